Background: an optimization exercise with open tools, aiming at small area, a short achievable clock period and few clock cycles per item. Do not read the settings as production practice.
RTL that was checked went through simulation tests only; none was proved equivalent to the original.
Order is by start time. A run may have started before the one above it ended, and the first run may already hold edits.
The series may have gaps, and a smaller design here may also do less where the tests do not look.
Function not checked in runs 2 to 4, 6 to 10, 16, 21, 24 and 30: the RTL went through the layout flow alone.
Power figures rest on the tool's default switching activity, not on a simulated workload.

--- config.mk ---
export PLATFORM = sky130hd
export DESIGN_NAME = RGB2YUV
export DESIGN_NICKNAME = RGB2YUV
export VERILOG_FILES = /design/flow/design.v
export SDC_FILE = /design/flow/constraint.sdc
export NUM_CORES = 4
export LEC_CHECK = 0
export CAP_MARGIN = 20
export CORE_MARGIN = 2
export CORE_UTILIZATION = 40
export SLEW_MARGIN = 20
--- constraint.sdc ---
create_clock -name core_clock -period 10.0 [get_ports {clk}]
set_input_delay 2.0000 -clock core_clock [delete_from_list [all_inputs] [get_ports {clk}]]
set_output_delay 2.0000 -clock core_clock [all_outputs]
set_load 0.01 [all_outputs]
--- design.v ---
module Add(A, B, Add);
	input signed [9-1:0] A, B;
	output [9-1:0] Add;
	assign Add = A + B;
endmodule
module MUX2 (
	input [9-1:0] A, B,
	input S,
	output reg [9-1:0] Y
);
	always @(*) begin
		case (S)
			1'b0: Y = A;
			1'b1: Y = B;
			default : Y = A;
		endcase
	end
endmodule
module MUX3 (
	input [9-1:0] A, B, C,
	input [1:0] S,
	output reg [9-1:0] Y
);
	always @(*) begin
		case (S)
			2'b00: Y = A;
			2'b01: Y = B;
			2'b10: Y = C;
			default : Y = A;
		endcase
	end
endmodule
module MUX4 (
	input [9-1:0] A, B, C, D,
	input [1:0] S,
	output reg [9-1:0] Y
);
	always @(*) begin
		case (S)
			2'b00: Y = A;
			2'b01: Y = B;
			2'b10: Y = C;
			2'b11: Y = D;
		endcase
	end
endmodule
module Mul(A, B, Mul);
	input signed [9-1:0] A, B; 
	output [9-1:0] Mul;
	wire s;
	wire [7:0] N;
	assign {s, Mul, N} = A * B;
endmodule
module ROM (clk, addr, data);
	input clk;
	input [2:0] addr;
	output reg [8:0] data;
	always @(*) 
	begin
		case(addr)
		3'b000: data <= 9'b001001100;
		3'b001: data <= 9'b010010110;
		3'b010: data <= 9'b111010101;
		3'b011: data <= 9'b110101100;
		3'b100: data <= 9'b010000000;
		3'b101: data <= 9'b110010101;
		3'b110: data <= 9'b111101100;
		3'b111: data <= 9'b000011101;
		endcase
	end
endmodule
module Register (
	input [9-1:0] D,
	input reset, clk, load,
	output reg [9-1:0] Q
);
	always @(posedge clk or negedge reset) begin
		if(!reset)
			Q <= 9'b0;
		else if(load)
			Q <= D;
	end
endmodule
`timescale 1ns/1ps
module Controller ( start, rst_n, clk, done, control);
	input start, rst_n, clk;
	output reg done;
	output reg [21:0] control;
	reg [3:0] Current_State, Next_State;
	always @(posedge clk or negedge rst_n) begin
		if(!rst_n) Current_State <= 4'b0000;
		else Current_State <= Next_State;
	end
	always @(Current_State or start) 
	begin
		case (Current_State)
			4'b0000:
			begin
				control = 22'b1_1_1_0_0_0_000_00_00_00_0_00_0_0_0_0;
				done = 1'b0;
				if(~start) Next_State = 4'b0000;
				else Next_State = 4'b0001;
			end
			4'b0001:
			begin
				control = 22'b0_0_0_1_0_0_000_10_00_00_0_00_0_0_0_0; 
				done = 1'b0;
				Next_State = 4'b0010;
			end
			4'b0010:
			begin
				control = 22'b0_0_0_0_1_0_001_01_00_00_0_00_0_0_0_0;
				done = 1'b0;
				Next_State = 4'b0011;
			end
			4'b0011:
			begin
				control = 22'b0_0_0_1_1_0_010_10_10_11_0_00_0_1_0_0;
				done = 1'b0;
				Next_State = 4'b0100;
			end
			4'b0100:
			begin
				control = 22'b0_0_0_0_0_1_011_01_00_00_0_00_0_0_0_0;
				done = 1'b0;
				Next_State = 4'b0101;
			end
			4'b0101:
			begin
				control = 22'b0_0_0_0_1_1_100_00_01_00_0_00_0_0_0_1;
				done = 1'b0;
				Next_State = 4'b0110;
			end
			4'b0110:
			begin
				control = 22'b1_0_0_0_1_0_100_10_00_11_1_00_0_0_0_0;
				done = 1'b0;
				Next_State = 4'b0111;
			end
			4'b0111:
			begin
				control = 22'b1_1_0_0_0_0_101_01_11_00_1_01_0_0_0_0;
				done = 1'b0;
				Next_State = 4'b1000;
			end
			4'b1000:
			begin
				control = 22'b0_1_0_0_1_0_110_00_01_10_0_01_0_0_1_0;
				done = 1'b0;
				Next_State = 4'b1001;
			end
			4'b1001:
			begin
				control = 22'b0_1_1_0_0_0_111_00_00_10_0_01_1_0_0_0;
				done = 1'b0;
				Next_State = 4'b1010;
			end
			4'b1010:
			begin
				control = 22'b0_1_0_0_0_0_000_00_10_10_0_10_0_0_0_0;
				done = 1'b0;
				Next_State = 4'b1011;
			end
			4'b1011:
			begin
				control = 22'b0_0_1_0_0_0_000_00_01_01_0_00_1_0_0_0; 
				done = 1'b1;
				Next_State = 4'b0000;
			end
			default:
				begin
					control= 22'b0_0_1_0_0_0_000_00_01_01_0_00_1_0_0_0;
					done = 1'b1;
					Next_State = 4'b0000;
				end
		endcase
	end
endmodule
`timescale 1ns/1ps
module Datapath ( inportR, inportG, inportB, control, clk, rst_n, outportY, outportU, outportV, done );
	input [9-1:0] inportR, inportG, inportB;
	input [21:0] control;
	input clk, rst_n, done;
	output [9-1:0] outportY, outportU, outportV;
	wire [9-1:0] M1_OUT, M2_OUT, M3_OUT, M4_OUT, M5_OUT, M6_OUT, M7_OUT;
	wire [9-1:0] M8_OUT, M9_OUT, Fadd, Fmul, R1, R2, R3, R4, R5, R6, data;
	Register r1( .D(M4_OUT), .reset(rst_n), .clk(clk), .load(control[21:21]), .Q(R1) );
	Register r2( .D(M5_OUT), .reset(rst_n), .clk(clk), .load(control[20:20]), .Q(R2) );
	Register r3( .D(M6_OUT), .reset(rst_n), .clk(clk), .load(control[19:19]), .Q(R3) );
	Register r4( .D(M7_OUT), .reset(rst_n), .clk(clk), .load(control[18:18]), .Q(R4) );
	Register r5( .D(M8_OUT), .reset(rst_n), .clk(clk), .load(control[17:17]), .Q(R5) );
	Register r6( .D(M9_OUT), .reset(rst_n), .clk(clk), .load(control[16:16]), .Q(R6) );
	MUX3 M1 ( .A(R3), .B(R2), .C(R1), .S(control[12:11]), .Y(M1_OUT) );
	MUX4 M2 ( .A(9'b010000000), .B(R5), .C(R4), .D(R1), .S(control[10:9]), .Y(M2_OUT) );
	MUX4 M3 ( .A(R6), .B(R3), .C(R2), .D(R5), .S(control[8:7]), .Y(M3_OUT) );
	MUX2 M4 ( .A(inportR), .B(Fadd), .S(control[6:6]), .Y(M4_OUT) );
	MUX3 M5 ( .A(inportG), .B(Fmul), .C(Fadd), .S(control[5:4]), .Y(M5_OUT) );
	MUX2 M6 ( .A(inportB), .B(Fadd), .S(control[3:3]), .Y(M6_OUT) );
	MUX2 M7 ( .A(Fmul), .B(Fadd), .S(control[2:2]), .Y(M7_OUT) );
	MUX2 M8 ( .A(Fmul), .B(Fadd), .S(control[1:1]), .Y(M8_OUT) );
	MUX2 M9 ( .A(Fmul), .B(Fadd), .S(control[0:0]), .Y(M9_OUT) );
	Mul FU1 ( .A(M1_OUT), .B(data), .Mul(Fmul) );
	Add FU2 ( .A(M2_OUT), .B(M3_OUT), .Add(Fadd) );
	ROM FU3 ( .clk(clk), .addr(control[15:13]), .data(data) );
	Register r7(R2, rst_n, clk, done, outportY);
	Register r9(R1, rst_n, clk, done, outportU);
	Register r8(Fadd, rst_n, clk, done, outportV);
endmodule
`timescale 1ns/1ps
module RGB2YUV (start, clk, rst_n, inportR, inportG, inportB, done, outportY, outportU, outportV);
	input start, clk, rst_n;
	input [9-1:0] inportR, inportG, inportB;
	output done;
	output [9-1:0] outportY, outportU, outportV;
	wire [21:0] control;
	Controller Controller( .start(start), .rst_n(rst_n), .clk(clk), .done(done), .control(control) );
	Datapath Datapath( .inportR(inportR), .inportG(inportG), .inportB(inportB), .control(control), .clk(clk), 
	.rst_n(rst_n), .outportY(outportY), .outportU(outportU), .outportV(outportV) ,.done(done) );
endmodule
--- run.sh ---
#!/bin/bash
# synth_recipe.tcl (not shown) runs the flow's synth.tcl, then flattens the netlist and writes it again
# the make line also repeats each setting of config.mk as NAME=value (left out here)
make -C /OpenROAD-flow-scripts/flow DESIGN_CONFIG=/design/flow/config.mk WORK_HOME=/design/flow/orfs CLKGATE_MAP_FILE= SYNTH_SCRIPT=/design/flow/synth_recipe.tcl finish
==> results.yml, run 1 <==
setup_path:
  worstSetupPathType: "reg -> reg"
  arrival_ps: 8470
  end_kind: "flop"
  critPathTopFamily: "adder cells"
  path_max_fanout: 14
  worst-path-buf-inv: 6
  worst_path_max_delay_cell: "o311ai_0"
  worstPathRequired_ps: 10270
  slowest_delay_ps: 910
  crit_path_start_kind: "flop"
  r2r-start: "Controller.Current_State[0]$_DFF_PN0_"
  crit_start: "Controller.Current_State[0]$_DFF_PN0_"
placement:
  gp_congestion: 0.968
  port_buffers: 57
  dpl.hpwl_mm: 18.4
  dp_slack_ps: 2000
routing:
  routed-via-count: 6683
  firstDrtPassIters: 7
  wl_mm: 23.9
  drc: 0
  wl_per_cell_um: 19.5
  routed_via_density: 5.47
  ant_nets: 0
  drtIter0Drc: 711
timing:
  skew_ps: 8.61
  setup_tns_ps: 0
  finalCritPeriodShare_pct: 82.0
  rsz0062_at_grt: "no"
  slew_violations: 0
  setup_ws_ps: 1800
  hold_viol: 0
  worstMarginPinSlew_ps: 1220
  timing.final.crit_period_ps: 8200
  relSlewSlack_pct: 17.9
  fmax_mhz: 122
  setup_violations: 0
logic_synthesis:
  syn_inst: 919
  async_flop_share_pct: 100
  yosysMostFrequentCell: "nand2_1"
  yosys_warnings: 6
  synth_edf_count: 0
  ys_types: 55
  ys_seq_area_share_pct: 27.6
  synth-seq-cells: 85
  netlist_top_cells_count: "173 x nand2_1, 103 x inv_1, 85 x dfrtp_1, 82 x nor2_1, 82 x o21ai_0"
  synth_area_mm2: 0.00771
  synth_ff_type: "dfrtp_1"
  synth_area_leaders: "dfrtp_1 28%, fa_1 17%, nand2_1 8.4%"
  yosys.area.top_type: "dfrtp_1"
  synth.top_cell.area_share_pct: 27.6
  synth_area_per_cell_um2: 8.39
floorplanning:
  ios: 58
  fp.coreArea_mm2: 0.0188
  die-area_mm2: 0.0204
  row_count: 50
  die_w_um: 143
  start_util_pct: 40.9
  die_h_um: 143
clock_network:
  htreeDepth: 3
  ctsResizeCount: 0
  clkTransAtPathRegs_ps: 70
  clock-sinks: 85
  cts_root_buf: "clkbuf_16"
  clock_latency_ps: 350
  cts_buffers: 9
  cts_setup_buffers: 0
  cts_buffer_depth: 2
  cts_tree: "done"
  postCtsHoldBufs: 0
global_routing:
  grt_pass1_vias: 6579
  track_usage_pct: 24.6
  grt_start_max_net_pins: 59
  grt_remaining_overflow: 0
  grt_pass1_wl_mm: 37.9
  antenna_found_initial: 0
finish:
  diodes: 0
  area_delta_synth_final_pct: 14.4
  drive_above_1_share_pct: 4.57
  final_nets: 1096
status:
  status: "timing/DRC/antenna clean"
min_path:
  min_from: "Datapath.r7.Q[7]$_DFFE_PN0P_"
  hp-class: "reg -> reg"
job:
  cap_violations: 0
path summary, 6_finish.rpt:
path                            cells past startpoint                      endpoint  slack [ps]
worst max-delay path                               25  Datapath.r2.Q[5]$_DFFE_PN0P_        1800
worst min-delay path                                2  Datapath.r7.Q[7]$_DFFE_PN0P_         470
worst max register to register                     25  Datapath.r2.Q[5]$_DFFE_PN0P_        1800
worst min register to register                      2  Datapath.r7.Q[7]$_DFFE_PN0P_         470
max in group asynchronous                           2  Datapath.r7.Q[7]$_DFFE_PN0P_        7340
min in group asynchronous                           1  Datapath.r5.Q[4]$_DFFE_PN0P_        1580
worst reg2reg max path: cells and delay by family, from the launching register on:
| kind | cells | cell delay (ps) |
|---|---|---|
| AO/OA/AOI/OAI | 8 | 2820 |
| adder cells (fa/ha/maj) | 7 | 3280 |
| buffers and inverters | 6 | 740 |
| flip-flops | 1 | 670 |
| multiplexers | 1 | 80 |
| AND/OR/NAND/NOR | 3 | 530 |
metrics by stage:
stage	std cells	cell area, µm²	hold slack (ps)	utilization, %
2_1_floorplan	919	7710	450	-
3_3_place_gp	1206	8530	459	45.3
3_5_place_dp	1206	8530	462	45.3
4_1_cts	1222	8810	479	46.8
5_1_grt	1222	8810	502	46.8
6_report	1222	8810	471	46.8
layer usage:
| layer | GRT usage (%) | wire (µm) |
|---|---|---|
| met5 | 0 | 0 |
| met4 | 6.04 | 498 |
| met3 | 3.76 | 1640 |
| met2 | 37.2 | 10700 |
| met1 | 36.9 | 11000 |
final cells by class:
| type | instances | area, µm² |
|---|---|---|
| Fill cell | 1905 | 10000 |
| Timing Repair Buffer | 68 | 651 |
| Clock inverter | 6 | 47.5 |
| Inverter | 105 | 394 |
| Multi-Input combinational cell | 688 | 5030 |
| Tap cell | 260 | 325 |
| Sequential cell | 85 | 2130 |
| Clock buffer | 10 | 239 |
placed cells by master, fill, tap and decap left out, types with 4 or more instances in the layout:
master             n
dfrtp_1           85
nor2b_1           11
clkbuf_16          9
a22oi_1           29
clkinvlp_4         4
buf_4             12
mux2_2             8
nor3_1             5
xor2_1             7
inv_1            103
nand2b_1          11
o211ai_1           7
clkdlybuf4s50_1   56
a222oi_1           7
a221oi_1           6
o21ai_0           82
a21oi_1           42
and2_1             5
a21o_1             6
nand3_1            6
fa_1              67
o21a_1             9
mux2i_1           14
nor2_1            82
nand2_1          173
ha_1              42
xnor2_1           23
kinds of logic after synthesis:
family                     synth area share (%)
AOI/OAI and AO/OA                          17.7
xor gates and xnor gates                   3.41
adders and majority gates                  24.2
buffers and inverters                      7.22
DFF                                        27.6
muxes                                      2.99
and+or+nand+nor                            16.9
state kept, by name, indices dropped and copies added, names as in the netlist:
signal / flops
Datapath.r3.Q: 9
Datapath.r9.Q: 9
Datapath.r2.Q: 9
Datapath.r7.Q: 9
Datapath.r4.Q: 9
Datapath.r5.Q: 9
Datapath.r1.Q: 9
Datapath.r6.Q: 9
Datapath.r8.Q: 9
Controller.Current_State: 4
Power of run 1 is left out: the tool's default activity adds up to more than one toggle a clock period on the data nets, which glitch-free logic cannot reach.
==> inputs of run 2 (changes only) <==
==> design.v (replaced) <==
`timescale 1ns/1ps
module RGB2YUV (start, clk, rst_n, inportR, inportG, inportB, done, outportY, outportU, outportV);
	input start, clk, rst_n;
	input [8:0] inportR, inportG, inportB;
	output done;
	output reg [8:0] outportY, outportU, outportV;
	function [8:0] m;
		input [8:0] x;
		input [8:0] c;
		reg signed [17:0] p;
		begin
			p = $signed({{9{x[8]}}, x}) * $signed({{9{c[8]}}, c});
			m = p[16:8];
		end
	endfunction
	wire [8:0] y = m(inportR, 9'd76) + m(inportG, 9'd150) + m(inportB, 9'd29);
	wire [8:0] u = 9'd128 + m(inportB, 9'd128) + m(inportR, 9'h1D5) + m(inportG, 9'h1AC);
	wire [8:0] v = m(inportR, 9'd128) + m(inportG, 9'h195) + 9'd128 + m(inportB, 9'h1EC);
	assign done = start;
	always @(posedge clk or negedge rst_n) begin
		if (!rst_n) begin
			outportY <= 9'd0;
			outportU <= 9'd0;
			outportV <= 9'd0;
		end else if (start) begin
			outportY <= y;
			outportU <= u;
			outportV <= v;
		end
	end
endmodule
==> run 2 against run 1 <==
- synthesized cell count increased by 7.0%
- highest routed layer unchanged
- critical path depth rose by 2
- die area increased by 19%
- clock skew fell by 8.6 ps
- clock-buffer cell count decreased by 6
- via count decreased by 5.8%
- global-route usage fell by 7.9 points
- non-clock buffer count fell by 7
- still clean on timing, DRC and antenna
- setup slack worse by 98 ps
==> results.yml, run 2 <==
global_routing:
  grt_pass1_wl_mm: 32.2
  antenna_found_initial: 0
  grt_remaining_overflow: 0
  grt_pass1_vias: 6589
  track_usage_pct: 16.6
  grt_start_max_net_pins: 36
finish:
  ff_latch_area_um2: 676
  diodes: 0
  multi_input_area_mm2: 0.00749
  layout_commonest_cell: "inv_1"
  final_nets: 1417
  mostFrequentLayoutCells: "266 x inv_1, 239 x ha_1, 106 x fa_1, 64 x xnor2_1, 57 x clkdlybuf4s50_1"
  drive_above_1_share_pct: 4.13
  area_delta_synth_final_pct: 10.9
  n_fill_cell: 2195
  top_regs: "outportU: 9 flops, outportV: 9 flops, outportY: 9 flops"
logic_synthesis:
  synth_ff_type: "dfrtp_1"
  yosys.area.top_type: "ha_1"
  synth.top_cell.area_share_pct: 32.5
  ys_types: 52
  synth-seq-cells: 27
  netlist_top_cells_count: "266 x inv_1, 239 x ha_1, 106 x fa_1, 64 x xnor2_1, 43 x nor2_1"
  syn_inst: 983
  synth_edf_count: 0
  async_flop_share_pct: 100
  yosysMostFrequentCell: "inv_1"
  synth_area_leaders: "ha_1 32%, fa_1 23%, inv_1 11%"
  synth_area_per_cell_um2: 9.36
  synth_area_mm2: 0.00920
  yosys_warnings: 1
  ys_seq_area_share_pct: 7.34
clock_network:
  clock-sinks: 27
  cts_setup_buffers: 0
  ctsResizeCount: 0
  postCtsHoldBufs: 0
  cts_buffer_depth: 2
  htreeDepth: 1
  clock_latency_ps: 270
  clkTransAtPathRegs_ps: 70
  cts_root_buf: "clkbuf_16"
  cts_tree: "done"
  cts_buffers: 3
min_path:
  hp-class: "reg -> reg"
placement:
  dp_slack_ps: 1390
  gp_congestion: 0.831
  port_buffers: 57
  dpl.hpwl_mm: 17.0
job:
  cap_violations: 0
floorplanning:
  fp.coreArea_mm2: 0.0226
  ios: 58
  die-area_mm2: 0.0242
  start_util_pct: 40.6
  row_count: 55
  die_h_um: 156
  die_w_um: 156
timing:
  skew_ps: 0
  finalCritPeriodShare_pct: 83.0
  slew_violations: 0
  fmax_mhz: 121
  rsz0062_at_grt: "no"
  hold_viol: 0
  setup_violations: 0
  worstMarginPinSlew_ps: 659
  setup_tns_ps: 0
  relSlewSlack_pct: 55.5
  setup_ws_ps: 1700
  timing.final.crit_period_ps: 8300
setup_path:
  worstSetupPathType: "in -> reg"
  crit_path_start_kind: "input port"
  end_kind: "flop"
  path_max_fanout: 10
  arrival_ps: 8460
  worstPathRequired_ps: 10160
routing:
  wl_per_cell_um: 14.3
  ant_nets: 0
  routed_via_density: 4.75
  routed-via-count: 6296
  drtIter0Drc: 198
  firstDrtPassIters: 4
  drc: 0
  wl_mm: 19.0
status:
  status: "timing/DRC/antenna clean"
run 2: cell count changes in the layout (fill, tap and decap cells not counted), moves of 11 or more:
cell and change:
nor3_1 +11, ha_1 +197, xnor2_1 +41, inv_1 +163, nor2_1 -39, fa_1 +39, nand2_1 -159, dfrtp_1 -58
xor2_1 +18, o21ai_0 -66, a22oi_1 -29, mux2_2 +14
run 2: final cells by class:
| class | count | area share (%) |
|---|---|---|
| Inverter | 267 | 9.82 |
| Timing Repair Buffer | 61 | 5.88 |
| Multi-Input combinational cell | 682 | 73.4 |
| Clock buffer | 4 | 0.772 |
| Sequential cell | 27 | 6.62 |
| Tap cell | 285 | 3.49 |
run 2: cell families after synthesis:
logic type | count (synthesis) | share of synthesized area (%)
adders and majority gates | 345 | 55.6
DFF | 27 | 7.34
and+or+nand+nor | 123 | 6.68
AOI/OAI and AO/OA | 97 | 7.26
buffers and inverters | 274 | 11.2
xor gates and xnor gates | 90 | 8.72
muxes | 27 | 3.24
run 2: layer usage:
metal  part of all wire [%]  wire (µm)  GRT usage, %  vias to the layer above
met2                     48       9010          29.5                       56
met1                     49       9250          22.7                     2988
met5                      0          0             0                        -
met4                    1.7        331          3.54                        0
li1                       -          -             -                     3241
met3                    1.9        364         0.583                       11
run 2: final timing paths:
path	from	endpoint	slack, ps	cells past startpoint
worst max-delay path	inportG[5]	outportV[8]$_DFFE_PN0P_	1700	27
worst min-delay path	outportY[5]$_DFFE_PN0P_	outportY[5]$_DFFE_PN0P_	510	1
worst max register to register	outportU[8]$_DFFE_PN0P_	outportU[8]$_DFFE_PN0P_	8970	3
worst min register to register	outportY[5]$_DFFE_PN0P_	outportY[5]$_DFFE_PN0P_	510	1
max in group asynchronous	rst_n	outportV[1]$_DFFE_PN0P_	7600	2
min in group asynchronous	rst_n	outportV[6]$_DFFE_PN0P_	2120	2
run 2: stage by stage:
step | instances | cell area (µm²) | hold WS [ps] | util [%]
after detailed placement | 1322 | 10100 | 500 | 44.7
after CTS | 1326 | 10200 | 517 | 45.1
after global routing | 1326 | 10200 | 533 | 45.1
final | 1326 | 10200 | 512 | 45.1
after floorplan | 983 | 9200 | 547 | -
after global placement | 1322 | 10100 | 491 | 44.7
run 2: critical path, stage by stage:
cell	delay (ps)
clkdlybuf4s50_1	840
inv_1	100
ha_1	340
inv_1	70
ha_1	290
ha_1	320
fa_1	500
ha_1	330
a21oi_1	240
nand2_1	120
a21oi_1	240
nor2b_1	70
nor2_1	110
xor2_1	200
fa_1	430
inv_1	70
ha_1	230
ha_1	240
fa_1	400
a21o_1	170
a21oi_1	230
o21bai_1	90
a21oi_1	170
xnor2_1	150
xnor2_1	150
xnor2_1	90
mux2_2	260
Power of run 2 is not shown: the default activity estimate is doubtful for this run.
==> inputs of run 3 (changes only) <==
==> design.v (replaced) <==
`timescale 1ns/1ps
module RGB2YUV (start, clk, rst_n, inportR, inportG, inportB, done, outportY, outportU, outportV);
	input start, clk, rst_n;
	input [8:0] inportR, inportG, inportB;
	output done;
	output reg [8:0] outportY, outportU, outportV;
	wire [8:0] y, u, v;
	wire s1;
	wire c2;
	assign s1 = ~inportR[4] ^ inportR[2];
	assign c2 = ~inportR[4] & inportR[2];
	wire s3;
	wire c4;
	assign s3 = ~inportR[5] ^ inportR[3] ^ inportR[1];
	assign c4 = (~inportR[5] & inportR[3]) | (~inportR[5] & inportR[1]) | (inportR[3] & inportR[1]);
	wire k5;
	assign k5 = ~inportR[0] & 1'b1;
	wire k6;
	assign k6 = ~inportR[1] & k5;
	wire k7;
	assign k7 = (~inportR[2] & inportR[0]) | ((~inportR[2] | inportR[0]) & k6);
	wire k8;
	assign k8 = (~inportR[3] & inportR[1]) | ((~inportR[3] | inportR[1]) & k7);
	wire k9;
	assign k9 = (inportR[0] & s1) | ((inportR[0] | s1) & k8);
	wire k10;
	assign k10 = (s3 & c2) | ((s3 | c2) & k9);
	wire s11;
	wire c12;
	assign s11 = ~inportG[6] ^ ~inportG[4];
	assign c12 = ~inportG[6] & ~inportG[4];
	wire s13;
	wire c14;
	assign s13 = ~inportG[2] ^ ~inportG[0];
	assign c14 = ~inportG[2] & ~inportG[0];
	wire s15;
	wire c16;
	assign s15 = ~inportG[3] ^ ~inportG[1];
	assign c16 = ~inportG[3] & ~inportG[1];
	wire s17;
	wire c18;
	assign s17 = ~inportG[4] ^ ~inportG[2] ^ inportG[0];
	assign c18 = (~inportG[4] & ~inportG[2]) | (~inportG[4] & inportG[0]) | (~inportG[2] & inportG[0]);
	wire s19;
	wire c20;
	assign s19 = ~inportG[5] ^ ~inportG[3] ^ inportG[1];
	assign c20 = (~inportG[5] & ~inportG[3]) | (~inportG[5] & inportG[1]) | (~inportG[3] & inportG[1]);
	wire s21;
	wire c22;
	assign s21 = inportG[2] ^ inportG[0] ^ s11;
	assign c22 = (inportG[2] & inportG[0]) | (inportG[2] & s11) | (inportG[0] & s11);
	wire k23;
	assign k23 = ~inportG[0] & 1'b1;
	wire k24;
	assign k24 = ~inportG[1] & k23;
	wire k25;
	assign k25 = (1'b1 & s13) | ((1'b1 | s13) & k24);
	wire k26;
	assign k26 = (s15 & c14) | ((s15 | c14) & k25);
	wire k27;
	assign k27 = (s17 & c16) | ((s17 | c16) & k26);
	wire k28;
	assign k28 = (s19 & c18) | ((s19 | c18) & k27);
	wire k29;
	assign k29 = (s21 & c20) | ((s21 | c20) & k28);
	wire s30;
	wire c31;
	assign s30 = inportB[2] ^ ~inportB[0];
	assign c31 = inportB[2] & ~inportB[0];
	wire s32;
	wire c33;
	assign s32 = inportB[3] ^ ~inportB[1];
	assign c33 = inportB[3] & ~inportB[1];
	wire s34;
	wire c35;
	assign s34 = inportB[4] ^ ~inportB[2];
	assign c35 = inportB[4] & ~inportB[2];
	wire s36;
	wire c37;
	assign s36 = inportB[5] ^ ~inportB[3] ^ inportB[0];
	assign c37 = (inportB[5] & ~inportB[3]) | (inportB[5] & inportB[0]) | (~inportB[3] & inportB[0]);
	wire s38;
	wire c39;
	assign s38 = inportB[6] ^ ~inportB[4] ^ inportB[1];
	assign c39 = (inportB[6] & ~inportB[4]) | (inportB[6] & inportB[1]) | (~inportB[4] & inportB[1]);
	wire s40;
	wire c41;
	assign s40 = inportB[7] ^ ~inportB[5] ^ inportB[2];
	assign c41 = (inportB[7] & ~inportB[5]) | (inportB[7] & inportB[2]) | (~inportB[5] & inportB[2]);
	wire k42;
	assign k42 = 1'b1 & s30;
	wire k43;
	assign k43 = (s32 & c31) | ((s32 | c31) & k42);
	wire k44;
	assign k44 = (s34 & c33) | ((s34 | c33) & k43);
	wire k45;
	assign k45 = (s36 & c35) | ((s36 | c35) & k44);
	wire k46;
	assign k46 = (s38 & c37) | ((s38 | c37) & k45);
	wire k47;
	assign k47 = (s40 & c39) | ((s40 | c39) & k46);
	wire [8:0] sg48;
	function [8:0] f_sg48;
		input [2:0] s;
		case (s)
			3'd0: f_sg48 = 9'd494;
			3'd1: f_sg48 = 9'd418;
			3'd2: f_sg48 = 9'd344;
			3'd3: f_sg48 = 9'd268;
			3'd4: f_sg48 = 9'd465;
			3'd5: f_sg48 = 9'd389;
			3'd6: f_sg48 = 9'd315;
			3'd7: f_sg48 = 9'd239;
			default: f_sg48 = 9'd0;
		endcase
	endfunction
	assign sg48 = f_sg48({inportB[8], inportG[8], inportR[8]});
	wire s49;
	wire c50;
	assign s49 = ~inportR[6] ^ inportR[4] ^ inportR[2];
	assign c50 = (~inportR[6] & inportR[4]) | (~inportR[6] & inportR[2]) | (inportR[4] & inportR[2]);
	wire s51;
	wire c52;
	assign s51 = c4 ^ k10 ^ ~inportG[7];
	assign c52 = (c4 & k10) | (c4 & ~inportG[7]) | (k10 & ~inportG[7]);
	wire s53;
	wire c54;
	assign s53 = ~inportG[5] ^ inportG[3] ^ inportG[1];
	assign c54 = (~inportG[5] & inportG[3]) | (~inportG[5] & inportG[1]) | (inportG[3] & inportG[1]);
	wire s55;
	wire c56;
	assign s55 = c12 ^ c22 ^ k29;
	assign c56 = (c12 & c22) | (c12 & k29) | (c22 & k29);
	wire s57;
	wire c58;
	assign s57 = ~inportR[7] ^ inportR[5] ^ inportR[3];
	assign c58 = (~inportR[7] & inportR[5]) | (~inportR[7] & inportR[3]) | (inportR[5] & inportR[3]);
	wire s59;
	wire c60;
	assign s59 = ~inportG[6] ^ inportG[4] ^ inportG[2];
	assign c60 = (~inportG[6] & inportG[4]) | (~inportG[6] & inportG[2]) | (inportG[4] & inportG[2]);
	wire s61;
	wire c62;
	assign s61 = ~inportB[6] ^ inportB[3] ^ c41;
	assign c62 = (~inportB[6] & inportB[3]) | (~inportB[6] & c41) | (inportB[3] & c41);
	wire s63;
	wire c64;
	assign s63 = k47 ^ sg48[0];
	assign c64 = k47 & sg48[0];
	wire s65;
	wire c66;
	assign s65 = ~inportB[7] ^ inportB[4] ^ sg48[1];
	assign c66 = (~inportB[7] & inportB[4]) | (~inportB[7] & sg48[1]) | (inportB[4] & sg48[1]);
	wire s67;
	wire c68;
	assign s67 = c50 ^ c52 ^ s57;
	assign c68 = (c50 & c52) | (c50 & s57) | (c52 & s57);
	wire s69;
	wire c70;
	assign s69 = s59 ^ c54;
	assign c70 = s59 & c54;
	wire s71;
	wire c72;
	assign s71 = inportR[6] ^ inportR[4] ^ ~inportG[7];
	assign c72 = (inportR[6] & inportR[4]) | (inportR[6] & ~inportG[7]) | (inportR[4] & ~inportG[7]);
	wire s73;
	wire c74;
	assign s73 = inportG[5] ^ inportG[3] ^ inportB[5];
	assign c74 = (inportG[5] & inportG[3]) | (inportG[5] & inportB[5]) | (inportG[3] & inportB[5]);
	wire s75;
	wire c76;
	assign s75 = sg48[2] ^ c58 ^ c60;
	assign c76 = (sg48[2] & c58) | (sg48[2] & c60) | (c58 & c60);
	wire s77;
	wire c78;
	assign s77 = inportR[7] ^ inportR[5] ^ inportG[6];
	assign c78 = (inportR[7] & inportR[5]) | (inportR[7] & inportG[6]) | (inportR[5] & inportG[6]);
	wire s79;
	wire c80;
	assign s79 = inportG[4] ^ inportB[6];
	assign c80 = inportG[4] & inportB[6];
	wire s81;
	wire c82;
	assign s81 = inportR[6] ^ inportG[7];
	assign c82 = inportR[6] & inportG[7];
	wire s83;
	wire c84;
	assign s83 = s49 ^ s51 ^ s53;
	assign c84 = (s49 & s51) | (s49 & s53) | (s51 & s53);
	wire s85;
	wire c86;
	assign s85 = c56 ^ s65 ^ s67;
	assign c86 = (c56 & s65) | (c56 & s67) | (s65 & s67);
	wire s87;
	wire c88;
	assign s87 = s69 ^ c62;
	assign c88 = s69 & c62;
	wire s89;
	wire c90;
	assign s89 = s71 ^ s73 ^ s75;
	assign c90 = (s71 & s73) | (s71 & s75) | (s73 & s75);
	wire s91;
	wire c92;
	assign s91 = c66 ^ c68 ^ c70;
	assign c92 = (c66 & c68) | (c66 & c70) | (c68 & c70);
	wire s93;
	wire c94;
	assign s93 = sg48[3] ^ s77 ^ s79;
	assign c94 = (sg48[3] & s77) | (sg48[3] & s79) | (s77 & s79);
	wire s95;
	wire c96;
	assign s95 = c72 ^ c74 ^ c76;
	assign c96 = (c72 & c74) | (c72 & c76) | (c74 & c76);
	wire s97;
	wire c98;
	assign s97 = inportG[5] ^ inportB[7] ^ sg48[4];
	assign c98 = (inportG[5] & inportB[7]) | (inportG[5] & sg48[4]) | (inportB[7] & sg48[4]);
	wire s99;
	wire c100;
	assign s99 = s81 ^ c78 ^ c80;
	assign c100 = (s81 & c78) | (s81 & c80) | (c78 & c80);
	wire s101;
	wire c102;
	assign s101 = inportR[7] ^ inportG[6] ^ sg48[5];
	assign c102 = (inportR[7] & inportG[6]) | (inportR[7] & sg48[5]) | (inportG[6] & sg48[5]);
	wire s103;
	wire c104;
	assign s103 = s55 ^ s61;
	assign c104 = s55 & s61;
	wire s105;
	wire c106;
	assign s105 = c64 ^ s85 ^ s87;
	assign c106 = (c64 & s85) | (c64 & s87) | (s85 & s87);
	wire s107;
	wire c108;
	assign s107 = s89 ^ s91 ^ c86;
	assign c108 = (s89 & s91) | (s89 & c86) | (s91 & c86);
	wire s109;
	wire c110;
	assign s109 = s93 ^ s95 ^ c90;
	assign c110 = (s93 & s95) | (s93 & c90) | (s95 & c90);
	wire s111;
	wire c112;
	assign s111 = s97 ^ s99 ^ c94;
	assign c112 = (s97 & s99) | (s97 & c94) | (s99 & c94);
	wire s113;
	wire c114;
	assign s113 = c82 ^ s101 ^ c98;
	assign c114 = (c82 & s101) | (c82 & c98) | (s101 & c98);
	wire s115;
	wire c116;
	assign s115 = inportG[7] ^ sg48[6];
	assign c116 = inportG[7] & sg48[6];
	wire s117;
	wire c118;
	assign s117 = s63 ^ s83;
	assign c118 = s63 & s83;
	wire s119;
	wire c120;
	assign s119 = c84 ^ s105 ^ c104;
	assign c120 = (c84 & s105) | (c84 & c104) | (s105 & c104);
	wire s121;
	wire c122;
	assign s121 = c88 ^ s107 ^ c106;
	assign c122 = (c88 & s107) | (c88 & c106) | (s107 & c106);
	wire s123;
	wire c124;
	assign s123 = c92 ^ s109 ^ c108;
	assign c124 = (c92 & s109) | (c92 & c108) | (s109 & c108);
	wire s125;
	wire c126;
	assign s125 = c96 ^ s111 ^ c110;
	assign c126 = (c96 & s111) | (c96 & c110) | (s111 & c110);
	wire s127;
	wire c128;
	assign s127 = c100 ^ s113 ^ c112;
	assign c128 = (c100 & s113) | (c100 & c112) | (s113 & c112);
	wire s129;
	wire c130;
	assign s129 = c102 ^ s115 ^ c114;
	assign c130 = (c102 & s115) | (c102 & c114) | (s115 & c114);
	wire s131;
	wire c132;
	assign s131 = sg48[7] ^ c116;
	assign c132 = sg48[7] & c116;
	wire s133;
	wire c134;
	assign s133 = s103 ^ s117;
	assign c134 = s103 & s117;
	wire s135;
	wire c136;
	assign s135 = s119 ^ c118 ^ c134;
	assign c136 = (s119 & c118) | (s119 & c134) | (c118 & c134);
	wire s137;
	wire c138;
	assign s137 = s121 ^ c120 ^ c136;
	assign c138 = (s121 & c120) | (s121 & c136) | (c120 & c136);
	wire s139;
	wire c140;
	assign s139 = s123 ^ c122 ^ c138;
	assign c140 = (s123 & c122) | (s123 & c138) | (c122 & c138);
	wire s141;
	wire c142;
	assign s141 = s125 ^ c124 ^ c140;
	assign c142 = (s125 & c124) | (s125 & c140) | (c124 & c140);
	wire s143;
	wire c144;
	assign s143 = s127 ^ c126 ^ c142;
	assign c144 = (s127 & c126) | (s127 & c142) | (c126 & c142);
	wire s145;
	wire c146;
	assign s145 = s129 ^ c128 ^ c144;
	assign c146 = (s129 & c128) | (s129 & c144) | (c128 & c144);
	wire s147;
	wire c148;
	assign s147 = s131 ^ c130 ^ c146;
	assign c148 = (s131 & c130) | (s131 & c146) | (c130 & c146);
	wire s149;
	wire c150;
	assign s149 = sg48[8] ^ c132 ^ c148;
	assign c150 = (sg48[8] & c132) | (sg48[8] & c148) | (c132 & c148);
	assign y = {s149, s147, s145, s143, s141, s139, s137, s135, s133};
	wire s151;
	wire c152;
	assign s151 = inportR[6] ^ inportR[4];
	assign c152 = inportR[6] & inportR[4];
	wire s153;
	wire c154;
	assign s153 = inportR[7] ^ inportR[5];
	assign c154 = inportR[7] & inportR[5];
	wire s155;
	wire c156;
	assign s155 = inportR[2] ^ ~inportR[0];
	assign c156 = inportR[2] & ~inportR[0];
	wire s157;
	wire c158;
	assign s157 = inportR[3] ^ ~inportR[1] ^ s153;
	assign c158 = (inportR[3] & ~inportR[1]) | (inportR[3] & s153) | (~inportR[1] & s153);
	wire s159;
	wire c160;
	assign s159 = inportR[4] ^ inportR[2];
	assign c160 = inportR[4] & inportR[2];
	wire s161;
	wire c162;
	assign s161 = inportR[5] ^ inportR[3] ^ inportR[1];
	assign c162 = (inportR[5] & inportR[3]) | (inportR[5] & inportR[1]) | (inportR[3] & inportR[1]);
	wire s163;
	wire c164;
	assign s163 = 1'b1 ^ s151 ^ s155;
	assign c164 = (1'b1 & s151) | (1'b1 & s155) | (s151 & s155);
	wire s165;
	wire c166;
	assign s165 = c152 ^ s157 ^ c156;
	assign c166 = (c152 & s157) | (c152 & c156) | (s157 & c156);
	wire k167;
	assign k167 = inportR[2] & inportR[0];
	wire k168;
	assign k168 = (inportR[3] & inportR[1]) | ((inportR[3] | inportR[1]) & k167);
	wire k169;
	assign k169 = (inportR[0] & s159) | ((inportR[0] | s159) & k168);
	wire k170;
	assign k170 = (s161 & c160) | ((s161 | c160) & k169);
	wire k171;
	assign k171 = (s163 & c162) | ((s163 | c162) & k170);
	wire k172;
	assign k172 = (s165 & c164) | ((s165 | c164) & k171);
	wire s173;
	wire c174;
	assign s173 = ~inportG[4] ^ ~inportG[2];
	assign c174 = ~inportG[4] & ~inportG[2];
	wire s175;
	wire c176;
	assign s175 = ~inportG[5] ^ ~inportG[3];
	assign c176 = ~inportG[5] & ~inportG[3];
	wire s177;
	wire c178;
	assign s177 = ~inportG[2] ^ ~inportG[0];
	assign c178 = ~inportG[2] & ~inportG[0];
	wire s179;
	wire c180;
	assign s179 = ~inportG[3] ^ ~inportG[1];
	assign c180 = ~inportG[3] & ~inportG[1];
	wire s181;
	wire c182;
	assign s181 = ~inportG[0] ^ 1'b1 ^ s173;
	assign c182 = (~inportG[0] & 1'b1) | (~inportG[0] & s173) | (1'b1 & s173);
	wire s183;
	wire c184;
	assign s183 = ~inportG[1] ^ s175 ^ c174;
	assign c184 = (~inportG[1] & s175) | (~inportG[1] & c174) | (s175 & c174);
	wire k185;
	assign k185 = ~inportG[0] & 1'b1;
	wire k186;
	assign k186 = ~inportG[1] & k185;
	wire k187;
	assign k187 = (1'b1 & s177) | ((1'b1 | s177) & k186);
	wire k188;
	assign k188 = (s179 & c178) | ((s179 | c178) & k187);
	wire k189;
	assign k189 = (s181 & c180) | ((s181 | c180) & k188);
	wire k190;
	assign k190 = (s183 & c182) | ((s183 | c182) & k189);
	wire [8:0] sg191;
	function [8:0] f_sg191;
		input [2:0] s;
		case (s)
			3'd0: f_sg191 = 9'd492;
			3'd1: f_sg191 = 9'd364;
			3'd2: f_sg191 = 9'd23;
			3'd3: f_sg191 = 9'd407;
			3'd4: f_sg191 = 9'd64;
			3'd5: f_sg191 = 9'd448;
			3'd6: f_sg191 = 9'd107;
			3'd7: f_sg191 = 9'd491;
			default: f_sg191 = 9'd0;
		endcase
	endfunction
	assign sg191 = f_sg191({inportG[8], inportR[8], inportB[8]});
	wire s192;
	wire c193;
	assign s192 = inportB[1] ^ inportR[6] ^ inportR[4];
	assign c193 = (inportB[1] & inportR[6]) | (inportB[1] & inportR[4]) | (inportR[6] & inportR[4]);
	wire s194;
	wire c195;
	assign s194 = ~inportR[2] ^ c154 ^ c158;
	assign c195 = (~inportR[2] & c154) | (~inportR[2] & c158) | (c154 & c158);
	wire s196;
	wire c197;
	assign s196 = c166 ^ k172 ^ ~inportG[6];
	assign c197 = (c166 & k172) | (c166 & ~inportG[6]) | (k172 & ~inportG[6]);
	wire s198;
	wire c199;
	assign s198 = inportB[2] ^ inportR[7] ^ inportR[5];
	assign c199 = (inportB[2] & inportR[7]) | (inportB[2] & inportR[5]) | (inportR[7] & inportR[5]);
	wire s200;
	wire c201;
	assign s200 = ~inportG[4] ^ ~inportG[2] ^ c176;
	assign c201 = (~inportG[4] & ~inportG[2]) | (~inportG[4] & c176) | (~inportG[2] & c176);
	wire s202;
	wire c203;
	assign s202 = c184 ^ k190;
	assign c203 = c184 & k190;
	wire s204;
	wire c205;
	assign s204 = ~inportR[3] ^ ~inportG[7] ^ ~inportG[5];
	assign c205 = (~inportR[3] & ~inportG[7]) | (~inportR[3] & ~inportG[5]) | (~inportG[7] & ~inportG[5]);
	wire s206;
	wire c207;
	assign s206 = ~inportG[3] ^ sg191[1] ^ c193;
	assign c207 = (~inportG[3] & sg191[1]) | (~inportG[3] & c193) | (sg191[1] & c193);
	wire s208;
	wire c209;
	assign s208 = s198 ^ c195;
	assign c209 = s198 & c195;
	wire s210;
	wire c211;
	assign s210 = inportB[3] ^ inportR[6] ^ ~inportR[4];
	assign c211 = (inportB[3] & inportR[6]) | (inportB[3] & ~inportR[4]) | (inportR[6] & ~inportR[4]);
	wire s212;
	wire c213;
	assign s212 = ~inportG[6] ^ ~inportG[4] ^ sg191[2];
	assign c213 = (~inportG[6] & ~inportG[4]) | (~inportG[6] & sg191[2]) | (~inportG[4] & sg191[2]);
	wire s214;
	wire c215;
	assign s214 = inportB[4] ^ inportR[7] ^ ~inportR[5];
	assign c215 = (inportB[4] & inportR[7]) | (inportB[4] & ~inportR[5]) | (inportR[7] & ~inportR[5]);
	wire s216;
	wire c217;
	assign s216 = sg191[0] ^ s192 ^ s194;
	assign c217 = (sg191[0] & s192) | (sg191[0] & s194) | (s192 & s194);
	wire s218;
	wire c219;
	assign s218 = c197 ^ s204 ^ s206;
	assign c219 = (c197 & s204) | (c197 & s206) | (s204 & s206);
	wire s220;
	wire c221;
	assign s220 = s208 ^ c201;
	assign c221 = s208 & c201;
	wire s222;
	wire c223;
	assign s222 = c199 ^ s210 ^ s212;
	assign c223 = (c199 & s210) | (c199 & s212) | (s210 & s212);
	wire s224;
	wire c225;
	assign s224 = c205 ^ c207 ^ c209;
	assign c225 = (c205 & c207) | (c205 & c209) | (c207 & c209);
	wire s226;
	wire c227;
	assign s226 = ~inportG[7] ^ ~inportG[5] ^ sg191[3];
	assign c227 = (~inportG[7] & ~inportG[5]) | (~inportG[7] & sg191[3]) | (~inportG[5] & sg191[3]);
	wire s228;
	wire c229;
	assign s228 = s214 ^ c211 ^ c213;
	assign c229 = (s214 & c211) | (s214 & c213) | (c211 & c213);
	wire s230;
	wire c231;
	assign s230 = inportB[5] ^ ~inportR[6] ^ ~inportG[6];
	assign c231 = (inportB[5] & ~inportR[6]) | (inportB[5] & ~inportG[6]) | (~inportR[6] & ~inportG[6]);
	wire s232;
	wire c233;
	assign s232 = sg191[4] ^ c215;
	assign c233 = sg191[4] & c215;
	wire s234;
	wire c235;
	assign s234 = inportB[6] ^ ~inportR[7] ^ ~inportG[7];
	assign c235 = (inportB[6] & ~inportR[7]) | (inportB[6] & ~inportG[7]) | (~inportR[7] & ~inportG[7]);
	wire s236;
	wire c237;
	assign s236 = s196 ^ s200;
	assign c237 = s196 & s200;
	wire s238;
	wire c239;
	assign s238 = c203 ^ s218 ^ s220;
	assign c239 = (c203 & s218) | (c203 & s220) | (s218 & s220);
	wire s240;
	wire c241;
	assign s240 = s222 ^ s224 ^ c219;
	assign c241 = (s222 & s224) | (s222 & c219) | (s224 & c219);
	wire s242;
	wire c243;
	assign s242 = s226 ^ s228 ^ c223;
	assign c243 = (s226 & s228) | (s226 & c223) | (s228 & c223);
	wire s244;
	wire c245;
	assign s244 = s230 ^ s232 ^ c227;
	assign c245 = (s230 & s232) | (s230 & c227) | (s232 & c227);
	wire s246;
	wire c247;
	assign s246 = sg191[5] ^ s234 ^ c231;
	assign c247 = (sg191[5] & s234) | (sg191[5] & c231) | (s234 & c231);
	wire s248;
	wire c249;
	assign s248 = inportB[7] ^ sg191[6];
	assign c249 = inportB[7] & sg191[6];
	wire s250;
	wire c251;
	assign s250 = s202 ^ s216;
	assign c251 = s202 & s216;
	wire s252;
	wire c253;
	assign s252 = c217 ^ s238 ^ c237;
	assign c253 = (c217 & s238) | (c217 & c237) | (s238 & c237);
	wire s254;
	wire c255;
	assign s254 = c221 ^ s240 ^ c239;
	assign c255 = (c221 & s240) | (c221 & c239) | (s240 & c239);
	wire s256;
	wire c257;
	assign s256 = c225 ^ s242 ^ c241;
	assign c257 = (c225 & s242) | (c225 & c241) | (s242 & c241);
	wire s258;
	wire c259;
	assign s258 = c229 ^ s244 ^ c243;
	assign c259 = (c229 & s244) | (c229 & c243) | (s244 & c243);
	wire s260;
	wire c261;
	assign s260 = c233 ^ s246 ^ c245;
	assign c261 = (c233 & s246) | (c233 & c245) | (s246 & c245);
	wire s262;
	wire c263;
	assign s262 = c235 ^ s248 ^ c247;
	assign c263 = (c235 & s248) | (c235 & c247) | (s248 & c247);
	wire s264;
	wire c265;
	assign s264 = sg191[7] ^ c249;
	assign c265 = sg191[7] & c249;
	wire s266;
	wire c267;
	assign s266 = s236 ^ s250;
	assign c267 = s236 & s250;
	wire s268;
	wire c269;
	assign s268 = s252 ^ c251 ^ c267;
	assign c269 = (s252 & c251) | (s252 & c267) | (c251 & c267);
	wire s270;
	wire c271;
	assign s270 = s254 ^ c253 ^ c269;
	assign c271 = (s254 & c253) | (s254 & c269) | (c253 & c269);
	wire s272;
	wire c273;
	assign s272 = s256 ^ c255 ^ c271;
	assign c273 = (s256 & c255) | (s256 & c271) | (c255 & c271);
	wire s274;
	wire c275;
	assign s274 = s258 ^ c257 ^ c273;
	assign c275 = (s258 & c257) | (s258 & c273) | (c257 & c273);
	wire s276;
	wire c277;
	assign s276 = s260 ^ c259 ^ c275;
	assign c277 = (s260 & c259) | (s260 & c275) | (c259 & c275);
	wire s278;
	wire c279;
	assign s278 = s262 ^ c261 ^ c277;
	assign c279 = (s262 & c261) | (s262 & c277) | (c261 & c277);
	wire s280;
	wire c281;
	assign s280 = s264 ^ c263 ^ c279;
	assign c281 = (s264 & c263) | (s264 & c279) | (c263 & c279);
	wire s282;
	wire c283;
	assign s282 = sg191[8] ^ c265 ^ c281;
	assign c283 = (sg191[8] & c265) | (sg191[8] & c281) | (c265 & c281);
	assign u = {s282, s280, s278, s276, s274, s272, s270, s268, s266};
	wire s284;
	wire c285;
	assign s284 = inportG[7] ^ inportG[5];
	assign c285 = inportG[7] & inportG[5];
	wire s286;
	wire c287;
	assign s286 = inportG[3] ^ ~inportG[0];
	assign c287 = inportG[3] & ~inportG[0];
	wire s288;
	wire c289;
	assign s288 = inportG[4] ^ inportG[2];
	assign c289 = inportG[4] & inportG[2];
	wire s290;
	wire c291;
	assign s290 = inportG[5] ^ inportG[3] ^ inportG[1];
	assign c291 = (inportG[5] & inportG[3]) | (inportG[5] & inportG[1]) | (inportG[3] & inportG[1]);
	wire s292;
	wire c293;
	assign s292 = inportG[6] ^ inportG[4] ^ inportG[2];
	assign c293 = (inportG[6] & inportG[4]) | (inportG[6] & inportG[2]) | (inportG[4] & inportG[2]);
	wire s294;
	wire c295;
	assign s294 = 1'b1 ^ s284 ^ s286;
	assign c295 = (1'b1 & s284) | (1'b1 & s286) | (s284 & s286);
	wire k296;
	assign k296 = inportG[2] & inportG[0];
	wire k297;
	assign k297 = (inportG[3] & inportG[1]) | ((inportG[3] | inportG[1]) & k296);
	wire k298;
	assign k298 = (inportG[0] & s288) | ((inportG[0] | s288) & k297);
	wire k299;
	assign k299 = (s290 & c289) | ((s290 | c289) & k298);
	wire k300;
	assign k300 = (s292 & c291) | ((s292 | c291) & k299);
	wire k301;
	assign k301 = (s294 & c293) | ((s294 | c293) & k300);
	wire s302;
	wire c303;
	assign s302 = ~inportB[2] ^ ~inportB[0];
	assign c303 = ~inportB[2] & ~inportB[0];
	wire s304;
	wire c305;
	assign s304 = ~inportB[3] ^ ~inportB[1];
	assign c305 = ~inportB[3] & ~inportB[1];
	wire s306;
	wire c307;
	assign s306 = ~inportB[4] ^ ~inportB[2];
	assign c307 = ~inportB[4] & ~inportB[2];
	wire s308;
	wire c309;
	assign s308 = ~inportB[5] ^ ~inportB[3];
	assign c309 = ~inportB[5] & ~inportB[3];
	wire k310;
	assign k310 = ~inportB[0] & 1'b1;
	wire k311;
	assign k311 = ~inportB[1] & k310;
	wire k312;
	assign k312 = (1'b1 & s302) | ((1'b1 | s302) & k311);
	wire k313;
	assign k313 = (s304 & c303) | ((s304 | c303) & k312);
	wire k314;
	assign k314 = (s306 & c305) | ((s306 | c305) & k313);
	wire k315;
	assign k315 = (s308 & c307) | ((s308 | c307) & k314);
	wire [8:0] sg316;
	function [8:0] f_sg316;
		input [2:0] s;
		case (s)
			3'd0: f_sg316 = 9'd492;
			3'd1: f_sg316 = 9'd364;
			3'd2: f_sg316 = 9'd87;
			3'd3: f_sg316 = 9'd471;
			3'd4: f_sg316 = 9'd0;
			3'd5: f_sg316 = 9'd384;
			3'd6: f_sg316 = 9'd107;
			3'd7: f_sg316 = 9'd491;
			default: f_sg316 = 9'd0;
		endcase
	endfunction
	assign sg316 = f_sg316({inportB[8], inportG[8], inportR[8]});
	wire s317;
	wire c318;
	assign s317 = inportR[1] ^ inportG[6] ^ inportG[4];
	assign c318 = (inportR[1] & inportG[6]) | (inportR[1] & inportG[4]) | (inportG[6] & inportG[4]);
	wire s319;
	wire c320;
	assign s319 = ~inportG[1] ^ c285 ^ c287;
	assign c320 = (~inportG[1] & c285) | (~inportG[1] & c287) | (c285 & c287);
	wire s321;
	wire c322;
	assign s321 = c295 ^ k301 ^ ~inportB[6];
	assign c322 = (c295 & k301) | (c295 & ~inportB[6]) | (k301 & ~inportB[6]);
	wire s323;
	wire c324;
	assign s323 = ~inportB[4] ^ c309;
	assign c324 = ~inportB[4] & c309;
	wire s325;
	wire c326;
	assign s325 = inportR[2] ^ inportG[7] ^ inportG[5];
	assign c326 = (inportR[2] & inportG[7]) | (inportR[2] & inportG[5]) | (inportG[7] & inportG[5]);
	wire s327;
	wire c328;
	assign s327 = ~inportG[2] ^ ~inportB[7] ^ ~inportB[5];
	assign c328 = (~inportG[2] & ~inportB[7]) | (~inportG[2] & ~inportB[5]) | (~inportB[7] & ~inportB[5]);
	wire s329;
	wire c330;
	assign s329 = sg316[1] ^ c318;
	assign c330 = sg316[1] & c318;
	wire s331;
	wire c332;
	assign s331 = inportR[3] ^ inportG[6] ^ ~inportG[3];
	assign c332 = (inportR[3] & inportG[6]) | (inportR[3] & ~inportG[3]) | (inportG[6] & ~inportG[3]);
	wire s333;
	wire c334;
	assign s333 = k315 ^ sg316[0] ^ s317;
	assign c334 = (k315 & sg316[0]) | (k315 & s317) | (sg316[0] & s317);
	wire s335;
	wire c336;
	assign s335 = c320 ^ s325 ^ s327;
	assign c336 = (c320 & s325) | (c320 & s327) | (s325 & s327);
	wire s337;
	wire c338;
	assign s337 = s329 ^ c322;
	assign c338 = s329 & c322;
	wire s339;
	wire c340;
	assign s339 = ~inportB[6] ^ sg316[2] ^ s331;
	assign c340 = (~inportB[6] & sg316[2]) | (~inportB[6] & s331) | (sg316[2] & s331);
	wire s341;
	wire c342;
	assign s341 = c326 ^ c328 ^ c330;
	assign c342 = (c326 & c328) | (c326 & c330) | (c328 & c330);
	wire s343;
	wire c344;
	assign s343 = inportR[4] ^ inportG[7] ^ ~inportG[4];
	assign c344 = (inportR[4] & inportG[7]) | (inportR[4] & ~inportG[4]) | (inportG[7] & ~inportG[4]);
	wire s345;
	wire c346;
	assign s345 = ~inportB[7] ^ sg316[3] ^ c332;
	assign c346 = (~inportB[7] & sg316[3]) | (~inportB[7] & c332) | (sg316[3] & c332);
	wire s347;
	wire c348;
	assign s347 = inportR[5] ^ ~inportG[5];
	assign c348 = inportR[5] & ~inportG[5];
	wire s349;
	wire c350;
	assign s349 = s319 ^ s321;
	assign c350 = s319 & s321;
	wire s351;
	wire c352;
	assign s351 = c324 ^ s335 ^ s337;
	assign c352 = (c324 & s335) | (c324 & s337) | (s335 & s337);
	wire s353;
	wire c354;
	assign s353 = s339 ^ s341 ^ c336;
	assign c354 = (s339 & s341) | (s339 & c336) | (s341 & c336);
	wire s355;
	wire c356;
	assign s355 = s343 ^ s345 ^ c340;
	assign c356 = (s343 & s345) | (s343 & c340) | (s345 & c340);
	wire s357;
	wire c358;
	assign s357 = sg316[4] ^ s347 ^ c344;
	assign c358 = (sg316[4] & s347) | (sg316[4] & c344) | (s347 & c344);
	wire s359;
	wire c360;
	assign s359 = inportR[6] ^ ~inportG[6] ^ sg316[5];
	assign c360 = (inportR[6] & ~inportG[6]) | (inportR[6] & sg316[5]) | (~inportG[6] & sg316[5]);
	wire s361;
	wire c362;
	assign s361 = inportR[7] ^ ~inportG[7];
	assign c362 = inportR[7] & ~inportG[7];
	wire s363;
	wire c364;
	assign s363 = s323 ^ s333;
	assign c364 = s323 & s333;
	wire s365;
	wire c366;
	assign s365 = c334 ^ s351 ^ c350;
	assign c366 = (c334 & s351) | (c334 & c350) | (s351 & c350);
	wire s367;
	wire c368;
	assign s367 = c338 ^ s353 ^ c352;
	assign c368 = (c338 & s353) | (c338 & c352) | (s353 & c352);
	wire s369;
	wire c370;
	assign s369 = c342 ^ s355 ^ c354;
	assign c370 = (c342 & s355) | (c342 & c354) | (s355 & c354);
	wire s371;
	wire c372;
	assign s371 = c346 ^ s357 ^ c356;
	assign c372 = (c346 & s357) | (c346 & c356) | (s357 & c356);
	wire s373;
	wire c374;
	assign s373 = c348 ^ s359 ^ c358;
	assign c374 = (c348 & s359) | (c348 & c358) | (s359 & c358);
	wire s375;
	wire c376;
	assign s375 = sg316[6] ^ s361 ^ c360;
	assign c376 = (sg316[6] & s361) | (sg316[6] & c360) | (s361 & c360);
	wire s377;
	wire c378;
	assign s377 = sg316[7] ^ c362;
	assign c378 = sg316[7] & c362;
	wire s379;
	wire c380;
	assign s379 = s349 ^ s363;
	assign c380 = s349 & s363;
	wire s381;
	wire c382;
	assign s381 = s365 ^ c364 ^ c380;
	assign c382 = (s365 & c364) | (s365 & c380) | (c364 & c380);
	wire s383;
	wire c384;
	assign s383 = s367 ^ c366 ^ c382;
	assign c384 = (s367 & c366) | (s367 & c382) | (c366 & c382);
	wire s385;
	wire c386;
	assign s385 = s369 ^ c368 ^ c384;
	assign c386 = (s369 & c368) | (s369 & c384) | (c368 & c384);
	wire s387;
	wire c388;
	assign s387 = s371 ^ c370 ^ c386;
	assign c388 = (s371 & c370) | (s371 & c386) | (c370 & c386);
	wire s389;
	wire c390;
	assign s389 = s373 ^ c372 ^ c388;
	assign c390 = (s373 & c372) | (s373 & c388) | (c372 & c388);
	wire s391;
	wire c392;
	assign s391 = s375 ^ c374 ^ c390;
	assign c392 = (s375 & c374) | (s375 & c390) | (c374 & c390);
	wire s393;
	wire c394;
	assign s393 = s377 ^ c376 ^ c392;
	assign c394 = (s377 & c376) | (s377 & c392) | (c376 & c392);
	wire s395;
	wire c396;
	assign s395 = sg316[8] ^ c378 ^ c394;
	assign c396 = (sg316[8] & c378) | (sg316[8] & c394) | (c378 & c394);
	assign v = {s395, s393, s391, s389, s387, s385, s383, s381, s379};
	assign done = start;
	always @(posedge clk or negedge rst_n) begin
		if (!rst_n) begin
			outportY <= 9'd0;
			outportU <= 9'd0;
			outportV <= 9'd0;
		end else if (start) begin
			outportY <= y;
			outportU <= u;
			outportV <= v;
		end
	end
endmodule
==> run 3 against run 2 <==
- first-iteration DRC count is 42% lower
- synthesized cell count down 52%
- non-clock buffer count grew 9
- utilization up 2.7 points
- critical path type unchanged
- setup slack got worse by 870 ps
- still clean
- die area decreased by 41%
==> results.yml, run 3 <==
status:
  status: "timing/DRC/antenna clean"
routing:
  drc: 0
  routed_via_density: 4.67
  wl_per_cell_um: 15.9
  routed-via-count: 3359
  firstDrtPassIters: 4
  ant_nets: 0
  drtIter0Drc: 114
  wl_mm: 11.4
finish:
  area_delta_synth_final_pct: 17.7
  final_cell_area_mm2: 0.00625
  diodes: 0
  n_fill_cell: 1214
  final_nets: 767
  postLayoutCoreUtil_pct: 47.8
  top_regs: "outportU: 9 flops, outportV: 9 flops, outportY: 9 flops"
  drive_above_1_share_pct: 4.96
  mostFrequentLayoutCells: "146 x inv_1, 119 x fa_1, 73 x ha_1, 57 x clkdlybuf4s50_1, 27 x dfrtp_1"
  ff_latch_area_um2: 676
  layout_commonest_cell: "inv_1"
  stdcell_count: 720
  multi_input_area_mm2: 0.00404
timing:
  relSlewSlack_pct: 60.6
  skew_ps: 0
  fmax_mhz: 109
  setup_ws_ps: 836
  hold_viol: 0
  setup_violations: 0
  setup_tns_ps: 0
  timing.final.crit_period_ps: 9160
  finalCritPeriodShare_pct: 91.6
  slew_violations: 0
  worstMarginPinSlew_ps: 590
  holdWs_ps: 486
  rsz0062_at_grt: "no"
placement:
  port_buffers: 57
  place_area_mm2: 0.00617
  gp_congestion: 0.954
  dpl.hpwl_mm: 10.2
  dp_slack_ps: 509
  dp.cells: 716
power:
  p_sw_share_pct: 43.8
  p_int_mw: 0.752
  leakagePower_nw: 3.12
  total_power_mw: 1.34
  pwr-share-clk_pct: 7.1
  power_density_mw_per_mm2: 214
  p_comb_share_pct: 77.8
  p_switching_mw: 0.585
  max-vdd-ir-drop_mv: 0.147
  power_frac_seq_pct: 15.2
logic_synthesis:
  synth.top_cell.area_share_pct: 44.9
  synth_area_mm2: 0.00531
  yosys_warnings: 1
  ys_seq_area_share_pct: 12.7
  synth-seq-cells: 27
  synth_area_per_cell_um2: 11.2
  synth_ff_type: "dfrtp_1"
  ys_types: 39
  yosys.area.top_type: "fa_1"
  yosysMostFrequentCell: "inv_1"
  synth_area_leaders: "fa_1 45%, ha_1 17%, dfrtp_1 13%"
  synth_edf_count: 0
  async_flop_share_pct: 100
  netlist_top_cells_count: "146 x inv_1, 119 x fa_1, 73 x ha_1, 27 x dfrtp_1, 18 x mux2_1"
  syn_inst: 475
floorplanning:
  fp.coreArea_mm2: 0.0131
  ios: 58
  die_w_um: 119
  start_util_pct: 40.6
  die-area_mm2: 0.0142
  row_count: 42
  die_h_um: 119
setup_path:
  path_max_fanout: 3
  worst-path-buf-inv: 6
  cpMostUsedCell: "fa_1"
  arrival_ps: 9320
  slowest_delay_ps: 550
  critPathTopFamily: "adder cells"
  worstPathRequired_ps: 10150
  crit_path_start_kind: "input port"
  reg2regPathDepth: 1
  cp_num_cells: 27
  worstSetupPathType: "in -> reg"
  end_kind: "flop"
  worst_path_max_delay_cell: "fa_1"
global_routing:
  antenna_found_initial: 0
  grt_remaining_overflow: 0
  grt_start_max_net_pins: 31
  track_usage_pct: 17.8
  grt_pass1_vias: 3869
  grt_pass1_wl_mm: 19.5
clock_network:
  clock-sinks: 27
  clkTransAtPathRegs_ps: 70
  cts_buffer_depth: 2
  clock_latency_ps: 260
  ctsResizeCount: 0
  cts_root_buf: "clkbuf_16"
  cts_buffers: 3
  postCtsHoldBufs: 0
  cts_setup_buffers: 0
  htreeDepth: 1
  cts_tree: "done"
min_path:
  worstHoldPathCells: 1
  hp-class: "reg -> reg"
job:
  cap_violations: 0
## run 3: kinds of logic after synthesis
logic type	Yosys count	synth area share (%)
AND/OR/NAND/NOR	30	2.64
buffers and inverters	155	11.2
adder cells (fa/ha/maj)	194	62.5
multiplexers	27	5.56
XOR/XNOR	6	0.990
flip-flops	27	12.7
AO/OA/AOI/OAI	36	4.38
## run 3: worst paths after layout
path | startpoint | end | slack, ps
max | inportR[5] | outportU[8]$_DFFE_PN0P_ | 840
min | outportV[0]$_DFFE_PN0P_ | outportV[0]$_DFFE_PN0P_ | 490
max reg2reg | outportV[7]$_DFFE_PN0P_ | outportV[7]$_DFFE_PN0P_ | 9190
min reg2reg | outportV[0]$_DFFE_PN0P_ | outportV[0]$_DFFE_PN0P_ | 490
max in group asynchronous | rst_n | outportY[2]$_DFFE_PN0P_ | 7630
min in group asynchronous | rst_n | outportY[8]$_DFFE_PN0P_ | 2110
## run 3: layer usage
metal / part of all wire, % / global-route usage [%] / wire [µm]
met1: 41 / 22.3 / 4740
met2: 54 / 33.4 / 6140
met3: 2.9 / 1.82 / 330
met4: 2.0 / 3.65 / 230
met5: 0 / 0 / 0
## run 3: layout make-up
type	count	area share [%]
Tap cell	176	3.52
Clock buffer	3	1.20
Inverter	150	9.09
Multi-Input combinational cell	293	64.6
Clock inverter	1	0.0801
Timing Repair Buffer	70	10.7
Sequential cell	27	10.8
## run 3: power groups by stage
stage | registers (mW) | logic (mW) | clock network, mW
floorplan | 0.231 | 0.657 | 0
global placement | 0.205 | 1.05 | 0
detailed placement | 0.206 | 1.07 | 0
CTS | 0.204 | 1.08 | 0.0983
global route | 0.211 | 1.22 | 0.101
finish | 0.203 | 1.04 | 0.0948
==> inputs of run 4 (changes only) <==
==> design.v (replaced) <==
`timescale 1ns/1ps
module RGB2YUV (start, clk, rst_n, inportR, inportG, inportB, done, outportY, outportU, outportV);
	input start, clk, rst_n;
	input [8:0] inportR, inportG, inportB;
	output done;
	output reg [8:0] outportY, outportU, outportV;
	wire [10:0] g51;
	assign g51 = {inportG[7], inportG[6], inportG[5], inportG[4], inportG[3], inportG[2], inportG[1], inportG[0]} + {inportG[7], inportG[6], inportG[5], inportG[4], inportG[3], inportG[2], inportG[1], inportG[0], 2'd0};
	wire [12:0] g212;
	assign g212 = {g51[10], g51[9], g51[8], g51[7], g51[6], g51[5], g51[4], g51[3], g51[2], g51[1], g51[0]} + {inportG[7], inportG[6], inportG[5], inportG[4], inportG[3], inportG[2], inportG[1], inportG[0], 4'd0};
	wire [10:0] b53;
	assign b53 = {inportB[7], inportB[6], inportB[5], inportB[4], inportB[3], inportB[2], inportB[1], inportB[0]} + {inportB[7], inportB[6], inportB[5], inportB[4], inportB[3], inportB[2], inportB[1], inportB[0], 2'd0};
	wire [8:0] y, u, v;
	wire s4;
	wire c5;
	assign s4 = ~inportR[4] ^ inportR[2];
	assign c5 = ~inportR[4] & inportR[2];
	wire s6;
	wire c7;
	assign s6 = ~inportR[5] ^ inportR[3] ^ inportR[1];
	assign c7 = (~inportR[5] & inportR[3]) | (~inportR[5] & inportR[1]) | (inportR[3] & inportR[1]);
	wire k8;
	assign k8 = ~inportR[0] & 1'b1;
	wire k9;
	assign k9 = ~inportR[1] & k8;
	wire k10;
	assign k10 = (~inportR[2] & inportR[0]) | ((~inportR[2] | inportR[0]) & k9);
	wire k11;
	assign k11 = (~inportR[3] & inportR[1]) | ((~inportR[3] | inportR[1]) & k10);
	wire k12;
	assign k12 = (inportR[0] & s4) | ((inportR[0] | s4) & k11);
	wire k13;
	assign k13 = (s6 & c5) | ((s6 | c5) & k12);
	wire s14;
	wire c15;
	assign s14 = inportG[0] ^ g212[7];
	assign c15 = inportG[0] & g212[7];
	wire k16;
	assign k16 = g212[0] & inportG[0];
	wire k17;
	assign k17 = (g212[1] & inportG[1]) | ((g212[1] | inportG[1]) & k16);
	wire k18;
	assign k18 = (g212[2] & inportG[2]) | ((g212[2] | inportG[2]) & k17);
	wire k19;
	assign k19 = (g212[3] & inportG[3]) | ((g212[3] | inportG[3]) & k18);
	wire k20;
	assign k20 = (g212[4] & inportG[4]) | ((g212[4] | inportG[4]) & k19);
	wire k21;
	assign k21 = (g212[5] & inportG[5]) | ((g212[5] | inportG[5]) & k20);
	wire k22;
	assign k22 = (g212[6] & inportG[6]) | ((g212[6] | inportG[6]) & k21);
	wire k23;
	assign k23 = (inportG[7] & s14) | ((inportG[7] | s14) & k22);
	wire s24;
	wire c25;
	assign s24 = b53[4] ^ inportB[1];
	assign c25 = b53[4] & inportB[1];
	wire s26;
	wire c27;
	assign s26 = b53[5] ^ inportB[2] ^ inportB[1];
	assign c27 = (b53[5] & inportB[2]) | (b53[5] & inportB[1]) | (inportB[2] & inportB[1]);
	wire s28;
	wire c29;
	assign s28 = b53[6] ^ inportB[3] ^ inportB[2];
	assign c29 = (b53[6] & inportB[3]) | (b53[6] & inportB[2]) | (inportB[3] & inportB[2]);
	wire s30;
	wire c31;
	assign s30 = b53[7] ^ inportB[4] ^ inportB[3];
	assign c31 = (b53[7] & inportB[4]) | (b53[7] & inportB[3]) | (inportB[4] & inportB[3]);
	wire k32;
	assign k32 = b53[3] & inportB[0];
	wire k33;
	assign k33 = (inportB[0] & s24) | ((inportB[0] | s24) & k32);
	wire k34;
	assign k34 = (s26 & c25) | ((s26 | c25) & k33);
	wire k35;
	assign k35 = (s28 & c27) | ((s28 | c27) & k34);
	wire k36;
	assign k36 = (s30 & c29) | ((s30 | c29) & k35);
	wire [8:0] sg37;
	function [8:0] f_sg37;
		input [2:0] s;
		case (s)
			3'd0: f_sg37 = 9'd508;
			3'd1: f_sg37 = 9'd432;
			3'd2: f_sg37 = 9'd358;
			3'd3: f_sg37 = 9'd282;
			3'd4: f_sg37 = 9'd479;
			3'd5: f_sg37 = 9'd403;
			3'd6: f_sg37 = 9'd329;
			3'd7: f_sg37 = 9'd253;
			default: f_sg37 = 9'd0;
		endcase
	endfunction
	assign sg37 = f_sg37({inportB[8], inportG[8], inportR[8]});
	wire s38;
	wire c39;
	assign s38 = ~inportR[6] ^ inportR[4] ^ inportR[2];
	assign c39 = (~inportR[6] & inportR[4]) | (~inportR[6] & inportR[2]) | (inportR[4] & inportR[2]);
	wire s40;
	wire c41;
	assign s40 = c7 ^ k13 ^ inportG[1];
	assign c41 = (c7 & k13) | (c7 & inportG[1]) | (k13 & inportG[1]);
	wire s42;
	wire c43;
	assign s42 = g212[8] ^ c15 ^ k23;
	assign c43 = (g212[8] & c15) | (g212[8] & k23) | (c15 & k23);
	wire s44;
	wire c45;
	assign s44 = ~inportR[7] ^ inportR[5] ^ inportR[3];
	assign c45 = (~inportR[7] & inportR[5]) | (~inportR[7] & inportR[3]) | (inportR[5] & inportR[3]);
	wire s46;
	wire c47;
	assign s46 = inportG[2] ^ g212[9];
	assign c47 = inportG[2] & g212[9];
	wire s48;
	wire c49;
	assign s48 = inportR[6] ^ inportR[4];
	assign c49 = inportR[6] & inportR[4];
	wire s50;
	wire c51;
	assign s50 = b53[8] ^ inportB[5] ^ inportB[4];
	assign c51 = (b53[8] & inportB[5]) | (b53[8] & inportB[4]) | (inportB[5] & inportB[4]);
	wire s52;
	wire c53;
	assign s52 = c31 ^ k36;
	assign c53 = c31 & k36;
	wire s54;
	wire c55;
	assign s54 = b53[9] ^ inportB[6] ^ inportB[5];
	assign c55 = (b53[9] & inportB[6]) | (b53[9] & inportB[5]) | (inportB[6] & inportB[5]);
	wire s56;
	wire c57;
	assign s56 = sg37[1] ^ c39 ^ s44;
	assign c57 = (sg37[1] & c39) | (sg37[1] & s44) | (c39 & s44);
	wire s58;
	wire c59;
	assign s58 = s46 ^ c41;
	assign c59 = s46 & c41;
	wire s60;
	wire c61;
	assign s60 = inportG[3] ^ g212[10] ^ b53[10];
	assign c61 = (inportG[3] & g212[10]) | (inportG[3] & b53[10]) | (g212[10] & b53[10]);
	wire s62;
	wire c63;
	assign s62 = inportB[7] ^ inportB[6] ^ sg37[2];
	assign c63 = (inportB[7] & inportB[6]) | (inportB[7] & sg37[2]) | (inportB[6] & sg37[2]);
	wire s64;
	wire c65;
	assign s64 = s48 ^ c45 ^ c47;
	assign c65 = (s48 & c45) | (s48 & c47) | (c45 & c47);
	wire s66;
	wire c67;
	assign s66 = inportR[7] ^ inportR[5] ^ inportG[4];
	assign c67 = (inportR[7] & inportR[5]) | (inportR[7] & inportG[4]) | (inportR[5] & inportG[4]);
	wire s68;
	wire c69;
	assign s68 = g212[11] ^ inportB[7] ^ sg37[3];
	assign c69 = (g212[11] & inportB[7]) | (g212[11] & sg37[3]) | (inportB[7] & sg37[3]);
	wire s70;
	wire c71;
	assign s70 = sg37[0] ^ s38 ^ s40;
	assign c71 = (sg37[0] & s38) | (sg37[0] & s40) | (s38 & s40);
	wire s72;
	wire c73;
	assign s72 = c43 ^ s54 ^ s56;
	assign c73 = (c43 & s54) | (c43 & s56) | (s54 & s56);
	wire s74;
	wire c75;
	assign s74 = s58 ^ c51;
	assign c75 = s58 & c51;
	wire s76;
	wire c77;
	assign s76 = s60 ^ s62 ^ s64;
	assign c77 = (s60 & s62) | (s60 & s64) | (s62 & s64);
	wire s78;
	wire c79;
	assign s78 = c55 ^ c57 ^ c59;
	assign c79 = (c55 & c57) | (c55 & c59) | (c57 & c59);
	wire s80;
	wire c81;
	assign s80 = c49 ^ s66 ^ s68;
	assign c81 = (c49 & s66) | (c49 & s68) | (s66 & s68);
	wire s82;
	wire c83;
	assign s82 = c61 ^ c63 ^ c65;
	assign c83 = (c61 & c63) | (c61 & c65) | (c63 & c65);
	wire s84;
	wire c85;
	assign s84 = inportR[6] ^ inportG[5] ^ g212[12];
	assign c85 = (inportR[6] & inportG[5]) | (inportR[6] & g212[12]) | (inportG[5] & g212[12]);
	wire s86;
	wire c87;
	assign s86 = sg37[4] ^ c67 ^ c69;
	assign c87 = (sg37[4] & c67) | (sg37[4] & c69) | (c67 & c69);
	wire s88;
	wire c89;
	assign s88 = inportR[7] ^ inportG[6];
	assign c89 = inportR[7] & inportG[6];
	wire s90;
	wire c91;
	assign s90 = s42 ^ s50;
	assign c91 = s42 & s50;
	wire s92;
	wire c93;
	assign s92 = c53 ^ s72 ^ s74;
	assign c93 = (c53 & s72) | (c53 & s74) | (s72 & s74);
	wire s94;
	wire c95;
	assign s94 = s76 ^ s78 ^ c73;
	assign c95 = (s76 & s78) | (s76 & c73) | (s78 & c73);
	wire s96;
	wire c97;
	assign s96 = s80 ^ s82 ^ c77;
	assign c97 = (s80 & s82) | (s80 & c77) | (s82 & c77);
	wire s98;
	wire c99;
	assign s98 = s84 ^ s86 ^ c81;
	assign c99 = (s84 & s86) | (s84 & c81) | (s86 & c81);
	wire s100;
	wire c101;
	assign s100 = sg37[5] ^ s88 ^ c85;
	assign c101 = (sg37[5] & s88) | (sg37[5] & c85) | (s88 & c85);
	wire s102;
	wire c103;
	assign s102 = inportG[7] ^ sg37[6];
	assign c103 = inportG[7] & sg37[6];
	wire s104;
	wire c105;
	assign s104 = s52 ^ s70;
	assign c105 = s52 & s70;
	wire s106;
	wire c107;
	assign s106 = c71 ^ s92 ^ c91;
	assign c107 = (c71 & s92) | (c71 & c91) | (s92 & c91);
	wire s108;
	wire c109;
	assign s108 = c75 ^ s94 ^ c93;
	assign c109 = (c75 & s94) | (c75 & c93) | (s94 & c93);
	wire s110;
	wire c111;
	assign s110 = c79 ^ s96 ^ c95;
	assign c111 = (c79 & s96) | (c79 & c95) | (s96 & c95);
	wire s112;
	wire c113;
	assign s112 = c83 ^ s98 ^ c97;
	assign c113 = (c83 & s98) | (c83 & c97) | (s98 & c97);
	wire s114;
	wire c115;
	assign s114 = c87 ^ s100 ^ c99;
	assign c115 = (c87 & s100) | (c87 & c99) | (s100 & c99);
	wire s116;
	wire c117;
	assign s116 = c89 ^ s102 ^ c101;
	assign c117 = (c89 & s102) | (c89 & c101) | (s102 & c101);
	wire s118;
	wire c119;
	assign s118 = sg37[7] ^ c103;
	assign c119 = sg37[7] & c103;
	assign y = {sg37[8], s118, s116, s114, s112, s110, s108, s106, s90} + {c119, c117, c115, c113, c111, c109, c107, c105, s104};
	wire s120;
	wire c121;
	assign s120 = inportR[6] ^ inportR[4];
	assign c121 = inportR[6] & inportR[4];
	wire s122;
	wire c123;
	assign s122 = inportR[7] ^ inportR[5];
	assign c123 = inportR[7] & inportR[5];
	wire s124;
	wire c125;
	assign s124 = inportR[2] ^ ~inportR[0];
	assign c125 = inportR[2] & ~inportR[0];
	wire s126;
	wire c127;
	assign s126 = inportR[3] ^ ~inportR[1] ^ s122;
	assign c127 = (inportR[3] & ~inportR[1]) | (inportR[3] & s122) | (~inportR[1] & s122);
	wire s128;
	wire c129;
	assign s128 = inportR[4] ^ inportR[2];
	assign c129 = inportR[4] & inportR[2];
	wire s130;
	wire c131;
	assign s130 = inportR[5] ^ inportR[3] ^ inportR[1];
	assign c131 = (inportR[5] & inportR[3]) | (inportR[5] & inportR[1]) | (inportR[3] & inportR[1]);
	wire s132;
	wire c133;
	assign s132 = 1'b1 ^ s120 ^ s124;
	assign c133 = (1'b1 & s120) | (1'b1 & s124) | (s120 & s124);
	wire s134;
	wire c135;
	assign s134 = c121 ^ s126 ^ c125;
	assign c135 = (c121 & s126) | (c121 & c125) | (s126 & c125);
	wire k136;
	assign k136 = inportR[2] & inportR[0];
	wire k137;
	assign k137 = (inportR[3] & inportR[1]) | ((inportR[3] | inportR[1]) & k136);
	wire k138;
	assign k138 = (inportR[0] & s128) | ((inportR[0] | s128) & k137);
	wire k139;
	assign k139 = (s130 & c129) | ((s130 | c129) & k138);
	wire k140;
	assign k140 = (s132 & c131) | ((s132 | c131) & k139);
	wire k141;
	assign k141 = (s134 & c133) | ((s134 | c133) & k140);
	wire k142;
	assign k142 = ~g212[0] & 1'b1;
	wire k143;
	assign k143 = ~g212[1] & k142;
	wire k144;
	assign k144 = ~g212[2] & k143;
	wire k145;
	assign k145 = ~g212[3] & k144;
	wire k146;
	assign k146 = ~g212[4] & k145;
	wire k147;
	assign k147 = ~g212[5] & k146;
	wire [8:0] sg148;
	function [8:0] f_sg148;
		input [2:0] s;
		case (s)
			3'd0: f_sg148 = 9'd448;
			3'd1: f_sg148 = 9'd320;
			3'd2: f_sg148 = 9'd491;
			3'd3: f_sg148 = 9'd363;
			3'd4: f_sg148 = 9'd20;
			3'd5: f_sg148 = 9'd404;
			3'd6: f_sg148 = 9'd63;
			3'd7: f_sg148 = 9'd447;
			default: f_sg148 = 9'd0;
		endcase
	endfunction
	assign sg148 = f_sg148({inportG[8], inportR[8], inportB[8]});
	wire s149;
	wire c150;
	assign s149 = inportB[1] ^ inportR[6] ^ inportR[4];
	assign c150 = (inportB[1] & inportR[6]) | (inportB[1] & inportR[4]) | (inportR[6] & inportR[4]);
	wire s151;
	wire c152;
	assign s151 = ~inportR[2] ^ c123 ^ c127;
	assign c152 = (~inportR[2] & c123) | (~inportR[2] & c127) | (c123 & c127);
	wire s153;
	wire c154;
	assign s153 = c135 ^ k141;
	assign c154 = c135 & k141;
	wire s155;
	wire c156;
	assign s155 = inportB[2] ^ inportR[7] ^ inportR[5];
	assign c156 = (inportB[2] & inportR[7]) | (inportB[2] & inportR[5]) | (inportR[7] & inportR[5]);
	wire s157;
	wire c158;
	assign s157 = ~inportR[3] ^ ~g212[7];
	assign c158 = ~inportR[3] & ~g212[7];
	wire s159;
	wire c160;
	assign s159 = inportB[3] ^ inportR[6];
	assign c160 = inportB[3] & inportR[6];
	wire s161;
	wire c162;
	assign s161 = ~g212[6] ^ k147 ^ sg148[0];
	assign c162 = (~g212[6] & k147) | (~g212[6] & sg148[0]) | (k147 & sg148[0]);
	wire s163;
	wire c164;
	assign s163 = sg148[1] ^ c150 ^ s155;
	assign c164 = (sg148[1] & c150) | (sg148[1] & s155) | (c150 & s155);
	wire s165;
	wire c166;
	assign s165 = s157 ^ c152;
	assign c166 = s157 & c152;
	wire s167;
	wire c168;
	assign s167 = ~inportR[4] ^ ~g212[8] ^ sg148[2];
	assign c168 = (~inportR[4] & ~g212[8]) | (~inportR[4] & sg148[2]) | (~g212[8] & sg148[2]);
	wire s169;
	wire c170;
	assign s169 = s159 ^ c156 ^ c158;
	assign c170 = (s159 & c156) | (s159 & c158) | (c156 & c158);
	wire s171;
	wire c172;
	assign s171 = inportB[4] ^ inportR[7] ^ ~inportR[5];
	assign c172 = (inportB[4] & inportR[7]) | (inportB[4] & ~inportR[5]) | (inportR[7] & ~inportR[5]);
	wire s173;
	wire c174;
	assign s173 = ~g212[9] ^ sg148[3] ^ c160;
	assign c174 = (~g212[9] & sg148[3]) | (~g212[9] & c160) | (sg148[3] & c160);
	wire s175;
	wire c176;
	assign s175 = inportB[5] ^ ~inportR[6] ^ ~g212[10];
	assign c176 = (inportB[5] & ~inportR[6]) | (inportB[5] & ~g212[10]) | (~inportR[6] & ~g212[10]);
	wire s177;
	wire c178;
	assign s177 = inportB[6] ^ ~inportR[7];
	assign c178 = inportB[6] & ~inportR[7];
	wire s179;
	wire c180;
	assign s179 = s149 ^ s151;
	assign c180 = s149 & s151;
	wire s181;
	wire c182;
	assign s181 = c154 ^ s163 ^ s165;
	assign c182 = (c154 & s163) | (c154 & s165) | (s163 & s165);
	wire s183;
	wire c184;
	assign s183 = s167 ^ s169 ^ c164;
	assign c184 = (s167 & s169) | (s167 & c164) | (s169 & c164);
	wire s185;
	wire c186;
	assign s185 = s171 ^ s173 ^ c168;
	assign c186 = (s171 & s173) | (s171 & c168) | (s173 & c168);
	wire s187;
	wire c188;
	assign s187 = sg148[4] ^ s175 ^ c172;
	assign c188 = (sg148[4] & s175) | (sg148[4] & c172) | (s175 & c172);
	wire s189;
	wire c190;
	assign s189 = ~g212[11] ^ sg148[5] ^ s177;
	assign c190 = (~g212[11] & sg148[5]) | (~g212[11] & s177) | (sg148[5] & s177);
	wire s191;
	wire c192;
	assign s191 = inportB[7] ^ ~g212[12] ^ sg148[6];
	assign c192 = (inportB[7] & ~g212[12]) | (inportB[7] & sg148[6]) | (~g212[12] & sg148[6]);
	wire s193;
	wire c194;
	assign s193 = s153 ^ s161;
	assign c194 = s153 & s161;
	wire s195;
	wire c196;
	assign s195 = c162 ^ s181 ^ c180;
	assign c196 = (c162 & s181) | (c162 & c180) | (s181 & c180);
	wire s197;
	wire c198;
	assign s197 = c166 ^ s183 ^ c182;
	assign c198 = (c166 & s183) | (c166 & c182) | (s183 & c182);
	wire s199;
	wire c200;
	assign s199 = c170 ^ s185 ^ c184;
	assign c200 = (c170 & s185) | (c170 & c184) | (s185 & c184);
	wire s201;
	wire c202;
	assign s201 = c174 ^ s187 ^ c186;
	assign c202 = (c174 & s187) | (c174 & c186) | (s187 & c186);
	wire s203;
	wire c204;
	assign s203 = c176 ^ s189 ^ c188;
	assign c204 = (c176 & s189) | (c176 & c188) | (s189 & c188);
	wire s205;
	wire c206;
	assign s205 = c178 ^ s191 ^ c190;
	assign c206 = (c178 & s191) | (c178 & c190) | (s191 & c190);
	wire s207;
	wire c208;
	assign s207 = sg148[7] ^ c192;
	assign c208 = sg148[7] & c192;
	assign u = {sg148[8], s207, s205, s203, s201, s199, s197, s195, s179} + {c208, c206, c204, c202, c200, c198, c196, c194, s193};
	wire s209;
	wire c210;
	assign s209 = g212[7] ^ ~inportG[0];
	assign c210 = g212[7] & ~inportG[0];
	wire k211;
	assign k211 = 1'b1 & s209;
	wire k212;
	assign k212 = ~b53[0] & 1'b1;
	wire k213;
	assign k213 = ~b53[1] & k212;
	wire k214;
	assign k214 = ~b53[2] & k213;
	wire k215;
	assign k215 = ~b53[3] & k214;
	wire k216;
	assign k216 = ~b53[4] & k215;
	wire k217;
	assign k217 = ~b53[5] & k216;
	wire [8:0] sg218;
	function [8:0] f_sg218;
		input [2:0] s;
		case (s)
			3'd0: f_sg218 = 9'd480;
			3'd1: f_sg218 = 9'd352;
			3'd2: f_sg218 = 9'd75;
			3'd3: f_sg218 = 9'd459;
			3'd4: f_sg218 = 9'd500;
			3'd5: f_sg218 = 9'd372;
			3'd6: f_sg218 = 9'd95;
			3'd7: f_sg218 = 9'd479;
			default: f_sg218 = 9'd0;
		endcase
	endfunction
	assign sg218 = f_sg218({inportB[8], inportG[8], inportR[8]});
	wire s219;
	wire c220;
	assign s219 = inportR[1] ^ g212[8] ^ ~inportG[1];
	assign c220 = (inportR[1] & g212[8]) | (inportR[1] & ~inportG[1]) | (g212[8] & ~inportG[1]);
	wire s221;
	wire c222;
	assign s221 = c210 ^ k211 ^ ~b53[6];
	assign c222 = (c210 & k211) | (c210 & ~b53[6]) | (k211 & ~b53[6]);
	wire s223;
	wire c224;
	assign s223 = inportR[2] ^ g212[9] ^ ~inportG[2];
	assign c224 = (inportR[2] & g212[9]) | (inportR[2] & ~inportG[2]) | (g212[9] & ~inportG[2]);
	wire s225;
	wire c226;
	assign s225 = ~b53[7] ^ sg218[1];
	assign c226 = ~b53[7] & sg218[1];
	wire s227;
	wire c228;
	assign s227 = inportR[3] ^ g212[10] ^ ~inportG[3];
	assign c228 = (inportR[3] & g212[10]) | (inportR[3] & ~inportG[3]) | (g212[10] & ~inportG[3]);
	wire s229;
	wire c230;
	assign s229 = ~b53[8] ^ sg218[2];
	assign c230 = ~b53[8] & sg218[2];
	wire s231;
	wire c232;
	assign s231 = inportR[4] ^ g212[11] ^ ~inportG[4];
	assign c232 = (inportR[4] & g212[11]) | (inportR[4] & ~inportG[4]) | (g212[11] & ~inportG[4]);
	wire s233;
	wire c234;
	assign s233 = ~b53[9] ^ sg218[3];
	assign c234 = ~b53[9] & sg218[3];
	wire s235;
	wire c236;
	assign s235 = inportR[5] ^ g212[12] ^ ~inportG[5];
	assign c236 = (inportR[5] & g212[12]) | (inportR[5] & ~inportG[5]) | (g212[12] & ~inportG[5]);
	wire s237;
	wire c238;
	assign s237 = ~b53[10] ^ sg218[4];
	assign c238 = ~b53[10] & sg218[4];
	wire s239;
	wire c240;
	assign s239 = inportR[6] ^ ~inportG[6];
	assign c240 = inportR[6] & ~inportG[6];
	wire s241;
	wire c242;
	assign s241 = k217 ^ sg218[0];
	assign c242 = k217 & sg218[0];
	wire s243;
	wire c244;
	assign s243 = c220 ^ s223 ^ s225;
	assign c244 = (c220 & s223) | (c220 & s225) | (s223 & s225);
	wire s245;
	wire c246;
	assign s245 = s227 ^ s229 ^ c224;
	assign c246 = (s227 & s229) | (s227 & c224) | (s229 & c224);
	wire s247;
	wire c248;
	assign s247 = s231 ^ s233 ^ c228;
	assign c248 = (s231 & s233) | (s231 & c228) | (s233 & c228);
	wire s249;
	wire c250;
	assign s249 = s235 ^ s237 ^ c232;
	assign c250 = (s235 & s237) | (s235 & c232) | (s237 & c232);
	wire s251;
	wire c252;
	assign s251 = sg218[5] ^ s239 ^ c236;
	assign c252 = (sg218[5] & s239) | (sg218[5] & c236) | (s239 & c236);
	wire s253;
	wire c254;
	assign s253 = inportR[7] ^ ~inportG[7] ^ sg218[6];
	assign c254 = (inportR[7] & ~inportG[7]) | (inportR[7] & sg218[6]) | (~inportG[7] & sg218[6]);
	wire s255;
	wire c256;
	assign s255 = s219 ^ s221;
	assign c256 = s219 & s221;
	wire s257;
	wire c258;
	assign s257 = c222 ^ s243 ^ c242;
	assign c258 = (c222 & s243) | (c222 & c242) | (s243 & c242);
	wire s259;
	wire c260;
	assign s259 = c226 ^ s245 ^ c244;
	assign c260 = (c226 & s245) | (c226 & c244) | (s245 & c244);
	wire s261;
	wire c262;
	assign s261 = c230 ^ s247 ^ c246;
	assign c262 = (c230 & s247) | (c230 & c246) | (s247 & c246);
	wire s263;
	wire c264;
	assign s263 = c234 ^ s249 ^ c248;
	assign c264 = (c234 & s249) | (c234 & c248) | (s249 & c248);
	wire s265;
	wire c266;
	assign s265 = c238 ^ s251 ^ c250;
	assign c266 = (c238 & s251) | (c238 & c250) | (s251 & c250);
	wire s267;
	wire c268;
	assign s267 = c240 ^ s253 ^ c252;
	assign c268 = (c240 & s253) | (c240 & c252) | (s253 & c252);
	wire s269;
	wire c270;
	assign s269 = sg218[7] ^ c254;
	assign c270 = sg218[7] & c254;
	assign v = {sg218[8], s269, s267, s265, s263, s261, s259, s257, s241} + {c270, c268, c266, c264, c262, c260, c258, c256, s255};
	assign done = start;
	always @(posedge clk or negedge rst_n) begin
		if (!rst_n) begin
			outportY <= 9'd0;
			outportU <= 9'd0;
			outportV <= 9'd0;
		end else if (start) begin
			outportY <= y;
			outportU <= u;
			outportV <= v;
		end
	end
endmodule
==> run 4 against run 3 <==
- worst hold slack better by 22 ps
- routed wire length is 9.2% higher
- highest routed layer unchanged
- cell area is 3.4% higher
- first-iteration DRC count is 22% higher
- non-clock buffer count is 10 lower
- clock skew stayed put
- largest cell class unchanged
- synthesized area is 5.2% higher
- maximum frequency is 7.8% higher
- clock-buffer cell count stayed put
- utilization is 0.86 points lower
- setup slack better by 660 ps
==> results.yml, run 4 <==
floorplanning:
  fp.coreArea_mm2: 0.0138
  die-area_mm2: 0.0149
  row_count: 43
  ios: 58
  die_h_um: 122
  die_w_um: 122
  start_util_pct: 40.5
timing:
  skew_ps: 0
  slew_violations: 0
  fmax_mhz: 118
  setup_tns_ps: 0
  relSlewSlack_pct: 50.9
  worstMarginPinSlew_ps: 735
  rsz0062_at_grt: "no"
  hold_viol: 0
  finalCritPeriodShare_pct: 85.0
  setup_violations: 0
  timing.final.crit_period_ps: 8500
clock_network:
  cts_setup_buffers: 0
  cts_tree: "done"
  clock-sinks: 27
  htreeDepth: 1
  postCtsHoldBufs: 0
  clock_latency_ps: 260
  clkTransAtPathRegs_ps: 70
  cts_root_buf: "clkbuf_16"
  cts_buffer_depth: 2
  cts_buffers: 3
  ctsResizeCount: 0
status:
  status: "timing/DRC/antenna clean"
global_routing:
  grt_start_max_net_pins: 41
  track_usage_pct: 18.6
  antenna_found_initial: 0
  grt_pass1_vias: 4338
  grt_pass1_wl_mm: 21.5
  grt_remaining_overflow: 0
routing:
  drtIter0Drc: 139
  ant_nets: 0
  routed_via_density: 4.98
  routed-via-count: 3930
  wl_mm: 12.5
  wl_per_cell_um: 15.8
  firstDrtPassIters: 6
  drc: 0
finish:
  postLayoutCoreUtil_pct: 46.9
  diodes: 0
  top_regs: "outportU: 9 flops, outportV: 9 flops, outportY: 9 flops"
  final_cell_area_mm2: 0.00646
  final_nets: 819
  multi_input_area_mm2: 0.00439
  ff_latch_area_um2: 676
  n_fill_cell: 1332
  layout_commonest_cell: "inv_1"
  mostFrequentLayoutCells: "132 x inv_1, 92 x ha_1, 87 x fa_1, 57 x clkdlybuf4s50_1, 28 x xnor2_1"
  area_delta_synth_final_pct: 15.7
  stdcell_count: 789
  drive_above_1_share_pct: 6.24
logic_synthesis:
  syn_inst: 551
  synth_edf_count: 0
  yosys_warnings: 1
  synth_area_per_cell_um2: 10.1
  yosys.area.top_type: "fa_1"
  ys_seq_area_share_pct: 12.1
  synth_ff_type: "dfrtp_1"
  ys_types: 46
  yosysMostFrequentCell: "inv_1"
  synth.top_cell.area_share_pct: 31.2
  synth_area_leaders: "fa_1 31%, ha_1 21%, dfrtp_1 12%"
  synth-seq-cells: 27
  synth_area_mm2: 0.00558
  netlist_top_cells_count: "132 x inv_1, 92 x ha_1, 87 x fa_1, 28 x xnor2_1, 27 x dfrtp_1"
  async_flop_share_pct: 100
setup_path:
  reg2reg_slack_ps: 8980
  r2r-start: "outportU[7]$_DFFE_PN0P_"
  worst_path_max_delay_cell: "clkdlybuf4s50_1"
  r2r-end: "outportU[7]$_DFFE_PN0P_"
  path_max_fanout: 6
  end_kind: "flop"
  arrival_ps: 8660
  reg2regPathDepth: 3
  path_cells: "clkdlybuf4s50_1 -> ha_1 -> ha_1 -> fa_1 -> maj3_2 -> maj3_2 -> maj3_2 -> maj3_2 -> fa_1 -> fa_1 -> fa_1 -> inv_1 -> fa_1 -> inv_1 -> fa_1 -> a21o_1 -> a21oi_1 -> o21ai_0 -> a31oi_1 -> xor2_1 -> mux2_2"
  cpMostUsedCell: "fa_1"
  slowest_delay_ps: 680
  worstSetupPathType: "in -> reg"
  worstPathRequired_ps: 10160
  crit_path_start_kind: "input port"
placement:
  port_buffers: 57
  place_area_mm2: 0.00638
  gp_congestion: 0.879
  dp.cells: 785
  dpl.hpwl_mm: 10.8
min_path:
  min_from: "outportU[0]$_DFFE_PN0P_"
  min_delay_worst_endpoint: "outportU[0]$_DFFE_PN0P_"
  worstHoldPathCells: 1
  hp-class: "reg -> reg"
job:
  cap_violations: 0
run 4: cell types whose count changed after synthesis, sizes merged, moves of 5 or more:
cell,change
mux2i,-5
a21oi,+14
inv,-17
nor2b,+6
maj3,+7
ha,+19
nor3,+10
o21bai,+5
a31oi,+5
fa,-32
xnor2,+24
a21o,+12
run 4: through the flow:
stage / hold WS (ps) / setup WS [ps]
3_5_place_dp: 496 / 1220
3_3_place_gp: 490 / 1310
5_1_grt: 530 / 1240
4_1_cts: 511 / 1490
2_1_floorplan: 551 / 2190
6_report: 508 / 1500
run 4: per-layer routing:
| layer | wire length [µm] | GRT usage (%) |
|---|---|---|
| met1 | 5510 | 24.0 |
| met2 | 6170 | 32.9 |
| met3 | 459 | 2.29 |
| met4 | 357 | 4.96 |
| met5 | 0 | 0 |
run 4: cells by family after synthesis:
logic type / synth area share [%]
AND/OR/NAND/NOR: 5.51
AO/OA/AOI/OAI: 9.48
adder cells (fa/ha/maj): 53.5
buffers and inverters: 9.34
multiplexers: 4.86
flip-flops: 12.1
XOR/XNOR: 5.18
run 4: worst max path at each step:
stage	from	to	depth (start not counted)
after floorplan	inportG[0]	outportY[8]$_DFFE_PN0P_	19
after global placement	inportG[3]	outportY[8]$_DFFE_PN0P_	21
after detailed placement	inportG[3]	outportY[8]$_DFFE_PN0P_	21
after CTS	inportG[3]	outportY[8]$_DFFE_PN0P_	21
after global routing	inportG[3]	outportY[8]$_DFFE_PN0P_	21
final	inportG[3]	outportY[8]$_DFFE_PN0P_	21
run 4: critical path: cells and delay by family:
kind	cells	cell delay (ps)
multiplexers	1	270
buffers and inverters	3	800
XOR/XNOR	1	80
adder cells (fa/ha/maj)	12	4700
AO/OA/AOI/OAI	4	810
run 4: layout make-up:
cell class / count / area share (%)
flip-flops and latches: 27 / 10.5
well taps: 180 / 3.49
clock inverters: 1 / 0.136
clock buffers: 3 / 1.16
multi-input cells: 386 / 67.9
repair buffers: 60 / 9.18
inverters: 132 / 7.67
Power of run 4 is not shown: the default activity estimate is doubtful for this run.
==> run 5: too many edits to list; what changed since run 4 <==
design.v: 605 -> 1133 lines; modules unchanged: 0
  RGB2YUV: edited, 604 -> 1132 lines, shown in part
==> module RGB2YUV as of run 5, first 68 of 1132 lines <==
module RGB2YUV (start, clk, rst_n, inportR, inportG, inportB, done, outportY, outportU, outportV);
	input start, clk, rst_n;
	input [8:0] inportR, inportG, inportB;
	output done;
	output reg [8:0] outportY, outportU, outportV;
	wire [8:0] y, u, v;
	wire n_inportR_0 = ~inportR[0];
	wire n_inportR_1 = ~inportR[1];
	wire n_inportR_2 = ~inportR[2];
	wire n_inportR_3 = ~inportR[3];
	wire n_inportR_4 = ~inportR[4];
	wire n_inportR_5 = ~inportR[5];
	wire n_inportR_6 = ~inportR[6];
	wire n_inportR_7 = ~inportR[7];
	wire s1;
	wire c2;
	assign s1 = inportR[2] ^ inportR[0] ^ n_inportR_4;
	assign c2 = (inportR[2] & inportR[0]) | (inportR[2] & n_inportR_4) | (inportR[0] & n_inportR_4);
	wire s3;
	wire c4;
	assign s3 = inportR[3] ^ inportR[1] ^ n_inportR_5;
	assign c4 = (inportR[3] & inportR[1]) | (inportR[3] & n_inportR_5) | (inportR[1] & n_inportR_5);
	wire g5;
	assign g5 = n_inportR_0 & 1'b1;
	wire g6;
	assign g6 = n_inportR_0 | 1'b1;
	wire g7;
	assign g7 = n_inportR_2 & inportR[0];
	wire g8;
	assign g8 = n_inportR_2 | inportR[0];
	wire g9;
	assign g9 = n_inportR_3 & inportR[1];
	wire g10;
	assign g10 = n_inportR_3 | inportR[1];
	wire g11;
	assign g11 = c2 & s3;
	wire g12;
	assign g12 = c2 | s3;
	wire g13;
	assign g13 = n_inportR_1 & g5;
	wire g14;
	assign g14 = n_inportR_1 & g6;
	wire g15;
	assign g15 = g8 & n_inportR_1;
	wire g16;
	assign g16 = g9 | (g10 & g7);
	wire g17;
	assign g17 = g10 & g8;
	wire g18;
	assign g18 = s1 & g9;
	wire g19;
	assign g19 = s1 & g10;
	wire g20;
	assign g20 = g12 & s1;
	wire g21;
	assign g21 = g7 | (g15 & g5);
	wire g22;
	assign g22 = g16 | (g17 & g13);
	wire g23;
	assign g23 = g17 & g14;
	wire g24;
	assign g24 = g18 | (g19 & g7);
	wire g25;
	assign g25 = g19 & g15;
	wire g26;
	assign g26 = g11 | (g20 & g16);
	wire g27;
	assign g27 = g20 & g17;
==> run 5 against run 4 <==
- synthesized area decreased by 6.8%
- clock skew stayed put
- final cell count shrank 8.9%
- synthesized cell count shrank 11%
- non-clock buffer count decreased by 2
- cell area down 6.4%
==> results.yml, run 5 <==
timing:
  worstMarginPinSlew_ps: 807
  rsz0062_at_grt: "no"
  timing.final.crit_period_ps: 7270
  setup_tns_ps: 0
  setup_violations: 0
  skew_ps: 0
  setup_ws_ps: 2730
  hold_viol: 0
  relSlewSlack_pct: 46.2
  fmax_mhz: 138
  finalCritPeriodShare_pct: 72.7
  slew_violations: 0
  holdWs_ps: 509
routing:
  routed_via_density: 4.60
  routed-via-count: 3307
  wl_per_cell_um: 15.6
  drc: 0
  wl_mm: 11.2
  firstDrtPassIters: 4
  drtIter0Drc: 122
  ant_nets: 0
placement:
  port_buffers: 57
  dpl.hpwl_mm: 10.1
  gp_congestion: 0.905
  dp_slack_ps: 2410
  place_area_mm2: 0.00596
finish:
  mostFrequentLayoutCells: "161 x inv_1, 124 x fa_1, 56 x clkdlybuf4s50_1, 43 x ha_1, 27 x dfrtp_1"
  n_fill_cell: 1226
  area_delta_synth_final_pct: 16.1
  final_nets: 745
  layout_commonest_cell: "inv_1"
  multi_input_area_mm2: 0.00390
  drive_above_1_share_pct: 3.84
  ff_latch_area_um2: 676
  diodes: 0
  final_cell_area_mm2: 0.00604
  postLayoutCoreUtil_pct: 47.7
  top_regs: "outportU: 9 flops, outportV: 9 flops, outportY: 9 flops"
setup_path:
  r2r-start: "outportU[7]$_DFFE_PN0P_"
  end_kind: "flop"
  crit_start: "inportG[2]"
  path_max_fanout: 7
  worstPathRequired_ps: 10150
  crit_path_start_kind: "input port"
  path_cells: "clkdlybuf4s50_1 -> inv_1 -> fa_1 -> inv_1 -> fa_1 -> inv_1 -> fa_1 -> inv_1 -> fa_1 -> inv_1 -> fa_1 -> fa_1 -> fa_1 -> inv_1 -> fa_1 -> inv_1 -> fa_1 -> inv_1 -> ha_1 -> ha_1 -> xnor2_1 -> mux2_2"
  worstSetupPathType: "in -> reg"
  worst_path_max_delay_cell: "clkdlybuf4s50_1"
  slowest_delay_ps: 610
  reg2reg_slack_ps: 9120
  cpMostUsedCell: "fa_1"
  arrival_ps: 7420
global_routing:
  grt_remaining_overflow: 0
  grt_pass1_wl_mm: 19.6
  grt_busiest_layer: "met2"
  track_usage_pct: 18.1
  grtUsageMet3_pct: 3.44
  grt_start_max_net_pins: 41
  use_met2_pct: 32.0
  grt_pass1_vias: 3771
  antenna_found_initial: 0
  use_met1_pct: 23.4
clock_network:
  htreeDepth: 1
  postCtsHoldBufs: 0
  clock_latency_ps: 270
  ctsResizeCount: 0
  cts_root_buf: "clkbuf_16"
  cts_tree: "done"
  cts_buffer_depth: 2
  clkTransAtPathRegs_ps: 70
  cts_setup_buffers: 0
  clock-sinks: 27
  cts_buffers: 3
floorplanning:
  ios: 58
  fp.coreArea_mm2: 0.0127
  die_h_um: 118
  die_w_um: 118
  row_count: 41
  start_util_pct: 41.1
  die-area_mm2: 0.0139
logic_synthesis:
  synth-seq-cells: 27
  yosys.area.top_type: "fa_1"
  synth_area_per_cell_um2: 10.6
  synth_area_mm2: 0.00520
  yosysMostFrequentCell: "inv_1"
  synth_ff_type: "dfrtp_1"
  yosys_warnings: 1
  synth.top_cell.area_share_pct: 47.7
  synth_edf_count: 0
  async_flop_share_pct: 100
  ys_types: 29
  netlist_top_cells_count: "161 x inv_1, 124 x fa_1, 43 x ha_1, 27 x dfrtp_1, 22 x a21oi_1"
  ys_seq_area_share_pct: 13.0
  syn_inst: 491
  synth_area_leaders: "fa_1 48%, dfrtp_1 13%, inv_1 12%"
status:
  status: "timing/DRC/antenna clean"
power:
  max-vdd-ir-drop_mv: 0.138
  leakagePower_nw: 2.97
  power_density_mw_per_mm2: 225
min_path:
  hp-class: "reg -> reg"
  min_from: "outportY[3]$_DFFE_PN0P_"
job:
  cap_violations: 0
==> run 5: cells by family after synthesis <==
family / synth area share [%]
adder cells (fa/ha/maj): 59.4
buffers and inverters: 12.2
AND/OR/NAND/NOR: 4.13
AO/OA/AOI/OAI: 4.21
flip-flops: 13.0
XOR/XNOR: 3.20
multiplexers: 3.87
==> run 5: area by class of cell <==
class | count | share of cell area [%]
Multi-Input combinational cell | 297 | 64.5
Timing Repair Buffer | 58 | 9.48
Inverter | 161 | 10.0
Clock buffer | 3 | 1.24
Tap cell | 172 | 3.56
Sequential cell | 27 | 11.2
Clock inverter | 1 | 0.0828
==> run 5: path summary, 6_finish.rpt <==
path / depth (start not counted) / endpoint
min in group asynchronous: 2 / outportY[4]$_DFFE_PN0P_
setup / recovery: 22 / outportY[7]$_DFFE_PN0P_
hold reg to reg: 1 / outportY[3]$_DFFE_PN0P_
setup reg to reg: 3 / outportU[7]$_DFFE_PN0P_
hold / removal: 1 / outportY[3]$_DFFE_PN0P_
max in group asynchronous: 2 / outportY[0]$_DFFE_PN0P_
==> run 5: stage by stage <==
stage	power (mW)	std cells
floorplan	0.915	491
global placement	1.28	715
detailed placement	1.30	715
CTS	1.40	719
global route	1.54	719
finish	1.36	719
==> run 5: worst max-delay path, delay by kind of cell <==
kind / cells / cell delay [ps]
xor gates and xnor gates: 1 / 70
adders and majority gates: 11 / 3670
buffers and inverters: 9 / 1400
muxes: 1 / 270
==> run 5: power breakdown <==
part | internal (mW) | switching (mW)
sequential | 0.173 | 0.0300
clock | 0.0541 | 0.0388
combinational | 0.523 | 0.540
total | 0.750 | 0.609
==> run 5: metal layers <==
layer | up-vias | share of wire [%]
met5 | - | 0
met4 | 0 | 1.7
met3 | 12 | 5.8
met2 | 87 | 52
met1 | 1689 | 40
li1 | 1519 | -
Testbench counts for the RTL of run 5, summed over its fixed seeds: cycles 3,208, items 3,200.
==> inputs of run 6 (changes only) <==
==> design.v (replaced) <==
`timescale 1ns/1ps
module RGB2YUV (start, clk, rst_n, inportR, inportG, inportB, done, outportY, outportU, outportV);
	input start, clk, rst_n;
	input [8:0] inportR, inportG, inportB;
	output done;
	output reg [8:0] outportY, outportU, outportV;
	wire [8:0] y, u, v;
	wire n_inportR_0 = ~inportR[0];
	wire n_inportR_1 = ~inportR[1];
	wire n_inportR_2 = ~inportR[2];
	wire n_inportR_3 = ~inportR[3];
	wire n_inportR_4 = ~inportR[4];
	wire n_inportR_5 = ~inportR[5];
	wire n_inportR_6 = ~inportR[6];
	wire n_inportR_7 = ~inportR[7];
	wire s1;
	wire c2;
	FA fa_s1 (.a(inportR[2]), .b(inportR[0]), .c(n_inportR_4), .s(s1), .co(c2));
	wire s3;
	wire c4;
	FA fa_s3 (.a(inportR[3]), .b(inportR[1]), .c(n_inportR_5), .s(s3), .co(c4));
	wire g5;
	assign g5 = n_inportR_0 & 1'b1;
	wire g6;
	assign g6 = n_inportR_0 | 1'b1;
	wire g7;
	assign g7 = n_inportR_2 & inportR[0];
	wire g8;
	assign g8 = n_inportR_2 | inportR[0];
	wire g9;
	assign g9 = n_inportR_3 & inportR[1];
	wire g10;
	assign g10 = n_inportR_3 | inportR[1];
	wire g11;
	assign g11 = c2 & s3;
	wire g12;
	assign g12 = c2 | s3;
	wire g13;
	assign g13 = n_inportR_1 & g5;
	wire g14;
	assign g14 = n_inportR_1 & g6;
	wire g15;
	assign g15 = g8 & n_inportR_1;
	wire g16;
	assign g16 = g9 | (g10 & g7);
	wire g17;
	assign g17 = g10 & g8;
	wire g18;
	assign g18 = s1 & g9;
	wire g19;
	assign g19 = s1 & g10;
	wire g20;
	assign g20 = g12 & s1;
	wire g21;
	assign g21 = g7 | (g15 & g5);
	wire g22;
	assign g22 = g16 | (g17 & g13);
	wire g23;
	assign g23 = g17 & g14;
	wire g24;
	assign g24 = g18 | (g19 & g7);
	wire g25;
	assign g25 = g19 & g15;
	wire g26;
	assign g26 = g11 | (g20 & g16);
	wire g27;
	assign g27 = g20 & g17;
	wire g28;
	assign g28 = g24 | (g25 & g5);
	wire g29;
	assign g29 = g26 | (g27 & g13);
	wire n_inportG_0 = ~inportG[0];
	wire n_inportG_1 = ~inportG[1];
	wire n_inportG_2 = ~inportG[2];
	wire n_inportG_3 = ~inportG[3];
	wire n_inportG_4 = ~inportG[4];
	wire n_inportG_5 = ~inportG[5];
	wire n_inportG_6 = ~inportG[6];
	wire n_inportG_7 = ~inportG[7];
	wire s30;
	wire c31;
	FA fa_s30 (.a(1'b1), .b(n_inportG_2), .c(n_inportG_0), .s(s30), .co(c31));
	wire s32;
	wire c33;
	FA fa_s32 (.a(n_inportG_3), .b(n_inportG_1), .c(c31), .s(s32), .co(c33));
	wire s34;
	wire c35;
	FA fa_s34 (.a(inportG[0]), .b(n_inportG_4), .c(n_inportG_2), .s(s34), .co(c35));
	wire s36;
	wire c37;
	FA fa_s36 (.a(inportG[1]), .b(n_inportG_5), .c(n_inportG_3), .s(s36), .co(c37));
	wire s38;
	wire c39;
	FA fa_s38 (.a(inportG[2]), .b(inportG[0]), .c(n_inportG_6), .s(s38), .co(c39));
	wire s40;
	wire c41;
	FA fa_s40 (.a(n_inportG_4), .b(c37), .c(s38), .s(s40), .co(c41));
	wire g42;
	assign g42 = n_inportG_0 & 1'b1;
	wire g43;
	assign g43 = n_inportG_0 | 1'b1;
	wire g44;
	assign g44 = c33 & s34;
	wire g45;
	assign g45 = c33 | s34;
	wire g46;
	assign g46 = c35 & s36;
	wire g47;
	assign g47 = c35 | s36;
	wire g48;
	assign g48 = n_inportG_1 & g42;
	wire g49;
	assign g49 = n_inportG_1 & g43;
	wire g50;
	assign g50 = s30 & n_inportG_1;
	wire g51;
	assign g51 = s32 & s30;
	wire g52;
	assign g52 = g45 & s32;
	wire g53;
	assign g53 = g46 | (g47 & g44);
	wire g54;
	assign g54 = g47 & g45;
	wire g55;
	assign g55 = s40 & g46;
	wire g56;
	assign g56 = s40 & g47;
	wire g57;
	assign g57 = g50 & g42;
	wire g58;
	assign g58 = g51 & g48;
	wire g59;
	assign g59 = g51 & g49;
	wire g60;
	assign g60 = g52 & g50;
	wire g61;
	assign g61 = g54 & g51;
	wire g62;
	assign g62 = g55 | (g56 & g44);
	wire g63;
	assign g63 = g56 & g52;
	wire g64;
	assign g64 = g44 | (g60 & g42);
	wire g65;
	assign g65 = g53 | (g61 & g48);
	wire g66;
	assign g66 = g62 | (g63 & g57);
	wire n_inportB_0 = ~inportB[0];
	wire n_inportB_1 = ~inportB[1];
	wire n_inportB_2 = ~inportB[2];
	wire n_inportB_3 = ~inportB[3];
	wire n_inportB_4 = ~inportB[4];
	wire n_inportB_5 = ~inportB[5];
	wire n_inportB_6 = ~inportB[6];
	wire n_inportB_7 = ~inportB[7];
	wire s67;
	wire c68;
	FA fa_s67 (.a(inportB[2]), .b(1'b1), .c(n_inportB_0), .s(s67), .co(c68));
	wire s69;
	wire c70;
	FA fa_s69 (.a(inportB[3]), .b(n_inportB_1), .c(c68), .s(s69), .co(c70));
	wire s71;
	wire c72;
	FA fa_s71 (.a(inportB[4]), .b(n_inportB_2), .c(c70), .s(s71), .co(c72));
	wire s73;
	wire c74;
	FA fa_s73 (.a(inportB[5]), .b(inportB[0]), .c(n_inportB_3), .s(s73), .co(c74));
	wire s75;
	wire c76;
	FA fa_s75 (.a(inportB[6]), .b(inportB[1]), .c(n_inportB_4), .s(s75), .co(c76));
	wire s77;
	wire c78;
	FA fa_s77 (.a(inportB[7]), .b(inportB[2]), .c(n_inportB_5), .s(s77), .co(c78));
	wire g79;
	assign g79 = c72 & s73;
	wire g80;
	assign g80 = c72 | s73;
	wire g81;
	assign g81 = c74 & s75;
	wire g82;
	assign g82 = c74 | s75;
	wire g83;
	assign g83 = c76 & s77;
	wire g84;
	assign g84 = c76 | s77;
	wire g85;
	assign g85 = inportB[1] & inportB[0];
	wire g86;
	assign g86 = s67 & inportB[1];
	wire g87;
	assign g87 = s69 & s67;
	wire g88;
	assign g88 = s71 & s69;
	wire g89;
	assign g89 = g80 & s71;
	wire g90;
	assign g90 = g81 | (g82 & g79);
	wire g91;
	assign g91 = g82 & g80;
	wire g92;
	assign g92 = g83 | (g84 & g81);
	wire g93;
	assign g93 = g84 & g82;
	wire g94;
	assign g94 = g87 & g85;
	wire g95;
	assign g95 = g88 & g86;
	wire g96;
	assign g96 = g89 & g87;
	wire g97;
	assign g97 = g91 & g88;
	wire g98;
	assign g98 = g92 | (g93 & g79);
	wire g99;
	assign g99 = g93 & g89;
	wire g100;
	assign g100 = g99 & g94;
	wire [8:0] sg_y;
	function [8:0] f_y;
		input [2:0] s;
		case (s)
			3'd0: f_y = 9'd494;
			3'd1: f_y = 9'd418;
			3'd2: f_y = 9'd344;
			3'd3: f_y = 9'd268;
			3'd4: f_y = 9'd465;
			3'd5: f_y = 9'd389;
			3'd6: f_y = 9'd315;
			3'd7: f_y = 9'd239;
			default: f_y = 9'd0;
		endcase
	endfunction
	assign sg_y = f_y({inportB[8], inportG[8], inportR[8]});
	wire s101;
	wire c102;
	FA fa_s101 (.a(inportR[4]), .b(inportR[2]), .c(inportG[3]), .s(s101), .co(c102));
	wire s103;
	wire c104;
	FA fa_s103 (.a(inportG[1]), .b(inportB[3]), .c(n_inportR_6), .s(s103), .co(c104));
	wire s105;
	wire c106;
	FA fa_s105 (.a(n_inportG_7), .b(n_inportG_5), .c(n_inportB_6), .s(s105), .co(c106));
	wire s107;
	wire c108;
	FA fa_s107 (.a(sg_y[0]), .b(c4), .c(c39), .s(s107), .co(c108));
	wire s109;
	wire c110;
	FA fa_s109 (.a(c78), .b(s101), .c(s103), .s(s109), .co(c110));
	wire s111;
	wire c112;
	FA fa_s111 (.a(s105), .b(s107), .c(c41), .s(s111), .co(c112));
	wire s113;
	wire c114;
	FA fa_s113 (.a(s109), .b(g29), .c(s111), .s(s113), .co(c114));
	wire s115;
	wire c116;
	FA fa_s115 (.a(g66), .b(g98), .c(s113), .s(s115), .co(c116));
	wire s117;
	wire c118;
	FA fa_s117 (.a(inportR[5]), .b(inportR[3]), .c(inportG[4]), .s(s117), .co(c118));
	wire s119;
	wire c120;
	FA fa_s119 (.a(inportG[2]), .b(inportB[4]), .c(n_inportR_7), .s(s119), .co(c120));
	wire s121;
	wire c122;
	FA fa_s121 (.a(n_inportG_6), .b(n_inportB_7), .c(sg_y[1]), .s(s121), .co(c122));
	wire s123;
	wire c124;
	FA fa_s123 (.a(c102), .b(c104), .c(c106), .s(s123), .co(c124));
	wire s125;
	wire c126;
	FA fa_s125 (.a(s117), .b(s119), .c(s121), .s(s125), .co(c126));
	wire s127;
	wire c128;
	FA fa_s127 (.a(c108), .b(s123), .c(c110), .s(s127), .co(c128));
	wire s129;
	wire c130;
	FA fa_s129 (.a(s125), .b(c112), .c(s127), .s(s129), .co(c130));
	wire s131;
	wire c132;
	FA fa_s131 (.a(c114), .b(s129), .c(c116), .s(s131), .co(c132));
	wire s133;
	wire c134;
	FA fa_s133 (.a(inportR[6]), .b(inportR[4]), .c(inportG[5]), .s(s133), .co(c134));
	wire s135;
	wire c136;
	FA fa_s135 (.a(inportG[3]), .b(inportB[5]), .c(n_inportG_7), .s(s135), .co(c136));
	wire s137;
	wire c138;
	FA fa_s137 (.a(sg_y[2]), .b(c118), .c(c120), .s(s137), .co(c138));
	wire s139;
	wire c140;
	FA fa_s139 (.a(s133), .b(s135), .c(c122), .s(s139), .co(c140));
	wire s141;
	wire c142;
	FA fa_s141 (.a(c124), .b(s137), .c(s139), .s(s141), .co(c142));
	wire s143;
	wire c144;
	FA fa_s143 (.a(c126), .b(c128), .c(s141), .s(s143), .co(c144));
	wire s145;
	wire c146;
	FA fa_s145 (.a(c130), .b(s143), .c(c132), .s(s145), .co(c146));
	wire s147;
	wire c148;
	FA fa_s147 (.a(inportR[7]), .b(inportR[5]), .c(inportG[6]), .s(s147), .co(c148));
	wire s149;
	wire c150;
	FA fa_s149 (.a(inportG[4]), .b(inportB[6]), .c(sg_y[3]), .s(s149), .co(c150));
	wire s151;
	wire c152;
	FA fa_s151 (.a(c134), .b(c136), .c(s147), .s(s151), .co(c152));
	wire s153;
	wire c154;
	FA fa_s153 (.a(s149), .b(c138), .c(s151), .s(s153), .co(c154));
	wire s155;
	wire c156;
	FA fa_s155 (.a(c140), .b(s153), .c(c142), .s(s155), .co(c156));
	wire s157;
	wire c158;
	FA fa_s157 (.a(c144), .b(s155), .c(c146), .s(s157), .co(c158));
	wire s159;
	wire c160;
	FA fa_s159 (.a(inportR[6]), .b(inportG[7]), .c(inportG[5]), .s(s159), .co(c160));
	wire s161;
	wire c162;
	FA fa_s161 (.a(inportB[7]), .b(sg_y[4]), .c(c148), .s(s161), .co(c162));
	wire s163;
	wire c164;
	FA fa_s163 (.a(s159), .b(c150), .c(c152), .s(s163), .co(c164));
	wire s165;
	wire c166;
	FA fa_s165 (.a(s161), .b(c154), .c(s163), .s(s165), .co(c166));
	wire s167;
	wire c168;
	FA fa_s167 (.a(s165), .b(c156), .c(c158), .s(s167), .co(c168));
	wire s169;
	wire c170;
	FA fa_s169 (.a(inportR[7]), .b(inportG[6]), .c(sg_y[5]), .s(s169), .co(c170));
	wire s171;
	wire c172;
	FA fa_s171 (.a(c160), .b(c162), .c(s169), .s(s171), .co(c172));
	wire s173;
	wire c174;
	FA fa_s173 (.a(c164), .b(s171), .c(c166), .s(s173), .co(c174));
	wire s175;
	wire c176;
	FA fa_s175 (.a(inportG[7]), .b(sg_y[6]), .c(c170), .s(s175), .co(c176));
	wire s177;
	wire c178;
	FA fa_s177 (.a(s175), .b(c172), .c(c174), .s(s177), .co(c178));
	wire s179;
	wire c180;
	FA fa_s179 (.a(sg_y[7]), .b(c176), .c(c178), .s(s179), .co(c180));
	wire g181;
	assign g181 = c168 & s173;
	wire g182;
	assign g182 = c168 | s173;
	wire g183;
	assign g183 = s131 & s115;
	wire g184;
	assign g184 = s145 & s131;
	wire g185;
	assign g185 = s157 & s145;
	wire g186;
	assign g186 = s167 & s157;
	wire g187;
	assign g187 = g182 & s167;
	wire g188;
	assign g188 = s177 & g181;
	wire g189;
	assign g189 = s177 & g182;
	wire g190;
	assign g190 = s179 & s177;
	wire g191;
	assign g191 = g185 & g183;
	wire g192;
	assign g192 = g186 & g184;
	wire g193;
	assign g193 = g187 & g185;
	wire g194;
	assign g194 = g189 & g186;
	wire g195;
	assign g195 = g190 & g181;
	wire g196;
	assign g196 = g190 & g187;
	wire g197;
	assign g197 = g196 & g191;
	assign y = {(sg_y[8] ^ c180 ^ g195), (s179 ^ g188), (s177 ^ g181), (c168 ^ s173), (s167), (s157), (s145), (s131), (s115)};
	wire s198;
	wire c199;
	FA fa_s198 (.a(inportR[4]), .b(inportR[2]), .c(inportR[0]), .s(s198), .co(c199));
	wire s200;
	wire c201;
	FA fa_s200 (.a(inportR[5]), .b(inportR[3]), .c(inportR[1]), .s(s200), .co(c201));
	wire s202;
	wire c203;
	FA fa_s202 (.a(inportR[6]), .b(inportR[4]), .c(inportR[2]), .s(s202), .co(c203));
	wire s204;
	wire c205;
	FA fa_s204 (.a(1'b1), .b(n_inportR_0), .c(c201), .s(s204), .co(c205));
	wire s206;
	wire c207;
	FA fa_s206 (.a(inportR[7]), .b(inportR[5]), .c(inportR[3]), .s(s206), .co(c207));
	wire s208;
	wire c209;
	FA fa_s208 (.a(n_inportR_1), .b(c203), .c(s206), .s(s208), .co(c209));
	wire g210;
	assign g210 = inportR[2] & inportR[0];
	wire g211;
	assign g211 = inportR[2] | inportR[0];
	wire g212;
	assign g212 = inportR[3] & inportR[1];
	wire g213;
	assign g213 = inportR[3] | inportR[1];
	wire g214;
	assign g214 = c199 & s200;
	wire g215;
	assign g215 = c199 | s200;
	wire g216;
	assign g216 = s202 & s204;
	wire g217;
	assign g217 = s202 | s204;
	wire g218;
	assign g218 = c205 & s208;
	wire g219;
	assign g219 = c205 | s208;
	wire g220;
	assign g220 = inportR[1] & inportR[0];
	wire g221;
	assign g221 = g211 & inportR[1];
	wire g222;
	assign g222 = g212 | (g213 & g210);
	wire g223;
	assign g223 = g213 & g211;
	wire g224;
	assign g224 = s198 & g212;
	wire g225;
	assign g225 = s198 & g213;
	wire g226;
	assign g226 = g215 & s198;
	wire g227;
	assign g227 = g216 | (g217 & g214);
	wire g228;
	assign g228 = g217 & g215;
	wire g229;
	assign g229 = g218 | (g219 & g216);
	wire g230;
	assign g230 = g219 & g217;
	wire g231;
	assign g231 = g223 & g220;
	wire g232;
	assign g232 = g224 | (g225 & g210);
	wire g233;
	assign g233 = g225 & g221;
	wire g234;
	assign g234 = g214 | (g226 & g222);
	wire g235;
	assign g235 = g226 & g223;
	wire g236;
	assign g236 = g227 | (g228 & g224);
	wire g237;
	assign g237 = g228 & g225;
	wire g238;
	assign g238 = g229 | (g230 & g214);
	wire g239;
	assign g239 = g230 & g226;
	wire g240;
	assign g240 = g236 | (g237 & g210);
	wire g241;
	assign g241 = g238 | (g239 & g222);
	wire g242;
	assign g242 = g239 & g231;
	wire s243;
	wire c244;
	FA fa_s243 (.a(1'b1), .b(n_inportG_2), .c(n_inportG_0), .s(s243), .co(c244));
	wire s245;
	wire c246;
	FA fa_s245 (.a(n_inportG_3), .b(n_inportG_1), .c(c244), .s(s245), .co(c246));
	wire s247;
	wire c248;
	FA fa_s247 (.a(1'b1), .b(n_inportG_4), .c(n_inportG_2), .s(s247), .co(c248));
	wire s249;
	wire c250;
	FA fa_s249 (.a(n_inportG_0), .b(s247), .c(c246), .s(s249), .co(c250));
	wire s251;
	wire c252;
	FA fa_s251 (.a(n_inportG_5), .b(n_inportG_3), .c(n_inportG_1), .s(s251), .co(c252));
	wire s253;
	wire c254;
	FA fa_s253 (.a(c248), .b(s251), .c(c250), .s(s253), .co(c254));
	wire g255;
	assign g255 = n_inportG_0 & 1'b1;
	wire g256;
	assign g256 = n_inportG_0 | 1'b1;
	wire g257;
	assign g257 = n_inportG_1 & g255;
	wire g258;
	assign g258 = n_inportG_1 & g256;
	wire g259;
	assign g259 = s243 & n_inportG_1;
	wire g260;
	assign g260 = s245 & s243;
	wire g261;
	assign g261 = s249 & s245;
	wire g262;
	assign g262 = s253 & s249;
	wire g263;
	assign g263 = g259 & g255;
	wire g264;
	assign g264 = g260 & g257;
	wire g265;
	assign g265 = g260 & g258;
	wire g266;
	assign g266 = g261 & g259;
	wire g267;
	assign g267 = g262 & g260;
	wire g268;
	assign g268 = g266 & g255;
	wire g269;
	assign g269 = g267 & g257;
	wire [8:0] sg_u;
	function [8:0] f_u;
		input [2:0] s;
		case (s)
			3'd0: f_u = 9'd492;
			3'd1: f_u = 9'd364;
			3'd2: f_u = 9'd23;
			3'd3: f_u = 9'd407;
			3'd4: f_u = 9'd64;
			3'd5: f_u = 9'd448;
			3'd6: f_u = 9'd107;
			3'd7: f_u = 9'd491;
			default: f_u = 9'd0;
		endcase
	endfunction
	assign sg_u = f_u({inportG[8], inportR[8], inportB[8]});
	wire s270;
	wire c271;
	FA fa_s270 (.a(inportB[1]), .b(inportR[6]), .c(inportR[4]), .s(s270), .co(c271));
	wire s272;
	wire c273;
	FA fa_s272 (.a(n_inportR_2), .b(n_inportG_6), .c(n_inportG_4), .s(s272), .co(c273));
	wire s274;
	wire c275;
	FA fa_s274 (.a(n_inportG_2), .b(sg_u[0]), .c(c207), .s(s274), .co(c275));
	wire s276;
	wire c277;
	FA fa_s276 (.a(c252), .b(s270), .c(s272), .s(s276), .co(c277));
	wire s278;
	wire c279;
	FA fa_s278 (.a(c209), .b(s274), .c(s276), .s(s278), .co(c279));
	wire s280;
	wire c281;
	FA fa_s280 (.a(s278), .b(c254), .c(g241), .s(s280), .co(c281));
	wire s282;
	wire c283;
	FA fa_s282 (.a(inportB[2]), .b(inportR[7]), .c(inportR[5]), .s(s282), .co(c283));
	wire s284;
	wire c285;
	FA fa_s284 (.a(n_inportR_3), .b(n_inportG_7), .c(n_inportG_5), .s(s284), .co(c285));
	wire s286;
	wire c287;
	FA fa_s286 (.a(n_inportG_3), .b(sg_u[1]), .c(c271), .s(s286), .co(c287));
	wire s288;
	wire c289;
	FA fa_s288 (.a(c273), .b(s282), .c(s284), .s(s288), .co(c289));
	wire s290;
	wire c291;
	FA fa_s290 (.a(c275), .b(s286), .c(c277), .s(s290), .co(c291));
	wire s292;
	wire c293;
	FA fa_s292 (.a(s288), .b(c279), .c(s290), .s(s292), .co(c293));
	wire s294;
	wire c295;
	FA fa_s294 (.a(inportB[3]), .b(inportR[6]), .c(n_inportR_4), .s(s294), .co(c295));
	wire s296;
	wire c297;
	FA fa_s296 (.a(n_inportG_6), .b(n_inportG_4), .c(sg_u[2]), .s(s296), .co(c297));
	wire s298;
	wire c299;
	FA fa_s298 (.a(c283), .b(c285), .c(s294), .s(s298), .co(c299));
	wire s300;
	wire c301;
	FA fa_s300 (.a(c287), .b(s296), .c(c289), .s(s300), .co(c301));
	wire s302;
	wire c303;
	FA fa_s302 (.a(s298), .b(c291), .c(s300), .s(s302), .co(c303));
	wire s304;
	wire c305;
	FA fa_s304 (.a(inportB[4]), .b(inportR[7]), .c(n_inportR_5), .s(s304), .co(c305));
	wire s306;
	wire c307;
	FA fa_s306 (.a(n_inportG_7), .b(n_inportG_5), .c(sg_u[3]), .s(s306), .co(c307));
	wire s308;
	wire c309;
	FA fa_s308 (.a(c295), .b(s304), .c(c297), .s(s308), .co(c309));
	wire s310;
	wire c311;
	FA fa_s310 (.a(s306), .b(c299), .c(s308), .s(s310), .co(c311));
	wire s312;
	wire c313;
	FA fa_s312 (.a(c301), .b(s310), .c(c303), .s(s312), .co(c313));
	wire s314;
	wire c315;
	FA fa_s314 (.a(inportB[5]), .b(n_inportR_6), .c(n_inportG_6), .s(s314), .co(c315));
	wire s316;
	wire c317;
	FA fa_s316 (.a(sg_u[4]), .b(c305), .c(s314), .s(s316), .co(c317));
	wire s318;
	wire c319;
	FA fa_s318 (.a(c307), .b(s316), .c(c309), .s(s318), .co(c319));
	wire s320;
	wire c321;
	FA fa_s320 (.a(c311), .b(s318), .c(c313), .s(s320), .co(c321));
	wire s322;
	wire c323;
	FA fa_s322 (.a(inportB[6]), .b(n_inportR_7), .c(n_inportG_7), .s(s322), .co(c323));
	wire s324;
	wire c325;
	FA fa_s324 (.a(sg_u[5]), .b(c315), .c(s322), .s(s324), .co(c325));
	wire s326;
	wire c327;
	FA fa_s326 (.a(c317), .b(s324), .c(c319), .s(s326), .co(c327));
	wire s328;
	wire c329;
	FA fa_s328 (.a(inportB[7]), .b(sg_u[6]), .c(c323), .s(s328), .co(c329));
	wire s330;
	wire c331;
	FA fa_s330 (.a(s328), .b(c325), .c(c327), .s(s330), .co(c331));
	wire s332;
	wire c333;
	FA fa_s332 (.a(sg_u[7]), .b(c329), .c(c331), .s(s332), .co(c333));
	wire g334;
	assign g334 = g269 & s280;
	wire g335;
	assign g335 = g269 | s280;
	wire g336;
	assign g336 = c281 & s292;
	wire g337;
	assign g337 = c281 | s292;
	wire g338;
	assign g338 = c293 & s302;
	wire g339;
	assign g339 = c293 | s302;
	wire g340;
	assign g340 = c321 & s326;
	wire g341;
	assign g341 = c321 | s326;
	wire g342;
	assign g342 = g336 | (g337 & g334);
	wire g343;
	assign g343 = g337 & g335;
	wire g344;
	assign g344 = g338 | (g339 & g336);
	wire g345;
	assign g345 = g339 & g337;
	wire g346;
	assign g346 = s312 & g338;
	wire g347;
	assign g347 = s312 & g339;
	wire g348;
	assign g348 = s320 & s312;
	wire g349;
	assign g349 = g341 & s320;
	wire g350;
	assign g350 = s330 & g340;
	wire g351;
	assign g351 = s330 & g341;
	wire g352;
	assign g352 = s332 & s330;
	wire g353;
	assign g353 = g344 | (g345 & g334);
	wire g354;
	assign g354 = g346 | (g347 & g342);
	wire g355;
	assign g355 = g347 & g343;
	wire g356;
	assign g356 = g348 & g344;
	wire g357;
	assign g357 = g348 & g345;
	wire g358;
	assign g358 = g340 | (g349 & g346);
	wire g359;
	assign g359 = g349 & g347;
	wire g360;
	assign g360 = g351 & g348;
	wire g361;
	assign g361 = g352 & g340;
	wire g362;
	assign g362 = g352 & g349;
	wire g363;
	assign g363 = g356 | (g357 & g334);
	wire g364;
	assign g364 = g358 | (g359 & g342);
	wire g365;
	assign g365 = g350 | (g360 & g353);
	wire g366;
	assign g366 = g361 | (g362 & g354);
	wire g367;
	assign g367 = g362 & g355;
	assign u = {(sg_u[8] ^ c333 ^ g366), (s332 ^ g365), (s330 ^ g364), (c321 ^ s326 ^ g363), (s320 ^ g354), (s312 ^ g353), (c293 ^ s302 ^ g342), (c281 ^ s292 ^ g334), (g269 ^ s280)};
	wire s368;
	wire c369;
	FA fa_s368 (.a(inportG[4]), .b(inportG[2]), .c(inportG[0]), .s(s368), .co(c369));
	wire s370;
	wire c371;
	FA fa_s370 (.a(inportG[5]), .b(inportG[3]), .c(inportG[1]), .s(s370), .co(c371));
	wire s372;
	wire c373;
	FA fa_s372 (.a(inportG[6]), .b(inportG[4]), .c(inportG[2]), .s(s372), .co(c373));
	wire s374;
	wire c375;
	FA fa_s374 (.a(inportG[7]), .b(inportG[5]), .c(inportG[3]), .s(s374), .co(c375));
	wire s376;
	wire c377;
	FA fa_s376 (.a(1'b1), .b(n_inportG_0), .c(c373), .s(s376), .co(c377));
	wire g378;
	assign g378 = inportG[2] & inportG[0];
	wire g379;
	assign g379 = inportG[2] | inportG[0];
	wire g380;
	assign g380 = inportG[3] & inportG[1];
	wire g381;
	assign g381 = inportG[3] | inportG[1];
	wire g382;
	assign g382 = c369 & s370;
	wire g383;
	assign g383 = c369 | s370;
	wire g384;
	assign g384 = c371 & s372;
	wire g385;
	assign g385 = c371 | s372;
	wire g386;
	assign g386 = s374 & s376;
	wire g387;
	assign g387 = s374 | s376;
	wire g388;
	assign g388 = inportG[1] & inportG[0];
	wire g389;
	assign g389 = g379 & inportG[1];
	wire g390;
	assign g390 = g380 | (g381 & g378);
	wire g391;
	assign g391 = g381 & g379;
	wire g392;
	assign g392 = s368 & g380;
	wire g393;
	assign g393 = s368 & g381;
	wire g394;
	assign g394 = g383 & s368;
	wire g395;
	assign g395 = g384 | (g385 & g382);
	wire g396;
	assign g396 = g385 & g383;
	wire g397;
	assign g397 = g386 | (g387 & g384);
	wire g398;
	assign g398 = g387 & g385;
	wire g399;
	assign g399 = g391 & g388;
	wire g400;
	assign g400 = g392 | (g393 & g378);
	wire g401;
	assign g401 = g393 & g389;
	wire g402;
	assign g402 = g382 | (g394 & g390);
	wire g403;
	assign g403 = g394 & g391;
	wire g404;
	assign g404 = g395 | (g396 & g392);
	wire g405;
	assign g405 = g396 & g393;
	wire g406;
	assign g406 = g397 | (g398 & g382);
	wire g407;
	assign g407 = g398 & g394;
	wire g408;
	assign g408 = g404 | (g405 & g378);
	wire g409;
	assign g409 = g406 | (g407 & g390);
	wire g410;
	assign g410 = g407 & g399;
	wire s411;
	wire c412;
	FA fa_s411 (.a(1'b1), .b(n_inportB_2), .c(n_inportB_0), .s(s411), .co(c412));
	wire s413;
	wire c414;
	FA fa_s413 (.a(n_inportB_3), .b(n_inportB_1), .c(c412), .s(s413), .co(c414));
	wire s415;
	wire c416;
	FA fa_s415 (.a(n_inportB_4), .b(n_inportB_2), .c(c414), .s(s415), .co(c416));
	wire s417;
	wire c418;
	FA fa_s417 (.a(n_inportB_5), .b(n_inportB_3), .c(c416), .s(s417), .co(c418));
	wire g419;
	assign g419 = n_inportB_0 & 1'b1;
	wire g420;
	assign g420 = n_inportB_0 | 1'b1;
	wire g421;
	assign g421 = n_inportB_1 & g419;
	wire g422;
	assign g422 = n_inportB_1 & g420;
	wire g423;
	assign g423 = s411 & n_inportB_1;
	wire g424;
	assign g424 = s413 & s411;
	wire g425;
	assign g425 = s415 & s413;
	wire g426;
	assign g426 = s417 & s415;
	wire g427;
	assign g427 = g423 & g419;
	wire g428;
	assign g428 = g424 & g421;
	wire g429;
	assign g429 = g424 & g422;
	wire g430;
	assign g430 = g425 & g423;
	wire g431;
	assign g431 = g426 & g424;
	wire g432;
	assign g432 = g430 & g419;
	wire g433;
	assign g433 = g431 & g421;
	wire [8:0] sg_v;
	function [8:0] f_v;
		input [2:0] s;
		case (s)
			3'd0: f_v = 9'd492;
			3'd1: f_v = 9'd364;
			3'd2: f_v = 9'd87;
			3'd3: f_v = 9'd471;
			3'd4: f_v = 9'd0;
			3'd5: f_v = 9'd384;
			3'd6: f_v = 9'd107;
			3'd7: f_v = 9'd491;
			default: f_v = 9'd0;
		endcase
	endfunction
	assign sg_v = f_v({inportB[8], inportG[8], inportR[8]});
	wire s434;
	wire c435;
	FA fa_s434 (.a(inportR[1]), .b(inportG[6]), .c(inportG[4]), .s(s434), .co(c435));
	wire s436;
	wire c437;
	FA fa_s436 (.a(n_inportG_1), .b(n_inportB_6), .c(n_inportB_4), .s(s436), .co(c437));
	wire s438;
	wire c439;
	FA fa_s438 (.a(sg_v[0]), .b(c375), .c(s434), .s(s438), .co(c439));
	wire s440;
	wire c441;
	FA fa_s440 (.a(s436), .b(c377), .c(s438), .s(s440), .co(c441));
	wire s442;
	wire c443;
	FA fa_s442 (.a(s440), .b(g409), .c(c418), .s(s442), .co(c443));
	wire s444;
	wire c445;
	FA fa_s444 (.a(inportR[2]), .b(inportG[7]), .c(inportG[5]), .s(s444), .co(c445));
	wire s446;
	wire c447;
	FA fa_s446 (.a(n_inportG_2), .b(n_inportB_7), .c(n_inportB_5), .s(s446), .co(c447));
	wire s448;
	wire c449;
	FA fa_s448 (.a(sg_v[1]), .b(c435), .c(c437), .s(s448), .co(c449));
	wire s450;
	wire c451;
	FA fa_s450 (.a(s444), .b(s446), .c(c439), .s(s450), .co(c451));
	wire s452;
	wire c453;
	FA fa_s452 (.a(s448), .b(c441), .c(s450), .s(s452), .co(c453));
	wire s454;
	wire c455;
	FA fa_s454 (.a(inportR[3]), .b(inportG[6]), .c(n_inportG_3), .s(s454), .co(c455));
	wire s456;
	wire c457;
	FA fa_s456 (.a(n_inportB_6), .b(sg_v[2]), .c(c445), .s(s456), .co(c457));
	wire s458;
	wire c459;
	FA fa_s458 (.a(c447), .b(s454), .c(c449), .s(s458), .co(c459));
	wire s460;
	wire c461;
	FA fa_s460 (.a(s456), .b(c451), .c(s458), .s(s460), .co(c461));
	wire s462;
	wire c463;
	FA fa_s462 (.a(inportR[4]), .b(inportG[7]), .c(n_inportG_4), .s(s462), .co(c463));
	wire s464;
	wire c465;
	FA fa_s464 (.a(n_inportB_7), .b(sg_v[3]), .c(c455), .s(s464), .co(c465));
	wire s466;
	wire c467;
	FA fa_s466 (.a(s462), .b(c457), .c(s464), .s(s466), .co(c467));
	wire s468;
	wire c469;
	FA fa_s468 (.a(c459), .b(s466), .c(c461), .s(s468), .co(c469));
	wire s470;
	wire c471;
	FA fa_s470 (.a(inportR[5]), .b(n_inportG_5), .c(sg_v[4]), .s(s470), .co(c471));
	wire s472;
	wire c473;
	FA fa_s472 (.a(c463), .b(s470), .c(c465), .s(s472), .co(c473));
	wire s474;
	wire c475;
	FA fa_s474 (.a(c467), .b(s472), .c(c469), .s(s474), .co(c475));
	wire s476;
	wire c477;
	FA fa_s476 (.a(inportR[6]), .b(n_inportG_6), .c(sg_v[5]), .s(s476), .co(c477));
	wire s478;
	wire c479;
	FA fa_s478 (.a(c471), .b(s476), .c(c473), .s(s478), .co(c479));
	wire s480;
	wire c481;
	FA fa_s480 (.a(inportR[7]), .b(n_inportG_7), .c(sg_v[6]), .s(s480), .co(c481));
	wire s482;
	wire c483;
	FA fa_s482 (.a(c477), .b(s480), .c(c479), .s(s482), .co(c483));
	wire s484;
	wire c485;
	FA fa_s484 (.a(sg_v[7]), .b(c481), .c(c483), .s(s484), .co(c485));
	wire g486;
	assign g486 = g433 & s442;
	wire g487;
	assign g487 = g433 | s442;
	wire g488;
	assign g488 = c443 & s452;
	wire g489;
	assign g489 = c443 | s452;
	wire g490;
	assign g490 = c453 & s460;
	wire g491;
	assign g491 = c453 | s460;
	wire g492;
	assign g492 = c475 & s478;
	wire g493;
	assign g493 = c475 | s478;
	wire g494;
	assign g494 = g488 | (g489 & g486);
	wire g495;
	assign g495 = g489 & g487;
	wire g496;
	assign g496 = g490 | (g491 & g488);
	wire g497;
	assign g497 = g491 & g489;
	wire g498;
	assign g498 = s468 & g490;
	wire g499;
	assign g499 = s468 & g491;
	wire g500;
	assign g500 = s474 & s468;
	wire g501;
	assign g501 = g493 & s474;
	wire g502;
	assign g502 = s482 & g492;
	wire g503;
	assign g503 = s482 & g493;
	wire g504;
	assign g504 = s484 & s482;
	wire g505;
	assign g505 = g496 | (g497 & g486);
	wire g506;
	assign g506 = g498 | (g499 & g494);
	wire g507;
	assign g507 = g499 & g495;
	wire g508;
	assign g508 = g500 & g496;
	wire g509;
	assign g509 = g500 & g497;
	wire g510;
	assign g510 = g492 | (g501 & g498);
	wire g511;
	assign g511 = g501 & g499;
	wire g512;
	assign g512 = g503 & g500;
	wire g513;
	assign g513 = g504 & g492;
	wire g514;
	assign g514 = g504 & g501;
	wire g515;
	assign g515 = g508 | (g509 & g486);
	wire g516;
	assign g516 = g510 | (g511 & g494);
	wire g517;
	assign g517 = g502 | (g512 & g505);
	wire g518;
	assign g518 = g513 | (g514 & g506);
	wire g519;
	assign g519 = g514 & g507;
	assign v = {(sg_v[8] ^ c485 ^ g518), (s484 ^ g517), (s482 ^ g516), (c475 ^ s478 ^ g515), (s474 ^ g506), (s468 ^ g505), (c453 ^ s460 ^ g494), (c443 ^ s452 ^ g486), (g433 ^ s442)};
	assign done = start;
	always @(posedge clk or negedge rst_n) begin
		if (!rst_n) begin
			outportY <= 9'd0;
			outportU <= 9'd0;
			outportV <= 9'd0;
		end else if (start) begin
			outportY <= y;
			outportU <= u;
			outportV <= v;
		end
	end
endmodule
module FA (a, b, c, s, co);
	input a, b, c;
	output s, co;
	assign s = a ^ b ^ c;
	assign co = (a & b) | (a & c) | (b & c);
endmodule
--- a/config.mk
+++ b/config.mk
@@ -10,2 +10,4 @@
 export CORE_UTILIZATION = 40
 export SLEW_MARGIN = 20
+export SYNTH_HIERARCHICAL = 1
+export SYNTH_MINIMUM_KEEP_SIZE = 0
==> run 6 against run 5 <==
- total power fell by 2.5%
- maximum frequency fell by 2.9%
- worst hold slack improved by 2.0 ps
- first-iteration DRC count is 24% lower
- via count is 8.2% lower
- critical path depth decreased by 5
- non-clock buffer count unchanged
- routed wire length down 7.4%
- clock power grew 6.4%
==> results.yml, run 6 <==
timing:
  setup_tns_ps: 0
  fmax_mhz: 134
  holdWs_ps: 511
  timing.final.crit_period_ps: 7490
  hold_viol: 0
  rsz0062_at_grt: "no"
  skew_ps: 0
  slew_violations: 0
  finalCritPeriodShare_pct: 74.9
  setup_violations: 0
  worstMarginPinSlew_ps: 806
  relSlewSlack_pct: 46.3
global_routing:
  grt_remaining_overflow: 0
  antenna_found_initial: 0
  grt_pass1_vias: 3668
  track_usage_pct: 18.9
  grt_start_max_net_pins: 44
  grt_pass1_wl_mm: 18.7
logic_synthesis:
  synth-seq-cells: 27
  yosysMostFrequentCell: "fa_1"
  synthMuxAreaShare_pct: 4.39
  synth_area_leaders: "fa_1 56%, dfrtp_1 14%, ha_1 6.2%"
  syn_inst: 377
  synth_compound_area_share_pct: 6.39
  synth_top_family_by_area: "adder cells"
  synth.top_cell.area_share_pct: 56.1
  synth_area_mm2: 0.00482
  yosys.area.top_type: "fa_1"
  synthAdderAreaFrac_pct: 63.0
  synth_xor_area_share_pct: 3.09
  async_flop_share_pct: 100
  ys_types: 39
  yosys_warnings: 7
  synth_edf_count: 0
  netlist_top_cells_count: "135 x fa_1, 47 x inv_1, 27 x dfrtp_1, 24 x ha_1, 20 x a21oi_1"
  synth_area_per_cell_um2: 12.8
  ys_seq_area_share_pct: 14.0
  synth_ff_type: "dfrtp_1"
  synth-simple-area-share_pct: 4.62
placement:
  dpl.hpwl_mm: 9.16
  port_buffers: 57
  gp_congestion: 0.891
  dp.cells: 581
  place_area_mm2: 0.00556
setup_path:
  r2r-start: "outportU[7]$_DFFE_PN0P_"
  cpMostUsedCell: "fa_1"
  cp_num_cells: 17
  worstPathRequired_ps: 10170
  worst-path-buf-inv: 2
  slowest_delay_ps: 740
  reg2regPathDepth: 2
  path_cells: "clkdlybuf4s50_1 -> inv_1 -> fa_1 -> fa_1 -> nand2_1 -> nor3_1 -> maj3_2 -> maj3_2 -> and2_1 -> fa_1 -> fa_1 -> fa_1 -> fa_1 -> fa_1 -> ha_1 -> ha_1 -> mux2_2"
  reg2reg_slack_ps: 9240
  path_max_fanout: 7
  crit_end: "outportY[6]$_DFFE_PN0P_"
  end_kind: "flop"
  critPathTopFamily: "adder cells"
  worst_path_max_delay_cell: "clkdlybuf4s50_1"
  crit_path_start_kind: "input port"
  worstSetupPathType: "in -> reg"
  crit_start: "inportG[2]"
  arrival_ps: 7650
  r2r-end: "outportU[7]$_DFFE_PN0P_"
finish:
  area_delta_synth_final_pct: 17.1
  layout_commonest_cell: "fa_1"
  final_cell_area_mm2: 0.00564
  top_regs: "outportU: 9 flops, outportV: 9 flops, outportY: 9 flops"
  stdcell_count: 585
  final_nets: 628
  diodes: 0
  drive_above_1_share_pct: 6.39
  mostFrequentLayoutCells: "135 x fa_1, 56 x clkdlybuf4s50_1, 47 x inv_1, 27 x dfrtp_1, 24 x ha_1"
floorplanning:
  die-area_mm2: 0.0129
  fp.coreArea_mm2: 0.0119
  start_util_pct: 40.6
  row_count: 40
  die_h_um: 114
  die_w_um: 114
  ios: 58
clock_network:
  postCtsHoldBufs: 0
  cts_setup_buffers: 0
  htreeDepth: 1
  clkTransAtPathRegs_ps: 70
  clock-sinks: 27
  clock_latency_ps: 280
  cts_buffer_depth: 2
  cts_buffers: 3
  ctsResizeCount: 0
  cts_root_buf: "clkbuf_16"
  cts_tree: "done"
power:
  total_power_mw: 1.32
  leakagePower_nw: 2.34
  power_density_mw_per_mm2: 235
  max-vdd-ir-drop_mv: 0.158
routing:
  drtIter0Drc: 93
  routed_via_density: 5.19
  firstDrtPassIters: 4
  routed-via-count: 3037
  drc: 0
  wl_mm: 10.4
  ant_nets: 0
  wl_per_cell_um: 17.8
job:
  cap_violations: 0
min_path:
  hp-class: "reg -> reg"
status:
  status: "timing/DRC/antenna clean"
==> run 6: changes by cell type after synthesis, sizes merged, moves of 3 or more <==
cell and delta:
ha -19, inv -114, o2111ai +3, nand4 +3, mux2i -8, mux2 +8, nand3 +3, fa +11
maj3 -4
==> run 6: final cells by class <==
type	instances	area (µm²)
Clock buffer	3	75.1
Clock inverter	1	7.51
Multi-Input combinational cell	302	3950
Fill cell	1049	6220
Inverter	47	176
Tap cell	147	184
Timing Repair Buffer	58	573
Sequential cell	27	676
==> run 6: per-layer routing <==
| metal | up-vias | part of all wire (%) | global-route usage [%] |
|---|---|---|---|
| met5 | - | 0 | 0 |
| met4 | 0 | 3.1 | 7.24 |
| met3 | 21 | 4.9 | 3.56 |
| met2 | 87 | 51 | 30.8 |
| met1 | 1618 | 41 | 25.4 |
| li1 | 1311 | - | - |
==> run 6: stage by stage <==
stage               setup slack [ps]  utilization [%]
floorplan                       3270                -
global placement                2250             46.9
detailed placement              2170             46.9
CTS                             2470             47.6
global route                    2270             47.6
finish                          2510             47.6
==> run 6: worst min path at each step <==
stage / cells after the start / end / slack [ps] / startpoint
after detailed placement: 1 / outportY[5]$_DFFE_PN0P_ / 500 / outportY[5]$_DFFE_PN0P_
final: 1 / outportY[1]$_DFFE_PN0P_ / 510 / outportY[1]$_DFFE_PN0P_
after global placement: 1 / outportY[1]$_DFFE_PN0P_ / 490 / outportY[1]$_DFFE_PN0P_
after global routing: 1 / outportU[1]$_DFFE_PN0P_ / 540 / outportU[1]$_DFFE_PN0P_
after CTS: 1 / outportV[3]$_DFFE_PN0P_ / 510 / outportV[3]$_DFFE_PN0P_
after floorplan: 1 / outportV[0]$_DFFE_PN0P_ / 550 / outportV[0]$_DFFE_PN0P_
==> run 6: modules after synthesis, one instance, submodules excluded <==
module   area, µm²  copies in the design  flip-flops and latches  cells
RGB2YUV       2160                     1                      27    244
FA            20.0                   133                       0      1
==> run 6: kinds of logic (layout without fill, tap and decap cells) <==
kind of cell	after synthesis	in the layout
AND/OR/NAND/NOR	48	48
XOR/XNOR	17	17
buffers and inverters	54	109
adder cells (fa/ha/maj)	162	162
AO/OA/AOI/OAI	49	49
multiplexers	19	19
other	1	7
flip-flops	27	27
==> run 6: power by group <==
part / leakage, nW / switching [mW] / total, mW / internal [mW]
clock network: 0.0371 / 0.0441 / 0.0988 / 0.0547
registers: 0.310 / 0.0294 / 0.202 / 0.172
logic: 1.99 / 0.498 / 1.02 / 0.526
==> inputs of run 7 (changes only) <==
--- a/config.mk
+++ b/config.mk
@@ -8,5 +8,5 @@
 export CAP_MARGIN = 20
 export CORE_MARGIN = 2
-export CORE_UTILIZATION = 40
+export CORE_UTILIZATION = 70
 export SLEW_MARGIN = 20
 export SYNTH_HIERARCHICAL = 1
==> run 7 against run 6 <==
- total power is 1.5% lower
- worst hold slack better by 2.3 ps
- critical path depth fell by 3
- synthesized cell count unchanged
- combinational power about the same
==> results.yml, run 7 <==
status:
  status: "timing/DRC/antenna clean"
floorplanning:
  start_util_pct: 71.7
  die_w_um: 87.0
  die-area_mm2: 0.00756
  row_count: 30
  die_h_um: 87.0
  fp.coreArea_mm2: 0.00672
  ios: 58
clock_network:
  ctsResizeCount: 0
  cts_root_buf: "clkbuf_8"
  postCtsHoldBufs: 0
  htreeDepth: 1
  clock_latency_ps: 270
  cts_buffer_depth: 2
  clkTransAtPathRegs_ps: 90
  cts_setup_buffers: 0
  cts_buffers: 3
  clock-sinks: 27
  cts_tree: "done"
global_routing:
  grt_start_max_net_pins: 44
  grt_pass1_wl_mm: 17.9
  antenna_found_initial: 0
  grt_remaining_overflow: 0
  track_usage_pct: 32.3
  grt_pass1_vias: 3644
finish:
  n_fill_cell: 399
  postLayoutCoreUtil_pct: 82.2
  layout_commonest_cell: "fa_1"
  diodes: 0
  top_regs: "outportU: 9 flops, outportV: 9 flops, outportY: 9 flops"
  area_delta_synth_final_pct: 14.6
  final_nets: 628
  mostFrequentLayoutCells: "135 x fa_1, 56 x clkdlybuf4s50_1, 47 x inv_1, 27 x dfrtp_1, 24 x ha_1"
  drive_above_1_share_pct: 6.39
  stdcell_count: 518
logic_synthesis:
  synth.top_cell.area_share_pct: 56.1
  synth_area_per_cell_um2: 12.8
  yosys_warnings: 7
  synth_area_leaders: "fa_1 56%, dfrtp_1 14%, ha_1 6.2%"
  synth_area_mm2: 0.00482
  synth_xor_area_share_pct: 3.09
  yosys.area.top_type: "fa_1"
  synth-seq-cells: 27
  netlist_top_cells_count: "135 x fa_1, 47 x inv_1, 27 x dfrtp_1, 24 x ha_1, 20 x a21oi_1"
  yosysMostFrequentCell: "fa_1"
  synth_edf_count: 0
  async_flop_share_pct: 100
  synthMuxAreaShare_pct: 4.39
  synthAdderAreaFrac_pct: 63.0
  synth_ff_type: "dfrtp_1"
  synth_top_family_by_area: "adder cells"
  ys_types: 39
  synth-simple-area-share_pct: 4.62
  syn_inst: 377
  ys_seq_area_share_pct: 14.0
  synth_compound_area_share_pct: 6.39
timing:
  setup_ws_ps: 2540
  finalCritPeriodShare_pct: 74.6
  setup_tns_ps: 0
  slew_violations: 0
  relSlewSlack_pct: 60.4
  rsz0062_at_grt: "no"
  fmax_mhz: 134
  hold_viol: 0
  skew_ps: 0
  timing.final.crit_period_ps: 7460
  setup_violations: 0
  worstMarginPinSlew_ps: 592
job:
  cap_violations: 0
placement:
  dpl.hpwl_mm: 9.21
  dp.cells: 514
  dp_slack_ps: 2210
  port_buffers: 57
  gp_congestion: 0.916
power:
  max-vdd-ir-drop_mv: 0.188
  total_power_mw: 1.30
  leakagePower_nw: 2.32
  power_density_mw_per_mm2: 236
setup_path:
  worstPathRequired_ps: 10160
  crit_path_start_kind: "input port"
  end_kind: "flop"
  arrival_ps: 7620
  path_max_fanout: 6
  worstSetupPathType: "in -> reg"
routing:
  routed_via_density: 5.81
  wl_mm: 10.3
  drtIter0Drc: 127
  drc: 0
  ant_nets: 0
  firstDrtPassIters: 4
  wl_per_cell_um: 19.9
  routed-via-count: 3009
min_path:
  hp-class: "reg -> reg"
## run 7: cell count changes in the layout (fill, tap and decap cells not counted), sizes merged
cell	change
clkinv	+1
clkinvlp	-1
## run 7: cell type report
| cell class | count | area [µm²] | share of cell area [%] |
|---|---|---|---|
| timing repair buffer | 58 | 573 | 10.4 |
| clock inverter | 1 | 5.00 | 0.0906 |
| multi-input combinational | 302 | 3950 | 71.6 |
| inverter | 47 | 176 | 3.19 |
| clock buffer | 3 | 41.3 | 0.747 |
| sequential | 27 | 676 | 12.2 |
| tap | 80 | 100 | 1.81 |
## run 7: final timing paths
check / start / to / slack, ps / cells after the start
max: inportG[6] / outportY[6]$_DFFE_PN0P_ / 2540 / 14
min: outportY[4]$_DFFE_PN0P_ / outportY[4]$_DFFE_PN0P_ / 510 / 1
max reg2reg: outportU[7]$_DFFE_PN0P_ / outportU[7]$_DFFE_PN0P_ / 9220 / 2
min reg2reg: outportY[4]$_DFFE_PN0P_ / outportY[4]$_DFFE_PN0P_ / 510 / 1
max in group asynchronous: rst_n / outportY[7]$_DFFE_PN0P_ / 7890 / 1
min in group asynchronous: rst_n / outportU[2]$_DFFE_PN0P_ / 1720 / 1
## run 7: per-layer routing
metal,track usage [%],part of all wire [%],wire length [µm],vias up
li1,-,-,-,1320
met1,41.3,37,3860,1574
met2,59.1,56,5760,94
met3,3.89,4.5,467,21
met4,7.39,2.2,228,0
met5,0,0,0,-
## run 7: cells by family (layout without fill, tap and decap cells)
logic type               count (synthesis)  after routing
multiplexers                            19             19
AND/OR/NAND/NOR                         48             48
buffers and inverters                   54            109
AO/OA/AOI/OAI                           49             49
adder cells (fa/ha/maj)                162            162
XOR/XNOR                                17             17
flip-flops                              27             27
other                                    1              7
## run 7: metrics by stage
stage	hold WS (ps)	instance area [µm²]
floorplan	551	4840
global placement	491	5480
detailed placement	496	5480
CTS	521	5520
global route	539	5520
finish	513	5520
## run 7: where the power goes
group	total (mW)	switching, mW	internal (mW)
Combinational	1.04	0.517	0.523
Clock	0.0615	0.0336	0.0279
Sequential	0.203	0.0310	0.172
## run 7: critical path, stage by stage
cell	delay (ps)
clkdlybuf4s50_1	720
inv_1	300
fa_1	450
fa_1	460
fa_1	540
fa_1	430
fa_1	410
fa_1	390
fa_1	390
fa_1	400
fa_1	380
ha_1	230
ha_1	270
mux2_2	260
## run 7: modules after synthesis, one instance, submodules excluded
module	copies in the design	cell area [µm²]	flops+latches
RGB2YUV	1	2160	27
FA	133	20.0	0
==> inputs of run 8 (changes only) <==
--- a/config.mk
+++ b/config.mk
@@ -9,4 +9,5 @@
 export CORE_MARGIN = 2
 export CORE_UTILIZATION = 70
+export SETUP_SLACK_MARGIN = 3
 export SLEW_MARGIN = 20
 export SYNTH_HIERARCHICAL = 1
==> run 8 against run 7 <==
- still clean
- sequential power barely moved
- synthesized area did not move
- setup slack improved by 590 ps
- critical path type unchanged
- critical endpoint unchanged
- largest cell class unchanged
==> results.yml, run 8 <==
status:
  status: "timing/DRC/antenna clean"
clock_network:
  cts_buffers: 3
  cts_root_buf: "clkbuf_8"
  postCtsHoldBufs: 0
  clock_latency_ps: 270
  cts_tree: "done"
  htreeDepth: 1
  clock-sinks: 27
  clkTransAtPathRegs_ps: 90
  cts_buffer_depth: 2
logic_synthesis:
  yosys.area.top_type: "fa_1"
  synth_area_leaders: "fa_1 56%, dfrtp_1 14%, ha_1 6.2%"
  ys_types: 39
  synth_area_mm2: 0.00482
  yosysMostFrequentCell: "fa_1"
  netlist_top_cells_count: "135 x fa_1, 47 x inv_1, 27 x dfrtp_1, 24 x ha_1, 20 x a21oi_1"
  synth_edf_count: 0
  synth_ff_type: "dfrtp_1"
  synth.top_cell.area_share_pct: 56.1
  async_flop_share_pct: 100
  syn_inst: 377
  ys_seq_area_share_pct: 14.0
  yosys_warnings: 7
  synth_area_per_cell_um2: 12.8
  synth-seq-cells: 27
floorplanning:
  die_w_um: 87.0
  die_h_um: 87.0
  ios: 58
  start_util_pct: 71.7
  row_count: 30
  die-area_mm2: 0.00756
  fp.coreArea_mm2: 0.00672
timing:
  fmax_mhz: 146
  relSlewSlack_pct: 60.8
  setup_ws_ps: 3140
  worstMarginPinSlew_ps: 588
  finalCritPeriodShare_pct: 68.6
  slew_violations: 0
  rsz0062_at_grt: "no"
  setup_violations: 0
  setup_tns_ps: 0
  timing.final.crit_period_ps: 6860
  hold_viol: 0
  skew_ps: 0
setup_path:
  crit_path_start_kind: "input port"
  path_max_fanout: 6
  end_kind: "flop"
  worstSetupPathType: "in -> reg"
  crit_start: "inportG[7]"
  arrival_ps: 7030
  r2r-start: "outportY[3]$_DFFE_PN0P_"
  path_cells: "clkdlybuf4s15_1 -> clkinvlp_4 -> fa_1 -> fa_1 -> fa_1 -> fa_1 -> fa_1 -> fa_1 -> fa_1 -> fa_1 -> ha_1 -> ha_1 -> mux2_2"
  worst_path_max_delay_cell: "fa_1"
  slowest_delay_ps: 550
  cpMostUsedCell: "fa_1"
  worstPathRequired_ps: 10160
placement:
  dp_slack_ps: 2210
  port_buffers: 57
  dpl.hpwl_mm: 9.21
  gp_congestion: 0.916
  dp.cells: 514
finish:
  drive_above_1_share_pct: 10.2
  diodes: 0
  final_nets: 630
  postLayoutCoreUtil_pct: 82.2
  layout_commonest_cell: "fa_1"
  area_delta_synth_final_pct: 14.6
  stdcell_count: 520
  mostFrequentLayoutCells: "134 x fa_1, 42 x inv_1, 35 x clkdlybuf4s50_1, 27 x dfrtp_1, 23 x ha_1"
  top_regs: "outportU: 9 flops, outportV: 9 flops, outportY: 9 flops"
global_routing:
  track_usage_pct: 32.3
  grt_remaining_overflow: 0
  grt_pass1_wl_mm: 17.9
  antenna_found_initial: 0
  grt_start_max_net_pins: 44
  grt_pass1_vias: 3636
routing:
  routed-via-count: 3033
  ant_nets: 0
  drtIter0Drc: 166
  drc: 0
  wl_mm: 10.4
  wl_per_cell_um: 19.9
  routed_via_density: 5.83
  firstDrtPassIters: 4
min_path:
  hp-class: "reg -> reg"
  min_from: "outportY[4]$_DFFE_PN0P_"
power:
  leakagePower_nw: 2.37
  max-vdd-ir-drop_mv: 0.189
  total_power_mw: 1.30
  power_density_mw_per_mm2: 236
job:
  cap_violations: 0
[run 8: cells by family (layout without fill, tap and decap cells)]
family                     count (synthesis)  count (layout)  share of synthesized area, %
AOI/OAI and AO/OA                         49              49                          6.39
xor gates and xnor gates                  17              17                          3.09
adders and majority gates                162             162                          63.0
buffers and inverters                     54             111                          4.41
DFF                                       27              27                          14.0
muxes                                     19              19                          4.39
other                                      1               7                        0.0778
and+or+nand+nor                           48              48                          4.62
[run 8: repair_timing]
item | CTS | global route
setup buffers | 2 | 0
gates resized for setup | 30 | 17
setup endpoints to repair | 5 | 3
[run 8: area by class of cell]
class	count	area [µm²]
clock buffer	3	41.3
clock inverter	1	5.00
fill	402	1190
inverter	47	184
multi-input combinational	302	3960
sequential	27	676
tap	80	100
timing repair buffer	60	561
[run 8: through the flow]
stage          hold slack (ps)  area [µm²]
3_5_place_dp               496        5480
2_1_floorplan              551        4840
5_1_grt                    539        5520
4_1_cts                    521        5540
3_3_place_gp               491        5480
6_report                   514        5520
[run 8: where the power goes]
part | internal [mW] | total (mW) | switching [mW]
Clock | 0.0279 | 0.0612 | 0.0333
Sequential | 0.172 | 0.203 | 0.0307
Combinational | 0.523 | 1.04 | 0.517
[run 8: final timing paths]
path                                           end  slack (ps)  cells past startpoint
hold reg to reg            outportY[4]$_DFFE_PN0P_         510                      1
setup / recovery           outportY[6]$_DFFE_PN0P_        3140                     13
setup reg to reg           outportY[3]$_DFFE_PN0P_        9230                      1
min in group asynchronous  outportU[2]$_DFFE_PN0P_        1720                      1
hold / removal             outportY[4]$_DFFE_PN0P_         510                      1
max in group asynchronous  outportU[7]$_DFFE_PN0P_        7900                      1
[run 8: critical path: cells and delay by family]
family | cells | cell delay (ps)
multiplexers | 1 | 260
buffers and inverters | 2 | 750
adder cells (fa/ha/maj) | 10 | 4030
[run 8: Yosys stat by module, one instance, submodules excluded]
module   area [µm²]  cells inside  copies in the design
RGB2YUV        2160           244                     1
FA             20.0             1                   133
[run 8: metal layers]
layer | vias to the layer above | share of wire (%) | GRT usage (%)
li1 | 1321 | - | -
met1 | 1593 | 37 | 41.4
met2 | 96 | 56 | 59.0
met3 | 23 | 4.3 | 4.08
met4 | 0 | 2.5 | 7.81
met5 | - | 0 | 0
==> inputs of run 9 (changes only) <==
--- a/config.mk
+++ b/config.mk
@@ -9,5 +9,5 @@
 export CORE_MARGIN = 2
 export CORE_UTILIZATION = 70
-export SETUP_SLACK_MARGIN = 3
+export SETUP_SLACK_MARGIN = 5
 export SLEW_MARGIN = 20
 export SYNTH_HIERARCHICAL = 1
==> run 9 against run 8 <==
- largest cell class unchanged
- sequential cell count unchanged
- cell area up 15%
- final cell count up 6.7%
- still clean
==> results.yml, run 9 <==
logic_synthesis:
  ys_seq_area_share_pct: 14.0
  syn_inst: 377
  ys_types: 39
  synth.top_cell.area_share_pct: 56.1
  yosys_warnings: 7
  synth_area_per_cell_um2: 12.8
  synth_area_leaders: "fa_1 56%, dfrtp_1 14%, ha_1 6.2%"
  netlist_top_cells_count: "135 x fa_1, 47 x inv_1, 27 x dfrtp_1, 24 x ha_1, 20 x a21oi_1"
  yosys.area.top_type: "fa_1"
  synth_edf_count: 0
  yosysMostFrequentCell: "fa_1"
  synth_ff_type: "dfrtp_1"
  async_flop_share_pct: 100
  synth-seq-cells: 27
  synth_area_mm2: 0.00482
setup_path:
  end_kind: "flop"
  worstPathRequired_ps: 10180
  worst-path-buf-inv: 2
  worstSetupPathType: "in -> reg"
  worst_path_max_delay_cell: "fa_1"
  reg2reg_slack_ps: 9140
  path_cells: "buf_12 -> inv_6 -> fa_2 -> fa_1 -> fa_1 -> fa_1 -> fa_2 -> fa_2 -> fa_2 -> fa_2 -> fa_2 -> ha_4 -> ha_4 -> mux2_2"
  arrival_ps: 6540
  slowest_delay_ps: 570
  cpMostUsedCell: "fa_2"
  path_max_fanout: 5
  crit_path_start_kind: "input port"
  critPathTopFamily: "adder cells"
clock_network:
  clock-sinks: 27
  postCtsHoldBufs: 0
  clkTransAtPathRegs_ps: 120
  cts_buffer_depth: 2
  clock_latency_ps: 280
  cts_root_buf: "clkbuf_8"
  htreeDepth: 1
  cts_tree: "done"
  cts_buffers: 3
finish:
  final_cell_area_mm2: 0.00635
  final_nets: 665
  area_delta_synth_final_pct: 31.7
  postLayoutCoreUtil_pct: 94.5
  drive_above_1_share_pct: 40.4
  mostFrequentLayoutCells: "88 x fa_1, 47 x fa_2, 31 x buf_4, 30 x inv_1, 29 x clkdlybuf4s50_1"
  layout_commonest_cell: "fa_1"
  diodes: 0
  stdcell_count: 555
  top_regs: "outportU: 9 flops, outportV: 9 flops, outportY: 9 flops"
power:
  p_sw_share_pct: 45.8
  pwr-share-clk_pct: 4.1
  power_density_mw_per_mm2: 274
  p_comb_share_pct: 83.7
  p_int_mw: 0.944
  power_frac_seq_pct: 12.1
  max-vdd-ir-drop_mv: 0.241
  leakagePower_nw: 2.52
  p_switching_mw: 0.797
  total_power_mw: 1.74
timing:
  relSlewSlack_pct: 61.5
  holdWs_ps: 523
  hold_viol: 0
  worstMarginPinSlew_ps: 578
  setup_tns_ps: 0
  setup_violations: 0
  skew_ps: 0
  slew_violations: 0
  finalCritPeriodShare_pct: 63.6
  setup_ws_ps: 3640
  timing.final.crit_period_ps: 6360
  fmax_mhz: 157
  rsz0062_at_grt: "yes"
routing:
  drc: 0
  drtIter0Drc: 353
  firstDrtPassIters: 5
  ant_nets: 0
  routed_via_density: 6.77
  wl_per_cell_um: 28.5
  routed-via-count: 3759
  wl_mm: 15.8
placement:
  place_area_mm2: 0.00563
  gp_congestion: 0.932
  dp.cells: 515
  dp_slack_ps: 2320
  port_buffers: 57
  dpl.hpwl_mm: 9.15
floorplanning:
  fp.coreArea_mm2: 0.00672
  die_h_um: 87.0
  die-area_mm2: 0.00756
  start_util_pct: 71.7
  die_w_um: 87.0
  ios: 58
  row_count: 30
job:
  cap_violations: 0
global_routing:
  grt_remaining_overflow: 0
  antenna_found_initial: 0
  track_usage_pct: 39.4
  grt_pass1_wl_mm: 21.3
  grt_pass1_vias: 4069
  grt_start_max_net_pins: 43
status:
  status: "timing/DRC/antenna clean"
min_path:
  hp-class: "reg -> reg"
[run 9: cell counts after synthesis]
No cell type changed its count.
[run 9: layer usage]
metal,routed length (µm),track usage [%]
met5,0,0
met4,1480,19.3
met2,7730,66.5
met1,4990,48.0
met3,1620,9.29
[run 9: Yosys stat by module (local to each module, per instance)]
module	times used	cell area, µm²	cells inside	flip-flops and latches
FA	133	20.0	1	0
RGB2YUV	1	2160	244	27
[run 9: worst paths after layout]
| path | cells after the start | end | from |
|---|---|---|---|
| worst min register to register | 1 | outportV[1]$_DFFE_PN0P_ | outportV[1]$_DFFE_PN0P_ |
| worst max register to register | 2 | outportU[7]$_DFFE_PN0P_ | outportU[7]$_DFFE_PN0P_ |
| max in group asynchronous | 2 | outportU[6]$_DFFE_PN0P_ | rst_n |
| worst max-delay path | 14 | outportY[6]$_DFFE_PN0P_ | inportR[5] |
| worst min-delay path | 1 | outportV[1]$_DFFE_PN0P_ | outportV[1]$_DFFE_PN0P_ |
| min in group asynchronous | 2 | outportV[0]$_DFFE_PN0P_ | rst_n |
[run 9: cells by family (layout without fill, tap and decap cells)]
family | Yosys count | in the layout | share of synthesized area (%)
AOI/OAI and AO/OA | 49 | 49 | 6.39
adders and majority gates | 162 | 162 | 63.0
xor gates and xnor gates | 17 | 17 | 3.09
other | 1 | 7 | 0.0778
DFF | 27 | 27 | 14.0
buffers and inverters | 54 | 146 | 4.41
muxes | 19 | 19 | 4.39
and+or+nand+nor | 48 | 48 | 4.62
[run 9: cell type report]
cell class / count / area (µm²)
clock inverter: 1 / 7.51
inverter: 47 / 223
fill: 176 / 372
sequential: 27 / 676
timing repair buffer: 95 / 930
multi-input combinational: 302 / 4370
clock buffer: 3 / 41.3
tap: 80 / 100
[run 9: power groups by stage]
| stage | Clock [mW] | Combinational (mW) | Sequential (mW) |
|---|---|---|---|
| final | 0.0720 | 1.46 | 0.211 |
| after floorplan | 0 | 0.732 | 0.227 |
| after global routing | 0.0744 | 1.57 | 0.214 |
| after CTS | 0.0704 | 1.24 | 0.201 |
| after detailed placement | 0 | 1.11 | 0.203 |
| after global placement | 0 | 1.05 | 0.199 |
[run 9: repair_timing]
item	4_1_cts	5_1_grt
pin swaps	30	28
buffers inserted	22	14
endpoints found under the setup margin	28	24
resized for setup	220	42
==> inputs of run 10 (changes only) <==
--- a/config.mk
+++ b/config.mk
@@ -8,5 +8,6 @@
 export CAP_MARGIN = 20
 export CORE_MARGIN = 2
-export CORE_UTILIZATION = 70
+export CORE_UTILIZATION = 85
+export PLACE_DENSITY = 0.9
 export SETUP_SLACK_MARGIN = 5
 export SLEW_MARGIN = 20
==> run 10 against run 9 <==
- the run now fails in global placement (3_3_place_gp)
- synthesized area is the same
- synthesized cell count is the same
==> results.yml, run 10 <==
status:
  status: "did not finish"
  stop_stage: "global placement (3_3_place_gp)"
  stop_error: "[ERROR GPL-0301] Utilization 101.640 % exceeds 100%."
floorplanning:
  die_w_um: 79.3
  row_count: 27
  ios: 58
  start_util_pct: 87.5
  die_h_um: 79.3
logic_synthesis:
  ys_types: 39
  synthAdderAreaFrac_pct: 63.0
  synth_top_family_by_area: "adder cells"
  synth_area_per_cell_um2: 12.8
  synth_area_leaders: "fa_1 56%, dfrtp_1 14%, ha_1 6.2%"
  syn_inst: 377
  synth_edf_count: 0
  netlist_top_cells_count: "135 x fa_1, 47 x inv_1, 27 x dfrtp_1, 24 x ha_1, 20 x a21oi_1"
  synth-simple-area-share_pct: 4.62
  synth.top_cell.area_share_pct: 56.1
  yosys.area.top_type: "fa_1"
  synth_ff_type: "dfrtp_1"
  ys_seq_area_share_pct: 14.0
  yosys_warnings: 7
  synthMuxAreaShare_pct: 4.39
  synth_area_mm2: 0.00482
  synth-seq-cells: 27
  synth_compound_area_share_pct: 6.39
  synth_xor_area_share_pct: 3.09
  async_flop_share_pct: 100
  yosysMostFrequentCell: "fa_1"
placement:
  port_buffers: 57
[run 10: cell counts after synthesis]
Identical to the previous run, type by type.
[run 10: per-module statistics from Yosys (local to each module, per instance)]
module	times used	area, µm²
RGB2YUV	1	2160
FA	133	20.0
[run 10: cell families after synthesis]
family,after synthesis
adder cells (fa/ha/maj),162
multiplexers,19
buffers and inverters,54
AND/OR/NAND/NOR,48
XOR/XNOR,17
flip-flops,27
other,1
AO/OA/AOI/OAI,49
==> inputs of run 11 (changes only) <==
==> design.v (replaced) <==
`timescale 1ns/1ps
module RGB2YUV (start, clk, rst_n, inportR, inportG, inportB, done, outportY, outportU, outportV);
	input start, clk, rst_n;
	input [8:0] inportR, inportG, inportB;
	output done;
	output reg [8:0] outportY, outportU, outportV;
	wire [8:0] y, u, v;
	wire n_inportR_0 = ~inportR[0];
	wire n_inportR_1 = ~inportR[1];
	wire n_inportR_2 = ~inportR[2];
	wire n_inportR_3 = ~inportR[3];
	wire n_inportR_4 = ~inportR[4];
	wire n_inportR_5 = ~inportR[5];
	wire n_inportR_6 = ~inportR[6];
	wire n_inportR_7 = ~inportR[7];
	wire s1;
	wire c2;
	FA fa_s1 (.a(inportR[2]), .b(inportR[0]), .c(n_inportR_4), .s(s1), .co(c2));
	wire s3;
	wire c4;
	FA fa_s3 (.a(inportR[3]), .b(inportR[1]), .c(n_inportR_5), .s(s3), .co(c4));
	wire g5;
	assign g5 = n_inportR_0 & 1'b1;
	wire g6;
	assign g6 = n_inportR_0 | 1'b1;
	wire g7;
	assign g7 = n_inportR_2 & inportR[0];
	wire g8;
	assign g8 = n_inportR_2 | inportR[0];
	wire g9;
	assign g9 = n_inportR_3 & inportR[1];
	wire g10;
	assign g10 = n_inportR_3 | inportR[1];
	wire g11;
	assign g11 = c2 & s3;
	wire g12;
	assign g12 = c2 | s3;
	wire g13;
	assign g13 = n_inportR_1 & g5;
	wire g14;
	assign g14 = n_inportR_1 & g6;
	wire g15;
	assign g15 = g8 & n_inportR_1;
	wire g16;
	assign g16 = g9 | (g10 & g7);
	wire g17;
	assign g17 = g10 & g8;
	wire g18;
	assign g18 = s1 & g9;
	wire g19;
	assign g19 = s1 & g10;
	wire g20;
	assign g20 = g12 & s1;
	wire g21;
	assign g21 = g7 | (g15 & g5);
	wire g22;
	assign g22 = g16 | (g17 & g13);
	wire g23;
	assign g23 = g17 & g14;
	wire g24;
	assign g24 = g18 | (g19 & g7);
	wire g25;
	assign g25 = g19 & g15;
	wire g26;
	assign g26 = g11 | (g20 & g16);
	wire g27;
	assign g27 = g20 & g17;
	wire g28;
	assign g28 = g24 | (g25 & g5);
	wire g29;
	assign g29 = g26 | (g27 & g13);
	wire n_inportG_0 = ~inportG[0];
	wire n_inportG_1 = ~inportG[1];
	wire n_inportG_2 = ~inportG[2];
	wire n_inportG_3 = ~inportG[3];
	wire n_inportG_4 = ~inportG[4];
	wire n_inportG_5 = ~inportG[5];
	wire n_inportG_6 = ~inportG[6];
	wire n_inportG_7 = ~inportG[7];
	wire s30;
	wire c31;
	FA fa_s30 (.a(1'b1), .b(n_inportG_2), .c(n_inportG_0), .s(s30), .co(c31));
	wire s32;
	wire c33;
	FA fa_s32 (.a(n_inportG_3), .b(n_inportG_1), .c(c31), .s(s32), .co(c33));
	wire s34;
	wire c35;
	FA fa_s34 (.a(inportG[0]), .b(n_inportG_4), .c(n_inportG_2), .s(s34), .co(c35));
	wire s36;
	wire c37;
	FA fa_s36 (.a(inportG[1]), .b(n_inportG_5), .c(n_inportG_3), .s(s36), .co(c37));
	wire s38;
	wire c39;
	FA fa_s38 (.a(inportG[2]), .b(inportG[0]), .c(n_inportG_6), .s(s38), .co(c39));
	wire s40;
	wire c41;
	FA fa_s40 (.a(n_inportG_4), .b(c37), .c(s38), .s(s40), .co(c41));
	wire g42;
	assign g42 = n_inportG_0 & 1'b1;
	wire g43;
	assign g43 = n_inportG_0 | 1'b1;
	wire g44;
	assign g44 = c33 & s34;
	wire g45;
	assign g45 = c33 | s34;
	wire g46;
	assign g46 = c35 & s36;
	wire g47;
	assign g47 = c35 | s36;
	wire g48;
	assign g48 = n_inportG_1 & g42;
	wire g49;
	assign g49 = n_inportG_1 & g43;
	wire g50;
	assign g50 = s30 & n_inportG_1;
	wire g51;
	assign g51 = s32 & s30;
	wire g52;
	assign g52 = g45 & s32;
	wire g53;
	assign g53 = g46 | (g47 & g44);
	wire g54;
	assign g54 = g47 & g45;
	wire g55;
	assign g55 = s40 & g46;
	wire g56;
	assign g56 = s40 & g47;
	wire g57;
	assign g57 = g50 & g42;
	wire g58;
	assign g58 = g51 & g48;
	wire g59;
	assign g59 = g51 & g49;
	wire g60;
	assign g60 = g52 & g50;
	wire g61;
	assign g61 = g54 & g51;
	wire g62;
	assign g62 = g55 | (g56 & g44);
	wire g63;
	assign g63 = g56 & g52;
	wire g64;
	assign g64 = g44 | (g60 & g42);
	wire g65;
	assign g65 = g53 | (g61 & g48);
	wire g66;
	assign g66 = g62 | (g63 & g57);
	wire n_inportB_0 = ~inportB[0];
	wire n_inportB_1 = ~inportB[1];
	wire n_inportB_2 = ~inportB[2];
	wire n_inportB_3 = ~inportB[3];
	wire n_inportB_4 = ~inportB[4];
	wire n_inportB_5 = ~inportB[5];
	wire n_inportB_6 = ~inportB[6];
	wire n_inportB_7 = ~inportB[7];
	wire s67;
	wire c68;
	FA fa_s67 (.a(inportB[2]), .b(1'b1), .c(n_inportB_0), .s(s67), .co(c68));
	wire s69;
	wire c70;
	FA fa_s69 (.a(inportB[3]), .b(n_inportB_1), .c(c68), .s(s69), .co(c70));
	wire s71;
	wire c72;
	FA fa_s71 (.a(inportB[4]), .b(n_inportB_2), .c(c70), .s(s71), .co(c72));
	wire s73;
	wire c74;
	FA fa_s73 (.a(inportB[5]), .b(inportB[0]), .c(n_inportB_3), .s(s73), .co(c74));
	wire s75;
	wire c76;
	FA fa_s75 (.a(inportB[6]), .b(inportB[1]), .c(n_inportB_4), .s(s75), .co(c76));
	wire s77;
	wire c78;
	FA fa_s77 (.a(inportB[7]), .b(inportB[2]), .c(n_inportB_5), .s(s77), .co(c78));
	wire g79;
	assign g79 = c72 & s73;
	wire g80;
	assign g80 = c72 | s73;
	wire g81;
	assign g81 = c74 & s75;
	wire g82;
	assign g82 = c74 | s75;
	wire g83;
	assign g83 = c76 & s77;
	wire g84;
	assign g84 = c76 | s77;
	wire g85;
	assign g85 = inportB[1] & inportB[0];
	wire g86;
	assign g86 = s67 & inportB[1];
	wire g87;
	assign g87 = s69 & s67;
	wire g88;
	assign g88 = s71 & s69;
	wire g89;
	assign g89 = g80 & s71;
	wire g90;
	assign g90 = g81 | (g82 & g79);
	wire g91;
	assign g91 = g82 & g80;
	wire g92;
	assign g92 = g83 | (g84 & g81);
	wire g93;
	assign g93 = g84 & g82;
	wire g94;
	assign g94 = g87 & g85;
	wire g95;
	assign g95 = g88 & g86;
	wire g96;
	assign g96 = g89 & g87;
	wire g97;
	assign g97 = g91 & g88;
	wire g98;
	assign g98 = g92 | (g93 & g79);
	wire g99;
	assign g99 = g93 & g89;
	wire g100;
	assign g100 = g99 & g94;
	wire [8:0] sg_y;
	function [8:0] f_y;
		input [2:0] s;
		case (s)
			3'd0: f_y = 9'd494;
			3'd1: f_y = 9'd418;
			3'd2: f_y = 9'd344;
			3'd3: f_y = 9'd268;
			3'd4: f_y = 9'd465;
			3'd5: f_y = 9'd389;
			3'd6: f_y = 9'd315;
			3'd7: f_y = 9'd239;
			default: f_y = 9'd0;
		endcase
	endfunction
	assign sg_y = f_y({inportB[8], inportG[8], inportR[8]});
	wire s101;
	wire c102;
	FA fa_s101 (.a(inportR[4]), .b(inportR[2]), .c(inportG[3]), .s(s101), .co(c102));
	wire s103;
	wire c104;
	FA fa_s103 (.a(inportG[1]), .b(inportB[3]), .c(n_inportR_6), .s(s103), .co(c104));
	wire s105;
	wire c106;
	FA fa_s105 (.a(n_inportG_7), .b(n_inportG_5), .c(n_inportB_6), .s(s105), .co(c106));
	wire s107;
	wire c108;
	FA fa_s107 (.a(sg_y[0]), .b(c4), .c(c39), .s(s107), .co(c108));
	wire s109;
	wire c110;
	FA fa_s109 (.a(c78), .b(s101), .c(s103), .s(s109), .co(c110));
	wire s111;
	wire c112;
	FA fa_s111 (.a(s105), .b(s107), .c(c41), .s(s111), .co(c112));
	wire s113;
	wire c114;
	FA fa_s113 (.a(s109), .b(g29), .c(s111), .s(s113), .co(c114));
	wire s115;
	wire c116;
	FA fa_s115 (.a(inportR[5]), .b(inportR[3]), .c(inportG[4]), .s(s115), .co(c116));
	wire s117;
	wire c118;
	FA fa_s117 (.a(inportG[2]), .b(inportB[4]), .c(n_inportR_7), .s(s117), .co(c118));
	wire s119;
	wire c120;
	FA fa_s119 (.a(n_inportG_6), .b(n_inportB_7), .c(sg_y[1]), .s(s119), .co(c120));
	wire s121;
	wire c122;
	FA fa_s121 (.a(c102), .b(c104), .c(c106), .s(s121), .co(c122));
	wire s123;
	wire c124;
	FA fa_s123 (.a(s115), .b(s117), .c(s119), .s(s123), .co(c124));
	wire s125;
	wire c126;
	FA fa_s125 (.a(c108), .b(s121), .c(c110), .s(s125), .co(c126));
	wire s127;
	wire c128;
	FA fa_s127 (.a(s123), .b(c112), .c(s125), .s(s127), .co(c128));
	wire s129;
	wire c130;
	FA fa_s129 (.a(inportR[6]), .b(inportR[4]), .c(inportG[5]), .s(s129), .co(c130));
	wire s131;
	wire c132;
	FA fa_s131 (.a(inportG[3]), .b(inportB[5]), .c(n_inportG_7), .s(s131), .co(c132));
	wire s133;
	wire c134;
	FA fa_s133 (.a(sg_y[2]), .b(c116), .c(c118), .s(s133), .co(c134));
	wire s135;
	wire c136;
	FA fa_s135 (.a(s129), .b(s131), .c(c120), .s(s135), .co(c136));
	wire s137;
	wire c138;
	FA fa_s137 (.a(c122), .b(s133), .c(s135), .s(s137), .co(c138));
	wire s139;
	wire c140;
	FA fa_s139 (.a(c124), .b(c126), .c(s137), .s(s139), .co(c140));
	wire s141;
	wire c142;
	FA fa_s141 (.a(inportR[7]), .b(inportR[5]), .c(inportG[6]), .s(s141), .co(c142));
	wire s143;
	wire c144;
	FA fa_s143 (.a(inportG[4]), .b(inportB[6]), .c(sg_y[3]), .s(s143), .co(c144));
	wire s145;
	wire c146;
	FA fa_s145 (.a(c130), .b(c132), .c(s141), .s(s145), .co(c146));
	wire s147;
	wire c148;
	FA fa_s147 (.a(s143), .b(c134), .c(s145), .s(s147), .co(c148));
	wire s149;
	wire c150;
	FA fa_s149 (.a(c136), .b(s147), .c(c138), .s(s149), .co(c150));
	wire s151;
	wire c152;
	FA fa_s151 (.a(inportR[6]), .b(inportG[7]), .c(inportG[5]), .s(s151), .co(c152));
	wire s153;
	wire c154;
	FA fa_s153 (.a(inportB[7]), .b(sg_y[4]), .c(c142), .s(s153), .co(c154));
	wire s155;
	wire c156;
	FA fa_s155 (.a(s151), .b(c144), .c(c146), .s(s155), .co(c156));
	wire s157;
	wire c158;
	FA fa_s157 (.a(s153), .b(c148), .c(s155), .s(s157), .co(c158));
	wire s159;
	wire c160;
	FA fa_s159 (.a(inportR[7]), .b(inportG[6]), .c(sg_y[5]), .s(s159), .co(c160));
	wire s161;
	wire c162;
	FA fa_s161 (.a(c152), .b(c154), .c(s159), .s(s161), .co(c162));
	wire s163;
	wire c164;
	FA fa_s163 (.a(c156), .b(s161), .c(c158), .s(s163), .co(c164));
	wire s165;
	wire c166;
	FA fa_s165 (.a(inportG[7]), .b(sg_y[6]), .c(c160), .s(s165), .co(c166));
	wire s167;
	wire c168;
	FA fa_s167 (.a(s165), .b(c162), .c(c164), .s(s167), .co(c168));
	wire s169;
	wire c170;
	FA fa_s169 (.a(sg_y[7]), .b(c166), .c(c168), .s(s169), .co(c170));
	wire g171;
	assign g171 = g66 & s113;
	wire g172;
	assign g172 = g66 | s113;
	wire g173;
	assign g173 = c114 & s127;
	wire g174;
	assign g174 = c114 | s127;
	wire g175;
	assign g175 = c128 & s139;
	wire g176;
	assign g176 = c128 | s139;
	wire g177;
	assign g177 = c140 & s149;
	wire g178;
	assign g178 = c140 | s149;
	wire g179;
	assign g179 = c150 & s157;
	wire g180;
	assign g180 = c150 | s157;
	wire g181;
	assign g181 = g171 | (g172 & g98);
	wire g182;
	assign g182 = g173 | (g174 & g171);
	wire g183;
	assign g183 = g174 & g172;
	wire g184;
	assign g184 = g175 | (g176 & g173);
	wire g185;
	assign g185 = g176 & g174;
	wire g186;
	assign g186 = g177 | (g178 & g175);
	wire g187;
	assign g187 = g178 & g176;
	wire g188;
	assign g188 = g179 | (g180 & g177);
	wire g189;
	assign g189 = g180 & g178;
	wire g190;
	assign g190 = s163 & g179;
	wire g191;
	assign g191 = s163 & g180;
	wire g192;
	assign g192 = s167 & s163;
	wire g193;
	assign g193 = s169 & s167;
	wire g194;
	assign g194 = g182 | (g183 & g98);
	wire g195;
	assign g195 = g184 | (g185 & g181);
	wire g196;
	assign g196 = g186 | (g187 & g182);
	wire g197;
	assign g197 = g187 & g183;
	wire g198;
	assign g198 = g188 | (g189 & g184);
	wire g199;
	assign g199 = g189 & g185;
	wire g200;
	assign g200 = g190 | (g191 & g186);
	wire g201;
	assign g201 = g191 & g187;
	wire g202;
	assign g202 = g192 & g188;
	wire g203;
	assign g203 = g192 & g189;
	wire g204;
	assign g204 = g193 & g190;
	wire g205;
	assign g205 = g193 & g191;
	wire g206;
	assign g206 = g196 | (g197 & g98);
	wire g207;
	assign g207 = g198 | (g199 & g181);
	wire g208;
	assign g208 = g200 | (g201 & g194);
	wire g209;
	assign g209 = g202 | (g203 & g195);
	wire g210;
	assign g210 = g204 | (g205 & g196);
	wire g211;
	assign g211 = g205 & g197;
	wire g212;
	assign g212 = g210 | (g211 & g98);
	assign y = {(sg_y[8] ^ c170 ^ g212), (s169 ^ g209), (s167 ^ g208), (s163 ^ g207), (c150 ^ s157 ^ g206), (c140 ^ s149 ^ g195), (c128 ^ s139 ^ g194), (c114 ^ s127 ^ g181), (g66 ^ s113 ^ g98)};
	wire s213;
	wire c214;
	FA fa_s213 (.a(inportR[4]), .b(inportR[2]), .c(inportR[0]), .s(s213), .co(c214));
	wire s215;
	wire c216;
	FA fa_s215 (.a(inportR[5]), .b(inportR[3]), .c(inportR[1]), .s(s215), .co(c216));
	wire s217;
	wire c218;
	FA fa_s217 (.a(inportR[6]), .b(inportR[4]), .c(inportR[2]), .s(s217), .co(c218));
	wire s219;
	wire c220;
	FA fa_s219 (.a(1'b1), .b(n_inportR_0), .c(c216), .s(s219), .co(c220));
	wire s221;
	wire c222;
	FA fa_s221 (.a(inportR[7]), .b(inportR[5]), .c(inportR[3]), .s(s221), .co(c222));
	wire s223;
	wire c224;
	FA fa_s223 (.a(n_inportR_1), .b(c218), .c(s221), .s(s223), .co(c224));
	wire g225;
	assign g225 = inportR[2] & inportR[0];
	wire g226;
	assign g226 = inportR[2] | inportR[0];
	wire g227;
	assign g227 = inportR[3] & inportR[1];
	wire g228;
	assign g228 = inportR[3] | inportR[1];
	wire g229;
	assign g229 = c214 & s215;
	wire g230;
	assign g230 = c214 | s215;
	wire g231;
	assign g231 = s217 & s219;
	wire g232;
	assign g232 = s217 | s219;
	wire g233;
	assign g233 = c220 & s223;
	wire g234;
	assign g234 = c220 | s223;
	wire g235;
	assign g235 = inportR[1] & inportR[0];
	wire g236;
	assign g236 = g226 & inportR[1];
	wire g237;
	assign g237 = g227 | (g228 & g225);
	wire g238;
	assign g238 = g228 & g226;
	wire g239;
	assign g239 = s213 & g227;
	wire g240;
	assign g240 = s213 & g228;
	wire g241;
	assign g241 = g230 & s213;
	wire g242;
	assign g242 = g231 | (g232 & g229);
	wire g243;
	assign g243 = g232 & g230;
	wire g244;
	assign g244 = g233 | (g234 & g231);
	wire g245;
	assign g245 = g234 & g232;
	wire g246;
	assign g246 = g238 & g235;
	wire g247;
	assign g247 = g239 | (g240 & g225);
	wire g248;
	assign g248 = g240 & g236;
	wire g249;
	assign g249 = g229 | (g241 & g237);
	wire g250;
	assign g250 = g241 & g238;
	wire g251;
	assign g251 = g242 | (g243 & g239);
	wire g252;
	assign g252 = g243 & g240;
	wire g253;
	assign g253 = g244 | (g245 & g229);
	wire g254;
	assign g254 = g245 & g241;
	wire g255;
	assign g255 = g251 | (g252 & g225);
	wire g256;
	assign g256 = g253 | (g254 & g237);
	wire g257;
	assign g257 = g254 & g246;
	wire s258;
	wire c259;
	FA fa_s258 (.a(1'b1), .b(n_inportG_2), .c(n_inportG_0), .s(s258), .co(c259));
	wire s260;
	wire c261;
	FA fa_s260 (.a(n_inportG_3), .b(n_inportG_1), .c(c259), .s(s260), .co(c261));
	wire s262;
	wire c263;
	FA fa_s262 (.a(1'b1), .b(n_inportG_4), .c(n_inportG_2), .s(s262), .co(c263));
	wire s264;
	wire c265;
	FA fa_s264 (.a(n_inportG_0), .b(s262), .c(c261), .s(s264), .co(c265));
	wire s266;
	wire c267;
	FA fa_s266 (.a(n_inportG_5), .b(n_inportG_3), .c(n_inportG_1), .s(s266), .co(c267));
	wire s268;
	wire c269;
	FA fa_s268 (.a(c263), .b(s266), .c(c265), .s(s268), .co(c269));
	wire g270;
	assign g270 = n_inportG_0 & 1'b1;
	wire g271;
	assign g271 = n_inportG_0 | 1'b1;
	wire g272;
	assign g272 = n_inportG_1 & g270;
	wire g273;
	assign g273 = n_inportG_1 & g271;
	wire g274;
	assign g274 = s258 & n_inportG_1;
	wire g275;
	assign g275 = s260 & s258;
	wire g276;
	assign g276 = s264 & s260;
	wire g277;
	assign g277 = s268 & s264;
	wire g278;
	assign g278 = g274 & g270;
	wire g279;
	assign g279 = g275 & g272;
	wire g280;
	assign g280 = g275 & g273;
	wire g281;
	assign g281 = g276 & g274;
	wire g282;
	assign g282 = g277 & g275;
	wire g283;
	assign g283 = g281 & g270;
	wire g284;
	assign g284 = g282 & g272;
	wire [8:0] sg_u;
	function [8:0] f_u;
		input [2:0] s;
		case (s)
			3'd0: f_u = 9'd492;
			3'd1: f_u = 9'd364;
			3'd2: f_u = 9'd23;
			3'd3: f_u = 9'd407;
			3'd4: f_u = 9'd64;
			3'd5: f_u = 9'd448;
			3'd6: f_u = 9'd107;
			3'd7: f_u = 9'd491;
			default: f_u = 9'd0;
		endcase
	endfunction
	assign sg_u = f_u({inportG[8], inportR[8], inportB[8]});
	wire s285;
	wire c286;
	FA fa_s285 (.a(inportB[1]), .b(inportR[6]), .c(inportR[4]), .s(s285), .co(c286));
	wire s287;
	wire c288;
	FA fa_s287 (.a(n_inportR_2), .b(n_inportG_6), .c(n_inportG_4), .s(s287), .co(c288));
	wire s289;
	wire c290;
	FA fa_s289 (.a(n_inportG_2), .b(sg_u[0]), .c(c222), .s(s289), .co(c290));
	wire s291;
	wire c292;
	FA fa_s291 (.a(c267), .b(s285), .c(s287), .s(s291), .co(c292));
	wire s293;
	wire c294;
	FA fa_s293 (.a(c224), .b(s289), .c(s291), .s(s293), .co(c294));
	wire s295;
	wire c296;
	FA fa_s295 (.a(s293), .b(c269), .c(g256), .s(s295), .co(c296));
	wire s297;
	wire c298;
	FA fa_s297 (.a(inportB[2]), .b(inportR[7]), .c(inportR[5]), .s(s297), .co(c298));
	wire s299;
	wire c300;
	FA fa_s299 (.a(n_inportR_3), .b(n_inportG_7), .c(n_inportG_5), .s(s299), .co(c300));
	wire s301;
	wire c302;
	FA fa_s301 (.a(n_inportG_3), .b(sg_u[1]), .c(c286), .s(s301), .co(c302));
	wire s303;
	wire c304;
	FA fa_s303 (.a(c288), .b(s297), .c(s299), .s(s303), .co(c304));
	wire s305;
	wire c306;
	FA fa_s305 (.a(c290), .b(s301), .c(c292), .s(s305), .co(c306));
	wire s307;
	wire c308;
	FA fa_s307 (.a(s303), .b(c294), .c(s305), .s(s307), .co(c308));
	wire s309;
	wire c310;
	FA fa_s309 (.a(inportB[3]), .b(inportR[6]), .c(n_inportR_4), .s(s309), .co(c310));
	wire s311;
	wire c312;
	FA fa_s311 (.a(n_inportG_6), .b(n_inportG_4), .c(sg_u[2]), .s(s311), .co(c312));
	wire s313;
	wire c314;
	FA fa_s313 (.a(c298), .b(c300), .c(s309), .s(s313), .co(c314));
	wire s315;
	wire c316;
	FA fa_s315 (.a(c302), .b(s311), .c(c304), .s(s315), .co(c316));
	wire s317;
	wire c318;
	FA fa_s317 (.a(s313), .b(c306), .c(s315), .s(s317), .co(c318));
	wire s319;
	wire c320;
	FA fa_s319 (.a(inportB[4]), .b(inportR[7]), .c(n_inportR_5), .s(s319), .co(c320));
	wire s321;
	wire c322;
	FA fa_s321 (.a(n_inportG_7), .b(n_inportG_5), .c(sg_u[3]), .s(s321), .co(c322));
	wire s323;
	wire c324;
	FA fa_s323 (.a(c310), .b(s319), .c(c312), .s(s323), .co(c324));
	wire s325;
	wire c326;
	FA fa_s325 (.a(s321), .b(c314), .c(s323), .s(s325), .co(c326));
	wire s327;
	wire c328;
	FA fa_s327 (.a(c316), .b(s325), .c(c318), .s(s327), .co(c328));
	wire s329;
	wire c330;
	FA fa_s329 (.a(inportB[5]), .b(n_inportR_6), .c(n_inportG_6), .s(s329), .co(c330));
	wire s331;
	wire c332;
	FA fa_s331 (.a(sg_u[4]), .b(c320), .c(s329), .s(s331), .co(c332));
	wire s333;
	wire c334;
	FA fa_s333 (.a(c322), .b(s331), .c(c324), .s(s333), .co(c334));
	wire s335;
	wire c336;
	FA fa_s335 (.a(c326), .b(s333), .c(c328), .s(s335), .co(c336));
	wire s337;
	wire c338;
	FA fa_s337 (.a(inportB[6]), .b(n_inportR_7), .c(n_inportG_7), .s(s337), .co(c338));
	wire s339;
	wire c340;
	FA fa_s339 (.a(sg_u[5]), .b(c330), .c(s337), .s(s339), .co(c340));
	wire s341;
	wire c342;
	FA fa_s341 (.a(c332), .b(s339), .c(c334), .s(s341), .co(c342));
	wire s343;
	wire c344;
	FA fa_s343 (.a(inportB[7]), .b(sg_u[6]), .c(c338), .s(s343), .co(c344));
	wire s345;
	wire c346;
	FA fa_s345 (.a(s343), .b(c340), .c(c342), .s(s345), .co(c346));
	wire s347;
	wire c348;
	FA fa_s347 (.a(sg_u[7]), .b(c344), .c(c346), .s(s347), .co(c348));
	wire g349;
	assign g349 = c296 & s307;
	wire g350;
	assign g350 = c296 | s307;
	wire g351;
	assign g351 = c308 & s317;
	wire g352;
	assign g352 = c308 | s317;
	wire g353;
	assign g353 = c336 & s341;
	wire g354;
	assign g354 = c336 | s341;
	wire g355;
	assign g355 = s295 & g284;
	wire g356;
	assign g356 = g350 & s295;
	wire g357;
	assign g357 = g351 | (g352 & g349);
	wire g358;
	assign g358 = g352 & g350;
	wire g359;
	assign g359 = s327 & g351;
	wire g360;
	assign g360 = s327 & g352;
	wire g361;
	assign g361 = s335 & s327;
	wire g362;
	assign g362 = g354 & s335;
	wire g363;
	assign g363 = s345 & g353;
	wire g364;
	assign g364 = s345 & g354;
	wire g365;
	assign g365 = s347 & s345;
	wire g366;
	assign g366 = g349 | (g356 & g284);
	wire g367;
	assign g367 = g357 | (g358 & g355);
	wire g368;
	assign g368 = g359 | (g360 & g349);
	wire g369;
	assign g369 = g360 & g356;
	wire g370;
	assign g370 = g361 & g357;
	wire g371;
	assign g371 = g361 & g358;
	wire g372;
	assign g372 = g353 | (g362 & g359);
	wire g373;
	assign g373 = g362 & g360;
	wire g374;
	assign g374 = g364 & g361;
	wire g375;
	assign g375 = g365 & g353;
	wire g376;
	assign g376 = g365 & g362;
	wire g377;
	assign g377 = g368 | (g369 & g284);
	wire g378;
	assign g378 = g370 | (g371 & g355);
	wire g379;
	assign g379 = g372 | (g373 & g366);
	wire g380;
	assign g380 = g363 | (g374 & g367);
	wire g381;
	assign g381 = g375 | (g376 & g368);
	wire g382;
	assign g382 = g376 & g369;
	wire g383;
	assign g383 = g381 | (g382 & g284);
	assign u = {(sg_u[8] ^ c348 ^ g383), (s347 ^ g380), (s345 ^ g379), (c336 ^ s341 ^ g378), (s335 ^ g377), (s327 ^ g367), (c308 ^ s317 ^ g366), (c296 ^ s307 ^ g355), (s295 ^ g284)};
	wire s384;
	wire c385;
	FA fa_s384 (.a(inportG[4]), .b(inportG[2]), .c(inportG[0]), .s(s384), .co(c385));
	wire s386;
	wire c387;
	FA fa_s386 (.a(inportG[5]), .b(inportG[3]), .c(inportG[1]), .s(s386), .co(c387));
	wire s388;
	wire c389;
	FA fa_s388 (.a(inportG[6]), .b(inportG[4]), .c(inportG[2]), .s(s388), .co(c389));
	wire s390;
	wire c391;
	FA fa_s390 (.a(inportG[7]), .b(inportG[5]), .c(inportG[3]), .s(s390), .co(c391));
	wire s392;
	wire c393;
	FA fa_s392 (.a(1'b1), .b(n_inportG_0), .c(c389), .s(s392), .co(c393));
	wire g394;
	assign g394 = inportG[2] & inportG[0];
	wire g395;
	assign g395 = inportG[2] | inportG[0];
	wire g396;
	assign g396 = inportG[3] & inportG[1];
	wire g397;
	assign g397 = inportG[3] | inportG[1];
	wire g398;
	assign g398 = c385 & s386;
	wire g399;
	assign g399 = c385 | s386;
	wire g400;
	assign g400 = c387 & s388;
	wire g401;
	assign g401 = c387 | s388;
	wire g402;
	assign g402 = s390 & s392;
	wire g403;
	assign g403 = s390 | s392;
	wire g404;
	assign g404 = inportG[1] & inportG[0];
	wire g405;
	assign g405 = g395 & inportG[1];
	wire g406;
	assign g406 = g396 | (g397 & g394);
	wire g407;
	assign g407 = g397 & g395;
	wire g408;
	assign g408 = s384 & g396;
	wire g409;
	assign g409 = s384 & g397;
	wire g410;
	assign g410 = g399 & s384;
	wire g411;
	assign g411 = g400 | (g401 & g398);
	wire g412;
	assign g412 = g401 & g399;
	wire g413;
	assign g413 = g402 | (g403 & g400);
	wire g414;
	assign g414 = g403 & g401;
	wire g415;
	assign g415 = g407 & g404;
	wire g416;
	assign g416 = g408 | (g409 & g394);
	wire g417;
	assign g417 = g409 & g405;
	wire g418;
	assign g418 = g398 | (g410 & g406);
	wire g419;
	assign g419 = g410 & g407;
	wire g420;
	assign g420 = g411 | (g412 & g408);
	wire g421;
	assign g421 = g412 & g409;
	wire g422;
	assign g422 = g413 | (g414 & g398);
	wire g423;
	assign g423 = g414 & g410;
	wire g424;
	assign g424 = g420 | (g421 & g394);
	wire g425;
	assign g425 = g422 | (g423 & g406);
	wire g426;
	assign g426 = g423 & g415;
	wire s427;
	wire c428;
	FA fa_s427 (.a(1'b1), .b(n_inportB_2), .c(n_inportB_0), .s(s427), .co(c428));
	wire s429;
	wire c430;
	FA fa_s429 (.a(n_inportB_3), .b(n_inportB_1), .c(c428), .s(s429), .co(c430));
	wire s431;
	wire c432;
	FA fa_s431 (.a(n_inportB_4), .b(n_inportB_2), .c(c430), .s(s431), .co(c432));
	wire s433;
	wire c434;
	FA fa_s433 (.a(n_inportB_5), .b(n_inportB_3), .c(c432), .s(s433), .co(c434));
	wire g435;
	assign g435 = n_inportB_0 & 1'b1;
	wire g436;
	assign g436 = n_inportB_0 | 1'b1;
	wire g437;
	assign g437 = n_inportB_1 & g435;
	wire g438;
	assign g438 = n_inportB_1 & g436;
	wire g439;
	assign g439 = s427 & n_inportB_1;
	wire g440;
	assign g440 = s429 & s427;
	wire g441;
	assign g441 = s431 & s429;
	wire g442;
	assign g442 = s433 & s431;
	wire g443;
	assign g443 = g439 & g435;
	wire g444;
	assign g444 = g440 & g437;
	wire g445;
	assign g445 = g440 & g438;
	wire g446;
	assign g446 = g441 & g439;
	wire g447;
	assign g447 = g442 & g440;
	wire g448;
	assign g448 = g446 & g435;
	wire g449;
	assign g449 = g447 & g437;
	wire [8:0] sg_v;
	function [8:0] f_v;
		input [2:0] s;
		case (s)
			3'd0: f_v = 9'd492;
			3'd1: f_v = 9'd364;
			3'd2: f_v = 9'd87;
			3'd3: f_v = 9'd471;
			3'd4: f_v = 9'd0;
			3'd5: f_v = 9'd384;
			3'd6: f_v = 9'd107;
			3'd7: f_v = 9'd491;
			default: f_v = 9'd0;
		endcase
	endfunction
	assign sg_v = f_v({inportB[8], inportG[8], inportR[8]});
	wire s450;
	wire c451;
	FA fa_s450 (.a(inportR[1]), .b(inportG[6]), .c(inportG[4]), .s(s450), .co(c451));
	wire s452;
	wire c453;
	FA fa_s452 (.a(n_inportG_1), .b(n_inportB_6), .c(n_inportB_4), .s(s452), .co(c453));
	wire s454;
	wire c455;
	FA fa_s454 (.a(sg_v[0]), .b(c391), .c(s450), .s(s454), .co(c455));
	wire s456;
	wire c457;
	FA fa_s456 (.a(s452), .b(c393), .c(s454), .s(s456), .co(c457));
	wire s458;
	wire c459;
	FA fa_s458 (.a(s456), .b(g425), .c(c434), .s(s458), .co(c459));
	wire s460;
	wire c461;
	FA fa_s460 (.a(inportR[2]), .b(inportG[7]), .c(inportG[5]), .s(s460), .co(c461));
	wire s462;
	wire c463;
	FA fa_s462 (.a(n_inportG_2), .b(n_inportB_7), .c(n_inportB_5), .s(s462), .co(c463));
	wire s464;
	wire c465;
	FA fa_s464 (.a(sg_v[1]), .b(c451), .c(c453), .s(s464), .co(c465));
	wire s466;
	wire c467;
	FA fa_s466 (.a(s460), .b(s462), .c(c455), .s(s466), .co(c467));
	wire s468;
	wire c469;
	FA fa_s468 (.a(s464), .b(c457), .c(s466), .s(s468), .co(c469));
	wire s470;
	wire c471;
	FA fa_s470 (.a(inportR[3]), .b(inportG[6]), .c(n_inportG_3), .s(s470), .co(c471));
	wire s472;
	wire c473;
	FA fa_s472 (.a(n_inportB_6), .b(sg_v[2]), .c(c461), .s(s472), .co(c473));
	wire s474;
	wire c475;
	FA fa_s474 (.a(c463), .b(s470), .c(c465), .s(s474), .co(c475));
	wire s476;
	wire c477;
	FA fa_s476 (.a(s472), .b(c467), .c(s474), .s(s476), .co(c477));
	wire s478;
	wire c479;
	FA fa_s478 (.a(inportR[4]), .b(inportG[7]), .c(n_inportG_4), .s(s478), .co(c479));
	wire s480;
	wire c481;
	FA fa_s480 (.a(n_inportB_7), .b(sg_v[3]), .c(c471), .s(s480), .co(c481));
	wire s482;
	wire c483;
	FA fa_s482 (.a(s478), .b(c473), .c(s480), .s(s482), .co(c483));
	wire s484;
	wire c485;
	FA fa_s484 (.a(c475), .b(s482), .c(c477), .s(s484), .co(c485));
	wire s486;
	wire c487;
	FA fa_s486 (.a(inportR[5]), .b(n_inportG_5), .c(sg_v[4]), .s(s486), .co(c487));
	wire s488;
	wire c489;
	FA fa_s488 (.a(c479), .b(s486), .c(c481), .s(s488), .co(c489));
	wire s490;
	wire c491;
	FA fa_s490 (.a(c483), .b(s488), .c(c485), .s(s490), .co(c491));
	wire s492;
	wire c493;
	FA fa_s492 (.a(inportR[6]), .b(n_inportG_6), .c(sg_v[5]), .s(s492), .co(c493));
	wire s494;
	wire c495;
	FA fa_s494 (.a(c487), .b(s492), .c(c489), .s(s494), .co(c495));
	wire s496;
	wire c497;
	FA fa_s496 (.a(inportR[7]), .b(n_inportG_7), .c(sg_v[6]), .s(s496), .co(c497));
	wire s498;
	wire c499;
	FA fa_s498 (.a(c493), .b(s496), .c(c495), .s(s498), .co(c499));
	wire s500;
	wire c501;
	FA fa_s500 (.a(sg_v[7]), .b(c497), .c(c499), .s(s500), .co(c501));
	wire g502;
	assign g502 = c459 & s468;
	wire g503;
	assign g503 = c459 | s468;
	wire g504;
	assign g504 = c469 & s476;
	wire g505;
	assign g505 = c469 | s476;
	wire g506;
	assign g506 = c491 & s494;
	wire g507;
	assign g507 = c491 | s494;
	wire g508;
	assign g508 = s458 & g449;
	wire g509;
	assign g509 = g503 & s458;
	wire g510;
	assign g510 = g504 | (g505 & g502);
	wire g511;
	assign g511 = g505 & g503;
	wire g512;
	assign g512 = s484 & g504;
	wire g513;
	assign g513 = s484 & g505;
	wire g514;
	assign g514 = s490 & s484;
	wire g515;
	assign g515 = g507 & s490;
	wire g516;
	assign g516 = s498 & g506;
	wire g517;
	assign g517 = s498 & g507;
	wire g518;
	assign g518 = s500 & s498;
	wire g519;
	assign g519 = g502 | (g509 & g449);
	wire g520;
	assign g520 = g510 | (g511 & g508);
	wire g521;
	assign g521 = g512 | (g513 & g502);
	wire g522;
	assign g522 = g513 & g509;
	wire g523;
	assign g523 = g514 & g510;
	wire g524;
	assign g524 = g514 & g511;
	wire g525;
	assign g525 = g506 | (g515 & g512);
	wire g526;
	assign g526 = g515 & g513;
	wire g527;
	assign g527 = g517 & g514;
	wire g528;
	assign g528 = g518 & g506;
	wire g529;
	assign g529 = g518 & g515;
	wire g530;
	assign g530 = g521 | (g522 & g449);
	wire g531;
	assign g531 = g523 | (g524 & g508);
	wire g532;
	assign g532 = g525 | (g526 & g519);
	wire g533;
	assign g533 = g516 | (g527 & g520);
	wire g534;
	assign g534 = g528 | (g529 & g521);
	wire g535;
	assign g535 = g529 & g522;
	wire g536;
	assign g536 = g534 | (g535 & g449);
	assign v = {(sg_v[8] ^ c501 ^ g536), (s500 ^ g533), (s498 ^ g532), (c491 ^ s494 ^ g531), (s490 ^ g530), (s484 ^ g520), (c469 ^ s476 ^ g519), (c459 ^ s468 ^ g508), (s458 ^ g449)};
	assign done = start;
	always @(posedge clk or negedge rst_n) begin
		if (!rst_n) begin
			outportY <= 9'd0;
			outportU <= 9'd0;
			outportV <= 9'd0;
		end else if (start) begin
			outportY <= y;
			outportU <= u;
			outportV <= v;
		end
	end
endmodule
module FA (a, b, c, s, co);
	input a, b, c;
	output s, co;
	assign s = a ^ b ^ c;
	assign co = (a & b) | (a & c) | (b & c);
endmodule
--- a/config.mk
+++ b/config.mk
@@ -8,6 +8,5 @@
 export CAP_MARGIN = 20
 export CORE_MARGIN = 2
-export CORE_UTILIZATION = 85
-export PLACE_DENSITY = 0.9
+export CORE_UTILIZATION = 70
 export SETUP_SLACK_MARGIN = 5
 export SLEW_MARGIN = 20
==> run 11 against run 10 <==
- the run fails in global routing (5_1_grt)
- synthesized cell count is 16% higher
- synthesized area up 6.8%
==> results.yml, run 11 <==
placement:
  port_buffers: 57
  gp_congestion: 0.953
  dpl.hpwl_mm: 11.3
logic_synthesis:
  netlist_top_cells_count: "129 x fa_1, 66 x inv_1, 32 x ha_1, 27 x dfrtp_1, 23 x a21oi_1"
  syn_inst: 437
  yosys_warnings: 7
  ys_seq_area_share_pct: 13.1
  async_flop_share_pct: 100
  ys_types: 50
  synth.top_cell.area_share_pct: 50.2
  synth_area_leaders: "fa_1 50%, dfrtp_1 13%, ha_1 7.8%"
  yosysMostFrequentCell: "fa_1"
  synth_area_per_cell_um2: 11.8
  yosys.area.top_type: "fa_1"
  synth_area_mm2: 0.00515
  synth-seq-cells: 27
  synth_edf_count: 0
  synth_ff_type: "dfrtp_1"
status:
  stop_stage: "global routing (5_1_grt)"
  stop_error: "[ERROR DPL-0038] Utilization greater than 100%, impossible to legalize"
  status: "did not finish"
floorplanning:
  row_count: 31
  start_util_pct: 71.7
  ios: 58
  die_w_um: 89.8
  die_h_um: 89.8
clock_network:
  cts_buffer_depth: 2
  cts_root_buf: "clkbuf_8"
  clock-sinks: 27
  htreeDepth: 1
  postCtsHoldBufs: 0
  cts_buffers: 3
timing:
  worstEndpointGrtRepair: "outportY[6]$_DFFE_PN0P_/D"
  worstEpCategory: "sequential cell input"
global_routing:
  grt_start_max_net_pins: 28
-- run 11: cell count changes after synthesis, sizes merged, moves of 3 or more --
cell and change:
inv +20, ha +8, fa -6, mux2 -6, nand2b +4, nor2 -4
o22ai +4, maj3 +3, nand2 +3, nor4 +3, o211ai +3, o311ai +3
-- run 11: timing repair --
action                     4_1_cts
setup endpoints to repair       28
pin swaps                       62
setup buffers                   50
gates cloned                     2
gates resized for setup        236
-- run 11: stage by stage --
step	hold slack, ps	std cells	util (%)	worst slack (ps)	area (µm²)
4_1_cts	516	650	95.4	4410	6850
3_5_place_dp	493	594	84.4	3140	6050
3_3_place_gp	480	594	84.4	3220	6050
2_1_floorplan	519	443	-	4280	5380
-- run 11: cell families after synthesis --
group | after synthesis | share of synthesized area (%)
buffers and inverters | 74 | 5.49
flip-flops | 27 | 13.1
multiplexers | 12 | 2.60
AND/OR/NAND/NOR | 66 | 6.68
other | 1 | 0.0729
adder cells (fa/ha/maj) | 167 | 59.1
AO/OA/AOI/OAI | 71 | 9.53
XOR/XNOR | 19 | 3.38
-- run 11: worst max path at each step --
| stage | depth (start not counted) | to | slack, ps | startpoint |
|---|---|---|---|---|
| 4_1_cts | 14 | outportY[7]$_DFFE_PN0P_ | 4410 | inportG[6] |
| 3_5_place_dp | 13 | outportY[6]$_DFFE_PN0P_ | 3140 | inportG[8] |
| 3_3_place_gp | 11 | outportY[7]$_DFFE_PN0P_ | 3220 | inportG[7] |
| 2_1_floorplan | 12 | outportY[6]$_DFFE_PN0P_ | 4280 | inportG[8] |
-- run 11: per-module statistics from Yosys, one instance, submodules excluded --
module | cell area, µm² | cells | flops+latches
RGB2YUV | 2580 | 309 | 27
FA | 20.0 | 1 | 0
Testbench counts for the RTL of run 11, summed over its fixed seeds: cycles 3,208, items 3,200.
==> inputs of run 12 (changes only) <==
--- a/config.mk
+++ b/config.mk
@@ -9,5 +9,5 @@
 export CORE_MARGIN = 2
 export CORE_UTILIZATION = 70
-export SETUP_SLACK_MARGIN = 5
+export SETUP_SLACK_MARGIN = 3
 export SLEW_MARGIN = 20
 export SYNTH_HIERARCHICAL = 1
==> run 12 against run 11 <==
- the run now finishes clean
- synthesized cell count is the same
- synthesized area stayed put
==> results.yml, run 12 <==
min_path:
  hp-class: "reg -> reg"
setup_path:
  arrival_ps: 6820
  worstSetupPathType: "in -> reg"
  worstPathRequired_ps: 10160
  cpMostUsedCell: "fa_1"
  path_max_fanout: 6
  worst-path-buf-inv: 3
  end_kind: "flop"
  worst_path_max_delay_cell: "clkdlybuf4s50_1"
  r2r-start: "outportV[8]$_DFFE_PN0P_"
  reg2reg_slack_ps: 9000
  crit_start: "inportG[7]"
  crit_end: "outportU[8]$_DFFE_PN0P_"
  cp_num_cells: 14
  critPathTopFamily: "adder cells"
  reg2regPathDepth: 2
  crit_path_start_kind: "input port"
  r2r-end: "outportV[8]$_DFFE_PN0P_"
  slowest_delay_ps: 750
  path_cells: "clkdlybuf4s50_1 -> inv_1 -> fa_1 -> fa_1 -> fa_1 -> fa_1 -> fa_1 -> fa_1 -> ha_1 -> inv_1 -> nand3_1 -> o22ai_1 -> nor3_1 -> a311o_1"
clock_network:
  clock-sinks: 27
  clock_latency_ps: 270
  htreeDepth: 1
  cts_buffers: 3
  cts_buffer_depth: 2
  postCtsHoldBufs: 0
  cts_root_buf: "clkbuf_8"
  cts_tree: "done"
  clkTransAtPathRegs_ps: 90
logic_synthesis:
  yosys.area.top_type: "fa_1"
  ys_seq_area_share_pct: 13.1
  synth_area_mm2: 0.00515
  synth_edf_count: 0
  synth_ff_type: "dfrtp_1"
  netlist_top_cells_count: "129 x fa_1, 66 x inv_1, 32 x ha_1, 27 x dfrtp_1, 23 x a21oi_1"
  async_flop_share_pct: 100
  syn_inst: 437
  yosysMostFrequentCell: "fa_1"
  synth_area_leaders: "fa_1 50%, dfrtp_1 13%, ha_1 7.8%"
  synth.top_cell.area_share_pct: 50.2
  synth_area_per_cell_um2: 11.8
  yosys_warnings: 7
  ys_types: 50
  synth-seq-cells: 27
timing:
  finalCritPeriodShare_pct: 66.6
  worstMarginPinSlew_ps: 742
  timing.final.crit_period_ps: 6660
  relSlewSlack_pct: 50.1
  hold_viol: 0
  setup_ws_ps: 3340
  rsz0062_at_grt: "no"
  fmax_mhz: 150
  slew_violations: 0
  setup_tns_ps: 0
  skew_ps: 0
  setup_violations: 0
power:
  power_density_mw_per_mm2: 261
  max-vdd-ir-drop_mv: 0.225
  p_switching_mw: 0.719
  pwr-share-clk_pct: 4.0
  p_sw_share_pct: 46.7
  p_comb_share_pct: 83.0
  p_int_mw: 0.822
  power_frac_seq_pct: 13.0
  leakagePower_nw: 2.48
global_routing:
  grt_pass1_vias: 4299
  track_usage_pct: 34.6
  grt_remaining_overflow: 0
  grt_start_max_net_pins: 47
  grt_pass1_wl_mm: 21.3
  grt_busiest_layer: "met2"
  antenna_found_initial: 0
  use_met1_pct: 42.0
  use_met2_pct: 61.4
  grtUsageMet3_pct: 5.78
floorplanning:
  row_count: 31
  die_h_um: 89.8
  die_w_um: 89.8
  die-area_mm2: 0.00806
  ios: 58
  fp.coreArea_mm2: 0.00718
  start_util_pct: 71.7
finish:
  mostFrequentLayoutCells: "129 x fa_1, 66 x inv_1, 56 x clkdlybuf4s50_1, 32 x ha_1, 27 x dfrtp_1"
  top_regs: "outportU: 9 flops, outportV: 9 flops, outportY: 9 flops"
  final_nets: 691
  layout_commonest_cell: "fa_1"
  drive_above_1_share_pct: 4.21
  n_fill_cell: 419
  diodes: 0
  area_delta_synth_final_pct: 14.5
routing:
  wl_per_cell_um: 20.8
  ant_nets: 0
  routed-via-count: 3627
  wl_mm: 12.4
  routed_via_density: 6.07
  firstDrtPassIters: 4
  drc: 0
  drtIter0Drc: 182
status:
  status: "timing/DRC/antenna clean"
placement:
  dpl.hpwl_mm: 10.8
  dp_slack_ps: 2930
  gp_congestion: 0.926
  port_buffers: 57
job:
  cap_violations: 0
run 12: cell counts after synthesis:
No cell type changed its count.
run 12: worst min path at each step:
stage / from / end / cells after the start
CTS: outportV[0]$_DFFE_PN0P_ / outportV[0]$_DFFE_PN0P_ / 1
global placement: outportY[2]$_DFFE_PN0P_ / outportY[2]$_DFFE_PN0P_ / 1
finish: outportV[3]$_DFFE_PN0P_ / outportV[3]$_DFFE_PN0P_ / 1
global route: outportV[3]$_DFFE_PN0P_ / outportV[3]$_DFFE_PN0P_ / 1
floorplan: outportY[0]$_DFFE_PN0P_ / outportY[0]$_DFFE_PN0P_ / 2
detailed placement: outportY[0]$_DFFE_PN0P_ / outportY[0]$_DFFE_PN0P_ / 2
run 12: metrics by stage:
stage                     power [mW]  area, µm²  cells  util, %  hold slack [ps]
after CTS                       1.55       5890    598     82.1              518
final                           1.54       5900    598     82.2              516
after floorplan                 1.08       5170    443        -              519
after global placement          1.42       5850    594     81.5              488
after detailed placement        1.48       5850    594     81.5              484
after global routing            1.71       5900    598     82.2              541
run 12: cells by family after synthesis:
kind of cell	count (synthesis)	share of synthesized area (%)
simple gates	66	6.68
other cells	1	0.0729
compound gates	71	9.53
buf+inv	74	5.49
flops	27	13.1
mux	12	2.60
fa+ha+maj	167	59.1
xor+xnor	19	3.38
run 12: area by class of cell:
cell class,count,area (µm²),area share (%)
Clock buffer,4,45.0,0.764
Inverter,67,251,4.27
Multi-Input combinational cell,342,4210,71.4
Sequential cell,27,676,11.5
Tap cell,99,124,2.10
Timing Repair Buffer,59,588,9.97
run 12: power groups by stage:
stage,clock [mW],combinational [mW],sequential (mW)
2_1_floorplan,0,0.854,0.228
3_3_place_gp,0,1.22,0.201
3_5_place_dp,0,1.28,0.203
4_1_cts,0.0635,1.28,0.202
5_1_grt,0.0687,1.43,0.209
6_report,0.0616,1.28,0.200
run 12: modules after synthesis, one instance, submodules excluded:
module	flip-flops and latches	copies in the design	area, µm²	cells
RGB2YUV	27	1	2580	309
FA	0	128	20.0	1
run 12: worst register-to-register path, cell delays in order, from the launching register on:
cell and delay [ps]:
dfrtp_1 390, a22o_1 230, a311o_1 270
run 12: repair_timing:
| item | CTS | global route |
|---|---|---|
| setup buffers | 0 | 0 |
| hold endpoints to repair | 0 | 0 |
| gates resized for setup | 0 | 1 |
| setup endpoints to repair | 0 | 1 |
run 12: metal layers:
metal / routed length (µm) / up-vias
met1: 4480 / 1888
li1: - / 1538
met5: 0 / -
met4: 632 / 0
met3: 712 / 48
met2: 6590 / 153
==> inputs of run 13 (changes only) <==
--- a/config.mk
+++ b/config.mk
@@ -8,6 +8,6 @@
 export CAP_MARGIN = 20
 export CORE_MARGIN = 2
-export CORE_UTILIZATION = 70
-export SETUP_SLACK_MARGIN = 3
+export CORE_UTILIZATION = 55
+export SETUP_SLACK_MARGIN = 4
 export SLEW_MARGIN = 20
 export SYNTH_HIERARCHICAL = 1
==> run 13 against run 12 <==
- still clean
- via count is 4.1% lower
- synthesized cell count did not move
- global-route usage down 7.8 points
- sequential power about the same
- maximum frequency up 13%
- clock power rose by 6.2%
- total power shrank 1.3%
- non-clock buffer count is 15 higher
- largest cell class unchanged
==> results.yml, run 13 <==
status:
  status: "timing/DRC/antenna clean"
timing:
  fmax_mhz: 170
  hold_viol: 0
  finalCritPeriodShare_pct: 58.9
  holdWs_ps: 494
  timing.final.crit_period_ps: 5890
  skew_ps: 0
  setup_tns_ps: 0
  relSlewSlack_pct: 46.2
  setup_ws_ps: 4110
  setup_violations: 0
  rsz0062_at_grt: "yes"
  slew_violations: 0
  worstMarginPinSlew_ps: 807
finish:
  top_regs: "outportU: 9 flops, outportV: 9 flops, outportY: 9 flops"
  final_nets: 706
  mostFrequentLayoutCells: "129 x fa_1, 58 x inv_1, 30 x ha_1, 30 x clkdlybuf4s50_1, 27 x dfrtp_1"
  diodes: 0
  area_delta_synth_final_pct: 17.0
  ff_latch_area_um2: 676
  final_cell_area_mm2: 0.00602
  layout_commonest_cell: "fa_1"
  multi_input_area_mm2: 0.00427
  drive_above_1_share_pct: 14.4
  n_fill_cell: 734
logic_synthesis:
  synth_area_leaders: "fa_1 50%, dfrtp_1 13%, ha_1 7.8%"
  ys_seq_area_share_pct: 13.1
  synth_area_per_cell_um2: 11.8
  syn_inst: 437
  yosysMostFrequentCell: "fa_1"
  synth_ff_type: "dfrtp_1"
  yosys_warnings: 7
  netlist_top_cells_count: "129 x fa_1, 66 x inv_1, 32 x ha_1, 27 x dfrtp_1, 23 x a21oi_1"
  synth_area_mm2: 0.00515
  yosys.area.top_type: "fa_1"
  synth.top_cell.area_share_pct: 50.2
  synth_edf_count: 0
  synth-seq-cells: 27
  async_flop_share_pct: 100
  ys_types: 50
setup_path:
  end_kind: "flop"
  arrival_ps: 6100
  reg2reg_slack_ps: 9000
  worstSetupPathType: "in -> reg"
  path_max_fanout: 7
  crit_path_start_kind: "input port"
  worstPathRequired_ps: 10210
clock_network:
  cts_root_buf: "clkbuf_8"
  clkTransAtPathRegs_ps: 110
  cts_buffers: 3
  cts_buffer_depth: 2
  clock_latency_ps: 270
  postCtsHoldBufs: 0
  cts_tree: "done"
  clock-sinks: 27
  htreeDepth: 1
placement:
  place_area_mm2: 0.00585
  port_buffers: 57
  gp_congestion: 0.945
  dpl.hpwl_mm: 10.4
  dp_slack_ps: 3050
routing:
  ant_nets: 0
  firstDrtPassIters: 4
  wl_mm: 11.9
  routed_via_density: 5.57
  drtIter0Drc: 113
  wl_per_cell_um: 19.1
  routed-via-count: 3479
  drc: 0
floorplanning:
  start_util_pct: 56.2
  die_h_um: 101
  die-area_mm2: 0.0101
  fp.coreArea_mm2: 0.00915
  row_count: 35
  die_w_um: 101
  ios: 58
global_routing:
  grt_pass1_wl_mm: 20.6
  track_usage_pct: 26.8
  grt_remaining_overflow: 0
  antenna_found_initial: 0
  grt_start_max_net_pins: 47
  grt_pass1_vias: 4064
power:
  leakagePower_nw: 2.56
  max-vdd-ir-drop_mv: 0.224
  total_power_mw: 1.52
  power_density_mw_per_mm2: 253
job:
  cap_violations: 0
min_path:
  hp-class: "reg -> reg"
-- run 13: worst paths after layout --
| kind | startpoint | cells after the start | endpoint |
|---|---|---|---|
| max | inportR[8] | 12 | outportY[7]$_DFFE_PN0P_ |
| max in group asynchronous | rst_n | 2 | outportV[2]$_DFFE_PN0P_ |
| max reg2reg | outportU[8]$_DFFE_PN0P_ | 2 | outportU[8]$_DFFE_PN0P_ |
| min | outportY[0]$_DFFE_PN0P_ | 2 | outportY[0]$_DFFE_PN0P_ |
| min in group asynchronous | rst_n | 2 | outportV[4]$_DFFE_PN0P_ |
| min reg2reg | outportY[0]$_DFFE_PN0P_ | 2 | outportY[0]$_DFFE_PN0P_ |
-- run 13: where the power goes --
| group | switching (mW) | internal, mW |
|---|---|---|
| logic | 0.630 | 0.627 |
| registers | 0.0277 | 0.172 |
| clock network | 0.0367 | 0.0286 |
-- run 13: per-layer routing --
layer | global-route usage [%] | wire (µm)
met4 | 9.69 | 487
met2 | 46.9 | 6150
met3 | 3.95 | 523
met5 | 0 | 0
met1 | 34.2 | 4770
-- run 13: logic make-up after synthesis --
| group | Yosys count | share of synthesized area, % |
|---|---|---|
| and+or+nand+nor | 66 | 6.68 |
| buffers and inverters | 74 | 5.49 |
| muxes | 12 | 2.60 |
| other | 1 | 0.0729 |
| AOI/OAI and AO/OA | 71 | 9.53 |
| xor gates and xnor gates | 19 | 3.38 |
| DFF | 27 | 13.1 |
| adders and majority gates | 167 | 59.1 |
-- run 13: layout make-up --
cell class	count	area share, %
sequential	27	11.2
tap	111	2.31
multi-input combinational	342	70.8
inverter	67	4.66
timing repair buffer	74	10.2
clock buffer	4	0.748
-- run 13: per-stage QoR --
| step | std cells | util (%) |
|---|---|---|
| 2_1_floorplan | 443 | - |
| 3_3_place_gp | 605 | 63.9 |
| 3_5_place_dp | 605 | 63.9 |
| 4_1_cts | 622 | 66.1 |
| 5_1_grt | 625 | 65.8 |
| 6_report | 625 | 65.8 |
-- run 13: critical path, cell delays in order --
cell and delay, ps:
buf_2 210, inv_1 170, ha_2 420, mux2i_4 110, fa_1 450, fa_1 440
fa_1 420, fa_1 390, fa_1 400, fa_1 500, or3_1 400, a31oi_1 180
-- run 13: modules after synthesis, one instance, submodules excluded --
module	cell area [µm²]	cells	flops+latches	copies in the design
FA	20.0	1	0	128
RGB2YUV	2580	309	27	1
-- run 13: repair_timing --
action / 4_1_cts / 5_1_grt
setup endpoints to repair: 18 / 16
buffers inserted: 13 / 3
gates resized for setup: 71 / 48
pin swaps: 0 / 1
==> inputs of run 14 (changes only) <==
--- a/config.mk
+++ b/config.mk
@@ -9,5 +9,5 @@
 export CORE_MARGIN = 2
 export CORE_UTILIZATION = 55
-export SETUP_SLACK_MARGIN = 4
+export SETUP_SLACK_MARGIN = 4.5
 export SLEW_MARGIN = 20
 export SYNTH_HIERARCHICAL = 1
==> run 14 against run 13 <==
- non-clock buffer count rose by 34
- worst hold slack improved by 14 ps
- cell area rose by 8.9%
- final cell count rose by 5.4%
- synthesized area did not move
- critical path depth rose by 2
- clock power rose by 3%
- clock-buffer cell count fell by 1
- clock skew did not move
- utilization rose by 5.9 points
- global-route usage rose by 1.0 points
- critical path type unchanged
- critical endpoint is now outportY[6]$_DFFE_PN0P_
- largest cell class unchanged
==> results.yml, run 14 <==
status:
  status: "timing/DRC/antenna clean"
power:
  p_switching_mw: 0.750
  power_density_mw_per_mm2: 255
  max-vdd-ir-drop_mv: 0.263
  power_frac_seq_pct: 12.0
  p_int_mw: 0.921
  total_power_mw: 1.67
  leakagePower_nw: 2.69
  p_sw_share_pct: 44.9
  p_comb_share_pct: 84.0
  pwr-share-clk_pct: 4.0
timing:
  worstMarginPinSlew_ps: 837
  relSlewSlack_pct: 44.2
  hold_viol: 0
  setup_violations: 0
  holdWs_ps: 508
  skew_ps: 0
  setup_tns_ps: 0
  slew_violations: 0
  timing.final.crit_period_ps: 5560
  finalCritPeriodShare_pct: 55.6
  rsz0062_at_grt: "yes"
  fmax_mhz: 180
floorplanning:
  die_h_um: 101
  start_util_pct: 56.2
  die-area_mm2: 0.0101
  ios: 58
  die_w_um: 101
  fp.coreArea_mm2: 0.00915
  row_count: 35
setup_path:
  worstSetupPathType: "in -> reg"
  path_max_fanout: 6
  crit_path_start_kind: "input port"
  end_kind: "flop"
  arrival_ps: 5740
  path_cells: "buf_12 -> clkinvlp_4 -> buf_4 -> buf_4 -> fa_2 -> fa_1 -> fa_2 -> fa_1 -> inv_1 -> ha_2 -> or2_4 -> or3b_4 -> o2111a_1 -> or3_1"
  worstPathRequired_ps: 10180
  worst-path-buf-inv: 5
  reg2reg_slack_ps: 8950
  critPathTopFamily: "adder cells"
  worst_path_max_delay_cell: "fa_1"
  slowest_delay_ps: 550
global_routing:
  antenna_found_initial: 0
  grt_pass1_wl_mm: 21.3
  grt_pass1_vias: 4203
  track_usage_pct: 27.8
  grt_remaining_overflow: 0
  grt_start_max_net_pins: 47
logic_synthesis:
  netlist_top_cells_count: "129 x fa_1, 66 x inv_1, 32 x ha_1, 27 x dfrtp_1, 23 x a21oi_1"
  ys_types: 50
  synth_area_mm2: 0.00515
  syn_inst: 437
  synth.top_cell.area_share_pct: 50.2
  yosys.area.top_type: "fa_1"
  ys_seq_area_share_pct: 13.1
  synth_edf_count: 0
  synth_area_per_cell_um2: 11.8
  synth-seq-cells: 27
  async_flop_share_pct: 100
  yosysMostFrequentCell: "fa_1"
  synth_ff_type: "dfrtp_1"
  yosys_warnings: 7
  synth_area_leaders: "fa_1 50%, dfrtp_1 13%, ha_1 7.8%"
placement:
  dp.cells: 605
  gp_congestion: 0.907
  port_buffers: 57
  dpl.hpwl_mm: 10.3
clock_network:
  clock_latency_ps: 270
  clkTransAtPathRegs_ps: 110
  cts_tree: "done"
  cts_root_buf: "clkbuf_8"
  cts_buffer_depth: 2
  clock-sinks: 27
  cts_buffers: 3
  htreeDepth: 1
routing:
  routed_via_density: 5.56
  wl_per_cell_um: 19.5
  drc: 0
  ant_nets: 0
  firstDrtPassIters: 4
  wl_mm: 12.9
  routed-via-count: 3667
  drtIter0Drc: 111
finish:
  mostFrequentLayoutCells: "100 x fa_1, 53 x buf_4, 50 x inv_1, 30 x clkdlybuf4s50_1, 29 x fa_2"
  diodes: 0
  layout_commonest_cell: "fa_1"
  area_delta_synth_final_pct: 27.4
  top_regs: "outportU: 9 flops, outportV: 9 flops, outportY: 9 flops"
  final_nets: 740
  drive_above_1_share_pct: 29.9
  stdcell_count: 659
min_path:
  hp-class: "reg -> reg"
job:
  cap_violations: 0
## run 14: cell counts after synthesis
Identical to the previous run, type by type.
## run 14: layer usage
| layer | up-vias | routed length, µm | global-route usage [%] | share of wire (%) |
|---|---|---|---|---|
| met5 | - | 0 | 0 | 0 |
| met4 | 0 | 376 | 7.69 | 2.9 |
| met3 | 21 | 653 | 4.30 | 5.1 |
| met2 | 96 | 6960 | 50.8 | 54 |
| met1 | 1910 | 4870 | 34.3 | 38 |
| li1 | 1640 | - | - | - |
## run 14: modules after synthesis, one instance, submodules excluded
module,times used,cells inside
RGB2YUV,1,309
FA,128,1
## run 14: final timing paths
kind | depth (start not counted) | from | end
worst min register to register | 2 | outportY[0]$_DFFE_PN0P_ | outportY[0]$_DFFE_PN0P_
worst max register to register | 3 | outportY[6]$_DFFE_PN0P_ | outportY[6]$_DFFE_PN0P_
max in group asynchronous | 2 | rst_n | outportV[0]$_DFFE_PN0P_
worst max-delay path | 14 | inportG[6] | outportY[6]$_DFFE_PN0P_
worst min-delay path | 2 | outportY[0]$_DFFE_PN0P_ | outportY[0]$_DFFE_PN0P_
min in group asynchronous | 2 | rst_n | outportV[3]$_DFFE_PN0P_
## run 14: power by group through the flow
| stage | Sequential [mW] | Combinational, mW | Clock [mW] |
|---|---|---|---|
| 3_3_place_gp | 0.201 | 1.25 | 0 |
| 4_1_cts | 0.201 | 1.35 | 0.0702 |
| 5_1_grt | 0.207 | 1.58 | 0.0745 |
| 2_1_floorplan | 0.228 | 0.878 | 0 |
| 6_report | 0.200 | 1.40 | 0.0671 |
| 3_5_place_dp | 0.203 | 1.27 | 0 |
## run 14: through the flow
| step | cell area, µm² | setup WS, ps | utilization [%] |
|---|---|---|---|
| after global placement | 5930 | 2990 | 64.8 |
| final | 6560 | 4440 | 71.6 |
| after CTS | 6280 | 4410 | 68.6 |
| after detailed placement | 5930 | 2980 | 64.8 |
| after floorplan | 5250 | 4280 | - |
| after global routing | 6560 | 4290 | 71.6 |
## run 14: area by class of cell
class                   instances  area (µm²)
clock buffers                   3        41.3
clock inverters                 1        5.00
flip-flops and latches         27         676
fillers                       695        2600
repair buffers                108         966
multi-input cells             342        4440
well taps                     111         139
inverters                      67         289
## run 14: tightest hold or removal path, stage by stage (launching register included)
cell and delay [ps]:
dfrtp_1 360, nand2_1 50, o21ai_0 70
## run 14: cells by family after synthesis
family / Yosys count / synth area share [%]
AOI/OAI and AO/OA: 71 / 9.53
xor gates and xnor gates: 19 / 3.38
adders and majority gates: 167 / 59.1
buffers and inverters: 74 / 5.49
DFF: 27 / 13.1
muxes: 12 / 2.60
other: 1 / 0.0729
and+or+nand+nor: 66 / 6.68
## run 14: timing repair
action | CTS | global route
pin swaps | 23 | 26
buffers inserted | 28 | 22
cloned | 0 | 0
gates resized for setup | 165 | 47
endpoints found under the setup margin | 25 | 18
hold buffers | 0 | 0
## Run 15: large edit since run 14, in outline
design.v: 1045 -> 1138 lines; modules unchanged: 1
  RGB2YUV: edited, 1038 -> 1131 lines, shown in part
==> module RGB2YUV, changes in run 15, first 73 of 1639 lines <==
@@ -3,5 +3,5 @@
 	input [8:0] inportR, inportG, inportB;
 	output done;
-	output reg [8:0] outportY, outportU, outportV;
+	output [8:0] outportY, outportU, outportV;
 	wire [8:0] y, u, v;
 	wire n_inportR_0 = ~inportR[0];
@@ -82,5 +82,6 @@
 	wire s32;
 	wire c33;
-	FA fa_s32 (.a(n_inportG_3), .b(n_inportG_1), .c(c31), .s(s32), .co(c33));
+	assign s32 = n_inportG_3 ^ n_inportG_1;
+	assign c33 = n_inportG_3 & n_inportG_1;
 	wire s34;
 	wire c35;
@@ -100,49 +101,57 @@
 	assign g43 = n_inportG_0 | 1'b1;
 	wire g44;
-	assign g44 = c33 & s34;
+	assign g44 = c31 & s32;
 	wire g45;
-	assign g45 = c33 | s34;
+	assign g45 = c31 | s32;
 	wire g46;
-	assign g46 = c35 & s36;
+	assign g46 = c33 & s34;
 	wire g47;
-	assign g47 = c35 | s36;
+	assign g47 = c33 | s34;
 	wire g48;
-	assign g48 = n_inportG_1 & g42;
+	assign g48 = c35 & s36;
 	wire g49;
-	assign g49 = n_inportG_1 & g43;
+	assign g49 = c35 | s36;
 	wire g50;
-	assign g50 = s30 & n_inportG_1;
+	assign g50 = n_inportG_1 & g42;
 	wire g51;
-	assign g51 = s32 & s30;
+	assign g51 = n_inportG_1 & g43;
 	wire g52;
-	assign g52 = g45 & s32;
+	assign g52 = s30 & n_inportG_1;
 	wire g53;
-	assign g53 = g46 | (g47 & g44);
+	assign g53 = g45 & s30;
 	wire g54;
-	assign g54 = g47 & g45;
+	assign g54 = g46 | (g47 & g44);
 	wire g55;
-	assign g55 = s40 & g46;
+	assign g55 = g47 & g45;
 	wire g56;
-	assign g56 = s40 & g47;
+	assign g56 = g48 | (g49 & g46);
 	wire g57;
-	assign g57 = g50 & g42;
+	assign g57 = g49 & g47;
 	wire g58;
-	assign g58 = g51 & g48;
+	assign g58 = s40 & g48;
 	wire g59;
-	assign g59 = g51 & g49;
+	assign g59 = s40 & g49;
 	wire g60;
-	assign g60 = g52 & g50;
+	assign g60 = g52 & g42;
 	wire g61;
-	assign g61 = g54 & g51;
+	assign g61 = g44 | (g53 & g50);
 	wire g62;
-	assign g62 = g55 | (g56 & g44);
--- a/config.mk
+++ b/config.mk
@@ -9,5 +9,5 @@
 export CORE_MARGIN = 2
 export CORE_UTILIZATION = 55
-export SETUP_SLACK_MARGIN = 4.5
+export SETUP_SLACK_MARGIN = 5
 export SLEW_MARGIN = 20
 export SYNTH_HIERARCHICAL = 1
==> run 15 against run 14 <==
- total power shrank 9.0%
- combinational power shrank 23%
- first-iteration DRC count grew 78%
- synthesized cell count grew 23%
- final cell count grew 13%
- sequential power grew 59%
- via count grew 10%
- worst hold slack gained 31 ps
- cell area grew 3.7%
- critical path type unchanged
- largest cell class unchanged
- largest power group unchanged
==> results.yml, run 15 <==
status:
  status: "timing/DRC/antenna clean"
power:
  p_int_mw: 0.879
  p_sw_share_pct: 42.2
  leakagePower_nw: 3.09
  max-vdd-ir-drop_mv: 0.187
  p_switching_mw: 0.641
  power_frac_seq_pct: 20.9
  pwr-share-clk_pct: 7.9
  p_comb_share_pct: 71.2
  power_density_mw_per_mm2: 223
finish:
  largest_reg_flops: 17
  diodes: 0
  mostFrequentLayoutCells: "119 x fa_1, 74 x inv_1, 54 x ha_1, 47 x nand2_1, 47 x dfrtp_1"
  drive_above_1_share_pct: 6.60
  final_nets: 808
  top_regs: "st_y: 17 flops, st_u: 15 flops, st_v: 15 flops"
  top_register: "st_y"
  layout_commonest_cell: "fa_1"
  area_delta_synth_final_pct: 14.1
routing:
  wl_per_cell_um: 18.2
  drtIter0Drc: 198
  routed_via_density: 5.43
  wl_met3_mm: 1.07
  wl_mm: 13.6
  ant_nets: 0
  dr_wl_met2_mm: 6.32
  drc: 0
  routed-via-count: 4051
  firstDrtPassIters: 4
  wl_met1_mm: 6.06
  top_layer: "met4"
placement:
  dp_slack_ps: 4250
  gp_congestion: 0.929
  dpl.hpwl_mm: 11.3
  port_buffers: 57
job:
  cap_violations: 0
logic_synthesis:
  async_flop_share_pct: 100
  synth_area_per_cell_um2: 11.1
  netlist_top_cells_count: "119 x fa_1, 79 x inv_1, 54 x ha_1, 47 x dfrtp_1, 47 x nand2_1"
  synth_edf_count: 0
  yosys.area.top_type: "fa_1"
  ys_types: 44
  synth_ff_type: "dfrtp_1"
  syn_inst: 539
  synth.top_cell.area_share_pct: 39.9
  synth_area_mm2: 0.00596
  ys_seq_area_share_pct: 19.7
  synth_area_leaders: "fa_1 40%, dfrtp_1 20%, ha_1 11%"
  synth-seq-cells: 47
  yosysMostFrequentCell: "fa_1"
  yosys_warnings: 7
clock_network:
  postCtsHoldBufs: 0
  clock_latency_ps: 320
  cts_buffers: 5
  htreeDepth: 2
  clock-sinks: 47
  clkTransAtPathRegs_ps: 100
  cts_root_buf: "clkbuf_8"
  cts_buffer_depth: 2
  cts_tree: "done"
global_routing:
  track_usage_pct: 26.2
  grt_pass1_wl_mm: 22.9
  grt_pass1_vias: 4338
  grt_remaining_overflow: 0
  grt_start_max_net_pins: 85
  antenna_found_initial: 0
setup_path:
  critPathTopFamily: "adder cells"
  crit_path_start_kind: "input port"
  cpMostUsedCell: "fa_1"
  worstPathRequired_ps: 10210
  worst_path_max_delay_cell: "dlygate4sd2_1"
  worst-path-buf-inv: 1
  slowest_delay_ps: 590
  path_cells: "dlygate4sd2_1 -> fa_1 -> fa_1 -> fa_1 -> fa_1 -> fa_1 -> mux2_2"
  end_kind: "flop"
  path_max_fanout: 7
  arrival_ps: 5140
  worstSetupPathType: "in -> reg"
floorplanning:
  die-area_mm2: 0.0117
  fp.coreArea_mm2: 0.0107
  die_h_um: 108
  die_w_um: 108
  start_util_pct: 55.7
  row_count: 38
  ios: 58
timing:
  holdWs_ps: 539
  slew_violations: 0
  setup_tns_ps: 0
  setup_ws_ps: 5070
  timing.final.crit_period_ps: 4930
  fmax_mhz: 203
  setup_violations: 0
  finalCritPeriodShare_pct: 49.3
  rsz0062_at_grt: "yes"
  hold_viol: 0
  worstMarginPinSlew_ps: 754
  skew_ps: 0
  relSlewSlack_pct: 49.7
min_path:
  hp-class: "reg -> reg"
run 15: cell count changes in the layout (fill, tap and decap cells not counted), moves of 6 or more:
cell	before	now
ha_1	26	54
dlygate4sd2_1	1	7
inv_1	50	74
o21ai_0	9	46
dfrtp_1	27	47
buf_4	53	7
buf_6	6	0
clkinvlp_4	10	4
fa_1	100	119
nand2_1	12	47
inv_2	7	1
fa_2	29	0
run 15: worst paths after layout:
check | start | end | slack (ps) | depth (start not counted)
min in group asynchronous | rst_n | st_v[10]$_DFFE_PN0P_ | 1770 | 2
max | inportR[7] | st_u[5]$_DFFE_PN0P_ | 5070 | 7
max in group asynchronous | rst_n | st_u[7]$_DFFE_PN0P_ | 7790 | 2
max reg2reg | st_y[12]$_DFFE_PN0P_ | st_y[12]$_DFFE_PN0P_ | 9130 | 1
min | st_y[15]$_DFFE_PN0P_ | st_y[15]$_DFFE_PN0P_ | 540 | 1
min reg2reg | st_y[15]$_DFFE_PN0P_ | st_y[15]$_DFFE_PN0P_ | 540 | 1
run 15: through the flow:
stage	area, µm²	instances	util (%)	total power [mW]
after floorplan	5990	545	-	0.969
after global placement	6690	733	62.5	1.39
after detailed placement	6690	733	62.5	1.41
after CTS	6810	746	63.6	1.54
after global routing	6800	746	63.6	1.68
final	6800	746	63.6	1.52
run 15: final cells by class:
| class | count | area (µm²) |
|---|---|---|
| Fill cell | 910 | 3900 |
| Sequential cell | 47 | 1180 |
| Clock inverter | 2 | 12.5 |
| Clock buffer | 6 | 72.6 |
| Multi-Input combinational cell | 408 | 4470 |
| Tap cell | 140 | 175 |
| Inverter | 79 | 310 |
| Timing Repair Buffer | 64 | 587 |
run 15: what timing repair did:
action,CTS,global route
hold endpoints to repair,0,0
setup endpoints to repair,11,9
setup buffers,5,0
resized for setup,22,20
run 15: per-module statistics from Yosys, one instance, submodules excluded:
module	copies in the design	flops+latches
FA	118	0
RGB2YUV	1	47
run 15: power groups by stage:
stage / Clock [mW] / Sequential [mW] / Combinational (mW)
floorplan: 0 / 0.307 / 0.662
global placement: 0 / 0.317 / 1.08
detailed placement: 0 / 0.323 / 1.08
CTS: 0.125 / 0.318 / 1.10
global route: 0.132 / 0.328 / 1.22
finish: 0.120 / 0.318 / 1.08
run 15: metal layers:
layer,vias to the layer above,GRT usage [%]
li1,1864,-
met5,-,0
met3,10,6.21
met4,0,5.49
met2,136,40.4
met1,2041,38.5
run 15: cells by family after synthesis:
group	count (synthesis)	synth area share [%]
AOI/OAI and AO/OA	92	9.13
xor gates and xnor gates	26	3.82
adders and majority gates	178	52.2
buffers and inverters	90	5.73
DFF	47	19.7
muxes	12	2.20
other	1	0.0629
and+or+nand+nor	93	7.15
Testbench counts for the RTL of run 15, summed over its fixed seeds: cycles 3,208, items 3,200.
==> inputs of run 16 (changes only) <==
==> design.v (replaced) <==
`timescale 1ns/1ps
module RGB2YUV (start, clk, rst_n, inportR, inportG, inportB, done, outportY, outportU, outportV);
	input start, clk, rst_n;
	input [8:0] inportR, inportG, inportB;
	output done;
	output [8:0] outportY, outportU, outportV;
	wire [8:0] y, u, v;
	wire n_inportR_0 = ~inportR[0];
	wire n_inportR_1 = ~inportR[1];
	wire n_inportR_2 = ~inportR[2];
	wire n_inportR_3 = ~inportR[3];
	wire n_inportR_4 = ~inportR[4];
	wire n_inportR_5 = ~inportR[5];
	wire n_inportR_6 = ~inportR[6];
	wire n_inportR_7 = ~inportR[7];
	wire s1;
	wire c2;
	FA fa_s1 (.a(inportR[2]), .b(inportR[0]), .c(n_inportR_4), .s(s1), .co(c2));
	wire s3;
	wire c4;
	FA fa_s3 (.a(inportR[3]), .b(inportR[1]), .c(n_inportR_5), .s(s3), .co(c4));
	wire g5;
	assign g5 = n_inportR_0 & 1'b1;
	wire g6;
	assign g6 = n_inportR_0 | 1'b1;
	wire g7;
	assign g7 = n_inportR_2 & inportR[0];
	wire g8;
	assign g8 = n_inportR_2 | inportR[0];
	wire g9;
	assign g9 = n_inportR_3 & inportR[1];
	wire g10;
	assign g10 = n_inportR_3 | inportR[1];
	wire g11;
	assign g11 = c2 & s3;
	wire g12;
	assign g12 = c2 | s3;
	wire g13;
	assign g13 = n_inportR_1 & g5;
	wire g14;
	assign g14 = n_inportR_1 & g6;
	wire g15;
	assign g15 = g8 & n_inportR_1;
	wire g16;
	assign g16 = g9 | (g10 & g7);
	wire g17;
	assign g17 = g10 & g8;
	wire g18;
	assign g18 = s1 & g9;
	wire g19;
	assign g19 = s1 & g10;
	wire g20;
	assign g20 = g12 & s1;
	wire g21;
	assign g21 = g7 | (g15 & g5);
	wire g22;
	assign g22 = g16 | (g17 & g13);
	wire g23;
	assign g23 = g17 & g14;
	wire g24;
	assign g24 = g18 | (g19 & g7);
	wire g25;
	assign g25 = g19 & g15;
	wire g26;
	assign g26 = g11 | (g20 & g16);
	wire g27;
	assign g27 = g20 & g17;
	wire g28;
	assign g28 = g24 | (g25 & g5);
	wire g29;
	assign g29 = g26 | (g27 & g13);
	wire n_inportG_0 = ~inportG[0];
	wire n_inportG_1 = ~inportG[1];
	wire n_inportG_2 = ~inportG[2];
	wire n_inportG_3 = ~inportG[3];
	wire n_inportG_4 = ~inportG[4];
	wire n_inportG_5 = ~inportG[5];
	wire n_inportG_6 = ~inportG[6];
	wire n_inportG_7 = ~inportG[7];
	wire s30;
	wire c31;
	FA fa_s30 (.a(1'b1), .b(n_inportG_2), .c(n_inportG_0), .s(s30), .co(c31));
	wire s32;
	wire c33;
	FA fa_s32 (.a(n_inportG_3), .b(n_inportG_1), .c(c31), .s(s32), .co(c33));
	wire s34;
	wire c35;
	FA fa_s34 (.a(inportG[0]), .b(n_inportG_4), .c(n_inportG_2), .s(s34), .co(c35));
	wire s36;
	wire c37;
	FA fa_s36 (.a(inportG[1]), .b(n_inportG_5), .c(n_inportG_3), .s(s36), .co(c37));
	wire s38;
	wire c39;
	FA fa_s38 (.a(inportG[2]), .b(inportG[0]), .c(n_inportG_6), .s(s38), .co(c39));
	wire s40;
	wire c41;
	FA fa_s40 (.a(n_inportG_4), .b(c37), .c(s38), .s(s40), .co(c41));
	wire g42;
	assign g42 = n_inportG_0 & 1'b1;
	wire g43;
	assign g43 = n_inportG_0 | 1'b1;
	wire g44;
	assign g44 = c33 & s34;
	wire g45;
	assign g45 = c33 | s34;
	wire g46;
	assign g46 = c35 & s36;
	wire g47;
	assign g47 = c35 | s36;
	wire g48;
	assign g48 = n_inportG_1 & g42;
	wire g49;
	assign g49 = n_inportG_1 & g43;
	wire g50;
	assign g50 = s30 & n_inportG_1;
	wire g51;
	assign g51 = s32 & s30;
	wire g52;
	assign g52 = g45 & s32;
	wire g53;
	assign g53 = g46 | (g47 & g44);
	wire g54;
	assign g54 = g47 & g45;
	wire g55;
	assign g55 = s40 & g46;
	wire g56;
	assign g56 = s40 & g47;
	wire g57;
	assign g57 = g50 & g42;
	wire g58;
	assign g58 = g51 & g48;
	wire g59;
	assign g59 = g51 & g49;
	wire g60;
	assign g60 = g52 & g50;
	wire g61;
	assign g61 = g54 & g51;
	wire g62;
	assign g62 = g55 | (g56 & g44);
	wire g63;
	assign g63 = g56 & g52;
	wire g64;
	assign g64 = g44 | (g60 & g42);
	wire g65;
	assign g65 = g53 | (g61 & g48);
	wire g66;
	assign g66 = g62 | (g63 & g57);
	wire n_inportB_0 = ~inportB[0];
	wire n_inportB_1 = ~inportB[1];
	wire n_inportB_2 = ~inportB[2];
	wire n_inportB_3 = ~inportB[3];
	wire n_inportB_4 = ~inportB[4];
	wire n_inportB_5 = ~inportB[5];
	wire n_inportB_6 = ~inportB[6];
	wire n_inportB_7 = ~inportB[7];
	wire s67;
	wire c68;
	FA fa_s67 (.a(inportB[2]), .b(1'b1), .c(n_inportB_0), .s(s67), .co(c68));
	wire s69;
	wire c70;
	FA fa_s69 (.a(inportB[3]), .b(n_inportB_1), .c(c68), .s(s69), .co(c70));
	wire s71;
	wire c72;
	FA fa_s71 (.a(inportB[4]), .b(n_inportB_2), .c(c70), .s(s71), .co(c72));
	wire s73;
	wire c74;
	FA fa_s73 (.a(inportB[5]), .b(inportB[0]), .c(n_inportB_3), .s(s73), .co(c74));
	wire s75;
	wire c76;
	FA fa_s75 (.a(inportB[6]), .b(inportB[1]), .c(n_inportB_4), .s(s75), .co(c76));
	wire s77;
	wire c78;
	FA fa_s77 (.a(inportB[7]), .b(inportB[2]), .c(n_inportB_5), .s(s77), .co(c78));
	wire g79;
	assign g79 = c72 & s73;
	wire g80;
	assign g80 = c72 | s73;
	wire g81;
	assign g81 = c74 & s75;
	wire g82;
	assign g82 = c74 | s75;
	wire g83;
	assign g83 = c76 & s77;
	wire g84;
	assign g84 = c76 | s77;
	wire g85;
	assign g85 = inportB[1] & inportB[0];
	wire g86;
	assign g86 = s67 & inportB[1];
	wire g87;
	assign g87 = s69 & s67;
	wire g88;
	assign g88 = s71 & s69;
	wire g89;
	assign g89 = g80 & s71;
	wire g90;
	assign g90 = g81 | (g82 & g79);
	wire g91;
	assign g91 = g82 & g80;
	wire g92;
	assign g92 = g83 | (g84 & g81);
	wire g93;
	assign g93 = g84 & g82;
	wire g94;
	assign g94 = g87 & g85;
	wire g95;
	assign g95 = g88 & g86;
	wire g96;
	assign g96 = g89 & g87;
	wire g97;
	assign g97 = g91 & g88;
	wire g98;
	assign g98 = g92 | (g93 & g79);
	wire g99;
	assign g99 = g93 & g89;
	wire g100;
	assign g100 = g99 & g94;
	wire [8:0] sg_y;
	function [8:0] f_y;
		input [2:0] s;
		case (s)
			3'd0: f_y = 9'd494;
			3'd1: f_y = 9'd418;
			3'd2: f_y = 9'd344;
			3'd3: f_y = 9'd268;
			3'd4: f_y = 9'd465;
			3'd5: f_y = 9'd389;
			3'd6: f_y = 9'd315;
			3'd7: f_y = 9'd239;
			default: f_y = 9'd0;
		endcase
	endfunction
	assign sg_y = f_y({inportB[8], inportG[8], inportR[8]});
	wire s101;
	wire c102;
	FA fa_s101 (.a(inportR[4]), .b(inportR[2]), .c(inportG[3]), .s(s101), .co(c102));
	wire s103;
	wire c104;
	FA fa_s103 (.a(inportG[1]), .b(inportB[3]), .c(n_inportR_6), .s(s103), .co(c104));
	wire s105;
	wire c106;
	FA fa_s105 (.a(n_inportG_7), .b(n_inportG_5), .c(n_inportB_6), .s(s105), .co(c106));
	wire s107;
	wire c108;
	FA fa_s107 (.a(c4), .b(c39), .c(c78), .s(s107), .co(c108));
	wire s109;
	wire c110;
	FA fa_s109 (.a(s101), .b(s103), .c(s105), .s(s109), .co(c110));
	wire s111;
	wire c112;
	FA fa_s111 (.a(sg_y[0]), .b(s107), .c(c41), .s(s111), .co(c112));
	wire s113;
	wire c114;
	FA fa_s113 (.a(s109), .b(g29), .c(s111), .s(s113), .co(c114));
	wire s115;
	wire c116;
	FA fa_s115 (.a(inportR[5]), .b(inportR[3]), .c(inportG[4]), .s(s115), .co(c116));
	wire s117;
	wire c118;
	FA fa_s117 (.a(inportG[2]), .b(inportB[4]), .c(n_inportR_7), .s(s117), .co(c118));
	wire s119;
	wire c120;
	FA fa_s119 (.a(n_inportG_6), .b(n_inportB_7), .c(c102), .s(s119), .co(c120));
	wire s121;
	wire c122;
	FA fa_s121 (.a(c104), .b(c106), .c(s115), .s(s121), .co(c122));
	wire s123;
	wire c124;
	FA fa_s123 (.a(s117), .b(sg_y[1]), .c(c108), .s(s123), .co(c124));
	wire s125;
	wire c126;
	FA fa_s125 (.a(s119), .b(c110), .c(s121), .s(s125), .co(c126));
	wire s127;
	wire c128;
	FA fa_s127 (.a(c112), .b(s123), .c(s125), .s(s127), .co(c128));
	wire s129;
	wire c130;
	FA fa_s129 (.a(inportR[6]), .b(inportR[4]), .c(inportG[5]), .s(s129), .co(c130));
	wire s131;
	wire c132;
	FA fa_s131 (.a(inportG[3]), .b(inportB[5]), .c(n_inportG_7), .s(s131), .co(c132));
	wire s133;
	wire c134;
	FA fa_s133 (.a(c116), .b(c118), .c(s129), .s(s133), .co(c134));
	wire s135;
	wire c136;
	FA fa_s135 (.a(s131), .b(sg_y[2]), .c(c120), .s(s135), .co(c136));
	wire s137;
	wire c138;
	FA fa_s137 (.a(c122), .b(s133), .c(c124), .s(s137), .co(c138));
	wire s139;
	wire c140;
	FA fa_s139 (.a(s135), .b(c126), .c(s137), .s(s139), .co(c140));
	wire s141;
	wire c142;
	FA fa_s141 (.a(inportR[7]), .b(inportR[5]), .c(inportG[6]), .s(s141), .co(c142));
	wire s143;
	wire c144;
	FA fa_s143 (.a(inportG[4]), .b(inportB[6]), .c(c130), .s(s143), .co(c144));
	wire s145;
	wire c146;
	FA fa_s145 (.a(c132), .b(s141), .c(sg_y[3]), .s(s145), .co(c146));
	wire s147;
	wire c148;
	FA fa_s147 (.a(c134), .b(s143), .c(s145), .s(s147), .co(c148));
	wire s149;
	wire c150;
	FA fa_s149 (.a(c136), .b(s147), .c(c138), .s(s149), .co(c150));
	wire s151;
	wire c152;
	FA fa_s151 (.a(inportR[6]), .b(inportG[7]), .c(inportG[5]), .s(s151), .co(c152));
	wire s153;
	wire c154;
	FA fa_s153 (.a(inportB[7]), .b(c142), .c(s151), .s(s153), .co(c154));
	wire s155;
	wire c156;
	FA fa_s155 (.a(sg_y[4]), .b(c144), .c(c146), .s(s155), .co(c156));
	wire s157;
	wire c158;
	FA fa_s157 (.a(s153), .b(c148), .c(s155), .s(s157), .co(c158));
	wire s159;
	wire c160;
	FA fa_s159 (.a(inportR[7]), .b(inportG[6]), .c(c152), .s(s159), .co(c160));
	wire s161;
	wire c162;
	FA fa_s161 (.a(sg_y[5]), .b(c154), .c(s159), .s(s161), .co(c162));
	wire s163;
	wire c164;
	FA fa_s163 (.a(c156), .b(s161), .c(c158), .s(s163), .co(c164));
	wire s165;
	wire c166;
	FA fa_s165 (.a(inportG[7]), .b(sg_y[6]), .c(c160), .s(s165), .co(c166));
	wire s167;
	wire c168;
	FA fa_s167 (.a(c162), .b(s165), .c(c164), .s(s167), .co(c168));
	wire s169;
	wire c170;
	FA fa_s169 (.a(sg_y[7]), .b(c166), .c(c168), .s(s169), .co(c170));
	reg [14:0] st_y;
	wire [14:0] nx_y = {g98, (sg_y[8] ^ c170), s169, s167, s163, s157, c150, s149, c140, s139, c128, s127, c114, s113, g66};
	wire g171;
	assign g171 = st_y[0] & st_y[1];
	wire g172;
	assign g172 = st_y[0] | st_y[1];
	wire g173;
	assign g173 = st_y[2] & st_y[3];
	wire g174;
	assign g174 = st_y[2] | st_y[3];
	wire g175;
	assign g175 = st_y[4] & st_y[5];
	wire g176;
	assign g176 = st_y[4] | st_y[5];
	wire g177;
	assign g177 = st_y[6] & st_y[7];
	wire g178;
	assign g178 = st_y[6] | st_y[7];
	wire g179;
	assign g179 = st_y[8] & st_y[9];
	wire g180;
	assign g180 = st_y[8] | st_y[9];
	wire g181;
	assign g181 = g171 | (g172 & st_y[14]);
	wire g182;
	assign g182 = g173 | (g174 & g171);
	wire g183;
	assign g183 = g174 & g172;
	wire g184;
	assign g184 = g175 | (g176 & g173);
	wire g185;
	assign g185 = g176 & g174;
	wire g186;
	assign g186 = g177 | (g178 & g175);
	wire g187;
	assign g187 = g178 & g176;
	wire g188;
	assign g188 = g179 | (g180 & g177);
	wire g189;
	assign g189 = g180 & g178;
	wire g190;
	assign g190 = st_y[10] & g179;
	wire g191;
	assign g191 = st_y[10] & g180;
	wire g192;
	assign g192 = st_y[11] & st_y[10];
	wire g193;
	assign g193 = st_y[12] & st_y[11];
	wire g194;
	assign g194 = g182 | (g183 & st_y[14]);
	wire g195;
	assign g195 = g184 | (g185 & g181);
	wire g196;
	assign g196 = g186 | (g187 & g182);
	wire g197;
	assign g197 = g187 & g183;
	wire g198;
	assign g198 = g188 | (g189 & g184);
	wire g199;
	assign g199 = g189 & g185;
	wire g200;
	assign g200 = g190 | (g191 & g186);
	wire g201;
	assign g201 = g191 & g187;
	wire g202;
	assign g202 = g192 & g188;
	wire g203;
	assign g203 = g192 & g189;
	wire g204;
	assign g204 = g193 & g190;
	wire g205;
	assign g205 = g193 & g191;
	wire g206;
	assign g206 = g196 | (g197 & st_y[14]);
	wire g207;
	assign g207 = g198 | (g199 & g181);
	wire g208;
	assign g208 = g200 | (g201 & g194);
	wire g209;
	assign g209 = g202 | (g203 & g195);
	wire g210;
	assign g210 = g204 | (g205 & g196);
	wire g211;
	assign g211 = g205 & g197;
	wire g212;
	assign g212 = g210 | (g211 & st_y[14]);
	assign y = {(st_y[13] ^ g212), (st_y[12] ^ g209), (st_y[11] ^ g208), (st_y[10] ^ g207), (st_y[8] ^ st_y[9] ^ g206), (st_y[6] ^ st_y[7] ^ g195), (st_y[4] ^ st_y[5] ^ g194), (st_y[2] ^ st_y[3] ^ g181), (st_y[0] ^ st_y[1] ^ st_y[14])};
	wire s213;
	wire c214;
	FA fa_s213 (.a(inportR[4]), .b(inportR[2]), .c(inportR[0]), .s(s213), .co(c214));
	wire s215;
	wire c216;
	FA fa_s215 (.a(inportR[5]), .b(inportR[3]), .c(inportR[1]), .s(s215), .co(c216));
	wire s217;
	wire c218;
	FA fa_s217 (.a(inportR[6]), .b(inportR[4]), .c(inportR[2]), .s(s217), .co(c218));
	wire s219;
	wire c220;
	FA fa_s219 (.a(1'b1), .b(n_inportR_0), .c(c216), .s(s219), .co(c220));
	wire s221;
	wire c222;
	FA fa_s221 (.a(inportR[7]), .b(inportR[5]), .c(inportR[3]), .s(s221), .co(c222));
	wire s223;
	wire c224;
	FA fa_s223 (.a(n_inportR_1), .b(c218), .c(s221), .s(s223), .co(c224));
	wire g225;
	assign g225 = inportR[2] & inportR[0];
	wire g226;
	assign g226 = inportR[2] | inportR[0];
	wire g227;
	assign g227 = inportR[3] & inportR[1];
	wire g228;
	assign g228 = inportR[3] | inportR[1];
	wire g229;
	assign g229 = c214 & s215;
	wire g230;
	assign g230 = c214 | s215;
	wire g231;
	assign g231 = s217 & s219;
	wire g232;
	assign g232 = s217 | s219;
	wire g233;
	assign g233 = c220 & s223;
	wire g234;
	assign g234 = c220 | s223;
	wire g235;
	assign g235 = inportR[1] & inportR[0];
	wire g236;
	assign g236 = g226 & inportR[1];
	wire g237;
	assign g237 = g227 | (g228 & g225);
	wire g238;
	assign g238 = g228 & g226;
	wire g239;
	assign g239 = s213 & g227;
	wire g240;
	assign g240 = s213 & g228;
	wire g241;
	assign g241 = g230 & s213;
	wire g242;
	assign g242 = g231 | (g232 & g229);
	wire g243;
	assign g243 = g232 & g230;
	wire g244;
	assign g244 = g233 | (g234 & g231);
	wire g245;
	assign g245 = g234 & g232;
	wire g246;
	assign g246 = g238 & g235;
	wire g247;
	assign g247 = g239 | (g240 & g225);
	wire g248;
	assign g248 = g240 & g236;
	wire g249;
	assign g249 = g229 | (g241 & g237);
	wire g250;
	assign g250 = g241 & g238;
	wire g251;
	assign g251 = g242 | (g243 & g239);
	wire g252;
	assign g252 = g243 & g240;
	wire g253;
	assign g253 = g244 | (g245 & g229);
	wire g254;
	assign g254 = g245 & g241;
	wire g255;
	assign g255 = g251 | (g252 & g225);
	wire g256;
	assign g256 = g253 | (g254 & g237);
	wire g257;
	assign g257 = g254 & g246;
	wire s258;
	wire c259;
	FA fa_s258 (.a(1'b1), .b(n_inportG_2), .c(n_inportG_0), .s(s258), .co(c259));
	wire s260;
	wire c261;
	FA fa_s260 (.a(n_inportG_3), .b(n_inportG_1), .c(c259), .s(s260), .co(c261));
	wire s262;
	wire c263;
	FA fa_s262 (.a(1'b1), .b(n_inportG_4), .c(n_inportG_2), .s(s262), .co(c263));
	wire s264;
	wire c265;
	FA fa_s264 (.a(n_inportG_0), .b(s262), .c(c261), .s(s264), .co(c265));
	wire s266;
	wire c267;
	FA fa_s266 (.a(n_inportG_5), .b(n_inportG_3), .c(n_inportG_1), .s(s266), .co(c267));
	wire s268;
	wire c269;
	FA fa_s268 (.a(c263), .b(s266), .c(c265), .s(s268), .co(c269));
	wire g270;
	assign g270 = n_inportG_0 & 1'b1;
	wire g271;
	assign g271 = n_inportG_0 | 1'b1;
	wire g272;
	assign g272 = n_inportG_1 & g270;
	wire g273;
	assign g273 = n_inportG_1 & g271;
	wire g274;
	assign g274 = s258 & n_inportG_1;
	wire g275;
	assign g275 = s260 & s258;
	wire g276;
	assign g276 = s264 & s260;
	wire g277;
	assign g277 = s268 & s264;
	wire g278;
	assign g278 = g274 & g270;
	wire g279;
	assign g279 = g275 & g272;
	wire g280;
	assign g280 = g275 & g273;
	wire g281;
	assign g281 = g276 & g274;
	wire g282;
	assign g282 = g277 & g275;
	wire g283;
	assign g283 = g281 & g270;
	wire g284;
	assign g284 = g282 & g272;
	wire [8:0] sg_u;
	function [8:0] f_u;
		input [2:0] s;
		case (s)
			3'd0: f_u = 9'd492;
			3'd1: f_u = 9'd364;
			3'd2: f_u = 9'd23;
			3'd3: f_u = 9'd407;
			3'd4: f_u = 9'd64;
			3'd5: f_u = 9'd448;
			3'd6: f_u = 9'd107;
			3'd7: f_u = 9'd491;
			default: f_u = 9'd0;
		endcase
	endfunction
	assign sg_u = f_u({inportG[8], inportR[8], inportB[8]});
	wire s285;
	wire c286;
	FA fa_s285 (.a(inportB[1]), .b(inportR[6]), .c(inportR[4]), .s(s285), .co(c286));
	wire s287;
	wire c288;
	FA fa_s287 (.a(n_inportR_2), .b(n_inportG_6), .c(n_inportG_4), .s(s287), .co(c288));
	wire s289;
	wire c290;
	FA fa_s289 (.a(n_inportG_2), .b(c222), .c(c267), .s(s289), .co(c290));
	wire s291;
	wire c292;
	FA fa_s291 (.a(s285), .b(s287), .c(sg_u[0]), .s(s291), .co(c292));
	wire s293;
	wire c294;
	FA fa_s293 (.a(c224), .b(s289), .c(s291), .s(s293), .co(c294));
	wire s295;
	wire c296;
	FA fa_s295 (.a(s293), .b(c269), .c(g256), .s(s295), .co(c296));
	wire s297;
	wire c298;
	FA fa_s297 (.a(inportB[2]), .b(inportR[7]), .c(inportR[5]), .s(s297), .co(c298));
	wire s299;
	wire c300;
	FA fa_s299 (.a(n_inportR_3), .b(n_inportG_7), .c(n_inportG_5), .s(s299), .co(c300));
	wire s301;
	wire c302;
	FA fa_s301 (.a(n_inportG_3), .b(c286), .c(c288), .s(s301), .co(c302));
	wire s303;
	wire c304;
	FA fa_s303 (.a(s297), .b(s299), .c(sg_u[1]), .s(s303), .co(c304));
	wire s305;
	wire c306;
	FA fa_s305 (.a(c290), .b(s301), .c(c292), .s(s305), .co(c306));
	wire s307;
	wire c308;
	FA fa_s307 (.a(s303), .b(c294), .c(s305), .s(s307), .co(c308));
	wire s309;
	wire c310;
	FA fa_s309 (.a(inportB[3]), .b(inportR[6]), .c(n_inportR_4), .s(s309), .co(c310));
	wire s311;
	wire c312;
	FA fa_s311 (.a(n_inportG_6), .b(n_inportG_4), .c(c298), .s(s311), .co(c312));
	wire s313;
	wire c314;
	FA fa_s313 (.a(c300), .b(s309), .c(sg_u[2]), .s(s313), .co(c314));
	wire s315;
	wire c316;
	FA fa_s315 (.a(c302), .b(s311), .c(c304), .s(s315), .co(c316));
	wire s317;
	wire c318;
	FA fa_s317 (.a(s313), .b(c306), .c(s315), .s(s317), .co(c318));
	wire s319;
	wire c320;
	FA fa_s319 (.a(inportB[4]), .b(inportR[7]), .c(n_inportR_5), .s(s319), .co(c320));
	wire s321;
	wire c322;
	FA fa_s321 (.a(n_inportG_7), .b(n_inportG_5), .c(c310), .s(s321), .co(c322));
	wire s323;
	wire c324;
	FA fa_s323 (.a(s319), .b(sg_u[3]), .c(c312), .s(s323), .co(c324));
	wire s325;
	wire c326;
	FA fa_s325 (.a(s321), .b(c314), .c(s323), .s(s325), .co(c326));
	wire s327;
	wire c328;
	FA fa_s327 (.a(c316), .b(s325), .c(c318), .s(s327), .co(c328));
	wire s329;
	wire c330;
	FA fa_s329 (.a(inportB[5]), .b(n_inportR_6), .c(n_inportG_6), .s(s329), .co(c330));
	wire s331;
	wire c332;
	FA fa_s331 (.a(c320), .b(s329), .c(sg_u[4]), .s(s331), .co(c332));
	wire s333;
	wire c334;
	FA fa_s333 (.a(c322), .b(s331), .c(c324), .s(s333), .co(c334));
	wire s335;
	wire c336;
	FA fa_s335 (.a(c326), .b(s333), .c(c328), .s(s335), .co(c336));
	wire s337;
	wire c338;
	FA fa_s337 (.a(inportB[6]), .b(n_inportR_7), .c(n_inportG_7), .s(s337), .co(c338));
	wire s339;
	wire c340;
	FA fa_s339 (.a(c330), .b(s337), .c(sg_u[5]), .s(s339), .co(c340));
	wire s341;
	wire c342;
	FA fa_s341 (.a(c332), .b(s339), .c(c334), .s(s341), .co(c342));
	wire s343;
	wire c344;
	FA fa_s343 (.a(inportB[7]), .b(c338), .c(sg_u[6]), .s(s343), .co(c344));
	wire s345;
	wire c346;
	FA fa_s345 (.a(c340), .b(s343), .c(c342), .s(s345), .co(c346));
	wire s347;
	wire c348;
	FA fa_s347 (.a(sg_u[7]), .b(c344), .c(c346), .s(s347), .co(c348));
	reg [12:0] st_u;
	wire [12:0] nx_u = {g284, (sg_u[8] ^ c348), s347, s345, s341, c336, s335, s327, s317, c308, s307, c296, s295};
	wire g349;
	assign g349 = st_u[1] & st_u[2];
	wire g350;
	assign g350 = st_u[1] | st_u[2];
	wire g351;
	assign g351 = st_u[3] & st_u[4];
	wire g352;
	assign g352 = st_u[3] | st_u[4];
	wire g353;
	assign g353 = st_u[7] & st_u[8];
	wire g354;
	assign g354 = st_u[7] | st_u[8];
	wire g355;
	assign g355 = st_u[0] & st_u[12];
	wire g356;
	assign g356 = g350 & st_u[0];
	wire g357;
	assign g357 = g351 | (g352 & g349);
	wire g358;
	assign g358 = g352 & g350;
	wire g359;
	assign g359 = st_u[5] & g351;
	wire g360;
	assign g360 = st_u[5] & g352;
	wire g361;
	assign g361 = st_u[6] & st_u[5];
	wire g362;
	assign g362 = g354 & st_u[6];
	wire g363;
	assign g363 = st_u[9] & g353;
	wire g364;
	assign g364 = st_u[9] & g354;
	wire g365;
	assign g365 = st_u[10] & st_u[9];
	wire g366;
	assign g366 = g349 | (g356 & st_u[12]);
	wire g367;
	assign g367 = g357 | (g358 & g355);
	wire g368;
	assign g368 = g359 | (g360 & g349);
	wire g369;
	assign g369 = g360 & g356;
	wire g370;
	assign g370 = g361 & g357;
	wire g371;
	assign g371 = g361 & g358;
	wire g372;
	assign g372 = g353 | (g362 & g359);
	wire g373;
	assign g373 = g362 & g360;
	wire g374;
	assign g374 = g364 & g361;
	wire g375;
	assign g375 = g365 & g353;
	wire g376;
	assign g376 = g365 & g362;
	wire g377;
	assign g377 = g368 | (g369 & st_u[12]);
	wire g378;
	assign g378 = g370 | (g371 & g355);
	wire g379;
	assign g379 = g372 | (g373 & g366);
	wire g380;
	assign g380 = g363 | (g374 & g367);
	wire g381;
	assign g381 = g375 | (g376 & g368);
	wire g382;
	assign g382 = g376 & g369;
	wire g383;
	assign g383 = g381 | (g382 & st_u[12]);
	assign u = {(st_u[11] ^ g383), (st_u[10] ^ g380), (st_u[9] ^ g379), (st_u[7] ^ st_u[8] ^ g378), (st_u[6] ^ g377), (st_u[5] ^ g367), (st_u[3] ^ st_u[4] ^ g366), (st_u[1] ^ st_u[2] ^ g355), (st_u[0] ^ st_u[12])};
	wire s384;
	wire c385;
	FA fa_s384 (.a(inportG[4]), .b(inportG[2]), .c(inportG[0]), .s(s384), .co(c385));
	wire s386;
	wire c387;
	FA fa_s386 (.a(inportG[5]), .b(inportG[3]), .c(inportG[1]), .s(s386), .co(c387));
	wire s388;
	wire c389;
	FA fa_s388 (.a(inportG[6]), .b(inportG[4]), .c(inportG[2]), .s(s388), .co(c389));
	wire s390;
	wire c391;
	FA fa_s390 (.a(inportG[7]), .b(inportG[5]), .c(inportG[3]), .s(s390), .co(c391));
	wire s392;
	wire c393;
	FA fa_s392 (.a(1'b1), .b(n_inportG_0), .c(c389), .s(s392), .co(c393));
	wire g394;
	assign g394 = inportG[2] & inportG[0];
	wire g395;
	assign g395 = inportG[2] | inportG[0];
	wire g396;
	assign g396 = inportG[3] & inportG[1];
	wire g397;
	assign g397 = inportG[3] | inportG[1];
	wire g398;
	assign g398 = c385 & s386;
	wire g399;
	assign g399 = c385 | s386;
	wire g400;
	assign g400 = c387 & s388;
	wire g401;
	assign g401 = c387 | s388;
	wire g402;
	assign g402 = s390 & s392;
	wire g403;
	assign g403 = s390 | s392;
	wire g404;
	assign g404 = inportG[1] & inportG[0];
	wire g405;
	assign g405 = g395 & inportG[1];
	wire g406;
	assign g406 = g396 | (g397 & g394);
	wire g407;
	assign g407 = g397 & g395;
	wire g408;
	assign g408 = s384 & g396;
	wire g409;
	assign g409 = s384 & g397;
	wire g410;
	assign g410 = g399 & s384;
	wire g411;
	assign g411 = g400 | (g401 & g398);
	wire g412;
	assign g412 = g401 & g399;
	wire g413;
	assign g413 = g402 | (g403 & g400);
	wire g414;
	assign g414 = g403 & g401;
	wire g415;
	assign g415 = g407 & g404;
	wire g416;
	assign g416 = g408 | (g409 & g394);
	wire g417;
	assign g417 = g409 & g405;
	wire g418;
	assign g418 = g398 | (g410 & g406);
	wire g419;
	assign g419 = g410 & g407;
	wire g420;
	assign g420 = g411 | (g412 & g408);
	wire g421;
	assign g421 = g412 & g409;
	wire g422;
	assign g422 = g413 | (g414 & g398);
	wire g423;
	assign g423 = g414 & g410;
	wire g424;
	assign g424 = g420 | (g421 & g394);
	wire g425;
	assign g425 = g422 | (g423 & g406);
	wire g426;
	assign g426 = g423 & g415;
	wire s427;
	wire c428;
	FA fa_s427 (.a(1'b1), .b(n_inportB_2), .c(n_inportB_0), .s(s427), .co(c428));
	wire s429;
	wire c430;
	FA fa_s429 (.a(n_inportB_3), .b(n_inportB_1), .c(c428), .s(s429), .co(c430));
	wire s431;
	wire c432;
	FA fa_s431 (.a(n_inportB_4), .b(n_inportB_2), .c(c430), .s(s431), .co(c432));
	wire s433;
	wire c434;
	FA fa_s433 (.a(n_inportB_5), .b(n_inportB_3), .c(c432), .s(s433), .co(c434));
	wire g435;
	assign g435 = n_inportB_0 & 1'b1;
	wire g436;
	assign g436 = n_inportB_0 | 1'b1;
	wire g437;
	assign g437 = n_inportB_1 & g435;
	wire g438;
	assign g438 = n_inportB_1 & g436;
	wire g439;
	assign g439 = s427 & n_inportB_1;
	wire g440;
	assign g440 = s429 & s427;
	wire g441;
	assign g441 = s431 & s429;
	wire g442;
	assign g442 = s433 & s431;
	wire g443;
	assign g443 = g439 & g435;
	wire g444;
	assign g444 = g440 & g437;
	wire g445;
	assign g445 = g440 & g438;
	wire g446;
	assign g446 = g441 & g439;
	wire g447;
	assign g447 = g442 & g440;
	wire g448;
	assign g448 = g446 & g435;
	wire g449;
	assign g449 = g447 & g437;
	wire [8:0] sg_v;
	function [8:0] f_v;
		input [2:0] s;
		case (s)
			3'd0: f_v = 9'd492;
			3'd1: f_v = 9'd364;
			3'd2: f_v = 9'd87;
			3'd3: f_v = 9'd471;
			3'd4: f_v = 9'd0;
			3'd5: f_v = 9'd384;
			3'd6: f_v = 9'd107;
			3'd7: f_v = 9'd491;
			default: f_v = 9'd0;
		endcase
	endfunction
	assign sg_v = f_v({inportB[8], inportG[8], inportR[8]});
	wire s450;
	wire c451;
	FA fa_s450 (.a(inportR[1]), .b(inportG[6]), .c(inportG[4]), .s(s450), .co(c451));
	wire s452;
	wire c453;
	FA fa_s452 (.a(n_inportG_1), .b(n_inportB_6), .c(n_inportB_4), .s(s452), .co(c453));
	wire s454;
	wire c455;
	FA fa_s454 (.a(c391), .b(s450), .c(s452), .s(s454), .co(c455));
	wire s456;
	wire c457;
	FA fa_s456 (.a(sg_v[0]), .b(c393), .c(s454), .s(s456), .co(c457));
	wire s458;
	wire c459;
	FA fa_s458 (.a(s456), .b(g425), .c(c434), .s(s458), .co(c459));
	wire s460;
	wire c461;
	FA fa_s460 (.a(inportR[2]), .b(inportG[7]), .c(inportG[5]), .s(s460), .co(c461));
	wire s462;
	wire c463;
	FA fa_s462 (.a(n_inportG_2), .b(n_inportB_7), .c(n_inportB_5), .s(s462), .co(c463));
	wire s464;
	wire c465;
	FA fa_s464 (.a(c451), .b(c453), .c(s460), .s(s464), .co(c465));
	wire s466;
	wire c467;
	FA fa_s466 (.a(s462), .b(sg_v[1]), .c(c455), .s(s466), .co(c467));
	wire s468;
	wire c469;
	FA fa_s468 (.a(s464), .b(c457), .c(s466), .s(s468), .co(c469));
	wire s470;
	wire c471;
	FA fa_s470 (.a(inportR[3]), .b(inportG[6]), .c(n_inportG_3), .s(s470), .co(c471));
	wire s472;
	wire c473;
	FA fa_s472 (.a(n_inportB_6), .b(c461), .c(c463), .s(s472), .co(c473));
	wire s474;
	wire c475;
	FA fa_s474 (.a(s470), .b(sg_v[2]), .c(c465), .s(s474), .co(c475));
	wire s476;
	wire c477;
	FA fa_s476 (.a(s472), .b(c467), .c(s474), .s(s476), .co(c477));
	wire s478;
	wire c479;
	FA fa_s478 (.a(inportR[4]), .b(inportG[7]), .c(n_inportG_4), .s(s478), .co(c479));
	wire s480;
	wire c481;
	FA fa_s480 (.a(n_inportB_7), .b(c471), .c(s478), .s(s480), .co(c481));
	wire s482;
	wire c483;
	FA fa_s482 (.a(sg_v[3]), .b(c473), .c(s480), .s(s482), .co(c483));
	wire s484;
	wire c485;
	FA fa_s484 (.a(c475), .b(s482), .c(c477), .s(s484), .co(c485));
	wire s486;
	wire c487;
	FA fa_s486 (.a(inportR[5]), .b(n_inportG_5), .c(c479), .s(s486), .co(c487));
	wire s488;
	wire c489;
	FA fa_s488 (.a(sg_v[4]), .b(s486), .c(c481), .s(s488), .co(c489));
	wire s490;
	wire c491;
	FA fa_s490 (.a(c483), .b(s488), .c(c485), .s(s490), .co(c491));
	wire s492;
	wire c493;
	FA fa_s492 (.a(inportR[6]), .b(n_inportG_6), .c(sg_v[5]), .s(s492), .co(c493));
	wire s494;
	wire c495;
	FA fa_s494 (.a(c487), .b(s492), .c(c489), .s(s494), .co(c495));
	wire s496;
	wire c497;
	FA fa_s496 (.a(inportR[7]), .b(n_inportG_7), .c(sg_v[6]), .s(s496), .co(c497));
	wire s498;
	wire c499;
	FA fa_s498 (.a(c493), .b(s496), .c(c495), .s(s498), .co(c499));
	wire s500;
	wire c501;
	FA fa_s500 (.a(sg_v[7]), .b(c497), .c(c499), .s(s500), .co(c501));
	reg [12:0] st_v;
	wire [12:0] nx_v = {g449, (sg_v[8] ^ c501), s500, s498, s494, c491, s490, s484, s476, c469, s468, c459, s458};
	wire g502;
	assign g502 = st_v[1] & st_v[2];
	wire g503;
	assign g503 = st_v[1] | st_v[2];
	wire g504;
	assign g504 = st_v[3] & st_v[4];
	wire g505;
	assign g505 = st_v[3] | st_v[4];
	wire g506;
	assign g506 = st_v[7] & st_v[8];
	wire g507;
	assign g507 = st_v[7] | st_v[8];
	wire g508;
	assign g508 = st_v[0] & st_v[12];
	wire g509;
	assign g509 = g503 & st_v[0];
	wire g510;
	assign g510 = g504 | (g505 & g502);
	wire g511;
	assign g511 = g505 & g503;
	wire g512;
	assign g512 = st_v[5] & g504;
	wire g513;
	assign g513 = st_v[5] & g505;
	wire g514;
	assign g514 = st_v[6] & st_v[5];
	wire g515;
	assign g515 = g507 & st_v[6];
	wire g516;
	assign g516 = st_v[9] & g506;
	wire g517;
	assign g517 = st_v[9] & g507;
	wire g518;
	assign g518 = st_v[10] & st_v[9];
	wire g519;
	assign g519 = g502 | (g509 & st_v[12]);
	wire g520;
	assign g520 = g510 | (g511 & g508);
	wire g521;
	assign g521 = g512 | (g513 & g502);
	wire g522;
	assign g522 = g513 & g509;
	wire g523;
	assign g523 = g514 & g510;
	wire g524;
	assign g524 = g514 & g511;
	wire g525;
	assign g525 = g506 | (g515 & g512);
	wire g526;
	assign g526 = g515 & g513;
	wire g527;
	assign g527 = g517 & g514;
	wire g528;
	assign g528 = g518 & g506;
	wire g529;
	assign g529 = g518 & g515;
	wire g530;
	assign g530 = g521 | (g522 & st_v[12]);
	wire g531;
	assign g531 = g523 | (g524 & g508);
	wire g532;
	assign g532 = g525 | (g526 & g519);
	wire g533;
	assign g533 = g516 | (g527 & g520);
	wire g534;
	assign g534 = g528 | (g529 & g521);
	wire g535;
	assign g535 = g529 & g522;
	wire g536;
	assign g536 = g534 | (g535 & st_v[12]);
	assign v = {(st_v[11] ^ g536), (st_v[10] ^ g533), (st_v[9] ^ g532), (st_v[7] ^ st_v[8] ^ g531), (st_v[6] ^ g530), (st_v[5] ^ g520), (st_v[3] ^ st_v[4] ^ g519), (st_v[1] ^ st_v[2] ^ g508), (st_v[0] ^ st_v[12])};
	assign done = start;
	always @(posedge clk or negedge rst_n) begin
		if (!rst_n) begin
			st_y <= 15'd0;
			st_u <= 13'd0;
			st_v <= 13'd0;
		end else if (start) begin
			st_y <= nx_y;
			st_u <= nx_u;
			st_v <= nx_v;
		end
	end
	assign outportY = y;
	assign outportU = u;
	assign outportV = v;
endmodule
module FA (a, b, c, s, co);
	input a, b, c;
	output s, co;
	assign s = a ^ b ^ c;
	assign co = (a & b) | (a & c) | (b & c);
endmodule
==> run 16 against run 15 <==
- register-to-register slack got worse by 50 ps
- utilization increased by 3.4 points
- global-route usage decreased by 0.98 points
- critical endpoint is now st_y[13]$_DFFE_PN0P_
- largest power group unchanged
==> results.yml, run 16 <==
status:
  status: "timing/DRC/antenna clean"
floorplanning:
  fp.coreArea_mm2: 0.00982
  ios: 58
  row_count: 36
  die_h_um: 105
  start_util_pct: 56.9
  die-area_mm2: 0.0110
  die_w_um: 105
placement:
  port_buffers: 57
  dpl.hpwl_mm: 10.3
  dp.cells: 669
  place_area_mm2: 0.00635
  dp_slack_ps: 3520
  gp_congestion: 0.884
setup_path:
  crit_end: "st_y[13]$_DFFE_PN0P_"
  r2r-start: "st_y[12]$_DFFE_PN0P_"
  worstPathRequired_ps: 10170
  end_kind: "flop"
  worstSetupPathType: "in -> reg"
  arrival_ps: 5290
  reg2reg_slack_ps: 9080
  reg2regPathDepth: 1
  crit_path_start_kind: "input port"
  crit_start: "inportR[5]"
  path_max_fanout: 4
  r2r-end: "st_y[12]$_DFFE_PN0P_"
clock_network:
  clock_latency_ps: 310
  cts_tree: "done"
  cts_root_buf: "clkbuf_8"
  clkTransAtPathRegs_ps: 80
  htreeDepth: 2
  cts_buffers: 5
  clock-sinks: 41
  cts_buffer_depth: 2
  postCtsHoldBufs: 0
finish:
  postLayoutCoreUtil_pct: 67.0
  n_fill_cell: 784
  mostFrequentLayoutCells: "101 x fa_1, 52 x inv_1, 41 x dfrtp_1, 40 x nand2_1, 36 x o21ai_0"
  top_register: "st_y"
  top_regs: "st_y: 15 flops, st_u: 13 flops, st_v: 13 flops"
  layout_commonest_cell: "fa_1"
  area_delta_synth_final_pct: 17.7
  final_cell_area_mm2: 0.00658
  diodes: 0
  drive_above_1_share_pct: 19.9
  stdcell_count: 691
  final_nets: 749
  largest_reg_flops: 15
timing:
  rsz0062_at_grt: "yes"
  worstMarginPinSlew_ps: 940
  hold_viol: 0
  finalCritPeriodShare_pct: 51.2
  setup_ws_ps: 4880
  timing.final.crit_period_ps: 5120
  setup_tns_ps: 0
  fmax_mhz: 195
  slew_violations: 0
  skew_ps: 0
  setup_violations: 0
  holdWs_ps: 546
  relSlewSlack_pct: 37.4
routing:
  routed-via-count: 3736
  drc: 0
  wl_mm: 12.3
  firstDrtPassIters: 5
  drtIter0Drc: 132
  routed_via_density: 5.41
  wl_per_cell_um: 17.9
  ant_nets: 0
logic_synthesis:
  async_flop_share_pct: 100
  ys_seq_area_share_pct: 18.4
  syn_inst: 483
  netlist_top_cells_count: "129 x fa_1, 63 x inv_1, 41 x dfrtp_1, 40 x nand2_1, 38 x o21ai_0"
  synth-seq-cells: 41
  yosys_warnings: 7
  synth.top_cell.area_share_pct: 46.2
  synth_area_per_cell_um2: 11.6
  ys_types: 46
  synth_edf_count: 0
  synth_ff_type: "dfrtp_1"
  yosys.area.top_type: "fa_1"
  yosysMostFrequentCell: "fa_1"
  synth_area_mm2: 0.00559
  synth_area_leaders: "fa_1 46%, dfrtp_1 18%, ha_1 7.2%"
power:
  p_comb_share_pct: 70.2
  max-vdd-ir-drop_mv: 0.130
  p_switching_mw: 0.609
  power_density_mw_per_mm2: 222
  power_frac_seq_pct: 20.7
  total_power_mw: 1.46
  p_int_mw: 0.850
  p_sw_share_pct: 41.8
  leakagePower_nw: 2.81
  pwr-share-clk_pct: 9.1
global_routing:
  grt_pass1_wl_mm: 21.1
  antenna_found_initial: 1
  grt_start_max_net_pins: 68
  track_usage_pct: 25.3
  grt_remaining_overflow: 0
  grt_pass1_vias: 4153
job:
  cap_violations: 0
min_path:
  min_from: "st_u[11]$_DFFE_PN0P_"
  hp-class: "reg -> reg"
==> run 16: cell count changes after synthesis, sizes merged, moves of 7 or more <==
cell,delta
fa,+10
nand2,-7
ha,-22
o21ai,-8
mux2,+7
inv,-16
==> run 16: power by group through the flow <==
stage                     Combinational, mW  Sequential [mW]  Clock (mW)
after floorplan                       0.625            0.282           0
after global placement                0.990            0.300           0
after detailed placement               1.01            0.304           0
after CTS                              1.03            0.302       0.138
after global routing                   1.15            0.312       0.144
final                                  1.02            0.302       0.133
==> run 16: worst min-delay path by stage <==
stage / depth (start not counted) / slack (ps) / to
global route: 1 / 570 / st_v[0]$_DFFE_PN0P_
floorplan: 1 / 500 / st_u[11]$_DFFE_PN0P_
global placement: 1 / 520 / st_u[11]$_DFFE_PN0P_
finish: 1 / 550 / st_u[11]$_DFFE_PN0P_
CTS: 1 / 550 / st_u[11]$_DFFE_PN0P_
detailed placement: 1 / 520 / st_u[11]$_DFFE_PN0P_
==> run 16: area by class of cell <==
type,instances,area (µm²),area share (%)
Sequential cell,41,1030,15.6
Clock buffer,5,68.8,1.05
Timing Repair Buffer,73,634,9.64
Clock inverter,2,35.0,0.533
Inverter,63,260,3.96
Multi-Input combinational cell,374,4390,66.7
Tap cell,133,166,2.53
==> run 16: critical path, cell delays in order <==
cell and delay, ps:
buf_12 110, fa_1 570, fa_2 460, fa_2 360
fa_2 380, fa_2 360, fa_2 340, fa_2 340
and3_1 180, o21ai_1 110, o21ai_1 80
==> run 16: per-module statistics from Yosys, one instance, submodules excluded <==
module / flops+latches / copies in the design
FA: 0 / 128
RGB2YUV: 41 / 1
==> run 16: timing repair <==
| action | 4_1_cts | 5_1_grt |
|---|---|---|
| pin swaps | 7 | 4 |
| buffers inserted | 12 | 3 |
| gates resized for setup | 144 | 21 |
| setup endpoints to repair | 34 | 10 |
==> run 16: routing by layer <==
metal	up-vias	wire length, µm	track usage, %
li1	1695	-	-
met1	1941	5510	34.5
met2	77	6200	42.9
met3	23	283	2.68
met4	0	349	8.00
met5	-	0	0
==> run 16: cells by family after synthesis <==
logic type | synth area share (%)
AO/OA/AOI/OAI | 8.15
multiplexers | 3.76
other | 0.0671
AND/OR/NAND/NOR | 6.81
buffers and inverters | 5.04
XOR/XNOR | 3.45
adder cells (fa/ha/maj) | 54.4
flip-flops | 18.4
--- run 17: outline of the changes from run 16 ---
design.v: 1054 -> 1109 lines; modules unchanged: 1
  RGB2YUV: edited, 1047 -> 1102 lines, shown in part
==> module RGB2YUV, changes in run 17, first 74 of 1476 lines <==
@@ -161,5 +161,6 @@
 	wire s71;
 	wire c72;
-	FA fa_s71 (.a(inportB[4]), .b(n_inportB_2), .c(c70), .s(s71), .co(c72));
+	assign s71 = inportB[4] ^ n_inportB_2;
+	assign c72 = inportB[4] & n_inportB_2;
 	wire s73;
 	wire c74;
@@ -172,47 +173,55 @@
 	FA fa_s77 (.a(inportB[7]), .b(inportB[2]), .c(n_inportB_5), .s(s77), .co(c78));
 	wire g79;
-	assign g79 = c72 & s73;
+	assign g79 = c70 & s71;
 	wire g80;
-	assign g80 = c72 | s73;
+	assign g80 = c70 | s71;
 	wire g81;
-	assign g81 = c74 & s75;
+	assign g81 = c72 & s73;
 	wire g82;
-	assign g82 = c74 | s75;
+	assign g82 = c72 | s73;
 	wire g83;
-	assign g83 = c76 & s77;
+	assign g83 = c74 & s75;
 	wire g84;
-	assign g84 = c76 | s77;
+	assign g84 = c74 | s75;
 	wire g85;
-	assign g85 = inportB[1] & inportB[0];
+	assign g85 = c76 & s77;
 	wire g86;
-	assign g86 = s67 & inportB[1];
+	assign g86 = c76 | s77;
 	wire g87;
-	assign g87 = s69 & s67;
+	assign g87 = inportB[1] & inportB[0];
 	wire g88;
-	assign g88 = s71 & s69;
+	assign g88 = s67 & inportB[1];
 	wire g89;
-	assign g89 = g80 & s71;
+	assign g89 = s69 & s67;
 	wire g90;
-	assign g90 = g81 | (g82 & g79);
+	assign g90 = g80 & s69;
 	wire g91;
-	assign g91 = g82 & g80;
+	assign g91 = g81 | (g82 & g79);
 	wire g92;
-	assign g92 = g83 | (g84 & g81);
+	assign g92 = g82 & g80;
 	wire g93;
-	assign g93 = g84 & g82;
+	assign g93 = g83 | (g84 & g81);
 	wire g94;
-	assign g94 = g87 & g85;
+	assign g94 = g84 & g82;
 	wire g95;
-	assign g95 = g88 & g86;
+	assign g95 = g85 | (g86 & g83);
 	wire g96;
-	assign g96 = g89 & g87;
+	assign g96 = g86 & g84;
 	wire g97;
-	assign g97 = g91 & g88;
+	assign g97 = g89 & g87;
 	wire g98;
-	assign g98 = g92 | (g93 & g79);
+	assign g98 = g90 & g88;
 	wire g99;
-	assign g99 = g93 & g89;
+	assign g99 = g92 & g89;
 	wire g100;
removed: run.sh
==> flow/run.sh (new file) <==
#!/bin/bash
# The standard layout, except that the port buffers are sky130_fd_sc_hd__buf_1
# cells rather than ORFS's default delay buffers. Each run's output goes to its own log.
set -euo pipefail
export BUFFER_PORTS_ARGS="-buffer_cell sky130_fd_sc_hd__buf_1"
bash standard.sh synth > synth.log 2>&1
bash standard.sh > layout.log 2>&1
==> standard.sh (new file) <==
#!/bin/bash
# synth_recipe.tcl (not shown) runs the flow's synth.tcl, then flattens the netlist and writes it again
# the make line also repeats each setting of config.mk as NAME=value (left out here)
make -C /OpenROAD-flow-scripts/flow DESIGN_CONFIG=/design/flow/config.mk WORK_HOME=/design/flow/orfs CLKGATE_MAP_FILE= SYNTH_SCRIPT=/design/flow/synth_recipe.tcl "${@:-finish}"
==> run 17 against run 16 <==
- critical path depth decreased by 3
- setup slack improved by 180 ps
- synthesized cell count increased by 8.9%
- clock skew unchanged
- sequential power increased by 4%
- combinational power decreased by 12%
==> results.yml, run 17 <==
status:
  status: "timing/DRC/antenna clean"
power:
  p_sw_share_pct: 46.0
  p_comb_share_pct: 66.0
  max-vdd-ir-drop_mv: 0.174
  power_frac_seq_pct: 23.1
  p_int_mw: 0.733
  power_density_mw_per_mm2: 210
  pwr-share-clk_pct: 10.9
  leakagePower_nw: 2.88
  p_switching_mw: 0.624
finish:
  area_delta_synth_final_pct: 9.35
  postLayoutCoreUtil_pct: 62.2
  top_regs: "st_y: 16 flops, st_u: 15 flops, st_v: 15 flops"
  layout_commonest_cell: "fa_1"
  largest_reg_flops: 16
  final_nets: 794
  diodes: 0
  top_register: "st_y"
  drive_above_1_share_pct: 7.25
  mostFrequentLayoutCells: "122 x fa_1, 76 x inv_1, 49 x ha_1"
floorplanning:
  start_util_pct: 56.9
  die_w_um: 108
  row_count: 37
  fp.coreArea_mm2: 0.0104
  ios: 58
  die-area_mm2: 0.0116
  die_h_um: 108
clock_network:
  htreeDepth: 2
  clock_latency_ps: 300
  clock-sinks: 46
  clkTransAtPathRegs_ps: 90
  cts_root_buf: "clkbuf_8"
  cts_buffers: 5
  cts_buffer_depth: 2
  postCtsHoldBufs: 0
  cts_tree: "done"
placement:
  dp_slack_ps: 4570
  dpl.hpwl_mm: 10.7
  gp_congestion: 0.935
  port_buffers: 57
routing:
  wl_per_cell_um: 17.3
  drc: 0
  wl_mm: 12.6
  routed_via_density: 5.36
  routed-via-count: 3907
  drtIter0Drc: 197
  firstDrtPassIters: 4
  ant_nets: 0
logic_synthesis:
  netlist_top_cells_count: "122 x fa_1, 78 x inv_1, 49 x ha_1, 46 x dfrtp_1, 46 x nand2_1"
  yosysMostFrequentCell: "fa_1"
  syn_inst: 526
  yosys_warnings: 7
  synth_ff_type: "dfrtp_1"
  yosys.area.top_type: "fa_1"
  async_flop_share_pct: 100
  synth.top_cell.area_share_pct: 41.4
  synthAdderAreaFrac_pct: 53.4
  synth_area_mm2: 0.00590
  synth-simple-area-share_pct: 6.87
  synth_xor_area_share_pct: 4.01
  ys_seq_area_share_pct: 19.5
  synth_compound_area_share_pct: 8.31
  synth_top_family_by_area: "adder cells"
  synth_area_per_cell_um2: 11.2
  synthMuxAreaShare_pct: 2.23
  synth_edf_count: 0
  ys_types: 43
  synth-seq-cells: 46
  synth_area_leaders: "fa_1 41%, dfrtp_1 20%, ha_1 10%"
timing:
  worstMarginPinSlew_ps: 730
  hold_viol: 0
  rsz0062_at_grt: "yes"
  slew_violations: 0
  setup_ws_ps: 5060
  skew_ps: 0
  timing.final.crit_period_ps: 4940
  setup_tns_ps: 0
  setup_violations: 0
  relSlewSlack_pct: 51.3
  fmax_mhz: 202
  finalCritPeriodShare_pct: 49.4
global_routing:
  grt_busiest_layer: "met2"
  grt_pass1_vias: 4284
  grt_start_max_net_pins: 81
  antenna_found_initial: 0
  grt_remaining_overflow: 0
  grtUsageMet3_pct: 3.33
  use_met1_pct: 35.6
  use_met2_pct: 39.6
  track_usage_pct: 24.5
  grt_pass1_wl_mm: 21.6
min_path:
  hp-class: "reg -> reg"
  min_from: "st_y[14]$_DFFE_PN0P_"
  min_delay_worst_endpoint: "st_y[14]$_DFFE_PN0P_"
  worstHoldPathCells: 1
setup_path:
  reg2reg_slack_ps: 9120
  r2r-end: "st_v[14]$_DFFE_PN0P_"
  crit_path_start_kind: "input port"
  worstPathRequired_ps: 10200
  r2r-start: "st_v[14]$_DFFE_PN0P_"
  worstSetupPathType: "in -> reg"
  reg2regPathDepth: 1
  end_kind: "flop"
  path_max_fanout: 8
  arrival_ps: 5140
job:
  cap_violations: 0
## run 17: final cells by class
class	instances	area (µm²)
Inverter	78	300
Tap cell	136	170
Clock buffer	6	82.6
Clock inverter	1	30.0
Sequential cell	46	1150
Timing Repair Buffer	64	280
Multi-Input combinational cell	398	4440
Fill cell	899	3920
## run 17: stage by stage
step / instances / cell area (µm²) / hold WS [ps] / total power [mW]
3_3_place_gp: 717 / 6280 / 517 / 1.20
5_1_grt: 729 / 6450 / 576 / 1.51
2_1_floorplan: 532 / 5920 / 462 / 0.949
4_1_cts: 726 / 6420 / 543 / 1.38
3_5_place_dp: 717 / 6280 / 521 / 1.22
6_report: 729 / 6450 / 538 / 1.36
## run 17: routing by layer
metal	vias up	part of all wire [%]	wire length [µm]
met5	-	0	0
met4	0	1.7	216
met3	15	3.7	471
met2	72	48	6080
met1	2017	46	5850
li1	1803	-	-
## run 17: modules after synthesis, one instance, submodules excluded
| module | flops+latches | area, µm² | cells | copies in the design |
|---|---|---|---|---|
| RGB2YUV | 46 | 3480 | 405 | 1 |
| FA | 0 | 20.0 | 1 | 121 |
## run 17: worst max path at each step
stage,depth (start not counted),start,to,slack (ps)
final,8,inportR[3],st_u[5]$_DFFE_PN0P_,5060
after global routing,8,inportR[3],st_u[5]$_DFFE_PN0P_,4910
after floorplan,7,inportG[5],st_u[5]$_DFFE_PN0P_,5290
after global placement,8,inportG[6],st_u[5]$_DFFE_PN0P_,4650
after CTS,8,inportG[4],st_u[5]$_DFFE_PN0P_,4980
after detailed placement,8,inportG[6],st_u[5]$_DFFE_PN0P_,4570
## run 17: cells by family after synthesis
group | Yosys count
AO/OA/AOI/OAI | 82
XOR/XNOR | 27
other | 1
buffers and inverters | 88
adder cells (fa/ha/maj) | 180
AND/OR/NAND/NOR | 90
multiplexers | 12
flip-flops | 46
## run 17: what timing repair did
item / CTS / global route
gates resized for setup: 5 / 6
endpoints found under the setup margin: 3 / 7
buffers inserted: 2 / 3
gates cloned: 0 / 0
## run 17: power groups by stage
stage	Sequential [mW]	Clock, mW	Combinational, mW
5_1_grt	0.323	0.159	1.03
6_report	0.314	0.148	0.896
3_3_place_gp	0.314	0	0.882
3_5_place_dp	0.318	0	0.900
2_1_floorplan	0.301	0	0.648
4_1_cts	0.314	0.154	0.910
## run 17: critical path: stages
cell and delay [ps]:
buf_1 450, inv_1 200, fa_1 540, fa_1 390, fa_1 450, fa_1 390, fa_1 440, mux2_2 270
Testbench counts for the RTL of run 17, summed over its fixed seeds: cycles 3,208, items 3,200.
==> inputs of run 18 (changes only) <==
==> run.sh (new file) <==
#!/bin/bash
# synth_recipe.tcl (not shown) runs the flow's synth.tcl, then flattens the netlist and writes it again
# the make line also repeats each setting of config.mk as NAME=value (left out here)
make -C /OpenROAD-flow-scripts/flow DESIGN_CONFIG=/design/flow/config.mk WORK_HOME=/design/flow/orfs CLKGATE_MAP_FILE= SYNTH_SCRIPT=/design/flow/synth_recipe.tcl finish
removed: flow/run.sh
removed: standard.sh
==> run 18 against run 17 <==
- sequential cell count did not move
- clock skew did not move
- cell area increased by 4.9%
- utilization increased by 3.1 points
- routed wire length increased by 2.6%
- still clean on timing, DRC and antenna
- sequential share of layout area decreased by 0.84 points
- die area is the same
- clock power is 18% lower
- critical path type unchanged
- first-iteration DRC count shrank 5.1%
==> results.yml, run 18 <==
routing:
  routed_via_density: 5.34
  firstDrtPassIters: 4
  wl_met3_um: 389
  drc: 0
  drtIter0Drc: 187
  wl_per_cell_um: 17.6
  wl_mm: 12.9
  wl_met1_mm: 5.84
  ant_nets: 0
  routed-via-count: 3928
  dr_wl_met2_mm: 6.48
  top_layer: "met4"
setup_path:
  path_max_fanout: 6
  reg2regPathDepth: 1
  reg2reg_slack_ps: 9140
  worstSetupPathType: "in -> reg"
  r2r-start: "st_v[14]$_DFFE_PN0P_"
  worstPathRequired_ps: 10200
  end_kind: "flop"
  r2r-end: "st_v[14]$_DFFE_PN0P_"
  arrival_ps: 5080
  crit_path_start_kind: "input port"
min_path:
  min_from: "st_y[14]$_DFFE_PN0P_"
  worstHoldPathCells: 1
  hp-class: "reg -> reg"
  min_delay_worst_endpoint: "st_y[14]$_DFFE_PN0P_"
finish:
  n_fill_cell: 864
  layout_commonest_cell: "fa_1"
  mostFrequentLayoutCells: "122 x fa_1, 72 x inv_1, 49 x ha_1, 46 x nand2_1, 46 x dfrtp_1"
  area_delta_synth_final_pct: 14.8
  multi_input_area_mm2: 0.00444
  largest_reg_flops: 16
  drive_above_1_share_pct: 9.18
  ff_latch_area_mm2: 0.00115
  top_regs: "st_y: 16 flops, st_u: 15 flops, st_v: 15 flops"
  top_register: "st_y"
  diodes: 0
  final_nets: 799
clock_network:
  cts_buffer_depth: 2
  htreeDepth: 2
  clkTransAtPathRegs_ps: 100
  clock_latency_ps: 310
  cts_buffers: 5
  cts_root_buf: "clkbuf_8"
  cts_tree: "done"
  postCtsHoldBufs: 0
  clock-sinks: 46
timing:
  finalCritPeriodShare_pct: 48.8
  relSlewSlack_pct: 51.7
  setup_tns_ps: 0
  skew_ps: 0
  rsz0062_at_grt: "yes"
  slew_violations: 0
  fmax_mhz: 205
  timing.final.crit_period_ps: 4880
  setup_violations: 0
  worstMarginPinSlew_ps: 724
  hold_viol: 0
logic_synthesis:
  yosys.area.top_type: "fa_1"
  synth_area_mm2: 0.00590
  synth_area_leaders: "fa_1 41%, dfrtp_1 20%, ha_1 10%"
  ys_seq_area_share_pct: 19.5
  synth_ff_type: "dfrtp_1"
  yosysMostFrequentCell: "fa_1"
  synth_area_per_cell_um2: 11.2
  ys_types: 43
  synth-seq-cells: 46
  syn_inst: 526
  synth.top_cell.area_share_pct: 41.4
  synth_edf_count: 0
  async_flop_share_pct: 100
  netlist_top_cells_count: "122 x fa_1, 78 x inv_1, 49 x ha_1, 46 x dfrtp_1, 46 x nand2_1"
  yosys_warnings: 7
floorplanning:
  die_h_um: 108
  die-area_mm2: 0.0116
  ios: 58
  row_count: 37
  fp.coreArea_mm2: 0.0104
  die_w_um: 108
  start_util_pct: 56.9
placement:
  gp_congestion: 0.898
  port_buffers: 57
  dpl.hpwl_mm: 10.8
global_routing:
  antenna_found_initial: 0
  grt_remaining_overflow: 0
  grt_pass1_wl_mm: 22.0
  track_usage_pct: 25.2
  grt_start_max_net_pins: 81
  grt_pass1_vias: 4264
job:
  cap_violations: 0
power:
  power_density_mw_per_mm2: 220
  leakagePower_nw: 3.05
  max-vdd-ir-drop_mv: 0.189
  total_power_mw: 1.49
status:
  status: "timing/DRC/antenna clean"
## run 18: cell counts after synthesis
No cell type changed its count.
## run 18: cell families (layout without fill, tap and decap cells)
logic type | after synthesis | count (layout) | share of synthesized area (%)
DFF | 46 | 46 | 19.5
adders and majority gates | 180 | 180 | 53.4
and+or+nand+nor | 90 | 90 | 6.87
AOI/OAI and AO/OA | 82 | 82 | 8.31
muxes | 12 | 12 | 2.23
buffers and inverters | 88 | 155 | 5.66
other | 1 | 7 | 0.0635
xor gates and xnor gates | 27 | 27 | 4.01
## run 18: layout make-up
cell class,instances,share of cell area [%]
Clock buffer,6,1.07
Tap cell,136,2.51
Inverter,78,4.64
Multi-Input combinational cell,398,65.6
Clock inverter,2,0.203
Timing Repair Buffer,69,9.02
Sequential cell,46,17.0
## run 18: Yosys stat by module, one instance, submodules excluded
module	copies in the design	cells	area (µm²)	flip-flops and latches
RGB2YUV	1	405	3480	46
FA	121	1	20.0	0
## run 18: timing repair
| item | in CTS | in global routing |
|---|---|---|
| endpoints found under the hold margin | 0 | 0 |
| gates cloned | 0 | 0 |
| setup endpoints to repair | 19 | 7 |
| buffers inserted | 6 | 5 |
| resized for setup | 31 | 24 |
## run 18: report_power, final
group          leakage [nW]  switching [mW]  internal [mW]
registers             0.560          0.0546          0.260
clock network        0.0452          0.0717         0.0496
logic                  2.44           0.503          0.551
## run 18: routing by layer
| layer | vias to the layer above | track usage, % |
|---|---|---|
| met2 | 64 | 41.8 |
| li1 | 1821 | - |
| met4 | 0 | 5.86 |
| met3 | 14 | 2.78 |
| met5 | - | 0 |
| met1 | 2029 | 36.1 |
## run 18: worst max path at each step
stage | startpoint | end | depth (start not counted)
6_report | inportG[7] | st_u[5]$_DFFE_PN0P_ | 8
5_1_grt | inportG[3] | st_u[5]$_DFFE_PN0P_ | 8
4_1_cts | inportG[5] | st_u[5]$_DFFE_PN0P_ | 8
3_5_place_dp | inportG[7] | st_u[5]$_DFFE_PN0P_ | 8
3_3_place_gp | inportG[6] | st_u[5]$_DFFE_PN0P_ | 8
2_1_floorplan | inportG[5] | st_u[5]$_DFFE_PN0P_ | 7
## run 18: per-stage QoR
step	worst slack (ps)	utilization [%]	instance area, µm²	std cells	hold WS, ps
6_report	5120	65.3	6770	735	553
3_3_place_gp	4330	63.9	6620	716	515
2_1_floorplan	5290	-	5920	532	462
5_1_grt	4990	65.3	6770	735	567
3_5_place_dp	4280	63.9	6620	716	527
4_1_cts	4950	65.1	6750	730	550
## run 18: worst max-delay path, stage by stage
cell and delay [ps]:
clkdlybuf4s15_2 300, inv_1 340, fa_1 500, fa_1 390, fa_1 470, fa_1 390, fa_1 430, mux2_2 260
==> inputs of run 19 (changes only) <==
==> flow/run.sh (new file) <==
#!/bin/bash
# The standard layout, except that the port buffers are sky130_fd_sc_hd__buf_2
# cells rather than ORFS's default delay buffers, and timing repair aims for
# 5.5 ns of setup slack. Each run's output goes to its own log.
set -euo pipefail
export BUFFER_PORTS_ARGS="-buffer_cell sky130_fd_sc_hd__buf_2"
export SETUP_SLACK_MARGIN=5.5
bash standard.sh synth > synth.log 2>&1
bash standard.sh > layout.log 2>&1
==> standard.sh (new file) <==
#!/bin/bash
# synth_recipe.tcl (not shown) runs the flow's synth.tcl, then flattens the netlist and writes it again
# the make line also repeats each setting of config.mk as NAME=value (left out here)
make -C /OpenROAD-flow-scripts/flow DESIGN_CONFIG=/design/flow/config.mk WORK_HOME=/design/flow/orfs CLKGATE_MAP_FILE= SYNTH_SCRIPT=/design/flow/synth_recipe.tcl "${@:-finish}"
--- a/config.mk
+++ b/config.mk
@@ -9,5 +9,4 @@
 export CORE_MARGIN = 2
 export CORE_UTILIZATION = 55
-export SETUP_SLACK_MARGIN = 5
 export SLEW_MARGIN = 20
 export SYNTH_HIERARCHICAL = 1
removed: run.sh
==> run 19 against run 18 <==
- still clean
- worst hold slack lost 29 ps
- first-iteration DRC count grew 75%
- die area is the same
- global-route usage shrank 0.24 points
- clock-buffer cell count grew 1
- utilization grew 1.0 points
- critical path depth shrank 5
- register-to-register slack is essentially flat
- synthesized cell count is the same
- final cell count grew 1.8%
- sequential share of layout area shrank 0.27 points
- non-clock buffer count grew 13
- largest power group unchanged
- highest routed layer unchanged
==> results.yml, run 19 <==
setup_path:
  r2r-start: "st_v[14]$_DFFE_PN0P_"
  r2r-end: "st_v[14]$_DFFE_PN0P_"
  reg2reg_slack_ps: 9150
  crit_path_start_kind: "input port"
  worst_path_max_delay_cell: "clkbuf_4"
  slowest_delay_ps: 190
  path_cells: "clkbuf_4 -> buf_12 -> buf_2"
  worstSetupPathType: "in -> out"
  worst-path-buf-inv: 3
  reg2regPathDepth: 1
  end_kind: "output pin"
  path_max_fanout: 11
  critPathTopFamily: "buffers and inverters"
  arrival_ps: 2490
  worstPathRequired_ps: 8000
logic_synthesis:
  syn_inst: 526
  yosys.area.top_type: "fa_1"
  async_flop_share_pct: 100
  netlist_top_cells_count: "122 x fa_1, 78 x inv_1, 49 x ha_1, 46 x dfrtp_1, 46 x nand2_1"
  yosysMostFrequentCell: "fa_1"
  synth_ff_type: "dfrtp_1"
  ys_seq_area_share_pct: 19.5
  synth_edf_count: 0
  synth_area_leaders: "fa_1 41%, dfrtp_1 20%, ha_1 10%"
  ys_types: 43
  synth.top_cell.area_share_pct: 41.4
  synth-seq-cells: 46
  yosys_warnings: 7
  synth_area_per_cell_um2: 11.2
  synth_area_mm2: 0.00590
job:
  cap_violations: 0
timing:
  fmax_mhz: 223
  rsz0062_at_grt: "yes"
  timing.final.crit_period_ps: 4490
  finalCritPeriodShare_pct: 44.9
  hold_viol: 0
  setup_violations: 0
  setup_ws_ps: 5510
  skew_ps: 0
  worstMarginPinSlew_ps: 592
  slew_violations: 0
  relSlewSlack_pct: 60.6
  setup_tns_ps: 0
clock_network:
  clock_latency_ps: 300
  cts_tree: "done"
  clkTransAtPathRegs_ps: 80
  clock-sinks: 46
  cts_root_buf: "clkbuf_8"
  cts_buffer_depth: 2
  cts_buffers: 5
  postCtsHoldBufs: 0
  htreeDepth: 2
finish:
  layout_commonest_cell: "fa_1"
  top_regs: "st_y: 16 flops, st_u: 15 flops, st_v: 15 flops"
  area_delta_synth_final_pct: 16.6
  stdcell_count: 748
  mostFrequentLayoutCells: "105 x fa_1, 65 x inv_1, 49 x ha_1, 46 x nand2_1, 46 x dfrtp_1"
  drive_above_1_share_pct: 22.4
  diodes: 0
  final_nets: 812
  top_register: "st_y"
  largest_reg_flops: 16
  final_cell_area_mm2: 0.00688
power:
  p_int_mw: 0.780
  p_switching_mw: 0.625
  power_density_mw_per_mm2: 204
  max-vdd-ir-drop_mv: 0.172
  total_power_mw: 1.41
  power_frac_seq_pct: 22.3
  leakagePower_nw: 3.09
  pwr-share-clk_pct: 9.8
  p_comb_share_pct: 67.9
  p_sw_share_pct: 44.5
routing:
  dr_wl_met2_mm: 6.67
  drtIter0Drc: 327
  routed-via-count: 4014
  top_layer: "met4"
  ant_nets: 0
  wl_per_cell_um: 18.3
  wl_mm: 13.7
  firstDrtPassIters: 4
  wl_met3_um: 777
  wl_met1_mm: 6.06
  routed_via_density: 5.37
  drc: 0
placement:
  gp_congestion: 0.914
  dp.cells: 716
  place_area_mm2: 0.00639
  dp_slack_ps: 4900
  port_buffers: 57
  dpl.hpwl_mm: 11.0
floorplanning:
  fp.coreArea_mm2: 0.0104
  row_count: 37
  die_w_um: 108
  start_util_pct: 56.9
  die_h_um: 108
  die-area_mm2: 0.0116
  ios: 58
global_routing:
  grt_pass1_vias: 4167
  grt_remaining_overflow: 0
  grt_start_max_net_pins: 82
  antenna_found_initial: 0
  track_usage_pct: 25.0
  grt_pass1_wl_mm: 21.5
min_path:
  worstHoldPathCells: 2
  min_from: "st_u[14]$_DFFE_PN0P_"
  min_delay_worst_endpoint: "st_u[14]$_DFFE_PN0P_"
  hp-class: "reg -> reg"
status:
  status: "timing/DRC/antenna clean"
[run 19: cell counts after synthesis]
No cell type changed its count.
[run 19: cells by family (layout without fill, tap and decap cells)]
kind of cell,after synthesis,count (layout),share of synthesized area [%]
compound gates,82,82,8.31
fa+ha+maj,180,180,53.4
buf+inv,88,168,5.66
xor+xnor,27,27,4.01
simple gates,90,90,6.87
flops,46,46,19.5
mux,12,12,2.23
other cells,1,7,0.0635
[run 19: timing repair]
item | CTS | global route
endpoints found under the setup margin | 14 | 12
gates resized for setup | 26 | 23
setup buffers | 13 | 8
hold endpoints to repair | 0 | 0
pin swaps | 3 | 2
cloned | 0 | 3
[run 19: stage by stage]
stage	hold slack, ps	util (%)
global placement	500	61.6
floorplan	462	-
global route	577	66.3
finish	524	66.3
CTS	540	64.4
detailed placement	520	61.6
[run 19: metal layers]
layer / global-route usage [%] / up-vias
li1: - / 1845
met1: 37.3 / 2051
met2: 40.6 / 106
met3: 2.78 / 12
met4: 4.12 / 0
met5: 0 / -
[run 19: per-module statistics from Yosys (local to each module, per instance)]
module   flip-flops and latches  times used  cells inside
FA                            0         121             1
RGB2YUV                      46           1           405
[run 19: cell type report]
cell class / count / area, µm²
Multi-Input combinational cell: 398 / 4490
Fill cell: 830 / 3490
Sequential cell: 46 / 1150
Timing Repair Buffer: 82 / 636
Inverter: 78 / 330
Tap cell: 136 / 170
Clock buffer: 7 / 76.3
Clock inverter: 1 / 30.0
[run 19: power groups by stage]
stage	logic (mW)	clock network, mW	registers (mW)
3_5_place_dp	0.943	0	0.318
5_1_grt	1.09	0.150	0.324
6_report	0.954	0.138	0.313
2_1_floorplan	0.651	0	0.301
3_3_place_gp	0.932	0	0.313
4_1_cts	0.960	0.141	0.314
[run 19: how the worst max path moves through the flow]
stage	from	to	slack (ps)	cells past startpoint
global placement	inportG[7]	st_u[5]$_DFFE_PN0P_	4960	8
finish	start	done	5510	3
floorplan	inportG[7]	st_u[5]$_DFFE_PN0P_	5390	7
detailed placement	inportG[7]	st_u[5]$_DFFE_PN0P_	4900	8
global route	start	done	5490	3
CTS	start	done	5410	3
==> inputs of run 20 (changes only) <==
==> flow/run.sh (replaced) <==
#!/bin/bash
# The standard layout (standard.sh), except that the port buffers are
# sky130_fd_sc_hd__buf_1 cells rather than ORFS's default delay buffers, and timing
# repair aims for 5.8 ns of setup slack. Each run's output goes to its own log.
set -euo pipefail
export BUFFER_PORTS_ARGS="-buffer_cell sky130_fd_sc_hd__buf_1"
export SETUP_SLACK_MARGIN=5.8
bash standard.sh synth > synth.log 2>&1
bash standard.sh > layout.log 2>&1
==> run 20 against run 19 <==
- sequential cell count did not move
- combinational power grew 2%
- via count is 3.8% higher
- sequential share of layout area shrank 0.91 points
==> results.yml, run 20 <==
status:
  status: "timing/DRC/antenna clean"
logic_synthesis:
  synth_area_per_cell_um2: 11.2
  synth_area_mm2: 0.00590
  ys_types: 43
  synth-seq-cells: 46
  ys_seq_area_share_pct: 19.5
  synth_ff_type: "dfrtp_1"
  synth_area_leaders: "fa_1 41%, dfrtp_1 20%, ha_1 10%"
  synth_edf_count: 0
  syn_inst: 526
  yosys_warnings: 7
  yosysMostFrequentCell: "fa_1"
  synth.top_cell.area_share_pct: 41.4
  yosys.area.top_type: "fa_1"
  async_flop_share_pct: 100
  netlist_top_cells_count: "122 x fa_1, 78 x inv_1, 49 x ha_1, 46 x dfrtp_1, 46 x nand2_1"
timing:
  worstMarginPinSlew_ps: 701
  slew_violations: 0
  setup_violations: 0
  setup_ws_ps: 5590
  timing.final.crit_period_ps: 4410
  relSlewSlack_pct: 53.3
  setup_tns_ps: 0
  hold_viol: 0
  skew_ps: 0
  finalCritPeriodShare_pct: 44.1
  fmax_mhz: 227
  rsz0062_at_grt: "yes"
routing:
  routed-via-count: 4166
  wl_mm: 14.1
  drc: 0
  routed_via_density: 5.45
  firstDrtPassIters: 5
  top_layer: "met4"
  dr_wl_met2_mm: 6.63
  wl_met1_mm: 6.41
  ant_nets: 0
  wl_per_cell_um: 18.4
  wl_met3_um: 709
  drtIter0Drc: 259
clock_network:
  clkTransAtPathRegs_ps: 80
  cts_root_buf: "clkbuf_8"
  cts_buffer_depth: 2
  postCtsHoldBufs: 0
  cts_buffers: 5
  htreeDepth: 2
  clock-sinks: 46
  cts_tree: "done"
  clock_latency_ps: 310
setup_path:
  end_kind: "flop"
  path_max_fanout: 4
  arrival_ps: 4600
  critPathTopFamily: "adder cells"
  cpMostUsedCell: "fa_2"
  worst_path_max_delay_cell: "fa_1"
  slowest_delay_ps: 520
  worstPathRequired_ps: 10190
  worst-path-buf-inv: 2
  worstSetupPathType: "in -> reg"
  path_cells: "buf_12 -> clkinvlp_4 -> fa_1 -> fa_2 -> fa_1 -> fa_2 -> fa_2 -> mux2_2"
  crit_path_start_kind: "input port"
floorplanning:
  row_count: 37
  start_util_pct: 56.9
  ios: 58
  fp.coreArea_mm2: 0.0104
  die_h_um: 108
  die_w_um: 108
  die-area_mm2: 0.0116
global_routing:
  track_usage_pct: 26.3
  antenna_found_initial: 0
  grt_pass1_vias: 4460
  grt_start_max_net_pins: 81
  grt_remaining_overflow: 0
  grt_pass1_wl_mm: 22.7
power:
  leakagePower_nw: 3.11
  max-vdd-ir-drop_mv: 0.171
  power_density_mw_per_mm2: 196
finish:
  drive_above_1_share_pct: 30.4
  mostFrequentLayoutCells: "68 x fa_1, 60 x inv_1, 54 x fa_2, 46 x nand2_1, 46 x dfrtp_1"
  diodes: 0
  top_regs: "st_y: 16 flops, st_u: 15 flops, st_v: 15 flops"
  layout_commonest_cell: "fa_1"
  postLayoutCoreUtil_pct: 70.2
  stdcell_count: 765
  final_nets: 830
  largest_reg_flops: 16
  top_register: "st_y"
  area_delta_synth_final_pct: 23.3
placement:
  dp_slack_ps: 4480
  gp_congestion: 0.923
  dp.cells: 718
  port_buffers: 57
  dpl.hpwl_mm: 11.2
min_path:
  hp-class: "reg -> reg"
job:
  cap_violations: 0
==> run 20: per-module statistics from Yosys (local to each module, per instance) <==
module,area [µm²],times used,cells
FA,20.0,121,1
RGB2YUV,3480,1,405
==> run 20: final cells by class <==
class                           instances  area (µm²)
Multi-Input combinational cell        398        4720
Inverter                               78         335
Clock inverter                          1        30.0
Tap cell                              136         170
Sequential cell                        46        1150
Fill cell                             779        3090
Timing Repair Buffer                  100         782
Clock buffer                            6        82.6
==> run 20: path summary, 6_finish.rpt <==
| path | depth (start not counted) | from | endpoint | slack [ps] |
|---|---|---|---|---|
| max | 8 | inportG[7] | st_u[5]$_DFFE_PN0P_ | 5590 |
| min | 1 | st_u[13]$_DFFE_PN0P_ | st_u[13]$_DFFE_PN0P_ | 540 |
| max reg2reg | 1 | st_v[14]$_DFFE_PN0P_ | st_v[14]$_DFFE_PN0P_ | 9150 |
| min reg2reg | 1 | st_u[13]$_DFFE_PN0P_ | st_u[13]$_DFFE_PN0P_ | 540 |
| max in group asynchronous | 2 | rst_n | st_y[15]$_DFFE_PN0P_ | 7810 |
| min in group asynchronous | 2 | rst_n | st_u[3]$_DFFE_PN0P_ | 1790 |
==> run 20: cells by family (layout without fill, tap and decap cells) <==
logic type,Yosys count,count (layout),synth area share (%)
and+or+nand+nor,90,90,6.87
other,1,7,0.0635
DFF,46,46,19.5
buffers and inverters,88,185,5.66
adders and majority gates,180,180,53.4
muxes,12,12,2.23
AOI/OAI and AO/OA,82,82,8.31
xor gates and xnor gates,27,27,4.01
==> run 20: metal layers <==
metal / up-vias / GRT usage (%)
li1: 1880 / -
met1: 2150 / 38.0
met2: 116 / 41.2
met3: 20 / 4.66
met4: 0 / 7.42
met5: - / 0
==> run 20: what timing repair did <==
| action | CTS | global route |
|---|---|---|
| endpoints found under the setup margin | 45 | 36 |
| pin swaps | 20 | 20 |
| gates resized for setup | 123 | 34 |
| setup buffers | 32 | 8 |
| cloned | 0 | 0 |
==> run 20: power breakdown <==
group	leakage [nW]	switching, mW	internal, mW	total [mW]
Combinational	2.50	0.530	0.443	0.972
Clock	0.0573	0.0643	0.0800	0.144
Sequential	0.560	0.0534	0.260	0.313
Total	3.11	0.647	0.782	1.43
==> run 20: metrics by stage <==
stage / instance area (µm²) / power, mW / hold slack [ps]
after floorplan: 6030 / 0.962 / 462
final: 7280 / 1.43 / 540
after global routing: 7280 / 1.58 / 559
after global placement: 6400 / 1.20 / 514
after detailed placement: 6400 / 1.23 / 527
after CTS: 7100 / 1.42 / 546
==> inputs of run 21 (changes only) <==
==> design.v: back to that of run 16 <==
==> flow/run.sh (replaced) <==
#!/bin/bash
# The standard layout (standard.sh), except that the port buffers are
# sky130_fd_sc_hd__buf_1 cells rather than ORFS's default delay buffers, and timing
# repair aims for 5.5 ns of setup slack. Each run's output goes to its own log.
set -euo pipefail
export BUFFER_PORTS_ARGS="-buffer_cell sky130_fd_sc_hd__buf_1"
export SETUP_SLACK_MARGIN=5.5
bash standard.sh synth > synth.log 2>&1
bash standard.sh > layout.log 2>&1
==> run 21 against run 20 <==
- setup slack worse by 720 ps
- clock power about the same
- highest routed layer unchanged
- non-clock buffer count down 6
- still clean
- total power down 4.9%
- sequential share of layout area down 0.67 points
- critical endpoint is now st_y[13]$_DFFE_PN0P_
- utilization down 1.2 points
- largest power group unchanged
- global-route usage up 0.68 points
==> results.yml, run 21 <==
routing:
  routed_via_density: 5.39
  drc: 0
  drtIter0Drc: 218
  routed-via-count: 3840
  firstDrtPassIters: 4
  ant_nets: 0
  wl_per_cell_um: 19.2
  wl_mm: 13.7
logic_synthesis:
  yosysMostFrequentCell: "fa_1"
  ys_seq_area_share_pct: 18.4
  synth.top_cell.area_share_pct: 46.2
  synth_area_mm2: 0.00559
  synth_area_leaders: "fa_1 46%, dfrtp_1 18%, ha_1 7.2%"
  synth_edf_count: 0
  ys_types: 46
  netlist_top_cells_count: "129 x fa_1, 63 x inv_1, 41 x dfrtp_1, 40 x nand2_1, 38 x o21ai_0"
  yosys.area.top_type: "fa_1"
  synth_ff_type: "dfrtp_1"
  synth_area_per_cell_um2: 11.6
  async_flop_share_pct: 100
  yosys_warnings: 7
  synth-seq-cells: 41
  syn_inst: 483
timing:
  skew_ps: 0
  relSlewSlack_pct: 60.0
  slew_violations: 0
  setup_violations: 0
  hold_viol: 0
  setup_tns_ps: 0
  holdWs_ps: 541
  timing.final.crit_period_ps: 5120
  rsz0062_at_grt: "yes"
  worstMarginPinSlew_ps: 584
  fmax_mhz: 195
  finalCritPeriodShare_pct: 51.2
clock_network:
  cts_root_buf: "clkbuf_8"
  clock-sinks: 41
  postCtsHoldBufs: 0
  cts_buffers: 5
  cts_buffer_depth: 2
  cts_tree: "done"
  clock_latency_ps: 310
  clkTransAtPathRegs_ps: 80
  htreeDepth: 2
setup_path:
  r2r-start: "st_y[12]$_DFFE_PN0P_"
  slowest_delay_ps: 520
  crit_start: "inportR[5]"
  worstPathRequired_ps: 10200
  cpMostUsedCell: "fa_2"
  end_kind: "flop"
  arrival_ps: 5320
  path_cells: "buf_12 -> fa_1 -> fa_2 -> fa_1 -> fa_2 -> fa_2 -> fa_2 -> fa_2 -> and3_1 -> o21ai_2 -> o21ai_1"
  path_max_fanout: 7
  worst_path_max_delay_cell: "fa_1"
  worstSetupPathType: "in -> reg"
  crit_path_start_kind: "input port"
global_routing:
  grt_start_max_net_pins: 42
  grt_pass1_wl_mm: 22.3
  antenna_found_initial: 0
  grt_pass1_vias: 4193
  grt_remaining_overflow: 0
  track_usage_pct: 26.9
power:
  leakagePower_nw: 2.86
  pwr-share-clk_pct: 10.8
  max-vdd-ir-drop_mv: 0.140
  p_sw_share_pct: 45.4
  p_comb_share_pct: 67.0
  power_density_mw_per_mm2: 201
  p_int_mw: 0.742
  power_frac_seq_pct: 22.2
  p_switching_mw: 0.618
finish:
  final_nets: 770
  top_register: "st_y"
  mostFrequentLayoutCells: "81 x fa_1, 50 x inv_1, 48 x fa_2, 41 x dfrtp_1, 40 x nand2_1"
  drive_above_1_share_pct: 27.4
  postLayoutCoreUtil_pct: 68.9
  top_regs: "st_y: 15 flops, st_u: 13 flops, st_v: 13 flops"
  diodes: 0
  largest_reg_flops: 15
  layout_commonest_cell: "fa_1"
  area_delta_synth_final_pct: 21.2
  n_fill_cell: 740
job:
  cap_violations: 0
floorplanning:
  die-area_mm2: 0.0110
  die_w_um: 105
  row_count: 36
  start_util_pct: 56.9
  die_h_um: 105
  fp.coreArea_mm2: 0.00982
  ios: 58
placement:
  port_buffers: 57
  dpl.hpwl_mm: 10.5
  gp_congestion: 0.897
status:
  status: "timing/DRC/antenna clean"
min_path:
  hp-class: "reg -> reg"
  min_from: "st_u[11]$_DFFE_PN0P_"
run 21: cell types whose count changed after synthesis, moves of 5 or more:
cell | previous run | this run
xnor2_1 | 15 | 10
dfrtp_1 | 46 | 41
o21ai_0 | 43 | 38
fa_1 | 122 | 129
nor2b_1 | 6 | 1
nand2_1 | 46 | 40
mux2_2 | 9 | 16
maj3_1 | 6 | 1
inv_1 | 78 | 63
ha_1 | 49 | 32
run 21: logic make-up after synthesis:
group / after synthesis / synth area share [%]
and+or+nand+nor: 83 / 6.81
DFF: 41 / 18.4
AOI/OAI and AO/OA: 77 / 8.15
muxes: 19 / 3.76
buffers and inverters: 74 / 5.04
other: 1 / 0.0671
adders and majority gates: 166 / 54.4
xor gates and xnor gates: 22 / 3.45
run 21: repair_timing:
item / in CTS / in global routing
pin swaps: 21 / 22
cloned: 2 / 0
endpoints found under the setup margin: 39 / 27
resized for setup: 73 / 26
setup buffers: 17 / 17
run 21: path summary, 6_finish.rpt:
path                            slack [ps]              endpoint  depth (start not counted)
worst max-delay path                  4880  st_y[13]$_DFFE_PN0P_                         11
worst min-delay path                   540  st_u[11]$_DFFE_PN0P_                          1
worst max register to register        9130  st_y[12]$_DFFE_PN0P_                          1
worst min register to register         540  st_u[11]$_DFFE_PN0P_                          1
max in group asynchronous             7920   st_v[5]$_DFFE_PN0P_                          1
min in group asynchronous             1680   st_u[0]$_DFFE_PN0P_                          1
run 21: final cells by class:
| cell class | instances | area (µm²) | share of cell area (%) |
|---|---|---|---|
| Sequential cell | 41 | 1030 | 15.2 |
| Inverter | 63 | 273 | 4.03 |
| Tap cell | 133 | 166 | 2.46 |
| Multi-Input combinational cell | 374 | 4460 | 65.9 |
| Clock buffer | 7 | 86.3 | 1.28 |
| Timing Repair Buffer | 94 | 724 | 10.7 |
| Clock inverter | 1 | 30.0 | 0.444 |
run 21: Yosys stat by module, one instance, submodules excluded:
| module | area [µm²] | cells |
|---|---|---|
| RGB2YUV | 3030 | 355 |
| FA | 20.0 | 1 |
run 21: per-stage QoR:
stage	power [mW]	setup slack (ps)	instance area [µm²]	instances
after detailed placement	1.17	3870	6070	669
after CTS	1.35	4910	6560	696
after floorplan	0.916	4740	5730	489
after global routing	1.50	4800	6770	713
final	1.36	4880	6770	713
after global placement	1.15	3940	6070	669
run 21: power groups by stage:
stage	logic, mW	registers (mW)	clock network, mW
finish	0.912	0.301	0.147
global route	1.03	0.311	0.158
CTS	0.897	0.301	0.151
detailed placement	0.867	0.304	0
global placement	0.850	0.299	0
floorplan	0.634	0.282	0
run 21: per-layer routing:
| metal | share of wire (%) | wire, µm | global-route usage [%] | up-vias |
|---|---|---|---|---|
| met5 | 0 | 0 | 0 | - |
| met4 | 2.0 | 268 | 8.19 | 0 |
| met3 | 3.9 | 536 | 4.18 | 23 |
| met2 | 51 | 6980 | 45.0 | 102 |
| met1 | 43 | 5930 | 36.7 | 1981 |
| li1 | - | - | - | 1734 |
run 21: critical path, delay by kind of cell:
| family | cells | cell delay [ps] |
|---|---|---|
| buffers and inverters | 1 | 110 |
| AOI/OAI and AO/OA | 2 | 170 |
| adders and majority gates | 7 | 2840 |
| and+or+nand+nor | 1 | 190 |
==> inputs of run 22 (changes only) <==
==> design.v: back to that of run 17 <==
==> flow/run.sh (replaced) <==
#!/bin/bash
# The standard layout, except that the port buffers are sky130_fd_sc_hd__buf_1
# cells rather than ORFS's default delay buffers, and timing repair aims for
# 5.5 ns of setup slack. Each run's output goes to its own log.
set -euo pipefail
export BUFFER_PORTS_ARGS="-buffer_cell sky130_fd_sc_hd__buf_1"
export SETUP_SLACK_MARGIN=5.5
bash standard.sh synth > synth.log 2>&1
bash standard.sh > layout.log 2>&1
==> run 22 against run 21 <==
- still clean on timing, DRC and antenna
- total power increased by 1.4%
- largest cell class unchanged
- routed wire length shrank 4.6%
- clock power fell by 3%
- sequential cell count grew 5
- combinational power is 1% higher
==> results.yml, run 22 <==
finish:
  top_register: "st_y"
  top_regs: "st_y: 16 flops, st_u: 15 flops, st_v: 15 flops"
  final_nets: 806
  drive_above_1_share_pct: 17.5
  layout_commonest_cell: "fa_1"
  diodes: 0
  area_delta_synth_final_pct: 13.4
  mostFrequentLayoutCells: "106 x fa_1, 63 x inv_1, 49 x ha_1, 46 x nand2_1, 46 x dfrtp_1"
  final_cell_area_mm2: 0.00670
  largest_reg_flops: 16
logic_synthesis:
  synth_area_leaders: "fa_1 41%, dfrtp_1 20%, ha_1 10%"
  netlist_top_cells_count: "122 x fa_1, 78 x inv_1, 49 x ha_1, 46 x dfrtp_1, 46 x nand2_1"
  yosys.area.top_type: "fa_1"
  ys_seq_area_share_pct: 19.5
  async_flop_share_pct: 100
  synth_area_per_cell_um2: 11.2
  synth_ff_type: "dfrtp_1"
  synth.top_cell.area_share_pct: 41.4
  synth_area_mm2: 0.00590
  syn_inst: 526
  synth-seq-cells: 46
  yosysMostFrequentCell: "fa_1"
  yosys_warnings: 7
  ys_types: 43
  synth_edf_count: 0
clock_network:
  cts_buffer_depth: 2
  clock_latency_ps: 300
  cts_buffers: 5
  clock-sinks: 46
  clkTransAtPathRegs_ps: 90
  cts_root_buf: "clkbuf_8"
  htreeDepth: 2
  cts_tree: "done"
timing:
  timing.final.crit_period_ps: 4500
  setup_violations: 0
  setup_tns_ps: 0
  hold_viol: 0
  rsz0062_at_grt: "yes"
  fmax_mhz: 222
  relSlewSlack_pct: 53.6
  worstMarginPinSlew_ps: 696
  skew_ps: 0
  finalCritPeriodShare_pct: 45.0
  slew_violations: 0
setup_path:
  reg2regPathDepth: 1
  path_cells: "buf_8 -> clkinvlp_4 -> fa_1 -> fa_2 -> fa_1 -> fa_2 -> fa_1 -> mux2_2"
  crit_path_start_kind: "input port"
  cpMostUsedCell: "fa_1"
  arrival_ps: 4690
  critPathTopFamily: "adder cells"
  reg2reg_slack_ps: 9150
  path_max_fanout: 6
  worst-path-buf-inv: 2
  end_kind: "flop"
  slowest_delay_ps: 520
  worstSetupPathType: "in -> reg"
  r2r-start: "st_v[14]$_DFFE_PN0P_"
  worstPathRequired_ps: 10200
  worst_path_max_delay_cell: "fa_1"
  r2r-end: "st_v[14]$_DFFE_PN0P_"
global_routing:
  antenna_found_initial: 0
  track_usage_pct: 25.3
  grt_remaining_overflow: 0
  grt_start_max_net_pins: 81
  grt_pass1_wl_mm: 21.9
  grt_pass1_vias: 4267
routing:
  wl_per_cell_um: 17.7
  routed_via_density: 5.41
  ant_nets: 0
  wl_mm: 13.1
  drc: 0
  firstDrtPassIters: 6
  routed-via-count: 4009
  drtIter0Drc: 202
power:
  p_comb_share_pct: 66.8
  max-vdd-ir-drop_mv: 0.175
  total_power_mw: 1.38
  power_frac_seq_pct: 22.8
  p_int_mw: 0.748
  p_switching_mw: 0.631
  leakagePower_nw: 2.95
  p_sw_share_pct: 45.8
  pwr-share-clk_pct: 10.4
  power_density_mw_per_mm2: 206
min_path:
  min_from: "st_u[14]$_DFFE_PN0P_"
  min_delay_worst_endpoint: "st_u[14]$_DFFE_PN0P_"
  hp-class: "reg -> reg"
  worstHoldPathCells: 2
floorplanning:
  row_count: 37
  ios: 58
  die_w_um: 108
  fp.coreArea_mm2: 0.0104
  die-area_mm2: 0.0116
  start_util_pct: 56.9
  die_h_um: 108
job:
  cap_violations: 0
placement:
  dpl.hpwl_mm: 11.0
  place_area_mm2: 0.00633
  gp_congestion: 0.897
  port_buffers: 57
status:
  status: "timing/DRC/antenna clean"
-- run 22: metal layers --
metal | vias to the layer above | global-route usage, % | wire, µm
met5 | - | 0 | 0
met4 | 0 | 6.14 | 200
met3 | 14 | 4.18 | 632
met2 | 109 | 40.3 | 6310
met1 | 2055 | 36.8 | 5950
li1 | 1831 | - | -
-- run 22: cell type report --
type / instances / area, µm²
multi-input combinational: 398 / 4490
tap: 136 / 170
clock inverter: 1 / 30.0
inverter: 78 / 319
sequential: 46 / 1150
timing repair buffer: 76 / 449
clock buffer: 6 / 82.6
fill: 861 / 3670
-- run 22: power by group through the flow --
stage                     Combinational, mW  Clock, mW  Sequential, mW
after floorplan                       0.651          0           0.301
after global placement                0.896          0           0.315
after detailed placement              0.914          0           0.319
after CTS                             0.926      0.148           0.316
after global routing                   1.05      0.155           0.327
final                                 0.921      0.143           0.315
-- run 22: logic make-up after synthesis --
group / share of synthesized area (%)
fa+ha+maj: 53.4
simple gates: 6.87
buf+inv: 5.66
compound gates: 8.31
flops: 19.5
xor+xnor: 4.01
mux: 2.23
other cells: 0.0635
-- run 22: stage by stage --
| stage | hold WS (ps) | instances | worst slack (ps) | utilization, % |
|---|---|---|---|---|
| after floorplan | 462 | 532 | 5390 | - |
| after global placement | 499 | 717 | 4600 | 61.0 |
| after detailed placement | 524 | 717 | 4540 | 61.0 |
| final | 527 | 741 | 5500 | 64.6 |
| after global routing | 567 | 741 | 5420 | 64.6 |
| after CTS | 545 | 736 | 5450 | 63.6 |
-- run 22: what timing repair did --
action                                  4_1_cts  5_1_grt
hold buffers                                  0        0
buffers inserted                             12        5
endpoints found under the setup margin       35       14
hold endpoints to repair                      0        0
pin swaps                                     3        4
gates resized for setup                      43       27
-- run 22: worst max-delay path by stage --
stage	startpoint	depth (start not counted)	endpoint	slack (ps)
finish	inportG[5]	8	st_u[5]$_DFFE_PN0P_	5500
global route	inportG[5]	8	st_u[5]$_DFFE_PN0P_	5420
CTS	inportR[3]	8	st_u[5]$_DFFE_PN0P_	5450
detailed placement	inportG[7]	8	st_u[5]$_DFFE_PN0P_	4540
global placement	inportG[6]	8	st_u[5]$_DFFE_PN0P_	4600
floorplan	inportG[7]	7	st_u[5]$_DFFE_PN0P_	5390
-- run 22: per-module statistics from Yosys, one instance, submodules excluded --
module,copies in the design,area [µm²]
FA,121,20.0
RGB2YUV,1,3480
Testbench counts for the RTL of run 22, summed over its fixed seeds: cycles 3,208, items 3,200.
==> inputs of run 23 (changes only) <==
==> design.v: back to that of run 15 <==
==> flow/run.sh (replaced) <==
#!/bin/bash
# The standard layout (standard.sh), except that the port buffers are
# sky130_fd_sc_hd__buf_1 cells rather than ORFS's default delay buffers, and timing
# repair aims for 5.5 ns of setup slack. Each run's output goes to its own log.
set -euo pipefail
export BUFFER_PORTS_ARGS="-buffer_cell sky130_fd_sc_hd__buf_1"
export SETUP_SLACK_MARGIN=5.5
bash standard.sh synth > synth.log 2>&1
bash standard.sh > layout.log 2>&1
==> run 23 against run 22 <==
- synthesized area is 1.0% higher
- setup slack better by 35 ps
- largest cell class unchanged
- critical path depth stayed put
- highest routed layer unchanged
- non-clock buffer count decreased by 3
- still clean on timing, DRC and antenna
- combinational power is 0.5% higher
- worst hold slack better by 21 ps
==> results.yml, run 23 <==
placement:
  port_buffers: 57
  place_area_mm2: 0.00638
  gp_congestion: 0.887
  dpl.hpwl_mm: 11.4
floorplanning:
  die_h_um: 108
  die_w_um: 108
  row_count: 38
  die-area_mm2: 0.0117
  ios: 58
  start_util_pct: 55.7
  fp.coreArea_mm2: 0.0107
setup_path:
  slowest_delay_ps: 470
  reg2regPathDepth: 1
  worstSetupPathType: "in -> reg"
  end_kind: "flop"
  arrival_ps: 4670
  worst_path_max_delay_cell: "fa_1"
  crit_path_start_kind: "input port"
  worst-path-buf-inv: 2
  worstPathRequired_ps: 10210
  cp_num_cells: 8
  critPathTopFamily: "adder cells"
  path_cells: "buf_4 -> clkinvlp_4 -> fa_2 -> fa_1 -> fa_1 -> fa_2 -> fa_1 -> mux2_2"
  path_max_fanout: 5
  cpMostUsedCell: "fa_1"
routing:
  routed_via_density: 5.47
  ant_nets: 0
  drc: 0
  drtIter0Drc: 270
  firstDrtPassIters: 4
  wl_per_cell_um: 18.1
  wl_mm: 13.7
  routed-via-count: 4130
logic_synthesis:
  netlist_top_cells_count: "119 x fa_1, 79 x inv_1, 54 x ha_1, 47 x dfrtp_1, 47 x nand2_1"
  synth_area_per_cell_um2: 11.1
  yosys_warnings: 7
  synth.top_cell.area_share_pct: 39.9
  ys_types: 44
  yosysMostFrequentCell: "fa_1"
  syn_inst: 539
  async_flop_share_pct: 100
  synth_area_leaders: "fa_1 40%, dfrtp_1 20%, ha_1 11%"
  synth-seq-cells: 47
  synth_area_mm2: 0.00596
  synth_ff_type: "dfrtp_1"
  ys_seq_area_share_pct: 19.7
  yosys.area.top_type: "fa_1"
  synth_edf_count: 0
finish:
  n_fill_cell: 913
  diodes: 0
  largest_reg_flops: 17
  top_register: "st_y"
  drive_above_1_share_pct: 13.5
  final_nets: 817
  postLayoutCoreUtil_pct: 62.6
  area_delta_synth_final_pct: 12.4
  mostFrequentLayoutCells: "106 x fa_1, 71 x inv_1, 53 x ha_1, 47 x nand2_1, 47 x dfrtp_1"
  layout_commonest_cell: "fa_1"
  final_cell_area_mm2: 0.00670
  top_regs: "st_y: 17 flops, st_u: 15 flops, st_v: 15 flops"
power:
  p_int_mw: 0.732
  max-vdd-ir-drop_mv: 0.141
  p_switching_mw: 0.639
  power_density_mw_per_mm2: 205
  leakagePower_nw: 2.98
  pwr-share-clk_pct: 9.1
  p_comb_share_pct: 67.5
  power_frac_seq_pct: 23.3
  p_sw_share_pct: 46.6
timing:
  timing.final.crit_period_ps: 4460
  fmax_mhz: 224
  slew_violations: 0
  relSlewSlack_pct: 51.1
  holdWs_ps: 547
  setup_tns_ps: 0
  rsz0062_at_grt: "yes"
  skew_ps: 0
  hold_viol: 0
  setup_violations: 0
  finalCritPeriodShare_pct: 44.6
  worstMarginPinSlew_ps: 733
global_routing:
  track_usage_pct: 26.2
  grt_start_max_net_pins: 85
  grt_pass1_wl_mm: 22.9
  antenna_found_initial: 0
  grt_remaining_overflow: 0
  grt_pass1_vias: 4374
clock_network:
  clock_latency_ps: 300
  clock-sinks: 47
  clkTransAtPathRegs_ps: 90
  cts_root_buf: "clkbuf_8"
  cts_buffer_depth: 2
  postCtsHoldBufs: 0
  cts_buffers: 5
  htreeDepth: 2
  cts_tree: "done"
job:
  cap_violations: 0
status:
  status: "timing/DRC/antenna clean"
min_path:
  worstHoldPathCells: 1
  hp-class: "reg -> reg"
==> run 23: cell count changes in the layout (fill, tap and decap cells not counted), moves of 4 or more <==
cell	change
buf_1	+4
ha_1	+4
nor2_1	-4
inv_1	+8
buf_4	-8
and3_1	+4
inv_2	-7
==> run 23: per-layer routing <==
metal / GRT usage [%] / vias to the layer above / share of wire, %
met3: 5.06 / 8 / 6.7
met5: 0 / - / 0
met4: 4.49 / 0 / 0.89
met1: 39.4 / 2123 / 46
li1: - / 1883 / -
met2: 40.6 / 116 / 46
==> run 23: repair_timing <==
action,CTS,global route
gates cloned,0,0
endpoints found under the setup margin,31,9
resized for setup,36,15
buffers inserted,12,2
==> run 23: path summary, 6_finish.rpt <==
check / startpoint / end / slack [ps]
worst max-delay path: inportG[1] / st_v[5]$_DFFE_PN0P_ / 5540
worst min-delay path: st_y[15]$_DFFE_PN0P_ / st_y[15]$_DFFE_PN0P_ / 550
worst max register to register: st_y[12]$_DFFE_PN0P_ / st_y[12]$_DFFE_PN0P_ / 9120
worst min register to register: st_y[15]$_DFFE_PN0P_ / st_y[15]$_DFFE_PN0P_ / 550
max in group asynchronous: rst_n / st_y[4]$_DFFE_PN0P_ / 7800
min in group asynchronous: rst_n / st_v[6]$_DFFE_PN0P_ / 1770
==> run 23: logic make-up after synthesis <==
logic type | count (synthesis) | synth area share (%)
adders and majority gates | 178 | 52.2
and+or+nand+nor | 93 | 7.15
AOI/OAI and AO/OA | 92 | 9.13
buffers and inverters | 90 | 5.73
DFF | 47 | 19.7
xor gates and xnor gates | 26 | 3.82
muxes | 12 | 2.20
other | 1 | 0.0629
==> run 23: Yosys stat by module, one instance, submodules excluded <==
module | cell area (µm²) | cells | copies in the design | flops+latches
FA | 20.0 | 1 | 118 | 0
RGB2YUV | 3600 | 421 | 1 | 47
==> run 23: final cells by class <==
type / instances / area [µm²] / share of cell area (%)
inverters: 79 / 323 / 4.82
clock buffers: 7 / 86.3 / 1.29
clock inverters: 1 / 8.76 / 0.131
flip-flops and latches: 47 / 1180 / 17.6
repair buffers: 73 / 407 / 6.07
well taps: 140 / 175 / 2.61
multi-input cells: 408 / 4530 / 67.5
==> run 23: stage by stage <==
stage	power, mW	setup WS, ps	std cells
detailed placement	1.25	4540	733
CTS	1.39	5490	753
global route	1.53	5500	755
floorplan	0.971	5390	545
finish	1.37	5540	755
global placement	1.22	4580	733
==> run 23: power groups by stage <==
stage	logic (mW)	clock network [mW]	registers, mW
floorplan	0.664	0	0.307
global placement	0.905	0	0.319
detailed placement	0.923	0	0.324
CTS	0.937	0.130	0.320
global route	1.06	0.137	0.331
finish	0.926	0.125	0.320
Testbench counts for the RTL of run 23, summed over its fixed seeds: cycles 3,208, items 3,200.
==> inputs of run 24 (changes only) <==
==> design.v (replaced) <==
`timescale 1ns/1ps
module RGB2YUV (start, clk, rst_n, inportR, inportG, inportB, done, outportY, outportU, outportV);
	input start, clk, rst_n;
	input [8:0] inportR, inportG, inportB;
	output done;
	output [8:0] outportY, outportU, outportV;
	wire [8:0] y, u, v;
	wire n_inportR_0 = ~inportR[0];
	wire n_inportR_1 = ~inportR[1];
	wire n_inportR_2 = ~inportR[2];
	wire n_inportR_3 = ~inportR[3];
	wire n_inportR_4 = ~inportR[4];
	wire n_inportR_5 = ~inportR[5];
	wire n_inportR_6 = ~inportR[6];
	wire n_inportR_7 = ~inportR[7];
	wire s1;
	wire c2;
	FA fa_s1 (.a(inportR[2]), .b(inportR[0]), .c(n_inportR_4), .s(s1), .co(c2));
	wire s3;
	wire c4;
	FA fa_s3 (.a(inportR[3]), .b(inportR[1]), .c(n_inportR_5), .s(s3), .co(c4));
	wire g5;
	assign g5 = n_inportR_0 & 1'b1;
	wire g6;
	assign g6 = n_inportR_0 | 1'b1;
	wire g7;
	assign g7 = n_inportR_2 & inportR[0];
	wire g8;
	assign g8 = n_inportR_2 | inportR[0];
	wire g9;
	assign g9 = n_inportR_3 & inportR[1];
	wire g10;
	assign g10 = n_inportR_3 | inportR[1];
	wire g11;
	assign g11 = c2 & s3;
	wire g12;
	assign g12 = c2 | s3;
	wire g13;
	assign g13 = n_inportR_1 & g5;
	wire g14;
	assign g14 = n_inportR_1 & g6;
	wire g15;
	assign g15 = g8 & n_inportR_1;
	wire g16;
	assign g16 = g9 | (g10 & g7);
	wire g17;
	assign g17 = g10 & g8;
	wire g18;
	assign g18 = s1 & g9;
	wire g19;
	assign g19 = s1 & g10;
	wire g20;
	assign g20 = g12 & s1;
	wire g21;
	assign g21 = g7 | (g15 & g5);
	wire g22;
	assign g22 = g16 | (g17 & g13);
	wire g23;
	assign g23 = g17 & g14;
	wire g24;
	assign g24 = g18 | (g19 & g7);
	wire g25;
	assign g25 = g19 & g15;
	wire g26;
	assign g26 = g11 | (g20 & g16);
	wire g27;
	assign g27 = g20 & g17;
	wire g28;
	assign g28 = g24 | (g25 & g5);
	wire g29;
	assign g29 = g26 | (g27 & g13);
	wire [12:0] t21 = {1'b0, inportG[7], inportG[6], inportG[7], inportG[6], inportG[7], inportG[6], inportG[5], inportG[4], inportG[3], inportG[2], inportG[1], inportG[0]} + {1'b0, 1'b0, 1'b0, inportG[5], inportG[4], inportG[5], inportG[4], inportG[3], inportG[2], inportG[1], inportG[0], 1'b0, 1'b0} + {1'b0, 1'b0, 1'b0, 1'b0, 1'b0, inportG[3], inportG[2], inportG[1], inportG[0], 1'b0, 1'b0, 1'b0, 1'b0};
	wire s30;
	wire c31;
	FA fa_s30 (.a(inportG[7]), .b(inportG[0]), .c(t21[7]), .s(s30), .co(c31));
	wire g32;
	assign g32 = t21[0] & inportG[0];
	wire g33;
	assign g33 = t21[0] | inportG[0];
	wire g34;
	assign g34 = t21[1] & inportG[1];
	wire g35;
	assign g35 = t21[1] | inportG[1];
	wire g36;
	assign g36 = t21[2] & inportG[2];
	wire g37;
	assign g37 = t21[2] | inportG[2];
	wire g38;
	assign g38 = t21[3] & inportG[3];
	wire g39;
	assign g39 = t21[3] | inportG[3];
	wire g40;
	assign g40 = t21[4] & inportG[4];
	wire g41;
	assign g41 = t21[4] | inportG[4];
	wire g42;
	assign g42 = t21[5] & inportG[5];
	wire g43;
	assign g43 = t21[5] | inportG[5];
	wire g44;
	assign g44 = t21[6] & inportG[6];
	wire g45;
	assign g45 = t21[6] | inportG[6];
	wire g46;
	assign g46 = g34 | (g35 & g32);
	wire g47;
	assign g47 = g35 & g33;
	wire g48;
	assign g48 = g36 | (g37 & g34);
	wire g49;
	assign g49 = g37 & g35;
	wire g50;
	assign g50 = g38 | (g39 & g36);
	wire g51;
	assign g51 = g39 & g37;
	wire g52;
	assign g52 = g40 | (g41 & g38);
	wire g53;
	assign g53 = g41 & g39;
	wire g54;
	assign g54 = g42 | (g43 & g40);
	wire g55;
	assign g55 = g43 & g41;
	wire g56;
	assign g56 = g44 | (g45 & g42);
	wire g57;
	assign g57 = g45 & g43;
	wire g58;
	assign g58 = s30 & g44;
	wire g59;
	assign g59 = s30 & g45;
	wire g60;
	assign g60 = g48 | (g49 & g32);
	wire g61;
	assign g61 = g50 | (g51 & g46);
	wire g62;
	assign g62 = g51 & g47;
	wire g63;
	assign g63 = g52 | (g53 & g48);
	wire g64;
	assign g64 = g53 & g49;
	wire g65;
	assign g65 = g54 | (g55 & g50);
	wire g66;
	assign g66 = g55 & g51;
	wire g67;
	assign g67 = g56 | (g57 & g52);
	wire g68;
	assign g68 = g57 & g53;
	wire g69;
	assign g69 = g58 | (g59 & g54);
	wire g70;
	assign g70 = g59 & g55;
	wire g71;
	assign g71 = g63 | (g64 & g32);
	wire g72;
	assign g72 = g65 | (g66 & g46);
	wire g73;
	assign g73 = g67 | (g68 & g60);
	wire g74;
	assign g74 = g69 | (g70 & g61);
	wire g75;
	assign g75 = g70 & g62;
	wire n_inportB_0 = ~inportB[0];
	wire n_inportB_1 = ~inportB[1];
	wire n_inportB_2 = ~inportB[2];
	wire n_inportB_3 = ~inportB[3];
	wire n_inportB_4 = ~inportB[4];
	wire n_inportB_5 = ~inportB[5];
	wire n_inportB_6 = ~inportB[6];
	wire n_inportB_7 = ~inportB[7];
	wire s76;
	wire c77;
	FA fa_s76 (.a(inportB[2]), .b(1'b1), .c(n_inportB_0), .s(s76), .co(c77));
	wire s78;
	wire c79;
	FA fa_s78 (.a(inportB[3]), .b(n_inportB_1), .c(c77), .s(s78), .co(c79));
	wire s80;
	wire c81;
	assign s80 = inportB[4] ^ n_inportB_2;
	assign c81 = inportB[4] & n_inportB_2;
	wire s82;
	wire c83;
	FA fa_s82 (.a(inportB[5]), .b(inportB[0]), .c(n_inportB_3), .s(s82), .co(c83));
	wire s84;
	wire c85;
	FA fa_s84 (.a(inportB[6]), .b(inportB[1]), .c(n_inportB_4), .s(s84), .co(c85));
	wire s86;
	wire c87;
	FA fa_s86 (.a(inportB[7]), .b(inportB[2]), .c(n_inportB_5), .s(s86), .co(c87));
	wire g88;
	assign g88 = c79 & s80;
	wire g89;
	assign g89 = c79 | s80;
	wire g90;
	assign g90 = c81 & s82;
	wire g91;
	assign g91 = c81 | s82;
	wire g92;
	assign g92 = c83 & s84;
	wire g93;
	assign g93 = c83 | s84;
	wire g94;
	assign g94 = c85 & s86;
	wire g95;
	assign g95 = c85 | s86;
	wire g96;
	assign g96 = inportB[1] & inportB[0];
	wire g97;
	assign g97 = s76 & inportB[1];
	wire g98;
	assign g98 = s78 & s76;
	wire g99;
	assign g99 = g89 & s78;
	wire g100;
	assign g100 = g90 | (g91 & g88);
	wire g101;
	assign g101 = g91 & g89;
	wire g102;
	assign g102 = g92 | (g93 & g90);
	wire g103;
	assign g103 = g93 & g91;
	wire g104;
	assign g104 = g94 | (g95 & g92);
	wire g105;
	assign g105 = g95 & g93;
	wire g106;
	assign g106 = g98 & g96;
	wire g107;
	assign g107 = g99 & g97;
	wire g108;
	assign g108 = g101 & g98;
	wire g109;
	assign g109 = g102 | (g103 & g88);
	wire g110;
	assign g110 = g103 & g99;
	wire g111;
	assign g111 = g104 | (g105 & g100);
	wire g112;
	assign g112 = g105 & g101;
	wire g113;
	assign g113 = g112 & g106;
	wire [8:0] sg_y;
	function [8:0] f_y;
		input [2:0] s;
		case (s)
			3'd0: f_y = 9'd504;
			3'd1: f_y = 9'd428;
			3'd2: f_y = 9'd354;
			3'd3: f_y = 9'd278;
			3'd4: f_y = 9'd475;
			3'd5: f_y = 9'd399;
			3'd6: f_y = 9'd325;
			3'd7: f_y = 9'd249;
			default: f_y = 9'd0;
		endcase
	endfunction
	assign sg_y = f_y({inportB[8], inportG[8], inportR[8]});
	wire s114;
	wire c115;
	FA fa_s114 (.a(inportR[4]), .b(inportR[2]), .c(inportG[1]), .s(s114), .co(c115));
	wire s116;
	wire c117;
	FA fa_s116 (.a(inportB[3]), .b(n_inportR_6), .c(n_inportB_6), .s(s116), .co(c117));
	wire s118;
	wire c119;
	FA fa_s118 (.a(c4), .b(c87), .c(sg_y[0]), .s(s118), .co(c119));
	wire s120;
	wire c121;
	FA fa_s120 (.a(s114), .b(s116), .c(s118), .s(s120), .co(c121));
	wire s122;
	wire c123;
	FA fa_s122 (.a(g29), .b(g111), .c(s120), .s(s122), .co(c123));
	wire s124;
	wire c125;
	FA fa_s124 (.a(t21[8]), .b(c31), .c(s122), .s(s124), .co(c125));
	wire s126;
	wire c127;
	FA fa_s126 (.a(inportR[5]), .b(inportR[3]), .c(inportG[2]), .s(s126), .co(c127));
	wire s128;
	wire c129;
	FA fa_s128 (.a(inportB[4]), .b(n_inportR_7), .c(n_inportB_7), .s(s128), .co(c129));
	wire s130;
	wire c131;
	FA fa_s130 (.a(c115), .b(c117), .c(sg_y[1]), .s(s130), .co(c131));
	wire s132;
	wire c133;
	FA fa_s132 (.a(s126), .b(s128), .c(c119), .s(s132), .co(c133));
	wire s134;
	wire c135;
	FA fa_s134 (.a(s130), .b(c121), .c(s132), .s(s134), .co(c135));
	wire s136;
	wire c137;
	FA fa_s136 (.a(t21[9]), .b(c123), .c(s134), .s(s136), .co(c137));
	wire s138;
	wire c139;
	FA fa_s138 (.a(inportR[6]), .b(inportR[4]), .c(inportG[3]), .s(s138), .co(c139));
	wire s140;
	wire c141;
	FA fa_s140 (.a(inportB[5]), .b(c127), .c(c129), .s(s140), .co(c141));
	wire s142;
	wire c143;
	FA fa_s142 (.a(sg_y[2]), .b(s138), .c(c131), .s(s142), .co(c143));
	wire s144;
	wire c145;
	FA fa_s144 (.a(s140), .b(c133), .c(s142), .s(s144), .co(c145));
	wire s146;
	wire c147;
	FA fa_s146 (.a(t21[10]), .b(c135), .c(s144), .s(s146), .co(c147));
	wire s148;
	wire c149;
	FA fa_s148 (.a(inportR[7]), .b(inportR[5]), .c(inportG[4]), .s(s148), .co(c149));
	wire s150;
	wire c151;
	FA fa_s150 (.a(inportB[6]), .b(c139), .c(sg_y[3]), .s(s150), .co(c151));
	wire s152;
	wire c153;
	FA fa_s152 (.a(s148), .b(c141), .c(s150), .s(s152), .co(c153));
	wire s154;
	wire c155;
	FA fa_s154 (.a(c143), .b(s152), .c(t21[11]), .s(s154), .co(c155));
	wire s156;
	wire c157;
	FA fa_s156 (.a(c145), .b(s154), .c(c147), .s(s156), .co(c157));
	wire s158;
	wire c159;
	FA fa_s158 (.a(inportR[6]), .b(inportG[5]), .c(inportB[7]), .s(s158), .co(c159));
	wire s160;
	wire c161;
	FA fa_s160 (.a(c149), .b(sg_y[4]), .c(s158), .s(s160), .co(c161));
	wire s162;
	wire c163;
	FA fa_s162 (.a(c151), .b(s160), .c(c153), .s(s162), .co(c163));
	wire s164;
	wire c165;
	FA fa_s164 (.a(t21[12]), .b(s162), .c(c155), .s(s164), .co(c165));
	wire s166;
	wire c167;
	FA fa_s166 (.a(inportR[7]), .b(inportG[6]), .c(c159), .s(s166), .co(c167));
	wire s168;
	wire c169;
	FA fa_s168 (.a(sg_y[5]), .b(c161), .c(s166), .s(s168), .co(c169));
	wire s170;
	wire c171;
	assign s170 = s168 ^ c163;
	assign c171 = s168 & c163;
	wire s172;
	wire c173;
	FA fa_s172 (.a(inportG[7]), .b(sg_y[6]), .c(c167), .s(s172), .co(c173));
	wire s174;
	wire c175;
	assign s174 = c169 ^ s172;
	assign c175 = c169 & s172;
	wire s176;
	wire c177;
	FA fa_s176 (.a(sg_y[7]), .b(c173), .c(c175), .s(s176), .co(c177));
	reg [14:0] st_y;
	wire [14:0] nx_y = {g74, (sg_y[8] ^ c177), s176, s174, c171, s170, c165, s164, c157, s156, s146, c137, s136, c125, s124};
	wire g178;
	assign g178 = st_y[1] & st_y[2];
	wire g179;
	assign g179 = st_y[1] | st_y[2];
	wire g180;
	assign g180 = st_y[3] & st_y[4];
	wire g181;
	assign g181 = st_y[3] | st_y[4];
	wire g182;
	assign g182 = st_y[6] & st_y[7];
	wire g183;
	assign g183 = st_y[6] | st_y[7];
	wire g184;
	assign g184 = st_y[8] & st_y[9];
	wire g185;
	assign g185 = st_y[8] | st_y[9];
	wire g186;
	assign g186 = st_y[10] & st_y[11];
	wire g187;
	assign g187 = st_y[10] | st_y[11];
	wire g188;
	assign g188 = st_y[0] & st_y[14];
	wire g189;
	assign g189 = g179 & st_y[0];
	wire g190;
	assign g190 = g180 | (g181 & g178);
	wire g191;
	assign g191 = g181 & g179;
	wire g192;
	assign g192 = st_y[5] & g180;
	wire g193;
	assign g193 = st_y[5] & g181;
	wire g194;
	assign g194 = g183 & st_y[5];
	wire g195;
	assign g195 = g184 | (g185 & g182);
	wire g196;
	assign g196 = g185 & g183;
	wire g197;
	assign g197 = g186 | (g187 & g184);
	wire g198;
	assign g198 = g187 & g185;
	wire g199;
	assign g199 = st_y[12] & g186;
	wire g200;
	assign g200 = st_y[12] & g187;
	wire g201;
	assign g201 = g178 | (g189 & st_y[14]);
	wire g202;
	assign g202 = g190 | (g191 & g188);
	wire g203;
	assign g203 = g192 | (g193 & g178);
	wire g204;
	assign g204 = g193 & g189;
	wire g205;
	assign g205 = g182 | (g194 & g190);
	wire g206;
	assign g206 = g194 & g191;
	wire g207;
	assign g207 = g195 | (g196 & g192);
	wire g208;
	assign g208 = g196 & g193;
	wire g209;
	assign g209 = g197 | (g198 & g182);
	wire g210;
	assign g210 = g198 & g194;
	wire g211;
	assign g211 = g199 | (g200 & g195);
	wire g212;
	assign g212 = g200 & g196;
	wire g213;
	assign g213 = g203 | (g204 & st_y[14]);
	wire g214;
	assign g214 = g205 | (g206 & g188);
	wire g215;
	assign g215 = g207 | (g208 & g201);
	wire g216;
	assign g216 = g209 | (g210 & g202);
	wire g217;
	assign g217 = g211 | (g212 & g203);
	wire g218;
	assign g218 = g212 & g204;
	wire g219;
	assign g219 = g217 | (g218 & st_y[14]);
	assign y = {(st_y[13] ^ g219), (st_y[12] ^ g216), (st_y[10] ^ st_y[11] ^ g215), (st_y[8] ^ st_y[9] ^ g214), (st_y[6] ^ st_y[7] ^ g213), (st_y[5] ^ g202), (st_y[3] ^ st_y[4] ^ g201), (st_y[1] ^ st_y[2] ^ g188), (st_y[0] ^ st_y[14])};
	wire s220;
	wire c221;
	FA fa_s220 (.a(inportR[4]), .b(inportR[2]), .c(inportR[0]), .s(s220), .co(c221));
	wire s222;
	wire c223;
	FA fa_s222 (.a(inportR[5]), .b(inportR[3]), .c(inportR[1]), .s(s222), .co(c223));
	wire s224;
	wire c225;
	FA fa_s224 (.a(inportR[6]), .b(inportR[4]), .c(inportR[2]), .s(s224), .co(c225));
	wire s226;
	wire c227;
	FA fa_s226 (.a(1'b1), .b(n_inportR_0), .c(c223), .s(s226), .co(c227));
	wire s228;
	wire c229;
	FA fa_s228 (.a(inportR[7]), .b(inportR[5]), .c(inportR[3]), .s(s228), .co(c229));
	wire s230;
	wire c231;
	FA fa_s230 (.a(n_inportR_1), .b(c225), .c(s228), .s(s230), .co(c231));
	wire g232;
	assign g232 = inportR[2] & inportR[0];
	wire g233;
	assign g233 = inportR[2] | inportR[0];
	wire g234;
	assign g234 = inportR[3] & inportR[1];
	wire g235;
	assign g235 = inportR[3] | inportR[1];
	wire g236;
	assign g236 = c221 & s222;
	wire g237;
	assign g237 = c221 | s222;
	wire g238;
	assign g238 = s224 & s226;
	wire g239;
	assign g239 = s224 | s226;
	wire g240;
	assign g240 = c227 & s230;
	wire g241;
	assign g241 = c227 | s230;
	wire g242;
	assign g242 = inportR[1] & inportR[0];
	wire g243;
	assign g243 = g233 & inportR[1];
	wire g244;
	assign g244 = g234 | (g235 & g232);
	wire g245;
	assign g245 = g235 & g233;
	wire g246;
	assign g246 = s220 & g234;
	wire g247;
	assign g247 = s220 & g235;
	wire g248;
	assign g248 = g237 & s220;
	wire g249;
	assign g249 = g238 | (g239 & g236);
	wire g250;
	assign g250 = g239 & g237;
	wire g251;
	assign g251 = g240 | (g241 & g238);
	wire g252;
	assign g252 = g241 & g239;
	wire g253;
	assign g253 = g245 & g242;
	wire g254;
	assign g254 = g246 | (g247 & g232);
	wire g255;
	assign g255 = g247 & g243;
	wire g256;
	assign g256 = g236 | (g248 & g244);
	wire g257;
	assign g257 = g248 & g245;
	wire g258;
	assign g258 = g249 | (g250 & g246);
	wire g259;
	assign g259 = g250 & g247;
	wire g260;
	assign g260 = g251 | (g252 & g236);
	wire g261;
	assign g261 = g252 & g248;
	wire g262;
	assign g262 = g258 | (g259 & g232);
	wire g263;
	assign g263 = g260 | (g261 & g244);
	wire g264;
	assign g264 = g261 & g253;
	wire n_t21_6 = ~t21[6];
	wire n_t21_7 = ~t21[7];
	wire n_t21_8 = ~t21[8];
	wire n_t21_9 = ~t21[9];
	wire n_t21_10 = ~t21[10];
	wire n_t21_11 = ~t21[11];
	wire n_t21_12 = ~t21[12];
	wire g265;
	assign g265 = ~(t21[0] | t21[1] | t21[2] | t21[3] | t21[4] | t21[5]);
	wire [8:0] sg_u;
	function [8:0] f_u;
		input [2:0] s;
		case (s)
			3'd0: f_u = 9'd448;
			3'd1: f_u = 9'd320;
			3'd2: f_u = 9'd491;
			3'd3: f_u = 9'd363;
			3'd4: f_u = 9'd20;
			3'd5: f_u = 9'd404;
			3'd6: f_u = 9'd63;
			3'd7: f_u = 9'd447;
			default: f_u = 9'd0;
		endcase
	endfunction
	assign sg_u = f_u({inportG[8], inportR[8], inportB[8]});
	wire s266;
	wire c267;
	FA fa_s266 (.a(inportB[1]), .b(inportR[6]), .c(inportR[4]), .s(s266), .co(c267));
	wire s268;
	wire c269;
	FA fa_s268 (.a(n_inportR_2), .b(c229), .c(sg_u[0]), .s(s268), .co(c269));
	wire s270;
	wire c271;
	FA fa_s270 (.a(s266), .b(c231), .c(s268), .s(s270), .co(c271));
	wire s272;
	wire c273;
	FA fa_s272 (.a(s270), .b(n_t21_6), .c(g263), .s(s272), .co(c273));
	wire s274;
	wire c275;
	FA fa_s274 (.a(inportB[2]), .b(inportR[7]), .c(inportR[5]), .s(s274), .co(c275));
	wire s276;
	wire c277;
	FA fa_s276 (.a(n_inportR_3), .b(c267), .c(sg_u[1]), .s(s276), .co(c277));
	wire s278;
	wire c279;
	FA fa_s278 (.a(s274), .b(c269), .c(s276), .s(s278), .co(c279));
	wire s280;
	wire c281;
	FA fa_s280 (.a(c271), .b(s278), .c(n_t21_7), .s(s280), .co(c281));
	wire s282;
	wire c283;
	FA fa_s282 (.a(inportB[3]), .b(inportR[6]), .c(n_inportR_4), .s(s282), .co(c283));
	wire s284;
	wire c285;
	FA fa_s284 (.a(c275), .b(sg_u[2]), .c(s282), .s(s284), .co(c285));
	wire s286;
	wire c287;
	FA fa_s286 (.a(c277), .b(s284), .c(c279), .s(s286), .co(c287));
	wire s288;
	wire c289;
	FA fa_s288 (.a(n_t21_8), .b(s286), .c(c281), .s(s288), .co(c289));
	wire s290;
	wire c291;
	FA fa_s290 (.a(inportB[4]), .b(inportR[7]), .c(n_inportR_5), .s(s290), .co(c291));
	wire s292;
	wire c293;
	FA fa_s292 (.a(c283), .b(sg_u[3]), .c(s290), .s(s292), .co(c293));
	wire s294;
	wire c295;
	FA fa_s294 (.a(c285), .b(s292), .c(n_t21_9), .s(s294), .co(c295));
	wire s296;
	wire c297;
	FA fa_s296 (.a(c287), .b(s294), .c(c289), .s(s296), .co(c297));
	wire s298;
	wire c299;
	FA fa_s298 (.a(inportB[5]), .b(n_inportR_6), .c(c291), .s(s298), .co(c299));
	wire s300;
	wire c301;
	FA fa_s300 (.a(sg_u[4]), .b(s298), .c(c293), .s(s300), .co(c301));
	wire s302;
	wire c303;
	FA fa_s302 (.a(s300), .b(n_t21_10), .c(c295), .s(s302), .co(c303));
	wire s304;
	wire c305;
	FA fa_s304 (.a(inportB[6]), .b(n_inportR_7), .c(sg_u[5]), .s(s304), .co(c305));
	wire s306;
	wire c307;
	FA fa_s306 (.a(c299), .b(s304), .c(c301), .s(s306), .co(c307));
	wire s308;
	wire c309;
	assign s308 = n_t21_11 ^ s306;
	assign c309 = n_t21_11 & s306;
	wire s310;
	wire c311;
	FA fa_s310 (.a(inportB[7]), .b(sg_u[6]), .c(c305), .s(s310), .co(c311));
	wire s312;
	wire c313;
	FA fa_s312 (.a(s310), .b(n_t21_12), .c(c307), .s(s312), .co(c313));
	wire s314;
	wire c315;
	assign s314 = sg_u[7] ^ c311;
	assign c315 = sg_u[7] & c311;
	reg [14:0] st_u;
	wire [14:0] nx_u = {g265, (sg_u[8] ^ c315), s314, c313, s312, c309, s308, c303, s302, c297, s296, s288, s280, c273, s272};
	wire g316;
	assign g316 = st_u[1] & st_u[2];
	wire g317;
	assign g317 = st_u[1] | st_u[2];
	wire g318;
	assign g318 = st_u[5] & st_u[6];
	wire g319;
	assign g319 = st_u[5] | st_u[6];
	wire g320;
	assign g320 = st_u[7] & st_u[8];
	wire g321;
	assign g321 = st_u[7] | st_u[8];
	wire g322;
	assign g322 = st_u[9] & st_u[10];
	wire g323;
	assign g323 = st_u[9] | st_u[10];
	wire g324;
	assign g324 = st_u[11] & st_u[12];
	wire g325;
	assign g325 = st_u[11] | st_u[12];
	wire g326;
	assign g326 = st_u[0] & st_u[14];
	wire g327;
	assign g327 = g317 & st_u[0];
	wire g328;
	assign g328 = st_u[3] & g316;
	wire g329;
	assign g329 = st_u[3] & g317;
	wire g330;
	assign g330 = st_u[4] & st_u[3];
	wire g331;
	assign g331 = g319 & st_u[4];
	wire g332;
	assign g332 = g320 | (g321 & g318);
	wire g333;
	assign g333 = g321 & g319;
	wire g334;
	assign g334 = g322 | (g323 & g320);
	wire g335;
	assign g335 = g323 & g321;
	wire g336;
	assign g336 = g324 | (g325 & g322);
	wire g337;
	assign g337 = g325 & g323;
	wire g338;
	assign g338 = g316 | (g327 & st_u[14]);
	wire g339;
	assign g339 = g328 | (g329 & g326);
	wire g340;
	assign g340 = g330 & g316;
	wire g341;
	assign g341 = g330 & g327;
	wire g342;
	assign g342 = g318 | (g331 & g328);
	wire g343;
	assign g343 = g331 & g329;
	wire g344;
	assign g344 = g333 & g330;
	wire g345;
	assign g345 = g334 | (g335 & g318);
	wire g346;
	assign g346 = g335 & g331;
	wire g347;
	assign g347 = g336 | (g337 & g332);
	wire g348;
	assign g348 = g337 & g333;
	wire g349;
	assign g349 = g340 | (g341 & st_u[14]);
	wire g350;
	assign g350 = g342 | (g343 & g326);
	wire g351;
	assign g351 = g332 | (g344 & g338);
	wire g352;
	assign g352 = g345 | (g346 & g339);
	wire g353;
	assign g353 = g347 | (g348 & g340);
	wire g354;
	assign g354 = g348 & g341;
	wire g355;
	assign g355 = g353 | (g354 & st_u[14]);
	assign u = {(st_u[13] ^ g355), (st_u[11] ^ st_u[12] ^ g352), (st_u[9] ^ st_u[10] ^ g351), (st_u[7] ^ st_u[8] ^ g350), (st_u[5] ^ st_u[6] ^ g349), (st_u[4] ^ g339), (st_u[3] ^ g338), (st_u[1] ^ st_u[2] ^ g326), (st_u[0] ^ st_u[14])};
	wire n_inportG_1 = ~inportG[1];
	wire n_inportG_2 = ~inportG[2];
	wire n_inportG_3 = ~inportG[3];
	wire n_inportG_4 = ~inportG[4];
	wire n_inportG_5 = ~inportG[5];
	wire n_inportG_6 = ~inportG[6];
	wire n_inportG_7 = ~inportG[7];
	wire g356;
	assign g356 = ~inportG[0] | t21[7];
	wire s357;
	wire c358;
	FA fa_s357 (.a(1'b1), .b(n_inportB_2), .c(n_inportB_0), .s(s357), .co(c358));
	wire s359;
	wire c360;
	FA fa_s359 (.a(n_inportB_3), .b(n_inportB_1), .c(c358), .s(s359), .co(c360));
	wire s361;
	wire c362;
	assign s361 = n_inportB_4 ^ n_inportB_2;
	assign c362 = n_inportB_4 & n_inportB_2;
	wire s363;
	wire c364;
	FA fa_s363 (.a(n_inportB_5), .b(n_inportB_3), .c(c362), .s(s363), .co(c364));
	wire g365;
	assign g365 = n_inportB_0 & 1'b1;
	wire g366;
	assign g366 = n_inportB_0 | 1'b1;
	wire g367;
	assign g367 = c360 & s361;
	wire g368;
	assign g368 = c360 | s361;
	wire g369;
	assign g369 = n_inportB_1 & g365;
	wire g370;
	assign g370 = n_inportB_1 & g366;
	wire g371;
	assign g371 = s357 & n_inportB_1;
	wire g372;
	assign g372 = s359 & s357;
	wire g373;
	assign g373 = g368 & s359;
	wire g374;
	assign g374 = s363 & g367;
	wire g375;
	assign g375 = s363 & g368;
	wire g376;
	assign g376 = g371 & g365;
	wire g377;
	assign g377 = g372 & g369;
	wire g378;
	assign g378 = g372 & g370;
	wire g379;
	assign g379 = g373 & g371;
	wire g380;
	assign g380 = g375 & g372;
	wire g381;
	assign g381 = g367 | (g379 & g365);
	wire g382;
	assign g382 = g374 | (g380 & g369);
	wire [8:0] sg_v;
	function [8:0] f_v;
		input [2:0] s;
		case (s)
			3'd0: f_v = 9'd492;
			3'd1: f_v = 9'd364;
			3'd2: f_v = 9'd87;
			3'd3: f_v = 9'd471;
			3'd4: f_v = 9'd0;
			3'd5: f_v = 9'd384;
			3'd6: f_v = 9'd107;
			3'd7: f_v = 9'd491;
			default: f_v = 9'd0;
		endcase
	endfunction
	assign sg_v = f_v({inportB[8], inportG[8], inportR[8]});
	wire s383;
	wire c384;
	FA fa_s383 (.a(inportR[1]), .b(n_inportG_1), .c(n_inportB_6), .s(s383), .co(c384));
	wire s385;
	wire c386;
	FA fa_s385 (.a(n_inportB_4), .b(sg_v[0]), .c(s383), .s(s385), .co(c386));
	wire s387;
	wire c388;
	FA fa_s387 (.a(c364), .b(s385), .c(g382), .s(s387), .co(c388));
	wire s389;
	wire c390;
	FA fa_s389 (.a(inportR[2]), .b(n_inportG_2), .c(n_inportB_7), .s(s389), .co(c390));
	wire s391;
	wire c392;
	FA fa_s391 (.a(n_inportB_5), .b(c384), .c(sg_v[1]), .s(s391), .co(c392));
	wire s393;
	wire c394;
	FA fa_s393 (.a(s389), .b(c386), .c(s391), .s(s393), .co(c394));
	wire s395;
	wire c396;
	FA fa_s395 (.a(s393), .b(t21[9]), .c(c388), .s(s395), .co(c396));
	wire s397;
	wire c398;
	FA fa_s397 (.a(inportR[3]), .b(n_inportG_3), .c(n_inportB_6), .s(s397), .co(c398));
	wire s399;
	wire c400;
	FA fa_s399 (.a(c390), .b(sg_v[2]), .c(s397), .s(s399), .co(c400));
	wire s401;
	wire c402;
	FA fa_s401 (.a(c392), .b(s399), .c(c394), .s(s401), .co(c402));
	wire s403;
	wire c404;
	FA fa_s403 (.a(t21[10]), .b(s401), .c(c396), .s(s403), .co(c404));
	wire s405;
	wire c406;
	FA fa_s405 (.a(inportR[4]), .b(n_inportG_4), .c(n_inportB_7), .s(s405), .co(c406));
	wire s407;
	wire c408;
	FA fa_s407 (.a(c398), .b(sg_v[3]), .c(s405), .s(s407), .co(c408));
	wire s409;
	wire c410;
	FA fa_s409 (.a(c400), .b(s407), .c(t21[11]), .s(s409), .co(c410));
	wire s411;
	wire c412;
	assign s411 = c402 ^ s409;
	assign c412 = c402 & s409;
	wire s413;
	wire c414;
	FA fa_s413 (.a(inportR[5]), .b(n_inportG_5), .c(c406), .s(s413), .co(c414));
	wire s415;
	wire c416;
	FA fa_s415 (.a(sg_v[4]), .b(s413), .c(c408), .s(s415), .co(c416));
	wire s417;
	wire c418;
	FA fa_s417 (.a(s415), .b(t21[12]), .c(c410), .s(s417), .co(c418));
	wire s419;
	wire c420;
	FA fa_s419 (.a(inportR[6]), .b(n_inportG_6), .c(sg_v[5]), .s(s419), .co(c420));
	wire s421;
	wire c422;
	FA fa_s421 (.a(c414), .b(s419), .c(c416), .s(s421), .co(c422));
	wire s423;
	wire c424;
	FA fa_s423 (.a(inportR[7]), .b(n_inportG_7), .c(sg_v[6]), .s(s423), .co(c424));
	wire s425;
	wire c426;
	assign s425 = c420 ^ s423;
	assign c426 = c420 & s423;
	wire s427;
	wire c428;
	FA fa_s427 (.a(sg_v[7]), .b(c424), .c(c426), .s(s427), .co(c428));
	reg [14:0] st_v;
	wire [14:0] nx_v = {g356, (sg_v[8] ^ c428), s427, s425, c422, s421, c418, s417, c412, s411, c404, s403, s395, s387, t21[8]};
	wire g429;
	assign g429 = st_v[0] & st_v[1];
	wire g430;
	assign g430 = st_v[0] | st_v[1];
	wire g431;
	assign g431 = st_v[4] & st_v[5];
	wire g432;
	assign g432 = st_v[4] | st_v[5];
	wire g433;
	assign g433 = st_v[6] & st_v[7];
	wire g434;
	assign g434 = st_v[6] | st_v[7];
	wire g435;
	assign g435 = st_v[8] & st_v[9];
	wire g436;
	assign g436 = st_v[8] | st_v[9];
	wire g437;
	assign g437 = st_v[10] & st_v[11];
	wire g438;
	assign g438 = st_v[10] | st_v[11];
	wire g439;
	assign g439 = g429 | (g430 & st_v[14]);
	wire g440;
	assign g440 = st_v[2] & g429;
	wire g441;
	assign g441 = st_v[2] & g430;
	wire g442;
	assign g442 = st_v[3] & st_v[2];
	wire g443;
	assign g443 = g432 & st_v[3];
	wire g444;
	assign g444 = g433 | (g434 & g431);
	wire g445;
	assign g445 = g434 & g432;
	wire g446;
	assign g446 = g435 | (g436 & g433);
	wire g447;
	assign g447 = g436 & g434;
	wire g448;
	assign g448 = g437 | (g438 & g435);
	wire g449;
	assign g449 = g438 & g436;
	wire g450;
	assign g450 = st_v[12] & g437;
	wire g451;
	assign g451 = st_v[12] & g438;
	wire g452;
	assign g452 = g440 | (g441 & st_v[14]);
	wire g453;
	assign g453 = g442 & g439;
	wire g454;
	assign g454 = g431 | (g443 & g440);
	wire g455;
	assign g455 = g443 & g441;
	wire g456;
	assign g456 = g445 & g442;
	wire g457;
	assign g457 = g446 | (g447 & g431);
	wire g458;
	assign g458 = g447 & g443;
	wire g459;
	assign g459 = g448 | (g449 & g444);
	wire g460;
	assign g460 = g449 & g445;
	wire g461;
	assign g461 = g450 | (g451 & g446);
	wire g462;
	assign g462 = g451 & g447;
	wire g463;
	assign g463 = g454 | (g455 & st_v[14]);
	wire g464;
	assign g464 = g444 | (g456 & g439);
	wire g465;
	assign g465 = g457 | (g458 & g452);
	wire g466;
	assign g466 = g459 | (g460 & g453);
	wire g467;
	assign g467 = g461 | (g462 & g454);
	wire g468;
	assign g468 = g462 & g455;
	wire g469;
	assign g469 = g467 | (g468 & st_v[14]);
	assign v = {(st_v[13] ^ g469), (st_v[12] ^ g466), (st_v[10] ^ st_v[11] ^ g465), (st_v[8] ^ st_v[9] ^ g464), (st_v[6] ^ st_v[7] ^ g463), (st_v[4] ^ st_v[5] ^ g453), (st_v[3] ^ g452), (st_v[2] ^ g439), (st_v[0] ^ st_v[1] ^ st_v[14])};
	assign done = start;
	always @(posedge clk or negedge rst_n) begin
		if (!rst_n) begin
			st_y <= 15'd0;
			st_u <= 15'd0;
			st_v <= 15'd0;
		end else if (start) begin
			st_y <= nx_y;
			st_u <= nx_u;
			st_v <= nx_v;
		end
	end
	assign outportY = y;
	assign outportU = u;
	assign outportV = v;
endmodule
module FA (a, b, c, s, co);
	input a, b, c;
	output s, co;
	assign s = a ^ b ^ c;
	assign co = (a & b) | (a & c) | (b & c);
endmodule
==> run 24 against run 23 <==
- setup slack got worse by 460 ps
- combinational power is 8% higher
- synthesized area shrank 7.0%
- clock skew unchanged
- final cell count is 4.0% lower
- critical endpoint is now st_y[0]$_DFFE_PN0P_
- sequential cell count decreased by 2
- worst hold slack lost 5.5 ps
- still clean
- global-route usage shrank 1.3 points
- synthesized cell count decreased by 5.2%
- sequential share of layout area decreased by 0.60 points
- critical path type unchanged
- utilization rose by 5.3 points
- sequential power shrank 3%
==> results.yml, run 24 <==
routing:
  firstDrtPassIters: 4
  drtIter0Drc: 166
  routed_via_density: 5.26
  drc: 0
  ant_nets: 0
  routed-via-count: 3817
  wl_per_cell_um: 17.3
  wl_mm: 12.6
timing:
  setup_ws_ps: 5080
  setup_tns_ps: 0
  slew_violations: 0
  rsz0062_at_grt: "yes"
  timing.final.crit_period_ps: 4920
  relSlewSlack_pct: 59.8
  worstMarginPinSlew_ps: 602
  fmax_mhz: 203
  setup_violations: 0
  finalCritPeriodShare_pct: 49.2
  skew_ps: 0
  hold_viol: 0
logic_synthesis:
  ys_types: 44
  yosys_warnings: 7
  synth-seq-cells: 45
  async_flop_share_pct: 100
  synth.top_cell.area_share_pct: 35.4
  synth_area_per_cell_um2: 10.9
  syn_inst: 511
  synth_edf_count: 0
  netlist_top_cells_count: "98 x fa_1, 80 x inv_1, 59 x ha_1, 45 x dfrtp_1, 45 x o21ai_0"
  yosys.area.top_type: "fa_1"
  synth_area_leaders: "fa_1 35%, dfrtp_1 20%, ha_1 13%"
  yosysMostFrequentCell: "fa_1"
  ys_seq_area_share_pct: 20.3
  synth_ff_type: "dfrtp_1"
  synth_area_mm2: 0.00555
setup_path:
  slowest_delay_ps: 560
  worstPathRequired_ps: 10210
  end_kind: "flop"
  worst_path_max_delay_cell: "fa_2"
  r2r-start: "st_u[14]$_DFFE_PN0P_"
  cpMostUsedCell: "fa_2"
  crit_path_start_kind: "input port"
  arrival_ps: 5130
  worstSetupPathType: "in -> reg"
  crit_start: "inportB[0]"
  worst-path-buf-inv: 2
  path_max_fanout: 2
  critPathTopFamily: "adder cells"
  path_cells: "buf_12 -> inv_12 -> fa_2 -> fa_2 -> nor2b_4 -> maj3_2 -> maj3_2 -> maj3_2 -> fa_2 -> fa_2 -> mux2_2"
global_routing:
  track_usage_pct: 24.9
  grt_pass1_wl_mm: 20.9
  grt_remaining_overflow: 0
  antenna_found_initial: 0
  grt_pass1_vias: 4189
  grt_start_max_net_pins: 79
finish:
  n_fill_cell: 802
  stdcell_count: 725
  ff_latch_area_mm2: 0.00113
  final_cell_area_mm2: 0.00665
  top_regs: "st_u: 15 flops, st_v: 15 flops, st_y: 15 flops"
  layout_commonest_cell: "fa_1"
  final_nets: 778
  diodes: 0
  drive_above_1_share_pct: 23.1
  postLayoutCoreUtil_pct: 68.0
  multi_input_area_mm2: 0.00434
  area_delta_synth_final_pct: 19.8
  mostFrequentLayoutCells: "73 x fa_1, 70 x inv_1, 57 x ha_1, 45 x dfrtp_1, 39 x nand2_1"
clock_network:
  clock_latency_ps: 320
  cts_tree: "done"
  cts_buffers: 5
  cts_root_buf: "clkbuf_8"
  postCtsHoldBufs: 0
  cts_buffer_depth: 2
  clkTransAtPathRegs_ps: 90
  clock-sinks: 45
  htreeDepth: 2
floorplanning:
  die-area_mm2: 0.0109
  start_util_pct: 56.8
  die_w_um: 104
  row_count: 36
  ios: 58
  die_h_um: 104
  fp.coreArea_mm2: 0.00977
power:
  max-vdd-ir-drop_mv: 0.151
  power_density_mw_per_mm2: 220
  leakagePower_nw: 3.01
placement:
  dp_slack_ps: 4130
  gp_congestion: 0.947
  dp.cells: 695
  dpl.hpwl_mm: 10.2
  place_area_mm2: 0.00601
  port_buffers: 57
job:
  cap_violations: 0
min_path:
  min_from: "st_y[13]$_DFFE_PN0P_"
  hp-class: "reg -> reg"
status:
  status: "timing/DRC/antenna clean"
-- run 24: kinds of logic (layout without fill, tap and decap cells) --
logic type,Yosys count,in the layout,share of synthesized area [%]
adders and majority gates,163,163,49.8
buffers and inverters,90,169,6.16
AOI/OAI and AO/OA,89,89,9.40
and+or+nand+nor,75,75,6.04
DFF,45,45,20.3
xor gates and xnor gates,33,33,5.21
muxes,15,15,2.98
other,1,3,0.0676
-- run 24: repair_timing --
action,CTS,global route
pin swaps,21,32
buffers inserted,11,11
gates cloned,0,0
setup endpoints to repair,34,26
resized for setup,75,44
-- run 24: final cells by class --
| cell class | instances | area share [%] |
|---|---|---|
| clock buffer | 6 | 1.24 |
| clock inverter | 2 | 0.565 |
| inverter | 80 | 4.80 |
| multi-input combinational | 378 | 65.2 |
| sequential | 45 | 16.9 |
| tap | 133 | 2.50 |
| timing repair buffer | 81 | 8.70 |
-- run 24: worst paths after layout --
path / cells after the start / end / slack (ps)
min reg2reg: 1 / st_y[13]$_DFFE_PN0P_ / 540
min: 1 / st_y[13]$_DFFE_PN0P_ / 540
max reg2reg: 2 / st_u[14]$_DFFE_PN0P_ / 9060
max in group asynchronous: 2 / st_u[8]$_DFFE_PN0P_ / 7810
max: 11 / st_y[0]$_DFFE_PN0P_ / 5080
min in group asynchronous: 2 / st_u[14]$_DFFE_PN0P_ / 1730
-- run 24: power breakdown --
group	internal, mW	switching, mW
logic	0.468	0.532
registers	0.257	0.0534
clock network	0.0814	0.0695
-- run 24: worst register-to-register path: stages, from the launching register on --
cell and delay [ps]:
dfrtp_1 460, nor2b_1 160, a41o_1 210
-- run 24: metrics by stage --
step	hold slack, ps	power (mW)
2_1_floorplan	497	0.969
3_3_place_gp	516	1.23
3_5_place_dp	526	1.26
4_1_cts	546	1.45
5_1_grt	574	1.61
6_report	542	1.46
-- run 24: Yosys stat by module, one instance, submodules excluded --
module,copies in the design,area (µm²)
FA,91,20.0
RGB2YUV,1,3730
-- run 24: metal layers --
| metal | routed length [µm] | global-route usage, % | up-vias |
|---|---|---|---|
| met1 | 5450 | 32.5 | 1935 |
| li1 | - | - | 1786 |
| met5 | 0 | 0 | - |
| met2 | 6250 | 42.2 | 83 |
| met3 | 680 | 6.27 | 13 |
| met4 | 184 | 5.21 | 0 |
==> inputs of run 25 (changes only) <==
==> design.v: back to that of run 17 <==
==> flow/run.sh (replaced) <==
#!/bin/bash
# The standard layout (standard.sh), except that the port buffers are
# sky130_fd_sc_hd__buf_1 cells rather than ORFS's default delay buffers, and timing
# repair aims for 5.4 ns of setup slack. Each run's output goes to its own log.
set -euo pipefail
export BUFFER_PORTS_ARGS="-buffer_cell sky130_fd_sc_hd__buf_1"
export SETUP_SLACK_MARGIN=5.4
bash standard.sh synth > synth.log 2>&1
bash standard.sh > layout.log 2>&1
==> run 25 against run 24 <==
- combinational power is 8% lower
- critical path depth decreased by 3
- routed wire length rose by 1.5%
- die area rose by 6.1%
- sequential power about the same
- synthesized cell count increased by 2.9%
- cell area is 0.40% lower
- setup slack better by 350 ps
- clock-buffer cell count up 1
- non-clock buffer count is 4 lower
- via count grew 2.8%
==> results.yml, run 25 <==
status:
  status: "timing/DRC/antenna clean"
logic_synthesis:
  yosys_warnings: 7
  synth_area_mm2: 0.00590
  yosys.area.top_type: "fa_1"
  synth_ff_type: "dfrtp_1"
  ys_types: 43
  synth_area_per_cell_um2: 11.2
  netlist_top_cells_count: "122 x fa_1, 78 x inv_1, 49 x ha_1, 46 x dfrtp_1, 46 x nand2_1"
  synth-seq-cells: 46
  yosysMostFrequentCell: "fa_1"
  async_flop_share_pct: 100
  synth.top_cell.area_share_pct: 41.4
  ys_seq_area_share_pct: 19.5
  synth_edf_count: 0
  syn_inst: 526
  synth_area_leaders: "fa_1 41%, dfrtp_1 20%, ha_1 10%"
floorplanning:
  start_util_pct: 56.9
  die_w_um: 108
  ios: 58
  row_count: 37
  fp.coreArea_mm2: 0.0104
  die_h_um: 108
  die-area_mm2: 0.0116
finish:
  mostFrequentLayoutCells: "115 x fa_1, 65 x inv_1, 49 x ha_1, 46 x nand2_1, 46 x dfrtp_1"
  layout_commonest_cell: "fa_1"
  largest_reg_flops: 16
  stdcell_count: 742
  final_nets: 807
  top_regs: "st_y: 16 flops, st_u: 15 flops, st_v: 15 flops"
  n_fill_cell: 900
  postLayoutCoreUtil_pct: 63.8
  top_register: "st_y"
  drive_above_1_share_pct: 14.5
  final_cell_area_mm2: 0.00662
  diodes: 0
  area_delta_synth_final_pct: 12.1
global_routing:
  grt_remaining_overflow: 0
  grt_start_max_net_pins: 81
  track_usage_pct: 24.8
  antenna_found_initial: 0
  grt_pass1_vias: 4118
  grt_pass1_wl_mm: 21.5
setup_path:
  end_kind: "flop"
  arrival_ps: 4760
  critPathTopFamily: "adder cells"
  crit_path_start_kind: "input port"
  worst-path-buf-inv: 2
  worstSetupPathType: "in -> reg"
  worstPathRequired_ps: 10190
  slowest_delay_ps: 530
  path_max_fanout: 6
  path_cells: "buf_4 -> clkinvlp_4 -> fa_1 -> fa_2 -> fa_1 -> fa_2 -> fa_1 -> mux2_2"
  cpMostUsedCell: "fa_1"
  worst_path_max_delay_cell: "fa_1"
routing:
  firstDrtPassIters: 6
  wl_met1_mm: 6.04
  routed_via_density: 5.29
  drtIter0Drc: 204
  wl_met3_um: 533
  drc: 0
  wl_per_cell_um: 17.2
  top_layer: "met4"
  routed-via-count: 3924
  wl_mm: 12.8
  dr_wl_met2_mm: 6.06
  ant_nets: 0
min_path:
  hp-class: "reg -> reg"
timing:
  rsz0062_at_grt: "yes"
  relSlewSlack_pct: 53.8
  setup_tns_ps: 0
  finalCritPeriodShare_pct: 45.7
  fmax_mhz: 219
  slew_violations: 0
  skew_ps: 0
  worstMarginPinSlew_ps: 693
  setup_violations: 0
  timing.final.crit_period_ps: 4570
  hold_viol: 0
job:
  cap_violations: 0
placement:
  gp_congestion: 0.937
  dp.cells: 717
  dpl.hpwl_mm: 11.0
  port_buffers: 57
  place_area_mm2: 0.00631
power:
  max-vdd-ir-drop_mv: 0.168
  power_density_mw_per_mm2: 202
  leakagePower_nw: 2.92
clock_network:
  cts_buffers: 5
  cts_root_buf: "clkbuf_8"
  postCtsHoldBufs: 0
  cts_tree: "done"
  cts_buffer_depth: 2
  clkTransAtPathRegs_ps: 80
  htreeDepth: 2
  clock-sinks: 46
  clock_latency_ps: 300
[run 25: layer usage]
layer | vias up | global-route usage [%]
li1 | 1833 | -
met1 | 2003 | 37.3
met2 | 80 | 38.9
met3 | 8 | 3.93
met4 | 0 | 4.85
met5 | - | 0
[run 25: cells by family (layout without fill, tap and decap cells)]
family          Yosys count  count (layout)  share of synthesized area (%)
compound gates           82              82                           8.31
xor+xnor                 27              27                           4.01
fa+ha+maj               180             180                           53.4
buf+inv                  88             162                           5.66
flops                    46              46                           19.5
mux                      12              12                           2.23
other cells               1               7                         0.0635
simple gates             90              90                           6.87
[run 25: area by class of cell]
type / instances / area, µm² / area share, %
Clock buffer: 7 / 76.3 / 1.15
Inverter: 78 / 330 / 4.99
Multi-Input combinational cell: 398 / 4460 / 67.4
Sequential cell: 46 / 1150 / 17.4
Tap cell: 136 / 170 / 2.57
Timing Repair Buffer: 77 / 433 / 6.54
[run 25: modules after synthesis (local to each module, per instance)]
module   flops+latches  cells  cell area (µm²)  times used
FA                   0      1             20.0         121
RGB2YUV             46    405             3480           1
[run 25: through the flow]
stage               worst slack, ps  power (mW)  hold slack (ps)
CTS                            5390        1.35              531
global placement               4580        1.21              501
floorplan                      5390       0.951              462
finish                         5430        1.34              530
detailed placement             4510        1.23              512
global route                   5380        1.49              560
[run 25: power by group]
part | total [mW] | internal [mW] | leakage (nW) | switching (mW)
registers | 0.312 | 0.260 | 0.560 | 0.0521
logic | 0.919 | 0.406 | 2.32 | 0.513
clock network | 0.107 | 0.0482 | 0.0383 | 0.0587
[run 25: repair_timing]
item	in CTS	in global routing
pin swaps	3	2
endpoints found under the setup margin	30	10
gates resized for setup	34	16
buffers inserted	10	8
[run 25: worst paths after layout]
check,start,end,slack [ps],cells past startpoint
max in group asynchronous,rst_n,st_u[1]$_DFFE_PN0P_,7800,2
min in group asynchronous,rst_n,st_y[8]$_DFFE_PN0P_,1780,2
worst max register to register,st_v[14]$_DFFE_PN0P_,st_v[14]$_DFFE_PN0P_,9150,1
worst min-delay path,st_u[14]$_DFFE_PN0P_,st_u[14]$_DFFE_PN0P_,530,2
worst max-delay path,inportG[7],st_u[5]$_DFFE_PN0P_,5430,8
worst min register to register,st_u[14]$_DFFE_PN0P_,st_u[14]$_DFFE_PN0P_,530,2
Testbench counts for the RTL of run 25, summed over its fixed seeds: cycles 3,208, items 3,200.
==> inputs of run 26 (changes only) <==
==> flow/run.sh (replaced) <==
#!/bin/bash
# The standard layout (standard.sh), except that the port buffers are
# sky130_fd_sc_hd__buf_1 cells rather than ORFS's default delay buffers, and timing
# repair aims for 5.6 ns of setup slack. Each run's output goes to its own log.
set -euo pipefail
export BUFFER_PORTS_ARGS="-buffer_cell sky130_fd_sc_hd__buf_1"
export SETUP_SLACK_MARGIN=5.6
bash standard.sh synth > synth.log 2>&1
bash standard.sh > layout.log 2>&1
==> run 26 against run 25 <==
- combinational power rose by 2.3%
- critical path depth increased by 3
- routed wire length rose by 4.3%
- sequential cell count unchanged
- global-route usage is 1.1 points higher
- clock-buffer cell count is the same
- setup slack gained 140 ps
- cell area is 4.4% higher
- register-to-register slack about the same
- critical path type unchanged
- largest power group unchanged
==> results.yml, run 26 <==
timing:
  rsz0062_at_grt: "yes"
  relSlewSlack_pct: 52.3
  worstMarginPinSlew_ps: 716
  finalCritPeriodShare_pct: 44.3
  setup_tns_ps: 0
  setup_violations: 0
  timing.final.crit_period_ps: 4430
  setup_ws_ps: 5570
  slew_violations: 0
  fmax_mhz: 226
  skew_ps: 0
  hold_viol: 0
placement:
  dp.cells: 717
  dpl.hpwl_mm: 10.9
  gp_congestion: 0.935
  dp_slack_ps: 4500
  port_buffers: 57
setup_path:
  worst_path_max_delay_cell: "fa_1"
  slowest_delay_ps: 590
  r2r-start: "st_v[14]$_DFFE_PN0P_"
  crit_start: "inportB[0]"
  worstPathRequired_ps: 10230
  r2r-end: "st_v[14]$_DFFE_PN0P_"
  cpMostUsedCell: "maj3_2"
  worstSetupPathType: "in -> reg"
  crit_path_start_kind: "input port"
  reg2regPathDepth: 1
  path_max_fanout: 3
  end_kind: "flop"
  reg2reg_slack_ps: 9150
  path_cells: "buf_8 -> inv_6 -> fa_2 -> fa_2 -> nor2b_4 -> maj3_2 -> maj3_2 -> maj3_2 -> fa_1 -> nand2_1 -> o21ai_1"
  arrival_ps: 4660
power:
  power_density_mw_per_mm2: 199
  leakagePower_nw: 3.02
  max-vdd-ir-drop_mv: 0.168
finish:
  mostFrequentLayoutCells: "93 x fa_1, 63 x inv_1, 48 x ha_1, 46 x nand2_1, 46 x dfrtp_1"
  final_nets: 820
  stdcell_count: 756
  diodes: 0
  drive_above_1_share_pct: 22.3
  top_regs: "st_y: 16 flops, st_u: 15 flops, st_v: 15 flops"
  area_delta_synth_final_pct: 17.1
  largest_reg_flops: 16
  top_register: "st_y"
  layout_commonest_cell: "fa_1"
logic_synthesis:
  synth_compound_area_share_pct: 8.31
  synth-seq-cells: 46
  netlist_top_cells_count: "122 x fa_1, 78 x inv_1, 49 x ha_1, 46 x dfrtp_1, 46 x nand2_1"
  synth_area_mm2: 0.00590
  synth.top_cell.area_share_pct: 41.4
  yosys.area.top_type: "fa_1"
  synth-simple-area-share_pct: 6.87
  synth_area_per_cell_um2: 11.2
  async_flop_share_pct: 100
  ys_seq_area_share_pct: 19.5
  yosysMostFrequentCell: "fa_1"
  synth_ff_type: "dfrtp_1"
  synthMuxAreaShare_pct: 2.23
  synth_top_family_by_area: "adder cells"
  yosys_warnings: 7
  syn_inst: 526
  synth_area_leaders: "fa_1 41%, dfrtp_1 20%, ha_1 10%"
  synth_edf_count: 0
  ys_types: 43
  synth_xor_area_share_pct: 4.01
  synthAdderAreaFrac_pct: 53.4
floorplanning:
  row_count: 37
  ios: 58
  die_h_um: 108
  fp.coreArea_mm2: 0.0104
  start_util_pct: 56.9
  die-area_mm2: 0.0116
  die_w_um: 108
min_path:
  hp-class: "reg -> reg"
  worstHoldPathCells: 2
  min_from: "st_u[14]$_DFFE_PN0P_"
  min_delay_worst_endpoint: "st_u[14]$_DFFE_PN0P_"
global_routing:
  grt_remaining_overflow: 0
  grt_pass1_wl_mm: 22.6
  grt_pass1_vias: 4365
  track_usage_pct: 25.9
  grt_start_max_net_pins: 81
  antenna_found_initial: 0
clock_network:
  clock_latency_ps: 300
  htreeDepth: 2
  cts_buffers: 5
  clock-sinks: 46
  cts_buffer_depth: 2
  cts_tree: "done"
  cts_root_buf: "clkbuf_8"
  postCtsHoldBufs: 0
  clkTransAtPathRegs_ps: 80
routing:
  drtIter0Drc: 216
  wl_per_cell_um: 17.6
  drc: 0
  routed_via_density: 5.40
  firstDrtPassIters: 4
  routed-via-count: 4086
  wl_mm: 13.3
  ant_nets: 0
job:
  cap_violations: 0
status:
  status: "timing/DRC/antenna clean"
run 26: layer usage:
layer | wire, µm | track usage, % | part of all wire [%]
met1 | 6020 | 37.5 | 45
met2 | 6430 | 40.7 | 48
met4 | 140 | 5.49 | 1.1
met3 | 712 | 5.51 | 5.4
met5 | 0 | 0 | 0
run 26: cell families after synthesis:
group	Yosys count
AOI/OAI and AO/OA	82
xor gates and xnor gates	27
adders and majority gates	180
buffers and inverters	88
DFF	46
muxes	12
other	1
and+or+nand+nor	90
run 26: Yosys stat by module (local to each module, per instance):
module	area, µm²	copies in the design	cells	flip-flops and latches
RGB2YUV	3480	1	405	46
FA	20.0	121	1	0
run 26: power breakdown:
group | switching, mW | internal, mW | total [mW]
Sequential | 0.0539 | 0.260 | 0.314
Combinational | 0.520 | 0.420 | 0.940
Clock | 0.0630 | 0.0558 | 0.119
Total | 0.637 | 0.735 | 1.37
run 26: what timing repair did:
action	in CTS	in global routing
setup buffers	15	16
setup endpoints to repair	39	16
gates resized for setup	53	48
pin swaps	1	9
run 26: worst max path at each step:
| stage | end | slack [ps] | cells past startpoint |
|---|---|---|---|
| CTS | st_y[10]$_DFFE_PN0P_ | 5550 | 10 |
| detailed placement | st_y[10]$_DFFE_PN0P_ | 4500 | 9 |
| global placement | st_y[10]$_DFFE_PN0P_ | 4600 | 9 |
| finish | st_y[1]$_DFFE_PN0P_ | 5570 | 11 |
| floorplan | st_u[5]$_DFFE_PN0P_ | 5410 | 7 |
| global route | st_y[1]$_DFFE_PN0P_ | 5510 | 11 |
run 26: per-stage QoR:
step | hold slack, ps | area [µm²] | util, % | total power [mW]
floorplan | 462 | 5990 | - | 0.954
global placement | 499 | 6350 | 61.3 | 1.22
detailed placement | 519 | 6350 | 61.3 | 1.23
CTS | 537 | 6650 | 64.2 | 1.37
global route | 560 | 6910 | 66.6 | 1.53
finish | 529 | 6910 | 66.6 | 1.37
run 26: area by class of cell:
cell class | count | area, µm²
clock inverter | 1 | 5.00
fill | 830 | 3460
inverter | 78 | 333
multi-input combinational | 398 | 4550
clock buffer | 7 | 86.3
tap | 136 | 170
timing repair buffer | 90 | 618
sequential | 46 | 1150
run 26: critical path: cells and delay by family:
kind,cells,cell delay (ps)
adder cells (fa/ha/maj),6,2250
AND/OR/NAND/NOR,2,190
buffers and inverters,2,120
AO/OA/AOI/OAI,1,100
==> inputs of run 27 (changes only) <==
==> flow/run.sh (replaced) <==
#!/bin/bash
# The standard layout (standard.sh), except that the port buffers are
# sky130_fd_sc_hd__buf_1 cells rather than ORFS's default delay buffers, and timing
# repair aims for 5.5 ns of setup slack. Each run's output goes to its own log.
set -euo pipefail
export BUFFER_PORTS_ARGS="-buffer_cell sky130_fd_sc_hd__buf_1"
export SETUP_SLACK_MARGIN=5.5
bash standard.sh synth > synth.log 2>&1
bash standard.sh > layout.log 2>&1
--- a/config.mk
+++ b/config.mk
@@ -8,5 +8,5 @@
 export CAP_MARGIN = 20
 export CORE_MARGIN = 2
-export CORE_UTILIZATION = 55
+export CORE_UTILIZATION = 45
 export SLEW_MARGIN = 20
 export SYNTH_HIERARCHICAL = 1
==> run 27 against run 26 <==
- cell area shrank 1.6%
- clock power grew about 50%
- synthesized cell count is the same
- sequential cell count is the same
- total power grew 2.1%
- synthesized area is the same
- global-route usage shrank 5.0 points
- largest power group unchanged
- largest cell class unchanged
- clock skew is the same
- still clean on timing, DRC and antenna
==> results.yml, run 27 <==
setup_path:
  crit_path_start_kind: "input port"
  path_max_fanout: 6
  cpMostUsedCell: "fa_1"
  end_kind: "flop"
  arrival_ps: 4720
  worstPathRequired_ps: 10200
  worst_path_max_delay_cell: "fa_1"
  slowest_delay_ps: 460
  worstSetupPathType: "in -> reg"
  path_cells: "buf_6 -> clkinvlp_4 -> buf_4 -> fa_1 -> fa_2 -> fa_1 -> fa_2 -> fa_1 -> mux2_2"
finish:
  layout_commonest_cell: "fa_1"
  top_regs: "st_y: 16 flops, st_u: 15 flops, st_v: 15 flops"
  area_delta_synth_final_pct: 15.2
  mostFrequentLayoutCells: "102 x fa_1, 63 x inv_1, 49 x ha_1, 46 x nand2_1, 46 x dfrtp_1"
  top_register: "st_y"
  drive_above_1_share_pct: 18.0
  stdcell_count: 776
  final_nets: 804
  n_fill_cell: 1162
  largest_reg_flops: 16
  postLayoutCoreUtil_pct: 53.5
  diodes: 0
routing:
  wl_mm: 13.3
  drtIter0Drc: 205
  routed-via-count: 3993
  drc: 0
  firstDrtPassIters: 5
  ant_nets: 0
  wl_per_cell_um: 17.1
  routed_via_density: 5.15
logic_synthesis:
  synth_area_leaders: "fa_1 41%, dfrtp_1 20%, ha_1 10%"
  yosys.area.top_type: "fa_1"
  async_flop_share_pct: 100
  syn_inst: 526
  synth_ff_type: "dfrtp_1"
  yosysMostFrequentCell: "fa_1"
  netlist_top_cells_count: "122 x fa_1, 78 x inv_1, 49 x ha_1, 46 x dfrtp_1, 46 x nand2_1"
  synth_edf_count: 0
  synth.top_cell.area_share_pct: 41.4
  synth_area_per_cell_um2: 11.2
  ys_types: 43
  ys_seq_area_share_pct: 19.5
  yosys_warnings: 7
  synth-seq-cells: 46
  synth_area_mm2: 0.00590
floorplanning:
  die_w_um: 119
  row_count: 41
  die-area_mm2: 0.0140
  ios: 58
  die_h_um: 119
  start_util_pct: 46.4
  fp.coreArea_mm2: 0.0127
clock_network:
  cts_buffers: 5
  clock_latency_ps: 300
  clock-sinks: 46
  htreeDepth: 2
  cts_buffer_depth: 2
  cts_tree: "done"
  cts_root_buf: "clkbuf_16"
  clkTransAtPathRegs_ps: 70
  postCtsHoldBufs: 0
timing:
  timing.final.crit_period_ps: 4520
  setup_tns_ps: 0
  slew_violations: 0
  skew_ps: 0
  rsz0062_at_grt: "yes"
  worstMarginPinSlew_ps: 727
  fmax_mhz: 221
  setup_ws_ps: 5480
  setup_violations: 0
  hold_viol: 0
  relSlewSlack_pct: 51.6
  finalCritPeriodShare_pct: 45.2
min_path:
  hp-class: "reg -> reg"
global_routing:
  grt_pass1_wl_mm: 22.8
  track_usage_pct: 20.9
  grt_remaining_overflow: 0
  grt_start_max_net_pins: 81
  grt_pass1_vias: 4425
  antenna_found_initial: 0
placement:
  dp.cells: 753
  gp_congestion: 0.936
  port_buffers: 57
  dp_slack_ps: 4490
  dpl.hpwl_mm: 11.0
power:
  power_density_mw_per_mm2: 206
  max-vdd-ir-drop_mv: 0.0886
  leakagePower_nw: 2.96
  total_power_mw: 1.40
status:
  status: "timing/DRC/antenna clean"
job:
  cap_violations: 0
run 27: changes by cell type in the layout (fill, tap and decap cells not counted), moves of 2 or more:
cell,change
clkbuf_4,+3
clkbuf_16,+5
fa_1,+9
inv_4,-2
inv_2,+3
fa_2,-9
buf_6,-7
clkbuf_8,-6
buf_4,-12
run 27: final cells by class:
cell class                      count  area (µm²)  share of cell area [%]
Multi-Input combinational cell    398        4500                    66.2
Sequential cell                    46        1150                    16.9
Timing Repair Buffer               74         457                    6.72
Inverter                           78         323                    4.75
Tap cell                          172         215                    3.16
Clock buffer                        5         125                    1.84
Clock inverter                      3        25.0                   0.368
run 27: per-stage QoR:
step	cell area, µm²	hold WS [ps]
floorplan	5970	462
global placement	6370	518
detailed placement	6370	520
CTS	6680	537
global route	6800	563
finish	6800	531
run 27: per-module statistics from Yosys, one instance, submodules excluded:
module | cell area [µm²] | times used | flops+latches | cells
FA | 20.0 | 121 | 0 | 1
RGB2YUV | 3480 | 1 | 46 | 405
run 27: per-layer routing:
metal  track usage, %  up-vias  share of wire (%)
met5                0        -                  0
met4             5.13        0                1.6
met3             4.63       13                4.4
met2             34.4       81                 49
met1             28.3     2069                 45
li1                 -     1830                  -
run 27: power breakdown:
group | internal, mW | total (mW) | switching (mW)
registers | 0.260 | 0.314 | 0.0544
clock network | 0.0943 | 0.179 | 0.0849
logic | 0.404 | 0.908 | 0.504
total | 0.758 | 1.40 | 0.644
run 27: worst paths after layout:
| path | start | to | slack [ps] | depth (start not counted) |
|---|---|---|---|---|
| setup / recovery | inportG[5] | st_u[5]$_DFFE_PN0P_ | 5480 | 9 |
| hold / removal | st_y[14]$_DFFE_PN0P_ | st_y[14]$_DFFE_PN0P_ | 530 | 1 |
| setup reg to reg | st_v[14]$_DFFE_PN0P_ | st_v[14]$_DFFE_PN0P_ | 9120 | 1 |
| hold reg to reg | st_y[14]$_DFFE_PN0P_ | st_y[14]$_DFFE_PN0P_ | 530 | 1 |
| max in group asynchronous | rst_n | st_u[9]$_DFFE_PN0P_ | 7750 | 2 |
| min in group asynchronous | rst_n | st_v[7]$_DFFE_PN0P_ | 1800 | 2 |
run 27: worst max-delay path, delay by kind of cell:
family / cells / cell delay, ps
muxes: 1 / 270
buffers and inverters: 3 / 390
adders and majority gates: 5 / 2060
run 27: logic make-up after synthesis:
family / Yosys count / synth area share, %
flip-flops: 46 / 19.5
buffers and inverters: 88 / 5.66
other: 1 / 0.0635
adder cells (fa/ha/maj): 180 / 53.4
AND/OR/NAND/NOR: 90 / 6.87
multiplexers: 12 / 2.23
XOR/XNOR: 27 / 4.01
AO/OA/AOI/OAI: 82 / 8.31
run 27: what timing repair did:
action | 4_1_cts | 5_1_grt
setup endpoints to repair | 35 | 15
pin swaps | 3 | 7
setup buffers | 11 | 4
resized for setup | 45 | 36
==> inputs of run 28 (changes only) <==
--- a/config.mk
+++ b/config.mk
@@ -8,5 +8,5 @@
 export CAP_MARGIN = 20
 export CORE_MARGIN = 2
-export CORE_UTILIZATION = 45
+export CORE_UTILIZATION = 65
 export SLEW_MARGIN = 20
 export SYNTH_HIERARCHICAL = 1
==> run 28 against run 27 <==
- first-iteration DRC count is 17% lower
- register-to-register slack improved by 20 ps
- setup slack improved by 44 ps
- die area fell by 30%
- critical path depth fell by 1
- via count down 0.48%
- sequential share of layout area increased by 0.38 points
- synthesized cell count did not move
- combinational power rose by 2.9%
- sequential power about the same
- critical endpoint is now st_y[10]$_DFFE_PN0P_
- highest routed layer unchanged
==> results.yml, run 28 <==
status:
  status: "timing/DRC/antenna clean"
placement:
  gp_congestion: 0.952
  port_buffers: 57
  dp_slack_ps: 4480
  place_area_mm2: 0.00629
  dpl.hpwl_mm: 11.0
power:
  power_frac_seq_pct: 23.1
  p_int_mw: 0.722
  pwr-share-clk_pct: 8.3
  power_density_mw_per_mm2: 205
  p_switching_mw: 0.642
  max-vdd-ir-drop_mv: 0.203
  p_sw_share_pct: 47.1
  leakagePower_nw: 2.93
  total_power_mw: 1.36
  p_comb_share_pct: 68.5
setup_path:
  worstPathRequired_ps: 10160
  reg2regPathDepth: 1
  arrival_ps: 4630
  r2r-start: "st_v[14]$_DFFE_PN0P_"
  crit_start: "inportR[7]"
  end_kind: "flop"
  path_max_fanout: 7
  worstSetupPathType: "in -> reg"
  path_cells: "buf_4 -> fa_1 -> fa_1 -> fa_2 -> fa_1 -> fa_1 -> nand2_1 -> o21ai_0"
  r2r-end: "st_v[14]$_DFFE_PN0P_"
  cpMostUsedCell: "fa_1"
  slowest_delay_ps: 590
  reg2reg_slack_ps: 9140
  crit_path_start_kind: "input port"
  worst_path_max_delay_cell: "fa_1"
finish:
  n_fill_cell: 627
  final_nets: 802
  top_register: "st_y"
  layout_commonest_cell: "fa_1"
  drive_above_1_share_pct: 17.8
  final_cell_area_mm2: 0.00665
  area_delta_synth_final_pct: 12.7
  diodes: 0
  mostFrequentLayoutCells: "101 x fa_1, 62 x inv_1, 49 x ha_1, 46 x nand2_1, 46 x dfrtp_1"
  top_regs: "st_y: 16 flops, st_u: 15 flops, st_v: 15 flops"
  largest_reg_flops: 16
logic_synthesis:
  synth_ff_type: "dfrtp_1"
  ys_types: 43
  synth_area_mm2: 0.00590
  syn_inst: 526
  synth.top_cell.area_share_pct: 41.4
  synth-seq-cells: 46
  ys_seq_area_share_pct: 19.5
  yosys_warnings: 7
  synth_area_per_cell_um2: 11.2
  yosysMostFrequentCell: "fa_1"
  yosys.area.top_type: "fa_1"
  synth_area_leaders: "fa_1 41%, dfrtp_1 20%, ha_1 10%"
  async_flop_share_pct: 100
  netlist_top_cells_count: "122 x fa_1, 78 x inv_1, 49 x ha_1, 46 x dfrtp_1, 46 x nand2_1"
  synth_edf_count: 0
clock_network:
  cts_tree: "done"
  clkTransAtPathRegs_ps: 90
  clock-sinks: 46
  clock_latency_ps: 300
  cts_buffer_depth: 2
  htreeDepth: 2
  cts_buffers: 5
  cts_root_buf: "clkbuf_8"
timing:
  finalCritPeriodShare_pct: 44.8
  rsz0062_at_grt: "yes"
  slew_violations: 0
  setup_ws_ps: 5520
  skew_ps: 0
  timing.final.crit_period_ps: 4480
  relSlewSlack_pct: 52.1
  fmax_mhz: 223
  hold_viol: 0
  worstMarginPinSlew_ps: 719
  setup_violations: 0
  setup_tns_ps: 0
min_path:
  min_delay_worst_endpoint: "st_v[0]$_DFFE_PN0P_"
  hp-class: "reg -> reg"
  min_from: "st_v[0]$_DFFE_PN0P_"
  worstHoldPathCells: 1
global_routing:
  antenna_found_initial: 0
  grt_start_max_net_pins: 81
  grt_remaining_overflow: 0
  track_usage_pct: 29.3
  grt_pass1_wl_mm: 22.0
  grt_pass1_vias: 4348
routing:
  ant_nets: 0
  routed_via_density: 5.60
  wl_per_cell_um: 18.9
  drtIter0Drc: 171
  drc: 0
  wl_mm: 13.4
  routed-via-count: 3974
  firstDrtPassIters: 5
floorplanning:
  ios: 58
  row_count: 34
  die_h_um: 99.3
  die_w_um: 99.3
  die-area_mm2: 0.00986
  start_util_pct: 67.3
  fp.coreArea_mm2: 0.00876
job:
  cap_violations: 0
run 28: routing by layer:
metal	vias up	share of wire, %	global-route usage (%)
li1	1820	-	-
met1	2038	43	42.9
met2	107	51	48.2
met3	9	5.2	4.57
met4	0	0.86	5.27
met5	-	0	0
run 28: power by group through the flow:
stage	clock network (mW)	registers [mW]	logic, mW
5_1_grt	0.122	0.325	1.06
2_1_floorplan	0	0.301	0.651
4_1_cts	0.118	0.315	0.927
3_3_place_gp	0	0.313	0.883
3_5_place_dp	0	0.319	0.910
6_report	0.114	0.316	0.934
run 28: cells by family (layout without fill, tap and decap cells):
family,after synthesis,count (layout),synth area share [%]
buffers and inverters,88,158,5.66
AO/OA/AOI/OAI,82,82,8.31
XOR/XNOR,27,27,4.01
other,1,7,0.0635
adder cells (fa/ha/maj),180,180,53.4
AND/OR/NAND/NOR,90,90,6.87
multiplexers,12,12,2.23
flip-flops,46,46,19.5
run 28: critical path, delay by kind of cell:
family	cells	cell delay, ps
adders and majority gates	5	2280
AOI/OAI and AO/OA	1	100
and+or+nand+nor	1	90
buffers and inverters	1	170
run 28: through the flow:
| stage | hold WS (ps) | utilization [%] | cells |
|---|---|---|---|
| floorplan | 462 | - | 532 |
| global placement | 504 | 71.8 | 689 |
| detailed placement | 531 | 71.8 | 689 |
| CTS | 553 | 74.5 | 707 |
| global route | 565 | 75.9 | 710 |
| finish | 550 | 75.9 | 710 |
run 28: layout make-up:
cell class | instances | area [µm²] | share of cell area, %
repair buffers | 72 | 450 | 6.77
multi-input cells | 398 | 4510 | 67.8
flip-flops and latches | 46 | 1150 | 17.3
inverters | 78 | 322 | 4.84
clock buffers | 6 | 72.6 | 1.09
clock inverters | 2 | 13.8 | 0.207
well taps | 108 | 135 | 2.03
run 28: repair_timing:
action,in CTS,in global routing
gates cloned,0,0
setup endpoints to repair,34,14
hold buffers,0,0
setup buffers,10,3
resized for setup,45,38
pin swaps,3,7
run 28: how the worst max path moves through the flow:
stage | to | slack (ps) | cells past startpoint
after detailed placement | st_y[10]$_DFFE_PN0P_ | 4480 | 9
after global placement | st_y[5]$_DFFE_PN0P_ | 4600 | 9
after global routing | st_y[10]$_DFFE_PN0P_ | 5460 | 8
after floorplan | st_u[5]$_DFFE_PN0P_ | 5390 | 7
final | st_y[10]$_DFFE_PN0P_ | 5520 | 8
after CTS | st_y[10]$_DFFE_PN0P_ | 5500 | 10
run 28: Yosys stat by module (local to each module, per instance):
module | copies in the design | cell area, µm²
FA | 121 | 20.0
RGB2YUV | 1 | 3480
==> inputs of run 29 (changes only) <==
--- a/config.mk
+++ b/config.mk
@@ -8,5 +8,5 @@
 export CAP_MARGIN = 20
 export CORE_MARGIN = 2
-export CORE_UTILIZATION = 65
+export CORE_UTILIZATION = 75
 export SLEW_MARGIN = 20
 export SYNTH_HIERARCHICAL = 1
==> run 29 against run 28 <==
- via count increased by 7.4%
- die area decreased by 13%
- sequential cell count unchanged
- sequential share of layout area decreased by 0.39 points
- non-clock buffer count increased by 15
- total power increased by 4.9%
- critical path depth increased by 2
- clock skew unchanged
- synthesized area unchanged
- routed wire length increased by 11%
- first-iteration DRC count increased by 78%
- cell area increased by 2.3%
- largest power group unchanged
- highest routed layer unchanged
==> results.yml, run 29 <==
status:
  status: "timing/DRC/antenna clean"
clock_network:
  htreeDepth: 2
  clkTransAtPathRegs_ps: 90
  cts_buffers: 5
  postCtsHoldBufs: 0
  cts_tree: "done"
  clock-sinks: 46
  cts_root_buf: "clkbuf_8"
  clock_latency_ps: 300
  cts_buffer_depth: 2
power:
  leakagePower_nw: 2.99
  max-vdd-ir-drop_mv: 0.272
  pwr-share-clk_pct: 10.2
  total_power_mw: 1.43
  p_sw_share_pct: 47.1
  p_switching_mw: 0.673
  power_frac_seq_pct: 22.1
  power_density_mw_per_mm2: 210
  p_comb_share_pct: 67.7
  p_int_mw: 0.757
routing:
  routed_via_density: 5.94
  wl_per_cell_um: 20.7
  drc: 0
  wl_mm: 14.9
  firstDrtPassIters: 4
  drtIter0Drc: 305
  routed-via-count: 4268
  ant_nets: 0
logic_synthesis:
  ys_types: 43
  synth_area_mm2: 0.00590
  synth_area_leaders: "fa_1 41%, dfrtp_1 20%, ha_1 10%"
  yosysMostFrequentCell: "fa_1"
  synth_area_per_cell_um2: 11.2
  async_flop_share_pct: 100
  netlist_top_cells_count: "122 x fa_1, 78 x inv_1, 49 x ha_1, 46 x dfrtp_1, 46 x nand2_1"
  synth.top_cell.area_share_pct: 41.4
  yosys_warnings: 7
  synth-seq-cells: 46
  synth_ff_type: "dfrtp_1"
  yosys.area.top_type: "fa_1"
  syn_inst: 526
  ys_seq_area_share_pct: 19.5
  synth_edf_count: 0
finish:
  postLayoutCoreUtil_pct: 88.5
  layout_commonest_cell: "fa_1"
  final_cell_area_mm2: 0.00680
  diodes: 0
  final_nets: 817
  top_regs: "st_y: 16 flops, st_u: 15 flops, st_v: 15 flops"
  largest_reg_flops: 16
  area_delta_synth_final_pct: 15.3
  stdcell_count: 719
  drive_above_1_share_pct: 19.4
  top_register: "st_y"
  mostFrequentLayoutCells: "102 x fa_1, 64 x inv_1, 48 x ha_1, 46 x nand2_1, 46 x dfrtp_1"
placement:
  port_buffers: 57
  gp_congestion: 0.964
  dpl.hpwl_mm: 10.9
  place_area_mm2: 0.00629
  dp.cells: 683
setup_path:
  path_max_fanout: 10
  path_cells: "buf_4 -> clkinvlp_4 -> ha_1 -> mux2i_2 -> fa_1 -> fa_2 -> fa_1 -> fa_1 -> nand2_1 -> o21ai_0"
  worst_path_max_delay_cell: "fa_1"
  end_kind: "flop"
  arrival_ps: 4760
  worstSetupPathType: "in -> reg"
  cpMostUsedCell: "fa_1"
  slowest_delay_ps: 490
  worstPathRequired_ps: 10150
  crit_path_start_kind: "input port"
timing:
  finalCritPeriodShare_pct: 46.0
  worstMarginPinSlew_ps: 712
  slew_violations: 0
  timing.final.crit_period_ps: 4600
  hold_viol: 0
  fmax_mhz: 217
  setup_tns_ps: 0
  setup_violations: 0
  relSlewSlack_pct: 52.5
  skew_ps: 0
  rsz0062_at_grt: "yes"
global_routing:
  grt_pass1_vias: 4478
  track_usage_pct: 35.5
  grt_remaining_overflow: 0
  grt_start_max_net_pins: 81
  antenna_found_initial: 0
  grt_pass1_wl_mm: 22.4
floorplanning:
  ios: 58
  start_util_pct: 76.8
  row_count: 32
  die_h_um: 92.7
  die_w_um: 92.7
  fp.coreArea_mm2: 0.00769
  die-area_mm2: 0.00860
job:
  cap_violations: 0
min_path:
  hp-class: "reg -> reg"
## run 29: final timing paths
check                           slack, ps            startpoint                   end  cells past startpoint
worst max-delay path                 5400            inportG[8]  st_y[10]$_DFFE_PN0P_                     10
worst min-delay path                  540  st_y[14]$_DFFE_PN0P_  st_y[14]$_DFFE_PN0P_                      1
worst max register to register       9140  st_v[14]$_DFFE_PN0P_  st_v[14]$_DFFE_PN0P_                      1
worst min register to register        540  st_y[14]$_DFFE_PN0P_  st_y[14]$_DFFE_PN0P_                      1
max in group asynchronous            7810                 rst_n   st_u[5]$_DFFE_PN0P_                      2
min in group asynchronous            1760                 rst_n   st_v[6]$_DFFE_PN0P_                      2
## run 29: logic make-up after synthesis
logic type / after synthesis / synth area share (%)
compound gates: 82 / 8.31
xor+xnor: 27 / 4.01
fa+ha+maj: 180 / 53.4
buf+inv: 88 / 5.66
flops: 46 / 19.5
mux: 12 / 2.23
other cells: 1 / 0.0635
simple gates: 90 / 6.87
## run 29: metrics by stage
| stage | hold slack [ps] | worst slack, ps |
|---|---|---|
| final | 541 | 5400 |
| after global routing | 564 | 5340 |
| after CTS | 544 | 5430 |
| after detailed placement | 521 | 4440 |
| after global placement | 499 | 4600 |
| after floorplan | 462 | 5390 |
## run 29: what timing repair did
item                       CTS  global route
resized for setup           47            36
buffers inserted            16            12
pin swaps                    2             3
setup endpoints to repair   34            16
## run 29: Yosys stat by module, one instance, submodules excluded
module	flip-flops and latches	cells	times used	cell area, µm²
FA	0	1	121	20.0
RGB2YUV	46	405	1	3480
## run 29: worst max-delay path: cells and delay by family
kind            cells  cell delay, ps
compound gates      1             130
simple gates        1             110
fa+ha+maj           5            1960
mux                 1             230
buf+inv             2             340
## run 29: per-layer routing
metal  vias up  share of wire (%)  track usage [%]
met4         0                3.2             11.6
li1       1863                  -                -
met3        38                6.9             5.61
met5         -                  0                0
met1      2160                 38             48.0
met2       207                 52             60.1
## run 29: cell type report
class,instances,area [µm²]
Sequential cell,46,1150
Multi-Input combinational cell,398,4500
Tap cell,102,128
Clock inverter,3,43.8
Inverter,78,338
Clock buffer,5,68.8
Fill cell,346,885
Timing Repair Buffer,87,571
## run 29: power by group through the flow
stage	Combinational, mW	Clock, mW	Sequential, mW
floorplan	0.651	0	0.301
global placement	0.874	0	0.311
detailed placement	0.915	0	0.317
CTS	0.934	0.146	0.314
global route	1.08	0.154	0.322
finish	0.968	0.146	0.316
==> inputs of run 30 (changes only) <==
--- a/design.v
+++ b/design.v
@@ -1087,10 +1087,13 @@
 	assign v = {(st_v[13] ^ g560), (st_v[12] ^ g557), (st_v[10] ^ st_v[11] ^ g556), (st_v[8] ^ st_v[9] ^ g555), (st_v[6] ^ st_v[7] ^ g554), (st_v[5] ^ g543), (st_v[3] ^ st_v[4] ^ g542), (st_v[1] ^ st_v[2] ^ g529), (st_v[0] ^ st_v[14])};
 	assign done = start;
+	reg valid;
 	always @(posedge clk or negedge rst_n) begin
-		if (!rst_n) begin
-			st_y <= 16'd0;
-			st_u <= 15'd0;
-			st_v <= 15'd0;
-		end else if (start) begin
+		if (!rst_n)
+			valid <= 1'b0;
+		else if (start)
+			valid <= 1'b1;
+	end
+	always @(posedge clk) begin
+		if (start) begin
 			st_y <= nx_y;
 			st_u <= nx_u;
@@ -1098,7 +1101,7 @@
 		end
 	end
-	assign outportY = y;
-	assign outportU = u;
-	assign outportV = v;
+	assign outportY = y & {9{valid}};
+	assign outportU = u & {9{valid}};
+	assign outportV = v & {9{valid}};
 endmodule
 module FA (a, b, c, s, co);
--- a/config.mk
+++ b/config.mk
@@ -8,5 +8,5 @@
 export CAP_MARGIN = 20
 export CORE_MARGIN = 2
-export CORE_UTILIZATION = 75
+export CORE_UTILIZATION = 65
 export SLEW_MARGIN = 20
 export SYNTH_HIERARCHICAL = 1
==> run 30 against run 29 <==
- sequential cell count up 1
- via count down 13%
- cell area down 1.5%
- first-iteration DRC count down 39%
- largest cell class unchanged
- highest routed layer unchanged
==> results.yml, run 30 <==
logic_synthesis:
  yosys_warnings: 7
  synth_edf_count: 46
  synth-seq-cells: 47
  synth.top_cell.area_share_pct: 41.5
  synth_area_leaders: "fa_1 42%, edfxtp_1 23%, ha_1 10%"
  netlist_top_cells_count: "122 x fa_1, 79 x inv_1, 49 x ha_1, 46 x edfxtp_1, 19 x and2_1"
  synth_area_per_cell_um2: 12.7
  ys_types: 43
  synth_area_mm2: 0.00588
  async_flop_share_pct: 2.13
  yosys.area.top_type: "fa_1"
  yosysMostFrequentCell: "fa_1"
  ys_seq_area_share_pct: 23.9
  syn_inst: 464
  synth_ff_type: "edfxtp_1"
floorplanning:
  ios: 58
  die_w_um: 99.1
  fp.coreArea_mm2: 0.00876
  start_util_pct: 67.1
  die_h_um: 99.1
  die-area_mm2: 0.00982
  row_count: 34
timing:
  skew_ps: 0
  slew_violations: 0
  setup_violations: 0
  finalCritPeriodShare_pct: 44.9
  setup_tns_ps: 0
  worstMarginPinSlew_ps: 848
  relSlewSlack_pct: 43.4
  fmax_mhz: 223
  rsz0062_at_grt: "yes"
  hold_viol: 0
  timing.final.crit_period_ps: 4490
routing:
  drc: 0
  wl_per_cell_um: 19.8
  top_layer: "met4"
  ant_nets: 0
  wl_met3_mm: 1.00
  wl_met1_mm: 5.72
  wl_mm: 13.0
  firstDrtPassIters: 4
  dr_wl_met2_mm: 6.12
  drtIter0Drc: 186
  routed_via_density: 5.65
  routed-via-count: 3719
setup_path:
  worstSetupPathType: "in -> reg"
  r2r-end: "valid$_DFFE_PN0P_"
  slowest_delay_ps: 500
  cpMostUsedCell: "fa_1"
  crit_start: "inportR[3]"
  path_cells: "buf_2 -> inv_1 -> fa_1 -> fa_2 -> fa_1 -> fa_2 -> fa_1"
  worstPathRequired_ps: 10050
  arrival_ps: 4540
  worst_path_max_delay_cell: "fa_1"
  reg2reg_slack_ps: 8740
  crit_end: "st_u[5]$_DFFE_PP_"
  reg2regPathDepth: 1
  crit_path_start_kind: "input port"
  r2r-start: "valid$_DFFE_PN0P_"
  end_kind: "flop"
  path_max_fanout: 8
finish:
  mostFrequentLayoutCells: "112 x fa_1, 66 x inv_1, 48 x ha_1, 46 x edfxtp_1, 31 x buf_1"
  largest_reg_flops: 16
  final_nets: 750
  stdcell_count: 658
  top_register: "st_y"
  n_fill_cell: 606
  layout_commonest_cell: "fa_1"
  area_delta_synth_final_pct: 14.0
  top_regs: "st_y: 16 flops, st_u: 15 flops, st_v: 15 flops"
  multi_input_area_mm2: 0.00424
  drive_above_1_share_pct: 16.7
  diodes: 0
  ff_latch_area_mm2: 0.00141
clock_network:
  cts_buffers: 5
  htreeDepth: 2
  cts_tree: "done"
  cts_root_buf: "clkbuf_8"
  clock-sinks: 47
  clkTransAtPathRegs_ps: 100
  clock_latency_ps: 310
  cts_buffer_depth: 2
placement:
  dpl.hpwl_mm: 10.5
  dp.cells: 631
  port_buffers: 57
  gp_congestion: 0.933
global_routing:
  grt_start_max_net_pins: 33
  track_usage_pct: 29.9
  grt_pass1_wl_mm: 21.6
  grt_remaining_overflow: 0
  antenna_found_initial: 0
  grt_pass1_vias: 4067
min_path:
  hp-class: "reg -> reg"
power:
  total_power_mw: 1.37
  power_density_mw_per_mm2: 205
  leakagePower_nw: 2.82
  max-vdd-ir-drop_mv: 0.0965
status:
  status: "timing/DRC/antenna clean"
job:
  cap_violations: 0
==> run 30: worst max-delay path, delay by kind of cell <==
| kind | cells | cell delay, ps |
|---|---|---|
| fa+ha+maj | 5 | 2110 |
| buf+inv | 2 | 440 |
==> run 30: Yosys stat by module, one instance, submodules excluded <==
| module | cells | cell area (µm²) |
|---|---|---|
| FA | 1 | 20.0 |
| RGB2YUV | 343 | 3460 |
==> run 30: power by group <==
part | total, mW | switching (mW) | internal, mW
clock | 0.124 | 0.0672 | 0.0565
sequential | 0.366 | 0.0458 | 0.320
combinational | 0.885 | 0.475 | 0.410
total | 1.37 | 0.588 | 0.787
==> run 30: logic make-up after synthesis <==
group / Yosys count / share of synthesized area [%]
xor gates and xnor gates: 18 / 2.68
and+or+nand+nor: 75 / 7.15
muxes: 9 / 1.55
adders and majority gates: 182 / 53.9
buffers and inverters: 84 / 5.43
DFF: 47 / 23.9
AOI/OAI and AO/OA: 48 / 5.26
other: 1 / 0.0638
==> run 30: worst min-delay path by stage <==
| stage | start | to | slack (ps) | cells after the start |
|---|---|---|---|---|
| 2_1_floorplan | valid$_DFFE_PN0P_ | valid$_DFFE_PN0P_ | 770 | 2 |
| 3_3_place_gp | valid$_DFFE_PN0P_ | valid$_DFFE_PN0P_ | 1110 | 1 |
| 3_5_place_dp | valid$_DFFE_PN0P_ | valid$_DFFE_PN0P_ | 1150 | 1 |
| 4_1_cts | valid$_DFFE_PN0P_ | valid$_DFFE_PN0P_ | 1170 | 1 |
| 5_1_grt | valid$_DFFE_PN0P_ | valid$_DFFE_PN0P_ | 1260 | 1 |
| 6_report | valid$_DFFE_PN0P_ | valid$_DFFE_PN0P_ | 1160 | 1 |
==> run 30: what timing repair did <==
item,4_1_cts,5_1_grt
hold buffers,0,0
pin swaps,0,4
setup endpoints to repair,33,18
cloned,2,0
setup buffers,11,6
gates resized for setup,34,23
==> run 30: area by class of cell <==
type	instances	share of cell area (%)
timing repair buffer	77	7.36
multi-input combinational	339	63.3
sequential	47	21.0
clock inverter	2	0.243
clock buffer	6	1.23
tap	108	2.02
inverter	79	4.87
==> run 30: per-layer routing <==
layer	track usage, %	vias to the layer above
li1	-	1670
met1	45.0	1887
met2	46.6	146
met3	5.62	16
met4	6.74	0
met5	0	-
==> run 30: stage by stage <==
stage | worst slack (ps) | hold slack (ps) | instance area (µm²) | utilization [%]
4_1_cts | 5450 | 1170 | 6590 | 75.2
5_1_grt | 5450 | 1260 | 6700 | 76.5
3_5_place_dp | 4670 | 1150 | 6280 | 71.6
2_1_floorplan | 5490 | 773 | 5940 | -
3_3_place_gp | 4720 | 1110 | 6280 | 71.6
6_report | 5510 | 1160 | 6700 | 76.5
==> inputs of run 31 (changes only) <==
--- a/design.v
+++ b/design.v
@@ -1087,13 +1087,10 @@
 	assign v = {(st_v[13] ^ g560), (st_v[12] ^ g557), (st_v[10] ^ st_v[11] ^ g556), (st_v[8] ^ st_v[9] ^ g555), (st_v[6] ^ st_v[7] ^ g554), (st_v[5] ^ g543), (st_v[3] ^ st_v[4] ^ g542), (st_v[1] ^ st_v[2] ^ g529), (st_v[0] ^ st_v[14])};
 	assign done = start;
-	reg valid;
 	always @(posedge clk or negedge rst_n) begin
-		if (!rst_n)
-			valid <= 1'b0;
-		else if (start)
-			valid <= 1'b1;
-	end
-	always @(posedge clk) begin
-		if (start) begin
+		if (!rst_n) begin
+			st_y <= 16'd0;
+			st_u <= 15'd0;
+			st_v <= 15'd0;
+		end else if (start) begin
 			st_y <= nx_y;
 			st_u <= nx_u;
@@ -1101,7 +1098,7 @@
 		end
 	end
-	assign outportY = y & {9{valid}};
-	assign outportU = u & {9{valid}};
-	assign outportV = v & {9{valid}};
+	assign outportY = y;
+	assign outportU = u;
+	assign outportV = v;
 endmodule
 module FA (a, b, c, s, co);
--- a/config.mk
+++ b/config.mk
@@ -9,4 +9,5 @@
 export CORE_MARGIN = 2
 export CORE_UTILIZATION = 65
+export CTS_BUF_LIST = sky130_fd_sc_hd__clkbuf_8
 export SLEW_MARGIN = 20
 export SYNTH_HIERARCHICAL = 1
==> run 31 against run 30 <==
- non-clock buffer count is 5 lower
- final cell count is 7.9% higher
- clock skew stayed put
- combinational power is 5.5% higher
- global-route usage is 0.55 points lower
- highest routed layer unchanged
- critical path depth is 1 higher
==> results.yml, run 31 <==
status:
  status: "timing/DRC/antenna clean"
routing:
  drc: 0
  ant_nets: 0
  wl_mm: 13.4
  drtIter0Drc: 171
  routed_via_density: 5.60
  routed-via-count: 3973
  wl_per_cell_um: 18.9
  firstDrtPassIters: 4
floorplanning:
  ios: 58
  start_util_pct: 67.3
  die_w_um: 99.3
  fp.coreArea_mm2: 0.00876
  row_count: 34
  die-area_mm2: 0.00986
  die_h_um: 99.3
logic_synthesis:
  synth_ff_type: "dfrtp_1"
  synth_area_leaders: "fa_1 41%, dfrtp_1 20%, ha_1 10%"
  ys_types: 43
  syn_inst: 526
  synth-seq-cells: 46
  yosys.area.top_type: "fa_1"
  netlist_top_cells_count: "122 x fa_1, 78 x inv_1, 49 x ha_1, 46 x dfrtp_1, 46 x nand2_1"
  synth_area_per_cell_um2: 11.2
  yosysMostFrequentCell: "fa_1"
  async_flop_share_pct: 100
  ys_seq_area_share_pct: 19.5
  yosys_warnings: 7
  synth_edf_count: 0
  synth.top_cell.area_share_pct: 41.4
  synth_area_mm2: 0.00590
timing:
  fmax_mhz: 223
  finalCritPeriodShare_pct: 44.8
  rsz0062_at_grt: "yes"
  setup_violations: 0
  slew_violations: 0
  skew_ps: 0
  relSlewSlack_pct: 52.2
  hold_viol: 0
  worstMarginPinSlew_ps: 717
  timing.final.crit_period_ps: 4480
  setup_tns_ps: 0
  setup_ws_ps: 5520
finish:
  top_regs: "st_y: 16 flops, st_u: 15 flops, st_v: 15 flops"
  final_nets: 802
  drive_above_1_share_pct: 17.8
  stdcell_count: 710
  area_delta_synth_final_pct: 12.7
  top_register: "st_y"
  n_fill_cell: 627
  diodes: 0
  layout_commonest_cell: "fa_1"
  largest_reg_flops: 16
  mostFrequentLayoutCells: "101 x fa_1, 63 x inv_1, 49 x ha_1, 46 x nand2_1, 46 x dfrtp_1"
clock_network:
  cts_buffer_depth: 2
  clock-sinks: 46
  cts_tree: "done"
  clkTransAtPathRegs_ps: 90
  postCtsHoldBufs: 0
  htreeDepth: 2
  cts_root_buf: "clkbuf_8"
  clock_latency_ps: 300
  cts_buffers: 5
min_path:
  hp-class: "reg -> reg"
placement:
  gp_congestion: 0.952
  dpl.hpwl_mm: 11.0
  port_buffers: 57
  dp_slack_ps: 4480
  dp.cells: 689
setup_path:
  crit_start: "inportR[7]"
  crit_path_start_kind: "input port"
  crit_end: "st_y[10]$_DFFE_PN0P_"
  r2r-end: "st_v[14]$_DFFE_PN0P_"
  worstSetupPathType: "in -> reg"
  reg2reg_slack_ps: 9140
  worstPathRequired_ps: 10160
  r2r-start: "st_v[14]$_DFFE_PN0P_"
  end_kind: "flop"
  path_max_fanout: 7
  reg2regPathDepth: 1
  arrival_ps: 4630
global_routing:
  grt_busiest_layer: "met2"
  grt_start_max_net_pins: 81
  grtUsageMet3_pct: 4.57
  track_usage_pct: 29.3
  use_met2_pct: 48.2
  use_met1_pct: 42.9
  antenna_found_initial: 0
  grt_pass1_wl_mm: 22.0
  grt_pass1_vias: 4348
  grt_remaining_overflow: 0
job:
  cap_violations: 0
power:
  max-vdd-ir-drop_mv: 0.202
  power_density_mw_per_mm2: 205
  leakagePower_nw: 2.93
run 31: changes by cell type after synthesis, moves of 4 or more:
cell,delta
mux2_2,+8
mux2i_1,-5
edfxtp_1,-46
nor2_1,+8
o21ai_0,+36
xnor2_1,+6
dfrtp_1,+45
nand2b_1,-6
and2_1,-18
nand2_1,+37
clkbuf_1,+4
run 31: cell families (layout without fill, tap and decap cells):
group / count (synthesis) / in the layout / synth area share [%]
simple gates: 90 / 90 / 6.87
buf+inv: 88 / 158 / 5.66
mux: 12 / 12 / 2.23
compound gates: 82 / 82 / 8.31
fa+ha+maj: 180 / 180 / 53.4
other cells: 1 / 7 / 0.0635
flops: 46 / 46 / 19.5
xor+xnor: 27 / 27 / 4.01
run 31: worst min path at each step:
| stage | from | endpoint | depth (start not counted) | slack, ps |
|---|---|---|---|---|
| 2_1_floorplan | st_u[14]$_DFFE_PN0P_ | st_u[14]$_DFFE_PN0P_ | 2 | 460 |
| 6_report | st_v[0]$_DFFE_PN0P_ | st_v[0]$_DFFE_PN0P_ | 1 | 550 |
| 3_3_place_gp | st_u[14]$_DFFE_PN0P_ | st_u[14]$_DFFE_PN0P_ | 2 | 500 |
| 3_5_place_dp | st_v[0]$_DFFE_PN0P_ | st_v[0]$_DFFE_PN0P_ | 1 | 530 |
| 4_1_cts | st_v[0]$_DFFE_PN0P_ | st_v[0]$_DFFE_PN0P_ | 1 | 550 |
| 5_1_grt | st_v[0]$_DFFE_PN0P_ | st_v[0]$_DFFE_PN0P_ | 1 | 570 |
run 31: layer usage:
metal	vias up	wire (µm)
met5	-	0
met4	0	114
met3	7	727
met2	111	6790
met1	2035	5770
li1	1820	-
run 31: repair_timing:
item	CTS	global route
pin swaps	3	7
setup endpoints to repair	34	14
resized for setup	45	38
buffers inserted	10	3
run 31: stage by stage:
stage	instance area, µm²	power [mW]	util [%]	hold WS (ps)
after floorplan	5970	0.952	-	462
after global placement	6290	1.20	71.8	504
after detailed placement	6290	1.23	71.8	531
after CTS	6530	1.36	74.5	553
after global routing	6650	1.51	75.9	565
final	6650	1.36	75.9	550
run 31: worst max-delay path, stage by stage:
cell     delay, ps
buf_4          170
fa_1           590
fa_1           450
fa_2           370
fa_1           420
fa_1           450
nand2_1         90
o21ai_0        100
run 31: cell type report:
type / instances / area (µm²) / area share, %
Multi-Input combinational cell: 398 / 4510 / 67.8
Sequential cell: 46 / 1150 / 17.3
Timing Repair Buffer: 72 / 450 / 6.77
Inverter: 78 / 322 / 4.84
Tap cell: 108 / 135 / 2.03
Clock buffer: 5 / 68.8 / 1.03
Clock inverter: 3 / 17.5 / 0.263
run 31: modules after synthesis (local to each module, per instance):
| module | flops+latches | copies in the design | area, µm² |
|---|---|---|---|
| RGB2YUV | 46 | 1 | 3480 |
| FA | 0 | 121 | 20.0 |
run 31: power by group:
group	total, mW	internal [mW]	switching [mW]
Combinational	0.934	0.412	0.522
Clock	0.113	0.0484	0.0645
Sequential	0.316	0.260	0.0560
Testbench counts for the RTL of run 31, summed over its fixed seeds: cycles 3,208, items 3,200.

==> re-timing with driven ports <==
Ports are ideal in the flow. The routed layouts listed here were re-timed in OpenROAD. Step 1 assumes that a clkbuf_16 drives the clock port and a buf_2 every other input. Step 2 times the ports against the registers' clock, not the clock port: input delays grow and output delays shrink by t, the midpoint of the rising clock arrivals with the driver on. a / b / c = no drivers / after step 1 / after step 2; a / b = the first two.
run | t (ns) | setup slack, ns | worst slew at a driven data input, ns
run 1 | 0.387 | 1.800 / 1.800 / 1.800 | 0.06
run 2 | 0.307 | 1.703 / 1.715 / 1.408 | 0.04
run 3 | 0.297 | 0.836 / 0.849 / 0.551 | 0.04
run 4 | 0.296 | 1.499 / 1.511 / 1.215 | 0.04
run 5 | 0.297 | 2.732 / 2.734 / 2.437 | 0.04
run 6 | 0.311 | 2.512 / 2.513 / 2.201 | 0.04
run 7 | 0.297 | 2.542 / 2.547 / 2.249 | 0.04
run 8 | 0.297 | 3.137 / 3.130 / 2.833 | 0.04
run 9 | 0.315 | 3.641 / 3.602 / 3.287 | 0.07
run 12 | 0.294 | 3.344 / 3.349 / 3.054 | 0.05
run 13 | 0.307 | 4.109 / 4.115 / 3.808 | 0.04
run 14 | 0.309 | 4.440 / 4.408 / 4.099 | 0.07
run 15 | 0.351 | 5.073 / 5.085 / 4.734 | 0.04
run 16 | 0.336 | 4.883 / 4.870 / 4.534 | 0.06
run 17 | 0.335 | 5.061 / 5.071 / 4.736 | 0.05
run 18 | 0.342 | 5.119 / 5.136 / 4.794 | 0.04
run 19 | 0.336 | 5.510 / 5.488 / 5.209 | 0.06
run 20 | 0.338 | 5.595 / 5.567 / 5.229 | 0.07
run 21 | 0.340 | 4.878 / 4.854 / 4.514 | 0.07
run 22 | 0.335 | 5.502 / 5.486 / 5.151 | 0.05
run 23 | 0.343 | 5.537 / 5.545 / 5.202 | 0.05
run 24 | 0.341 | 5.081 / 5.042 / 4.701 | 0.09
run 25 | 0.332 | 5.430 / 5.437 / 5.105 | 0.04
run 26 | 0.339 | 5.569 / 5.553 / 5.214 | 0.06
run 27 | 0.340 | 5.478 / 5.476 / 5.136 | 0.07
run 28 | 0.329 | 5.522 / 5.500 / 5.171 | 0.06
run 29 | 0.339 | 5.396 / 5.387 / 5.048 | 0.06
run 30 | 0.341 | 5.508 / 5.486 / 5.179 | 0.05
run 31 | 0.330 | 5.524 / 5.497 / 5.167 | 0.06
After both steps setup and hold are still met in every run listed. For run 24, which loses most, drivers alone change the setup slack by -0.039 ns; drivers and shift together by -0.380 ns.
